Background: an optimization exercise with open tools, aiming at small area and a short achievable clock period. Do not read the settings as production practice. RTL that was checked went through simulation tests only; none was proved equivalent to the original. Runs are listed by start time; runs that overlapped did not see each other's results, and the first one shown may already differ from the original design. Some runs may be left out. An edit can pass the tests and still lose a function that they never use. No functional check of the RTL was part of runs 2, 3, 5, 11, 15, 18 and 22.

==> design/flow/design.v <==
module addition_normaliser(in_e, in_m, out_e, out_m);
  input [7:0] in_e;
  input [24:0] in_m;
  output [7:0] out_e;
  output [24:0] out_m;
  wire [7:0] in_e;
  wire [24:0] in_m;
  reg [7:0] out_e;
  reg [24:0] out_m;
  always @ ( * ) 
  begin
		out_e = in_e;
		out_m = in_m;
		if (in_m[23:3] == 21'b000000000000000000001) 
		begin
			out_e = in_e - 20;
			out_m = in_m << 20;
		end 
		else if (in_m[23:4] == 20'b00000000000000000001) 
		begin
			out_e = in_e - 19;
			out_m = in_m << 19;
		end 
		else if (in_m[23:5] == 19'b0000000000000000001) 
		begin
			out_e = in_e - 18;
			out_m = in_m << 18;
		end 
		else if (in_m[23:6] == 18'b000000000000000001) 
		begin
			out_e = in_e - 17;
			out_m = in_m << 17;
		end 
		else if (in_m[23:7] == 17'b00000000000000001) 
		begin
			out_e = in_e - 16;
			out_m = in_m << 16;
		end 
		else if (in_m[23:8] == 16'b0000000000000001) 
		begin
			out_e = in_e - 15;
			out_m = in_m << 15;
		end 
		else if (in_m[23:9] == 15'b000000000000001) 
		begin
			out_e = in_e - 14;
			out_m = in_m << 14;
		end 
		else if (in_m[23:10] == 14'b00000000000001) 
		begin
			out_e = in_e - 13;
			out_m = in_m << 13;
		end 
		else if (in_m[23:11] == 13'b0000000000001) 
		begin
			out_e = in_e - 12;
			out_m = in_m << 12;
		end 
		else if (in_m[23:12] == 12'b000000000001) 
		begin
			out_e = in_e - 11;
			out_m = in_m << 11;
		end 
		else if (in_m[23:13] == 11'b00000000001) 
		begin
			out_e = in_e - 10;
			out_m = in_m << 10;
		end 
		else if (in_m[23:14] == 10'b0000000001) 
		begin
			out_e = in_e - 9;
			out_m = in_m << 9;
		end 
		else if (in_m[23:15] == 9'b000000001) 
		begin
			out_e = in_e - 8;
			out_m = in_m << 8;
		end 
		else if (in_m[23:16] == 8'b00000001) 
		begin
			out_e = in_e - 7;
			out_m = in_m << 7;
		end 
		else if (in_m[23:17] == 7'b0000001) 
		begin
			out_e = in_e - 6;
			out_m = in_m << 6;
		end 
		else if (in_m[23:18] == 6'b000001) 
		begin
			out_e = in_e - 5;
			out_m = in_m << 5;
		end 
		else if (in_m[23:19] == 5'b00001) 
		begin
			out_e = in_e - 4;
			out_m = in_m << 4;
		end 
		else if (in_m[23:20] == 4'b0001) 
		begin
			out_e = in_e - 3;
			out_m = in_m << 3;
		end 
		else if (in_m[23:21] == 3'b001) 
		begin
			out_e = in_e - 2;
			out_m = in_m << 2;
		end 
		else if (in_m[23:22] == 2'b01) 
		begin
			out_e = in_e - 1;
			out_m = in_m << 1;
		end
  end
endmodule
module adder(a, b, out);
  input  [31:0] a, b;
  output [31:0] out;
  wire [31:0] out;
	reg a_sign;
	reg [7:0] a_exponent;
	reg [23:0] a_mantissa;
	reg b_sign;
	reg [7:0] b_exponent;
	reg [23:0] b_mantissa;
  reg o_sign;
  reg [7:0] o_exponent;
  reg [24:0] o_mantissa;
  reg [7:0] diff;
  reg [23:0] tmp_mantissa;
  reg [7:0] tmp_exponent;
  reg  [7:0] i_e;
  reg  [24:0] i_m;
  reg  [7:0] pre_exponent;
  reg  [24:0] pre_mantissa;
  reg  pre_sign;
  wire [7:0] o_e;
  wire [24:0] o_m;
  addition_normaliser norm1
  (
    .in_e(i_e),
    .in_m(i_m),
    .out_e(o_e),
    .out_m(o_m)
  );
  reg n_sign;
  reg [7:0] n_exponent;
  reg [24:0] n_mantissa;
  assign out[31] = n_sign;
  assign out[30:23] = n_exponent;
  assign out[22:0] = n_mantissa[22:0];
  always @ ( * ) begin
		diff = 0;
		tmp_mantissa = 0;
		a_sign = a[31];
		if(a[30:23] == 0) 
		begin
			a_exponent = 8'b00000001;
			a_mantissa = {1'b0, a[22:0]};
		end 
		else 
		begin
			a_exponent = a[30:23];
			a_mantissa = {1'b1, a[22:0]};
		end
		b_sign = b[31];
		if(b[30:23] == 0) 
		begin
			b_exponent = 8'b00000001;
			b_mantissa = {1'b0, b[22:0]};
		end 
		else 
		begin
			b_exponent = b[30:23];
			b_mantissa = {1'b1, b[22:0]};
		end
    if (a_exponent == b_exponent) 
	 begin  
      o_exponent = a_exponent;
      if (a_sign == b_sign) 
		begin  
        o_mantissa = a_mantissa + b_mantissa;
        o_mantissa[24] = 1;
        o_sign = a_sign;
      end 
		else 
		begin  
        if(a_mantissa > b_mantissa) 
		  begin
          o_mantissa = a_mantissa - b_mantissa;
          o_sign = a_sign;
        end 
		  else 
		  begin
          o_mantissa = b_mantissa - a_mantissa;
          o_sign = b_sign;
        end
      end
    end 
	 else 
	 begin  
      if (a_exponent > b_exponent) 
		begin  
        o_exponent = a_exponent;
        o_sign = a_sign;
				diff = a_exponent - b_exponent;
        tmp_mantissa = b_mantissa >> diff;
        if (a_sign == b_sign)
          o_mantissa = a_mantissa + tmp_mantissa;
        else
          	o_mantissa = a_mantissa - tmp_mantissa;
      end 
		else
		begin  
        o_exponent = b_exponent;
        o_sign = b_sign;
        diff = b_exponent - a_exponent;
        tmp_mantissa = a_mantissa >> diff;
        if (a_sign == b_sign) 
		  begin
          o_mantissa = b_mantissa + tmp_mantissa;
        end 
		  else 
		  begin
					o_mantissa = b_mantissa - tmp_mantissa;
        end
      end
    end
    pre_sign = o_sign;
    pre_exponent = o_exponent;
    pre_mantissa = o_mantissa;
  end
  always @ ( * ) begin
    i_e = pre_exponent;
    i_m = pre_mantissa;
    n_sign = pre_sign;
    n_exponent = pre_exponent;
    n_mantissa = pre_mantissa;
    if(n_mantissa[24] == 1) 
	 begin
      n_exponent = n_exponent + 1;
      n_mantissa = n_mantissa >> 1;
    end 
	 else if((n_mantissa[23] != 1) && (n_exponent != 0)) 
	 begin
      n_exponent = o_e;
      n_mantissa = o_m;
    end
  end
endmodule
module multiplication_normaliser(in_e, in_m, out_e, out_m);
  input [7:0] in_e;
  input [47:0] in_m;
  output [7:0] out_e;
  output [47:0] out_m;
  wire [7:0] in_e;
  wire [47:0] in_m;
  reg [7:0] out_e;
  reg [47:0] out_m;
  always @ ( * ) 
  begin
		out_e = in_e;
		out_m = in_m;
	  if (in_m[46:41] == 6'b000001) 
	  begin
			out_e = in_e - 5;
			out_m = in_m << 5;
		end 
		else if (in_m[46:42] == 5'b00001) 
		begin
			out_e = in_e - 4;
			out_m = in_m << 4;
		end 
		else if (in_m[46:43] == 4'b0001) 
		begin
			out_e = in_e - 3;
			out_m = in_m << 3;
		end 
		else if (in_m[46:44] == 3'b001) 
		begin
			out_e = in_e - 2;
			out_m = in_m << 2;
		end 
		else if (in_m[46:45] == 2'b01) 
		begin
			out_e = in_e - 1;
			out_m = in_m << 1;
		end
  end
endmodule
module multiplier(a, b, out);
  input  [31:0] a, b;
  output [31:0] out;
  wire [31:0] out;
	reg a_sign;
  reg [7:0] a_exponent;
  reg [23:0] a_mantissa;
	reg b_sign;
  reg [7:0] b_exponent;
  reg [23:0] b_mantissa;
  reg o_sign;
  reg [7:0] o_exponent;
  reg [24:0] o_mantissa;
	reg [47:0] product;
  reg [7:0] n_exponent;
  reg [24:0] n_mantissa;
  reg [47:0] n_product;
  assign out[31] = o_sign;
  assign out[30:23] = n_exponent;
  assign out[22:0] = n_mantissa[22:0];
	reg  [7:0] i_e;
	reg  [47:0] i_m;
	reg  [7:0] pre_exponent;
	reg  [47:0] pre_product;
	wire [7:0] o_e;
	wire [47:0] o_m;
	multiplication_normaliser norm1
	(
		.in_e(i_e),
		.in_m(i_m),
		.out_e(o_e),
		.out_m(o_m)
	);
  always @ ( * ) 
  begin
		a_sign = a[31];
		if(a[30:23] == 0) 
		begin
			a_exponent = 8'b00000001;
			a_mantissa = {1'b0, a[22:0]};
		end 
		else 
		begin
			a_exponent = a[30:23];
			a_mantissa = {1'b1, a[22:0]};
		end
		b_sign = b[31];
		if(b[30:23] == 0) 
		begin
			b_exponent = 8'b00000001;
			b_mantissa = {1'b0, b[22:0]};
		end 
		else 
		begin
			b_exponent = b[30:23];
			b_mantissa = {1'b1, b[22:0]};
		end
    o_sign = a_sign ^ b_sign;
    o_exponent = a_exponent + b_exponent - 127;
    product = a_mantissa * b_mantissa;
    pre_exponent = o_exponent;
    pre_product = product;
	end
	always @ ( * ) 
	begin
    i_e = pre_exponent;
    i_m = pre_product;
    n_exponent = pre_exponent;
    n_product = pre_product;
    if(n_product[47] == 1) 
	 begin
      n_exponent = n_exponent + 1;
      n_product = n_product >> 1;
    end 
	 else if((n_product[46] != 1) && (n_exponent != 0)) 
	 begin
      n_exponent = o_e;
      n_product = o_m;
    end
		n_mantissa = n_product[46:23];
	end
endmodule
module FPU(clk, A, B, opcode, O,flags);
	input clk;
	input [31:0] A, B;
	input [1:0] opcode;
	output [31:0] O;
	output [6:0] flags;
	wire [31:0] O;
	wire [7:0] a_exponent;
	wire [23:0] a_mantissa;
	wire [7:0] b_exponent;
	wire [23:0] b_mantissa;
	reg        o_sign;
	reg [7:0]  o_exponent;
	reg [24:0] o_mantissa;
	wire a_sign, b_sign;
	wire [31:0] adder_a_in;
	wire [31:0] adder_b_in;
	wire [31:0] adder_out;
	wire [31:0] multiplier_a_in;
	wire [31:0] multiplier_b_in;
	wire [31:0] multiplier_out;
	reg Z,S,NaN_A,NaN_B,inf_A,inf_B,NOP;
	assign O[31] = o_sign;
	assign O[30:23] = o_exponent;
	assign O[22:0] = o_mantissa[22:0];
	assign a_sign = A[31];
	assign a_exponent[7:0] = A[30:23];
	assign a_mantissa[23:0] = {1'b1, A[22:0]};
	assign b_sign = B[31];
	assign b_exponent[7:0] = B[30:23];
	assign b_mantissa[23:0] = {1'b1, B[22:0]};
	assign adder_a_in = A;
	assign adder_b_in = opcode[0] ? {~B[31], B[30:0]} : B;
	assign multiplier_a_in = A;
	assign multiplier_b_in = B;
	assign flags[0]=inf_B;
	assign flags[1]=inf_A;
	assign flags[2]=NaN_B;
	assign flags[3]=NaN_A;
	assign flags[4]=S;
	assign flags[5]=Z;
	assign flags[6]=NOP;
	adder A1
	(
		.a(adder_a_in),
		.b(adder_b_in),
		.out(adder_out)
	);
	multiplier M1
	(
		.a(multiplier_a_in),
		.b(multiplier_b_in),
		.out(multiplier_out)
	);
	always @ (*)
	begin
		NOP=0;
		o_sign=0;
		o_exponent=0;
		o_mantissa=0;
		if (opcode[1]==0 && opcode[0]==0) 
		begin
			NOP=0;
			if ((a_exponent == 255 && a_mantissa != 0) || (b_exponent == 0) && (b_mantissa == 0)) 
				begin
					o_sign = a_sign;
					o_exponent = a_exponent;
					o_mantissa = a_mantissa;
				end 
			else if ((b_exponent == 255 && b_mantissa != 0) || (a_exponent == 0) && (a_mantissa == 0)) 
				begin
					o_sign = b_sign;
					o_exponent = b_exponent;
					o_mantissa = b_mantissa;
				end 
			else if ((a_exponent == 255) || (b_exponent == 255)) 
				begin
					o_sign = a_sign ^ b_sign;
					o_exponent = 255;
					o_mantissa = 0;
				end 
			else 
				begin  
					o_sign = adder_out[31];
					o_exponent = adder_out[30:23];
					o_mantissa = adder_out[22:0];
				end
		end
		else if (opcode[1]==0 && opcode[0]==1) 
		begin
			NOP=0;
			if(A==B)
				begin
					o_exponent=0;
					o_mantissa[22:0]=0;
					o_sign=0;
				end
			else
			begin
			if ((a_exponent == 255 && a_mantissa != 0) || (b_exponent == 0) && (b_mantissa == 0)) 
				begin
					o_sign = a_sign;
					o_exponent = a_exponent;
					o_mantissa = a_mantissa;
				end 
			else if ((b_exponent == 255 && b_mantissa != 0) || (a_exponent == 0) && (a_mantissa == 0)) 
				begin
					o_sign = b_sign;
					o_exponent = b_exponent;
					o_mantissa = b_mantissa;
				end 
			else if ((a_exponent == 255) || (b_exponent == 255)) 
				begin
					o_sign = a_sign ^ b_sign;
					o_exponent = 255;
					o_mantissa = 0;
				end 
			else 
				begin  
					o_sign = adder_out[31];
					o_exponent = adder_out[30:23];
					o_mantissa = adder_out[22:0];
				end
		end
		end
		else if(opcode[1]==1 && opcode[0]==0) 
		begin  
			NOP=0;
			if (a_exponent == 255 && a_mantissa != 0) 
				begin
					o_sign = a_sign;
					o_exponent = 255;
					o_mantissa = a_mantissa;
				end 
			else if (b_exponent == 255 && b_mantissa != 0) 
				begin
					o_sign = b_sign;
					o_exponent = 255;
					o_mantissa = b_mantissa;
				end 
			else if ((a_exponent == 0) && (a_mantissa == 0) || (b_exponent == 0) && (b_mantissa == 0)) 
				begin
					o_sign = a_sign ^ b_sign;
					o_exponent = 0;
					o_mantissa = 0;
				end 
			else if ((a_exponent == 255) || (b_exponent == 255)) 
				begin
					o_sign = a_sign;
					o_exponent = 255;
					o_mantissa = 0;
				end 
			else 
				begin  
					o_sign = multiplier_out[31];
					o_exponent = multiplier_out[30:23];
					o_mantissa = multiplier_out[22:0];
				end
		end
		else if(opcode[0]==1 && opcode[1]==1)
			begin
				NOP=1;
			end
	end
	always@(posedge clk)
	begin
		if(a_exponent == 255 && a_mantissa[22:0] != 0)
			NaN_A=1;
		else 
			NaN_A=0;
		if(b_exponent == 255 && b_mantissa[22:0] != 0)
			NaN_B=1;
		else
			NaN_B=0;
		if(b_exponent == 255 && b_mantissa[22:0] == 0)
			inf_B=1;
		else
			inf_B=0;
		if(a_exponent == 255 && a_mantissa[22:0] == 0)
			inf_A=1;
		else
			inf_A=0;
		if(o_sign==1)
			S=1;
		else
			S=0;
		if(o_exponent==8'b0 && o_mantissa[22:0]==0)
			Z=1;
		else
			Z=0;	
	end
endmodule
==> design/flow/run.sh <==
#!/bin/bash
# synth_recipe.tcl (not shown) runs the flow's synth.tcl, then flattens the netlist and writes it again
# the make line also repeats each setting of config.mk as NAME=value (left out here)
make -C /OpenROAD-flow-scripts/flow DESIGN_CONFIG=/design/flow/config.mk WORK_HOME=/design/flow/orfs CLKGATE_MAP_FILE= SYNTH_SCRIPT=/design/flow/synth_recipe.tcl finish
==> design/flow/config.mk <==
export PLATFORM = sky130hd
export DESIGN_NAME = FPU
export DESIGN_NICKNAME = FPU
export VERILOG_FILES = /design/flow/design.v
export SDC_FILE = /design/flow/constraint.sdc
export NUM_CORES = 4
export LEC_CHECK = 0
export CAP_MARGIN = 20
export CORE_MARGIN = 2
export CORE_UTILIZATION = 40
export SLEW_MARGIN = 20
==> design/flow/constraint.sdc <==
create_clock -name core_clock -period 21.0 [get_ports {clk}]
set_input_delay 4.2000 -clock core_clock [delete_from_list [all_inputs] [get_ports {clk}]]
set_output_delay 4.2000 -clock core_clock [all_outputs]
set_load 0.01 [all_outputs]
==> results of run 1 <==
## cells in the mapped netlist, drive strengths merged, types with 72 or more instances
library cell	number	share of area, %
ha	353	11
nor3	134	1.7
xnor2	100	2.1
nand2	772	7.0
clkbuf	317	2.9
mux2i	72	1.7
o22ai	88	1.3
a31oi	75	1.1
nand4	72	1.2
a21oi	398	4.8
nand3	153	1.9
o21ai	344	4.2
inv	627	5.7
buf	128	1.6
o211ai	101	1.8
nor2	541	4.9
a211oi	76	1.4
fa	488	24
## repair_timing
action                                  CTS  global route
hold endpoints to repair                  0             0
setup buffers                             0             2
endpoints found under the setup margin    0             3
resized for setup                         0             2
hold buffers                              0             0
## state kept, by name, indices dropped and copies added, names as in the netlist
register / count
S: 1
NaN_A: 1
NaN_B: 1
Z: 1
inf_A: 1
inf_B: 1
## cells by family after synthesis
group,after synthesis
AO/OA/AOI/OAI,1650
buffers and inverters,1091
adder cells (fa/ha/maj),841
XOR/XNOR,149
multiplexers,104
flip-flops,6
AND/OR/NAND/NOR,2010
## critical path: cells and delay by family
| family | cells | cell delay, ns |
|---|---|---|
| simple gates | 8 | 2.79 |
| compound gates | 6 | 3.30 |
| fa+ha+maj | 8 | 4.14 |
| buf+inv | 6 | 2.08 |
## through the flow
step | setup WS [ns] | hold slack (ns) | instance area, sq um | std cells
after global routing | 0.0535 | 4.71 | 44400 | 7137
after floorplan | 3.52 | 4.38 | 41300 | 5851
final | 0.241 | 4.71 | 44400 | 7141
after CTS | 0.778 | 4.67 | 44400 | 7134
after global placement | 0.590 | 4.93 | 44300 | 7131
after detailed placement | 0.812 | 4.94 | 44300 | 7131
## area by class of cell
| cell class | count | area (sq um) |
|---|---|---|
| Antenna cell | 5 | 12.5 |
| Inverter | 646 | 2420 |
| Tap cell | 1368 | 1710 |
| Clock buffer | 3 | 75.1 |
| Multi-Input combinational cell | 4754 | 37100 |
| Timing Repair Buffer | 359 | 2960 |
| Fill cell | 10800 | 57800 |
| Sequential cell | 6 | 120 |
## layout by cell type, fill, tap and decap left out, types with 48 or more instances in the layout
master | Yosys | routed
nand2_1 | 772 | 772
inv_1 | 623 | 623
nor2_1 | 537 | 532
fa_1 | 488 | 488
a21oi_1 | 396 | 396
ha_1 | 353 | 352
o21ai_0 | 336 | 335
buf_4 | 16 | 250
nand3_1 | 152 | 152
nor3_1 | 128 | 126
o211ai_1 | 100 | 100
clkdlybuf4s50_1 | 0 | 95
xnor2_1 | 99 | 94
o22ai_1 | 88 | 88
a31oi_1 | 75 | 74
a211oi_1 | 74 | 74
mux2i_1 | 72 | 72
nand4_1 | 69 | 69
a21o_1 | 59 | 59
nor4_1 | 50 | 48
## how the worst min path moves through the flow
stage,from,to,slack [ns],cells after the start
final,B[17],inf_B$_DFF_P_,4.71,4
after global routing,B[17],inf_B$_DFF_P_,4.71,4
after CTS,B[17],inf_B$_DFF_P_,4.67,4
after detailed placement,B[17],inf_B$_DFF_P_,4.94,4
after global placement,B[17],inf_B$_DFF_P_,4.93,4
after floorplan,B[16],inf_B$_DFF_P_,4.38,3
## routing by layer
layer | up-vias | wire, microns
met1 | 23900 | 87800
met4 | 10 | 20500
met3 | 1052 | 28400
met5 | - | 63
li1 | 20300 | -
met2 | 3694 | 99700
==> impl_metrics.json, run 1 <==
{
  "die_w_microns": 325,
  "crit_top_cell": "fa_1",
  "dieArea_sq_um": 106000,
  "synth_fp_nets": 6759,
  "gr-total-overflow": 0,
  "setup_viol": 0,
  "drtAntennaViolNets": 0,
  "status": "finished clean",
  "dieHeight_microns": 325,
  "cts_root_buf": "clkbuf_16",
  "drt_pass1_iterations": 7,
  "met2_usage_pct": 65.2,
  "synthToLayoutAreaGrowth_pct": 7.48,
  "grt_pass1_wl_mm": 336,
  "critPathRequiredTime_ns": 16.80,
  "worst_setup_path_start_kind": "input port",
  "synth_adder_area_share_pct": 34.3,
  "path_max_fanout": 24,
  "via_per_inst": 6.86,
  "max_slew_margin_pct": 14.2,
  "slew_violations": 0,
  "tns_ns": 0,
  "grt_antenna_before_repair": 8,
  "routed-via-count": 49000,
  "synth_area_per_cell_sq_um": 7.06,
  "initialDrtViolationCount": 6735,
  "criticalPathCategory": "input port to primary output",
  "cts_tree": "done",
  "cpPeakStageDelay_ns": 0.96,
  "synth_compound_area_share_pct": 26.7,
  "synth-seq-cells": 6,
  "dp_hpwl_mm": 183,
  "min_period_ns": 20.76,
  "grt_pass1_vias": 47200,
  "synthSimpleGateAreaFrac_pct": 22.3,
  "min_path_type": "input port to flip-flop",
  "finalHoldViolCount": 0,
  "ys_async_sr_fraction_pct": 0,
  "wl_mm": 236,
  "crit_path_end": "O[4]",
  "grt_max_degree": 57,
  "worst_pin_slew_ns": 1.29,
  "clockBufferDepth": 2,
  "synth_top_family_by_area": "adder cells",
  "met3_usage_pct": 11.3,
  "cp.arrival_ns": 16.56,
  "gr-usage-all-layers_pct": 43.0,
  "netlist_area_sq_um": 41300,
  "synth_mux_area_share_pct": 2.94,
  "synth-xor-area-share_pct": 3.19,
  "numPortBuffers": 105,
  "drcViolationCount": 0,
  "syn_inst": 5851,
  "synth_edf_count": 0,
  "numClockSinks": 6,
  "cts_buffers": 3,
  "cts_max_level": 1,
  "synth.distinct_cells": 106,
  "fin_nets": 6678,
  "fin_crit_sh_pct": 98.9,
  "use_met1_pct": 53.3,
  "maxCapViolations": 0,
  "crit_start": "A[24]",
  "globalplace.congestion": 1.13,
  "rsz0062_at_grt": "false",
  "fp-row-count": 117,
  "fmax_mhz": 48.2,
  "coreArea_sq_um": 102000,
  "io_pins": 106,
  "critical_path.endpoint_type": "primary output",
  "start_util_pct": 40.4,
  "post_drt_wl_per_cell_microns": 33.1,
  "synth_seq_area_share_pct": 0.291,
  "drive_gt1_share_pct": 7.19,
  "yosysWarnings": 5,
  "final_util_pct": 43.5,
  "clkSlewWorstSetupHoldPaths_ns": 0.04,
  "grt.busiest_layer": "met2",
  "slowest_stage": "and3_1",
  "synth_flop_cell": "dfxtp_1"
}
Power of run 1 is not shown: default switching activity piles up to over one toggle a cycle in this logic, so the estimate is an artifact.
==> run 2: too many edits to list; what changed since run 1 <==
design/flow/design.v: 564 -> 1524 lines; modules unchanged: 0
  fa: new, 6 lines
  FPU: edited, 192 -> 1518 lines, shown in part
  removed: addition_normaliser, adder, multiplication_normaliser, multiplier
==> module fa as of run 2 <==
module fa(a, b, c, s, co);
  input a, b, c;
  output s, co;
  assign s = a ^ b ^ c;
  assign co = (a & b) | (a & c) | (b & c);
endmodule
==> module FPU as of run 2, first 49 of 1518 lines <==
module FPU(clk, A, B, opcode, O, flags);
	input clk;
	input [31:0] A, B;
	input [1:0] opcode;
	output [31:0] O;
	output [6:0] flags;
	wire az = ~|A[30:23];
	wire bz = ~|B[30:23];
	wire [7:0]  ea = {A[30:24], A[23] | az};
	wire [7:0]  eb = {B[30:24], B[23] | bz};
	wire [23:0] ma = {~az, A[22:0]};
	wire [23:0] mb = {~bz, B[22:0]};
	wire sx = A[31];
	wire sy = B[31] ^ opcode[0];
	wire [30:0] cmp_x = B[30:0];
	wire [30:0] cmp_y = ~A[30:0];
	wire [30:0] c_g = cmp_x & cmp_y;
	wire [30:0] c_p = cmp_x ^ cmp_y;
	wire c_G0_m1 = c_g[0] | (c_p[0] & 1'b1);
	wire c_G2_1 = c_g[2] | (c_p[2] & c_g[1]);
	wire c_P2_1 = c_p[2] & c_p[1];
	wire c_G4_3 = c_g[4] | (c_p[4] & c_g[3]);
	wire c_P4_3 = c_p[4] & c_p[3];
	wire c_G6_5 = c_g[6] | (c_p[6] & c_g[5]);
	wire c_P6_5 = c_p[6] & c_p[5];
	wire c_G8_7 = c_g[8] | (c_p[8] & c_g[7]);
	wire c_P8_7 = c_p[8] & c_p[7];
	wire c_G10_9 = c_g[10] | (c_p[10] & c_g[9]);
	wire c_P10_9 = c_p[10] & c_p[9];
	wire c_G12_11 = c_g[12] | (c_p[12] & c_g[11]);
	wire c_P12_11 = c_p[12] & c_p[11];
	wire c_G14_13 = c_g[14] | (c_p[14] & c_g[13]);
	wire c_P14_13 = c_p[14] & c_p[13];
	wire c_G16_15 = c_g[16] | (c_p[16] & c_g[15]);
	wire c_P16_15 = c_p[16] & c_p[15];
	wire c_G18_17 = c_g[18] | (c_p[18] & c_g[17]);
	wire c_P18_17 = c_p[18] & c_p[17];
	wire c_G20_19 = c_g[20] | (c_p[20] & c_g[19]);
	wire c_P20_19 = c_p[20] & c_p[19];
	wire c_G22_21 = c_g[22] | (c_p[22] & c_g[21]);
	wire c_P22_21 = c_p[22] & c_p[21];
	wire c_G24_23 = c_g[24] | (c_p[24] & c_g[23]);
	wire c_P24_23 = c_p[24] & c_p[23];
	wire c_G26_25 = c_g[26] | (c_p[26] & c_g[25]);
	wire c_P26_25 = c_p[26] & c_p[25];
	wire c_G28_27 = c_g[28] | (c_p[28] & c_g[27]);
	wire c_P28_27 = c_p[28] & c_p[27];
	wire c_G30_29 = c_g[30] | (c_p[30] & c_g[29]);
	wire c_P30_29 = c_p[30] & c_p[29];
--- a/design/flow/config.mk
+++ b/design/flow/config.mk
@@ -5,7 +5,10 @@
 export SDC_FILE = /design/flow/constraint.sdc
 export NUM_CORES = 4
 export LEC_CHECK = 0
+export ABC_AREA = 1
 export CAP_MARGIN = 20
 export CORE_MARGIN = 2
-export CORE_UTILIZATION = 40
+export CORE_UTILIZATION = 55
 export SLEW_MARGIN = 20
+export SYNTH_HIERARCHICAL = 1
+export SYNTH_MINIMUM_KEEP_SIZE = 0
==> impl_metrics.json, run 2 <==
{
  "min_path_type": "input port to flip-flop",
  "cts_root_buf": "clkbuf_16",
  "gr-total-overflow": 0,
  "worst_pin_slew_ns": 1.11,
  "routed-via-count": 24500,
  "hold_buffers": 0,
  "numPortBuffers": 105,
  "use_met1_pct": 54.4,
  "rsz0062_at_grt": "false",
  "dieArea_sq_um": 46600,
  "met3_usage_pct": 7.79,
  "critPathRequiredTime_ns": 16.80,
  "crit_top_cell": "nand2_1",
  "post_drt_wl_per_cell_microns": 23.7,
  "synth_area_per_cell_sq_um": 7.34,
  "slew_violations": 0,
  "cts_tree": "done",
  "numClockSinks": 6,
  "die_w_microns": 216,
  "cts_buffers": 3,
  "cpPeakStageDelay_ns": 1.21,
  "maxCapViolations": 0,
  "fin_nets": 4113,
  "synth_fp_nets": 4126,
  "clockBufferDepth": 2,
  "synth_edf_count": 0,
  "grt_pass1_vias": 25400,
  "synth_common_cells": "nand2_1, fa_1, inv_1",
  "wl_mm": 93.5,
  "status": "finished clean",
  "netlist_area_sq_um": 24700,
  "drcViolationCount": 0,
  "layout_common_cells": "nand2_1, fa_1, inv_1, ha_1, o21ai_0",
  "critical_path.endpoint_type": "primary output",
  "slowest_stage": "clkdlybuf4s50_1",
  "drtAntennaViolNets": 0,
  "synthToLayoutAreaGrowth_pct": 7.10,
  "finalHoldViolCount": 0,
  "start_util_pct": 55.8,
  "synthSimpleGateAreaFrac_pct": 23.9,
  "max_slew_margin_pct": 25.9,
  "synth_adder_area_share_pct": 50.9,
  "fp-row-count": 77,
  "fillers": 4137,
  "crit_start": "B[1]",
  "syn_inst": 3364,
  "via_per_inst": 6.22,
  "yosysWarnings": 7,
  "drive_gt1_share_pct": 5.05,
  "clkSlewWorstSetupHoldPaths_ns": 0.05,
  "cp.arrival_ns": 15.85,
  "place_area_sq_um": 26400,
  "layoutNonFillerInstCount": 3941,
  "synth-xor-area-share_pct": 2.27,
  "fin_crit_sh_pct": 95.5,
  "synth-seq-cells": 6,
  "grt_antenna_before_repair": 1,
  "fmax_mhz": 49.9,
  "gr-usage-all-layers_pct": 41.0,
  "criticalPathCategory": "input port to primary output",
  "synth_flop_cell": "dfxtp_1",
  "synth_mux_area_share_pct": 0.0811,
  "synth_largest_area_cell": "fa_1",
  "n_antenna_cell": 0,
  "worst_setup_path_start_kind": "input port",
  "fin_ws_ns": 0.951,
  "dp_hpwl_mm": 73.1,
  "met2_usage_pct": 63.5,
  "post-synth-top-area-fraction_pct": 41.8,
  "grt_pass1_wl_mm": 146,
  "grt_max_degree": 39,
  "synth_top_family_by_area": "adder cells",
  "post-synth-top-count-cell": "nand2_1",
  "crit_path_end": "O[30]",
  "drt_pass1_iterations": 8,
  "synthTopCellsByArea": "fa_1, nand2_1, ha_1",
  "place_ws_ns": 1.14,
  "synth.distinct_cells": 61,
  "layout.cells.most_common": "nand2_1",
  "path_max_fanout": 17,
  "setup_viol": 0,
  "io_pins": 106,
  "ys_async_sr_fraction_pct": 0,
  "dieHeight_microns": 216,
  "synth_seq_area_share_pct": 0.487,
  "initialDrtViolationCount": 2695,
  "min_period_ns": 20.05,
  "final_area_sq_um": 26400,
  "dpl.cell_count": 3938,
  "tns_ns": 0,
  "coreArea_sq_um": 44200,
  "cts_max_level": 1,
  "grt.busiest_layer": "met2",
  "synth_compound_area_share_pct": 11.6,
  "globalplace.congestion": 1.06,
  "min_path_cells": 3
}
## run 2: cell types whose count changed after synthesis, sizes merged, moves of 135 or more
cell,delta
nor2,-390
nand2,+284
a21oi,-282
inv,-184
o21ai,-176
ha,-173
clkbuf,-135
## run 2: how the worst min path moves through the flow
stage / start / endpoint / slack [ns]
floorplan: B[23] / NaN_B$_DFF_P_ / 4.41
global placement: S$_DFF_P_ / flags[4] / 4.94
detailed placement: S$_DFF_P_ / flags[4] / 4.95
CTS: B[31] / S$_DFF_P_ / 4.88
global route: B[31] / S$_DFF_P_ / 4.93
finish: B[31] / S$_DFF_P_ / 4.88
## run 2: area by class of cell
type / instances / area, sq um / area share [%]
Sequential cell: 6 / 120 / 0.454
Clock buffer: 3 / 75.1 / 0.284
Inverter: 450 / 1690 / 6.39
Tap cell: 592 / 741 / 2.80
Timing Repair Buffer: 218 / 1900 / 7.18
Multi-Input combinational cell: 2672 / 21900 / 82.9
## run 2: cell families (layout without fill, tap and decap cells)
family / Yosys count / after routing
multiplexers: 2 / 2
AND/OR/NAND/NOR: 1439 / 1439
XOR/XNOR: 63 / 63
flip-flops: 6 / 6
adder cells (fa/ha/maj): 695 / 695
buffers and inverters: 686 / 671
AO/OA/AOI/OAI: 473 / 473
## run 2: Yosys stat by module, one instance, submodules excluded
| module | area [sq um] | flops+latches | cells |
|---|---|---|---|
| fa | 20.0 | 0 | 1 |
| FPU | 15000 | 6 | 2881 |
## run 2: repair_timing
action | 4_1_cts | 5_1_grt
gates resized for setup | 0 | 1
endpoints found under the setup margin | 0 | 1
buffers inserted | 0 | 0
## run 2: worst max-delay path, delay by kind of cell
family | cells | cell delay, ns
buffers and inverters | 7 | 2.33
and+or+nand+nor | 26 | 3.75
adders and majority gates | 10 | 3.84
xor gates and xnor gates | 2 | 0.32
AOI/OAI and AO/OA | 7 | 1.35
## run 2: routing by layer
| metal | vias up | wire (microns) |
|---|---|---|
| met5 | - | 12 |
| met3 | 394 | 10400 |
| met1 | 12000 | 35300 |
| li1 | 10500 | - |
| met2 | 1622 | 41400 |
| met4 | 2 | 6390 |
## run 2: through the flow
step | util, % | hold slack [ns]
after floorplan | - | 4.41
after detailed placement | 59.6 | 4.95
after CTS | 59.8 | 4.88
final | 59.8 | 4.88
after global placement | 59.6 | 4.94
after global routing | 59.8 | 4.93
Power of run 2 is left out for the same reason.
==> run 3: changes to the inputs <==
--- a/design/flow/config.mk
+++ b/design/flow/config.mk
@@ -9,6 +9,7 @@
 export CAP_MARGIN = 20
 export CORE_MARGIN = 2
 export CORE_UTILIZATION = 55
+export SETUP_SLACK_MARGIN = 3
 export SLEW_MARGIN = 20
 export SYNTH_HIERARCHICAL = 1
 export SYNTH_MINIMUM_KEEP_SIZE = 0
==> impl_metrics.json, run 3 <==
{
  "grt_pass1_wl_mm": 150,
  "min_path_type": "input port to flip-flop",
  "crit_path_end": "O[30]",
  "clockBufferDepth": 2,
  "io_pins": 106,
  "gr-usage-all-layers_pct": 42.2,
  "cp.arrival_ns": 13.55,
  "globalplace.congestion": 1.06,
  "numClockSinks": 6,
  "setup_viol": 0,
  "via_per_inst": 6.24,
  "post-synth-top-area-fraction_pct": 41.8,
  "finalHoldViolCount": 0,
  "crit_top_cell": "fa_1",
  "worst_pin_slew_ns": 1.01,
  "synth-xor-area-share_pct": 2.27,
  "netlist_area_sq_um": 24700,
  "wl_mm": 100,
  "start_util_pct": 55.8,
  "fin_crit_sh_pct": 84.5,
  "min_period_ns": 17.75,
  "drive_gt1_share_pct": 18.1,
  "drcViolationCount": 0,
  "fmax_mhz": 56.3,
  "ys_async_sr_fraction_pct": 0,
  "criticalPathCategory": "input port to primary output",
  "synth_top_family_by_area": "adder cells",
  "gr-total-overflow": 0,
  "numPortBuffers": 105,
  "synth_adder_area_share_pct": 50.9,
  "synth_flop_cell": "dfxtp_1",
  "post-synth-top-count-cell": "nand2_1",
  "syn_inst": 3364,
  "dpl.cell_count": 3938,
  "synth_fp_nets": 4126,
  "n_antenna_cell": 0,
  "worst_setup_path_start_kind": "input port",
  "yosysWarnings": 7,
  "synth-seq-cells": 6,
  "dp_hpwl_mm": 73.1,
  "coreArea_sq_um": 44200,
  "cts_tree": "done",
  "synth_largest_area_cell": "fa_1",
  "synth_edf_count": 0,
  "maxCapViolations": 0,
  "place_area_sq_um": 26400,
  "tns_ns": 0,
  "layout_common_cells": "nand2_1, fa_1, inv_1, buf_4, ha_1",
  "slowest_stage": "fa_1",
  "post_drt_wl_per_cell_microns": 24.4,
  "hold_buffers": 0,
  "initialDrtViolationCount": 3007,
  "cts_root_buf": "clkbuf_16",
  "synthSimpleGateAreaFrac_pct": 23.9,
  "layout.cells.most_common": "nand2_1",
  "fp-row-count": 77,
  "synthTopCellsByArea": "fa_1, nand2_1, ha_1",
  "critPathRequiredTime_ns": 16.80,
  "path_max_fanout": 17,
  "cpPeakStageDelay_ns": 0.58,
  "cts_max_level": 1,
  "synth_mux_area_share_pct": 0.0811,
  "dieHeight_microns": 216,
  "max_slew_margin_pct": 32.3,
  "synth_common_cells": "nand2_1, fa_1, inv_1",
  "synth_area_per_cell_sq_um": 7.34,
  "synth_seq_area_share_pct": 0.487,
  "fin_nets": 4290,
  "min_path_cells": 5,
  "drt_pass1_iterations": 6,
  "synthToLayoutAreaGrowth_pct": 19.2,
  "status": "finished clean",
  "drtAntennaViolNets": 0,
  "synth.distinct_cells": 61,
  "die_w_microns": 216,
  "crit_start": "B[18]",
  "synth_compound_area_share_pct": 11.6,
  "rsz0062_at_grt": "false",
  "grt_antenna_before_repair": 1,
  "layoutNonFillerInstCount": 4118,
  "slew_violations": 0,
  "grt_pass1_vias": 26000,
  "routed-via-count": 25700,
  "cts_buffers": 3,
  "fillers": 3849,
  "final_area_sq_um": 29400,
  "critical_path.endpoint_type": "primary output",
  "grt_max_degree": 39,
  "dieArea_sq_um": 46600,
  "clkSlewWorstSetupHoldPaths_ns": 0.05
}
[run 3: metrics by stage]
stage                     setup slack [ns]  hold slack, ns  util [%]
after global placement                1.26            4.94      59.6
after floorplan                       3.43            4.41         -
final                                 3.25            4.55      66.6
after detailed placement              1.14            4.95      59.6
after CTS                             2.92            4.73      62.2
after global routing                  2.80            4.54      66.6
[run 3: per-layer routing]
layer | share of wire, % | global-route usage (%)
met1 | 37 | 55.5
met2 | 44 | 64.9
met3 | 12 | 8.71
met4 | 7.0 | 24.5
met5 | 0.069 | 0
[run 3: critical path, delay by kind of cell]
kind / cells / cell delay (ns)
AO/OA/AOI/OAI: 8 / 1.26
XOR/XNOR: 2 / 0.32
adder cells (fa/ha/maj): 11 / 4.52
buffers and inverters: 11 / 1.26
AND/OR/NAND/NOR: 16 / 1.97
[run 3: how the worst min path moves through the flow]
stage                   start            end  slack (ns)
floorplan               B[23]  NaN_B$_DFF_P_        4.41
global placement    S$_DFF_P_       flags[4]        4.94
detailed placement  S$_DFF_P_       flags[4]        4.95
CTS                     B[29]  NaN_B$_DFF_P_        4.73
global route            B[23]  NaN_B$_DFF_P_        4.54
finish                  B[23]  NaN_B$_DFF_P_        4.55
[run 3: cell type report]
type	instances	area (sq um)	share of cell area, %
multi-input combinational	2674	23000	78.0
timing repair buffer	392	3780	12.8
inverter	450	1750	5.94
tap	592	741	2.52
sequential	6	120	0.408
clock buffer	3	75.1	0.255
timing repair inverter	1	6.26	0.0213
[run 3: cell families (layout without fill, tap and decap cells)]
family,count (synthesis),after routing
AO/OA/AOI/OAI,473,473
XOR/XNOR,63,63
adder cells (fa/ha/maj),695,695
buffers and inverters,686,846
flip-flops,6,6
multiplexers,2,2
AND/OR/NAND/NOR,1439,1441
[run 3: Yosys stat by module (local to each module, per instance)]
module  copies in the design  cells inside
fa                       483             1
FPU                        1          2881
[run 3: timing repair]
action,in CTS,in global routing
endpoints found under the setup margin,31,31
gates resized for setup,256,496
cloned,9,5
setup buffers,43,120
pin swaps,26,145
Power of run 3 is left out for the same reason.
==> run 4: changes to the inputs <==
==> design/flow/design.v (replaced) <==
module addition_normaliser(in_e, in_m, out_e, out_m);
	input  [7:0]  in_e;
	input  [24:0] in_m;
	output [7:0]  out_e;
	output [22:0] out_m;
	wire [23:0] m0 = in_m[23:0];
	wire none = ~|m0[23:3];
	wire s16 = ~none & ~|m0[23:8];
	wire [23:0] m1 = s16 ? {m0[7:0], 16'd0} : m0;
	wire s8 = ~none & ~|m1[23:16];
	wire [23:0] m2 = s8 ? {m1[15:0], 8'd0} : m1;
	wire s4 = ~none & ~|m2[23:20];
	wire [23:0] m3 = s4 ? {m2[19:0], 4'd0} : m2;
	wire s2 = ~none & ~|m3[23:22];
	wire [23:0] m4 = s2 ? {m3[21:0], 2'd0} : m3;
	wire s1 = ~none & ~m4[23];
	wire [23:0] m5 = s1 ? {m4[22:0], 1'b0} : m4;
	wire [4:0] shift = {s16, s8, s4, s2, s1};
	assign out_e = in_m[24] ? in_e + 8'd1 : in_e - {3'd0, shift};
	assign out_m = in_m[24] ? in_m[23:1] : m5[22:0];
endmodule
module adder(a, b, out);
	input  [31:0] a, b;
	output [31:0] out;
	wire az = ~|a[30:23];
	wire bz = ~|b[30:23];
	wire [7:0]  ea = {a[30:24], a[23] | az};
	wire [7:0]  eb = {b[30:24], b[23] | bz};
	wire [23:0] ma = {~az, a[22:0]};
	wire [23:0] mb = {~bz, b[22:0]};
	wire swap = b[30:0] >= a[30:0];
	wire [7:0]  d_ab = ea - eb;
	wire [7:0]  d_ba = eb - ea;
	wire [7:0]  diff = swap ? d_ba : d_ab;
	wire [23:0] big_m   = swap ? mb : ma;
	wire [23:0] small_m = swap ? ma : mb;
	wire [7:0]  big_e   = swap ? eb : ea;
	wire        big_s   = swap ? b[31] : a[31];
	wire        eff_sub = a[31] ^ b[31];
	wire [23:0] aligned = (|diff[7:5]) ? 24'd0 : (small_m >> diff[4:0]);
	wire [24:0] addend = {1'b0, aligned} ^ {25{eff_sub}};
	wire [24:0] raw = {1'b0, big_m} + addend + {24'd0, eff_sub};
	wire force24 = ~eff_sub & (diff == 8'd0);
	wire [24:0] sum = {raw[24] | force24, raw[23:0]};
	wire [7:0]  n_e;
	wire [22:0] n_m;
	addition_normaliser norm1
	(
		.in_e(big_e),
		.in_m(sum),
		.out_e(n_e),
		.out_m(n_m)
	);
	assign out = {big_s, n_e, n_m};
endmodule
module multiplication_normaliser(in_e, in_m, out_e, out_m);
	input  [7:0]  in_e;
	input  [47:18] in_m;
	output [7:0]  out_e;
	output [22:0] out_m;
	wire ok = ~in_m[46] & (in_e != 8'd0);
	reg [2:0]  k;
	reg [22:0] m;
	always @(*) begin
		k = 3'd0;
		m = in_m[45:23];
		if (ok) begin
			if (in_m[45])      begin k = 3'd1; m = in_m[44:22]; end
			else if (in_m[44]) begin k = 3'd2; m = in_m[43:21]; end
			else if (in_m[43]) begin k = 3'd3; m = in_m[42:20]; end
			else if (in_m[42]) begin k = 3'd4; m = in_m[41:19]; end
			else if (in_m[41]) begin k = 3'd5; m = in_m[40:18]; end
		end
	end
	assign out_e = in_m[47] ? in_e + 8'd1 : in_e - {5'd0, k};
	assign out_m = in_m[47] ? in_m[46:24] : m;
endmodule
module multiplier(a, b, out);
	input  [31:0] a, b;
	output [31:0] out;
	wire az = ~|a[30:23];
	wire bz = ~|b[30:23];
	wire [7:0]  ea = {a[30:24], a[23] | az};
	wire [7:0]  eb = {b[30:24], b[23] | bz};
	wire [23:0] ma = {~az, a[22:0]};
	wire [23:0] mb = {~bz, b[22:0]};
	wire [7:0] e0 = ea + eb + 8'h81;
	wire [47:0] px, py;
	mul24 tree(.a(ma), .b(mb), .x(px), .y(py));
	wire [47:0] p = px + py;
	wire [7:0]  n_e;
	wire [22:0] n_m;
	multiplication_normaliser norm1
	(
		.in_e(e0),
		.in_m(p[47:18]),
		.out_e(n_e),
		.out_m(n_m)
	);
	assign out = {a[31] ^ b[31], n_e, n_m};
endmodule
module mul24(a, b, x, y);
  input  [23:0] a, b;
  output [47:0] x, y;
  wire one0 = b[0] ^ 1'b0;
  wire two0 = (b[1] & ~b[0] & ~1'b0) | (~b[1] & b[0] & 1'b0);
  wire neg0 = b[1];
  wire [24:0] pp0;
  assign pp0[0] = ((one0 & a[0]) | (two0 & 1'b0)) ^ neg0;
  assign pp0[1] = ((one0 & a[1]) | (two0 & a[0])) ^ neg0;
  assign pp0[2] = ((one0 & a[2]) | (two0 & a[1])) ^ neg0;
  assign pp0[3] = ((one0 & a[3]) | (two0 & a[2])) ^ neg0;
  assign pp0[4] = ((one0 & a[4]) | (two0 & a[3])) ^ neg0;
  assign pp0[5] = ((one0 & a[5]) | (two0 & a[4])) ^ neg0;
  assign pp0[6] = ((one0 & a[6]) | (two0 & a[5])) ^ neg0;
  assign pp0[7] = ((one0 & a[7]) | (two0 & a[6])) ^ neg0;
  assign pp0[8] = ((one0 & a[8]) | (two0 & a[7])) ^ neg0;
  assign pp0[9] = ((one0 & a[9]) | (two0 & a[8])) ^ neg0;
  assign pp0[10] = ((one0 & a[10]) | (two0 & a[9])) ^ neg0;
  assign pp0[11] = ((one0 & a[11]) | (two0 & a[10])) ^ neg0;
  assign pp0[12] = ((one0 & a[12]) | (two0 & a[11])) ^ neg0;
  assign pp0[13] = ((one0 & a[13]) | (two0 & a[12])) ^ neg0;
  assign pp0[14] = ((one0 & a[14]) | (two0 & a[13])) ^ neg0;
  assign pp0[15] = ((one0 & a[15]) | (two0 & a[14])) ^ neg0;
  assign pp0[16] = ((one0 & a[16]) | (two0 & a[15])) ^ neg0;
  assign pp0[17] = ((one0 & a[17]) | (two0 & a[16])) ^ neg0;
  assign pp0[18] = ((one0 & a[18]) | (two0 & a[17])) ^ neg0;
  assign pp0[19] = ((one0 & a[19]) | (two0 & a[18])) ^ neg0;
  assign pp0[20] = ((one0 & a[20]) | (two0 & a[19])) ^ neg0;
  assign pp0[21] = ((one0 & a[21]) | (two0 & a[20])) ^ neg0;
  assign pp0[22] = ((one0 & a[22]) | (two0 & a[21])) ^ neg0;
  assign pp0[23] = ((one0 & a[23]) | (two0 & a[22])) ^ neg0;
  assign pp0[24] = ((one0 & 1'b0) | (two0 & a[23])) ^ neg0;
  wire one1 = b[2] ^ b[1];
  wire two1 = (b[3] & ~b[2] & ~b[1]) | (~b[3] & b[2] & b[1]);
  wire neg1 = b[3];
  wire [24:0] pp1;
  assign pp1[0] = ((one1 & a[0]) | (two1 & 1'b0)) ^ neg1;
  assign pp1[1] = ((one1 & a[1]) | (two1 & a[0])) ^ neg1;
  assign pp1[2] = ((one1 & a[2]) | (two1 & a[1])) ^ neg1;
  assign pp1[3] = ((one1 & a[3]) | (two1 & a[2])) ^ neg1;
  assign pp1[4] = ((one1 & a[4]) | (two1 & a[3])) ^ neg1;
  assign pp1[5] = ((one1 & a[5]) | (two1 & a[4])) ^ neg1;
  assign pp1[6] = ((one1 & a[6]) | (two1 & a[5])) ^ neg1;
  assign pp1[7] = ((one1 & a[7]) | (two1 & a[6])) ^ neg1;
  assign pp1[8] = ((one1 & a[8]) | (two1 & a[7])) ^ neg1;
  assign pp1[9] = ((one1 & a[9]) | (two1 & a[8])) ^ neg1;
  assign pp1[10] = ((one1 & a[10]) | (two1 & a[9])) ^ neg1;
  assign pp1[11] = ((one1 & a[11]) | (two1 & a[10])) ^ neg1;
  assign pp1[12] = ((one1 & a[12]) | (two1 & a[11])) ^ neg1;
  assign pp1[13] = ((one1 & a[13]) | (two1 & a[12])) ^ neg1;
  assign pp1[14] = ((one1 & a[14]) | (two1 & a[13])) ^ neg1;
  assign pp1[15] = ((one1 & a[15]) | (two1 & a[14])) ^ neg1;
  assign pp1[16] = ((one1 & a[16]) | (two1 & a[15])) ^ neg1;
  assign pp1[17] = ((one1 & a[17]) | (two1 & a[16])) ^ neg1;
  assign pp1[18] = ((one1 & a[18]) | (two1 & a[17])) ^ neg1;
  assign pp1[19] = ((one1 & a[19]) | (two1 & a[18])) ^ neg1;
  assign pp1[20] = ((one1 & a[20]) | (two1 & a[19])) ^ neg1;
  assign pp1[21] = ((one1 & a[21]) | (two1 & a[20])) ^ neg1;
  assign pp1[22] = ((one1 & a[22]) | (two1 & a[21])) ^ neg1;
  assign pp1[23] = ((one1 & a[23]) | (two1 & a[22])) ^ neg1;
  assign pp1[24] = ((one1 & 1'b0) | (two1 & a[23])) ^ neg1;
  wire one2 = b[4] ^ b[3];
  wire two2 = (b[5] & ~b[4] & ~b[3]) | (~b[5] & b[4] & b[3]);
  wire neg2 = b[5];
  wire [24:0] pp2;
  assign pp2[0] = ((one2 & a[0]) | (two2 & 1'b0)) ^ neg2;
  assign pp2[1] = ((one2 & a[1]) | (two2 & a[0])) ^ neg2;
  assign pp2[2] = ((one2 & a[2]) | (two2 & a[1])) ^ neg2;
  assign pp2[3] = ((one2 & a[3]) | (two2 & a[2])) ^ neg2;
  assign pp2[4] = ((one2 & a[4]) | (two2 & a[3])) ^ neg2;
  assign pp2[5] = ((one2 & a[5]) | (two2 & a[4])) ^ neg2;
  assign pp2[6] = ((one2 & a[6]) | (two2 & a[5])) ^ neg2;
  assign pp2[7] = ((one2 & a[7]) | (two2 & a[6])) ^ neg2;
  assign pp2[8] = ((one2 & a[8]) | (two2 & a[7])) ^ neg2;
  assign pp2[9] = ((one2 & a[9]) | (two2 & a[8])) ^ neg2;
  assign pp2[10] = ((one2 & a[10]) | (two2 & a[9])) ^ neg2;
  assign pp2[11] = ((one2 & a[11]) | (two2 & a[10])) ^ neg2;
  assign pp2[12] = ((one2 & a[12]) | (two2 & a[11])) ^ neg2;
  assign pp2[13] = ((one2 & a[13]) | (two2 & a[12])) ^ neg2;
  assign pp2[14] = ((one2 & a[14]) | (two2 & a[13])) ^ neg2;
  assign pp2[15] = ((one2 & a[15]) | (two2 & a[14])) ^ neg2;
  assign pp2[16] = ((one2 & a[16]) | (two2 & a[15])) ^ neg2;
  assign pp2[17] = ((one2 & a[17]) | (two2 & a[16])) ^ neg2;
  assign pp2[18] = ((one2 & a[18]) | (two2 & a[17])) ^ neg2;
  assign pp2[19] = ((one2 & a[19]) | (two2 & a[18])) ^ neg2;
  assign pp2[20] = ((one2 & a[20]) | (two2 & a[19])) ^ neg2;
  assign pp2[21] = ((one2 & a[21]) | (two2 & a[20])) ^ neg2;
  assign pp2[22] = ((one2 & a[22]) | (two2 & a[21])) ^ neg2;
  assign pp2[23] = ((one2 & a[23]) | (two2 & a[22])) ^ neg2;
  assign pp2[24] = ((one2 & 1'b0) | (two2 & a[23])) ^ neg2;
  wire one3 = b[6] ^ b[5];
  wire two3 = (b[7] & ~b[6] & ~b[5]) | (~b[7] & b[6] & b[5]);
  wire neg3 = b[7];
  wire [24:0] pp3;
  assign pp3[0] = ((one3 & a[0]) | (two3 & 1'b0)) ^ neg3;
  assign pp3[1] = ((one3 & a[1]) | (two3 & a[0])) ^ neg3;
  assign pp3[2] = ((one3 & a[2]) | (two3 & a[1])) ^ neg3;
  assign pp3[3] = ((one3 & a[3]) | (two3 & a[2])) ^ neg3;
  assign pp3[4] = ((one3 & a[4]) | (two3 & a[3])) ^ neg3;
  assign pp3[5] = ((one3 & a[5]) | (two3 & a[4])) ^ neg3;
  assign pp3[6] = ((one3 & a[6]) | (two3 & a[5])) ^ neg3;
  assign pp3[7] = ((one3 & a[7]) | (two3 & a[6])) ^ neg3;
  assign pp3[8] = ((one3 & a[8]) | (two3 & a[7])) ^ neg3;
  assign pp3[9] = ((one3 & a[9]) | (two3 & a[8])) ^ neg3;
  assign pp3[10] = ((one3 & a[10]) | (two3 & a[9])) ^ neg3;
  assign pp3[11] = ((one3 & a[11]) | (two3 & a[10])) ^ neg3;
  assign pp3[12] = ((one3 & a[12]) | (two3 & a[11])) ^ neg3;
  assign pp3[13] = ((one3 & a[13]) | (two3 & a[12])) ^ neg3;
  assign pp3[14] = ((one3 & a[14]) | (two3 & a[13])) ^ neg3;
  assign pp3[15] = ((one3 & a[15]) | (two3 & a[14])) ^ neg3;
  assign pp3[16] = ((one3 & a[16]) | (two3 & a[15])) ^ neg3;
  assign pp3[17] = ((one3 & a[17]) | (two3 & a[16])) ^ neg3;
  assign pp3[18] = ((one3 & a[18]) | (two3 & a[17])) ^ neg3;
  assign pp3[19] = ((one3 & a[19]) | (two3 & a[18])) ^ neg3;
  assign pp3[20] = ((one3 & a[20]) | (two3 & a[19])) ^ neg3;
  assign pp3[21] = ((one3 & a[21]) | (two3 & a[20])) ^ neg3;
  assign pp3[22] = ((one3 & a[22]) | (two3 & a[21])) ^ neg3;
  assign pp3[23] = ((one3 & a[23]) | (two3 & a[22])) ^ neg3;
  assign pp3[24] = ((one3 & 1'b0) | (two3 & a[23])) ^ neg3;
  wire one4 = b[8] ^ b[7];
  wire two4 = (b[9] & ~b[8] & ~b[7]) | (~b[9] & b[8] & b[7]);
  wire neg4 = b[9];
  wire [24:0] pp4;
  assign pp4[0] = ((one4 & a[0]) | (two4 & 1'b0)) ^ neg4;
  assign pp4[1] = ((one4 & a[1]) | (two4 & a[0])) ^ neg4;
  assign pp4[2] = ((one4 & a[2]) | (two4 & a[1])) ^ neg4;
  assign pp4[3] = ((one4 & a[3]) | (two4 & a[2])) ^ neg4;
  assign pp4[4] = ((one4 & a[4]) | (two4 & a[3])) ^ neg4;
  assign pp4[5] = ((one4 & a[5]) | (two4 & a[4])) ^ neg4;
  assign pp4[6] = ((one4 & a[6]) | (two4 & a[5])) ^ neg4;
  assign pp4[7] = ((one4 & a[7]) | (two4 & a[6])) ^ neg4;
  assign pp4[8] = ((one4 & a[8]) | (two4 & a[7])) ^ neg4;
  assign pp4[9] = ((one4 & a[9]) | (two4 & a[8])) ^ neg4;
  assign pp4[10] = ((one4 & a[10]) | (two4 & a[9])) ^ neg4;
  assign pp4[11] = ((one4 & a[11]) | (two4 & a[10])) ^ neg4;
  assign pp4[12] = ((one4 & a[12]) | (two4 & a[11])) ^ neg4;
  assign pp4[13] = ((one4 & a[13]) | (two4 & a[12])) ^ neg4;
  assign pp4[14] = ((one4 & a[14]) | (two4 & a[13])) ^ neg4;
  assign pp4[15] = ((one4 & a[15]) | (two4 & a[14])) ^ neg4;
  assign pp4[16] = ((one4 & a[16]) | (two4 & a[15])) ^ neg4;
  assign pp4[17] = ((one4 & a[17]) | (two4 & a[16])) ^ neg4;
  assign pp4[18] = ((one4 & a[18]) | (two4 & a[17])) ^ neg4;
  assign pp4[19] = ((one4 & a[19]) | (two4 & a[18])) ^ neg4;
  assign pp4[20] = ((one4 & a[20]) | (two4 & a[19])) ^ neg4;
  assign pp4[21] = ((one4 & a[21]) | (two4 & a[20])) ^ neg4;
  assign pp4[22] = ((one4 & a[22]) | (two4 & a[21])) ^ neg4;
  assign pp4[23] = ((one4 & a[23]) | (two4 & a[22])) ^ neg4;
  assign pp4[24] = ((one4 & 1'b0) | (two4 & a[23])) ^ neg4;
  wire one5 = b[10] ^ b[9];
  wire two5 = (b[11] & ~b[10] & ~b[9]) | (~b[11] & b[10] & b[9]);
  wire neg5 = b[11];
  wire [24:0] pp5;
  assign pp5[0] = ((one5 & a[0]) | (two5 & 1'b0)) ^ neg5;
  assign pp5[1] = ((one5 & a[1]) | (two5 & a[0])) ^ neg5;
  assign pp5[2] = ((one5 & a[2]) | (two5 & a[1])) ^ neg5;
  assign pp5[3] = ((one5 & a[3]) | (two5 & a[2])) ^ neg5;
  assign pp5[4] = ((one5 & a[4]) | (two5 & a[3])) ^ neg5;
  assign pp5[5] = ((one5 & a[5]) | (two5 & a[4])) ^ neg5;
  assign pp5[6] = ((one5 & a[6]) | (two5 & a[5])) ^ neg5;
  assign pp5[7] = ((one5 & a[7]) | (two5 & a[6])) ^ neg5;
  assign pp5[8] = ((one5 & a[8]) | (two5 & a[7])) ^ neg5;
  assign pp5[9] = ((one5 & a[9]) | (two5 & a[8])) ^ neg5;
  assign pp5[10] = ((one5 & a[10]) | (two5 & a[9])) ^ neg5;
  assign pp5[11] = ((one5 & a[11]) | (two5 & a[10])) ^ neg5;
  assign pp5[12] = ((one5 & a[12]) | (two5 & a[11])) ^ neg5;
  assign pp5[13] = ((one5 & a[13]) | (two5 & a[12])) ^ neg5;
  assign pp5[14] = ((one5 & a[14]) | (two5 & a[13])) ^ neg5;
  assign pp5[15] = ((one5 & a[15]) | (two5 & a[14])) ^ neg5;
  assign pp5[16] = ((one5 & a[16]) | (two5 & a[15])) ^ neg5;
  assign pp5[17] = ((one5 & a[17]) | (two5 & a[16])) ^ neg5;
  assign pp5[18] = ((one5 & a[18]) | (two5 & a[17])) ^ neg5;
  assign pp5[19] = ((one5 & a[19]) | (two5 & a[18])) ^ neg5;
  assign pp5[20] = ((one5 & a[20]) | (two5 & a[19])) ^ neg5;
  assign pp5[21] = ((one5 & a[21]) | (two5 & a[20])) ^ neg5;
  assign pp5[22] = ((one5 & a[22]) | (two5 & a[21])) ^ neg5;
  assign pp5[23] = ((one5 & a[23]) | (two5 & a[22])) ^ neg5;
  assign pp5[24] = ((one5 & 1'b0) | (two5 & a[23])) ^ neg5;
  wire one6 = b[12] ^ b[11];
  wire two6 = (b[13] & ~b[12] & ~b[11]) | (~b[13] & b[12] & b[11]);
  wire neg6 = b[13];
  wire [24:0] pp6;
  assign pp6[0] = ((one6 & a[0]) | (two6 & 1'b0)) ^ neg6;
  assign pp6[1] = ((one6 & a[1]) | (two6 & a[0])) ^ neg6;
  assign pp6[2] = ((one6 & a[2]) | (two6 & a[1])) ^ neg6;
  assign pp6[3] = ((one6 & a[3]) | (two6 & a[2])) ^ neg6;
  assign pp6[4] = ((one6 & a[4]) | (two6 & a[3])) ^ neg6;
  assign pp6[5] = ((one6 & a[5]) | (two6 & a[4])) ^ neg6;
  assign pp6[6] = ((one6 & a[6]) | (two6 & a[5])) ^ neg6;
  assign pp6[7] = ((one6 & a[7]) | (two6 & a[6])) ^ neg6;
  assign pp6[8] = ((one6 & a[8]) | (two6 & a[7])) ^ neg6;
  assign pp6[9] = ((one6 & a[9]) | (two6 & a[8])) ^ neg6;
  assign pp6[10] = ((one6 & a[10]) | (two6 & a[9])) ^ neg6;
  assign pp6[11] = ((one6 & a[11]) | (two6 & a[10])) ^ neg6;
  assign pp6[12] = ((one6 & a[12]) | (two6 & a[11])) ^ neg6;
  assign pp6[13] = ((one6 & a[13]) | (two6 & a[12])) ^ neg6;
  assign pp6[14] = ((one6 & a[14]) | (two6 & a[13])) ^ neg6;
  assign pp6[15] = ((one6 & a[15]) | (two6 & a[14])) ^ neg6;
  assign pp6[16] = ((one6 & a[16]) | (two6 & a[15])) ^ neg6;
  assign pp6[17] = ((one6 & a[17]) | (two6 & a[16])) ^ neg6;
  assign pp6[18] = ((one6 & a[18]) | (two6 & a[17])) ^ neg6;
  assign pp6[19] = ((one6 & a[19]) | (two6 & a[18])) ^ neg6;
  assign pp6[20] = ((one6 & a[20]) | (two6 & a[19])) ^ neg6;
  assign pp6[21] = ((one6 & a[21]) | (two6 & a[20])) ^ neg6;
  assign pp6[22] = ((one6 & a[22]) | (two6 & a[21])) ^ neg6;
  assign pp6[23] = ((one6 & a[23]) | (two6 & a[22])) ^ neg6;
  assign pp6[24] = ((one6 & 1'b0) | (two6 & a[23])) ^ neg6;
  wire one7 = b[14] ^ b[13];
  wire two7 = (b[15] & ~b[14] & ~b[13]) | (~b[15] & b[14] & b[13]);
  wire neg7 = b[15];
  wire [24:0] pp7;
  assign pp7[0] = ((one7 & a[0]) | (two7 & 1'b0)) ^ neg7;
  assign pp7[1] = ((one7 & a[1]) | (two7 & a[0])) ^ neg7;
  assign pp7[2] = ((one7 & a[2]) | (two7 & a[1])) ^ neg7;
  assign pp7[3] = ((one7 & a[3]) | (two7 & a[2])) ^ neg7;
  assign pp7[4] = ((one7 & a[4]) | (two7 & a[3])) ^ neg7;
  assign pp7[5] = ((one7 & a[5]) | (two7 & a[4])) ^ neg7;
  assign pp7[6] = ((one7 & a[6]) | (two7 & a[5])) ^ neg7;
  assign pp7[7] = ((one7 & a[7]) | (two7 & a[6])) ^ neg7;
  assign pp7[8] = ((one7 & a[8]) | (two7 & a[7])) ^ neg7;
  assign pp7[9] = ((one7 & a[9]) | (two7 & a[8])) ^ neg7;
  assign pp7[10] = ((one7 & a[10]) | (two7 & a[9])) ^ neg7;
  assign pp7[11] = ((one7 & a[11]) | (two7 & a[10])) ^ neg7;
  assign pp7[12] = ((one7 & a[12]) | (two7 & a[11])) ^ neg7;
  assign pp7[13] = ((one7 & a[13]) | (two7 & a[12])) ^ neg7;
  assign pp7[14] = ((one7 & a[14]) | (two7 & a[13])) ^ neg7;
  assign pp7[15] = ((one7 & a[15]) | (two7 & a[14])) ^ neg7;
  assign pp7[16] = ((one7 & a[16]) | (two7 & a[15])) ^ neg7;
  assign pp7[17] = ((one7 & a[17]) | (two7 & a[16])) ^ neg7;
  assign pp7[18] = ((one7 & a[18]) | (two7 & a[17])) ^ neg7;
  assign pp7[19] = ((one7 & a[19]) | (two7 & a[18])) ^ neg7;
  assign pp7[20] = ((one7 & a[20]) | (two7 & a[19])) ^ neg7;
  assign pp7[21] = ((one7 & a[21]) | (two7 & a[20])) ^ neg7;
  assign pp7[22] = ((one7 & a[22]) | (two7 & a[21])) ^ neg7;
  assign pp7[23] = ((one7 & a[23]) | (two7 & a[22])) ^ neg7;
  assign pp7[24] = ((one7 & 1'b0) | (two7 & a[23])) ^ neg7;
  wire one8 = b[16] ^ b[15];
  wire two8 = (b[17] & ~b[16] & ~b[15]) | (~b[17] & b[16] & b[15]);
  wire neg8 = b[17];
  wire [24:0] pp8;
  assign pp8[0] = ((one8 & a[0]) | (two8 & 1'b0)) ^ neg8;
  assign pp8[1] = ((one8 & a[1]) | (two8 & a[0])) ^ neg8;
  assign pp8[2] = ((one8 & a[2]) | (two8 & a[1])) ^ neg8;
  assign pp8[3] = ((one8 & a[3]) | (two8 & a[2])) ^ neg8;
  assign pp8[4] = ((one8 & a[4]) | (two8 & a[3])) ^ neg8;
  assign pp8[5] = ((one8 & a[5]) | (two8 & a[4])) ^ neg8;
  assign pp8[6] = ((one8 & a[6]) | (two8 & a[5])) ^ neg8;
  assign pp8[7] = ((one8 & a[7]) | (two8 & a[6])) ^ neg8;
  assign pp8[8] = ((one8 & a[8]) | (two8 & a[7])) ^ neg8;
  assign pp8[9] = ((one8 & a[9]) | (two8 & a[8])) ^ neg8;
  assign pp8[10] = ((one8 & a[10]) | (two8 & a[9])) ^ neg8;
  assign pp8[11] = ((one8 & a[11]) | (two8 & a[10])) ^ neg8;
  assign pp8[12] = ((one8 & a[12]) | (two8 & a[11])) ^ neg8;
  assign pp8[13] = ((one8 & a[13]) | (two8 & a[12])) ^ neg8;
  assign pp8[14] = ((one8 & a[14]) | (two8 & a[13])) ^ neg8;
  assign pp8[15] = ((one8 & a[15]) | (two8 & a[14])) ^ neg8;
  assign pp8[16] = ((one8 & a[16]) | (two8 & a[15])) ^ neg8;
  assign pp8[17] = ((one8 & a[17]) | (two8 & a[16])) ^ neg8;
  assign pp8[18] = ((one8 & a[18]) | (two8 & a[17])) ^ neg8;
  assign pp8[19] = ((one8 & a[19]) | (two8 & a[18])) ^ neg8;
  assign pp8[20] = ((one8 & a[20]) | (two8 & a[19])) ^ neg8;
  assign pp8[21] = ((one8 & a[21]) | (two8 & a[20])) ^ neg8;
  assign pp8[22] = ((one8 & a[22]) | (two8 & a[21])) ^ neg8;
  assign pp8[23] = ((one8 & a[23]) | (two8 & a[22])) ^ neg8;
  assign pp8[24] = ((one8 & 1'b0) | (two8 & a[23])) ^ neg8;
  wire one9 = b[18] ^ b[17];
  wire two9 = (b[19] & ~b[18] & ~b[17]) | (~b[19] & b[18] & b[17]);
  wire neg9 = b[19];
  wire [24:0] pp9;
  assign pp9[0] = ((one9 & a[0]) | (two9 & 1'b0)) ^ neg9;
  assign pp9[1] = ((one9 & a[1]) | (two9 & a[0])) ^ neg9;
  assign pp9[2] = ((one9 & a[2]) | (two9 & a[1])) ^ neg9;
  assign pp9[3] = ((one9 & a[3]) | (two9 & a[2])) ^ neg9;
  assign pp9[4] = ((one9 & a[4]) | (two9 & a[3])) ^ neg9;
  assign pp9[5] = ((one9 & a[5]) | (two9 & a[4])) ^ neg9;
  assign pp9[6] = ((one9 & a[6]) | (two9 & a[5])) ^ neg9;
  assign pp9[7] = ((one9 & a[7]) | (two9 & a[6])) ^ neg9;
  assign pp9[8] = ((one9 & a[8]) | (two9 & a[7])) ^ neg9;
  assign pp9[9] = ((one9 & a[9]) | (two9 & a[8])) ^ neg9;
  assign pp9[10] = ((one9 & a[10]) | (two9 & a[9])) ^ neg9;
  assign pp9[11] = ((one9 & a[11]) | (two9 & a[10])) ^ neg9;
  assign pp9[12] = ((one9 & a[12]) | (two9 & a[11])) ^ neg9;
  assign pp9[13] = ((one9 & a[13]) | (two9 & a[12])) ^ neg9;
  assign pp9[14] = ((one9 & a[14]) | (two9 & a[13])) ^ neg9;
  assign pp9[15] = ((one9 & a[15]) | (two9 & a[14])) ^ neg9;
  assign pp9[16] = ((one9 & a[16]) | (two9 & a[15])) ^ neg9;
  assign pp9[17] = ((one9 & a[17]) | (two9 & a[16])) ^ neg9;
  assign pp9[18] = ((one9 & a[18]) | (two9 & a[17])) ^ neg9;
  assign pp9[19] = ((one9 & a[19]) | (two9 & a[18])) ^ neg9;
  assign pp9[20] = ((one9 & a[20]) | (two9 & a[19])) ^ neg9;
  assign pp9[21] = ((one9 & a[21]) | (two9 & a[20])) ^ neg9;
  assign pp9[22] = ((one9 & a[22]) | (two9 & a[21])) ^ neg9;
  assign pp9[23] = ((one9 & a[23]) | (two9 & a[22])) ^ neg9;
  assign pp9[24] = ((one9 & 1'b0) | (two9 & a[23])) ^ neg9;
  wire one10 = b[20] ^ b[19];
  wire two10 = (b[21] & ~b[20] & ~b[19]) | (~b[21] & b[20] & b[19]);
  wire neg10 = b[21];
  wire [24:0] pp10;
  assign pp10[0] = ((one10 & a[0]) | (two10 & 1'b0)) ^ neg10;
  assign pp10[1] = ((one10 & a[1]) | (two10 & a[0])) ^ neg10;
  assign pp10[2] = ((one10 & a[2]) | (two10 & a[1])) ^ neg10;
  assign pp10[3] = ((one10 & a[3]) | (two10 & a[2])) ^ neg10;
  assign pp10[4] = ((one10 & a[4]) | (two10 & a[3])) ^ neg10;
  assign pp10[5] = ((one10 & a[5]) | (two10 & a[4])) ^ neg10;
  assign pp10[6] = ((one10 & a[6]) | (two10 & a[5])) ^ neg10;
  assign pp10[7] = ((one10 & a[7]) | (two10 & a[6])) ^ neg10;
  assign pp10[8] = ((one10 & a[8]) | (two10 & a[7])) ^ neg10;
  assign pp10[9] = ((one10 & a[9]) | (two10 & a[8])) ^ neg10;
  assign pp10[10] = ((one10 & a[10]) | (two10 & a[9])) ^ neg10;
  assign pp10[11] = ((one10 & a[11]) | (two10 & a[10])) ^ neg10;
  assign pp10[12] = ((one10 & a[12]) | (two10 & a[11])) ^ neg10;
  assign pp10[13] = ((one10 & a[13]) | (two10 & a[12])) ^ neg10;
  assign pp10[14] = ((one10 & a[14]) | (two10 & a[13])) ^ neg10;
  assign pp10[15] = ((one10 & a[15]) | (two10 & a[14])) ^ neg10;
  assign pp10[16] = ((one10 & a[16]) | (two10 & a[15])) ^ neg10;
  assign pp10[17] = ((one10 & a[17]) | (two10 & a[16])) ^ neg10;
  assign pp10[18] = ((one10 & a[18]) | (two10 & a[17])) ^ neg10;
  assign pp10[19] = ((one10 & a[19]) | (two10 & a[18])) ^ neg10;
  assign pp10[20] = ((one10 & a[20]) | (two10 & a[19])) ^ neg10;
  assign pp10[21] = ((one10 & a[21]) | (two10 & a[20])) ^ neg10;
  assign pp10[22] = ((one10 & a[22]) | (two10 & a[21])) ^ neg10;
  assign pp10[23] = ((one10 & a[23]) | (two10 & a[22])) ^ neg10;
  assign pp10[24] = ((one10 & 1'b0) | (two10 & a[23])) ^ neg10;
  wire one11 = b[22] ^ b[21];
  wire two11 = (b[23] & ~b[22] & ~b[21]) | (~b[23] & b[22] & b[21]);
  wire neg11 = b[23];
  wire [24:0] pp11;
  assign pp11[0] = ((one11 & a[0]) | (two11 & 1'b0)) ^ neg11;
  assign pp11[1] = ((one11 & a[1]) | (two11 & a[0])) ^ neg11;
  assign pp11[2] = ((one11 & a[2]) | (two11 & a[1])) ^ neg11;
  assign pp11[3] = ((one11 & a[3]) | (two11 & a[2])) ^ neg11;
  assign pp11[4] = ((one11 & a[4]) | (two11 & a[3])) ^ neg11;
  assign pp11[5] = ((one11 & a[5]) | (two11 & a[4])) ^ neg11;
  assign pp11[6] = ((one11 & a[6]) | (two11 & a[5])) ^ neg11;
  assign pp11[7] = ((one11 & a[7]) | (two11 & a[6])) ^ neg11;
  assign pp11[8] = ((one11 & a[8]) | (two11 & a[7])) ^ neg11;
  assign pp11[9] = ((one11 & a[9]) | (two11 & a[8])) ^ neg11;
  assign pp11[10] = ((one11 & a[10]) | (two11 & a[9])) ^ neg11;
  assign pp11[11] = ((one11 & a[11]) | (two11 & a[10])) ^ neg11;
  assign pp11[12] = ((one11 & a[12]) | (two11 & a[11])) ^ neg11;
  assign pp11[13] = ((one11 & a[13]) | (two11 & a[12])) ^ neg11;
  assign pp11[14] = ((one11 & a[14]) | (two11 & a[13])) ^ neg11;
  assign pp11[15] = ((one11 & a[15]) | (two11 & a[14])) ^ neg11;
  assign pp11[16] = ((one11 & a[16]) | (two11 & a[15])) ^ neg11;
  assign pp11[17] = ((one11 & a[17]) | (two11 & a[16])) ^ neg11;
  assign pp11[18] = ((one11 & a[18]) | (two11 & a[17])) ^ neg11;
  assign pp11[19] = ((one11 & a[19]) | (two11 & a[18])) ^ neg11;
  assign pp11[20] = ((one11 & a[20]) | (two11 & a[19])) ^ neg11;
  assign pp11[21] = ((one11 & a[21]) | (two11 & a[20])) ^ neg11;
  assign pp11[22] = ((one11 & a[22]) | (two11 & a[21])) ^ neg11;
  assign pp11[23] = ((one11 & a[23]) | (two11 & a[22])) ^ neg11;
  assign pp11[24] = ((one11 & 1'b0) | (two11 & a[23])) ^ neg11;
  wire s1 = ~(a[1] & b[23]);
  wire s3 = ~(a[1] & b[23]);
  wire s5 = ~(a[4] & b[23]);
  wire s7 = ~(a[6] & b[23]);
  wire s9 = ~(a[8] & b[23]);
  wire s11 = ~(a[10] & b[23]);
  wire s13 = ~(a[12] & b[23]);
  wire s15 = ~(a[14] & b[23]);
  wire s17 = ~(a[16] & b[23]);
  wire s19 = ~(a[18] & b[23]);
  wire s21 = ~(a[20] & b[23]);
  wire s23 = ~(a[22] & b[23]);
  wire s25 = neg8 ^ pp0[16];
  wire c26 = neg8 & pp0[16];
  wire s27 = pp0[17] ^ pp1[15];
  wire c28 = pp0[17] & pp1[15];
  wire s29 = neg9 ^ pp0[18] ^ pp1[16];
  wire c30 = (neg9 & pp0[18]) | (neg9 & pp1[16]) | (pp0[18] & pp1[16]);
  wire s31 = pp2[14] ^ pp3[12];
  wire c32 = pp2[14] & pp3[12];
  wire s33 = pp0[19] ^ pp1[17] ^ pp2[15];
  wire c34 = (pp0[19] & pp1[17]) | (pp0[19] & pp2[15]) | (pp1[17] & pp2[15]);
  wire s35 = pp3[13] ^ pp4[11];
  wire c36 = pp3[13] & pp4[11];
  wire s37 = neg10 ^ pp0[20] ^ pp10[0];
  wire c38 = (neg10 & pp0[20]) | (neg10 & pp10[0]) | (pp0[20] & pp10[0]);
  wire s39 = pp1[18] ^ pp2[16] ^ pp3[14];
  wire c40 = (pp1[18] & pp2[16]) | (pp1[18] & pp3[14]) | (pp2[16] & pp3[14]);
  wire s41 = pp4[12] ^ pp5[10];
  wire c42 = pp4[12] & pp5[10];
  wire s43 = pp0[21] ^ pp10[1] ^ pp1[19];
  wire c44 = (pp0[21] & pp10[1]) | (pp0[21] & pp1[19]) | (pp10[1] & pp1[19]);
  wire s45 = pp2[17] ^ pp3[15] ^ pp4[13];
  wire c46 = (pp2[17] & pp3[15]) | (pp2[17] & pp4[13]) | (pp3[15] & pp4[13]);
  wire s47 = pp5[11] ^ pp6[9];
  wire c48 = pp5[11] & pp6[9];
  wire s49 = neg11 ^ pp0[22] ^ pp10[2];
  wire c50 = (neg11 & pp0[22]) | (neg11 & pp10[2]) | (pp0[22] & pp10[2]);
  wire s51 = pp11[0] ^ pp1[20] ^ pp2[18];
  wire c52 = (pp11[0] & pp1[20]) | (pp11[0] & pp2[18]) | (pp1[20] & pp2[18]);
  wire s53 = pp3[16] ^ pp4[14] ^ pp5[12];
  wire c54 = (pp3[16] & pp4[14]) | (pp3[16] & pp5[12]) | (pp4[14] & pp5[12]);
  wire s55 = pp6[10] ^ pp7[8];
  wire c56 = pp6[10] & pp7[8];
  wire s57 = pp0[23] ^ pp10[3] ^ pp11[1];
  wire c58 = (pp0[23] & pp10[3]) | (pp0[23] & pp11[1]) | (pp10[3] & pp11[1]);
  wire s59 = pp1[21] ^ pp2[19] ^ pp3[17];
  wire c60 = (pp1[21] & pp2[19]) | (pp1[21] & pp3[17]) | (pp2[19] & pp3[17]);
  wire s61 = pp4[15] ^ pp5[13] ^ pp6[11];
  wire c62 = (pp4[15] & pp5[13]) | (pp4[15] & pp6[11]) | (pp5[13] & pp6[11]);
  wire s63 = pp7[9] ^ pp8[7];
  wire c64 = pp7[9] & pp8[7];
  wire s65 = (a[0] & b[23]) ^ pp0[24] ^ pp10[4];
  wire c66 = ((a[0] & b[23]) & pp0[24]) | ((a[0] & b[23]) & pp10[4]) | (pp0[24] & pp10[4]);
  wire s67 = pp11[2] ^ pp1[22] ^ pp2[20];
  wire c68 = (pp11[2] & pp1[22]) | (pp11[2] & pp2[20]) | (pp1[22] & pp2[20]);
  wire s69 = pp3[18] ^ pp4[16] ^ pp5[14];
  wire c70 = (pp3[18] & pp4[16]) | (pp3[18] & pp5[14]) | (pp4[16] & pp5[14]);
  wire s71 = pp6[12] ^ pp7[10] ^ pp8[8];
  wire c72 = (pp6[12] & pp7[10]) | (pp6[12] & pp8[8]) | (pp7[10] & pp8[8]);
  wire s73 = s1 ^ ~neg0 ^ pp10[5];
  wire c74 = (s1 & ~neg0) | (s1 & pp10[5]) | (~neg0 & pp10[5]);
  wire s75 = pp11[3] ^ pp1[23] ^ pp2[21];
  wire c76 = (pp11[3] & pp1[23]) | (pp11[3] & pp2[21]) | (pp1[23] & pp2[21]);
  wire s77 = pp3[19] ^ pp4[17] ^ pp5[15];
  wire c78 = (pp3[19] & pp4[17]) | (pp3[19] & pp5[15]) | (pp4[17] & pp5[15]);
  wire s79 = pp6[13] ^ pp7[11] ^ pp8[9];
  wire c80 = (pp6[13] & pp7[11]) | (pp6[13] & pp8[9]) | (pp7[11] & pp8[9]);
  wire s81 = (a[2] & b[23]) ^ s3 ^ pp10[6];
  wire c82 = ((a[2] & b[23]) & s3) | ((a[2] & b[23]) & pp10[6]) | (s3 & pp10[6]);
  wire s83 = pp11[4] ^ pp1[24] ^ pp2[22];
  wire c84 = (pp11[4] & pp1[24]) | (pp11[4] & pp2[22]) | (pp1[24] & pp2[22]);
  wire s85 = pp3[20] ^ pp4[18] ^ pp5[16];
  wire c86 = (pp3[20] & pp4[18]) | (pp3[20] & pp5[16]) | (pp4[18] & pp5[16]);
  wire s87 = pp6[14] ^ pp7[12] ^ pp8[10];
  wire c88 = (pp6[14] & pp7[12]) | (pp6[14] & pp8[10]) | (pp7[12] & pp8[10]);
  wire s89 = (a[1] & b[23]) ^ (a[3] & b[23]) ^ ~neg1;
  wire c90 = ((a[1] & b[23]) & (a[3] & b[23])) | ((a[1] & b[23]) & ~neg1) | ((a[3] & b[23]) & ~neg1);
  wire s91 = pp10[7] ^ pp11[5] ^ pp2[23];
  wire c92 = (pp10[7] & pp11[5]) | (pp10[7] & pp2[23]) | (pp11[5] & pp2[23]);
  wire s93 = pp3[21] ^ pp4[19] ^ pp5[17];
  wire c94 = (pp3[21] & pp4[19]) | (pp3[21] & pp5[17]) | (pp4[19] & pp5[17]);
  wire s95 = pp6[15] ^ pp7[13] ^ pp8[11];
  wire c96 = (pp6[15] & pp7[13]) | (pp6[15] & pp8[11]) | (pp7[13] & pp8[11]);
  wire s97 = s5 ^ pp10[8] ^ pp11[6];
  wire c98 = (s5 & pp10[8]) | (s5 & pp11[6]) | (pp10[8] & pp11[6]);
  wire s99 = pp2[24] ^ pp3[22] ^ pp4[20];
  wire c100 = (pp2[24] & pp3[22]) | (pp2[24] & pp4[20]) | (pp3[22] & pp4[20]);
  wire s101 = pp5[18] ^ pp6[16] ^ pp7[14];
  wire c102 = (pp5[18] & pp6[16]) | (pp5[18] & pp7[14]) | (pp6[16] & pp7[14]);
  wire s103 = (a[4] & b[23]) ^ (a[5] & b[23]) ^ ~neg2;
  wire c104 = ((a[4] & b[23]) & (a[5] & b[23])) | ((a[4] & b[23]) & ~neg2) | ((a[5] & b[23]) & ~neg2);
  wire s105 = pp10[9] ^ pp11[7] ^ pp3[23];
  wire c106 = (pp10[9] & pp11[7]) | (pp10[9] & pp3[23]) | (pp11[7] & pp3[23]);
  wire s107 = pp4[21] ^ pp5[19] ^ pp6[17];
  wire c108 = (pp4[21] & pp5[19]) | (pp4[21] & pp6[17]) | (pp5[19] & pp6[17]);
  wire s109 = s7 ^ pp10[10] ^ pp11[8];
  wire c110 = (s7 & pp10[10]) | (s7 & pp11[8]) | (pp10[10] & pp11[8]);
  wire s111 = pp3[24] ^ pp4[22] ^ pp5[20];
  wire c112 = (pp3[24] & pp4[22]) | (pp3[24] & pp5[20]) | (pp4[22] & pp5[20]);
  wire s113 = (a[6] & b[23]) ^ (a[7] & b[23]) ^ ~neg3;
  wire c114 = ((a[6] & b[23]) & (a[7] & b[23])) | ((a[6] & b[23]) & ~neg3) | ((a[7] & b[23]) & ~neg3);
  wire s115 = pp10[11] ^ pp11[9] ^ pp4[23];
  wire c116 = (pp10[11] & pp11[9]) | (pp10[11] & pp4[23]) | (pp11[9] & pp4[23]);
  wire s117 = s9 ^ pp10[12] ^ pp11[10];
  wire c118 = (s9 & pp10[12]) | (s9 & pp11[10]) | (pp10[12] & pp11[10]);
  wire s119 = (a[8] & b[23]) ^ (a[9] & b[23]) ^ ~neg4;
  wire c120 = ((a[8] & b[23]) & (a[9] & b[23])) | ((a[8] & b[23]) & ~neg4) | ((a[9] & b[23]) & ~neg4);
  wire s121 = neg5 ^ pp0[10];
  wire c122 = neg5 & pp0[10];
  wire s123 = pp0[11] ^ pp1[9];
  wire c124 = pp0[11] & pp1[9];
  wire s125 = neg6 ^ pp0[12] ^ pp1[10];
  wire c126 = (neg6 & pp0[12]) | (neg6 & pp1[10]) | (pp0[12] & pp1[10]);
  wire s127 = pp2[8] ^ pp3[6];
  wire c128 = pp2[8] & pp3[6];
  wire s129 = pp0[13] ^ pp1[11] ^ pp2[9];
  wire c130 = (pp0[13] & pp1[11]) | (pp0[13] & pp2[9]) | (pp1[11] & pp2[9]);
  wire s131 = pp3[7] ^ pp4[5];
  wire c132 = pp3[7] & pp4[5];
  wire s133 = neg7 ^ pp0[14] ^ pp1[12];
  wire c134 = (neg7 & pp0[14]) | (neg7 & pp1[12]) | (pp0[14] & pp1[12]);
  wire s135 = pp2[10] ^ pp3[8] ^ pp4[6];
  wire c136 = (pp2[10] & pp3[8]) | (pp2[10] & pp4[6]) | (pp3[8] & pp4[6]);
  wire s137 = pp5[4] ^ pp6[2];
  wire c138 = pp5[4] & pp6[2];
  wire s139 = pp0[15] ^ pp1[13] ^ pp2[11];
  wire c140 = (pp0[15] & pp1[13]) | (pp0[15] & pp2[11]) | (pp1[13] & pp2[11]);
  wire s141 = pp3[9] ^ pp4[7] ^ pp5[5];
  wire c142 = (pp3[9] & pp4[7]) | (pp3[9] & pp5[5]) | (pp4[7] & pp5[5]);
  wire s143 = pp6[3] ^ pp7[1];
  wire c144 = pp6[3] & pp7[1];
  wire s145 = pp1[14] ^ pp2[12] ^ pp3[10];
  wire c146 = (pp1[14] & pp2[12]) | (pp1[14] & pp3[10]) | (pp2[12] & pp3[10]);
  wire s147 = pp4[8] ^ pp5[6] ^ pp6[4];
  wire c148 = (pp4[8] & pp5[6]) | (pp4[8] & pp6[4]) | (pp5[6] & pp6[4]);
  wire s149 = pp7[2] ^ pp8[0] ^ s25;
  wire c150 = (pp7[2] & pp8[0]) | (pp7[2] & s25) | (pp8[0] & s25);
  wire s151 = pp2[13] ^ pp3[11] ^ pp4[9];
  wire c152 = (pp2[13] & pp3[11]) | (pp2[13] & pp4[9]) | (pp3[11] & pp4[9]);
  wire s153 = pp5[7] ^ pp6[5] ^ pp7[3];
  wire c154 = (pp5[7] & pp6[5]) | (pp5[7] & pp7[3]) | (pp6[5] & pp7[3]);
  wire s155 = pp8[1] ^ c26 ^ s27;
  wire c156 = (pp8[1] & c26) | (pp8[1] & s27) | (c26 & s27);
  wire s157 = pp4[10] ^ pp5[8] ^ pp6[6];
  wire c158 = (pp4[10] & pp5[8]) | (pp4[10] & pp6[6]) | (pp5[8] & pp6[6]);
  wire s159 = pp7[4] ^ pp8[2] ^ pp9[0];
  wire c160 = (pp7[4] & pp8[2]) | (pp7[4] & pp9[0]) | (pp8[2] & pp9[0]);
  wire s161 = c28 ^ s31 ^ s29;
  wire c162 = (c28 & s31) | (c28 & s29) | (s31 & s29);
  wire s163 = pp5[9] ^ pp6[7] ^ pp7[5];
  wire c164 = (pp5[9] & pp6[7]) | (pp5[9] & pp7[5]) | (pp6[7] & pp7[5]);
  wire s165 = pp8[3] ^ pp9[1] ^ c32;
  wire c166 = (pp8[3] & pp9[1]) | (pp8[3] & c32) | (pp9[1] & c32);
  wire s167 = s35 ^ c30 ^ s33;
  wire c168 = (s35 & c30) | (s35 & s33) | (c30 & s33);
  wire s169 = pp6[8] ^ pp7[6] ^ pp8[4];
  wire c170 = (pp6[8] & pp7[6]) | (pp6[8] & pp8[4]) | (pp7[6] & pp8[4]);
  wire s171 = pp9[2] ^ c36 ^ s41;
  wire c172 = (pp9[2] & c36) | (pp9[2] & s41) | (c36 & s41);
  wire s173 = c34 ^ s37 ^ s39;
  wire c174 = (c34 & s37) | (c34 & s39) | (s37 & s39);
  wire s175 = pp7[7] ^ pp8[5] ^ pp9[3];
  wire c176 = (pp7[7] & pp8[5]) | (pp7[7] & pp9[3]) | (pp8[5] & pp9[3]);
  wire s177 = c42 ^ s47 ^ c38;
  wire c178 = (c42 & s47) | (c42 & c38) | (s47 & c38);
  wire s179 = c40 ^ s43 ^ s45;
  wire c180 = (c40 & s43) | (c40 & s45) | (s43 & s45);
  wire s181 = pp8[6] ^ pp9[4] ^ c48;
  wire c182 = (pp8[6] & pp9[4]) | (pp8[6] & c48) | (pp9[4] & c48);
  wire s183 = s55 ^ c44 ^ c46;
  wire c184 = (s55 & c44) | (s55 & c46) | (c44 & c46);
  wire s185 = s49 ^ s51 ^ s53;
  wire c186 = (s49 & s51) | (s49 & s53) | (s51 & s53);
  wire s187 = pp9[5] ^ c56 ^ s63;
  wire c188 = (pp9[5] & c56) | (pp9[5] & s63) | (c56 & s63);
  wire s189 = c50 ^ c52 ^ c54;
  wire c190 = (c50 & c52) | (c50 & c54) | (c52 & c54);
  wire s191 = s57 ^ s59 ^ s61;
  wire c192 = (s57 & s59) | (s57 & s61) | (s59 & s61);
  wire s193 = pp9[6] ^ c64 ^ c58;
  wire c194 = (pp9[6] & c64) | (pp9[6] & c58) | (c64 & c58);
  wire s195 = c60 ^ c62 ^ s65;
  wire c196 = (c60 & c62) | (c60 & s65) | (c62 & s65);
  wire s197 = s67 ^ s69 ^ s71;
  wire c198 = (s67 & s69) | (s67 & s71) | (s69 & s71);
  wire s199 = pp9[7] ^ c66 ^ c68;
  wire c200 = (pp9[7] & c66) | (pp9[7] & c68) | (c66 & c68);
  wire s201 = c70 ^ c72 ^ s73;
  wire c202 = (c70 & c72) | (c70 & s73) | (c72 & s73);
  wire s203 = s75 ^ s77 ^ s79;
  wire c204 = (s75 & s77) | (s75 & s79) | (s77 & s79);
  wire s205 = pp9[8] ^ c74 ^ c76;
  wire c206 = (pp9[8] & c74) | (pp9[8] & c76) | (c74 & c76);
  wire s207 = c78 ^ c80 ^ s81;
  wire c208 = (c78 & c80) | (c78 & s81) | (c80 & s81);
  wire s209 = s83 ^ s85 ^ s87;
  wire c210 = (s83 & s85) | (s83 & s87) | (s85 & s87);
  wire s211 = pp9[9] ^ s89 ^ c82;
  wire c212 = (pp9[9] & s89) | (pp9[9] & c82) | (s89 & c82);
  wire s213 = c84 ^ c86 ^ c88;
  wire c214 = (c84 & c86) | (c84 & c88) | (c86 & c88);
  wire s215 = s91 ^ s93 ^ s95;
  wire c216 = (s91 & s93) | (s91 & s95) | (s93 & s95);
  wire s217 = c90 ^ pp8[12] ^ pp9[10];
  wire c218 = (c90 & pp8[12]) | (c90 & pp9[10]) | (pp8[12] & pp9[10]);
  wire s219 = c92 ^ c94 ^ c96;
  wire c220 = (c92 & c94) | (c92 & c96) | (c94 & c96);
  wire s221 = s101 ^ s97 ^ s99;
  wire c222 = (s101 & s97) | (s101 & s99) | (s97 & s99);
  wire s223 = pp7[15] ^ pp8[13] ^ pp9[11];
  wire c224 = (pp7[15] & pp8[13]) | (pp7[15] & pp9[11]) | (pp8[13] & pp9[11]);
  wire s225 = s103 ^ c100 ^ c102;
  wire c226 = (s103 & c100) | (s103 & c102) | (c100 & c102);
  wire s227 = c98 ^ s105 ^ s107;
  wire c228 = (c98 & s105) | (c98 & s107) | (s105 & s107);
  wire s229 = c104 ^ pp6[18] ^ pp7[16];
  wire c230 = (c104 & pp6[18]) | (c104 & pp7[16]) | (pp6[18] & pp7[16]);
  wire s231 = pp8[14] ^ pp9[12] ^ c106;
  wire c232 = (pp8[14] & pp9[12]) | (pp8[14] & c106) | (pp9[12] & c106);
  wire s233 = c108 ^ s109 ^ s111;
  wire c234 = (c108 & s109) | (c108 & s111) | (s109 & s111);
  wire s235 = pp5[21] ^ pp6[19] ^ pp7[17];
  wire c236 = (pp5[21] & pp6[19]) | (pp5[21] & pp7[17]) | (pp6[19] & pp7[17]);
  wire s237 = pp8[15] ^ pp9[13] ^ s113;
  wire c238 = (pp8[15] & pp9[13]) | (pp8[15] & s113) | (pp9[13] & s113);
  wire s239 = c110 ^ c112 ^ s115;
  wire c240 = (c110 & c112) | (c110 & s115) | (c112 & s115);
  wire s241 = c114 ^ pp4[24] ^ pp5[22];
  wire c242 = (c114 & pp4[24]) | (c114 & pp5[22]) | (pp4[24] & pp5[22]);
  wire s243 = pp6[20] ^ pp7[18] ^ pp8[16];
  wire c244 = (pp6[20] & pp7[18]) | (pp6[20] & pp8[16]) | (pp7[18] & pp8[16]);
  wire s245 = pp9[14] ^ c116 ^ s117;
  wire c246 = (pp9[14] & c116) | (pp9[14] & s117) | (c116 & s117);
  wire s247 = pp10[13] ^ pp11[11] ^ pp5[23];
  wire c248 = (pp10[13] & pp11[11]) | (pp10[13] & pp5[23]) | (pp11[11] & pp5[23]);
  wire s249 = pp6[21] ^ pp7[19] ^ pp8[17];
  wire c250 = (pp6[21] & pp7[19]) | (pp6[21] & pp8[17]) | (pp7[19] & pp8[17]);
  wire s251 = pp9[15] ^ s119 ^ c118;
  wire c252 = (pp9[15] & s119) | (pp9[15] & c118) | (s119 & c118);
  wire s253 = s11 ^ c120 ^ pp10[14];
  wire c254 = (s11 & c120) | (s11 & pp10[14]) | (c120 & pp10[14]);
  wire s255 = pp11[12] ^ pp5[24] ^ pp6[22];
  wire c256 = (pp11[12] & pp5[24]) | (pp11[12] & pp6[22]) | (pp5[24] & pp6[22]);
  wire s257 = pp7[20] ^ pp8[18] ^ pp9[16];
  wire c258 = (pp7[20] & pp8[18]) | (pp7[20] & pp9[16]) | (pp8[18] & pp9[16]);
  wire s259 = (a[10] & b[23]) ^ (a[11] & b[23]) ^ ~neg5;
  wire c260 = ((a[10] & b[23]) & (a[11] & b[23])) | ((a[10] & b[23]) & ~neg5) | ((a[11] & b[23]) & ~neg5);
  wire s261 = pp10[15] ^ pp11[13] ^ pp6[23];
  wire c262 = (pp10[15] & pp11[13]) | (pp10[15] & pp6[23]) | (pp11[13] & pp6[23]);
  wire s263 = pp7[21] ^ pp8[19] ^ pp9[17];
  wire c264 = (pp7[21] & pp8[19]) | (pp7[21] & pp9[17]) | (pp8[19] & pp9[17]);
  wire s265 = s13 ^ pp10[16] ^ pp11[14];
  wire c266 = (s13 & pp10[16]) | (s13 & pp11[14]) | (pp10[16] & pp11[14]);
  wire s267 = pp6[24] ^ pp7[22] ^ pp8[20];
  wire c268 = (pp6[24] & pp7[22]) | (pp6[24] & pp8[20]) | (pp7[22] & pp8[20]);
  wire s269 = (a[12] & b[23]) ^ (a[13] & b[23]) ^ ~neg6;
  wire c270 = ((a[12] & b[23]) & (a[13] & b[23])) | ((a[12] & b[23]) & ~neg6) | ((a[13] & b[23]) & ~neg6);
  wire s271 = pp10[17] ^ pp11[15] ^ pp7[23];
  wire c272 = (pp10[17] & pp11[15]) | (pp10[17] & pp7[23]) | (pp11[15] & pp7[23]);
  wire s273 = s15 ^ pp10[18] ^ pp11[16];
  wire c274 = (s15 & pp10[18]) | (s15 & pp11[16]) | (pp10[18] & pp11[16]);
  wire s275 = (a[14] & b[23]) ^ (a[15] & b[23]) ^ ~neg7;
  wire c276 = ((a[14] & b[23]) & (a[15] & b[23])) | ((a[14] & b[23]) & ~neg7) | ((a[15] & b[23]) & ~neg7);
  wire s277 = neg3 ^ pp0[6];
  wire c278 = neg3 & pp0[6];
  wire s279 = pp0[7] ^ pp1[5];
  wire c280 = pp0[7] & pp1[5];
  wire s281 = neg4 ^ pp0[8] ^ pp1[6];
  wire c282 = (neg4 & pp0[8]) | (neg4 & pp1[6]) | (pp0[8] & pp1[6]);
  wire s283 = pp2[4] ^ pp3[2];
  wire c284 = pp2[4] & pp3[2];
  wire s285 = pp0[9] ^ pp1[7] ^ pp2[5];
  wire c286 = (pp0[9] & pp1[7]) | (pp0[9] & pp2[5]) | (pp1[7] & pp2[5]);
  wire s287 = pp3[3] ^ pp4[1];
  wire c288 = pp3[3] & pp4[1];
  wire s289 = pp1[8] ^ pp2[6] ^ pp3[4];
  wire c290 = (pp1[8] & pp2[6]) | (pp1[8] & pp3[4]) | (pp2[6] & pp3[4]);
  wire s291 = pp4[2] ^ pp5[0] ^ s121;
  wire c292 = (pp4[2] & pp5[0]) | (pp4[2] & s121) | (pp5[0] & s121);
  wire s293 = pp2[7] ^ pp3[5] ^ pp4[3];
  wire c294 = (pp2[7] & pp3[5]) | (pp2[7] & pp4[3]) | (pp3[5] & pp4[3]);
  wire s295 = pp5[1] ^ c122 ^ s123;
  wire c296 = (pp5[1] & c122) | (pp5[1] & s123) | (c122 & s123);
  wire s297 = pp4[4] ^ pp5[2] ^ pp6[0];
  wire c298 = (pp4[4] & pp5[2]) | (pp4[4] & pp6[0]) | (pp5[2] & pp6[0]);
  wire s299 = c124 ^ s127 ^ s125;
  wire c300 = (c124 & s127) | (c124 & s125) | (s127 & s125);
  wire s301 = pp5[3] ^ pp6[1] ^ c128;
  wire c302 = (pp5[3] & pp6[1]) | (pp5[3] & c128) | (pp6[1] & c128);
  wire s303 = s131 ^ c126 ^ s129;
  wire c304 = (s131 & c126) | (s131 & s129) | (c126 & s129);
  wire s305 = pp7[0] ^ c132 ^ s137;
  wire c306 = (pp7[0] & c132) | (pp7[0] & s137) | (c132 & s137);
  wire s307 = c130 ^ s133 ^ s135;
  wire c308 = (c130 & s133) | (c130 & s135) | (s133 & s135);
  wire s309 = c138 ^ s143 ^ c134;
  wire c310 = (c138 & s143) | (c138 & c134) | (s143 & c134);
  wire s311 = c136 ^ s139 ^ s141;
  wire c312 = (c136 & s139) | (c136 & s141) | (s139 & s141);
  wire s313 = c144 ^ c140 ^ c142;
  wire c314 = (c144 & c140) | (c144 & c142) | (c140 & c142);
  wire s315 = s145 ^ s147 ^ s149;
  wire c316 = (s145 & s147) | (s145 & s149) | (s147 & s149);
  wire s317 = c146 ^ c148 ^ s151;
  wire c318 = (c146 & c148) | (c146 & s151) | (c148 & s151);
  wire s319 = s153 ^ c150 ^ s155;
  wire c320 = (s153 & c150) | (s153 & s155) | (c150 & s155);
  wire s321 = c152 ^ c154 ^ s157;
  wire c322 = (c152 & c154) | (c152 & s157) | (c154 & s157);
  wire s323 = s159 ^ c156 ^ s161;
  wire c324 = (s159 & c156) | (s159 & s161) | (c156 & s161);
  wire s325 = c158 ^ c160 ^ s163;
  wire c326 = (c158 & c160) | (c158 & s163) | (c160 & s163);
  wire s327 = s165 ^ c162 ^ s167;
  wire c328 = (s165 & c162) | (s165 & s167) | (c162 & s167);
  wire s329 = c164 ^ s169 ^ c166;
  wire c330 = (c164 & s169) | (c164 & c166) | (s169 & c166);
  wire s331 = s171 ^ c168 ^ s173;
  wire c332 = (s171 & c168) | (s171 & s173) | (c168 & s173);
  wire s333 = c170 ^ s175 ^ c172;
  wire c334 = (c170 & s175) | (c170 & c172) | (s175 & c172);
  wire s335 = c174 ^ s177 ^ s179;
  wire c336 = (c174 & s177) | (c174 & s179) | (s177 & s179);
  wire s337 = c176 ^ s181 ^ c178;
  wire c338 = (c176 & s181) | (c176 & c178) | (s181 & c178);
  wire s339 = c180 ^ s183 ^ s185;
  wire c340 = (c180 & s183) | (c180 & s185) | (s183 & s185);
  wire s341 = c182 ^ c184 ^ s187;
  wire c342 = (c182 & c184) | (c182 & s187) | (c184 & s187);
  wire s343 = c186 ^ s189 ^ s191;
  wire c344 = (c186 & s189) | (c186 & s191) | (s189 & s191);
  wire s345 = c188 ^ c190 ^ c192;
  wire c346 = (c188 & c190) | (c188 & c192) | (c190 & c192);
  wire s347 = s193 ^ s195 ^ s197;
  wire c348 = (s193 & s195) | (s193 & s197) | (s195 & s197);
  wire s349 = c194 ^ c196 ^ c198;
  wire c350 = (c194 & c196) | (c194 & c198) | (c196 & c198);
  wire s351 = s199 ^ s201 ^ s203;
  wire c352 = (s199 & s201) | (s199 & s203) | (s201 & s203);
  wire s353 = c200 ^ c202 ^ c204;
  wire c354 = (c200 & c202) | (c200 & c204) | (c202 & c204);
  wire s355 = s205 ^ s207 ^ s209;
  wire c356 = (s205 & s207) | (s205 & s209) | (s207 & s209);
  wire s357 = c206 ^ c208 ^ c210;
  wire c358 = (c206 & c208) | (c206 & c210) | (c208 & c210);
  wire s359 = s211 ^ s213 ^ s215;
  wire c360 = (s211 & s213) | (s211 & s215) | (s213 & s215);
  wire s361 = s217 ^ c212 ^ c214;
  wire c362 = (s217 & c212) | (s217 & c214) | (c212 & c214);
  wire s363 = c216 ^ s219 ^ s221;
  wire c364 = (c216 & s219) | (c216 & s221) | (s219 & s221);
  wire s365 = c218 ^ s223 ^ c220;
  wire c366 = (c218 & s223) | (c218 & c220) | (s223 & c220);
  wire s367 = c222 ^ s225 ^ s227;
  wire c368 = (c222 & s225) | (c222 & s227) | (s225 & s227);
  wire s369 = c224 ^ s229 ^ c226;
  wire c370 = (c224 & s229) | (c224 & c226) | (s229 & c226);
  wire s371 = c228 ^ s231 ^ s233;
  wire c372 = (c228 & s231) | (c228 & s233) | (s231 & s233);
  wire s373 = c230 ^ s235 ^ s237;
  wire c374 = (c230 & s235) | (c230 & s237) | (s235 & s237);
  wire s375 = c232 ^ c234 ^ s239;
  wire c376 = (c232 & c234) | (c232 & s239) | (c234 & s239);
  wire s377 = c236 ^ c238 ^ s241;
  wire c378 = (c236 & c238) | (c236 & s241) | (c238 & s241);
  wire s379 = s243 ^ c240 ^ s245;
  wire c380 = (s243 & c240) | (s243 & s245) | (c240 & s245);
  wire s381 = c242 ^ c244 ^ s247;
  wire c382 = (c242 & c244) | (c242 & s247) | (c244 & s247);
  wire s383 = s249 ^ c246 ^ s251;
  wire c384 = (s249 & c246) | (s249 & s251) | (c246 & s251);
  wire s385 = c248 ^ c250 ^ s253;
  wire c386 = (c248 & c250) | (c248 & s253) | (c250 & s253);
  wire s387 = s255 ^ s257 ^ c252;
  wire c388 = (s255 & s257) | (s255 & c252) | (s257 & c252);
  wire s389 = s259 ^ c254 ^ c256;
  wire c390 = (s259 & c254) | (s259 & c256) | (c254 & c256);
  wire s391 = c258 ^ s261 ^ s263;
  wire c392 = (c258 & s261) | (c258 & s263) | (s261 & s263);
  wire s393 = c260 ^ pp9[18] ^ c262;
  wire c394 = (c260 & pp9[18]) | (c260 & c262) | (pp9[18] & c262);
  wire s395 = c264 ^ s265 ^ s267;
  wire c396 = (c264 & s265) | (c264 & s267) | (s265 & s267);
  wire s397 = pp8[21] ^ pp9[19] ^ s269;
  wire c398 = (pp8[21] & pp9[19]) | (pp8[21] & s269) | (pp9[19] & s269);
  wire s399 = c266 ^ c268 ^ s271;
  wire c400 = (c266 & c268) | (c266 & s271) | (c268 & s271);
  wire s401 = c270 ^ pp7[24] ^ pp8[22];
  wire c402 = (c270 & pp7[24]) | (c270 & pp8[22]) | (pp7[24] & pp8[22]);
  wire s403 = pp9[20] ^ c272 ^ s273;
  wire c404 = (pp9[20] & c272) | (pp9[20] & s273) | (c272 & s273);
  wire s405 = pp10[19] ^ pp11[17] ^ pp8[23];
  wire c406 = (pp10[19] & pp11[17]) | (pp10[19] & pp8[23]) | (pp11[17] & pp8[23]);
  wire s407 = pp9[21] ^ s275 ^ c274;
  wire c408 = (pp9[21] & s275) | (pp9[21] & c274) | (s275 & c274);
  wire s409 = s17 ^ c276 ^ pp10[20];
  wire c410 = (s17 & c276) | (s17 & pp10[20]) | (c276 & pp10[20]);
  wire s411 = pp11[18] ^ pp8[24] ^ pp9[22];
  wire c412 = (pp11[18] & pp8[24]) | (pp11[18] & pp9[22]) | (pp8[24] & pp9[22]);
  wire s413 = (a[16] & b[23]) ^ (a[17] & b[23]) ^ ~neg8;
  wire c414 = ((a[16] & b[23]) & (a[17] & b[23])) | ((a[16] & b[23]) & ~neg8) | ((a[17] & b[23]) & ~neg8);
  wire s415 = pp10[21] ^ pp11[19] ^ pp9[23];
  wire c416 = (pp10[21] & pp11[19]) | (pp10[21] & pp9[23]) | (pp11[19] & pp9[23]);
  wire s417 = s19 ^ pp10[22] ^ pp11[20];
  wire c418 = (s19 & pp10[22]) | (s19 & pp11[20]) | (pp10[22] & pp11[20]);
  wire s419 = (a[18] & b[23]) ^ (a[19] & b[23]) ^ ~neg9;
  wire c420 = ((a[18] & b[23]) & (a[19] & b[23])) | ((a[18] & b[23]) & ~neg9) | ((a[19] & b[23]) & ~neg9);
  wire s421 = neg2 ^ pp0[4];
  wire c422 = neg2 & pp0[4];
  wire s423 = pp0[5] ^ pp1[3];
  wire c424 = pp0[5] & pp1[3];
  wire s425 = pp1[4] ^ pp2[2] ^ pp3[0];
  wire c426 = (pp1[4] & pp2[2]) | (pp1[4] & pp3[0]) | (pp2[2] & pp3[0]);
  wire s427 = pp2[3] ^ pp3[1] ^ c278;
  wire c428 = (pp2[3] & pp3[1]) | (pp2[3] & c278) | (pp3[1] & c278);
  wire s429 = pp4[0] ^ c280 ^ s283;
  wire c430 = (pp4[0] & c280) | (pp4[0] & s283) | (c280 & s283);
  wire s431 = c284 ^ s287 ^ c282;
  wire c432 = (c284 & s287) | (c284 & c282) | (s287 & c282);
  wire s433 = c288 ^ c286 ^ s289;
  wire c434 = (c288 & c286) | (c288 & s289) | (c286 & s289);
  wire s435 = c290 ^ s293 ^ c292;
  wire c436 = (c290 & s293) | (c290 & c292) | (s293 & c292);
  wire s437 = c294 ^ s297 ^ c296;
  wire c438 = (c294 & s297) | (c294 & c296) | (s297 & c296);
  wire s439 = c298 ^ s301 ^ c300;
  wire c440 = (c298 & s301) | (c298 & c300) | (s301 & c300);
  wire s441 = c302 ^ s305 ^ c304;
  wire c442 = (c302 & s305) | (c302 & c304) | (s305 & c304);
  wire s443 = c306 ^ c308 ^ s309;
  wire c444 = (c306 & c308) | (c306 & s309) | (c308 & s309);
  wire s445 = c310 ^ c312 ^ s313;
  wire c446 = (c310 & c312) | (c310 & s313) | (c312 & s313);
  wire s447 = c314 ^ s317 ^ c316;
  wire c448 = (c314 & s317) | (c314 & c316) | (s317 & c316);
  wire s449 = c318 ^ s321 ^ c320;
  wire c450 = (c318 & s321) | (c318 & c320) | (s321 & c320);
  wire s451 = c322 ^ s325 ^ c324;
  wire c452 = (c322 & s325) | (c322 & c324) | (s325 & c324);
  wire s453 = c326 ^ s329 ^ c328;
  wire c454 = (c326 & s329) | (c326 & c328) | (s329 & c328);
  wire s455 = c330 ^ s333 ^ c332;
  wire c456 = (c330 & s333) | (c330 & c332) | (s333 & c332);
  wire s457 = c334 ^ s337 ^ c336;
  wire c458 = (c334 & s337) | (c334 & c336) | (s337 & c336);
  wire s459 = c338 ^ s341 ^ c340;
  wire c460 = (c338 & s341) | (c338 & c340) | (s341 & c340);
  wire s461 = c342 ^ c344 ^ s345;
  wire c462 = (c342 & c344) | (c342 & s345) | (c344 & s345);
  wire s463 = c346 ^ c348 ^ s349;
  wire c464 = (c346 & c348) | (c346 & s349) | (c348 & s349);
  wire s465 = c350 ^ c352 ^ s353;
  wire c466 = (c350 & c352) | (c350 & s353) | (c352 & s353);
  wire s467 = c354 ^ c356 ^ s357;
  wire c468 = (c354 & c356) | (c354 & s357) | (c356 & s357);
  wire s469 = c358 ^ s361 ^ c360;
  wire c470 = (c358 & s361) | (c358 & c360) | (s361 & c360);
  wire s471 = c362 ^ s365 ^ c364;
  wire c472 = (c362 & s365) | (c362 & c364) | (s365 & c364);
  wire s473 = c366 ^ s369 ^ c368;
  wire c474 = (c366 & s369) | (c366 & c368) | (s369 & c368);
  wire s475 = s373 ^ c370 ^ c372;
  wire c476 = (s373 & c370) | (s373 & c372) | (c370 & c372);
  wire s477 = c374 ^ s377 ^ c376;
  wire c478 = (c374 & s377) | (c374 & c376) | (s377 & c376);
  wire s479 = c378 ^ s381 ^ c380;
  wire c480 = (c378 & s381) | (c378 & c380) | (s381 & c380);
  wire s481 = c382 ^ s385 ^ c384;
  wire c482 = (c382 & s385) | (c382 & c384) | (s385 & c384);
  wire s483 = c386 ^ s389 ^ s391;
  wire c484 = (c386 & s389) | (c386 & s391) | (s389 & s391);
  wire s485 = c390 ^ c392 ^ s393;
  wire c486 = (c390 & c392) | (c390 & s393) | (c392 & s393);
  wire s487 = s397 ^ c394 ^ c396;
  wire c488 = (s397 & c394) | (s397 & c396) | (c394 & c396);
  wire s489 = c398 ^ s401 ^ c400;
  wire c490 = (c398 & s401) | (c398 & c400) | (s401 & c400);
  wire s491 = c402 ^ s405 ^ c404;
  wire c492 = (c402 & s405) | (c402 & c404) | (s405 & c404);
  wire s493 = c406 ^ s409 ^ s411;
  wire c494 = (c406 & s409) | (c406 & s411) | (s409 & s411);
  wire s495 = s413 ^ c410 ^ c412;
  wire c496 = (s413 & c410) | (s413 & c412) | (c410 & c412);
  wire s497 = c414 ^ pp9[24] ^ c416;
  wire c498 = (c414 & pp9[24]) | (c414 & c416) | (pp9[24] & c416);
  wire s499 = pp10[23] ^ pp11[21] ^ s419;
  wire c500 = (pp10[23] & pp11[21]) | (pp10[23] & s419) | (pp11[21] & s419);
  wire s501 = s21 ^ c420 ^ pp10[24];
  wire c502 = (s21 & c420) | (s21 & pp10[24]) | (c420 & pp10[24]);
  wire s503 = (a[20] & b[23]) ^ (a[21] & b[23]) ^ ~neg10;
  wire c504 = ((a[20] & b[23]) & (a[21] & b[23])) | ((a[20] & b[23]) & ~neg10) | ((a[21] & b[23]) & ~neg10);
  wire s505 = neg1 ^ pp0[2];
  wire c506 = neg1 & pp0[2];
  wire s507 = pp0[3] ^ pp1[1];
  wire c508 = pp0[3] & pp1[1];
  wire s509 = pp1[2] ^ pp2[0] ^ s421;
  wire c510 = (pp1[2] & pp2[0]) | (pp1[2] & s421) | (pp2[0] & s421);
  wire s511 = pp2[1] ^ c422 ^ s423;
  wire c512 = (pp2[1] & c422) | (pp2[1] & s423) | (c422 & s423);
  wire s513 = c424 ^ s277 ^ s425;
  wire c514 = (c424 & s277) | (c424 & s425) | (s277 & s425);
  wire s515 = s279 ^ c426 ^ s427;
  wire c516 = (s279 & c426) | (s279 & s427) | (c426 & s427);
  wire s517 = s281 ^ c428 ^ s429;
  wire c518 = (s281 & c428) | (s281 & s429) | (c428 & s429);
  wire s519 = s285 ^ c430 ^ s431;
  wire c520 = (s285 & c430) | (s285 & s431) | (c430 & s431);
  wire s521 = c432 ^ s291 ^ s433;
  wire c522 = (c432 & s291) | (c432 & s433) | (s291 & s433);
  wire s523 = s295 ^ c434 ^ s435;
  wire c524 = (s295 & c434) | (s295 & s435) | (c434 & s435);
  wire s525 = s299 ^ c436 ^ s437;
  wire c526 = (s299 & c436) | (s299 & s437) | (c436 & s437);
  wire s527 = s303 ^ c438 ^ s439;
  wire c528 = (s303 & c438) | (s303 & s439) | (c438 & s439);
  wire s529 = s307 ^ c440 ^ s441;
  wire c530 = (s307 & c440) | (s307 & s441) | (c440 & s441);
  wire s531 = s311 ^ c442 ^ s443;
  wire c532 = (s311 & c442) | (s311 & s443) | (c442 & s443);
  wire s533 = c444 ^ s315 ^ s445;
  wire c534 = (c444 & s315) | (c444 & s445) | (s315 & s445);
  wire s535 = c446 ^ s319 ^ s447;
  wire c536 = (c446 & s319) | (c446 & s447) | (s319 & s447);
  wire s537 = s323 ^ c448 ^ s449;
  wire c538 = (s323 & c448) | (s323 & s449) | (c448 & s449);
  wire s539 = s327 ^ c450 ^ s451;
  wire c540 = (s327 & c450) | (s327 & s451) | (c450 & s451);
  wire s541 = s331 ^ c452 ^ s453;
  wire c542 = (s331 & c452) | (s331 & s453) | (c452 & s453);
  wire s543 = s335 ^ c454 ^ s455;
  wire c544 = (s335 & c454) | (s335 & s455) | (c454 & s455);
  wire s545 = s339 ^ c456 ^ s457;
  wire c546 = (s339 & c456) | (s339 & s457) | (c456 & s457);
  wire s547 = s343 ^ c458 ^ s459;
  wire c548 = (s343 & c458) | (s343 & s459) | (c458 & s459);
  wire s549 = s347 ^ c460 ^ s461;
  wire c550 = (s347 & c460) | (s347 & s461) | (c460 & s461);
  wire s551 = s351 ^ c462 ^ s463;
  wire c552 = (s351 & c462) | (s351 & s463) | (c462 & s463);
  wire s553 = s355 ^ c464 ^ s465;
  wire c554 = (s355 & c464) | (s355 & s465) | (c464 & s465);
  wire s555 = s359 ^ c466 ^ s467;
  wire c556 = (s359 & c466) | (s359 & s467) | (c466 & s467);
  wire s557 = s363 ^ c468 ^ s469;
  wire c558 = (s363 & c468) | (s363 & s469) | (c468 & s469);
  wire s559 = s367 ^ c470 ^ s471;
  wire c560 = (s367 & c470) | (s367 & s471) | (c470 & s471);
  wire s561 = s371 ^ c472 ^ s473;
  wire c562 = (s371 & c472) | (s371 & s473) | (c472 & s473);
  wire s563 = s375 ^ c474 ^ s475;
  wire c564 = (s375 & c474) | (s375 & s475) | (c474 & s475);
  wire s565 = s379 ^ c476 ^ s477;
  wire c566 = (s379 & c476) | (s379 & s477) | (c476 & s477);
  wire s567 = s383 ^ c478 ^ s479;
  wire c568 = (s383 & c478) | (s383 & s479) | (c478 & s479);
  wire s569 = s387 ^ c480 ^ s481;
  wire c570 = (s387 & c480) | (s387 & s481) | (c480 & s481);
  wire s571 = c388 ^ s483 ^ c482;
  wire c572 = (c388 & s483) | (c388 & c482) | (s483 & c482);
  wire s573 = s395 ^ c484 ^ s485;
  wire c574 = (s395 & c484) | (s395 & s485) | (c484 & s485);
  wire s575 = s399 ^ c486 ^ s487;
  wire c576 = (s399 & c486) | (s399 & s487) | (c486 & s487);
  wire s577 = s403 ^ c488 ^ s489;
  wire c578 = (s403 & c488) | (s403 & s489) | (c488 & s489);
  wire s579 = s407 ^ c490 ^ s491;
  wire c580 = (s407 & c490) | (s407 & s491) | (c490 & s491);
  wire s581 = c408 ^ s493 ^ c492;
  wire c582 = (c408 & s493) | (c408 & c492) | (s493 & c492);
  wire s583 = s415 ^ c494 ^ s495;
  wire c584 = (s415 & c494) | (s415 & s495) | (c494 & s495);
  wire s585 = s417 ^ c496 ^ s497;
  wire c586 = (s417 & c496) | (s417 & s497) | (c496 & s497);
  wire s587 = c418 ^ s499 ^ c498;
  wire c588 = (c418 & s499) | (c418 & c498) | (s499 & c498);
  wire s589 = pp11[22] ^ c500 ^ s501;
  wire c590 = (pp11[22] & c500) | (pp11[22] & s501) | (c500 & s501);
  wire s591 = pp11[23] ^ s503 ^ c502;
  wire c592 = (pp11[23] & s503) | (pp11[23] & c502) | (s503 & c502);
  wire s593 = s23 ^ c504 ^ pp11[24];
  wire c594 = (s23 & c504) | (s23 & pp11[24]) | (c504 & pp11[24]);
  wire s595 = (a[22] & b[23]) ^ (a[23] & b[23]) ^ ~neg11;
  wire c596 = ((a[22] & b[23]) & (a[23] & b[23])) | ((a[22] & b[23]) & ~neg11) | ((a[23] & b[23]) & ~neg11);
  assign x = {c594, c592, c590, c588, c586, c584, c582, c580, c578, c576, c574, c572, c570, c568, c566, c564, c562, c560, c558, c556, c554, c552, c550, c548, c546, c544, c542, c540, c538, c536, c534, c532, c530, c528, c526, c524, c522, c520, c518, c516, c514, c512, c510, c508, c506, s505, pp0[1], neg0};
  assign y = {s595, s593, s591, s589, s587, s585, s583, s581, s579, s577, s575, s573, s571, s569, s567, s565, s563, s561, s559, s557, s555, s553, s551, s549, s547, s545, s543, s541, s539, s537, s535, s533, s531, s529, s527, s525, s523, s521, s519, s517, s515, s513, s511, s509, s507, pp1[0], 1'b0, pp0[0]};
endmodule
module FPU(clk, A, B, opcode, O, flags);
	input clk;
	input [31:0] A, B;
	input [1:0] opcode;
	output [31:0] O;
	output [6:0] flags;
	wire [31:0] adder_out;
	wire [31:0] multiplier_out;
	wire a_max = &A[30:23];
	wire b_max = &B[30:23];
	wire a_frac_zero = ~|A[22:0];
	wire b_frac_zero = ~|B[22:0];
	adder A1
	(
		.a(A),
		.b({B[31] ^ opcode[0], B[30:0]}),
		.out(adder_out)
	);
	multiplier M1
	(
		.a(A),
		.b(B),
		.out(multiplier_out)
	);
	wire nop = opcode[1] & opcode[0];
	wire zero_out = nop | (~opcode[1] & opcode[0] & (A == B));
	wire [31:0] arith = opcode[1] ? multiplier_out : adder_out;
	wire [31:0] special = a_max ? A : B;
	wire [31:0] res = (a_max | b_max) ? special : arith;
	assign O = zero_out ? 32'd0 : res;
	reg Z, S, NaN_A, NaN_B, inf_A, inf_B;
	always @(posedge clk)
	begin
		NaN_A <= a_max & ~a_frac_zero;
		NaN_B <= b_max & ~b_frac_zero;
		inf_A <= a_max & a_frac_zero;
		inf_B <= b_max & b_frac_zero;
		S <= O[31];
		Z <= ~|O[30:0];
	end
	assign flags[0] = inf_B;
	assign flags[1] = inf_A;
	assign flags[2] = NaN_B;
	assign flags[3] = NaN_A;
	assign flags[4] = S;
	assign flags[5] = Z;
	assign flags[6] = nop;
endmodule
--- a/design/flow/config.mk
+++ b/design/flow/config.mk
@@ -8,8 +8,5 @@
 export ABC_AREA = 1
 export CAP_MARGIN = 20
 export CORE_MARGIN = 2
-export CORE_UTILIZATION = 55
-export SETUP_SLACK_MARGIN = 3
+export CORE_UTILIZATION = 60
 export SLEW_MARGIN = 20
-export SYNTH_HIERARCHICAL = 1
-export SYNTH_MINIMUM_KEEP_SIZE = 0
==> impl_metrics.json, run 4 <==
{
  "fmax_mhz": 50.0,
  "clkSlewWorstSetupHoldPaths_ns": 0.04,
  "grt_antenna_before_repair": 0,
  "hold_buffers": 0,
  "critical_path.endpoint_type": "primary output",
  "min_from": "B[31]",
  "critPathRequiredTime_ns": 16.80,
  "cts_max_level": 1,
  "synth_flop_cell": "dfxtp_1",
  "slew_violations": 0,
  "synthTopCellsByArea": "fa_1, xor2_1, nand2_1",
  "min_path_cells": 3,
  "initialDrtViolationCount": 4370,
  "drtAntennaViolNets": 0,
  "fp-row-count": 73,
  "clockBufferDepth": 2,
  "synth-seq-cells": 6,
  "cts_tree": "done",
  "min_period_ns": 20.02,
  "wl_mm": 99.8,
  "die_w_microns": 203,
  "cpPeakStageDelay_ns": 0.75,
  "ys_async_sr_fraction_pct": 0,
  "fin_crit_sh_pct": 95.3,
  "post-cts-setup-buffer-count": 0,
  "routed-via-count": 27400,
  "post_drt_wl_per_cell_microns": 24.2,
  "grt_max_degree": 48,
  "drcViolationCount": 0,
  "yosysWarnings": 2,
  "criticalPathCategory": "input port to primary output",
  "via_per_inst": 6.64,
  "post-synth-top-count-cell": "nand2_1",
  "fin_nets": 4097,
  "synthToLayoutAreaGrowth_pct": 6.80,
  "numPortBuffers": 105,
  "dp_hpwl_mm": 75.8,
  "globalplace.congestion": 1.02,
  "cts_buffers": 3,
  "fillers": 3571,
  "register_area_sq_um": 120,
  "crit_top_cell": "nand2_1",
  "grt_pass1_wl_mm": 152,
  "n_antenna_cell": 0,
  "worst_setup_path_start_kind": "input port",
  "synth_area_per_cell_sq_um": 6.58,
  "gr-total-overflow": 0,
  "cts_root_buf": "clkbuf_16",
  "cp.arrival_ns": 15.82,
  "rsz0062_at_grt": "false",
  "synth_common_cells": "nand2_1, inv_1, xor2_1",
  "synth_largest_area_cell": "fa_1",
  "synth_seq_area_share_pct": 0.503,
  "maxCapViolations": 0,
  "dieArea_sq_um": 41400,
  "drt_pass1_iterations": 10,
  "coreArea_sq_um": 39500,
  "layout_common_cells": "nand2_1, inv_1, xor2_1, o22ai_1, fa_1",
  "start_util_pct": 60.4,
  "netlist_area_sq_um": 23900,
  "finalHoldViolCount": 0,
  "drive_gt1_share_pct": 5.11,
  "min_path_type": "input port to flip-flop",
  "synth.distinct_cells": 58,
  "min_to": "S$_DFF_P_",
  "grt_pass1_vias": 26600,
  "status": "finished clean",
  "syn_inst": 3631,
  "dieHeight_microns": 203,
  "max_slew_margin_pct": 27.3,
  "io_pins": 106,
  "post-synth-top-area-fraction_pct": 22.5,
  "synth_fp_nets": 4126,
  "worst_pin_slew_ns": 1.08,
  "slowest_stage": "clkdlybuf4s50_1",
  "multi_input_area_sq_um": 20800,
  "setup_viol": 0,
  "layout.cells.most_common": "nand2_1",
  "gr-usage-all-layers_pct": 47.3,
  "path_max_fanout": 20,
  "tns_ns": 0,
  "numClockSinks": 6,
  "synth_edf_count": 0
}
==> run 4: cell types whose count changed after synthesis, sizes merged, moves of 28 or more <==
cell,before,now
o22ai,49,300
inv,443,529
o21ai,168,196
xor2,44,360
fa,515,268
a21oi,116,202
nand3,153,188
nand2,1056,697
nor2,151,247
==> run 4: logic make-up (layout without fill, tap and decap cells) <==
family	Yosys count	after routing	synth area share, %
xor gates and xnor gates	379	379	14.0
buffers and inverters	783	752	12.7
DFF	6	6	0.503
muxes	2	2	0.0838
adders and majority gates	428	428	30.9
and+or+nand+nor	1207	1207	21.2
AOI/OAI and AO/OA	826	826	20.6
==> run 4: how the worst max path moves through the flow <==
stage / startpoint / end / slack [ns]
finish: B[6] / O[30] / 0.98
global route: A[19] / O[30] / 0.04
CTS: B[5] / O[30] / 0.73
detailed placement: B[5] / O[30] / 0.75
global placement: B[5] / O[30] / 1.04
floorplan: B[24] / O[30] / 3.54
==> run 4: worst max-delay path: cells and delay by family <==
family / cells / cell delay (ns)
AND/OR/NAND/NOR: 28 / 3.62
XOR/XNOR: 3 / 0.56
AO/OA/AOI/OAI: 8 / 1.30
adder cells (fa/ha/maj): 9 / 3.51
buffers and inverters: 10 / 2.60
==> run 4: per-stage QoR <==
stage               setup WS [ns]  instances  utilization (%)  hold slack (ns)  cell area, sq um
finish                      0.981       4125             64.5             4.75             25500
global route               0.0403       4125             64.5             4.77             25500
CTS                         0.734       4125             64.3             4.75             25400
detailed placement          0.754       4122             64.1             4.94             25400
global placement             1.04       4122             64.1             4.94             25400
floorplan                    3.54       3631                -             4.39             23900
==> run 4: final cells by class <==
type / count / area share [%]
tap: 525 / 2.58
clock buffer: 3 / 0.294
inverter: 550 / 8.11
timing repair buffer: 199 / 6.96
multi-input combinational: 2842 / 81.6
sequential: 6 / 0.471
==> run 4: repair_timing <==
action,CTS,global route
gates resized for setup,0,19
hold endpoints to repair,0,0
setup endpoints to repair,0,3
==> run 4: per-layer routing <==
layer / global-route usage, % / wire length (microns)
met3: 16.3 / 15200
met1: 61.4 / 36800
met5: 0 / 0
met4: 23.5 / 7200
met2: 70.1 / 40600
Power of run 4 is left out for the same reason.
--- run 5: outline of the changes from run 4 ---
design/flow/design.v: 1087 -> 1386 lines; modules unchanged: 0
  fa: new, 6 lines
  FPU: edited, 48 -> 1380 lines, shown in part
  removed: addition_normaliser, adder, multiplication_normaliser, multiplier, mul24
==> module fa as of run 5 <==
module fa(a, b, c, s, co);
  input a, b, c;
  output s, co;
  assign s = a ^ b ^ c;
  assign co = (a & b) | (a & c) | (b & c);
endmodule
==> module FPU, changes in run 5, first 48 of 1375 lines <==
@@ -4,27 +4,1359 @@
 	input [1:0] opcode;
 	output [31:0] O;
 	output [6:0] flags;
-	wire [31:0] adder_out;
-	wire [31:0] multiplier_out;
+	wire az = ~|A[30:23];
+	wire bz = ~|B[30:23];
+	wire [7:0]  ea = {A[30:24], A[23] | az};
+	wire [7:0]  eb = {B[30:24], B[23] | bz};
+	wire [23:0] ma = {~az, A[22:0]};
+	wire [23:0] mb = {~bz, B[22:0]};
+	wire sx = A[31];
+	wire sy = B[31] ^ opcode[0];
+	wire [30:0] cmp_x = B[30:0];
+	wire [30:0] cmp_y = ~A[30:0];
+	wire [30:0] c_g = cmp_x & cmp_y;
+	wire [30:0] c_p = cmp_x ^ cmp_y;
+	wire c_G0_m1 = c_g[0] | (c_p[0] & 1'b1);
+	wire c_G2_1 = c_g[2] | (c_p[2] & c_g[1]);
+	wire c_P2_1 = c_p[2] & c_p[1];
+	wire c_G4_3 = c_g[4] | (c_p[4] & c_g[3]);
+	wire c_P4_3 = c_p[4] & c_p[3];
+	wire c_G6_5 = c_g[6] | (c_p[6] & c_g[5]);
+	wire c_P6_5 = c_p[6] & c_p[5];
+	wire c_G8_7 = c_g[8] | (c_p[8] & c_g[7]);
+	wire c_P8_7 = c_p[8] & c_p[7];
+	wire c_G10_9 = c_g[10] | (c_p[10] & c_g[9]);
+	wire c_P10_9 = c_p[10] & c_p[9];
+	wire c_G12_11 = c_g[12] | (c_p[12] & c_g[11]);
+	wire c_P12_11 = c_p[12] & c_p[11];
+	wire c_G14_13 = c_g[14] | (c_p[14] & c_g[13]);
+	wire c_P14_13 = c_p[14] & c_p[13];
+	wire c_G16_15 = c_g[16] | (c_p[16] & c_g[15]);
+	wire c_P16_15 = c_p[16] & c_p[15];
+	wire c_G18_17 = c_g[18] | (c_p[18] & c_g[17]);
+	wire c_P18_17 = c_p[18] & c_p[17];
+	wire c_G20_19 = c_g[20] | (c_p[20] & c_g[19]);
+	wire c_P20_19 = c_p[20] & c_p[19];
+	wire c_G22_21 = c_g[22] | (c_p[22] & c_g[21]);
+	wire c_P22_21 = c_p[22] & c_p[21];
+	wire c_G24_23 = c_g[24] | (c_p[24] & c_g[23]);
+	wire c_P24_23 = c_p[24] & c_p[23];
+	wire c_G26_25 = c_g[26] | (c_p[26] & c_g[25]);
+	wire c_P26_25 = c_p[26] & c_p[25];
+	wire c_G28_27 = c_g[28] | (c_p[28] & c_g[27]);
+	wire c_P28_27 = c_p[28] & c_p[27];
+	wire c_G30_29 = c_g[30] | (c_p[30] & c_g[29]);
--- a/design/flow/config.mk
+++ b/design/flow/config.mk
@@ -8,5 +8,7 @@
 export ABC_AREA = 1
 export CAP_MARGIN = 20
 export CORE_MARGIN = 2
-export CORE_UTILIZATION = 60
+export CORE_UTILIZATION = 55
 export SLEW_MARGIN = 20
+export SYNTH_HIERARCHICAL = 1
+export SYNTH_MINIMUM_KEEP_SIZE = 0
==> impl_metrics.json, run 5 <==
{
  "finalHoldViolCount": 0,
  "cpPeakStageDelay_ns": 0.83,
  "ys_async_sr_fraction_pct": 0,
  "routed-via-count": 25800,
  "synthTopCellsByArea": "fa_1, xor2_1, nand2_1",
  "via_per_inst": 6.16,
  "start_util_pct": 55.7,
  "grt_max_degree": 76,
  "cts_tree": "done",
  "synthToLayoutAreaGrowth_pct": 6.56,
  "criticalPathCategory": "input port to primary output",
  "crit_start": "B[4]",
  "grt_antenna_before_repair": 2,
  "synth_seq_area_share_pct": 0.499,
  "drtAntennaViolNets": 0,
  "syn_inst": 3627,
  "fmax_mhz": 50.8,
  "min_path_type": "input port to flip-flop",
  "min_path_cells": 3,
  "layout.cells.most_common": "nand2_1",
  "gr-usage-all-layers_pct": 41.4,
  "grt_pass1_wl_mm": 144,
  "worst_pin_slew_ns": 1.12,
  "synth_fp_nets": 4141,
  "fin_ws_ns": 1.33,
  "cp.arrival_ns": 15.47,
  "die_w_microns": 213,
  "synth_area_per_cell_sq_um": 6.63,
  "post_drt_wl_per_cell_microns": 22.6,
  "wl_mm": 94.5,
  "path_depth": 50,
  "initialDrtViolationCount": 3586,
  "final_area_sq_um": 25600,
  "dp_hpwl_mm": 76.9,
  "critPathRequiredTime_ns": 16.80,
  "critPathBufInv": 11,
  "maxCapViolations": 0,
  "synth_largest_area_cell": "fa_1",
  "cts_buffers": 3,
  "fp-row-count": 76,
  "drcViolationCount": 0,
  "rsz0062_at_grt": "false",
  "synth_common_cells": "nand2_1, inv_1, o22ai_1",
  "cts_root_buf": "clkbuf_16",
  "layout_common_cells": "nand2_1, inv_1, o22ai_1, xor2_1, fa_1",
  "dieHeight_microns": 213,
  "netlist_area_sq_um": 24100,
  "post-synth-top-area-fraction_pct": 23.7,
  "io_pins": 106,
  "status": "finished clean",
  "slowest_stage": "nor2_2",
  "synth_edf_count": 0,
  "slew_violations": 0,
  "coreArea_sq_um": 43200,
  "post-synth-top-count-cell": "nand2_1",
  "gr-total-overflow": 0,
  "synth_flop_cell": "dfxtp_1",
  "critPathTopFamily": "adder cells",
  "place_area_sq_um": 25500,
  "numPortBuffers": 105,
  "synth.distinct_cells": 65,
  "fin_crit_sh_pct": 93.7,
  "numClockSinks": 6,
  "min_from": "B[31]",
  "drive_gt1_share_pct": 4.94,
  "worst_setup_path_start_kind": "input port",
  "grt_pass1_vias": 24700,
  "clkSlewWorstSetupHoldPaths_ns": 0.04,
  "cts_max_level": 1,
  "fillers": 4221,
  "setup_viol": 0,
  "path_max_fanout": 20,
  "min_period_ns": 19.67,
  "critical_path.endpoint_type": "primary output",
  "synth-seq-cells": 6,
  "place_ws_ns": 1.21,
  "max_slew_margin_pct": 25.5,
  "clockBufferDepth": 2,
  "crit_top_cell": "nand2_1",
  "globalplace.congestion": 0.997,
  "drt_pass1_iterations": 6,
  "fin_nets": 4119,
  "yosysWarnings": 7,
  "dieArea_sq_um": 45400,
  "min_to": "S$_DFF_P_",
  "tns_ns": 0
}
-- run 5: cell type report --
| class | count | area [sq um] | share of cell area [%] |
|---|---|---|---|
| Antenna cell | 2 | 5.00 | 0.0195 |
| Sequential cell | 6 | 120 | 0.468 |
| Timing Repair Buffer | 165 | 1500 | 5.85 |
| Clock buffer | 3 | 75.1 | 0.293 |
| Multi-Input combinational cell | 2715 | 20500 | 80.1 |
| Tap cell | 585 | 732 | 2.85 |
| Inverter | 714 | 2680 | 10.5 |
-- run 5: routing by layer --
| layer | global-route usage (%) | routed length [microns] | vias to the layer above |
|---|---|---|---|
| li1 | - | - | 11700 |
| met1 | 57.4 | 39200 | 12200 |
| met2 | 62.9 | 39600 | 1674 |
| met3 | 10.6 | 11700 | 285 |
| met4 | 14.0 | 3990 | 0 |
| met5 | 0 | 0 | - |
-- run 5: modules after synthesis, one instance, submodules excluded --
module,cells inside,flip-flops and latches,copies in the design
FPU,3363,6,1
fa,1,0,264
-- run 5: logic make-up after synthesis --
family	count (synthesis)	share of synthesized area, %
adders and majority gates	447	32.1
and+or+nand+nor	1127	20.0
xor gates and xnor gates	359	13.2
buffers and inverters	906	14.6
DFF	6	0.499
muxes	2	0.0832
AOI/OAI and AO/OA	780	19.5
-- run 5: how the worst max path moves through the flow --
stage | to | slack [ns]
6_report | O[28] | 1.33
5_1_grt | O[30] | 0.31
4_1_cts | O[30] | 1.18
3_5_place_dp | O[30] | 1.21
3_3_place_gp | O[30] | 1.37
2_1_floorplan | O[30] | 4.24
-- run 5: metrics by stage --
step	hold WS, ns	utilization (%)	cells
floorplan	4.39	-	3627
CTS	4.75	59.3	4188
detailed placement	4.94	59.1	4185
global placement	4.94	59.1	4185
finish	4.75	59.4	4190
global route	4.77	59.4	4188
-- run 5: timing repair --
action                                 CTS  global route
resized for setup                        0             3
buffers inserted                         0             0
endpoints found under the hold margin    0             0
hold buffers                             0             0
setup endpoints to repair                0             3
Power of run 5 is left out for the same reason.
==> run 6: changes to the inputs <==
--- a/design/flow/design.v
+++ b/design/flow/design.v
@@ -394,75 +394,75 @@
 	wire m_two0 = (mb[1] & ~mb[0] & ~1'b0) | (~mb[1] & mb[0] & 1'b0);
 	wire m_neg0 = mb[1] & ~(mb[0] & 1'b0);
 	wire [24:0] m_bx0 = {1'b0, ma} ^ {25{m_neg0}};
-	wire [24:0] m_pp0 = ~(({25{m_one0}} & m_bx0) | ({25{m_two0}} & {m_bx0[23:0], m_neg0}));
+	wire [24:0] m_pp0 = ({25{m_one0}} & m_bx0) | ({25{m_two0}} & {m_bx0[23:0], m_neg0});
 	wire m_nn1 = ~m_neg0;
 	wire m_one1 = mb[2] ^ mb[1];
 	wire m_two1 = (mb[3] & ~mb[2] & ~mb[1]) | (~mb[3] & mb[2] & mb[1]);
 	wire m_neg1 = mb[3] & ~(mb[2] & mb[1]);
 	wire [24:0] m_bx1 = {1'b0, ma} ^ {25{m_neg1}};
-	wire [24:0] m_pp1 = ~(({25{m_one1}} & m_bx1) | ({25{m_two1}} & {m_bx1[23:0], m_neg1}));
+	wire [24:0] m_pp1 = ({25{m_one1}} & m_bx1) | ({25{m_two1}} & {m_bx1[23:0], m_neg1});
 	wire m_nn2 = ~m_neg1;
 	wire m_one2 = mb[4] ^ mb[3];
 	wire m_two2 = (mb[5] & ~mb[4] & ~mb[3]) | (~mb[5] & mb[4] & mb[3]);
 	wire m_neg2 = mb[5] & ~(mb[4] & mb[3]);
 	wire [24:0] m_bx2 = {1'b0, ma} ^ {25{m_neg2}};
-	wire [24:0] m_pp2 = ~(({25{m_one2}} & m_bx2) | ({25{m_two2}} & {m_bx2[23:0], m_neg2}));
+	wire [24:0] m_pp2 = ({25{m_one2}} & m_bx2) | ({25{m_two2}} & {m_bx2[23:0], m_neg2});
 	wire m_nn3 = ~m_neg2;
 	wire m_one3 = mb[6] ^ mb[5];
 	wire m_two3 = (mb[7] & ~mb[6] & ~mb[5]) | (~mb[7] & mb[6] & mb[5]);
 	wire m_neg3 = mb[7] & ~(mb[6] & mb[5]);
 	wire [24:0] m_bx3 = {1'b0, ma} ^ {25{m_neg3}};
-	wire [24:0] m_pp3 = ~(({25{m_one3}} & m_bx3) | ({25{m_two3}} & {m_bx3[23:0], m_neg3}));
+	wire [24:0] m_pp3 = ({25{m_one3}} & m_bx3) | ({25{m_two3}} & {m_bx3[23:0], m_neg3});
 	wire m_nn4 = ~m_neg3;
 	wire m_one4 = mb[8] ^ mb[7];
 	wire m_two4 = (mb[9] & ~mb[8] & ~mb[7]) | (~mb[9] & mb[8] & mb[7]);
 	wire m_neg4 = mb[9] & ~(mb[8] & mb[7]);
 	wire [24:0] m_bx4 = {1'b0, ma} ^ {25{m_neg4}};
-	wire [24:0] m_pp4 = ~(({25{m_one4}} & m_bx4) | ({25{m_two4}} & {m_bx4[23:0], m_neg4}));
+	wire [24:0] m_pp4 = ({25{m_one4}} & m_bx4) | ({25{m_two4}} & {m_bx4[23:0], m_neg4});
 	wire m_nn5 = ~m_neg4;
 	wire m_one5 = mb[10] ^ mb[9];
 	wire m_two5 = (mb[11] & ~mb[10] & ~mb[9]) | (~mb[11] & mb[10] & mb[9]);
 	wire m_neg5 = mb[11] & ~(mb[10] & mb[9]);
 	wire [24:0] m_bx5 = {1'b0, ma} ^ {25{m_neg5}};
-	wire [24:0] m_pp5 = ~(({25{m_one5}} & m_bx5) | ({25{m_two5}} & {m_bx5[23:0], m_neg5}));
+	wire [24:0] m_pp5 = ({25{m_one5}} & m_bx5) | ({25{m_two5}} & {m_bx5[23:0], m_neg5});
 	wire m_nn6 = ~m_neg5;
 	wire m_one6 = mb[12] ^ mb[11];
 	wire m_two6 = (mb[13] & ~mb[12] & ~mb[11]) | (~mb[13] & mb[12] & mb[11]);
 	wire m_neg6 = mb[13] & ~(mb[12] & mb[11]);
 	wire [24:0] m_bx6 = {1'b0, ma} ^ {25{m_neg6}};
-	wire [24:0] m_pp6 = ~(({25{m_one6}} & m_bx6) | ({25{m_two6}} & {m_bx6[23:0], m_neg6}));
+	wire [24:0] m_pp6 = ({25{m_one6}} & m_bx6) | ({25{m_two6}} & {m_bx6[23:0], m_neg6});
 	wire m_nn7 = ~m_neg6;
 	wire m_one7 = mb[14] ^ mb[13];
 	wire m_two7 = (mb[15] & ~mb[14] & ~mb[13]) | (~mb[15] & mb[14] & mb[13]);
 	wire m_neg7 = mb[15] & ~(mb[14] & mb[13]);
 	wire [24:0] m_bx7 = {1'b0, ma} ^ {25{m_neg7}};
-	wire [24:0] m_pp7 = ~(({25{m_one7}} & m_bx7) | ({25{m_two7}} & {m_bx7[23:0], m_neg7}));
+	wire [24:0] m_pp7 = ({25{m_one7}} & m_bx7) | ({25{m_two7}} & {m_bx7[23:0], m_neg7});
 	wire m_nn8 = ~m_neg7;
 	wire m_one8 = mb[16] ^ mb[15];
 	wire m_two8 = (mb[17] & ~mb[16] & ~mb[15]) | (~mb[17] & mb[16] & mb[15]);
 	wire m_neg8 = mb[17] & ~(mb[16] & mb[15]);
 	wire [24:0] m_bx8 = {1'b0, ma} ^ {25{m_neg8}};
-	wire [24:0] m_pp8 = ~(({25{m_one8}} & m_bx8) | ({25{m_two8}} & {m_bx8[23:0], m_neg8}));
+	wire [24:0] m_pp8 = ({25{m_one8}} & m_bx8) | ({25{m_two8}} & {m_bx8[23:0], m_neg8});
 	wire m_nn9 = ~m_neg8;
 	wire m_one9 = mb[18] ^ mb[17];
 	wire m_two9 = (mb[19] & ~mb[18] & ~mb[17]) | (~mb[19] & mb[18] & mb[17]);
 	wire m_neg9 = mb[19] & ~(mb[18] & mb[17]);
 	wire [24:0] m_bx9 = {1'b0, ma} ^ {25{m_neg9}};
-	wire [24:0] m_pp9 = ~(({25{m_one9}} & m_bx9) | ({25{m_two9}} & {m_bx9[23:0], m_neg9}));
+	wire [24:0] m_pp9 = ({25{m_one9}} & m_bx9) | ({25{m_two9}} & {m_bx9[23:0], m_neg9});
 	wire m_nn10 = ~m_neg9;
 	wire m_one10 = mb[20] ^ mb[19];
 	wire m_two10 = (mb[21] & ~mb[20] & ~mb[19]) | (~mb[21] & mb[20] & mb[19]);
 	wire m_neg10 = mb[21] & ~(mb[20] & mb[19]);
 	wire [24:0] m_bx10 = {1'b0, ma} ^ {25{m_neg10}};
-	wire [24:0] m_pp10 = ~(({25{m_one10}} & m_bx10) | ({25{m_two10}} & {m_bx10[23:0], m_neg10}));
+	wire [24:0] m_pp10 = ({25{m_one10}} & m_bx10) | ({25{m_two10}} & {m_bx10[23:0], m_neg10});
 	wire m_nn11 = ~m_neg10;
 	wire m_one11 = mb[22] ^ mb[21];
 	wire m_two11 = (mb[23] & ~mb[22] & ~mb[21]) | (~mb[23] & mb[22] & mb[21]);
 	wire m_neg11 = mb[23] & ~(mb[22] & mb[21]);
 	wire [24:0] m_bx11 = {1'b0, ma} ^ {25{m_neg11}};
-	wire [24:0] m_pp11 = ~(({25{m_one11}} & m_bx11) | ({25{m_two11}} & {m_bx11[23:0], m_neg11}));
+	wire [24:0] m_pp11 = ({25{m_one11}} & m_bx11) | ({25{m_two11}} & {m_bx11[23:0], m_neg11});
 	wire m_nn12 = ~m_neg11;
-	wire [23:0] m_pt = ~(ma & {24{mb[23]}});
+	wire [23:0] m_pt = ma & {24{mb[23]}};
 	wire m_s13 = ~m_pt[1];
 	wire m_s15 = ~m_pt[1];
 	wire m_s17 = ~m_pt[4];
@@ -475,46 +475,46 @@
 	wire m_s31 = ~m_pt[18];
 	wire m_s33 = ~m_pt[20];
 	wire m_s35 = ~m_pt[22];
-	wire m_s37 = ~(m_nn9 ^ m_pp0[16]);
-	wire m_c38 = m_nn9 | m_pp0[16];
-	wire m_s39 = ~(m_pp0[17] ^ m_pp1[15]);
-	wire m_c40 = m_pp0[17] | m_pp1[15];
+	wire m_s37 = m_neg8 ^ m_pp0[16];
+	wire m_c38 = m_neg8 & m_pp0[16];
+	wire m_s39 = m_pp0[17] ^ m_pp1[15];
+	wire m_c40 = m_pp0[17] & m_pp1[15];
 	wire m_s41, m_c42;
-	fa m_um_s41(.a(m_nn10), .b(m_pp0[18]), .c(m_pp1[16]), .s(m_s41), .co(m_c42));
-	wire m_s43 = ~(m_pp2[14] ^ m_pp3[12]);
-	wire m_c44 = m_pp2[14] | m_pp3[12];
+	fa m_um_s41(.a(m_neg9), .b(m_pp0[18]), .c(m_pp1[16]), .s(m_s41), .co(m_c42));
+	wire m_s43 = m_pp2[14] ^ m_pp3[12];
+	wire m_c44 = m_pp2[14] & m_pp3[12];
 	wire m_s45, m_c46;
 	fa m_um_s45(.a(m_pp0[19]), .b(m_pp1[17]), .c(m_pp2[15]), .s(m_s45), .co(m_c46));
-	wire m_s47 = ~(m_pp3[13] ^ m_pp4[11]);
-	wire m_c48 = m_pp3[13] | m_pp4[11];
+	wire m_s47 = m_pp3[13] ^ m_pp4[11];
+	wire m_c48 = m_pp3[13] & m_pp4[11];
 	wire m_s49, m_c50;
-	fa m_um_s49(.a(m_nn11), .b(m_pp0[20]), .c(m_pp1[18]), .s(m_s49), .co(m_c50));
+	fa m_um_s49(.a(m_neg10), .b(m_pp0[20]), .c(m_pp1[18]), .s(m_s49), .co(m_c50));
 	wire m_s51, m_c52;
 	fa m_um_s51(.a(m_pp2[16]), .b(m_pp3[14]), .c(m_pp4[12]), .s(m_s51), .co(m_c52));
-	wire m_s53 = ~(m_pp5[10] ^ m_pp6[8]);
-	wire m_c54 = m_pp5[10] | m_pp6[8];
+	wire m_s53 = m_pp5[10] ^ m_pp6[8];
+	wire m_c54 = m_pp5[10] & m_pp6[8];
 	wire m_s55, m_c56;
 	fa m_um_s55(.a(m_pp0[21]), .b(m_pp1[19]), .c(m_pp2[17]), .s(m_s55), .co(m_c56));
 	wire m_s57, m_c58;
 	fa m_um_s57(.a(m_pp3[15]), .b(m_pp4[13]), .c(m_pp5[11]), .s(m_s57), .co(m_c58));
-	wire m_s59 = ~(m_pp6[9] ^ m_pp7[7]);
-	wire m_c60 = m_pp6[9] | m_pp7[7];
+	wire m_s59 = m_pp6[9] ^ m_pp7[7];
+	wire m_c60 = m_pp6[9] & m_pp7[7];
 	wire m_s61, m_c62;
-	fa m_um_s61(.a(m_nn12), .b(m_pp0[22]), .c(m_pp1[20]), .s(m_s61), .co(m_c62));
+	fa m_um_s61(.a(m_neg11), .b(m_pp0[22]), .c(m_pp1[20]), .s(m_s61), .co(m_c62));
 	wire m_s63, m_c64;
 	fa m_um_s63(.a(m_pp2[18]), .b(m_pp3[16]), .c(m_pp4[14]), .s(m_s63), .co(m_c64));
 	wire m_s65, m_c66;
 	fa m_um_s65(.a(m_pp5[12]), .b(m_pp6[10]), .c(m_pp7[8]), .s(m_s65), .co(m_c66));
-	wire m_s67 = ~(m_pp8[6] ^ m_pp9[4]);
-	wire m_c68 = m_pp8[6] | m_pp9[4];
+	wire m_s67 = m_pp8[6] ^ m_pp9[4];
+	wire m_c68 = m_pp8[6] & m_pp9[4];
 	wire m_s69, m_c70;
 	fa m_um_s69(.a(m_pp0[23]), .b(m_pp1[21]), .c(m_pp2[19]), .s(m_s69), .co(m_c70));
 	wire m_s71, m_c72;
 	fa m_um_s71(.a(m_pp3[17]), .b(m_pp4[15]), .c(m_pp5[13]), .s(m_s71), .co(m_c72));
 	wire m_s73, m_c74;
 	fa m_um_s73(.a(m_pp6[11]), .b(m_pp7[9]), .c(m_pp8[7]), .s(m_s73), .co(m_c74));
-	wire m_s75 = ~(m_pp9[5] ^ m_pp10[3]);
-	wire m_c76 = m_pp9[5] | m_pp10[3];
+	wire m_s75 = m_pp9[5] ^ m_pp10[3];
+	wire m_c76 = m_pp9[5] & m_pp10[3];
 	wire m_s77, m_c78;
 	fa m_um_s77(.a(m_pt[0]), .b(m_pp0[24]), .c(m_pp1[22]), .s(m_s77), .co(m_c78));
 	wire m_s79, m_c80;
@@ -524,7 +524,7 @@
 	wire m_s83, m_c84;
 	fa m_um_s83(.a(m_pp8[8]), .b(m_pp9[6]), .c(m_pp10[4]), .s(m_s83), .co(m_c84));
 	wire m_s85, m_c86;
-	fa m_um_s85(.a(m_s13), .b(m_neg0), .c(m_pp1[23]), .s(m_s85), .co(m_c86));
+	fa m_um_s85(.a(m_s13), .b(m_nn1), .c(m_pp1[23]), .s(m_s85), .co(m_c86));
 	wire m_s87, m_c88;
 	fa m_um_s87(.a(m_pp2[21]), .b(m_pp3[19]), .c(m_pp4[17]), .s(m_s87), .co(m_c88));
 	wire m_s89, m_c90;
@@ -540,7 +540,7 @@
 	wire m_s99, m_c100;
 	fa m_um_s99(.a(m_pp8[10]), .b(m_pp9[8]), .c(m_pp10[6]), .s(m_s99), .co(m_c100));
 	wire m_s101, m_c102;
-	fa m_um_s101(.a(m_pt[3]), .b(m_pt[1]), .c(m_neg1), .s(m_s101), .co(m_c102));
+	fa m_um_s101(.a(m_pt[3]), .b(m_pt[1]), .c(m_nn2), .s(m_s101), .co(m_c102));
 	wire m_s103, m_c104;
 	fa m_um_s103(.a(m_pp2[23]), .b(m_pp3[21]), .c(m_pp4[19]), .s(m_s103), .co(m_c104));
 	wire m_s105, m_c106;
@@ -554,7 +554,7 @@
 	wire m_s113, m_c114;
 	fa m_um_s113(.a(m_pp7[14]), .b(m_pp8[12]), .c(m_pp9[10]), .s(m_s113), .co(m_c114));
 	wire m_s115, m_c116;
-	fa m_um_s115(.a(m_pt[5]), .b(m_pt[4]), .c(m_neg2), .s(m_s115), .co(m_c116));
+	fa m_um_s115(.a(m_pt[5]), .b(m_pt[4]), .c(m_nn3), .s(m_s115), .co(m_c116));
 	wire m_s117, m_c118;
 	fa m_um_s117(.a(m_pp3[23]), .b(m_pp4[21]), .c(m_pp5[19]), .s(m_s117), .co(m_c118));
 	wire m_s119, m_c120;
@@ -564,37 +564,37 @@
 	wire m_s123, m_c124;
 	fa m_um_s123(.a(m_pp5[20]), .b(m_pp6[18]), .c(m_pp7[16]), .s(m_s123), .co(m_c124));
 	wire m_s125, m_c126;
-	fa m_um_s125(.a(m_pt[7]), .b(m_pt[6]), .c(m_neg3), .s(m_s125), .co(m_c126));
+	fa m_um_s125(.a(m_pt[7]), .b(m_pt[6]), .c(m_nn4), .s(m_s125), .co(m_c126));
 	wire m_s127, m_c128;
 	fa m_um_s127(.a(m_pp4[23]), .b(m_pp5[21]), .c(m_pp6[19]), .s(m_s127), .co(m_c128));
 	wire m_s129, m_c130;
 	fa m_um_s129(.a(m_s21), .b(m_pp4[24]), .c(m_pp5[22]), .s(m_s129), .co(m_c130));
 	wire m_s131, m_c132;
-	fa m_um_s131(.a(m_pt[9]), .b(m_pt[8]), .c(m_neg4), .s(m_s131), .co(m_c132));
-	wire m_s133 = ~(m_nn6 ^ m_pp0[10]);
-	wire m_c134 = m_nn6 | m_pp0[10];
-	wire m_s135 = ~(m_pp0[11] ^ m_pp1[9]);
-	wire m_c136 = m_pp0[11] | m_pp1[9];
+	fa m_um_s131(.a(m_pt[9]), .b(m_pt[8]), .c(m_nn5), .s(m_s131), .co(m_c132));
+	wire m_s133 = m_neg5 ^ m_pp0[10];
+	wire m_c134 = m_neg5 & m_pp0[10];
+	wire m_s135 = m_pp0[11] ^ m_pp1[9];
+	wire m_c136 = m_pp0[11] & m_pp1[9];
 	wire m_s137, m_c138;
-	fa m_um_s137(.a(m_nn7), .b(m_pp0[12]), .c(m_pp1[10]), .s(m_s137), .co(m_c138));
-	wire m_s139 = ~(m_pp2[8] ^ m_pp3[6]);
-	wire m_c140 = m_pp2[8] | m_pp3[6];
+	fa m_um_s137(.a(m_neg6), .b(m_pp0[12]), .c(m_pp1[10]), .s(m_s137), .co(m_c138));
+	wire m_s139 = m_pp2[8] ^ m_pp3[6];
+	wire m_c140 = m_pp2[8] & m_pp3[6];
 	wire m_s141, m_c142;
 	fa m_um_s141(.a(m_pp0[13]), .b(m_pp1[11]), .c(m_pp2[9]), .s(m_s141), .co(m_c142));
-	wire m_s143 = ~(m_pp3[7] ^ m_pp4[5]);
-	wire m_c144 = m_pp3[7] | m_pp4[5];
+	wire m_s143 = m_pp3[7] ^ m_pp4[5];
+	wire m_c144 = m_pp3[7] & m_pp4[5];
 	wire m_s145, m_c146;
-	fa m_um_s145(.a(m_nn8), .b(m_pp0[14]), .c(m_pp1[12]), .s(m_s145), .co(m_c146));
+	fa m_um_s145(.a(m_neg7), .b(m_pp0[14]), .c(m_pp1[12]), .s(m_s145), .co(m_c146));
 	wire m_s147, m_c148;
 	fa m_um_s147(.a(m_pp2[10]), .b(m_pp3[8]), .c(m_pp4[6]), .s(m_s147), .co(m_c148));
-	wire m_s149 = ~(m_pp5[4] ^ m_pp6[2]);
-	wire m_c150 = m_pp5[4] | m_pp6[2];
+	wire m_s149 = m_pp5[4] ^ m_pp6[2];
+	wire m_c150 = m_pp5[4] & m_pp6[2];
 	wire m_s151, m_c152;
 	fa m_um_s151(.a(m_pp0[15]), .b(m_pp1[13]), .c(m_pp2[11]), .s(m_s151), .co(m_c152));
 	wire m_s153, m_c154;
 	fa m_um_s153(.a(m_pp3[9]), .b(m_pp4[7]), .c(m_pp5[5]), .s(m_s153), .co(m_c154));
-	wire m_s155 = ~(m_pp6[3] ^ m_pp7[1]);
-	wire m_c156 = m_pp6[3] | m_pp7[1];
+	wire m_s155 = m_pp6[3] ^ m_pp7[1];
+	wire m_c156 = m_pp6[3] & m_pp7[1];
 	wire m_s157, m_c158;
 	fa m_um_s157(.a(m_pp1[14]), .b(m_pp2[12]), .c(m_pp3[10]), .s(m_s157), .co(m_c158));
 	wire m_s159, m_c160;
@@ -710,7 +710,7 @@
 	wire m_s269, m_c270;
 	fa m_um_s269(.a(m_pp9[16]), .b(m_pp10[14]), .c(m_pp11[12]), .s(m_s269), .co(m_c270));
 	wire m_s271, m_c272;
-	fa m_um_s271(.a(m_pt[11]), .b(m_pt[10]), .c(m_neg5), .s(m_s271), .co(m_c272));
+	fa m_um_s271(.a(m_pt[11]), .b(m_pt[10]), .c(m_nn6), .s(m_s271), .co(m_c272));
 	wire m_s273, m_c274;
 	fa m_um_s273(.a(m_pp6[23]), .b(m_pp7[21]), .c(m_pp8[19]), .s(m_s273), .co(m_c274));
 	wire m_s275, m_c276;
@@ -720,25 +720,25 @@
 	wire m_s279, m_c280;
 	fa m_um_s279(.a(m_pp8[20]), .b(m_pp9[18]), .c(m_pp10[16]), .s(m_s279), .co(m_c280));
 	wire m_s281, m_c282;
-	fa m_um_s281(.a(m_pt[13]), .b(m_pt[12]), .c(m_neg6), .s(m_s281), .co(m_c282));
+	fa m_um_s281(.a(m_pt[13]), .b(m_pt[12]), .c(m_nn7), .s(m_s281), .co(m_c282));
 	wire m_s283, m_c284;
 	fa m_um_s283(.a(m_pp7[23]), .b(m_pp8[21]), .c(m_pp9[19]), .s(m_s283), .co(m_c284));
 	wire m_s285, m_c286;
 	fa m_um_s285(.a(m_s27), .b(m_pp7[24]), .c(m_pp8[22]), .s(m_s285), .co(m_c286));
 	wire m_s287, m_c288;
-	fa m_um_s287(.a(m_pt[15]), .b(m_pt[14]), .c(m_neg7), .s(m_s287), .co(m_c288));
-	wire m_s289 = ~(m_nn4 ^ m_pp0[6]);
-	wire m_c290 = m_nn4 | m_pp0[6];
-	wire m_s291 = ~(m_pp0[7] ^ m_pp1[5]);
-	wire m_c292 = m_pp0[7] | m_pp1[5];
+	fa m_um_s287(.a(m_pt[15]), .b(m_pt[14]), .c(m_nn8), .s(m_s287), .co(m_c288));
+	wire m_s289 = m_neg3 ^ m_pp0[6];
+	wire m_c290 = m_neg3 & m_pp0[6];
+	wire m_s291 = m_pp0[7] ^ m_pp1[5];
+	wire m_c292 = m_pp0[7] & m_pp1[5];
 	wire m_s293, m_c294;
-	fa m_um_s293(.a(m_nn5), .b(m_pp0[8]), .c(m_pp1[6]), .s(m_s293), .co(m_c294));
-	wire m_s295 = ~(m_pp2[4] ^ m_pp3[2]);
-	wire m_c296 = m_pp2[4] | m_pp3[2];
+	fa m_um_s293(.a(m_neg4), .b(m_pp0[8]), .c(m_pp1[6]), .s(m_s293), .co(m_c294));
+	wire m_s295 = m_pp2[4] ^ m_pp3[2];
+	wire m_c296 = m_pp2[4] & m_pp3[2];
 	wire m_s297, m_c298;
 	fa m_um_s297(.a(m_pp0[9]), .b(m_pp1[7]), .c(m_pp2[5]), .s(m_s297), .co(m_c298));
-	wire m_s299 = ~(m_pp3[3] ^ m_pp4[1]);
-	wire m_c300 = m_pp3[3] | m_pp4[1];
+	wire m_s299 = m_pp3[3] ^ m_pp4[1];
+	wire m_c300 = m_pp3[3] & m_pp4[1];
 	wire m_s301, m_c302;
 	fa m_um_s301(.a(m_pp1[8]), .b(m_pp2[6]), .c(m_pp3[4]), .s(m_s301), .co(m_c302));
 	wire m_s303, m_c304;
@@ -864,17 +864,17 @@
 	wire m_s423, m_c424;
 	fa m_um_s423(.a(m_pp9[22]), .b(m_pp10[20]), .c(m_pp11[18]), .s(m_s423), .co(m_c424));
 	wire m_s425, m_c426;
-	fa m_um_s425(.a(m_pt[17]), .b(m_pt[16]), .c(m_neg8), .s(m_s425), .co(m_c426));
+	fa m_um_s425(.a(m_pt[17]), .b(m_pt[16]), .c(m_nn9), .s(m_s425), .co(m_c426));
 	wire m_s427, m_c428;
 	fa m_um_s427(.a(m_pp9[23]), .b(m_pp10[21]), .c(m_pp11[19]), .s(m_s427), .co(m_c428));
 	wire m_s429, m_c430;
 	fa m_um_s429(.a(m_s31), .b(m_pp9[24]), .c(m_pp10[22]), .s(m_s429), .co(m_c430));
 	wire m_s431, m_c432;
-	fa m_um_s431(.a(m_pt[19]), .b(m_pt[18]), .c(m_neg9), .s(m_s431), .co(m_c432));
-	wire m_s433 = ~(m_nn3 ^ m_pp0[4]);
-	wire m_c434 = m_nn3 | m_pp0[4];
-	wire m_s435 = ~(m_pp0[5] ^ m_pp1[3]);
-	wire m_c436 = m_pp0[5] | m_pp1[3];
+	fa m_um_s431(.a(m_pt[19]), .b(m_pt[18]), .c(m_nn10), .s(m_s431), .co(m_c432));
+	wire m_s433 = m_neg2 ^ m_pp0[4];
+	wire m_c434 = m_neg2 & m_pp0[4];
+	wire m_s435 = m_pp0[5] ^ m_pp1[3];
+	wire m_c436 = m_pp0[5] & m_pp1[3];
 	wire m_s437, m_c438;
 	fa m_um_s437(.a(m_pp1[4]), .b(m_pp2[2]), .c(m_pp3[0]), .s(m_s437), .co(m_c438));
 	wire m_s439, m_c440;
@@ -954,11 +954,11 @@
 	wire m_s513, m_c514;
 	fa m_um_s513(.a(m_s33), .b(m_c432), .c(m_pp10[24]), .s(m_s513), .co(m_c514));
 	wire m_s515, m_c516;
-	fa m_um_s515(.a(m_pt[21]), .b(m_pt[20]), .c(m_neg10), .s(m_s515), .co(m_c516));
-	wire m_s517 = ~(m_nn2 ^ m_pp0[2]);
-	wire m_c518 = m_nn2 | m_pp0[2];
-	wire m_s519 = ~(m_pp0[3] ^ m_pp1[1]);
-	wire m_c520 = m_pp0[3] | m_pp1[1];
+	fa m_um_s515(.a(m_pt[21]), .b(m_pt[20]), .c(m_nn11), .s(m_s515), .co(m_c516));
+	wire m_s517 = m_neg1 ^ m_pp0[2];
+	wire m_c518 = m_neg1 & m_pp0[2];
+	wire m_s519 = m_pp0[3] ^ m_pp1[1];
+	wire m_c520 = m_pp0[3] & m_pp1[1];
 	wire m_s521, m_c522;
 	fa m_um_s521(.a(m_pp1[2]), .b(m_pp2[0]), .c(m_s433), .s(m_s521), .co(m_c522));
 	wire m_s523, m_c524;
@@ -1046,297 +1046,225 @@
 	wire m_s605, m_c606;
 	fa m_um_s605(.a(m_s35), .b(m_c516), .c(m_pp11[24]), .s(m_s605), .co(m_c606));
 	wire m_s607, m_c608;
-	fa m_um_s607(.a(m_pt[23]), .b(m_pt[22]), .c(m_neg11), .s(m_s607), .co(m_c608));
-	wire [47:0] m_rx = {~m_c606, ~m_c604, ~m_c602, ~m_c600, ~m_c598, ~m_c596, ~m_c594, ~m_c592, ~m_c590, ~m_c588, ~m_c586, ~m_c584, ~m_c582, ~m_c580, ~m_c578, ~m_c576, ~m_c574, ~m_c572, ~m_c570, ~m_c568, ~m_c566, ~m_c564, ~m_c562, ~m_c560, ~m_c558, ~m_c556, ~m_c554, ~m_c552, ~m_c550, ~m_c548, ~m_c546, ~m_c544, ~m_c542, ~m_c540, ~m_c538, ~m_c536, ~m_c534, ~m_c532, ~m_c530, ~m_c528, ~m_c526, ~m_c524, ~m_c522, ~m_c520, ~m_c518, ~m_s517, ~m_pp0[1], ~m_nn1};
-	wire [47:0] m_ry = {~m_s607, ~m_s605, ~m_s603, ~m_s601, ~m_s599, ~m_s597, ~m_s595, ~m_s593, ~m_s591, ~m_s589, ~m_s587, ~m_s585, ~m_s583, ~m_s581, ~m_s579, ~m_s577, ~m_s575, ~m_s573, ~m_s571, ~m_s569, ~m_s567, ~m_s565, ~m_s563, ~m_s561, ~m_s559, ~m_s557, ~m_s555, ~m_s553, ~m_s551, ~m_s549, ~m_s547, ~m_s545, ~m_s543, ~m_s541, ~m_s539, ~m_s537, ~m_s535, ~m_s533, ~m_s531, ~m_s529, ~m_s527, ~m_s525, ~m_s523, ~m_s521, ~m_s519, ~m_pp1[0], 1'b0, ~m_pp0[0]};
-	wire [47:0] m_fg = m_rx & m_ry;
-	wire [47:0] m_fp = m_rx ^ m_ry;
-	wire m_fG1_0 = m_fg[1] | (m_fp[1] & m_fg[0]);
-	wire m_fP1_0 = m_fp[1] & m_fp[0];
-	wire m_fG3_2 = m_fg[3] | (m_fp[3] & m_fg[2]);
-	wire m_fP3_2 = m_fp[3] & m_fp[2];
-	wire m_fG5_4 = m_fg[5] | (m_fp[5] & m_fg[4]);
-	wire m_fP5_4 = m_fp[5] & m_fp[4];
-	wire m_fG7_6 = m_fg[7] | (m_fp[7] & m_fg[6]);
-	wire m_fP7_6 = m_fp[7] & m_fp[6];
-	wire m_fG9_8 = m_fg[9] | (m_fp[9] & m_fg[8]);
-	wire m_fP9_8 = m_fp[9] & m_fp[8];
-	wire m_fG11_10 = m_fg[11] | (m_fp[11] & m_fg[10]);
-	wire m_fP11_10 = m_fp[11] & m_fp[10];
-	wire m_fG13_12 = m_fg[13] | (m_fp[13] & m_fg[12]);
-	wire m_fP13_12 = m_fp[13] & m_fp[12];
-	wire m_fG15_14 = m_fg[15] | (m_fp[15] & m_fg[14]);
-	wire m_fP15_14 = m_fp[15] & m_fp[14];
-	wire m_fG17_16 = m_fg[17] | (m_fp[17] & m_fg[16]);
-	wire m_fP17_16 = m_fp[17] & m_fp[16];
-	wire m_fG19_18 = m_fg[19] | (m_fp[19] & m_fg[18]);
-	wire m_fP19_18 = m_fp[19] & m_fp[18];
-	wire m_fG21_20 = m_fg[21] | (m_fp[21] & m_fg[20]);
-	wire m_fP21_20 = m_fp[21] & m_fp[20];
-	wire m_fG23_22 = m_fg[23] | (m_fp[23] & m_fg[22]);
-	wire m_fP23_22 = m_fp[23] & m_fp[22];
-	wire m_fG25_24 = m_fg[25] | (m_fp[25] & m_fg[24]);
-	wire m_fP25_24 = m_fp[25] & m_fp[24];
-	wire m_fG27_26 = m_fg[27] | (m_fp[27] & m_fg[26]);
-	wire m_fP27_26 = m_fp[27] & m_fp[26];
-	wire m_fG29_28 = m_fg[29] | (m_fp[29] & m_fg[28]);
-	wire m_fP29_28 = m_fp[29] & m_fp[28];
-	wire m_fG31_30 = m_fg[31] | (m_fp[31] & m_fg[30]);
-	wire m_fP31_30 = m_fp[31] & m_fp[30];
-	wire m_fG33_32 = m_fg[33] | (m_fp[33] & m_fg[32]);
-	wire m_fP33_32 = m_fp[33] & m_fp[32];
-	wire m_fG35_34 = m_fg[35] | (m_fp[35] & m_fg[34]);
-	wire m_fP35_34 = m_fp[35] & m_fp[34];
-	wire m_fG37_36 = m_fg[37] | (m_fp[37] & m_fg[36]);
-	wire m_fP37_36 = m_fp[37] & m_fp[36];
-	wire m_fG39_38 = m_fg[39] | (m_fp[39] & m_fg[38]);
-	wire m_fP39_38 = m_fp[39] & m_fp[38];
-	wire m_fG41_40 = m_fg[41] | (m_fp[41] & m_fg[40]);
-	wire m_fP41_40 = m_fp[41] & m_fp[40];
-	wire m_fG43_42 = m_fg[43] | (m_fp[43] & m_fg[42]);
-	wire m_fP43_42 = m_fp[43] & m_fp[42];
-	wire m_fG45_44 = m_fg[45] | (m_fp[45] & m_fg[44]);
-	wire m_fP45_44 = m_fp[45] & m_fp[44];
-	wire m_fG47_46 = m_fg[47] | (m_fp[47] & m_fg[46]);
-	wire m_fP47_46 = m_fp[47] & m_fp[46];
-	wire m_fG2_0 = m_fg[2] | (m_fp[2] & m_fG1_0);
-	wire m_fP2_0 = m_fp[2] & m_fP1_0;
-	wire m_fG3_0 = m_fG3_2 | (m_fP3_2 & m_fG1_0);
-	wire m_fP3_0 = m_fP3_2 & m_fP1_0;
-	wire m_fG6_4 = m_fg[6] | (m_fp[6] & m_fG5_4);
-	wire m_fP6_4 = m_fp[6] & m_fP5_4;
-	wire m_fG7_4 = m_fG7_6 | (m_fP7_6 & m_fG5_4);
-	wire m_fP7_4 = m_fP7_6 & m_fP5_4;
-	wire m_fG10_8 = m_fg[10] | (m_fp[10] & m_fG9_8);
-	wire m_fP10_8 = m_fp[10] & m_fP9_8;
-	wire m_fG11_8 = m_fG11_10 | (m_fP11_10 & m_fG9_8);
-	wire m_fP11_8 = m_fP11_10 & m_fP9_8;
-	wire m_fG14_12 = m_fg[14] | (m_fp[14] & m_fG13_12);
-	wire m_fP14_12 = m_fp[14] & m_fP13_12;
-	wire m_fG15_12 = m_fG15_14 | (m_fP15_14 & m_fG13_12);
-	wire m_fP15_12 = m_fP15_14 & m_fP13_12;
-	wire m_fG18_16 = m_fg[18] | (m_fp[18] & m_fG17_16);
-	wire m_fP18_16 = m_fp[18] & m_fP17_16;
-	wire m_fG19_16 = m_fG19_18 | (m_fP19_18 & m_fG17_16);
-	wire m_fP19_16 = m_fP19_18 & m_fP17_16;
-	wire m_fG22_20 = m_fg[22] | (m_fp[22] & m_fG21_20);
-	wire m_fP22_20 = m_fp[22] & m_fP21_20;
-	wire m_fG23_20 = m_fG23_22 | (m_fP23_22 & m_fG21_20);
-	wire m_fP23_20 = m_fP23_22 & m_fP21_20;
-	wire m_fG26_24 = m_fg[26] | (m_fp[26] & m_fG25_24);
-	wire m_fP26_24 = m_fp[26] & m_fP25_24;
-	wire m_fG27_24 = m_fG27_26 | (m_fP27_26 & m_fG25_24);
-	wire m_fP27_24 = m_fP27_26 & m_fP25_24;
-	wire m_fG30_28 = m_fg[30] | (m_fp[30] & m_fG29_28);
-	wire m_fP30_28 = m_fp[30] & m_fP29_28;
-	wire m_fG31_28 = m_fG31_30 | (m_fP31_30 & m_fG29_28);
-	wire m_fP31_28 = m_fP31_30 & m_fP29_28;
-	wire m_fG34_32 = m_fg[34] | (m_fp[34] & m_fG33_32);
-	wire m_fP34_32 = m_fp[34] & m_fP33_32;
-	wire m_fG35_32 = m_fG35_34 | (m_fP35_34 & m_fG33_32);
-	wire m_fP35_32 = m_fP35_34 & m_fP33_32;
-	wire m_fG38_36 = m_fg[38] | (m_fp[38] & m_fG37_36);
-	wire m_fP38_36 = m_fp[38] & m_fP37_36;
-	wire m_fG39_36 = m_fG39_38 | (m_fP39_38 & m_fG37_36);
-	wire m_fP39_36 = m_fP39_38 & m_fP37_36;
-	wire m_fG42_40 = m_fg[42] | (m_fp[42] & m_fG41_40);
-	wire m_fP42_40 = m_fp[42] & m_fP41_40;
-	wire m_fG43_40 = m_fG43_42 | (m_fP43_42 & m_fG41_40);
-	wire m_fP43_40 = m_fP43_42 & m_fP41_40;
-	wire m_fG46_44 = m_fg[46] | (m_fp[46] & m_fG45_44);
-	wire m_fP46_44 = m_fp[46] & m_fP45_44;
-	wire m_fG47_44 = m_fG47_46 | (m_fP47_46 & m_fG45_44);
-	wire m_fP47_44 = m_fP47_46 & m_fP45_44;
-	wire m_fG4_0 = m_fg[4] | (m_fp[4] & m_fG3_0);
-	wire m_fP4_0 = m_fp[4] & m_fP3_0;
-	wire m_fG5_0 = m_fG5_4 | (m_fP5_4 & m_fG3_0);
-	wire m_fP5_0 = m_fP5_4 & m_fP3_0;
-	wire m_fG6_0 = m_fG6_4 | (m_fP6_4 & m_fG3_0);
-	wire m_fP6_0 = m_fP6_4 & m_fP3_0;
-	wire m_fG7_0 = m_fG7_4 | (m_fP7_4 & m_fG3_0);
-	wire m_fP7_0 = m_fP7_4 & m_fP3_0;
-	wire m_fG12_8 = m_fg[12] | (m_fp[12] & m_fG11_8);
-	wire m_fP12_8 = m_fp[12] & m_fP11_8;
-	wire m_fG13_8 = m_fG13_12 | (m_fP13_12 & m_fG11_8);
-	wire m_fP13_8 = m_fP13_12 & m_fP11_8;
-	wire m_fG14_8 = m_fG14_12 | (m_fP14_12 & m_fG11_8);
-	wire m_fP14_8 = m_fP14_12 & m_fP11_8;
-	wire m_fG15_8 = m_fG15_12 | (m_fP15_12 & m_fG11_8);
-	wire m_fP15_8 = m_fP15_12 & m_fP11_8;
-	wire m_fG20_16 = m_fg[20] | (m_fp[20] & m_fG19_16);
-	wire m_fP20_16 = m_fp[20] & m_fP19_16;
-	wire m_fG21_16 = m_fG21_20 | (m_fP21_20 & m_fG19_16);
-	wire m_fP21_16 = m_fP21_20 & m_fP19_16;
-	wire m_fG22_16 = m_fG22_20 | (m_fP22_20 & m_fG19_16);
-	wire m_fP22_16 = m_fP22_20 & m_fP19_16;
-	wire m_fG23_16 = m_fG23_20 | (m_fP23_20 & m_fG19_16);
-	wire m_fP23_16 = m_fP23_20 & m_fP19_16;
-	wire m_fG28_24 = m_fg[28] | (m_fp[28] & m_fG27_24);
-	wire m_fP28_24 = m_fp[28] & m_fP27_24;
-	wire m_fG29_24 = m_fG29_28 | (m_fP29_28 & m_fG27_24);
-	wire m_fP29_24 = m_fP29_28 & m_fP27_24;
-	wire m_fG30_24 = m_fG30_28 | (m_fP30_28 & m_fG27_24);
-	wire m_fP30_24 = m_fP30_28 & m_fP27_24;
-	wire m_fG31_24 = m_fG31_28 | (m_fP31_28 & m_fG27_24);
-	wire m_fP31_24 = m_fP31_28 & m_fP27_24;
-	wire m_fG36_32 = m_fg[36] | (m_fp[36] & m_fG35_32);
-	wire m_fP36_32 = m_fp[36] & m_fP35_32;
-	wire m_fG37_32 = m_fG37_36 | (m_fP37_36 & m_fG35_32);
-	wire m_fP37_32 = m_fP37_36 & m_fP35_32;
-	wire m_fG38_32 = m_fG38_36 | (m_fP38_36 & m_fG35_32);
-	wire m_fP38_32 = m_fP38_36 & m_fP35_32;
-	wire m_fG39_32 = m_fG39_36 | (m_fP39_36 & m_fG35_32);
-	wire m_fP39_32 = m_fP39_36 & m_fP35_32;
-	wire m_fG44_40 = m_fg[44] | (m_fp[44] & m_fG43_40);
-	wire m_fP44_40 = m_fp[44] & m_fP43_40;
-	wire m_fG45_40 = m_fG45_44 | (m_fP45_44 & m_fG43_40);
-	wire m_fP45_40 = m_fP45_44 & m_fP43_40;
-	wire m_fG46_40 = m_fG46_44 | (m_fP46_44 & m_fG43_40);
-	wire m_fP46_40 = m_fP46_44 & m_fP43_40;
-	wire m_fG47_40 = m_fG47_44 | (m_fP47_44 & m_fG43_40);
-	wire m_fP47_40 = m_fP47_44 & m_fP43_40;
-	wire m_fG8_0 = m_fg[8] | (m_fp[8] & m_fG7_0);
-	wire m_fP8_0 = m_fp[8] & m_fP7_0;
-	wire m_fG9_0 = m_fG9_8 | (m_fP9_8 & m_fG7_0);
-	wire m_fP9_0 = m_fP9_8 & m_fP7_0;
-	wire m_fG10_0 = m_fG10_8 | (m_fP10_8 & m_fG7_0);
-	wire m_fP10_0 = m_fP10_8 & m_fP7_0;
-	wire m_fG11_0 = m_fG11_8 | (m_fP11_8 & m_fG7_0);
-	wire m_fP11_0 = m_fP11_8 & m_fP7_0;
-	wire m_fG12_0 = m_fG12_8 | (m_fP12_8 & m_fG7_0);
-	wire m_fP12_0 = m_fP12_8 & m_fP7_0;
-	wire m_fG13_0 = m_fG13_8 | (m_fP13_8 & m_fG7_0);
-	wire m_fP13_0 = m_fP13_8 & m_fP7_0;
-	wire m_fG14_0 = m_fG14_8 | (m_fP14_8 & m_fG7_0);
-	wire m_fP14_0 = m_fP14_8 & m_fP7_0;
-	wire m_fG15_0 = m_fG15_8 | (m_fP15_8 & m_fG7_0);
-	wire m_fP15_0 = m_fP15_8 & m_fP7_0;
-	wire m_fG24_16 = m_fg[24] | (m_fp[24] & m_fG23_16);
-	wire m_fP24_16 = m_fp[24] & m_fP23_16;
-	wire m_fG25_16 = m_fG25_24 | (m_fP25_24 & m_fG23_16);
-	wire m_fP25_16 = m_fP25_24 & m_fP23_16;
-	wire m_fG26_16 = m_fG26_24 | (m_fP26_24 & m_fG23_16);
-	wire m_fP26_16 = m_fP26_24 & m_fP23_16;
-	wire m_fG27_16 = m_fG27_24 | (m_fP27_24 & m_fG23_16);
-	wire m_fP27_16 = m_fP27_24 & m_fP23_16;
-	wire m_fG28_16 = m_fG28_24 | (m_fP28_24 & m_fG23_16);
-	wire m_fP28_16 = m_fP28_24 & m_fP23_16;
-	wire m_fG29_16 = m_fG29_24 | (m_fP29_24 & m_fG23_16);
-	wire m_fP29_16 = m_fP29_24 & m_fP23_16;
-	wire m_fG30_16 = m_fG30_24 | (m_fP30_24 & m_fG23_16);
-	wire m_fP30_16 = m_fP30_24 & m_fP23_16;
-	wire m_fG31_16 = m_fG31_24 | (m_fP31_24 & m_fG23_16);
-	wire m_fP31_16 = m_fP31_24 & m_fP23_16;
-	wire m_fG40_32 = m_fg[40] | (m_fp[40] & m_fG39_32);
-	wire m_fP40_32 = m_fp[40] & m_fP39_32;
-	wire m_fG41_32 = m_fG41_40 | (m_fP41_40 & m_fG39_32);
-	wire m_fP41_32 = m_fP41_40 & m_fP39_32;
-	wire m_fG42_32 = m_fG42_40 | (m_fP42_40 & m_fG39_32);
-	wire m_fP42_32 = m_fP42_40 & m_fP39_32;
-	wire m_fG43_32 = m_fG43_40 | (m_fP43_40 & m_fG39_32);
-	wire m_fP43_32 = m_fP43_40 & m_fP39_32;
-	wire m_fG44_32 = m_fG44_40 | (m_fP44_40 & m_fG39_32);
-	wire m_fP44_32 = m_fP44_40 & m_fP39_32;
-	wire m_fG45_32 = m_fG45_40 | (m_fP45_40 & m_fG39_32);
-	wire m_fP45_32 = m_fP45_40 & m_fP39_32;
-	wire m_fG46_32 = m_fG46_40 | (m_fP46_40 & m_fG39_32);
-	wire m_fP46_32 = m_fP46_40 & m_fP39_32;
-	wire m_fG47_32 = m_fG47_40 | (m_fP47_40 & m_fG39_32);
-	wire m_fP47_32 = m_fP47_40 & m_fP39_32;
-	wire m_fG16_0 = m_fg[16] | (m_fp[16] & m_fG15_0);
-	wire m_fP16_0 = m_fp[16] & m_fP15_0;
-	wire m_fG17_0 = m_fG17_16 | (m_fP17_16 & m_fG15_0);
-	wire m_fP17_0 = m_fP17_16 & m_fP15_0;
-	wire m_fG18_0 = m_fG18_16 | (m_fP18_16 & m_fG15_0);
-	wire m_fP18_0 = m_fP18_16 & m_fP15_0;
-	wire m_fG19_0 = m_fG19_16 | (m_fP19_16 & m_fG15_0);
-	wire m_fP19_0 = m_fP19_16 & m_fP15_0;
-	wire m_fG20_0 = m_fG20_16 | (m_fP20_16 & m_fG15_0);
-	wire m_fP20_0 = m_fP20_16 & m_fP15_0;
-	wire m_fG21_0 = m_fG21_16 | (m_fP21_16 & m_fG15_0);
-	wire m_fP21_0 = m_fP21_16 & m_fP15_0;
-	wire m_fG22_0 = m_fG22_16 | (m_fP22_16 & m_fG15_0);
-	wire m_fP22_0 = m_fP22_16 & m_fP15_0;
-	wire m_fG23_0 = m_fG23_16 | (m_fP23_16 & m_fG15_0);
-	wire m_fP23_0 = m_fP23_16 & m_fP15_0;
-	wire m_fG24_0 = m_fG24_16 | (m_fP24_16 & m_fG15_0);
-	wire m_fP24_0 = m_fP24_16 & m_fP15_0;
-	wire m_fG25_0 = m_fG25_16 | (m_fP25_16 & m_fG15_0);
-	wire m_fP25_0 = m_fP25_16 & m_fP15_0;
-	wire m_fG26_0 = m_fG26_16 | (m_fP26_16 & m_fG15_0);
-	wire m_fP26_0 = m_fP26_16 & m_fP15_0;
-	wire m_fG27_0 = m_fG27_16 | (m_fP27_16 & m_fG15_0);
-	wire m_fP27_0 = m_fP27_16 & m_fP15_0;
-	wire m_fG28_0 = m_fG28_16 | (m_fP28_16 & m_fG15_0);
-	wire m_fP28_0 = m_fP28_16 & m_fP15_0;
-	wire m_fG29_0 = m_fG29_16 | (m_fP29_16 & m_fG15_0);
-	wire m_fP29_0 = m_fP29_16 & m_fP15_0;
-	wire m_fG30_0 = m_fG30_16 | (m_fP30_16 & m_fG15_0);
-	wire m_fP30_0 = m_fP30_16 & m_fP15_0;
-	wire m_fG31_0 = m_fG31_16 | (m_fP31_16 & m_fG15_0);
-	wire m_fP31_0 = m_fP31_16 & m_fP15_0;
-	wire m_fG32_0 = m_fg[32] | (m_fp[32] & m_fG31_0);
-	wire m_fP32_0 = m_fp[32] & m_fP31_0;
-	wire m_fG33_0 = m_fG33_32 | (m_fP33_32 & m_fG31_0);
-	wire m_fP33_0 = m_fP33_32 & m_fP31_0;
-	wire m_fG34_0 = m_fG34_32 | (m_fP34_32 & m_fG31_0);
-	wire m_fP34_0 = m_fP34_32 & m_fP31_0;
-	wire m_fG35_0 = m_fG35_32 | (m_fP35_32 & m_fG31_0);
-	wire m_fP35_0 = m_fP35_32 & m_fP31_0;
-	wire m_fG36_0 = m_fG36_32 | (m_fP36_32 & m_fG31_0);
-	wire m_fP36_0 = m_fP36_32 & m_fP31_0;
-	wire m_fG37_0 = m_fG37_32 | (m_fP37_32 & m_fG31_0);
-	wire m_fP37_0 = m_fP37_32 & m_fP31_0;
-	wire m_fG38_0 = m_fG38_32 | (m_fP38_32 & m_fG31_0);
-	wire m_fP38_0 = m_fP38_32 & m_fP31_0;
-	wire m_fG39_0 = m_fG39_32 | (m_fP39_32 & m_fG31_0);
-	wire m_fP39_0 = m_fP39_32 & m_fP31_0;
-	wire m_fG40_0 = m_fG40_32 | (m_fP40_32 & m_fG31_0);
-	wire m_fP40_0 = m_fP40_32 & m_fP31_0;
-	wire m_fG41_0 = m_fG41_32 | (m_fP41_32 & m_fG31_0);
-	wire m_fP41_0 = m_fP41_32 & m_fP31_0;
-	wire m_fG42_0 = m_fG42_32 | (m_fP42_32 & m_fG31_0);
-	wire m_fP42_0 = m_fP42_32 & m_fP31_0;
-	wire m_fG43_0 = m_fG43_32 | (m_fP43_32 & m_fG31_0);
-	wire m_fP43_0 = m_fP43_32 & m_fP31_0;
-	wire m_fG44_0 = m_fG44_32 | (m_fP44_32 & m_fG31_0);
-	wire m_fP44_0 = m_fP44_32 & m_fP31_0;
-	wire m_fG45_0 = m_fG45_32 | (m_fP45_32 & m_fG31_0);
-	wire m_fP45_0 = m_fP45_32 & m_fP31_0;
-	wire m_fG46_0 = m_fG46_32 | (m_fP46_32 & m_fG31_0);
-	wire m_fP46_0 = m_fP46_32 & m_fP31_0;
-	wire m_fG47_0 = m_fG47_32 | (m_fP47_32 & m_fG31_0);
-	wire m_fP47_0 = m_fP47_32 & m_fP31_0;
-	assign p[18] = m_fp[18] ^ m_fG17_0;
-	assign p[19] = m_fp[19] ^ m_fG18_0;
-	assign p[20] = m_fp[20] ^ m_fG19_0;
-	assign p[21] = m_fp[21] ^ m_fG20_0;
-	assign p[22] = m_fp[22] ^ m_fG21_0;
-	assign p[23] = m_fp[23] ^ m_fG22_0;
-	assign p[24] = m_fp[24] ^ m_fG23_0;
-	assign p[25] = m_fp[25] ^ m_fG24_0;
-	assign p[26] = m_fp[26] ^ m_fG25_0;
-	assign p[27] = m_fp[27] ^ m_fG26_0;
-	assign p[28] = m_fp[28] ^ m_fG27_0;
-	assign p[29] = m_fp[29] ^ m_fG28_0;
-	assign p[30] = m_fp[30] ^ m_fG29_0;
-	assign p[31] = m_fp[31] ^ m_fG30_0;
-	assign p[32] = m_fp[32] ^ m_fG31_0;
-	assign p[33] = m_fp[33] ^ m_fG32_0;
-	assign p[34] = m_fp[34] ^ m_fG33_0;
-	assign p[35] = m_fp[35] ^ m_fG34_0;
-	assign p[36] = m_fp[36] ^ m_fG35_0;
-	assign p[37] = m_fp[37] ^ m_fG36_0;
-	assign p[38] = m_fp[38] ^ m_fG37_0;
-	assign p[39] = m_fp[39] ^ m_fG38_0;
-	assign p[40] = m_fp[40] ^ m_fG39_0;
-	assign p[41] = m_fp[41] ^ m_fG40_0;
-	assign p[42] = m_fp[42] ^ m_fG41_0;
-	assign p[43] = m_fp[43] ^ m_fG42_0;
-	assign p[44] = m_fp[44] ^ m_fG43_0;
-	assign p[45] = m_fp[45] ^ m_fG44_0;
-	assign p[46] = m_fp[46] ^ m_fG45_0;
-	assign p[47] = m_fp[47] ^ m_fG46_0;
+	fa m_um_s607(.a(m_pt[23]), .b(m_pt[22]), .c(m_nn12), .s(m_s607), .co(m_c608));
+	wire [47:0] m_rx = {m_c606, m_c604, m_c602, m_c600, m_c598, m_c596, m_c594, m_c592, m_c590, m_c588, m_c586, m_c584, m_c582, m_c580, m_c578, m_c576, m_c574, m_c572, m_c570, m_c568, m_c566, m_c564, m_c562, m_c560, m_c558, m_c556, m_c554, m_c552, m_c550, m_c548, m_c546, m_c544, m_c542, m_c540, m_c538, m_c536, m_c534, m_c532, m_c530, m_c528, m_c526, m_c524, m_c522, m_c520, m_c518, m_s517, m_pp0[1], m_neg0};
+	wire [47:0] m_ry = {m_s607, m_s605, m_s603, m_s601, m_s599, m_s597, m_s595, m_s593, m_s591, m_s589, m_s587, m_s585, m_s583, m_s581, m_s579, m_s577, m_s575, m_s573, m_s571, m_s569, m_s567, m_s565, m_s563, m_s561, m_s559, m_s557, m_s555, m_s553, m_s551, m_s549, m_s547, m_s545, m_s543, m_s541, m_s539, m_s537, m_s535, m_s533, m_s531, m_s529, m_s527, m_s525, m_s523, m_s521, m_s519, m_pp1[0], 1'b0, m_pp0[0]};
+	wire [17:0] m_lx = m_rx[17:0];
+	wire [17:0] m_ly = m_ry[17:0];
+	wire [29:0] m_hx = m_rx[47:18];
+	wire [29:0] m_hy = m_ry[47:18];
+	wire [17:0] m_flg = m_lx & m_ly;
+	wire [17:0] m_flp = m_lx ^ m_ly;
+	wire m_flG1_0 = m_flg[1] | (m_flp[1] & m_flg[0]);
+	wire m_flP1_0 = m_flp[1] & m_flp[0];
+	wire m_flG3_2 = m_flg[3] | (m_flp[3] & m_flg[2]);
+	wire m_flP3_2 = m_flp[3] & m_flp[2];
+	wire m_flG5_4 = m_flg[5] | (m_flp[5] & m_flg[4]);
+	wire m_flP5_4 = m_flp[5] & m_flp[4];
+	wire m_flG7_6 = m_flg[7] | (m_flp[7] & m_flg[6]);
+	wire m_flP7_6 = m_flp[7] & m_flp[6];
+	wire m_flG9_8 = m_flg[9] | (m_flp[9] & m_flg[8]);
+	wire m_flP9_8 = m_flp[9] & m_flp[8];
+	wire m_flG11_10 = m_flg[11] | (m_flp[11] & m_flg[10]);
+	wire m_flP11_10 = m_flp[11] & m_flp[10];
+	wire m_flG13_12 = m_flg[13] | (m_flp[13] & m_flg[12]);
+	wire m_flP13_12 = m_flp[13] & m_flp[12];
+	wire m_flG15_14 = m_flg[15] | (m_flp[15] & m_flg[14]);
+	wire m_flP15_14 = m_flp[15] & m_flp[14];
+	wire m_flG17_16 = m_flg[17] | (m_flp[17] & m_flg[16]);
+	wire m_flP17_16 = m_flp[17] & m_flp[16];
+	wire m_flG3_0 = m_flG3_2 | (m_flP3_2 & m_flG1_0);
+	wire m_flP3_0 = m_flP3_2 & m_flP1_0;
+	wire m_flG7_4 = m_flG7_6 | (m_flP7_6 & m_flG5_4);
+	wire m_flP7_4 = m_flP7_6 & m_flP5_4;
+	wire m_flG11_8 = m_flG11_10 | (m_flP11_10 & m_flG9_8);
+	wire m_flP11_8 = m_flP11_10 & m_flP9_8;
+	wire m_flG15_12 = m_flG15_14 | (m_flP15_14 & m_flG13_12);
+	wire m_flP15_12 = m_flP15_14 & m_flP13_12;
+	wire m_flG7_0 = m_flG7_4 | (m_flP7_4 & m_flG3_0);
+	wire m_flP7_0 = m_flP7_4 & m_flP3_0;
+	wire m_flG15_8 = m_flG15_12 | (m_flP15_12 & m_flG11_8);
+	wire m_flP15_8 = m_flP15_12 & m_flP11_8;
+	wire m_flG15_0 = m_flG15_8 | (m_flP15_8 & m_flG7_0);
+	wire m_flP15_0 = m_flP15_8 & m_flP7_0;
+	wire m_flG11_0 = m_flG11_8 | (m_flP11_8 & m_flG7_0);
+	wire m_flP11_0 = m_flP11_8 & m_flP7_0;
+	wire m_flG5_0 = m_flG5_4 | (m_flP5_4 & m_flG3_0);
+	wire m_flP5_0 = m_flP5_4 & m_flP3_0;
+	wire m_flG9_0 = m_flG9_8 | (m_flP9_8 & m_flG7_0);
+	wire m_flP9_0 = m_flP9_8 & m_flP7_0;
+	wire m_flG13_0 = m_flG13_12 | (m_flP13_12 & m_flG11_0);
+	wire m_flP13_0 = m_flP13_12 & m_flP11_0;
+	wire m_flG17_0 = m_flG17_16 | (m_flP17_16 & m_flG15_0);
+	wire m_flP17_0 = m_flP17_16 & m_flP15_0;
+	wire m_flG2_0 = m_flg[2] | (m_flp[2] & m_flG1_0);
+	wire m_flP2_0 = m_flp[2] & m_flP1_0;
+	wire m_flG4_0 = m_flg[4] | (m_flp[4] & m_flG3_0);
+	wire m_flP4_0 = m_flp[4] & m_flP3_0;
+	wire m_flG6_0 = m_flg[6] | (m_flp[6] & m_flG5_0);
+	wire m_flP6_0 = m_flp[6] & m_flP5_0;
+	wire m_flG8_0 = m_flg[8] | (m_flp[8] & m_flG7_0);
+	wire m_flP8_0 = m_flp[8] & m_flP7_0;
+	wire m_flG10_0 = m_flg[10] | (m_flp[10] & m_flG9_0);
+	wire m_flP10_0 = m_flp[10] & m_flP9_0;
+	wire m_flG12_0 = m_flg[12] | (m_flp[12] & m_flG11_0);
+	wire m_flP12_0 = m_flp[12] & m_flP11_0;
+	wire m_flG14_0 = m_flg[14] | (m_flp[14] & m_flG13_0);
+	wire m_flP14_0 = m_flp[14] & m_flP13_0;
+	wire m_flG16_0 = m_flg[16] | (m_flp[16] & m_flG15_0);
+	wire m_flP16_0 = m_flp[16] & m_flP15_0;
+	wire [29:0] m_fhg = m_hx & m_hy;
+	wire [29:0] m_fhp = m_hx ^ m_hy;
+	wire m_fhG0_m1 = m_fhg[0] | (m_fhp[0] & m_flG17_0);
+	wire m_fhG2_1 = m_fhg[2] | (m_fhp[2] & m_fhg[1]);
+	wire m_fhP2_1 = m_fhp[2] & m_fhp[1];
+	wire m_fhG4_3 = m_fhg[4] | (m_fhp[4] & m_fhg[3]);
+	wire m_fhP4_3 = m_fhp[4] & m_fhp[3];
+	wire m_fhG6_5 = m_fhg[6] | (m_fhp[6] & m_fhg[5]);
+	wire m_fhP6_5 = m_fhp[6] & m_fhp[5];
+	wire m_fhG8_7 = m_fhg[8] | (m_fhp[8] & m_fhg[7]);
+	wire m_fhP8_7 = m_fhp[8] & m_fhp[7];
+	wire m_fhG10_9 = m_fhg[10] | (m_fhp[10] & m_fhg[9]);
+	wire m_fhP10_9 = m_fhp[10] & m_fhp[9];
+	wire m_fhG12_11 = m_fhg[12] | (m_fhp[12] & m_fhg[11]);
+	wire m_fhP12_11 = m_fhp[12] & m_fhp[11];
+	wire m_fhG14_13 = m_fhg[14] | (m_fhp[14] & m_fhg[13]);
+	wire m_fhP14_13 = m_fhp[14] & m_fhp[13];
+	wire m_fhG16_15 = m_fhg[16] | (m_fhp[16] & m_fhg[15]);
+	wire m_fhP16_15 = m_fhp[16] & m_fhp[15];
+	wire m_fhG18_17 = m_fhg[18] | (m_fhp[18] & m_fhg[17]);
+	wire m_fhP18_17 = m_fhp[18] & m_fhp[17];
+	wire m_fhG20_19 = m_fhg[20] | (m_fhp[20] & m_fhg[19]);
+	wire m_fhP20_19 = m_fhp[20] & m_fhp[19];
+	wire m_fhG22_21 = m_fhg[22] | (m_fhp[22] & m_fhg[21]);
+	wire m_fhP22_21 = m_fhp[22] & m_fhp[21];
+	wire m_fhG24_23 = m_fhg[24] | (m_fhp[24] & m_fhg[23]);
+	wire m_fhP24_23 = m_fhp[24] & m_fhp[23];
+	wire m_fhG26_25 = m_fhg[26] | (m_fhp[26] & m_fhg[25]);
+	wire m_fhP26_25 = m_fhp[26] & m_fhp[25];
+	wire m_fhG28_27 = m_fhg[28] | (m_fhp[28] & m_fhg[27]);
+	wire m_fhP28_27 = m_fhp[28] & m_fhp[27];
+	wire m_fhG1_m1 = m_fhg[1] | (m_fhp[1] & m_fhG0_m1);
+	wire m_fhG2_m1 = m_fhG2_1 | (m_fhP2_1 & m_fhG0_m1);
+	wire m_fhG5_3 = m_fhg[5] | (m_fhp[5] & m_fhG4_3);
+	wire m_fhP5_3 = m_fhp[5] & m_fhP4_3;
+	wire m_fhG6_3 = m_fhG6_5 | (m_fhP6_5 & m_fhG4_3);
+	wire m_fhP6_3 = m_fhP6_5 & m_fhP4_3;
+	wire m_fhG9_7 = m_fhg[9] | (m_fhp[9] & m_fhG8_7);
+	wire m_fhP9_7 = m_fhp[9] & m_fhP8_7;
+	wire m_fhG10_7 = m_fhG10_9 | (m_fhP10_9 & m_fhG8_7);
+	wire m_fhP10_7 = m_fhP10_9 & m_fhP8_7;
+	wire m_fhG13_11 = m_fhg[13] | (m_fhp[13] & m_fhG12_11);
+	wire m_fhP13_11 = m_fhp[13] & m_fhP12_11;
+	wire m_fhG14_11 = m_fhG14_13 | (m_fhP14_13 & m_fhG12_11);
+	wire m_fhP14_11 = m_fhP14_13 & m_fhP12_11;
+	wire m_fhG17_15 = m_fhg[17] | (m_fhp[17] & m_fhG16_15);
+	wire m_fhP17_15 = m_fhp[17] & m_fhP16_15;
+	wire m_fhG18_15 = m_fhG18_17 | (m_fhP18_17 & m_fhG16_15);
+	wire m_fhP18_15 = m_fhP18_17 & m_fhP16_15;
+	wire m_fhG21_19 = m_fhg[21] | (m_fhp[21] & m_fhG20_19);
+	wire m_fhP21_19 = m_fhp[21] & m_fhP20_19;
+	wire m_fhG22_19 = m_fhG22_21 | (m_fhP22_21 & m_fhG20_19);
+	wire m_fhP22_19 = m_fhP22_21 & m_fhP20_19;
+	wire m_fhG25_23 = m_fhg[25] | (m_fhp[25] & m_fhG24_23);
+	wire m_fhP25_23 = m_fhp[25] & m_fhP24_23;
+	wire m_fhG26_23 = m_fhG26_25 | (m_fhP26_25 & m_fhG24_23);
+	wire m_fhP26_23 = m_fhP26_25 & m_fhP24_23;
+	wire m_fhG29_27 = m_fhg[29] | (m_fhp[29] & m_fhG28_27);
+	wire m_fhP29_27 = m_fhp[29] & m_fhP28_27;
+	wire m_fhG3_m1 = m_fhg[3] | (m_fhp[3] & m_fhG2_m1);
+	wire m_fhG4_m1 = m_fhG4_3 | (m_fhP4_3 & m_fhG2_m1);
+	wire m_fhG5_m1 = m_fhG5_3 | (m_fhP5_3 & m_fhG2_m1);
+	wire m_fhG6_m1 = m_fhG6_3 | (m_fhP6_3 & m_fhG2_m1);
+	wire m_fhG11_7 = m_fhg[11] | (m_fhp[11] & m_fhG10_7);
+	wire m_fhP11_7 = m_fhp[11] & m_fhP10_7;
+	wire m_fhG12_7 = m_fhG12_11 | (m_fhP12_11 & m_fhG10_7);
+	wire m_fhP12_7 = m_fhP12_11 & m_fhP10_7;
+	wire m_fhG13_7 = m_fhG13_11 | (m_fhP13_11 & m_fhG10_7);
+	wire m_fhP13_7 = m_fhP13_11 & m_fhP10_7;
+	wire m_fhG14_7 = m_fhG14_11 | (m_fhP14_11 & m_fhG10_7);
+	wire m_fhP14_7 = m_fhP14_11 & m_fhP10_7;
+	wire m_fhG19_15 = m_fhg[19] | (m_fhp[19] & m_fhG18_15);
+	wire m_fhP19_15 = m_fhp[19] & m_fhP18_15;
+	wire m_fhG20_15 = m_fhG20_19 | (m_fhP20_19 & m_fhG18_15);
+	wire m_fhP20_15 = m_fhP20_19 & m_fhP18_15;
+	wire m_fhG21_15 = m_fhG21_19 | (m_fhP21_19 & m_fhG18_15);
+	wire m_fhP21_15 = m_fhP21_19 & m_fhP18_15;
+	wire m_fhG22_15 = m_fhG22_19 | (m_fhP22_19 & m_fhG18_15);
+	wire m_fhP22_15 = m_fhP22_19 & m_fhP18_15;
+	wire m_fhG27_23 = m_fhg[27] | (m_fhp[27] & m_fhG26_23);
+	wire m_fhP27_23 = m_fhp[27] & m_fhP26_23;
+	wire m_fhG28_23 = m_fhG28_27 | (m_fhP28_27 & m_fhG26_23);
+	wire m_fhP28_23 = m_fhP28_27 & m_fhP26_23;
+	wire m_fhG29_23 = m_fhG29_27 | (m_fhP29_27 & m_fhG26_23);
+	wire m_fhP29_23 = m_fhP29_27 & m_fhP26_23;
+	wire m_fhG7_m1 = m_fhg[7] | (m_fhp[7] & m_fhG6_m1);
+	wire m_fhG8_m1 = m_fhG8_7 | (m_fhP8_7 & m_fhG6_m1);
+	wire m_fhG9_m1 = m_fhG9_7 | (m_fhP9_7 & m_fhG6_m1);
+	wire m_fhG10_m1 = m_fhG10_7 | (m_fhP10_7 & m_fhG6_m1);
+	wire m_fhG11_m1 = m_fhG11_7 | (m_fhP11_7 & m_fhG6_m1);
+	wire m_fhG12_m1 = m_fhG12_7 | (m_fhP12_7 & m_fhG6_m1);
+	wire m_fhG13_m1 = m_fhG13_7 | (m_fhP13_7 & m_fhG6_m1);
+	wire m_fhG14_m1 = m_fhG14_7 | (m_fhP14_7 & m_fhG6_m1);
+	wire m_fhG23_15 = m_fhg[23] | (m_fhp[23] & m_fhG22_15);
+	wire m_fhP23_15 = m_fhp[23] & m_fhP22_15;
+	wire m_fhG24_15 = m_fhG24_23 | (m_fhP24_23 & m_fhG22_15);
+	wire m_fhP24_15 = m_fhP24_23 & m_fhP22_15;
+	wire m_fhG25_15 = m_fhG25_23 | (m_fhP25_23 & m_fhG22_15);
+	wire m_fhP25_15 = m_fhP25_23 & m_fhP22_15;
+	wire m_fhG26_15 = m_fhG26_23 | (m_fhP26_23 & m_fhG22_15);
+	wire m_fhP26_15 = m_fhP26_23 & m_fhP22_15;
+	wire m_fhG27_15 = m_fhG27_23 | (m_fhP27_23 & m_fhG22_15);
+	wire m_fhP27_15 = m_fhP27_23 & m_fhP22_15;
+	wire m_fhG28_15 = m_fhG28_23 | (m_fhP28_23 & m_fhG22_15);
+	wire m_fhP28_15 = m_fhP28_23 & m_fhP22_15;
+	wire m_fhG29_15 = m_fhG29_23 | (m_fhP29_23 & m_fhG22_15);
+	wire m_fhP29_15 = m_fhP29_23 & m_fhP22_15;
+	wire m_fhG15_m1 = m_fhg[15] | (m_fhp[15] & m_fhG14_m1);
+	wire m_fhG16_m1 = m_fhG16_15 | (m_fhP16_15 & m_fhG14_m1);
+	wire m_fhG17_m1 = m_fhG17_15 | (m_fhP17_15 & m_fhG14_m1);
+	wire m_fhG18_m1 = m_fhG18_15 | (m_fhP18_15 & m_fhG14_m1);
+	wire m_fhG19_m1 = m_fhG19_15 | (m_fhP19_15 & m_fhG14_m1);
+	wire m_fhG20_m1 = m_fhG20_15 | (m_fhP20_15 & m_fhG14_m1);
+	wire m_fhG21_m1 = m_fhG21_15 | (m_fhP21_15 & m_fhG14_m1);
+	wire m_fhG22_m1 = m_fhG22_15 | (m_fhP22_15 & m_fhG14_m1);
+	wire m_fhG23_m1 = m_fhG23_15 | (m_fhP23_15 & m_fhG14_m1);
+	wire m_fhG24_m1 = m_fhG24_15 | (m_fhP24_15 & m_fhG14_m1);
+	wire m_fhG25_m1 = m_fhG25_15 | (m_fhP25_15 & m_fhG14_m1);
+	wire m_fhG26_m1 = m_fhG26_15 | (m_fhP26_15 & m_fhG14_m1);
+	wire m_fhG27_m1 = m_fhG27_15 | (m_fhP27_15 & m_fhG14_m1);
+	wire m_fhG28_m1 = m_fhG28_15 | (m_fhP28_15 & m_fhG14_m1);
+	wire m_fhG29_m1 = m_fhG29_15 | (m_fhP29_15 & m_fhG14_m1);
+	assign p[18] = m_fhp[0] ^ m_flG17_0;
+	assign p[19] = m_fhp[1] ^ m_fhG0_m1;
+	assign p[20] = m_fhp[2] ^ m_fhG1_m1;
+	assign p[21] = m_fhp[3] ^ m_fhG2_m1;
+	assign p[22] = m_fhp[4] ^ m_fhG3_m1;
+	assign p[23] = m_fhp[5] ^ m_fhG4_m1;
+	assign p[24] = m_fhp[6] ^ m_fhG5_m1;
+	assign p[25] = m_fhp[7] ^ m_fhG6_m1;
+	assign p[26] = m_fhp[8] ^ m_fhG7_m1;
+	assign p[27] = m_fhp[9] ^ m_fhG8_m1;
+	assign p[28] = m_fhp[10] ^ m_fhG9_m1;
+	assign p[29] = m_fhp[11] ^ m_fhG10_m1;
+	assign p[30] = m_fhp[12] ^ m_fhG11_m1;
+	assign p[31] = m_fhp[13] ^ m_fhG12_m1;
+	assign p[32] = m_fhp[14] ^ m_fhG13_m1;
+	assign p[33] = m_fhp[15] ^ m_fhG14_m1;
+	assign p[34] = m_fhp[16] ^ m_fhG15_m1;
+	assign p[35] = m_fhp[17] ^ m_fhG16_m1;
+	assign p[36] = m_fhp[18] ^ m_fhG17_m1;
+	assign p[37] = m_fhp[19] ^ m_fhG18_m1;
+	assign p[38] = m_fhp[20] ^ m_fhG19_m1;
+	assign p[39] = m_fhp[21] ^ m_fhG20_m1;
+	assign p[40] = m_fhp[22] ^ m_fhG21_m1;
+	assign p[41] = m_fhp[23] ^ m_fhG22_m1;
+	assign p[42] = m_fhp[24] ^ m_fhG23_m1;
+	assign p[43] = m_fhp[25] ^ m_fhG24_m1;
+	assign p[44] = m_fhp[26] ^ m_fhG25_m1;
+	assign p[45] = m_fhp[27] ^ m_fhG26_m1;
+	assign p[46] = m_fhp[28] ^ m_fhG27_m1;
+	assign p[47] = m_fhp[29] ^ m_fhG28_m1;
 	wire mok = ~p[46] & (e0 != 8'd0);
 	reg [2:0]  mk;
 	reg [22:0] mm;
@@ -1362,10 +1290,12 @@
 	wire b_frac_zero = ~|B[22:0];
 	wire nop = opcode[1] & opcode[0];
 	wire zero_out = nop | (~opcode[1] & opcode[0] & (A == B));
-	wire [31:0] arith = opcode[1] ? mul_out : add_out;
-	wire [31:0] special = a_max ? A : B;
-	wire [31:0] res = (a_max | b_max) ? special : arith;
-	assign O = zero_out ? 32'd0 : res;
+	wire sel_a = ~zero_out & a_max;
+	wire sel_b = ~zero_out & ~a_max & b_max;
+	wire sel_m = ~zero_out & ~a_max & ~b_max & opcode[1];
+	wire sel_d = ~zero_out & ~a_max & ~b_max & ~opcode[1];
+	assign O = ({32{sel_a}} & A) | ({32{sel_b}} & B) |
+	           ({32{sel_m}} & mul_out) | ({32{sel_d}} & add_out);
 	reg Z, S, NaN_A, NaN_B, inf_A, inf_B;
 	always @(posedge clk)
 	begin
==> impl_metrics.json, run 6 <==
{
  "status": "finished clean",
  "cp.arrival_ns": 15.69,
  "grt_pass1_wl_mm": 138,
  "yosysWarnings": 7,
  "fin_nets": 3649,
  "maxCapViolations": 0,
  "syn_inst": 3156,
  "synthTopCellsByArea": "fa_1, xor2_1, o22ai_1",
  "numClockSinks": 6,
  "drcViolationCount": 0,
  "dieHeight_microns": 206,
  "critPathRequiredTime_ns": 16.80,
  "coreArea_sq_um": 40000,
  "slew_violations": 0,
  "post-synth-top-area-fraction_pct": 25.8,
  "gr-total-overflow": 0,
  "post-cts-setup-buffer-count": 0,
  "drive_gt1_share_pct": 5.27,
  "synth-seq-cells": 6,
  "via_per_inst": 6.61,
  "cts_tree": "done",
  "synth_largest_area_cell": "fa_1",
  "path_max_fanout": 50,
  "dpl.cell_count": 3651,
  "clockBufferDepth": 2,
  "synth_flop_cell": "dfxtp_1",
  "register_area_sq_um": 120,
  "io_pins": 106,
  "min_period_ns": 19.89,
  "gr-usage-all-layers_pct": 43.0,
  "hold_buffers": 0,
  "fmax_mhz": 50.3,
  "grt_antenna_before_repair": 7,
  "die_w_microns": 206,
  "netlist_area_sq_um": 22400,
  "drt_pass1_iterations": 10,
  "dieArea_sq_um": 42400,
  "fin_crit_sh_pct": 94.7,
  "fillers": 3833,
  "synthToLayoutAreaGrowth_pct": 6.36,
  "cts_resized": 0,
  "grt_max_degree": 54,
  "synth_fp_nets": 3673,
  "grt_pass1_vias": 23300,
  "initialDrtViolationCount": 3491,
  "dp_hpwl_mm": 73.5,
  "multi_input_area_sq_um": 20200,
  "cts_buffers": 3,
  "layout_common_cells": "nand2_1, o22ai_1, xor2_1, inv_1, fa_1",
  "ys_async_sr_fraction_pct": 0,
  "cpPeakStageDelay_ns": 0.89,
  "start_util_pct": 56.0,
  "synth_edf_count": 0,
  "finalHoldViolCount": 0,
  "place_area_sq_um": 23700,
  "slowest_stage": "o21ai_2",
  "criticalPathCategory": "input port to primary output",
  "crit_top_cell": "nand2_1",
  "cts_root_buf": "clkbuf_16",
  "synth_seq_area_share_pct": 0.536,
  "final_area_sq_um": 23800,
  "drtAntennaViolNets": 0,
  "tns_ns": 0,
  "clkSlewWorstSetupHoldPaths_ns": 0.04,
  "min_path_type": "input port to flip-flop",
  "worst_pin_slew_ns": 1.17,
  "fp-row-count": 73,
  "wl_mm": 92.3,
  "layout.cells.most_common": "nand2_1",
  "post_drt_wl_per_cell_microns": 25.2,
  "cts_max_level": 1,
  "max_slew_margin_pct": 21.8,
  "post-synth-top-count-cell": "nand2_1",
  "rsz0062_at_grt": "false",
  "numPortBuffers": 105,
  "worst_setup_path_start_kind": "input port",
  "layoutNonFillerInstCount": 3658,
  "critical_path.endpoint_type": "primary output",
  "synth.distinct_cells": 63,
  "routed-via-count": 24200,
  "setup_viol": 0,
  "globalplace.congestion": 1.04,
  "synth_area_per_cell_sq_um": 7.10,
  "synth_common_cells": "nand2_1, o22ai_1, xor2_1"
}
## run 6: worst max-delay path: cells and delay by family
kind            cells  cell delay [ns]
buf+inv             9             2.34
simple gates       31             4.25
compound gates     12             3.23
xor+xnor            1             0.25
fa+ha+maj           4             1.34
## run 6: final cells by class
class,instances,area share (%)
antenna,3,0.0315
clock buffer,3,0.315
inverter,338,5.35
multi-input combinational,2625,85.0
sequential,6,0.504
tap,525,2.76
timing repair buffer,158,6.08
## run 6: logic make-up (layout without fill, tap and decap cells)
kind of cell	Yosys count	after routing	share of synthesized area [%]
AND/OR/NAND/NOR	1011	1011	19.7
AO/OA/AOI/OAI	801	801	21.3
buffers and inverters	525	499	9.43
adder cells (fa/ha/maj)	450	450	34.8
XOR/XNOR	358	358	14.0
flip-flops	6	6	0.536
multiplexers	5	5	0.223
other	0	3	0
## run 6: per-module statistics from Yosys, one instance, submodules excluded
| module | flip-flops and latches | cells inside | cell area, sq um | times used |
|---|---|---|---|---|
| FPU | 6 | 2892 | 17100 | 1 |
| fa | 0 | 1 | 20.0 | 264 |
## run 6: final timing paths
| kind | startpoint | end | cells after the start |
|---|---|---|---|
| worst max-delay path | A[15] | O[30] | 57 |
| worst min-delay path | B[31] | S$_DFF_P_ | 3 |
## run 6: metal layers
layer | track usage (%) | wire length [microns] | vias up
met5 | 0 | 210 | -
met4 | 16.6 | 4590 | 10
met3 | 16.3 | 13300 | 384
met2 | 63.1 | 37900 | 1728
met1 | 57.0 | 36400 | 11400
li1 | - | - | 10700
## run 6: per-stage QoR
step / utilization (%) / hold WS (ns) / worst slack, ns
floorplan: - / 4.39 / 4.51
global placement: 59.3 / 4.94 / 1.60
detailed placement: 59.3 / 4.95 / 1.46
CTS: 59.5 / 4.75 / 1.41
global route: 59.5 / 4.78 / 0.196
finish: 59.6 / 4.76 / 1.11
Power of run 6 is left out for the same reason.
==> run 7: changes to the inputs <==
--- a/design/flow/config.mk
+++ b/design/flow/config.mk
@@ -9,6 +9,7 @@
 export CAP_MARGIN = 20
 export CORE_MARGIN = 2
 export CORE_UTILIZATION = 55
+export SETUP_SLACK_MARGIN = 2
 export SLEW_MARGIN = 20
 export SYNTH_HIERARCHICAL = 1
 export SYNTH_MINIMUM_KEEP_SIZE = 0
==> impl_metrics.json, run 7 <==
{
  "post-synth-top-count-cell": "nand2_1",
  "synth_fp_nets": 3673,
  "finalHoldViolCount": 0,
  "crit_top_cell": "nand2_1",
  "start_util_pct": 56.0,
  "tns_ns": 0,
  "fmax_mhz": 53.6,
  "synth.distinct_cells": 63,
  "synth_edf_count": 0,
  "synth_seq_area_share_pct": 0.536,
  "layout.cells.most_common": "nand2_1",
  "slew_violations": 0,
  "synth_largest_area_cell": "fa_1",
  "path_max_fanout": 28,
  "wl_mm": 94.0,
  "initialDrtViolationCount": 3771,
  "final_area_sq_um": 24400,
  "routed-via-count": 24600,
  "worst_pin_slew_ns": 1.22,
  "synth_compound_area_share_pct": 21.3,
  "numClockSinks": 6,
  "grt_pass1_vias": 23500,
  "status": "finished clean",
  "coreArea_sq_um": 40000,
  "synth_top_family_by_area": "adder cells",
  "synthTopCellsByArea": "fa_1, xor2_1, o22ai_1",
  "dieHeight_microns": 206,
  "synth-xor-area-share_pct": 14.0,
  "cp.arrival_ns": 14.46,
  "criticalPathCategory": "input port to primary output",
  "maxCapViolations": 0,
  "min_period_ns": 18.66,
  "netlist_area_sq_um": 22400,
  "synthSimpleGateAreaFrac_pct": 19.7,
  "drt_pass1_iterations": 10,
  "drive_gt1_share_pct": 7.21,
  "setup_viol": 0,
  "clockBufferDepth": 2,
  "place_area_sq_um": 23700,
  "io_pins": 106,
  "grt_antenna_before_repair": 5,
  "fp-row-count": 73,
  "ys_async_sr_fraction_pct": 0,
  "synth_adder_area_share_pct": 34.8,
  "gr-usage-all-layers_pct": 43.3,
  "fin_nets": 3683,
  "numPortBuffers": 105,
  "dp_hpwl_mm": 73.5,
  "cts_root_buf": "clkbuf_16",
  "final_util_pct": 61.0,
  "cts_buffers": 3,
  "min_from": "A[21]",
  "worst_setup_path_start_kind": "input port",
  "drcViolationCount": 0,
  "cpPeakStageDelay_ns": 0.77,
  "grt_max_degree": 54,
  "synth_common_cells": "nand2_1, o22ai_1, xor2_1",
  "synth_mux_area_share_pct": 0.223,
  "gr-total-overflow": 0,
  "layout_common_cells": "nand2_1, o22ai_1, xor2_1, fa_1, inv_1",
  "max_slew_margin_pct": 18.8,
  "fillers": 3762,
  "cts_max_level": 1,
  "post_drt_wl_per_cell_microns": 25.5,
  "dieArea_sq_um": 42400,
  "synth_flop_cell": "dfxtp_1",
  "critPathRequiredTime_ns": 16.80,
  "synth-seq-cells": 6,
  "fin_crit_sh_pct": 88.9,
  "die_w_microns": 206,
  "min_path_type": "input port to flip-flop",
  "synth_area_per_cell_sq_um": 7.10,
  "clkSlewWorstSetupHoldPaths_ns": 0.04,
  "hold-worst-slack_ns": 4.71,
  "rsz0062_at_grt": "true",
  "yosysWarnings": 7,
  "slowest_stage": "clkdlybuf4s50_1",
  "globalplace.congestion": 1.04,
  "post-synth-top-area-fraction_pct": 25.8,
  "cts_tree": "done",
  "synthToLayoutAreaGrowth_pct": 9.00,
  "critical_path.endpoint_type": "primary output",
  "grt_pass1_wl_mm": 139,
  "syn_inst": 3156,
  "via_per_inst": 6.65,
  "drtAntennaViolNets": 0,
  "crit_start": "B[15]"
}
[run 7: cell count changes in the layout (fill, tap and decap cells not counted), sizes merged]
cell           before  now
clkdlybuf4s50     105   89
diode               3    4
a21oi             154  155
buf                52   76
o21ai             201  202
dlymetal6s2s        0   15
nand2             568  571
clkinv             18   17
inv               320  313
clkbuf              4    5
clkinvlp            0   13
[run 7: cells by family after synthesis]
logic type / after synthesis
simple gates: 1011
compound gates: 801
buf+inv: 525
fa+ha+maj: 450
xor+xnor: 358
flops: 6
mux: 5
[run 7: area by class of cell]
type | count | area [sq um] | share of cell area [%]
clock buffer | 3 | 75.1 | 0.307
antenna | 4 | 10.0 | 0.0410
tap | 525 | 657 | 2.69
timing repair inverter | 5 | 27.5 | 0.113
sequential | 6 | 120 | 0.492
timing repair buffer | 182 | 1720 | 7.03
multi-input combinational | 2630 | 20500 | 83.8
inverter | 338 | 1340 | 5.48
[run 7: through the flow]
stage,worst slack [ns],cells
after global routing,1.98,3690
after detailed placement,1.46,3651
after global placement,1.60,3651
final,2.34,3693
after CTS,2.07,3661
after floorplan,4.51,3156
[run 7: per-module statistics from Yosys (local to each module, per instance)]
module,cell area (sq um),cells inside,times used
FPU,17100,2892,1
fa,20.0,1,264
[run 7: timing repair]
action                     in CTS  in global routing
buffers inserted                2                 21
gates resized for setup        12                 90
pin swaps                       4                  6
setup endpoints to repair       5                  6
cloned                          5                  6
hold buffers                    0                  0
[run 7: path summary, 6_finish.rpt]
kind / end / depth (start not counted) / slack [ns]
worst max-delay path: O[27] / 46 / 2.34
worst min-delay path: inf_A$_DFF_P_ / 4 / 4.71
[run 7: critical path, delay by kind of cell]
kind | cells | cell delay [ns]
simple gates | 19 | 2.53
fa+ha+maj | 9 | 3.48
compound gates | 8 | 1.21
buf+inv | 9 | 2.80
xor+xnor | 1 | 0.21
[run 7: routing by layer]
metal,up-vias,wire length (microns),GRT usage [%]
met5,-,26,0
met3,386,13800,16.5
met4,4,4680,17.4
met1,11600,36800,57.3
li1,10700,-,-
met2,1871,38700,63.4
Power of run 7 is left out for the same reason.
==> run 8: changes to the inputs <==
--- a/design/flow/config.mk
+++ b/design/flow/config.mk
@@ -9,7 +9,7 @@
 export CAP_MARGIN = 20
 export CORE_MARGIN = 2
 export CORE_UTILIZATION = 55
-export SETUP_SLACK_MARGIN = 2
+export SETUP_SLACK_MARGIN = 4
 export SLEW_MARGIN = 20
 export SYNTH_HIERARCHICAL = 1
 export SYNTH_MINIMUM_KEEP_SIZE = 0
==> impl_metrics.json, run 8 <==
{
  "slowest_stage": "clkdlybuf4s50_1",
  "drcViolationCount": 0,
  "worst_pin_slew_ns": 1.20,
  "finalHoldViolCount": 0,
  "slew_violations": 0,
  "post-synth-top-area-fraction_pct": 25.8,
  "drt_pass1_iterations": 14,
  "rsz0062_at_grt": "true",
  "fmax_mhz": 59.5,
  "post-synth-top-count-cell": "nand2_1",
  "synth_area_per_cell_sq_um": 7.10,
  "crit_start": "A[30]",
  "fin_crit_sh_pct": 80.1,
  "grt_max_degree": 39,
  "synth_edf_count": 0,
  "worst_setup_path_start_kind": "input port",
  "wl_mm": 101,
  "max_slew_margin_pct": 19.2,
  "gr-usage-all-layers_pct": 46.0,
  "synth_seq_area_share_pct": 0.536,
  "maxCapViolations": 0,
  "netlist_area_sq_um": 22400,
  "synth.distinct_cells": 63,
  "via_per_inst": 6.72,
  "synthToLayoutAreaGrowth_pct": 18.8,
  "cts_root_buf": "clkbuf_16",
  "numClockSinks": 6,
  "dp_hpwl_mm": 73.5,
  "setup_viol": 0,
  "min_path_type": "input port to flip-flop",
  "drive_gt1_share_pct": 17.0,
  "fp-row-count": 73,
  "cts_buffers": 3,
  "grt_antenna_before_repair": 7,
  "crit_top_cell": "nand2_1",
  "cpPeakStageDelay_ns": 0.48,
  "synthTopCellsByArea": "fa_1, xor2_1, o22ai_1",
  "clockBufferDepth": 2,
  "cp.arrival_ns": 12.62,
  "numPortBuffers": 105,
  "routed-via-count": 25600,
  "status": "finished clean",
  "layout_common_cells": "nand2_1, o22ai_1, xor2_1, fa_1, inv_1",
  "grt_pass1_vias": 24700,
  "synth_fp_nets": 3673,
  "hold_buffers": 0,
  "yosysWarnings": 7,
  "min_path_cells": 4,
  "crit_path_end": "O[30]",
  "cts_tree": "done",
  "dieArea_sq_um": 42400,
  "synth_flop_cell": "dfxtp_1",
  "syn_inst": 3156,
  "dieHeight_microns": 206,
  "coreArea_sq_um": 40000,
  "drtAntennaViolNets": 0,
  "start_util_pct": 56.0,
  "tns_ns": 0,
  "post_drt_wl_per_cell_microns": 26.4,
  "synth-seq-cells": 6,
  "min_period_ns": 16.82,
  "layout.cells.most_common": "nand2_1",
  "fin_nets": 3806,
  "critPathRequiredTime_ns": 16.80,
  "synth_largest_area_cell": "fa_1",
  "ys_async_sr_fraction_pct": 0,
  "cts_max_level": 1,
  "globalplace.congestion": 1.04,
  "die_w_microns": 206,
  "grt_pass1_wl_mm": 147,
  "io_pins": 106,
  "gr-total-overflow": 0,
  "initialDrtViolationCount": 4009,
  "criticalPathCategory": "input port to primary output",
  "clkSlewWorstSetupHoldPaths_ns": 0.04,
  "synth_common_cells": "nand2_1, o22ai_1, xor2_1",
  "critical_path.endpoint_type": "primary output",
  "path_max_fanout": 13
}
run 8: layout make-up:
type,instances,area (sq um)
Multi-Input combinational cell,2635,21500
Clock buffer,3,75.1
Timing Repair inverter,10,55.1
Sequential cell,6,120
Tap cell,525,657
Inverter,338,1500
Antenna cell,1,2.50
Timing Repair Buffer,295,2710
Fill cell,3493,13400
run 8: per-layer routing:
metal	part of all wire (%)	vias to the layer above	track usage [%]
met3	15	564	18.3
met5	0.21	-	0
li1	-	11000	-
met4	6.4	15	21.8
met2	40	2049	66.9
met1	38	12000	59.6
run 8: modules after synthesis (local to each module, per instance):
module	flops+latches	times used	cells	cell area, sq um
FPU	6	1	2892	17100
fa	0	264	1	20.0
run 8: cells by family after synthesis:
| logic type | synth area share (%) |
|---|---|
| AO/OA/AOI/OAI | 21.3 |
| XOR/XNOR | 14.0 |
| adder cells (fa/ha/maj) | 34.8 |
| buffers and inverters | 9.43 |
| flip-flops | 0.536 |
| multiplexers | 0.223 |
| AND/OR/NAND/NOR | 19.7 |
run 8: worst min-delay path by stage:
stage	startpoint	to	slack, ns
6_report	A[1]	inf_A$_DFF_P_	4.55
5_1_grt	A[1]	inf_A$_DFF_P_	4.53
4_1_cts	A[12]	inf_A$_DFF_P_	4.59
3_5_place_dp	S$_DFF_P_	flags[4]	4.95
3_3_place_gp	S$_DFF_P_	flags[4]	4.94
2_1_floorplan	A[9]	inf_A$_DFF_P_	4.39
run 8: per-stage QoR:
stage	hold WS (ns)	util, %	instance area [sq um]	worst slack [ns]	instances
floorplan	4.39	-	22400	4.51	3156
global placement	4.94	59.3	23700	1.60	3651
detailed placement	4.95	59.3	23700	1.46	3651
CTS	4.59	64.1	25700	3.98	3767
global route	4.53	66.5	26600	3.73	3812
finish	4.55	66.5	26600	4.18	3813
run 8: repair_timing:
item,4_1_cts,5_1_grt
buffers inserted,90,41
endpoints found under the hold margin,0,0
pin swaps,45,63
endpoints found under the setup margin,31,29
resized for setup,361,239
gates cloned,23,3
run 8: critical path, delay by kind of cell:
kind | cells | cell delay [ns]
AND/OR/NAND/NOR | 24 | 2.89
buffers and inverters | 11 | 1.55
AO/OA/AOI/OAI | 13 | 1.88
adder cells (fa/ha/maj) | 5 | 1.46
XOR/XNOR | 3 | 0.61
Power of run 8 is left out for the same reason.
==> run 9: changes to the inputs <==
--- a/design/flow/design.v
+++ b/design/flow/design.v
@@ -353,9 +353,69 @@
 	wire none = ~lz_v;
 	wire [4:0] lshift = none ? 5'd0 : lz_cnt;
 	wire [23:0] m5 = sum[23:0] << lshift;
-	wire [6:0] ae_lo = {2'b00, big_e[4:0]} + (sum[24] ? 7'd1 : -{2'b00, lshift});
-	wire [2:0] ae_hi = ae_lo[6] ? big_e[7:5] - 3'd1 : (ae_lo[5] ? big_e[7:5] + 3'd1 : big_e[7:5]);
-	wire [7:0]  add_e = {ae_hi, ae_lo[4:0]};
+	wire [7:0] ae_y = ~{3'b000, lshift};
+	wire [7:0] aes_g = big_e & ae_y;
+	wire [7:0] aes_p = big_e ^ ae_y;
+	wire aes_G0_m1 = aes_g[0] | (aes_p[0] & 1'b1);
+	wire aes_G2_1 = aes_g[2] | (aes_p[2] & aes_g[1]);
+	wire aes_P2_1 = aes_p[2] & aes_p[1];
+	wire aes_G4_3 = aes_g[4] | (aes_p[4] & aes_g[3]);
+	wire aes_P4_3 = aes_p[4] & aes_p[3];
+	wire aes_G6_5 = aes_g[6] | (aes_p[6] & aes_g[5]);
+	wire aes_P6_5 = aes_p[6] & aes_p[5];
+	wire aes_G1_m1 = aes_g[1] | (aes_p[1] & aes_G0_m1);
+	wire aes_G2_m1 = aes_G2_1 | (aes_P2_1 & aes_G0_m1);
+	wire aes_G5_3 = aes_g[5] | (aes_p[5] & aes_G4_3);
+	wire aes_P5_3 = aes_p[5] & aes_P4_3;
+	wire aes_G6_3 = aes_G6_5 | (aes_P6_5 & aes_G4_3);
+	wire aes_P6_3 = aes_P6_5 & aes_P4_3;
+	wire aes_G3_m1 = aes_g[3] | (aes_p[3] & aes_G2_m1);
+	wire aes_G4_m1 = aes_G4_3 | (aes_P4_3 & aes_G2_m1);
+	wire aes_G5_m1 = aes_G5_3 | (aes_P5_3 & aes_G2_m1);
+	wire aes_G6_m1 = aes_G6_3 | (aes_P6_3 & aes_G2_m1);
+	wire aes_G7_m1 = aes_g[7] | (aes_p[7] & aes_G6_m1);
+	wire [7:0] aes_s;
+	assign aes_s[0] = aes_p[0] ^ 1'b1;
+	assign aes_s[1] = aes_p[1] ^ aes_G0_m1;
+	assign aes_s[2] = aes_p[2] ^ aes_G1_m1;
+	assign aes_s[3] = aes_p[3] ^ aes_G2_m1;
+	assign aes_s[4] = aes_p[4] ^ aes_G3_m1;
+	assign aes_s[5] = aes_p[5] ^ aes_G4_m1;
+	assign aes_s[6] = aes_p[6] ^ aes_G5_m1;
+	assign aes_s[7] = aes_p[7] ^ aes_G6_m1;
+	wire aes_co = aes_G7_m1;
+	wire [7:0] ae_z = 8'd0;
+	wire [7:0] aei_g = big_e & ae_z;
+	wire [7:0] aei_p = big_e ^ ae_z;
+	wire aei_G0_m1 = aei_g[0] | (aei_p[0] & 1'b1);
+	wire aei_G2_1 = aei_g[2] | (aei_p[2] & aei_g[1]);
+	wire aei_P2_1 = aei_p[2] & aei_p[1];
+	wire aei_G4_3 = aei_g[4] | (aei_p[4] & aei_g[3]);
+	wire aei_P4_3 = aei_p[4] & aei_p[3];
+	wire aei_G6_5 = aei_g[6] | (aei_p[6] & aei_g[5]);
+	wire aei_P6_5 = aei_p[6] & aei_p[5];
+	wire aei_G1_m1 = aei_g[1] | (aei_p[1] & aei_G0_m1);
+	wire aei_G2_m1 = aei_G2_1 | (aei_P2_1 & aei_G0_m1);
+	wire aei_G5_3 = aei_g[5] | (aei_p[5] & aei_G4_3);
+	wire aei_P5_3 = aei_p[5] & aei_P4_3;
+	wire aei_G6_3 = aei_G6_5 | (aei_P6_5 & aei_G4_3);
+	wire aei_P6_3 = aei_P6_5 & aei_P4_3;
+	wire aei_G3_m1 = aei_g[3] | (aei_p[3] & aei_G2_m1);
+	wire aei_G4_m1 = aei_G4_3 | (aei_P4_3 & aei_G2_m1);
+	wire aei_G5_m1 = aei_G5_3 | (aei_P5_3 & aei_G2_m1);
+	wire aei_G6_m1 = aei_G6_3 | (aei_P6_3 & aei_G2_m1);
+	wire aei_G7_m1 = aei_g[7] | (aei_p[7] & aei_G6_m1);
+	wire [7:0] aei_s;
+	assign aei_s[0] = aei_p[0] ^ 1'b1;
+	assign aei_s[1] = aei_p[1] ^ aei_G0_m1;
+	assign aei_s[2] = aei_p[2] ^ aei_G1_m1;
+	assign aei_s[3] = aei_p[3] ^ aei_G2_m1;
+	assign aei_s[4] = aei_p[4] ^ aei_G3_m1;
+	assign aei_s[5] = aei_p[5] ^ aei_G4_m1;
+	assign aei_s[6] = aei_p[6] ^ aei_G5_m1;
+	assign aei_s[7] = aei_p[7] ^ aei_G6_m1;
+	wire aei_co = aei_G7_m1;
+	wire [7:0]  add_e = sum[24] ? aei_s : aes_s;
 	wire [22:0] add_m = sum[24] ? sum[23:1] : m5[22:0];
 	wire [31:0] add_out = {big_s, add_e, add_m};
 	wire [7:0] es_g = ea & eb;
@@ -1265,24 +1325,32 @@
 	assign p[45] = m_fhp[27] ^ m_fhG26_m1;
 	assign p[46] = m_fhp[28] ^ m_fhG27_m1;
 	assign p[47] = m_fhp[29] ^ m_fhG28_m1;
-	wire mok = ~p[46] & (e0 != 8'd0);
-	reg [2:0]  mk;
-	reg [22:0] mm;
-	always @(*) begin
-		mk = 3'd0;
-		mm = p[45:23];
-		if (mok) begin
-			if (p[45])      begin mk = 3'd1; mm = p[44:22]; end
-			else if (p[44]) begin mk = 3'd2; mm = p[43:21]; end
-			else if (p[43]) begin mk = 3'd3; mm = p[42:20]; end
-			else if (p[42]) begin mk = 3'd4; mm = p[41:19]; end
-			else if (p[41]) begin mk = 3'd5; mm = p[40:18]; end
-		end
-	end
-	wire [4:0] me_lo = {2'b00, e0[2:0]} + (p[47] ? 5'd1 : -{2'b00, mk});
-	wire [4:0] me_hi = me_lo[4] ? e0[7:3] - 5'd1 : (me_lo[3] ? e0[7:3] + 5'd1 : e0[7:3]);
-	wire [7:0] mul_e = {me_hi, me_lo[2:0]};
-	wire [22:0] mul_m = p[47] ? p[46:24] : mm;
+	wire mok = ~p[47] & ~p[46] & (e0 != 8'd0);
+	wire hr = p[47];
+	wire h1 = mok & p[45];
+	wire h2 = mok & ~p[45] & p[44];
+	wire h3 = mok & ~p[45] & ~p[44] & p[43];
+	wire h4 = mok & ~p[45] & ~p[44] & ~p[43] & p[42];
+	wire h5 = mok & ~p[45] & ~p[44] & ~p[43] & ~p[42] & p[41];
+	wire h0 = ~(hr | h1 | h2 | h3 | h4 | h5);
+	wire [22:0] mul_m = ({23{hr}} & p[46:24]) | ({23{h0}} & p[45:23]) |
+	                    ({23{h1}} & p[44:22]) | ({23{h2}} & p[43:21]) |
+	                    ({23{h3}} & p[42:20]) | ({23{h4}} & p[41:19]) |
+	                    ({23{h5}} & p[40:18]);
+	wire [3:0] el_r = {1'b0, e0[2:0]} + 4'd1;
+	wire [3:0] el_0 = {1'b0, e0[2:0]};
+	wire [3:0] el_1 = {1'b0, e0[2:0]} - 4'd1;
+	wire [3:0] el_2 = {1'b0, e0[2:0]} - 4'd2;
+	wire [3:0] el_3 = {1'b0, e0[2:0]} - 4'd3;
+	wire [3:0] el_4 = {1'b0, e0[2:0]} - 4'd4;
+	wire [3:0] el_5 = {1'b0, e0[2:0]} - 4'd5;
+	wire [4:0] eh_m = e0[7:3] - 5'd1;
+	wire [4:0] eh_p = e0[7:3] + 5'd1;
+	wire [3:0] el = ({4{hr}} & el_r) | ({4{h0}} & el_0) | ({4{h1}} & el_1) |
+	                ({4{h2}} & el_2) | ({4{h3}} & el_3) | ({4{h4}} & el_4) |
+	                ({4{h5}} & el_5);
+	wire [4:0] mul_eh = el[3] ? (hr ? eh_p : eh_m) : e0[7:3];
+	wire [7:0] mul_e = {mul_eh, el[2:0]};
 	wire [31:0] mul_out = {A[31] ^ B[31], mul_e, mul_m};
 	wire a_max = &A[30:23];
 	wire b_max = &B[30:23];
==> design/flow/flow/run.sh (new file) <==
#!/bin/bash
# Layout flow: the standard flow (standard.sh: ORFS synthesis to the
# final layout), with the input and output port buffers taken from
# sky130_fd_sc_hd__buf_4 instead of the cell buffer_ports picks by itself.
# ORFS writes each step's log under orfs/logs; make's own output goes to
# standard.log here.
set -euo pipefail
bash standard.sh BUFFER_PORTS_ARGS="-buffer_cell sky130_fd_sc_hd__buf_4" finish > standard.log 2>&1
==> design/flow/standard.sh (new file) <==
#!/bin/bash
# synth_recipe.tcl (not shown) runs the flow's synth.tcl, then flattens the netlist and writes it again
# the make line also repeats each setting of config.mk as NAME=value (left out here)
make -C /OpenROAD-flow-scripts/flow DESIGN_CONFIG=/design/flow/config.mk WORK_HOME=/design/flow/orfs CLKGATE_MAP_FILE= SYNTH_SCRIPT=/design/flow/synth_recipe.tcl "${@:-finish}"
--- a/design/flow/config.mk
+++ b/design/flow/config.mk
@@ -8,8 +8,8 @@
 export ABC_AREA = 1
 export CAP_MARGIN = 20
 export CORE_MARGIN = 2
-export CORE_UTILIZATION = 55
-export SETUP_SLACK_MARGIN = 4
+export CORE_UTILIZATION = 50
+export SETUP_SLACK_MARGIN = 3
 export SLEW_MARGIN = 20
 export SYNTH_HIERARCHICAL = 1
 export SYNTH_MINIMUM_KEEP_SIZE = 0
removed: design/flow/run.sh
==> impl_metrics.json, run 9 <==
{
  "cp.arrival_ns": 13.23,
  "slew_violations": 0,
  "synth_fp_nets": 3660,
  "hold_buffers": 0,
  "fp-row-count": 77,
  "path_depth": 55,
  "grt_antenna_before_repair": 2,
  "synthToLayoutAreaGrowth_pct": 6.93,
  "crit_start": "A[15]",
  "wl_mm": 93.8,
  "start_util_pct": 50.4,
  "fin_crit_sh_pct": 83.0,
  "synth_flop_cell": "dfxtp_1",
  "worst_setup_path_start_kind": "input port",
  "dieArea_sq_um": 45900,
  "min_period_ns": 17.44,
  "coreArea_sq_um": 43900,
  "drtAntennaViolNets": 0,
  "cts_root_buf": "clkbuf_16",
  "syn_inst": 3141,
  "post_drt_wl_per_cell_microns": 25.2,
  "synth.distinct_cells": 63,
  "yosysWarnings": 7,
  "numPortBuffers": 105,
  "critPathRequiredTime_ns": 16.80,
  "post-synth-top-area-fraction_pct": 26.2,
  "critical_path.endpoint_type": "primary output",
  "dpl.cell_count": 3705,
  "dieHeight_microns": 214,
  "crit_top_cell": "nand2_1",
  "max_slew_margin_pct": 24.3,
  "post-synth-top-count-cell": "nand2_1",
  "setup_viol": 0,
  "place_ws_ns": 2.12,
  "initialDrtViolationCount": 3071,
  "synth_seq_area_share_pct": 0.543,
  "drcViolationCount": 0,
  "tns_ns": 0,
  "gr-total-overflow": 0,
  "cts_max_level": 1,
  "fin_ws_ns": 3.57,
  "numClockSinks": 6,
  "synth-seq-cells": 6,
  "ys_async_sr_fraction_pct": 0,
  "rsz0062_at_grt": "true",
  "fin_nets": 3656,
  "die_w_microns": 214,
  "globalplace.congestion": 1.00,
  "synthTopCellsByArea": "fa_1, xor2_1, nand2_1",
  "crit_path_end": "O[30]",
  "layoutNonFillerInstCount": 3730,
  "routed-via-count": 23900,
  "via_per_inst": 6.41,
  "cts_tree": "done",
  "cpPeakStageDelay_ns": 0.48,
  "fmax_mhz": 57.4,
  "gr-usage-all-layers_pct": 39.6,
  "slowest_stage": "inv_2",
  "grt_pass1_vias": 23400,
  "worst_pin_slew_ns": 1.12,
  "synth_edf_count": 0,
  "criticalPathCategory": "input port to primary output",
  "io_pins": 106,
  "synth_largest_area_cell": "fa_1",
  "grt_max_degree": 53,
  "min_path_type": "input port to flip-flop",
  "critPathBufInv": 9,
  "synth_common_cells": "nand2_1, o22ai_1, xor2_1",
  "drt_pass1_iterations": 6,
  "drive_gt1_share_pct": 9.54,
  "clockBufferDepth": 2,
  "layout.cells.most_common": "nand2_1",
  "synth_area_per_cell_sq_um": 7.04,
  "critPathTopFamily": "simple AND/OR/NAND/NOR gates",
  "maxCapViolations": 0,
  "dp_hpwl_mm": 73.2,
  "cts_buffers": 3,
  "clkSlewWorstSetupHoldPaths_ns": 0.04,
  "path_max_fanout": 26,
  "netlist_area_sq_um": 22100,
  "status": "finished clean",
  "finalHoldViolCount": 0,
  "layout_common_cells": "nand2_1, o22ai_1, xor2_1, fa_1, inv_1",
  "grt_pass1_wl_mm": 141
}
[run 9: cell types whose count changed after synthesis, sizes merged, moves of 8 or more]
cell and delta:
buf -11, o22ai -24, o21bai -8, nand2 +30
inv -13, a21oi -23, o221ai -8, nor2 +53
xnor2 -16, nand3 -9, xor2 +8, o21ai -16
nand4 +19
[run 9: what timing repair did]
action | CTS | global route
pin swaps | 3 | 3
gates resized for setup | 13 | 37
endpoints found under the setup margin | 26 | 29
buffers inserted | 1 | 10
cloned | 3 | 5
[run 9: layout make-up]
class / count / area [sq um]
fill: 4429 / 20300
multi-input combinational: 2630 / 20200
inverter: 329 / 1290
timing repair buffer: 164 / 1240
tap: 592 / 741
sequential: 6 / 120
clock buffer: 3 / 75.1
timing repair inverter: 3 / 17.5
antenna: 3 / 7.51
[run 9: logic make-up (layout without fill, tap and decap cells)]
kind of cell / count (synthesis) / count (layout) / share of synthesized area, %
multiplexers: 1 / 1 / 0.0452
adder cells (fa/ha/maj): 452 / 452 / 35.4
other: 0 / 3 / 0
flip-flops: 6 / 6 / 0.543
AND/OR/NAND/NOR: 1098 / 1101 / 21.5
AO/OA/AOI/OAI: 724 / 726 / 19.4
XOR/XNOR: 350 / 350 / 13.9
buffers and inverters: 510 / 499 / 9.23
[run 9: Yosys stat by module, one instance, submodules excluded]
| module | cell area [sq um] | cells |
|---|---|---|
| FPU | 16800 | 2877 |
| fa | 20.0 | 1 |
[run 9: how the worst min path moves through the flow]
stage	startpoint	cells past startpoint	end	slack (ns)
floorplan	A[12]	3	inf_A$_DFF_P_	4.39
global placement	B[31]	3	S$_DFF_P_	4.52
detailed placement	B[31]	3	S$_DFF_P_	4.53
CTS	B[31]	3	S$_DFF_P_	4.29
global route	B[31]	3	S$_DFF_P_	4.33
finish	B[31]	3	S$_DFF_P_	4.31
[run 9: metrics by stage]
| step | hold WS, ns | util [%] | cell area, sq um |
|---|---|---|---|
| after floorplan | 4.39 | - | 22100 |
| after global placement | 4.52 | 53.0 | 23300 |
| after detailed placement | 4.53 | 53.0 | 23300 |
| final | 4.31 | 53.9 | 23700 |
| after global routing | 4.33 | 53.8 | 23700 |
| after CTS | 4.29 | 53.3 | 23400 |
[run 9: metal layers]
| metal | vias up | global-route usage, % | part of all wire, % |
|---|---|---|---|
| met2 | 1550 | 60.1 | 42 |
| met4 | 4 | 12.9 | 3.8 |
| met3 | 249 | 10.8 | 12 |
| met5 | - | 2.81 | 0.21 |
| li1 | 10600 | - | - |
| met1 | 11500 | 54.4 | 42 |
Power of run 9 is left out for the same reason.
==> run 10: changes to the inputs <==
==> design/flow/run.sh (new file) <==
#!/bin/bash
# synth_recipe.tcl (not shown) runs the flow's synth.tcl, then flattens the netlist and writes it again
# the make line also repeats each setting of config.mk as NAME=value (left out here)
make -C /OpenROAD-flow-scripts/flow DESIGN_CONFIG=/design/flow/config.mk WORK_HOME=/design/flow/orfs CLKGATE_MAP_FILE= SYNTH_SCRIPT=/design/flow/synth_recipe.tcl finish
removed: design/flow/flow/run.sh
removed: design/flow/standard.sh
==> impl_metrics.json, run 10 <==
{
  "status": "finished clean",
  "final_util_pct": 56.5,
  "gr-usage-all-layers_pct": 39.6,
  "io_pins": 106,
  "n_antenna_cell": 0,
  "grt_pass1_vias": 23200,
  "min_path_type": "input port to flip-flop",
  "max_slew_margin_pct": 24.2,
  "fin_nets": 3721,
  "post-synth-top-area-fraction_pct": 26.2,
  "post-synth-top-count-cell": "nand2_1",
  "post_drt_wl_per_cell_microns": 25.1,
  "numPortBuffers": 105,
  "die_w_microns": 214,
  "rsz0062_at_grt": "false",
  "globalplace.congestion": 1.01,
  "cp.arrival_ns": 13.39,
  "cts_tree": "done",
  "fmax_mhz": 56.8,
  "setup_viol": 0,
  "synth_largest_area_cell": "fa_1",
  "yosysWarnings": 7,
  "drive_gt1_share_pct": 9.16,
  "maxCapViolations": 0,
  "routed-via-count": 24200,
  "worst_pin_slew_ns": 1.13,
  "synth_edf_count": 0,
  "dpl.cell_count": 3706,
  "critPathBufInv": 6,
  "dieHeight_microns": 214,
  "drt_pass1_iterations": 9,
  "cpPeakStageDelay_ns": 0.62,
  "fin_ws_ns": 3.41,
  "slew_violations": 0,
  "grt_pass1_wl_mm": 140,
  "clkSlewWorstSetupHoldPaths_ns": 0.03,
  "slowest_stage": "clkdlybuf4s50_1",
  "crit_top_cell": "nand2_1",
  "synth.distinct_cells": 63,
  "criticalPathCategory": "input port to primary output",
  "via_per_inst": 6.39,
  "synth_seq_area_share_pct": 0.543,
  "dieArea_sq_um": 45900,
  "ys_async_sr_fraction_pct": 0,
  "netlist_area_sq_um": 22100,
  "layoutNonFillerInstCount": 3792,
  "path_max_fanout": 20,
  "synthTopCellsByArea": "fa_1, xor2_1, nand2_1",
  "synth_common_cells": "nand2_1, o22ai_1, xor2_1",
  "synth-seq-cells": 6,
  "fin_crit_sh_pct": 83.8,
  "finalHoldViolCount": 0,
  "layout_common_cells": "nand2_1, o22ai_1, xor2_1, fa_1, inv_1",
  "start_util_pct": 50.4,
  "syn_inst": 3141,
  "critPathRequiredTime_ns": 16.80,
  "grt_max_degree": 53,
  "wl_mm": 95.3,
  "coreArea_sq_um": 43900,
  "drtAntennaViolNets": 0,
  "cts_root_buf": "clkbuf_16",
  "min_path_cells": 6,
  "dp_hpwl_mm": 73.4,
  "synth_fp_nets": 3660,
  "numClockSinks": 6,
  "cts_max_level": 1,
  "drcViolationCount": 0,
  "synthToLayoutAreaGrowth_pct": 12.1,
  "top_layer_used": "met5",
  "route.met2.wl_mm": 40.1,
  "min_to": "NaN_A$_DFF_P_",
  "layout.cells.most_common": "nand2_1",
  "gr-total-overflow": 0,
  "cts_buffers": 3,
  "critPathTopFamily": "adder cells",
  "place_ws_ns": 1.66,
  "min_from": "A[28]",
  "tns_ns": 0,
  "wl_met1_mm": 39.1,
  "grt_antenna_before_repair": 2,
  "initialDrtViolationCount": 3139,
  "wl_met3_mm": 12.1,
  "critical_path.endpoint_type": "primary output",
  "synth_area_per_cell_sq_um": 7.04,
  "fp-row-count": 77,
  "worst_setup_path_start_kind": "input port",
  "min_period_ns": 17.59,
  "clockBufferDepth": 2,
  "synth_flop_cell": "dfxtp_1"
}
## run 10: area by class of cell
cell class | count | area (sq um)
Tap cell | 592 | 741
Clock buffer | 3 | 75.1
Fill cell | 4297 | 19100
Timing Repair Buffer | 226 | 2130
Sequential cell | 6 | 120
Multi-Input combinational cell | 2631 | 20400
Inverter | 329 | 1330
Timing Repair inverter | 5 | 30.0
## run 10: layer usage
layer	GRT usage [%]	up-vias
met2	59.4	1529
li1	-	10700
met4	13.0	2
met5	0	-
met1	53.9	11700
met3	12.6	290
## run 10: worst max-delay path by stage
stage                      from  cells after the start     to
after floorplan           A[16]                     61  O[30]
after global placement    A[18]                     56  O[30]
after detailed placement  A[18]                     53  O[30]
after CTS                  B[3]                     38  O[27]
after global routing      A[27]                     59  O[30]
final                      B[7]                     40  O[20]
## run 10: logic make-up (layout without fill, tap and decap cells)
family                   Yosys count  after routing  share of synthesized area (%)
AND/OR/NAND/NOR                 1098           1102                           21.5
AO/OA/AOI/OAI                    724            726                           19.4
buffers and inverters            510            563                           9.23
adder cells (fa/ha/maj)          452            452                           35.4
XOR/XNOR                         350            350                           13.9
flip-flops                         6              6                          0.543
multiplexers                       1              1                         0.0452
## run 10: repair_timing
action,CTS,global route
hold buffers,0,0
endpoints found under the hold margin,0,0
pin swaps,4,18
gates resized for setup,41,142
gates cloned,4,8
setup endpoints to repair,31,31
buffers inserted,11,60
## run 10: per-stage QoR
| stage | instance area [sq um] | hold WS, ns |
|---|---|---|
| after floorplan | 22100 | 4.39 |
| after global placement | 23500 | 4.94 |
| after detailed placement | 23500 | 4.94 |
| after CTS | 23800 | 4.72 |
| after global routing | 24800 | 4.65 |
| final | 24800 | 4.66 |
## run 10: worst min-delay path, stage by stage
cell            delay [ns]
dlymetal6s2s_1        0.17
inv_1                 0.12
nor4_1                0.06
and2_1                0.18
nand2_1               0.08
inv_1                 0.03
## run 10: per-module statistics from Yosys (local to each module, per instance)
module  area (sq um)  cells inside  times used  flip-flops and latches
fa              20.0             1         264                       0
FPU            16800          2877           1                       6
Power of run 10 is left out for the same reason.
==> run 11: changes to the inputs <==
--- a/design/flow/design.v
+++ b/design/flow/design.v
@@ -171,7 +171,7 @@
 	wire dba_co = dba_G7_m1;
 	wire [7:0]  d_ab = dab_s;
 	wire [7:0]  d_ba = dba_s;
-	wire [7:0]  diff = swap ? d_ba : d_ab;
+	wire [7:0]  diff = dab_co ? d_ab : d_ba;
 	wire [23:0] big_m   = swap ? mb : ma;
 	wire [23:0] small_m = swap ? ma : mb;
 	wire [7:0]  big_e   = swap ? eb : ea;
==> design/flow/flow/run.sh (new file) <==
#!/bin/bash
# Layout flow: the standard flow (standard.sh: ORFS synthesis to the
# final layout), with the input and output port buffers taken from
# sky130_fd_sc_hd__buf_4 instead of the cell buffer_ports picks by itself.
# ORFS writes each step's log under orfs/logs; make's own output goes to
# standard.log here.
set -euo pipefail
bash standard.sh BUFFER_PORTS_ARGS="-buffer_cell sky130_fd_sc_hd__buf_4" finish > standard.log 2>&1
==> design/flow/standard.sh (new file) <==
#!/bin/bash
# synth_recipe.tcl (not shown) runs the flow's synth.tcl, then flattens the netlist and writes it again
# the make line also repeats each setting of config.mk as NAME=value (left out here)
make -C /OpenROAD-flow-scripts/flow DESIGN_CONFIG=/design/flow/config.mk WORK_HOME=/design/flow/orfs CLKGATE_MAP_FILE= SYNTH_SCRIPT=/design/flow/synth_recipe.tcl "${@:-finish}"
removed: design/flow/run.sh
==> impl_metrics.json, run 11 <==
{
  "status": "finished clean",
  "via_per_inst": 6.39,
  "cts_max_level": 1,
  "numPortBuffers": 105,
  "layout_common_cells": "nand2_1, xor2_1, o22ai_1, fa_1, inv_1",
  "fin_crit_sh_pct": 83.9,
  "tns_ns": 0,
  "fmax_mhz": 56.8,
  "dieHeight_microns": 215,
  "synth-seq-cells": 6,
  "grt_pass1_vias": 22600,
  "cpPeakStageDelay_ns": 0.80,
  "slew_violations": 0,
  "slowest_stage": "nor2_2",
  "worst_setup_path_start_kind": "input port",
  "finalHoldViolCount": 0,
  "rsz0062_at_grt": "false",
  "synth_area_per_cell_sq_um": 7.08,
  "synth_edf_count": 0,
  "syn_inst": 3149,
  "worst_pin_slew_ns": 1.13,
  "hold_buffers": 0,
  "crit_top_cell": "nand2_1",
  "wl_mm": 94.6,
  "cts_buffers": 3,
  "cts_tree": "done",
  "netlist_area_sq_um": 22300,
  "min_period_ns": 17.62,
  "synth_seq_area_share_pct": 0.539,
  "start_util_pct": 50.5,
  "cts_root_buf": "clkbuf_16",
  "dp_hpwl_mm": 74.6,
  "post_drt_wl_per_cell_microns": 25.3,
  "cp.arrival_ns": 13.42,
  "fp-row-count": 77,
  "grt_max_degree": 96,
  "critical_path.endpoint_type": "primary output",
  "synthTopCellsByArea": "fa_1, xor2_1, nand2_1",
  "layout.cells.most_common": "nand2_1",
  "synth.distinct_cells": 66,
  "yosysWarnings": 7,
  "initialDrtViolationCount": 3209,
  "clkSlewWorstSetupHoldPaths_ns": 0.04,
  "critPathBufInv": 5,
  "synth_largest_area_cell": "fa_1",
  "synth_flop_cell": "dfxtp_1",
  "criticalPathCategory": "input port to primary output",
  "fin_nets": 3670,
  "synth_fp_nets": 3669,
  "synthToLayoutAreaGrowth_pct": 7.49,
  "die_w_microns": 215,
  "post-synth-top-count-cell": "nand2_1",
  "drive_gt1_share_pct": 10.8,
  "grt_antenna_before_repair": 3,
  "maxCapViolations": 0,
  "clockBufferDepth": 2,
  "dieArea_sq_um": 46300,
  "max_slew_margin_pct": 24.3,
  "synth_common_cells": "nand2_1, xor2_1, o22ai_1",
  "ys_async_sr_fraction_pct": 0,
  "path_max_fanout": 21,
  "drtAntennaViolNets": 0,
  "drcViolationCount": 0,
  "coreArea_sq_um": 44100,
  "globalplace.congestion": 1.05,
  "io_pins": 106,
  "setup_viol": 0,
  "grt_pass1_wl_mm": 140,
  "routed-via-count": 23900,
  "post-synth-top-area-fraction_pct": 26.1,
  "gr-usage-all-layers_pct": 39.5,
  "gr-total-overflow": 0,
  "drt_pass1_iterations": 8,
  "numClockSinks": 6,
  "critPathTopFamily": "simple AND/OR/NAND/NOR gates",
  "critPathRequiredTime_ns": 16.80,
  "min_path_type": "input port to flip-flop"
}
## run 11: final timing paths
check	cells after the start	from	endpoint	slack, ns
worst max-delay path	39	B[5]	O[18]	3.38
worst min-delay path	3	A[31]	S$_DFF_P_	4.27
## run 11: modules after synthesis, one instance, submodules excluded
module	cell area, sq um	flops+latches
FPU	17000	6
fa	20.0	0
## run 11: cell type report
cell class                      instances  area, sq um
Inverter                              342         1320
Antenna cell                            1         2.50
Fill cell                            4496        20200
Tap cell                              592          741
Sequential cell                         6          120
Timing Repair inverter                  2         10.0
Clock buffer                            3         75.1
Multi-Input combinational cell       2616        20300
Timing Repair Buffer                  179         1410
## run 11: what timing repair did
action,in CTS,in global routing
pin swaps,0,8
setup endpoints to repair,19,31
gates resized for setup,7,63
setup buffers,1,13
cloned,1,6
## run 11: cell families (layout without fill, tap and decap cells)
kind of cell | after synthesis | after routing | synth area share, %
xor+xnor | 352 | 352 | 13.9
simple gates | 1087 | 1089 | 21.2
fa+ha+maj | 453 | 453 | 35.2
compound gates | 717 | 718 | 19.3
mux | 4 | 4 | 0.180
flops | 6 | 6 | 0.539
buf+inv | 530 | 526 | 9.66
other cells | 0 | 1 | 0
## run 11: through the flow
step / instances / cell area, sq um / util [%] / hold slack [ns] / worst slack [ns]
finish: 3741 / 24000 / 54.3 / 4.27 / 3.38
global route: 3740 / 24000 / 54.3 / 4.30 / 2.97
CTS: 3721 / 23600 / 53.5 / 4.27 / 3.03
detailed placement: 3716 / 23500 / 53.2 / 4.51 / 2.20
global placement: 3716 / 23500 / 53.2 / 4.49 / 2.51
floorplan: 3149 / 22300 / - / 4.39 / 4.27
## run 11: routing by layer
metal  track usage, %  vias to the layer above  routed length [microns]
met5                0                        -                       23
met4             14.3                        4                     4350
met3             10.1                      265                    12500
met2             58.9                     1631                    39400
met1             55.1                    11400                    38400
li1                 -                    10600                        -
Power of run 11 is left out for the same reason.
==> run 12: changes to the inputs <==
--- a/design/flow/design.v
+++ b/design/flow/design.v
@@ -171,7 +171,7 @@
 	wire dba_co = dba_G7_m1;
 	wire [7:0]  d_ab = dab_s;
 	wire [7:0]  d_ba = dba_s;
-	wire [7:0]  diff = dab_co ? d_ab : d_ba;
+	wire [7:0]  diff = swap ? d_ba : d_ab;
 	wire [23:0] big_m   = swap ? mb : ma;
 	wire [23:0] small_m = swap ? ma : mb;
 	wire [7:0]  big_e   = swap ? eb : ea;
==> design/flow/flow/run.sh (replaced) <==
#!/bin/bash
# Layout flow: the standard flow (standard.sh: ORFS synthesis to the
# final layout) with two changes: synthesis maps with an area-oriented ABC
# script (flow/synth.tcl), and the input and output port buffers are
# sky130_fd_sc_hd__buf_4 instead of the cell buffer_ports picks by itself.
# ORFS writes each step's log under orfs/logs; make's own output goes to
# standard.log here.
set -euo pipefail
here=$(pwd)
bash standard.sh SYNTH_SCRIPT="$here/flow/synth.tcl" BUFFER_PORTS_ARGS="-buffer_cell sky130_fd_sc_hd__buf_4" finish > standard.log 2>&1
==> design/flow/flow/abc_area_nodelay.script (new file) <==
strash
dch
map -a
topo
stime -c
buffer -c
upsize -c
dnsize -c
==> design/flow/flow/synth.tcl (new file) <==
# synth_recipe.tcl (the standard synthesis: ORFS synth.tcl without the
# fsm and share passes, then flatten and rename), with ORFS's ABC area
# script replaced by flow/abc_area_nodelay.script (area-oriented mapping
# without ORFS's delay bound).
set my_dir [file dirname [file normalize [info script]]]
set f [open $::env(SCRIPTS_DIR)/synth.tcl]; set synth_txt [read $f]; close $f
set pre "source \$::env(SCRIPTS_DIR)/synth_preamble.tcl"
set synth_txt [string map [list $pre "$pre\nset abc_args \[lreplace \$abc_args 1 1 [file join $my_dir abc_area_nodelay.script]\]"] $synth_txt]
set f [open [file join $my_dir .. synth_recipe.tcl]]; set my_txt [read $f]; close $f
set my_txt [string map [list "source \$::env(SCRIPTS_DIR)/synth.tcl" "eval \$synth_txt"] $my_txt]
eval $my_txt
==> impl_metrics.json, run 12 <==
{
  "cts_tree": "done",
  "ys_async_sr_fraction_pct": 0,
  "drt_pass1_iterations": 6,
  "worst_setup_path_start_kind": "input port",
  "post_drt_wl_per_cell_microns": 26.0,
  "multi_input_area_sq_um": 19700,
  "fmax_mhz": 56.9,
  "grt_max_degree": 50,
  "layout.cells.most_common": "xor2_1",
  "synth_fp_nets": 3309,
  "layout_common_cells": "xor2_1, o22ai_1, nand2_1, fa_1, buf_4",
  "rsz0062_at_grt": "true",
  "dieArea_sq_um": 43300,
  "criticalPathCategory": "input port to primary output",
  "max_slew_margin_pct": 31.8,
  "fillers": 3919,
  "dp_hpwl_mm": 67.9,
  "min_period_ns": 17.58,
  "io_pins": 106,
  "slowest_stage": "fa_1",
  "netlist_area_sq_um": 20800,
  "clkSlewWorstSetupHoldPaths_ns": 0.03,
  "dieHeight_microns": 208,
  "grt_pass1_wl_mm": 134,
  "synth_seq_area_share_pct": 0.577,
  "critical_path.endpoint_type": "primary output",
  "cp.arrival_ns": 13.38,
  "tns_ns": 0,
  "grt_antenna_before_repair": 4,
  "drive_gt1_share_pct": 16.8,
  "drcViolationCount": 0,
  "path_max_fanout": 30,
  "via_per_inst": 6.61,
  "finalHoldViolCount": 0,
  "initialDrtViolationCount": 2621,
  "cts_root_buf": "clkbuf_16",
  "critPathRequiredTime_ns": 16.80,
  "fin_nets": 3408,
  "syn_inst": 2790,
  "globalplace.congestion": 0.988,
  "gr-total-overflow": 0,
  "synth_largest_area_cell": "fa_1",
  "start_util_pct": 50.9,
  "drtAntennaViolNets": 0,
  "wl_mm": 89.0,
  "synth_edf_count": 0,
  "yosysWarnings": 7,
  "gr-usage-all-layers_pct": 39.9,
  "status": "finished clean",
  "fin_crit_sh_pct": 83.7,
  "register_area_sq_um": 120,
  "met3_usage_pct": 8.39,
  "synth_flop_cell": "dfxtp_1",
  "place_area_sq_um": 22100,
  "use_met1_pct": 52.1,
  "worst_pin_slew_ns": 1.01,
  "synth.distinct_cells": 63,
  "synth_common_cells": "xor2_1, o22ai_1, nand2_1",
  "synth-seq-cells": 6,
  "min_path_type": "input port to flip-flop",
  "die_w_microns": 208,
  "synthToLayoutAreaGrowth_pct": 15.1,
  "final_area_sq_um": 24000,
  "coreArea_sq_um": 40900,
  "synth_area_per_cell_sq_um": 7.46,
  "cpPeakStageDelay_ns": 0.56,
  "clockBufferDepth": 2,
  "post-synth-top-count-cell": "xor2_1",
  "post-synth-top-area-fraction_pct": 27.9,
  "numClockSinks": 6,
  "final_util_pct": 58.6,
  "grt_pass1_vias": 22200,
  "met2_usage_pct": 63.0,
  "fp-row-count": 74,
  "slew_violations": 0,
  "routed-via-count": 22600,
  "setup_viol": 0,
  "synthTopCellsByArea": "fa_1, xor2_1, ha_1",
  "crit_top_cell": "nor2_2",
  "cts_max_level": 1,
  "grt.busiest_layer": "met2",
  "numPortBuffers": 105,
  "cts_buffers": 3,
  "maxCapViolations": 0
}
[run 12: cell types whose count changed in the layout (fill, tap and decap cells not counted), sizes merged, moves of 8 or more]
| cell | before | now |
|---|---|---|
| a21oi | 106 | 134 |
| a22oi | 11 | 37 |
| a31oi | 11 | 19 |
| buf | 178 | 260 |
| inv | 320 | 251 |
| nand2 | 619 | 314 |
| nand3 | 168 | 53 |
| nand4 | 40 | 22 |
| nor2 | 199 | 233 |
| nor4 | 8 | 18 |
| o21ai | 205 | 249 |
| o221ai | 3 | 26 |
| or2 | 15 | 6 |
[run 12: worst paths after layout]
kind / endpoint / cells past startpoint / startpoint / slack (ns)
worst min-delay path: S$_DFF_P_ / 3 / B[31] / 4.33
worst max-delay path: O[17] / 50 / B[1] / 3.42
[run 12: cell type report]
| type | instances | area share, % |
|---|---|---|
| multi-input cells | 2336 | 82.1 |
| repair inverters | 4 | 0.0835 |
| flip-flops and latches | 6 | 0.501 |
| inverters | 273 | 4.75 |
| clock buffers | 3 | 0.313 |
| repair buffers | 265 | 9.45 |
| diodes | 3 | 0.0313 |
| well taps | 532 | 2.78 |
[run 12: stage by stage]
stage / setup WS, ns / cells / hold slack, ns
floorplan: 3.23 / 2790 / 4.39
global placement: 1.34 / 3309 / 4.56
detailed placement: 1.20 / 3309 / 4.55
CTS: 3.00 / 3354 / 4.32
global route: 2.89 / 3422 / 4.35
finish: 3.42 / 3422 / 4.33
[run 12: cells by family (layout without fill, tap and decap cells)]
| kind of cell | count (synthesis) | after routing | synth area share (%) |
|---|---|---|---|
| mux | 4 | 4 | 0.192 |
| other cells | 0 | 3 | 0 |
| fa+ha+maj | 452 | 452 | 37.6 |
| buf+inv | 452 | 545 | 8.40 |
| compound gates | 858 | 858 | 25.1 |
| xor+xnor | 347 | 347 | 14.6 |
| simple gates | 671 | 675 | 13.5 |
| flops | 6 | 6 | 0.577 |
[run 12: repair_timing]
item,in CTS,in global routing
buffers inserted,36,57
gates cloned,6,8
pin swaps,20,45
gates resized for setup,75,159
endpoints found under the setup margin,31,31
hold buffers,0,0
[run 12: worst max-delay path: cells and delay by family]
family                   cells  cell delay (ns)
AO/OA/AOI/OAI               16             3.04
adder cells (fa/ha/maj)      6             2.46
AND/OR/NAND/NOR             18             2.13
buffers and inverters        8             0.98
XOR/XNOR                     2             0.53
[run 12: modules after synthesis, one instance, submodules excluded]
module	copies in the design	cell area [sq um]
fa	264	20.0
FPU	1	15500
[run 12: metal layers]
layer,wire length [microns],up-vias
met3,9810,351
met1,34100,10900
li1,-,9882
met5,0,-
met2,39600,1465
met4,5480,0
Power of run 12 is left out for the same reason.
==> run 13: changes to the inputs <==
==> design/flow/flow/run.sh (replaced) <==
#!/bin/bash
# Layout flow: the standard flow (standard.sh: ORFS synthesis to the
# final layout), with the input and output port buffers taken from
# sky130_fd_sc_hd__buf_4 instead of the cell buffer_ports picks by itself.
# ORFS writes each step's log under orfs/logs; make's own output goes to
# standard.log here.
set -euo pipefail
bash standard.sh BUFFER_PORTS_ARGS="-buffer_cell sky130_fd_sc_hd__buf_4" finish > standard.log 2>&1
--- a/design/flow/config.mk
+++ b/design/flow/config.mk
@@ -9,7 +9,7 @@
 export CAP_MARGIN = 20
 export CORE_MARGIN = 2
 export CORE_UTILIZATION = 50
-export SETUP_SLACK_MARGIN = 3
+export SETUP_SLACK_MARGIN = 5
 export SLEW_MARGIN = 20
 export SYNTH_HIERARCHICAL = 1
 export SYNTH_MINIMUM_KEEP_SIZE = 0
removed: design/flow/flow/abc_area_nodelay.script
removed: design/flow/flow/synth.tcl
==> impl_metrics.json, run 13 <==
{
  "ys_async_sr_fraction_pct": 0,
  "fillers": 3969,
  "numClockSinks": 6,
  "synth-seq-cells": 6,
  "drive_gt1_share_pct": 23.1,
  "finalHoldViolCount": 0,
  "initialDrtViolationCount": 3286,
  "synth_seq_area_share_pct": 0.543,
  "dpl.cell_count": 3706,
  "dieArea_sq_um": 45900,
  "hold_buffers": 0,
  "drt_pass1_iterations": 8,
  "slowest_stage": "a22oi_2",
  "synth_fp_nets": 3660,
  "layout.cells.most_common": "nand2_1",
  "max_slew_margin_pct": 32.9,
  "syn_inst": 3141,
  "slew_violations": 0,
  "setup_viol": 0,
  "start_util_pct": 50.4,
  "min_path_type": "input port to flip-flop",
  "min_period_ns": 16.04,
  "post-synth-top-count-cell": "nand2_1",
  "critPathBufInv": 44,
  "routed-via-count": 25900,
  "synth_common_cells": "nand2_1, o22ai_1, xor2_1",
  "grt_pass1_vias": 24100,
  "post-synth-top-area-fraction_pct": 26.2,
  "die_w_microns": 214,
  "critPathRequiredTime_ns": 16.80,
  "drtAntennaViolNets": 0,
  "netlist_area_sq_um": 22100,
  "yosysWarnings": 7,
  "grt_antenna_before_repair": 2,
  "synthToLayoutAreaGrowth_pct": 25.1,
  "maxCapViolations": 0,
  "coreArea_sq_um": 43900,
  "fmax_mhz": 62.4,
  "clkSlewWorstSetupHoldPaths_ns": 0.04,
  "gr-usage-all-layers_pct": 42.1,
  "dieHeight_microns": 214,
  "synth.distinct_cells": 63,
  "cpPeakStageDelay_ns": 0.38,
  "criticalPathCategory": "input port to primary output",
  "cp.arrival_ns": 11.84,
  "tns_ns": 0,
  "gr-total-overflow": 0,
  "layoutNonFillerInstCount": 3960,
  "critical_path.endpoint_type": "primary output",
  "via_per_inst": 6.53,
  "drcViolationCount": 0,
  "io_pins": 106,
  "cts_max_level": 1,
  "numPortBuffers": 105,
  "synth_edf_count": 0,
  "status": "finished clean",
  "grt_max_degree": 53,
  "fp-row-count": 77,
  "dp_hpwl_mm": 74.1,
  "cts_root_buf": "clkbuf_16",
  "rsz0062_at_grt": "true",
  "critPathTopFamily": "buffers and inverters",
  "layout_common_cells": "nand2_1, o22ai_1, buf_4, xor2_1, fa_1",
  "cts_buffers": 3,
  "worst_pin_slew_ns": 0.995,
  "crit_top_cell": "buf_4",
  "synthTopCellsByArea": "fa_1, xor2_1, nand2_1",
  "path_max_fanout": 18,
  "synth_flop_cell": "dfxtp_1",
  "fin_crit_sh_pct": 76.4,
  "synth_largest_area_cell": "fa_1",
  "synth_area_per_cell_sq_um": 7.04,
  "fin_nets": 3887,
  "wl_mm": 104,
  "clockBufferDepth": 2,
  "cts_tree": "done",
  "post_drt_wl_per_cell_microns": 26.2,
  "globalplace.congestion": 0.991,
  "worst_setup_path_start_kind": "input port",
  "grt_pass1_wl_mm": 149
}
==> run 13: changes by cell type in the layout (fill, tap and decap cells not counted), sizes merged, moves of 9 or more <==
cell / before / now
nand2: 314 / 607
nand3: 53 / 181
buf: 260 / 373
o21ai: 249 / 187
inv: 251 / 282
a22oi: 37 / 10
clkinvlp: 11 / 38
o221ai: 26 / 3
nand4: 22 / 43
o22ai: 309 / 322
a221oi: 11 / 2
nor4: 18 / 9
==> run 13: timing repair <==
item,CTS,global route
gates cloned,21,10
setup endpoints to repair,31,32
setup buffers,102,116
pin swaps,43,123
gates resized for setup,218,335
==> run 13: tightest hold or removal path, cell delays in order <==
cell and delay (ns):
buf_4 0.10, nand2_1 0.05, o2111ai_1 0.10
==> run 13: kinds of logic after synthesis <==
| group | Yosys count | synth area share [%] |
|---|---|---|
| AND/OR/NAND/NOR | 1098 | 21.5 |
| AO/OA/AOI/OAI | 724 | 19.4 |
| buffers and inverters | 510 | 9.23 |
| adder cells (fa/ha/maj) | 452 | 35.4 |
| XOR/XNOR | 350 | 13.9 |
| flip-flops | 6 | 0.543 |
| multiplexers | 1 | 0.0452 |
==> run 13: layout make-up <==
| cell class | count | area [sq um] | share of cell area (%) |
|---|---|---|---|
| diodes | 2 | 5.00 | 0.0181 |
| clock buffers | 3 | 75.1 | 0.271 |
| inverters | 329 | 1560 | 5.64 |
| multi-input cells | 2637 | 21700 | 78.3 |
| flip-flops and latches | 6 | 120 | 0.434 |
| well taps | 592 | 741 | 2.68 |
| repair buffers | 379 | 3430 | 12.4 |
| repair inverters | 12 | 72.6 | 0.262 |
==> run 13: per-stage QoR <==
stage                     setup WS (ns)  area, sq um  util, %  hold WS [ns]
final                              4.96        27700     63.0          4.26
after global routing               4.74        27700     63.0          4.27
after CTS                          4.99        25300     57.5          4.25
after detailed placement           2.03        23300     53.0          4.49
after global placement             2.25        23300     53.0          4.48
after floorplan                    5.00        22200        -          4.39
==> run 13: final timing paths <==
check | startpoint | to | slack (ns) | cells after the start
min | B[31] | S$_DFF_P_ | 4.26 | 3
max | A[22] | O[16] | 4.96 | 56
==> run 13: routing by layer <==
layer  global-route usage [%]  vias up  share of wire, %
met2                     61.6     1964                41
met3                     13.0      489                14
met5                    0.833        -             0.073
met1                     57.7    12400                39
li1                         -    11100                 -
met4                     17.4        6               5.9
==> run 13: modules after synthesis (local to each module, per instance) <==
module	times used	cell area, sq um
FPU	1	16800
fa	264	20.0
Power of run 13 is left out for the same reason.
==> run 14: changes to the inputs <==
--- a/design/flow/config.mk
+++ b/design/flow/config.mk
@@ -8,8 +8,8 @@
 export ABC_AREA = 1
 export CAP_MARGIN = 20
 export CORE_MARGIN = 2
-export CORE_UTILIZATION = 50
-export SETUP_SLACK_MARGIN = 5
+export CORE_UTILIZATION = 65
+export SETUP_SLACK_MARGIN = 3
 export SLEW_MARGIN = 20
 export SYNTH_HIERARCHICAL = 1
 export SYNTH_MINIMUM_KEEP_SIZE = 0
==> impl_metrics.json, run 14 <==
{
  "clockBufferDepth": 2,
  "die_w_microns": 188,
  "ys_async_sr_fraction_pct": 0,
  "synth_fp_nets": 3660,
  "routed-via-count": 25500,
  "fin_crit_sh_pct": 84.3,
  "synth_seq_area_share_pct": 0.543,
  "setup_viol": 0,
  "final_area_sq_um": 23500,
  "cp.arrival_ns": 13.50,
  "place_ws_ns": 2.15,
  "grt_max_degree": 53,
  "synth_common_cells": "nand2_1, o22ai_1, xor2_1",
  "fin_nets": 3658,
  "gr-usage-all-layers_pct": 51.5,
  "grt_antenna_before_repair": 1,
  "worst_pin_slew_ns": 1.14,
  "crit_top_cell": "nand2_1",
  "clkSlewWorstSetupHoldPaths_ns": 0.04,
  "path_max_fanout": 30,
  "initialDrtViolationCount": 4529,
  "critical_path.endpoint_type": "primary output",
  "synthTopCellsByArea": "fa_1, xor2_1, nand2_1",
  "post_drt_wl_per_cell_microns": 26.1,
  "synth_edf_count": 0,
  "layoutNonFillerInstCount": 3586,
  "fp-row-count": 67,
  "cts_max_level": 1,
  "synth.distinct_cells": 63,
  "hold_buffers": 0,
  "fin_ws_ns": 3.30,
  "io_pins": 106,
  "finalHoldViolCount": 0,
  "maxCapViolations": 0,
  "min_period_ns": 17.70,
  "tns_ns": 0,
  "slowest_stage": "fa_1",
  "via_per_inst": 7.11,
  "synth_largest_area_cell": "fa_1",
  "dpl.cell_count": 3552,
  "synth_flop_cell": "dfxtp_1",
  "dieArea_sq_um": 35500,
  "synth-seq-cells": 6,
  "place_area_sq_um": 23000,
  "syn_inst": 3141,
  "netlist_area_sq_um": 22100,
  "critPathRequiredTime_ns": 16.80,
  "layout_common_cells": "nand2_1, o22ai_1, xor2_1, fa_1, inv_1",
  "fillers": 2755,
  "coreArea_sq_um": 33500,
  "drive_gt1_share_pct": 9.75,
  "layout.cells.most_common": "nand2_1",
  "cts_root_buf": "clkbuf_16",
  "dp_hpwl_mm": 71.8,
  "status": "finished clean",
  "numClockSinks": 6,
  "yosysWarnings": 7,
  "grt_pass1_wl_mm": 141,
  "synth_area_per_cell_sq_um": 7.04,
  "grt_pass1_vias": 24700,
  "max_slew_margin_pct": 22.9,
  "cpPeakStageDelay_ns": 0.54,
  "dieHeight_microns": 188,
  "cts_tree": "done",
  "min_path_type": "input port to flip-flop",
  "post-synth-top-area-fraction_pct": 26.2,
  "cts_buffers": 3,
  "rsz0062_at_grt": "false",
  "numPortBuffers": 105,
  "drt_pass1_iterations": 14,
  "criticalPathCategory": "input port to primary output",
  "globalplace.congestion": 1.08,
  "drcViolationCount": 0,
  "worst_setup_path_start_kind": "input port",
  "slew_violations": 0,
  "synthToLayoutAreaGrowth_pct": 6.24,
  "gr-total-overflow": 0,
  "drtAntennaViolNets": 0,
  "post-synth-top-count-cell": "nand2_1",
  "start_util_pct": 66.0,
  "fmax_mhz": 56.5,
  "wl_mm": 93.7
}
## run 14: cell families (layout without fill, tap and decap cells)
kind of cell / Yosys count / after routing / share of synthesized area (%)
AND/OR/NAND/NOR: 1098 / 1100 / 21.5
AO/OA/AOI/OAI: 724 / 725 / 19.4
buffers and inverters: 510 / 503 / 9.23
adder cells (fa/ha/maj): 452 / 452 / 35.4
XOR/XNOR: 350 / 350 / 13.9
flip-flops: 6 / 6 / 0.543
multiplexers: 1 / 1 / 0.0452
other: 0 / 1 / 0
## run 14: critical path: cells and delay by family
family          cells  cell delay, ns
simple gates       17            2.85
buf+inv             4            1.19
fa+ha+maj           7            3.00
compound gates      8            2.17
## run 14: path summary, 6_finish.rpt
| check | start | endpoint | slack, ns | depth (start not counted) |
|---|---|---|---|---|
| worst max-delay path | B[1] | O[21] | 3.30 | 36 |
| worst min-delay path | B[31] | S$_DFF_P_ | 4.26 | 3 |
## run 14: cell type report
cell class	count	area [sq um]	share of cell area, %
Timing Repair inverter	1	5.00	0.0213
Tap cell	448	561	2.38
Antenna cell	1	2.50	0.0106
Timing Repair Buffer	170	1300	5.53
Clock buffer	3	75.1	0.319
Sequential cell	6	120	0.511
Multi-Input combinational cell	2628	20200	85.7
Inverter	329	1290	5.49
## run 14: stage by stage
step	utilization, %	hold WS [ns]
floorplan	-	4.39
global placement	68.7	4.47
detailed placement	68.7	4.49
CTS	69.1	4.25
global route	70.1	4.26
finish	70.1	4.26
## run 14: Yosys stat by module, one instance, submodules excluded
module,flops+latches,area [sq um]
FPU,6,16800
fa,0,20.0
## run 14: routing by layer
| metal | GRT usage, % | wire (microns) | part of all wire, % | up-vias |
|---|---|---|---|---|
| li1 | - | - | - | 10600 |
| met3 | 22.9 | 16300 | 17 | 794 |
| met2 | 73.7 | 37100 | 40 | 2522 |
| met4 | 28.7 | 7800 | 8.3 | 10 |
| met1 | 64.3 | 32200 | 34 | 11600 |
| met5 | 3.98 | 316 | 0.34 | - |
## run 14: timing repair
action,in CTS,in global routing
buffers inserted,0,25
resized for setup,15,36
cloned,2,2
setup endpoints to repair,23,30
pin swaps,2,6
Power of run 14 is left out for the same reason.
==> run 15: changes to the inputs <==
--- a/design/flow/design.v
+++ b/design/flow/design.v
@@ -53,58 +53,104 @@
 	wire c_P28_27 = c_p[28] & c_p[27];
 	wire c_G30_29 = c_g[30] | (c_p[30] & c_g[29]);
 	wire c_P30_29 = c_p[30] & c_p[29];
+	wire c_G1_m1 = c_g[1] | (c_p[1] & c_G0_m1);
 	wire c_G2_m1 = c_G2_1 | (c_P2_1 & c_G0_m1);
+	wire c_G5_3 = c_g[5] | (c_p[5] & c_G4_3);
+	wire c_P5_3 = c_p[5] & c_P4_3;
 	wire c_G6_3 = c_G6_5 | (c_P6_5 & c_G4_3);
 	wire c_P6_3 = c_P6_5 & c_P4_3;
+	wire c_G9_7 = c_g[9] | (c_p[9] & c_G8_7);
+	wire c_P9_7 = c_p[9] & c_P8_7;
 	wire c_G10_7 = c_G10_9 | (c_P10_9 & c_G8_7);
 	wire c_P10_7 = c_P10_9 & c_P8_7;
+	wire c_G13_11 = c_g[13] | (c_p[13] & c_G12_11);
+	wire c_P13_11 = c_p[13] & c_P12_11;
 	wire c_G14_11 = c_G14_13 | (c_P14_13 & c_G12_11);
 	wire c_P14_11 = c_P14_13 & c_P12_11;
+	wire c_G17_15 = c_g[17] | (c_p[17] & c_G16_15);
+	wire c_P17_15 = c_p[17] & c_P16_15;
 	wire c_G18_15 = c_G18_17 | (c_P18_17 & c_G16_15);
 	wire c_P18_15 = c_P18_17 & c_P16_15;
+	wire c_G21_19 = c_g[21] | (c_p[21] & c_G20_19);
+	wire c_P21_19 = c_p[21] & c_P20_19;
 	wire c_G22_19 = c_G22_21 | (c_P22_21 & c_G20_19);
 	wire c_P22_19 = c_P22_21 & c_P20_19;
+	wire c_G25_23 = c_g[25] | (c_p[25] & c_G24_23);
+	wire c_P25_23 = c_p[25] & c_P24_23;
 	wire c_G26_23 = c_G26_25 | (c_P26_25 & c_G24_23);
 	wire c_P26_23 = c_P26_25 & c_P24_23;
+	wire c_G29_27 = c_g[29] | (c_p[29] & c_G28_27);
+	wire c_P29_27 = c_p[29] & c_P28_27;
 	wire c_G30_27 = c_G30_29 | (c_P30_29 & c_G28_27);
 	wire c_P30_27 = c_P30_29 & c_P28_27;
+	wire c_G3_m1 = c_g[3] | (c_p[3] & c_G2_m1);
+	wire c_G4_m1 = c_G4_3 | (c_P4_3 & c_G2_m1);
+	wire c_G5_m1 = c_G5_3 | (c_P5_3 & c_G2_m1);
 	wire c_G6_m1 = c_G6_3 | (c_P6_3 & c_G2_m1);
+	wire c_G11_7 = c_g[11] | (c_p[11] & c_G10_7);
+	wire c_P11_7 = c_p[11] & c_P10_7;
+	wire c_G12_7 = c_G12_11 | (c_P12_11 & c_G10_7);
+	wire c_P12_7 = c_P12_11 & c_P10_7;
+	wire c_G13_7 = c_G13_11 | (c_P13_11 & c_G10_7);
+	wire c_P13_7 = c_P13_11 & c_P10_7;
 	wire c_G14_7 = c_G14_11 | (c_P14_11 & c_G10_7);
 	wire c_P14_7 = c_P14_11 & c_P10_7;
+	wire c_G19_15 = c_g[19] | (c_p[19] & c_G18_15);
+	wire c_P19_15 = c_p[19] & c_P18_15;
+	wire c_G20_15 = c_G20_19 | (c_P20_19 & c_G18_15);
+	wire c_P20_15 = c_P20_19 & c_P18_15;
+	wire c_G21_15 = c_G21_19 | (c_P21_19 & c_G18_15);
+	wire c_P21_15 = c_P21_19 & c_P18_15;
 	wire c_G22_15 = c_G22_19 | (c_P22_19 & c_G18_15);
 	wire c_P22_15 = c_P22_19 & c_P18_15;
+	wire c_G27_23 = c_g[27] | (c_p[27] & c_G26_23);
+	wire c_P27_23 = c_p[27] & c_P26_23;
+	wire c_G28_23 = c_G28_27 | (c_P28_27 & c_G26_23);
+	wire c_P28_23 = c_P28_27 & c_P26_23;
+	wire c_G29_23 = c_G29_27 | (c_P29_27 & c_G26_23);
+	wire c_P29_23 = c_P29_27 & c_P26_23;
 	wire c_G30_23 = c_G30_27 | (c_P30_27 & c_G26_23);
 	wire c_P30_23 = c_P30_27 & c_P26_23;
+	wire c_G7_m1 = c_g[7] | (c_p[7] & c_G6_m1);
+	wire c_G8_m1 = c_G8_7 | (c_P8_7 & c_G6_m1);
+	wire c_G9_m1 = c_G9_7 | (c_P9_7 & c_G6_m1);
+	wire c_G10_m1 = c_G10_7 | (c_P10_7 & c_G6_m1);
+	wire c_G11_m1 = c_G11_7 | (c_P11_7 & c_G6_m1);
+	wire c_G12_m1 = c_G12_7 | (c_P12_7 & c_G6_m1);
+	wire c_G13_m1 = c_G13_7 | (c_P13_7 & c_G6_m1);
 	wire c_G14_m1 = c_G14_7 | (c_P14_7 & c_G6_m1);
+	wire c_G23_15 = c_g[23] | (c_p[23] & c_G22_15);
+	wire c_P23_15 = c_p[23] & c_P22_15;
+	wire c_G24_15 = c_G24_23 | (c_P24_23 & c_G22_15);
+	wire c_P24_15 = c_P24_23 & c_P22_15;
+	wire c_G25_15 = c_G25_23 | (c_P25_23 & c_G22_15);
+	wire c_P25_15 = c_P25_23 & c_P22_15;
+	wire c_G26_15 = c_G26_23 | (c_P26_23 & c_G22_15);
+	wire c_P26_15 = c_P26_23 & c_P22_15;
+	wire c_G27_15 = c_G27_23 | (c_P27_23 & c_G22_15);
+	wire c_P27_15 = c_P27_23 & c_P22_15;
+	wire c_G28_15 = c_G28_23 | (c_P28_23 & c_G22_15);
+	wire c_P28_15 = c_P28_23 & c_P22_15;
+	wire c_G29_15 = c_G29_23 | (c_P29_23 & c_G22_15);
+	wire c_P29_15 = c_P29_23 & c_P22_15;
 	wire c_G30_15 = c_G30_23 | (c_P30_23 & c_G22_15);
 	wire c_P30_15 = c_P30_23 & c_P22_15;
-	wire c_G30_m1 = c_G30_15 | (c_P30_15 & c_G14_m1);
-	wire c_G22_m1 = c_G22_15 | (c_P22_15 & c_G14_m1);
-	wire c_G10_m1 = c_G10_7 | (c_P10_7 & c_G6_m1);
-	wire c_G18_m1 = c_G18_15 | (c_P18_15 & c_G14_m1);
-	wire c_G26_m1 = c_G26_23 | (c_P26_23 & c_G22_m1);
-	wire c_G4_m1 = c_G4_3 | (c_P4_3 & c_G2_m1);
-	wire c_G8_m1 = c_G8_7 | (c_P8_7 & c_G6_m1);
-	wire c_G12_m1 = c_G12_11 | (c_P12_11 & c_G10_m1);
-	wire c_G16_m1 = c_G16_15 | (c_P16_15 & c_G14_m1);
-	wire c_G20_m1 = c_G20_19 | (c_P20_19 & c_G18_m1);
-	wire c_G24_m1 = c_G24_23 | (c_P24_23 & c_G22_m1);
-	wire c_G28_m1 = c_G28_27 | (c_P28_27 & c_G26_m1);
-	wire c_G1_m1 = c_g[1] | (c_p[1] & c_G0_m1);
-	wire c_G3_m1 = c_g[3] | (c_p[3] & c_G2_m1);
-	wire c_G5_m1 = c_g[5] | (c_p[5] & c_G4_m1);
-	wire c_G7_m1 = c_g[7] | (c_p[7] & c_G6_m1);
-	wire c_G9_m1 = c_g[9] | (c_p[9] & c_G8_m1);
-	wire c_G11_m1 = c_g[11] | (c_p[11] & c_G10_m1);
-	wire c_G13_m1 = c_g[13] | (c_p[13] & c_G12_m1);
 	wire c_G15_m1 = c_g[15] | (c_p[15] & c_G14_m1);
-	wire c_G17_m1 = c_g[17] | (c_p[17] & c_G16_m1);
-	wire c_G19_m1 = c_g[19] | (c_p[19] & c_G18_m1);
-	wire c_G21_m1 = c_g[21] | (c_p[21] & c_G20_m1);
-	wire c_G23_m1 = c_g[23] | (c_p[23] & c_G22_m1);
-	wire c_G25_m1 = c_g[25] | (c_p[25] & c_G24_m1);
-	wire c_G27_m1 = c_g[27] | (c_p[27] & c_G26_m1);
-	wire c_G29_m1 = c_g[29] | (c_p[29] & c_G28_m1);
+	wire c_G16_m1 = c_G16_15 | (c_P16_15 & c_G14_m1);
+	wire c_G17_m1 = c_G17_15 | (c_P17_15 & c_G14_m1);
+	wire c_G18_m1 = c_G18_15 | (c_P18_15 & c_G14_m1);
+	wire c_G19_m1 = c_G19_15 | (c_P19_15 & c_G14_m1);
+	wire c_G20_m1 = c_G20_15 | (c_P20_15 & c_G14_m1);
+	wire c_G21_m1 = c_G21_15 | (c_P21_15 & c_G14_m1);
+	wire c_G22_m1 = c_G22_15 | (c_P22_15 & c_G14_m1);
+	wire c_G23_m1 = c_G23_15 | (c_P23_15 & c_G14_m1);
+	wire c_G24_m1 = c_G24_15 | (c_P24_15 & c_G14_m1);
+	wire c_G25_m1 = c_G25_15 | (c_P25_15 & c_G14_m1);
+	wire c_G26_m1 = c_G26_15 | (c_P26_15 & c_G14_m1);
+	wire c_G27_m1 = c_G27_15 | (c_P27_15 & c_G14_m1);
+	wire c_G28_m1 = c_G28_15 | (c_P28_15 & c_G14_m1);
+	wire c_G29_m1 = c_G29_15 | (c_P29_15 & c_G14_m1);
+	wire c_G30_m1 = c_G30_15 | (c_P30_15 & c_G14_m1);
 	wire c_co = c_G30_m1;
 	wire swap = c_co;
 	wire [7:0]  eb_n = ~eb;
@@ -207,44 +253,70 @@
 	wire s_P22_21 = s_p[22] & s_p[21];
 	wire s_G24_23 = s_g[24] | (s_p[24] & s_g[23]);
 	wire s_P24_23 = s_p[24] & s_p[23];
+	wire s_G1_m1 = s_g[1] | (s_p[1] & s_G0_m1);
 	wire s_G2_m1 = s_G2_1 | (s_P2_1 & s_G0_m1);
+	wire s_G5_3 = s_g[5] | (s_p[5] & s_G4_3);
+	wire s_P5_3 = s_p[5] & s_P4_3;
 	wire s_G6_3 = s_G6_5 | (s_P6_5 & s_G4_3);
 	wire s_P6_3 = s_P6_5 & s_P4_3;
+	wire s_G9_7 = s_g[9] | (s_p[9] & s_G8_7);
+	wire s_P9_7 = s_p[9] & s_P8_7;
 	wire s_G10_7 = s_G10_9 | (s_P10_9 & s_G8_7);
 	wire s_P10_7 = s_P10_9 & s_P8_7;
+	wire s_G13_11 = s_g[13] | (s_p[13] & s_G12_11);
+	wire s_P13_11 = s_p[13] & s_P12_11;
 	wire s_G14_11 = s_G14_13 | (s_P14_13 & s_G12_11);
 	wire s_P14_11 = s_P14_13 & s_P12_11;
+	wire s_G17_15 = s_g[17] | (s_p[17] & s_G16_15);
+	wire s_P17_15 = s_p[17] & s_P16_15;
 	wire s_G18_15 = s_G18_17 | (s_P18_17 & s_G16_15);
 	wire s_P18_15 = s_P18_17 & s_P16_15;
+	wire s_G21_19 = s_g[21] | (s_p[21] & s_G20_19);
+	wire s_P21_19 = s_p[21] & s_P20_19;
 	wire s_G22_19 = s_G22_21 | (s_P22_21 & s_G20_19);
 	wire s_P22_19 = s_P22_21 & s_P20_19;
+	wire s_G3_m1 = s_g[3] | (s_p[3] & s_G2_m1);
+	wire s_G4_m1 = s_G4_3 | (s_P4_3 & s_G2_m1);
+	wire s_G5_m1 = s_G5_3 | (s_P5_3 & s_G2_m1);
 	wire s_G6_m1 = s_G6_3 | (s_P6_3 & s_G2_m1);
+	wire s_G11_7 = s_g[11] | (s_p[11] & s_G10_7);
+	wire s_P11_7 = s_p[11] & s_P10_7;
+	wire s_G12_7 = s_G12_11 | (s_P12_11 & s_G10_7);
+	wire s_P12_7 = s_P12_11 & s_P10_7;
+	wire s_G13_7 = s_G13_11 | (s_P13_11 & s_G10_7);
+	wire s_P13_7 = s_P13_11 & s_P10_7;
 	wire s_G14_7 = s_G14_11 | (s_P14_11 & s_G10_7);
 	wire s_P14_7 = s_P14_11 & s_P10_7;
+	wire s_G19_15 = s_g[19] | (s_p[19] & s_G18_15);
+	wire s_P19_15 = s_p[19] & s_P18_15;
+	wire s_G20_15 = s_G20_19 | (s_P20_19 & s_G18_15);
+	wire s_P20_15 = s_P20_19 & s_P18_15;
+	wire s_G21_15 = s_G21_19 | (s_P21_19 & s_G18_15);
+	wire s_P21_15 = s_P21_19 & s_P18_15;
 	wire s_G22_15 = s_G22_19 | (s_P22_19 & s_G18_15);
 	wire s_P22_15 = s_P22_19 & s_P18_15;
-	wire s_G14_m1 = s_G14_7 | (s_P14_7 & s_G6_m1);
-	wire s_G22_m1 = s_G22_15 | (s_P22_15 & s_G14_m1);
-	wire s_G10_m1 = s_G10_7 | (s_P10_7 & s_G6_m1);
-	wire s_G18_m1 = s_G18_15 | (s_P18_15 & s_G14_m1);
-	wire s_G4_m1 = s_G4_3 | (s_P4_3 & s_G2_m1);
-	wire s_G8_m1 = s_G8_7 | (s_P8_7 & s_G6_m1);
-	wire s_G12_m1 = s_G12_11 | (s_P12_11 & s_G10_m1);
-	wire s_G16_m1 = s_G16_15 | (s_P16_15 & s_G14_m1);
-	wire s_G20_m1 = s_G20_19 | (s_P20_19 & s_G18_m1);
-	wire s_G24_m1 = s_G24_23 | (s_P24_23 & s_G22_m1);
-	wire s_G1_m1 = s_g[1] | (s_p[1] & s_G0_m1);
-	wire s_G3_m1 = s_g[3] | (s_p[3] & s_G2_m1);
-	wire s_G5_m1 = s_g[5] | (s_p[5] & s_G4_m1);
 	wire s_G7_m1 = s_g[7] | (s_p[7] & s_G6_m1);
-	wire s_G9_m1 = s_g[9] | (s_p[9] & s_G8_m1);
-	wire s_G11_m1 = s_g[11] | (s_p[11] & s_G10_m1);
-	wire s_G13_m1 = s_g[13] | (s_p[13] & s_G12_m1);
+	wire s_G8_m1 = s_G8_7 | (s_P8_7 & s_G6_m1);
+	wire s_G9_m1 = s_G9_7 | (s_P9_7 & s_G6_m1);
+	wire s_G10_m1 = s_G10_7 | (s_P10_7 & s_G6_m1);
+	wire s_G11_m1 = s_G11_7 | (s_P11_7 & s_G6_m1);
+	wire s_G12_m1 = s_G12_7 | (s_P12_7 & s_G6_m1);
+	wire s_G13_m1 = s_G13_7 | (s_P13_7 & s_G6_m1);
+	wire s_G14_m1 = s_G14_7 | (s_P14_7 & s_G6_m1);
+	wire s_G23_15 = s_g[23] | (s_p[23] & s_G22_15);
+	wire s_P23_15 = s_p[23] & s_P22_15;
+	wire s_G24_15 = s_G24_23 | (s_P24_23 & s_G22_15);
+	wire s_P24_15 = s_P24_23 & s_P22_15;
 	wire s_G15_m1 = s_g[15] | (s_p[15] & s_G14_m1);
-	wire s_G17_m1 = s_g[17] | (s_p[17] & s_G16_m1);
-	wire s_G19_m1 = s_g[19] | (s_p[19] & s_G18_m1);
-	wire s_G21_m1 = s_g[21] | (s_p[21] & s_G20_m1);
-	wire s_G23_m1 = s_g[23] | (s_p[23] & s_G22_m1);
+	wire s_G16_m1 = s_G16_15 | (s_P16_15 & s_G14_m1);
+	wire s_G17_m1 = s_G17_15 | (s_P17_15 & s_G14_m1);
+	wire s_G18_m1 = s_G18_15 | (s_P18_15 & s_G14_m1);
+	wire s_G19_m1 = s_G19_15 | (s_P19_15 & s_G14_m1);
+	wire s_G20_m1 = s_G20_15 | (s_P20_15 & s_G14_m1);
+	wire s_G21_m1 = s_G21_15 | (s_P21_15 & s_G14_m1);
+	wire s_G22_m1 = s_G22_15 | (s_P22_15 & s_G14_m1);
+	wire s_G23_m1 = s_G23_15 | (s_P23_15 & s_G14_m1);
+	wire s_G24_m1 = s_G24_15 | (s_P24_15 & s_G14_m1);
 	wire [24:0] s_s;
 	assign s_s[0] = s_p[0] ^ eff_sub;
 	assign s_s[1] = s_p[1] ^ s_G0_m1;
@@ -1325,18 +1397,17 @@
 	assign p[45] = m_fhp[27] ^ m_fhG26_m1;
 	assign p[46] = m_fhp[28] ^ m_fhG27_m1;
 	assign p[47] = m_fhp[29] ^ m_fhG28_m1;
-	wire mok = ~p[47] & ~p[46] & (e0 != 8'd0);
-	wire hr = p[47];
-	wire h1 = mok & p[45];
-	wire h2 = mok & ~p[45] & p[44];
-	wire h3 = mok & ~p[45] & ~p[44] & p[43];
-	wire h4 = mok & ~p[45] & ~p[44] & ~p[43] & p[42];
-	wire h5 = mok & ~p[45] & ~p[44] & ~p[43] & ~p[42] & p[41];
-	wire h0 = ~(hr | h1 | h2 | h3 | h4 | h5);
-	wire [22:0] mul_m = ({23{hr}} & p[46:24]) | ({23{h0}} & p[45:23]) |
-	                    ({23{h1}} & p[44:22]) | ({23{h2}} & p[43:21]) |
-	                    ({23{h3}} & p[42:20]) | ({23{h4}} & p[41:19]) |
-	                    ({23{h5}} & p[40:18]);
+	wire mok = ~p[46] & (e0 != 8'd0);
+	wire g1 = mok & p[45];
+	wire g2 = mok & ~p[45] & p[44];
+	wire g3 = mok & ~p[45] & ~p[44] & p[43];
+	wire g4 = mok & ~p[45] & ~p[44] & ~p[43] & p[42];
+	wire g5 = mok & ~p[45] & ~p[44] & ~p[43] & ~p[42] & p[41];
+	wire g0 = ~(g1 | g2 | g3 | g4 | g5);
+	wire [22:0] mm = ({23{g0}} & p[45:23]) | ({23{g1}} & p[44:22]) |
+	                 ({23{g2}} & p[43:21]) | ({23{g3}} & p[42:20]) |
+	                 ({23{g4}} & p[41:19]) | ({23{g5}} & p[40:18]);
+	wire [22:0] mul_m = p[47] ? p[46:24] : mm;
 	wire [3:0] el_r = {1'b0, e0[2:0]} + 4'd1;
 	wire [3:0] el_0 = {1'b0, e0[2:0]};
 	wire [3:0] el_1 = {1'b0, e0[2:0]} - 4'd1;
@@ -1346,11 +1417,11 @@
 	wire [3:0] el_5 = {1'b0, e0[2:0]} - 4'd5;
 	wire [4:0] eh_m = e0[7:3] - 5'd1;
 	wire [4:0] eh_p = e0[7:3] + 5'd1;
-	wire [3:0] el = ({4{hr}} & el_r) | ({4{h0}} & el_0) | ({4{h1}} & el_1) |
-	                ({4{h2}} & el_2) | ({4{h3}} & el_3) | ({4{h4}} & el_4) |
-	                ({4{h5}} & el_5);
-	wire [4:0] mul_eh = el[3] ? (hr ? eh_p : eh_m) : e0[7:3];
-	wire [7:0] mul_e = {mul_eh, el[2:0]};
+	wire [3:0] el = ({4{g0}} & el_0) | ({4{g1}} & el_1) | ({4{g2}} & el_2) |
+	                ({4{g3}} & el_3) | ({4{g4}} & el_4) | ({4{g5}} & el_5);
+	wire [7:0] me_r = {el_r[3] ? eh_p : e0[7:3], el_r[2:0]};
+	wire [7:0] me_n = {el[3] ? eh_m : e0[7:3], el[2:0]};
+	wire [7:0] mul_e = p[47] ? me_r : me_n;
 	wire [31:0] mul_out = {A[31] ^ B[31], mul_e, mul_m};
 	wire a_max = &A[30:23];
 	wire b_max = &B[30:23];
--- a/design/flow/config.mk
+++ b/design/flow/config.mk
@@ -8,7 +8,7 @@
 export ABC_AREA = 1
 export CAP_MARGIN = 20
 export CORE_MARGIN = 2
-export CORE_UTILIZATION = 65
+export CORE_UTILIZATION = 50
 export SETUP_SLACK_MARGIN = 3
 export SLEW_MARGIN = 20
 export SYNTH_HIERARCHICAL = 1
==> impl_metrics.json, run 15 <==
{
  "status": "finished clean",
  "worst_pin_slew_ns": 1.10,
  "slew_violations": 0,
  "die_w_microns": 215,
  "crit_top_cell": "nand2_1",
  "synth_fp_nets": 3640,
  "clkSlewWorstSetupHoldPaths_ns": 0.05,
  "post-synth-top-area-fraction_pct": 25.2,
  "crit_path_end": "O[22]",
  "synth_seq_area_share_pct": 0.538,
  "rsz0062_at_grt": "true",
  "start_util_pct": 50.6,
  "synth-seq-cells": 6,
  "yosysWarnings": 7,
  "path_max_fanout": 25,
  "initialDrtViolationCount": 2816,
  "fin_nets": 3642,
  "synth_largest_area_cell": "fa_1",
  "criticalPathCategory": "input port to primary output",
  "finalHoldViolCount": 0,
  "fin_crit_sh_pct": 83.1,
  "gr-total-overflow": 0,
  "synth_common_cells": "nand2_1, xor2_1, o22ai_1",
  "grt_max_degree": 86,
  "dieArea_sq_um": 46300,
  "fillers": 4472,
  "critPathRequiredTime_ns": 16.80,
  "drcViolationCount": 0,
  "globalplace.congestion": 1.10,
  "cts_buffers": 3,
  "dieHeight_microns": 215,
  "synth_flop_cell": "dfxtp_1",
  "cpPeakStageDelay_ns": 0.65,
  "routed-via-count": 24200,
  "crit_start": "B[11]",
  "drive_gt1_share_pct": 10.8,
  "synth_area_per_cell_sq_um": 7.13,
  "cts_tree": "done",
  "min_period_ns": 17.45,
  "grt_pass1_wl_mm": 141,
  "worst_setup_path_start_kind": "input port",
  "syn_inst": 3130,
  "fp-row-count": 77,
  "slowest_stage": "inv_1",
  "gr-usage-all-layers_pct": 39.2,
  "io_pins": 106,
  "wl_mm": 93.1,
  "cts_max_level": 1,
  "ys_async_sr_fraction_pct": 0,
  "critical_path.endpoint_type": "primary output",
  "synthTopCellsByArea": "fa_1, xor2_1, ha_1",
  "numClockSinks": 6,
  "setup_viol": 0,
  "cts_root_buf": "clkbuf_16",
  "fmax_mhz": 57.3,
  "cp.arrival_ns": 13.25,
  "layout_common_cells": "nand2_1, xor2_1, o22ai_1, fa_1, inv_1",
  "layout.cells.most_common": "nand2_1",
  "min_path_type": "input port to flip-flop",
  "drtAntennaViolNets": 0,
  "hold_buffers": 0,
  "synth_edf_count": 0,
  "post-synth-top-count-cell": "nand2_1",
  "dp_hpwl_mm": 72.4,
  "netlist_area_sq_um": 22300,
  "tns_ns": 0,
  "numPortBuffers": 105,
  "drt_pass1_iterations": 9,
  "maxCapViolations": 0,
  "grt_pass1_vias": 23700,
  "synthToLayoutAreaGrowth_pct": 7.59,
  "clockBufferDepth": 2,
  "post_drt_wl_per_cell_microns": 25.0,
  "coreArea_sq_um": 44100,
  "max_slew_margin_pct": 26.4,
  "grt_antenna_before_repair": 3,
  "synth.distinct_cells": 61,
  "via_per_inst": 6.49
}
## run 15: changes by cell type after synthesis, sizes merged, moves of 8 or more
cell | before | now
nand2 | 598 | 565
nor2 | 225 | 187
o22ai | 322 | 312
o21ai | 185 | 143
a221oi | 2 | 11
fa | 290 | 281
buf | 54 | 68
nand3 | 181 | 246
o221ai | 3 | 43
a31oi | 16 | 25
a22oi | 10 | 2
## run 15: area by class of cell
class / instances / area (sq um) / share of cell area, %
diodes: 2 / 5.00 / 0.0208
multi-input cells: 2613 / 20300 / 84.8
well taps: 592 / 741 / 3.09
repair inverters: 3 / 15.0 / 0.0625
clock buffers: 3 / 75.1 / 0.313
repair buffers: 178 / 1420 / 5.93
flip-flops and latches: 6 / 120 / 0.500
inverters: 327 / 1280 / 5.33
## run 15: per-layer routing
metal	wire length (microns)	vias to the layer above	share of wire [%]	track usage (%)
met1	36900	11500	40	53.0
met2	39400	1649	42	59.4
li1	-	10700	-	-
met5	0	-	0	0
met3	11500	330	12	8.97
met4	5340	0	5.7	17.8
## run 15: logic make-up after synthesis
kind of cell | Yosys count | synth area share, %
flip-flops | 6 | 0.538
buffers and inverters | 515 | 9.41
AND/OR/NAND/NOR | 1090 | 21.9
adder cells (fa/ha/maj) | 443 | 34.3
XOR/XNOR | 352 | 13.8
multiplexers | 1 | 0.0449
AO/OA/AOI/OAI | 723 | 20.0
## run 15: what timing repair did
| action | CTS | global route |
|---|---|---|
| gates resized for setup | 23 | 39 |
| cloned | 2 | 6 |
| pin swaps | 1 | 9 |
| setup endpoints to repair | 30 | 31 |
| buffers inserted | 1 | 28 |
## run 15: how the worst min path moves through the flow
stage | slack (ns) | depth (start not counted) | endpoint | startpoint
2_1_floorplan | 4.39 | 3 | inf_A$_DFF_P_ | A[22]
3_3_place_gp | 4.60 | 1 | flags[5] | Z$_DFF_P_
3_5_place_dp | 4.60 | 1 | flags[5] | Z$_DFF_P_
4_1_cts | 4.40 | 3 | S$_DFF_P_ | A[31]
5_1_grt | 4.42 | 3 | S$_DFF_P_ | A[31]
6_report | 4.42 | 3 | S$_DFF_P_ | A[31]
## run 15: Yosys stat by module, one instance, submodules excluded
| module | cells inside | copies in the design |
|---|---|---|
| FPU | 2866 | 1 |
| fa | 1 | 264 |
## run 15: stage by stage
stage	worst slack [ns]	std cells	util, %	hold slack [ns]	instance area [sq um]
floorplan	4.64	3130	-	4.39	22300
global placement	2.15	3682	52.9	4.60	23400
detailed placement	1.98	3682	52.9	4.60	23400
CTS	2.96	3688	53.4	4.40	23500
global route	2.93	3722	54.4	4.42	24000
finish	3.55	3724	54.4	4.42	24000
## run 15: critical path: cells and delay by family
family                   cells  cell delay (ns)
AO/OA/AOI/OAI               10             1.98
AND/OR/NAND/NOR             23             2.88
buffers and inverters        5             1.30
adder cells (fa/ha/maj)      7             2.85
Power of run 15 is left out for the same reason.
==> run 16: changes to the inputs <==
==> design/flow/design.v: back to that of run 9 <==
--- a/design/flow/config.mk
+++ b/design/flow/config.mk
@@ -6,10 +6,10 @@
 export NUM_CORES = 4
 export LEC_CHECK = 0
 export ABC_AREA = 1
-export CAP_MARGIN = 20
+export CAP_MARGIN = 5
 export CORE_MARGIN = 2
 export CORE_UTILIZATION = 50
 export SETUP_SLACK_MARGIN = 3
-export SLEW_MARGIN = 20
+export SLEW_MARGIN = 5
 export SYNTH_HIERARCHICAL = 1
 export SYNTH_MINIMUM_KEEP_SIZE = 0
==> impl_metrics.json, run 16 <==
{
  "cts_root_buf": "clkbuf_16",
  "worst_pin_slew_ns": 1.12,
  "grt_max_degree": 53,
  "post-synth-top-area-fraction_pct": 26.2,
  "post_drt_wl_per_cell_microns": 25.2,
  "drt_pass1_iterations": 6,
  "cts_buffers": 3,
  "netlist_area_sq_um": 22100,
  "crit_top_cell": "nand2_1",
  "dpl.cell_count": 3705,
  "worst_setup_path_start_kind": "input port",
  "coreArea_sq_um": 43900,
  "gr-usage-all-layers_pct": 39.6,
  "synth_fp_nets": 3660,
  "numPortBuffers": 105,
  "criticalPathCategory": "input port to primary output",
  "rsz0062_at_grt": "true",
  "synth_largest_area_cell": "fa_1",
  "dieArea_sq_um": 45900,
  "critPathRequiredTime_ns": 16.80,
  "wl_mm": 93.8,
  "hold_buffers": 0,
  "maxCapViolations": 0,
  "synth_edf_count": 0,
  "register_area_sq_um": 120,
  "cts_max_level": 1,
  "dieHeight_microns": 214,
  "grt_pass1_vias": 23400,
  "numClockSinks": 6,
  "crit_start": "A[15]",
  "slew_violations": 0,
  "layout_common_cells": "nand2_1, o22ai_1, xor2_1, fa_1, inv_1",
  "syn_inst": 3141,
  "hold-worst-slack_ns": 4.31,
  "cp.arrival_ns": 13.23,
  "gr-total-overflow": 0,
  "synthTopCellsByArea": "fa_1, xor2_1, nand2_1",
  "fillers": 4429,
  "synthToLayoutAreaGrowth_pct": 6.93,
  "synth_flop_cell": "dfxtp_1",
  "path_max_fanout": 26,
  "final_area_sq_um": 23700,
  "min_from": "B[31]",
  "multi_input_area_sq_um": 20200,
  "max_slew_margin_pct": 24.3,
  "layoutNonFillerInstCount": 3730,
  "synth-seq-cells": 6,
  "tns_ns": 0,
  "post-synth-top-count-cell": "nand2_1",
  "synth_area_per_cell_sq_um": 7.04,
  "fp-row-count": 77,
  "globalplace.congestion": 1.00,
  "die_w_microns": 214,
  "grt_antenna_before_repair": 2,
  "setup_viol": 0,
  "routed-via-count": 23900,
  "fmax_mhz": 57.4,
  "io_pins": 106,
  "start_util_pct": 50.4,
  "drive_gt1_share_pct": 9.54,
  "synth_common_cells": "nand2_1, o22ai_1, xor2_1",
  "place_area_sq_um": 23300,
  "fin_nets": 3656,
  "min_path_type": "input port to flip-flop",
  "initialDrtViolationCount": 3071,
  "synth_seq_area_share_pct": 0.543,
  "critical_path.endpoint_type": "primary output",
  "drcViolationCount": 0,
  "cts_tree": "done",
  "status": "finished clean",
  "min_to": "S$_DFF_P_",
  "clockBufferDepth": 2,
  "min_period_ns": 17.44,
  "grt_pass1_wl_mm": 141,
  "finalHoldViolCount": 0,
  "yosysWarnings": 7,
  "via_per_inst": 6.41,
  "dp_hpwl_mm": 73.2,
  "fin_crit_sh_pct": 83.0,
  "synth.distinct_cells": 63,
  "ys_async_sr_fraction_pct": 0,
  "clkSlewWorstSetupHoldPaths_ns": 0.04,
  "drtAntennaViolNets": 0,
  "cpPeakStageDelay_ns": 0.48,
  "layout.cells.most_common": "nand2_1",
  "min_path_cells": 3,
  "slowest_stage": "inv_2"
}
run 16: layout make-up:
type	instances	area share [%]
antenna	3	0.0317
timing repair buffer	164	5.25
tap	592	3.13
inverter	329	5.47
timing repair inverter	3	0.0740
clock buffer	3	0.317
sequential	6	0.508
multi-input combinational	2630	85.2
run 16: metal layers:
| metal | up-vias | GRT usage [%] | share of wire (%) |
|---|---|---|---|
| li1 | 10600 | - | - |
| met1 | 11500 | 54.4 | 42 |
| met2 | 1550 | 60.1 | 42 |
| met3 | 249 | 10.8 | 12 |
| met4 | 4 | 12.9 | 3.8 |
| met5 | - | 2.81 | 0.21 |
run 16: repair_timing:
action | CTS | global route
endpoints found under the hold margin | 0 | 0
pin swaps | 3 | 3
gates cloned | 3 | 5
setup buffers | 1 | 10
setup endpoints to repair | 26 | 29
gates resized for setup | 13 | 37
run 16: worst max-delay path by stage:
stage / to / slack (ns)
2_1_floorplan: O[30] / 4.71
3_3_place_gp: O[30] / 2.30
3_5_place_dp: O[30] / 2.12
4_1_cts: O[30] / 3.05
5_1_grt: O[30] / 2.98
6_report: O[30] / 3.57
run 16: per-stage QoR:
step	utilization (%)	setup slack (ns)
2_1_floorplan	-	4.71
3_3_place_gp	53.0	2.30
5_1_grt	53.8	2.98
6_report	53.9	3.57
4_1_cts	53.3	3.05
3_5_place_dp	53.0	2.12
run 16: critical path: cells and delay by family:
kind	cells	cell delay (ns)
buffers and inverters	9	1.62
AO/OA/AOI/OAI	13	2.27
adder cells (fa/ha/maj)	4	1.46
XOR/XNOR	1	0.23
AND/OR/NAND/NOR	28	3.41
run 16: logic make-up (layout without fill, tap and decap cells):
group                      after synthesis  after routing  synth area share (%)
DFF                                      6              6                 0.543
muxes                                    1              1                0.0452
other                                    0              3                     0
AOI/OAI and AO/OA                      724            726                  19.4
adders and majority gates              452            452                  35.4
xor gates and xnor gates               350            350                  13.9
and+or+nand+nor                       1098           1101                  21.5
buffers and inverters                  510            499                  9.23
run 16: Yosys stat by module (local to each module, per instance):
module	cells inside	cell area [sq um]	flops+latches
FPU	2877	16800	6
fa	1	20.0	0
Power of run 16 is left out for the same reason.
==> run 17: changes to the inputs <==
==> design/flow/flow/run.sh (replaced) <==
#!/bin/bash
# Layout flow: the standard flow (standard.sh: ORFS synthesis to the
# final layout), with the input and output port buffers taken from
# sky130_fd_sc_hd__buf_2 instead of the cell buffer_ports picks by itself.
# ORFS writes each step's log under orfs/logs; make's own output goes to
# standard.log here.
set -euo pipefail
bash standard.sh BUFFER_PORTS_ARGS="-buffer_cell sky130_fd_sc_hd__buf_2" finish > standard.log 2>&1
--- a/design/flow/config.mk
+++ b/design/flow/config.mk
@@ -6,10 +6,10 @@
 export NUM_CORES = 4
 export LEC_CHECK = 0
 export ABC_AREA = 1
-export CAP_MARGIN = 5
+export CAP_MARGIN = 20
 export CORE_MARGIN = 2
 export CORE_UTILIZATION = 50
 export SETUP_SLACK_MARGIN = 3
-export SLEW_MARGIN = 5
+export SLEW_MARGIN = 20
 export SYNTH_HIERARCHICAL = 1
 export SYNTH_MINIMUM_KEEP_SIZE = 0
==> impl_metrics.json, run 17 <==
{
  "routed-via-count": 23700,
  "grt_pass1_wl_mm": 141,
  "crit_top_cell": "nand2_1",
  "setup_viol": 0,
  "io_pins": 106,
  "gr-usage-all-layers_pct": 39.9,
  "wl_mm": 93.9,
  "cts_max_level": 1,
  "layout.cells.most_common": "nand2_1",
  "path_max_fanout": 30,
  "min_path_type": "input port to flip-flop",
  "yosysWarnings": 7,
  "synthToLayoutAreaGrowth_pct": 6.16,
  "post-synth-top-area-fraction_pct": 26.2,
  "criticalPathCategory": "input port to primary output",
  "fin_crit_sh_pct": 83.5,
  "clockBufferDepth": 2,
  "start_util_pct": 50.4,
  "hold_buffers": 0,
  "clkSlewWorstSetupHoldPaths_ns": 0.04,
  "fillers": 4504,
  "dieArea_sq_um": 45900,
  "synth_largest_area_cell": "fa_1",
  "place_ws_ns": 1.92,
  "dp_hpwl_mm": 73.0,
  "globalplace.congestion": 1.00,
  "finalHoldViolCount": 0,
  "synth.distinct_cells": 63,
  "synth_fp_nets": 3660,
  "dpl.cell_count": 3706,
  "cpPeakStageDelay_ns": 0.54,
  "drt_pass1_iterations": 7,
  "cp.arrival_ns": 13.33,
  "post_drt_wl_per_cell_microns": 25.1,
  "cts_root_buf": "clkbuf_16",
  "slew_violations": 0,
  "post-synth-top-count-cell": "nand2_1",
  "synth_area_per_cell_sq_um": 7.04,
  "tns_ns": 0,
  "slowest_stage": "fa_1",
  "fin_nets": 3664,
  "status": "finished clean",
  "synth_common_cells": "nand2_1, o22ai_1, xor2_1",
  "netlist_area_sq_um": 22100,
  "synth_flop_cell": "dfxtp_1",
  "maxCapViolations": 0,
  "layout_common_cells": "nand2_1, o22ai_1, xor2_1, fa_1, inv_1",
  "register_area_sq_um": 120,
  "cts_buffers": 3,
  "synth_seq_area_share_pct": 0.543,
  "numClockSinks": 6,
  "drcViolationCount": 0,
  "grt_pass1_vias": 23400,
  "syn_inst": 3141,
  "worst_pin_slew_ns": 1.18,
  "critical_path.endpoint_type": "primary output",
  "fp-row-count": 77,
  "ys_async_sr_fraction_pct": 0,
  "fmax_mhz": 57.1,
  "drive_gt1_share_pct": 9.99,
  "synthTopCellsByArea": "fa_1, xor2_1, nand2_1",
  "grt_antenna_before_repair": 3,
  "worst_setup_path_start_kind": "input port",
  "grt_max_degree": 53,
  "gr-total-overflow": 0,
  "numPortBuffers": 105,
  "drtAntennaViolNets": 0,
  "synth-seq-cells": 6,
  "via_per_inst": 6.35,
  "hold-worst-slack_ns": 4.34,
  "cts_tree": "done",
  "die_w_microns": 214,
  "n_antenna_cell": 0,
  "dieHeight_microns": 214,
  "fin_ws_ns": 3.47,
  "initialDrtViolationCount": 3019,
  "rsz0062_at_grt": "true",
  "min_period_ns": 17.53,
  "synth_edf_count": 0,
  "layoutNonFillerInstCount": 3735,
  "multi_input_area_sq_um": 20200,
  "critPathRequiredTime_ns": 16.80,
  "max_slew_margin_pct": 20.5,
  "coreArea_sq_um": 43900
}
[run 17: cell counts after synthesis]
No cell type changed its count.
[run 17: logic make-up (layout without fill, tap and decap cells)]
kind of cell,after synthesis,after routing,share of synthesized area (%)
multiplexers,1,1,0.0452
adder cells (fa/ha/maj),452,452,35.4
buffers and inverters,510,507,9.23
AND/OR/NAND/NOR,1098,1101,21.5
AO/OA/AOI/OAI,724,726,19.4
flip-flops,6,6,0.543
XOR/XNOR,350,350,13.9
[run 17: worst paths after layout]
kind	from	endpoint	slack [ns]	cells after the start
setup / recovery	B[1]	O[21]	3.47	42
hold / removal	B[31]	S$_DFF_P_	4.34	3
[run 17: per-layer routing]
layer / share of wire (%) / wire length (microns) / global-route usage, % / vias up
met2: 42 / 39800 / 60.3 / 1451
met1: 41 / 38900 / 55.1 / 11400
met4: 3.6 / 3350 / 12.1 / 6
met5: 0.033 / 31 / 0 / -
met3: 13 / 11800 / 11.7 / 248
li1: - / - / - / 10600
[run 17: area by class of cell]
class	count	area share, %
multi-input combinational	2630	86.0
tap	592	3.15
sequential	6	0.511
inverter	329	5.54
timing repair inverter	2	0.0533
clock buffer	3	0.320
timing repair buffer	173	4.46
[run 17: stage by stage]
stage,utilization (%),instance area (sq um)
after floorplan,-,22100
after global placement,52.4,23000
after detailed placement,52.4,23000
after CTS,52.7,23200
after global routing,53.5,23500
final,53.5,23500
[run 17: repair_timing]
action	in CTS	in global routing
pin swaps	2	5
setup endpoints to repair	30	31
setup buffers	1	18
gates cloned	4	3
resized for setup	12	49
[run 17: critical path, delay by kind of cell]
family | cells | cell delay (ns)
buffers and inverters | 7 | 1.63
AOI/OAI and AO/OA | 8 | 1.84
and+or+nand+nor | 19 | 2.42
xor gates and xnor gates | 1 | 0.15
adders and majority gates | 7 | 3.05
[run 17: per-module statistics from Yosys, one instance, submodules excluded]
module,flip-flops and latches,times used,cells inside,area (sq um)
FPU,6,1,2877,16800
fa,0,264,1,20.0
Power of run 17 is left out for the same reason.
==> run 18: changes to the inputs <==
--- a/design/flow/design.v
+++ b/design/flow/design.v
@@ -53,58 +53,104 @@
 	wire c_P28_27 = c_p[28] & c_p[27];
 	wire c_G30_29 = c_g[30] | (c_p[30] & c_g[29]);
 	wire c_P30_29 = c_p[30] & c_p[29];
+	wire c_G1_m1 = c_g[1] | (c_p[1] & c_G0_m1);
 	wire c_G2_m1 = c_G2_1 | (c_P2_1 & c_G0_m1);
+	wire c_G5_3 = c_g[5] | (c_p[5] & c_G4_3);
+	wire c_P5_3 = c_p[5] & c_P4_3;
 	wire c_G6_3 = c_G6_5 | (c_P6_5 & c_G4_3);
 	wire c_P6_3 = c_P6_5 & c_P4_3;
+	wire c_G9_7 = c_g[9] | (c_p[9] & c_G8_7);
+	wire c_P9_7 = c_p[9] & c_P8_7;
 	wire c_G10_7 = c_G10_9 | (c_P10_9 & c_G8_7);
 	wire c_P10_7 = c_P10_9 & c_P8_7;
+	wire c_G13_11 = c_g[13] | (c_p[13] & c_G12_11);
+	wire c_P13_11 = c_p[13] & c_P12_11;
 	wire c_G14_11 = c_G14_13 | (c_P14_13 & c_G12_11);
 	wire c_P14_11 = c_P14_13 & c_P12_11;
+	wire c_G17_15 = c_g[17] | (c_p[17] & c_G16_15);
+	wire c_P17_15 = c_p[17] & c_P16_15;
 	wire c_G18_15 = c_G18_17 | (c_P18_17 & c_G16_15);
 	wire c_P18_15 = c_P18_17 & c_P16_15;
+	wire c_G21_19 = c_g[21] | (c_p[21] & c_G20_19);
+	wire c_P21_19 = c_p[21] & c_P20_19;
 	wire c_G22_19 = c_G22_21 | (c_P22_21 & c_G20_19);
 	wire c_P22_19 = c_P22_21 & c_P20_19;
+	wire c_G25_23 = c_g[25] | (c_p[25] & c_G24_23);
+	wire c_P25_23 = c_p[25] & c_P24_23;
 	wire c_G26_23 = c_G26_25 | (c_P26_25 & c_G24_23);
 	wire c_P26_23 = c_P26_25 & c_P24_23;
+	wire c_G29_27 = c_g[29] | (c_p[29] & c_G28_27);
+	wire c_P29_27 = c_p[29] & c_P28_27;
 	wire c_G30_27 = c_G30_29 | (c_P30_29 & c_G28_27);
 	wire c_P30_27 = c_P30_29 & c_P28_27;
+	wire c_G3_m1 = c_g[3] | (c_p[3] & c_G2_m1);
+	wire c_G4_m1 = c_G4_3 | (c_P4_3 & c_G2_m1);
+	wire c_G5_m1 = c_G5_3 | (c_P5_3 & c_G2_m1);
 	wire c_G6_m1 = c_G6_3 | (c_P6_3 & c_G2_m1);
+	wire c_G11_7 = c_g[11] | (c_p[11] & c_G10_7);
+	wire c_P11_7 = c_p[11] & c_P10_7;
+	wire c_G12_7 = c_G12_11 | (c_P12_11 & c_G10_7);
+	wire c_P12_7 = c_P12_11 & c_P10_7;
+	wire c_G13_7 = c_G13_11 | (c_P13_11 & c_G10_7);
+	wire c_P13_7 = c_P13_11 & c_P10_7;
 	wire c_G14_7 = c_G14_11 | (c_P14_11 & c_G10_7);
 	wire c_P14_7 = c_P14_11 & c_P10_7;
+	wire c_G19_15 = c_g[19] | (c_p[19] & c_G18_15);
+	wire c_P19_15 = c_p[19] & c_P18_15;
+	wire c_G20_15 = c_G20_19 | (c_P20_19 & c_G18_15);
+	wire c_P20_15 = c_P20_19 & c_P18_15;
+	wire c_G21_15 = c_G21_19 | (c_P21_19 & c_G18_15);
+	wire c_P21_15 = c_P21_19 & c_P18_15;
 	wire c_G22_15 = c_G22_19 | (c_P22_19 & c_G18_15);
 	wire c_P22_15 = c_P22_19 & c_P18_15;
+	wire c_G27_23 = c_g[27] | (c_p[27] & c_G26_23);
+	wire c_P27_23 = c_p[27] & c_P26_23;
+	wire c_G28_23 = c_G28_27 | (c_P28_27 & c_G26_23);
+	wire c_P28_23 = c_P28_27 & c_P26_23;
+	wire c_G29_23 = c_G29_27 | (c_P29_27 & c_G26_23);
+	wire c_P29_23 = c_P29_27 & c_P26_23;
 	wire c_G30_23 = c_G30_27 | (c_P30_27 & c_G26_23);
 	wire c_P30_23 = c_P30_27 & c_P26_23;
+	wire c_G7_m1 = c_g[7] | (c_p[7] & c_G6_m1);
+	wire c_G8_m1 = c_G8_7 | (c_P8_7 & c_G6_m1);
+	wire c_G9_m1 = c_G9_7 | (c_P9_7 & c_G6_m1);
+	wire c_G10_m1 = c_G10_7 | (c_P10_7 & c_G6_m1);
+	wire c_G11_m1 = c_G11_7 | (c_P11_7 & c_G6_m1);
+	wire c_G12_m1 = c_G12_7 | (c_P12_7 & c_G6_m1);
+	wire c_G13_m1 = c_G13_7 | (c_P13_7 & c_G6_m1);
 	wire c_G14_m1 = c_G14_7 | (c_P14_7 & c_G6_m1);
+	wire c_G23_15 = c_g[23] | (c_p[23] & c_G22_15);
+	wire c_P23_15 = c_p[23] & c_P22_15;
+	wire c_G24_15 = c_G24_23 | (c_P24_23 & c_G22_15);
+	wire c_P24_15 = c_P24_23 & c_P22_15;
+	wire c_G25_15 = c_G25_23 | (c_P25_23 & c_G22_15);
+	wire c_P25_15 = c_P25_23 & c_P22_15;
+	wire c_G26_15 = c_G26_23 | (c_P26_23 & c_G22_15);
+	wire c_P26_15 = c_P26_23 & c_P22_15;
+	wire c_G27_15 = c_G27_23 | (c_P27_23 & c_G22_15);
+	wire c_P27_15 = c_P27_23 & c_P22_15;
+	wire c_G28_15 = c_G28_23 | (c_P28_23 & c_G22_15);
+	wire c_P28_15 = c_P28_23 & c_P22_15;
+	wire c_G29_15 = c_G29_23 | (c_P29_23 & c_G22_15);
+	wire c_P29_15 = c_P29_23 & c_P22_15;
 	wire c_G30_15 = c_G30_23 | (c_P30_23 & c_G22_15);
 	wire c_P30_15 = c_P30_23 & c_P22_15;
-	wire c_G30_m1 = c_G30_15 | (c_P30_15 & c_G14_m1);
-	wire c_G22_m1 = c_G22_15 | (c_P22_15 & c_G14_m1);
-	wire c_G10_m1 = c_G10_7 | (c_P10_7 & c_G6_m1);
-	wire c_G18_m1 = c_G18_15 | (c_P18_15 & c_G14_m1);
-	wire c_G26_m1 = c_G26_23 | (c_P26_23 & c_G22_m1);
-	wire c_G4_m1 = c_G4_3 | (c_P4_3 & c_G2_m1);
-	wire c_G8_m1 = c_G8_7 | (c_P8_7 & c_G6_m1);
-	wire c_G12_m1 = c_G12_11 | (c_P12_11 & c_G10_m1);
-	wire c_G16_m1 = c_G16_15 | (c_P16_15 & c_G14_m1);
-	wire c_G20_m1 = c_G20_19 | (c_P20_19 & c_G18_m1);
-	wire c_G24_m1 = c_G24_23 | (c_P24_23 & c_G22_m1);
-	wire c_G28_m1 = c_G28_27 | (c_P28_27 & c_G26_m1);
-	wire c_G1_m1 = c_g[1] | (c_p[1] & c_G0_m1);
-	wire c_G3_m1 = c_g[3] | (c_p[3] & c_G2_m1);
-	wire c_G5_m1 = c_g[5] | (c_p[5] & c_G4_m1);
-	wire c_G7_m1 = c_g[7] | (c_p[7] & c_G6_m1);
-	wire c_G9_m1 = c_g[9] | (c_p[9] & c_G8_m1);
-	wire c_G11_m1 = c_g[11] | (c_p[11] & c_G10_m1);
-	wire c_G13_m1 = c_g[13] | (c_p[13] & c_G12_m1);
 	wire c_G15_m1 = c_g[15] | (c_p[15] & c_G14_m1);
-	wire c_G17_m1 = c_g[17] | (c_p[17] & c_G16_m1);
-	wire c_G19_m1 = c_g[19] | (c_p[19] & c_G18_m1);
-	wire c_G21_m1 = c_g[21] | (c_p[21] & c_G20_m1);
-	wire c_G23_m1 = c_g[23] | (c_p[23] & c_G22_m1);
-	wire c_G25_m1 = c_g[25] | (c_p[25] & c_G24_m1);
-	wire c_G27_m1 = c_g[27] | (c_p[27] & c_G26_m1);
-	wire c_G29_m1 = c_g[29] | (c_p[29] & c_G28_m1);
+	wire c_G16_m1 = c_G16_15 | (c_P16_15 & c_G14_m1);
+	wire c_G17_m1 = c_G17_15 | (c_P17_15 & c_G14_m1);
+	wire c_G18_m1 = c_G18_15 | (c_P18_15 & c_G14_m1);
+	wire c_G19_m1 = c_G19_15 | (c_P19_15 & c_G14_m1);
+	wire c_G20_m1 = c_G20_15 | (c_P20_15 & c_G14_m1);
+	wire c_G21_m1 = c_G21_15 | (c_P21_15 & c_G14_m1);
+	wire c_G22_m1 = c_G22_15 | (c_P22_15 & c_G14_m1);
+	wire c_G23_m1 = c_G23_15 | (c_P23_15 & c_G14_m1);
+	wire c_G24_m1 = c_G24_15 | (c_P24_15 & c_G14_m1);
+	wire c_G25_m1 = c_G25_15 | (c_P25_15 & c_G14_m1);
+	wire c_G26_m1 = c_G26_15 | (c_P26_15 & c_G14_m1);
+	wire c_G27_m1 = c_G27_15 | (c_P27_15 & c_G14_m1);
+	wire c_G28_m1 = c_G28_15 | (c_P28_15 & c_G14_m1);
+	wire c_G29_m1 = c_G29_15 | (c_P29_15 & c_G14_m1);
+	wire c_G30_m1 = c_G30_15 | (c_P30_15 & c_G14_m1);
 	wire c_co = c_G30_m1;
 	wire swap = c_co;
 	wire [7:0]  eb_n = ~eb;
@@ -207,44 +253,70 @@
 	wire s_P22_21 = s_p[22] & s_p[21];
 	wire s_G24_23 = s_g[24] | (s_p[24] & s_g[23]);
 	wire s_P24_23 = s_p[24] & s_p[23];
+	wire s_G1_m1 = s_g[1] | (s_p[1] & s_G0_m1);
 	wire s_G2_m1 = s_G2_1 | (s_P2_1 & s_G0_m1);
+	wire s_G5_3 = s_g[5] | (s_p[5] & s_G4_3);
+	wire s_P5_3 = s_p[5] & s_P4_3;
 	wire s_G6_3 = s_G6_5 | (s_P6_5 & s_G4_3);
 	wire s_P6_3 = s_P6_5 & s_P4_3;
+	wire s_G9_7 = s_g[9] | (s_p[9] & s_G8_7);
+	wire s_P9_7 = s_p[9] & s_P8_7;
 	wire s_G10_7 = s_G10_9 | (s_P10_9 & s_G8_7);
 	wire s_P10_7 = s_P10_9 & s_P8_7;
+	wire s_G13_11 = s_g[13] | (s_p[13] & s_G12_11);
+	wire s_P13_11 = s_p[13] & s_P12_11;
 	wire s_G14_11 = s_G14_13 | (s_P14_13 & s_G12_11);
 	wire s_P14_11 = s_P14_13 & s_P12_11;
+	wire s_G17_15 = s_g[17] | (s_p[17] & s_G16_15);
+	wire s_P17_15 = s_p[17] & s_P16_15;
 	wire s_G18_15 = s_G18_17 | (s_P18_17 & s_G16_15);
 	wire s_P18_15 = s_P18_17 & s_P16_15;
+	wire s_G21_19 = s_g[21] | (s_p[21] & s_G20_19);
+	wire s_P21_19 = s_p[21] & s_P20_19;
 	wire s_G22_19 = s_G22_21 | (s_P22_21 & s_G20_19);
 	wire s_P22_19 = s_P22_21 & s_P20_19;
+	wire s_G3_m1 = s_g[3] | (s_p[3] & s_G2_m1);
+	wire s_G4_m1 = s_G4_3 | (s_P4_3 & s_G2_m1);
+	wire s_G5_m1 = s_G5_3 | (s_P5_3 & s_G2_m1);
 	wire s_G6_m1 = s_G6_3 | (s_P6_3 & s_G2_m1);
+	wire s_G11_7 = s_g[11] | (s_p[11] & s_G10_7);
+	wire s_P11_7 = s_p[11] & s_P10_7;
+	wire s_G12_7 = s_G12_11 | (s_P12_11 & s_G10_7);
+	wire s_P12_7 = s_P12_11 & s_P10_7;
+	wire s_G13_7 = s_G13_11 | (s_P13_11 & s_G10_7);
+	wire s_P13_7 = s_P13_11 & s_P10_7;
 	wire s_G14_7 = s_G14_11 | (s_P14_11 & s_G10_7);
 	wire s_P14_7 = s_P14_11 & s_P10_7;
+	wire s_G19_15 = s_g[19] | (s_p[19] & s_G18_15);
+	wire s_P19_15 = s_p[19] & s_P18_15;
+	wire s_G20_15 = s_G20_19 | (s_P20_19 & s_G18_15);
+	wire s_P20_15 = s_P20_19 & s_P18_15;
+	wire s_G21_15 = s_G21_19 | (s_P21_19 & s_G18_15);
+	wire s_P21_15 = s_P21_19 & s_P18_15;
 	wire s_G22_15 = s_G22_19 | (s_P22_19 & s_G18_15);
 	wire s_P22_15 = s_P22_19 & s_P18_15;
-	wire s_G14_m1 = s_G14_7 | (s_P14_7 & s_G6_m1);
-	wire s_G22_m1 = s_G22_15 | (s_P22_15 & s_G14_m1);
-	wire s_G10_m1 = s_G10_7 | (s_P10_7 & s_G6_m1);
-	wire s_G18_m1 = s_G18_15 | (s_P18_15 & s_G14_m1);
-	wire s_G4_m1 = s_G4_3 | (s_P4_3 & s_G2_m1);
-	wire s_G8_m1 = s_G8_7 | (s_P8_7 & s_G6_m1);
-	wire s_G12_m1 = s_G12_11 | (s_P12_11 & s_G10_m1);
-	wire s_G16_m1 = s_G16_15 | (s_P16_15 & s_G14_m1);
-	wire s_G20_m1 = s_G20_19 | (s_P20_19 & s_G18_m1);
-	wire s_G24_m1 = s_G24_23 | (s_P24_23 & s_G22_m1);
-	wire s_G1_m1 = s_g[1] | (s_p[1] & s_G0_m1);
-	wire s_G3_m1 = s_g[3] | (s_p[3] & s_G2_m1);
-	wire s_G5_m1 = s_g[5] | (s_p[5] & s_G4_m1);
 	wire s_G7_m1 = s_g[7] | (s_p[7] & s_G6_m1);
-	wire s_G9_m1 = s_g[9] | (s_p[9] & s_G8_m1);
-	wire s_G11_m1 = s_g[11] | (s_p[11] & s_G10_m1);
-	wire s_G13_m1 = s_g[13] | (s_p[13] & s_G12_m1);
+	wire s_G8_m1 = s_G8_7 | (s_P8_7 & s_G6_m1);
+	wire s_G9_m1 = s_G9_7 | (s_P9_7 & s_G6_m1);
+	wire s_G10_m1 = s_G10_7 | (s_P10_7 & s_G6_m1);
+	wire s_G11_m1 = s_G11_7 | (s_P11_7 & s_G6_m1);
+	wire s_G12_m1 = s_G12_7 | (s_P12_7 & s_G6_m1);
+	wire s_G13_m1 = s_G13_7 | (s_P13_7 & s_G6_m1);
+	wire s_G14_m1 = s_G14_7 | (s_P14_7 & s_G6_m1);
+	wire s_G23_15 = s_g[23] | (s_p[23] & s_G22_15);
+	wire s_P23_15 = s_p[23] & s_P22_15;
+	wire s_G24_15 = s_G24_23 | (s_P24_23 & s_G22_15);
+	wire s_P24_15 = s_P24_23 & s_P22_15;
 	wire s_G15_m1 = s_g[15] | (s_p[15] & s_G14_m1);
-	wire s_G17_m1 = s_g[17] | (s_p[17] & s_G16_m1);
-	wire s_G19_m1 = s_g[19] | (s_p[19] & s_G18_m1);
-	wire s_G21_m1 = s_g[21] | (s_p[21] & s_G20_m1);
-	wire s_G23_m1 = s_g[23] | (s_p[23] & s_G22_m1);
+	wire s_G16_m1 = s_G16_15 | (s_P16_15 & s_G14_m1);
+	wire s_G17_m1 = s_G17_15 | (s_P17_15 & s_G14_m1);
+	wire s_G18_m1 = s_G18_15 | (s_P18_15 & s_G14_m1);
+	wire s_G19_m1 = s_G19_15 | (s_P19_15 & s_G14_m1);
+	wire s_G20_m1 = s_G20_15 | (s_P20_15 & s_G14_m1);
+	wire s_G21_m1 = s_G21_15 | (s_P21_15 & s_G14_m1);
+	wire s_G22_m1 = s_G22_15 | (s_P22_15 & s_G14_m1);
+	wire s_G23_m1 = s_G23_15 | (s_P23_15 & s_G14_m1);
+	wire s_G24_m1 = s_G24_15 | (s_P24_15 & s_G14_m1);
 	wire [24:0] s_s;
 	assign s_s[0] = s_p[0] ^ eff_sub;
 	assign s_s[1] = s_p[1] ^ s_G0_m1;
@@ -1109,222 +1181,294 @@
 	fa m_um_s607(.a(m_pt[23]), .b(m_pt[22]), .c(m_nn12), .s(m_s607), .co(m_c608));
 	wire [47:0] m_rx = {m_c606, m_c604, m_c602, m_c600, m_c598, m_c596, m_c594, m_c592, m_c590, m_c588, m_c586, m_c584, m_c582, m_c580, m_c578, m_c576, m_c574, m_c572, m_c570, m_c568, m_c566, m_c564, m_c562, m_c560, m_c558, m_c556, m_c554, m_c552, m_c550, m_c548, m_c546, m_c544, m_c542, m_c540, m_c538, m_c536, m_c534, m_c532, m_c530, m_c528, m_c526, m_c524, m_c522, m_c520, m_c518, m_s517, m_pp0[1], m_neg0};
 	wire [47:0] m_ry = {m_s607, m_s605, m_s603, m_s601, m_s599, m_s597, m_s595, m_s593, m_s591, m_s589, m_s587, m_s585, m_s583, m_s581, m_s579, m_s577, m_s575, m_s573, m_s571, m_s569, m_s567, m_s565, m_s563, m_s561, m_s559, m_s557, m_s555, m_s553, m_s551, m_s549, m_s547, m_s545, m_s543, m_s541, m_s539, m_s537, m_s535, m_s533, m_s531, m_s529, m_s527, m_s525, m_s523, m_s521, m_s519, m_pp1[0], 1'b0, m_pp0[0]};
-	wire [17:0] m_lx = m_rx[17:0];
-	wire [17:0] m_ly = m_ry[17:0];
-	wire [29:0] m_hx = m_rx[47:18];
-	wire [29:0] m_hy = m_ry[47:18];
-	wire [17:0] m_flg = m_lx & m_ly;
-	wire [17:0] m_flp = m_lx ^ m_ly;
-	wire m_flG1_0 = m_flg[1] | (m_flp[1] & m_flg[0]);
-	wire m_flP1_0 = m_flp[1] & m_flp[0];
-	wire m_flG3_2 = m_flg[3] | (m_flp[3] & m_flg[2]);
-	wire m_flP3_2 = m_flp[3] & m_flp[2];
-	wire m_flG5_4 = m_flg[5] | (m_flp[5] & m_flg[4]);
-	wire m_flP5_4 = m_flp[5] & m_flp[4];
-	wire m_flG7_6 = m_flg[7] | (m_flp[7] & m_flg[6]);
-	wire m_flP7_6 = m_flp[7] & m_flp[6];
-	wire m_flG9_8 = m_flg[9] | (m_flp[9] & m_flg[8]);
-	wire m_flP9_8 = m_flp[9] & m_flp[8];
-	wire m_flG11_10 = m_flg[11] | (m_flp[11] & m_flg[10]);
-	wire m_flP11_10 = m_flp[11] & m_flp[10];
-	wire m_flG13_12 = m_flg[13] | (m_flp[13] & m_flg[12]);
-	wire m_flP13_12 = m_flp[13] & m_flp[12];
-	wire m_flG15_14 = m_flg[15] | (m_flp[15] & m_flg[14]);
-	wire m_flP15_14 = m_flp[15] & m_flp[14];
-	wire m_flG17_16 = m_flg[17] | (m_flp[17] & m_flg[16]);
-	wire m_flP17_16 = m_flp[17] & m_flp[16];
-	wire m_flG3_0 = m_flG3_2 | (m_flP3_2 & m_flG1_0);
-	wire m_flP3_0 = m_flP3_2 & m_flP1_0;
-	wire m_flG7_4 = m_flG7_6 | (m_flP7_6 & m_flG5_4);
-	wire m_flP7_4 = m_flP7_6 & m_flP5_4;
-	wire m_flG11_8 = m_flG11_10 | (m_flP11_10 & m_flG9_8);
-	wire m_flP11_8 = m_flP11_10 & m_flP9_8;
-	wire m_flG15_12 = m_flG15_14 | (m_flP15_14 & m_flG13_12);
-	wire m_flP15_12 = m_flP15_14 & m_flP13_12;
-	wire m_flG7_0 = m_flG7_4 | (m_flP7_4 & m_flG3_0);
-	wire m_flP7_0 = m_flP7_4 & m_flP3_0;
-	wire m_flG15_8 = m_flG15_12 | (m_flP15_12 & m_flG11_8);
-	wire m_flP15_8 = m_flP15_12 & m_flP11_8;
-	wire m_flG15_0 = m_flG15_8 | (m_flP15_8 & m_flG7_0);
-	wire m_flP15_0 = m_flP15_8 & m_flP7_0;
-	wire m_flG11_0 = m_flG11_8 | (m_flP11_8 & m_flG7_0);
-	wire m_flP11_0 = m_flP11_8 & m_flP7_0;
-	wire m_flG5_0 = m_flG5_4 | (m_flP5_4 & m_flG3_0);
-	wire m_flP5_0 = m_flP5_4 & m_flP3_0;
-	wire m_flG9_0 = m_flG9_8 | (m_flP9_8 & m_flG7_0);
-	wire m_flP9_0 = m_flP9_8 & m_flP7_0;
-	wire m_flG13_0 = m_flG13_12 | (m_flP13_12 & m_flG11_0);
-	wire m_flP13_0 = m_flP13_12 & m_flP11_0;
-	wire m_flG17_0 = m_flG17_16 | (m_flP17_16 & m_flG15_0);
-	wire m_flP17_0 = m_flP17_16 & m_flP15_0;
-	wire m_flG2_0 = m_flg[2] | (m_flp[2] & m_flG1_0);
-	wire m_flP2_0 = m_flp[2] & m_flP1_0;
-	wire m_flG4_0 = m_flg[4] | (m_flp[4] & m_flG3_0);
-	wire m_flP4_0 = m_flp[4] & m_flP3_0;
-	wire m_flG6_0 = m_flg[6] | (m_flp[6] & m_flG5_0);
-	wire m_flP6_0 = m_flp[6] & m_flP5_0;
-	wire m_flG8_0 = m_flg[8] | (m_flp[8] & m_flG7_0);
-	wire m_flP8_0 = m_flp[8] & m_flP7_0;
-	wire m_flG10_0 = m_flg[10] | (m_flp[10] & m_flG9_0);
-	wire m_flP10_0 = m_flp[10] & m_flP9_0;
-	wire m_flG12_0 = m_flg[12] | (m_flp[12] & m_flG11_0);
-	wire m_flP12_0 = m_flp[12] & m_flP11_0;
-	wire m_flG14_0 = m_flg[14] | (m_flp[14] & m_flG13_0);
-	wire m_flP14_0 = m_flp[14] & m_flP13_0;
-	wire m_flG16_0 = m_flg[16] | (m_flp[16] & m_flG15_0);
-	wire m_flP16_0 = m_flp[16] & m_flP15_0;
-	wire [29:0] m_fhg = m_hx & m_hy;
-	wire [29:0] m_fhp = m_hx ^ m_hy;
-	wire m_fhG0_m1 = m_fhg[0] | (m_fhp[0] & m_flG17_0);
-	wire m_fhG2_1 = m_fhg[2] | (m_fhp[2] & m_fhg[1]);
-	wire m_fhP2_1 = m_fhp[2] & m_fhp[1];
-	wire m_fhG4_3 = m_fhg[4] | (m_fhp[4] & m_fhg[3]);
-	wire m_fhP4_3 = m_fhp[4] & m_fhp[3];
-	wire m_fhG6_5 = m_fhg[6] | (m_fhp[6] & m_fhg[5]);
-	wire m_fhP6_5 = m_fhp[6] & m_fhp[5];
-	wire m_fhG8_7 = m_fhg[8] | (m_fhp[8] & m_fhg[7]);
-	wire m_fhP8_7 = m_fhp[8] & m_fhp[7];
-	wire m_fhG10_9 = m_fhg[10] | (m_fhp[10] & m_fhg[9]);
-	wire m_fhP10_9 = m_fhp[10] & m_fhp[9];
-	wire m_fhG12_11 = m_fhg[12] | (m_fhp[12] & m_fhg[11]);
-	wire m_fhP12_11 = m_fhp[12] & m_fhp[11];
-	wire m_fhG14_13 = m_fhg[14] | (m_fhp[14] & m_fhg[13]);
-	wire m_fhP14_13 = m_fhp[14] & m_fhp[13];
-	wire m_fhG16_15 = m_fhg[16] | (m_fhp[16] & m_fhg[15]);
-	wire m_fhP16_15 = m_fhp[16] & m_fhp[15];
-	wire m_fhG18_17 = m_fhg[18] | (m_fhp[18] & m_fhg[17]);
-	wire m_fhP18_17 = m_fhp[18] & m_fhp[17];
-	wire m_fhG20_19 = m_fhg[20] | (m_fhp[20] & m_fhg[19]);
-	wire m_fhP20_19 = m_fhp[20] & m_fhp[19];
-	wire m_fhG22_21 = m_fhg[22] | (m_fhp[22] & m_fhg[21]);
-	wire m_fhP22_21 = m_fhp[22] & m_fhp[21];
-	wire m_fhG24_23 = m_fhg[24] | (m_fhp[24] & m_fhg[23]);
-	wire m_fhP24_23 = m_fhp[24] & m_fhp[23];
-	wire m_fhG26_25 = m_fhg[26] | (m_fhp[26] & m_fhg[25]);
-	wire m_fhP26_25 = m_fhp[26] & m_fhp[25];
-	wire m_fhG28_27 = m_fhg[28] | (m_fhp[28] & m_fhg[27]);
-	wire m_fhP28_27 = m_fhp[28] & m_fhp[27];
-	wire m_fhG1_m1 = m_fhg[1] | (m_fhp[1] & m_fhG0_m1);
-	wire m_fhG2_m1 = m_fhG2_1 | (m_fhP2_1 & m_fhG0_m1);
-	wire m_fhG5_3 = m_fhg[5] | (m_fhp[5] & m_fhG4_3);
-	wire m_fhP5_3 = m_fhp[5] & m_fhP4_3;
-	wire m_fhG6_3 = m_fhG6_5 | (m_fhP6_5 & m_fhG4_3);
-	wire m_fhP6_3 = m_fhP6_5 & m_fhP4_3;
-	wire m_fhG9_7 = m_fhg[9] | (m_fhp[9] & m_fhG8_7);
-	wire m_fhP9_7 = m_fhp[9] & m_fhP8_7;
-	wire m_fhG10_7 = m_fhG10_9 | (m_fhP10_9 & m_fhG8_7);
-	wire m_fhP10_7 = m_fhP10_9 & m_fhP8_7;
-	wire m_fhG13_11 = m_fhg[13] | (m_fhp[13] & m_fhG12_11);
-	wire m_fhP13_11 = m_fhp[13] & m_fhP12_11;
-	wire m_fhG14_11 = m_fhG14_13 | (m_fhP14_13 & m_fhG12_11);
-	wire m_fhP14_11 = m_fhP14_13 & m_fhP12_11;
-	wire m_fhG17_15 = m_fhg[17] | (m_fhp[17] & m_fhG16_15);
-	wire m_fhP17_15 = m_fhp[17] & m_fhP16_15;
-	wire m_fhG18_15 = m_fhG18_17 | (m_fhP18_17 & m_fhG16_15);
-	wire m_fhP18_15 = m_fhP18_17 & m_fhP16_15;
-	wire m_fhG21_19 = m_fhg[21] | (m_fhp[21] & m_fhG20_19);
-	wire m_fhP21_19 = m_fhp[21] & m_fhP20_19;
-	wire m_fhG22_19 = m_fhG22_21 | (m_fhP22_21 & m_fhG20_19);
-	wire m_fhP22_19 = m_fhP22_21 & m_fhP20_19;
-	wire m_fhG25_23 = m_fhg[25] | (m_fhp[25] & m_fhG24_23);
-	wire m_fhP25_23 = m_fhp[25] & m_fhP24_23;
-	wire m_fhG26_23 = m_fhG26_25 | (m_fhP26_25 & m_fhG24_23);
-	wire m_fhP26_23 = m_fhP26_25 & m_fhP24_23;
-	wire m_fhG29_27 = m_fhg[29] | (m_fhp[29] & m_fhG28_27);
-	wire m_fhP29_27 = m_fhp[29] & m_fhP28_27;
-	wire m_fhG3_m1 = m_fhg[3] | (m_fhp[3] & m_fhG2_m1);
-	wire m_fhG4_m1 = m_fhG4_3 | (m_fhP4_3 & m_fhG2_m1);
-	wire m_fhG5_m1 = m_fhG5_3 | (m_fhP5_3 & m_fhG2_m1);
-	wire m_fhG6_m1 = m_fhG6_3 | (m_fhP6_3 & m_fhG2_m1);
-	wire m_fhG11_7 = m_fhg[11] | (m_fhp[11] & m_fhG10_7);
-	wire m_fhP11_7 = m_fhp[11] & m_fhP10_7;
-	wire m_fhG12_7 = m_fhG12_11 | (m_fhP12_11 & m_fhG10_7);
-	wire m_fhP12_7 = m_fhP12_11 & m_fhP10_7;
-	wire m_fhG13_7 = m_fhG13_11 | (m_fhP13_11 & m_fhG10_7);
-	wire m_fhP13_7 = m_fhP13_11 & m_fhP10_7;
-	wire m_fhG14_7 = m_fhG14_11 | (m_fhP14_11 & m_fhG10_7);
-	wire m_fhP14_7 = m_fhP14_11 & m_fhP10_7;
-	wire m_fhG19_15 = m_fhg[19] | (m_fhp[19] & m_fhG18_15);
-	wire m_fhP19_15 = m_fhp[19] & m_fhP18_15;
-	wire m_fhG20_15 = m_fhG20_19 | (m_fhP20_19 & m_fhG18_15);
-	wire m_fhP20_15 = m_fhP20_19 & m_fhP18_15;
-	wire m_fhG21_15 = m_fhG21_19 | (m_fhP21_19 & m_fhG18_15);
-	wire m_fhP21_15 = m_fhP21_19 & m_fhP18_15;
-	wire m_fhG22_15 = m_fhG22_19 | (m_fhP22_19 & m_fhG18_15);
-	wire m_fhP22_15 = m_fhP22_19 & m_fhP18_15;
-	wire m_fhG27_23 = m_fhg[27] | (m_fhp[27] & m_fhG26_23);
-	wire m_fhP27_23 = m_fhp[27] & m_fhP26_23;
-	wire m_fhG28_23 = m_fhG28_27 | (m_fhP28_27 & m_fhG26_23);
-	wire m_fhP28_23 = m_fhP28_27 & m_fhP26_23;
-	wire m_fhG29_23 = m_fhG29_27 | (m_fhP29_27 & m_fhG26_23);
-	wire m_fhP29_23 = m_fhP29_27 & m_fhP26_23;
-	wire m_fhG7_m1 = m_fhg[7] | (m_fhp[7] & m_fhG6_m1);
-	wire m_fhG8_m1 = m_fhG8_7 | (m_fhP8_7 & m_fhG6_m1);
-	wire m_fhG9_m1 = m_fhG9_7 | (m_fhP9_7 & m_fhG6_m1);
-	wire m_fhG10_m1 = m_fhG10_7 | (m_fhP10_7 & m_fhG6_m1);
-	wire m_fhG11_m1 = m_fhG11_7 | (m_fhP11_7 & m_fhG6_m1);
-	wire m_fhG12_m1 = m_fhG12_7 | (m_fhP12_7 & m_fhG6_m1);
-	wire m_fhG13_m1 = m_fhG13_7 | (m_fhP13_7 & m_fhG6_m1);
-	wire m_fhG14_m1 = m_fhG14_7 | (m_fhP14_7 & m_fhG6_m1);
-	wire m_fhG23_15 = m_fhg[23] | (m_fhp[23] & m_fhG22_15);
-	wire m_fhP23_15 = m_fhp[23] & m_fhP22_15;
-	wire m_fhG24_15 = m_fhG24_23 | (m_fhP24_23 & m_fhG22_15);
-	wire m_fhP24_15 = m_fhP24_23 & m_fhP22_15;
-	wire m_fhG25_15 = m_fhG25_23 | (m_fhP25_23 & m_fhG22_15);
-	wire m_fhP25_15 = m_fhP25_23 & m_fhP22_15;
-	wire m_fhG26_15 = m_fhG26_23 | (m_fhP26_23 & m_fhG22_15);
-	wire m_fhP26_15 = m_fhP26_23 & m_fhP22_15;
-	wire m_fhG27_15 = m_fhG27_23 | (m_fhP27_23 & m_fhG22_15);
-	wire m_fhP27_15 = m_fhP27_23 & m_fhP22_15;
-	wire m_fhG28_15 = m_fhG28_23 | (m_fhP28_23 & m_fhG22_15);
-	wire m_fhP28_15 = m_fhP28_23 & m_fhP22_15;
-	wire m_fhG29_15 = m_fhG29_23 | (m_fhP29_23 & m_fhG22_15);
-	wire m_fhP29_15 = m_fhP29_23 & m_fhP22_15;
-	wire m_fhG15_m1 = m_fhg[15] | (m_fhp[15] & m_fhG14_m1);
-	wire m_fhG16_m1 = m_fhG16_15 | (m_fhP16_15 & m_fhG14_m1);
-	wire m_fhG17_m1 = m_fhG17_15 | (m_fhP17_15 & m_fhG14_m1);
-	wire m_fhG18_m1 = m_fhG18_15 | (m_fhP18_15 & m_fhG14_m1);
-	wire m_fhG19_m1 = m_fhG19_15 | (m_fhP19_15 & m_fhG14_m1);
-	wire m_fhG20_m1 = m_fhG20_15 | (m_fhP20_15 & m_fhG14_m1);
-	wire m_fhG21_m1 = m_fhG21_15 | (m_fhP21_15 & m_fhG14_m1);
-	wire m_fhG22_m1 = m_fhG22_15 | (m_fhP22_15 & m_fhG14_m1);
-	wire m_fhG23_m1 = m_fhG23_15 | (m_fhP23_15 & m_fhG14_m1);
-	wire m_fhG24_m1 = m_fhG24_15 | (m_fhP24_15 & m_fhG14_m1);
-	wire m_fhG25_m1 = m_fhG25_15 | (m_fhP25_15 & m_fhG14_m1);
-	wire m_fhG26_m1 = m_fhG26_15 | (m_fhP26_15 & m_fhG14_m1);
-	wire m_fhG27_m1 = m_fhG27_15 | (m_fhP27_15 & m_fhG14_m1);
-	wire m_fhG28_m1 = m_fhG28_15 | (m_fhP28_15 & m_fhG14_m1);
-	wire m_fhG29_m1 = m_fhG29_15 | (m_fhP29_15 & m_fhG14_m1);
-	assign p[18] = m_fhp[0] ^ m_flG17_0;
-	assign p[19] = m_fhp[1] ^ m_fhG0_m1;
-	assign p[20] = m_fhp[2] ^ m_fhG1_m1;
-	assign p[21] = m_fhp[3] ^ m_fhG2_m1;
-	assign p[22] = m_fhp[4] ^ m_fhG3_m1;
-	assign p[23] = m_fhp[5] ^ m_fhG4_m1;
-	assign p[24] = m_fhp[6] ^ m_fhG5_m1;
-	assign p[25] = m_fhp[7] ^ m_fhG6_m1;
-	assign p[26] = m_fhp[8] ^ m_fhG7_m1;
-	assign p[27] = m_fhp[9] ^ m_fhG8_m1;
-	assign p[28] = m_fhp[10] ^ m_fhG9_m1;
-	assign p[29] = m_fhp[11] ^ m_fhG10_m1;
-	assign p[30] = m_fhp[12] ^ m_fhG11_m1;
-	assign p[31] = m_fhp[13] ^ m_fhG12_m1;
-	assign p[32] = m_fhp[14] ^ m_fhG13_m1;
-	assign p[33] = m_fhp[15] ^ m_fhG14_m1;
-	assign p[34] = m_fhp[16] ^ m_fhG15_m1;
-	assign p[35] = m_fhp[17] ^ m_fhG16_m1;
-	assign p[36] = m_fhp[18] ^ m_fhG17_m1;
-	assign p[37] = m_fhp[19] ^ m_fhG18_m1;
-	assign p[38] = m_fhp[20] ^ m_fhG19_m1;
-	assign p[39] = m_fhp[21] ^ m_fhG20_m1;
-	assign p[40] = m_fhp[22] ^ m_fhG21_m1;
-	assign p[41] = m_fhp[23] ^ m_fhG22_m1;
-	assign p[42] = m_fhp[24] ^ m_fhG23_m1;
-	assign p[43] = m_fhp[25] ^ m_fhG24_m1;
-	assign p[44] = m_fhp[26] ^ m_fhG25_m1;
-	assign p[45] = m_fhp[27] ^ m_fhG26_m1;
-	assign p[46] = m_fhp[28] ^ m_fhG27_m1;
-	assign p[47] = m_fhp[29] ^ m_fhG28_m1;
+	wire [47:0] m_fg = m_rx & m_ry;
+	wire [47:0] m_fp = m_rx ^ m_ry;
+	wire m_fG1_0 = m_fg[1] | (m_fp[1] & m_fg[0]);
+	wire m_fP1_0 = m_fp[1] & m_fp[0];
+	wire m_fG3_2 = m_fg[3] | (m_fp[3] & m_fg[2]);
+	wire m_fP3_2 = m_fp[3] & m_fp[2];
+	wire m_fG5_4 = m_fg[5] | (m_fp[5] & m_fg[4]);
+	wire m_fP5_4 = m_fp[5] & m_fp[4];
+	wire m_fG7_6 = m_fg[7] | (m_fp[7] & m_fg[6]);
+	wire m_fP7_6 = m_fp[7] & m_fp[6];
+	wire m_fG9_8 = m_fg[9] | (m_fp[9] & m_fg[8]);
+	wire m_fP9_8 = m_fp[9] & m_fp[8];
+	wire m_fG11_10 = m_fg[11] | (m_fp[11] & m_fg[10]);
+	wire m_fP11_10 = m_fp[11] & m_fp[10];
+	wire m_fG13_12 = m_fg[13] | (m_fp[13] & m_fg[12]);
+	wire m_fP13_12 = m_fp[13] & m_fp[12];
+	wire m_fG15_14 = m_fg[15] | (m_fp[15] & m_fg[14]);
+	wire m_fP15_14 = m_fp[15] & m_fp[14];
+	wire m_fG17_16 = m_fg[17] | (m_fp[17] & m_fg[16]);
+	wire m_fP17_16 = m_fp[17] & m_fp[16];
+	wire m_fG19_18 = m_fg[19] | (m_fp[19] & m_fg[18]);
+	wire m_fP19_18 = m_fp[19] & m_fp[18];
+	wire m_fG21_20 = m_fg[21] | (m_fp[21] & m_fg[20]);
+	wire m_fP21_20 = m_fp[21] & m_fp[20];
+	wire m_fG23_22 = m_fg[23] | (m_fp[23] & m_fg[22]);
+	wire m_fP23_22 = m_fp[23] & m_fp[22];
+	wire m_fG25_24 = m_fg[25] | (m_fp[25] & m_fg[24]);
+	wire m_fP25_24 = m_fp[25] & m_fp[24];
+	wire m_fG27_26 = m_fg[27] | (m_fp[27] & m_fg[26]);
+	wire m_fP27_26 = m_fp[27] & m_fp[26];
+	wire m_fG29_28 = m_fg[29] | (m_fp[29] & m_fg[28]);
+	wire m_fP29_28 = m_fp[29] & m_fp[28];
+	wire m_fG31_30 = m_fg[31] | (m_fp[31] & m_fg[30]);
+	wire m_fP31_30 = m_fp[31] & m_fp[30];
+	wire m_fG33_32 = m_fg[33] | (m_fp[33] & m_fg[32]);
+	wire m_fP33_32 = m_fp[33] & m_fp[32];
+	wire m_fG35_34 = m_fg[35] | (m_fp[35] & m_fg[34]);
+	wire m_fP35_34 = m_fp[35] & m_fp[34];
+	wire m_fG37_36 = m_fg[37] | (m_fp[37] & m_fg[36]);
+	wire m_fP37_36 = m_fp[37] & m_fp[36];
+	wire m_fG39_38 = m_fg[39] | (m_fp[39] & m_fg[38]);
+	wire m_fP39_38 = m_fp[39] & m_fp[38];
+	wire m_fG41_40 = m_fg[41] | (m_fp[41] & m_fg[40]);
+	wire m_fP41_40 = m_fp[41] & m_fp[40];
+	wire m_fG43_42 = m_fg[43] | (m_fp[43] & m_fg[42]);
+	wire m_fP43_42 = m_fp[43] & m_fp[42];
+	wire m_fG45_44 = m_fg[45] | (m_fp[45] & m_fg[44]);
+	wire m_fP45_44 = m_fp[45] & m_fp[44];
+	wire m_fG47_46 = m_fg[47] | (m_fp[47] & m_fg[46]);
+	wire m_fP47_46 = m_fp[47] & m_fp[46];
+	wire m_fG2_0 = m_fg[2] | (m_fp[2] & m_fG1_0);
+	wire m_fP2_0 = m_fp[2] & m_fP1_0;
+	wire m_fG3_0 = m_fG3_2 | (m_fP3_2 & m_fG1_0);
+	wire m_fP3_0 = m_fP3_2 & m_fP1_0;
+	wire m_fG6_4 = m_fg[6] | (m_fp[6] & m_fG5_4);
+	wire m_fP6_4 = m_fp[6] & m_fP5_4;
+	wire m_fG7_4 = m_fG7_6 | (m_fP7_6 & m_fG5_4);
+	wire m_fP7_4 = m_fP7_6 & m_fP5_4;
+	wire m_fG10_8 = m_fg[10] | (m_fp[10] & m_fG9_8);
+	wire m_fP10_8 = m_fp[10] & m_fP9_8;
+	wire m_fG11_8 = m_fG11_10 | (m_fP11_10 & m_fG9_8);
+	wire m_fP11_8 = m_fP11_10 & m_fP9_8;
+	wire m_fG14_12 = m_fg[14] | (m_fp[14] & m_fG13_12);
+	wire m_fP14_12 = m_fp[14] & m_fP13_12;
+	wire m_fG15_12 = m_fG15_14 | (m_fP15_14 & m_fG13_12);
+	wire m_fP15_12 = m_fP15_14 & m_fP13_12;
+	wire m_fG18_16 = m_fg[18] | (m_fp[18] & m_fG17_16);
+	wire m_fP18_16 = m_fp[18] & m_fP17_16;
+	wire m_fG19_16 = m_fG19_18 | (m_fP19_18 & m_fG17_16);
+	wire m_fP19_16 = m_fP19_18 & m_fP17_16;
+	wire m_fG22_20 = m_fg[22] | (m_fp[22] & m_fG21_20);
+	wire m_fP22_20 = m_fp[22] & m_fP21_20;
+	wire m_fG23_20 = m_fG23_22 | (m_fP23_22 & m_fG21_20);
+	wire m_fP23_20 = m_fP23_22 & m_fP21_20;
+	wire m_fG26_24 = m_fg[26] | (m_fp[26] & m_fG25_24);
+	wire m_fP26_24 = m_fp[26] & m_fP25_24;
+	wire m_fG27_24 = m_fG27_26 | (m_fP27_26 & m_fG25_24);
+	wire m_fP27_24 = m_fP27_26 & m_fP25_24;
+	wire m_fG30_28 = m_fg[30] | (m_fp[30] & m_fG29_28);
+	wire m_fP30_28 = m_fp[30] & m_fP29_28;
+	wire m_fG31_28 = m_fG31_30 | (m_fP31_30 & m_fG29_28);
+	wire m_fP31_28 = m_fP31_30 & m_fP29_28;
+	wire m_fG34_32 = m_fg[34] | (m_fp[34] & m_fG33_32);
+	wire m_fP34_32 = m_fp[34] & m_fP33_32;
+	wire m_fG35_32 = m_fG35_34 | (m_fP35_34 & m_fG33_32);
+	wire m_fP35_32 = m_fP35_34 & m_fP33_32;
+	wire m_fG38_36 = m_fg[38] | (m_fp[38] & m_fG37_36);
+	wire m_fP38_36 = m_fp[38] & m_fP37_36;
+	wire m_fG39_36 = m_fG39_38 | (m_fP39_38 & m_fG37_36);
+	wire m_fP39_36 = m_fP39_38 & m_fP37_36;
+	wire m_fG42_40 = m_fg[42] | (m_fp[42] & m_fG41_40);
+	wire m_fP42_40 = m_fp[42] & m_fP41_40;
+	wire m_fG43_40 = m_fG43_42 | (m_fP43_42 & m_fG41_40);
+	wire m_fP43_40 = m_fP43_42 & m_fP41_40;
+	wire m_fG46_44 = m_fg[46] | (m_fp[46] & m_fG45_44);
+	wire m_fP46_44 = m_fp[46] & m_fP45_44;
+	wire m_fG47_44 = m_fG47_46 | (m_fP47_46 & m_fG45_44);
+	wire m_fP47_44 = m_fP47_46 & m_fP45_44;
+	wire m_fG4_0 = m_fg[4] | (m_fp[4] & m_fG3_0);
+	wire m_fP4_0 = m_fp[4] & m_fP3_0;
+	wire m_fG5_0 = m_fG5_4 | (m_fP5_4 & m_fG3_0);
+	wire m_fP5_0 = m_fP5_4 & m_fP3_0;
+	wire m_fG6_0 = m_fG6_4 | (m_fP6_4 & m_fG3_0);
+	wire m_fP6_0 = m_fP6_4 & m_fP3_0;
+	wire m_fG7_0 = m_fG7_4 | (m_fP7_4 & m_fG3_0);
+	wire m_fP7_0 = m_fP7_4 & m_fP3_0;
+	wire m_fG12_8 = m_fg[12] | (m_fp[12] & m_fG11_8);
+	wire m_fP12_8 = m_fp[12] & m_fP11_8;
+	wire m_fG13_8 = m_fG13_12 | (m_fP13_12 & m_fG11_8);
+	wire m_fP13_8 = m_fP13_12 & m_fP11_8;
+	wire m_fG14_8 = m_fG14_12 | (m_fP14_12 & m_fG11_8);
+	wire m_fP14_8 = m_fP14_12 & m_fP11_8;
+	wire m_fG15_8 = m_fG15_12 | (m_fP15_12 & m_fG11_8);
+	wire m_fP15_8 = m_fP15_12 & m_fP11_8;
+	wire m_fG20_16 = m_fg[20] | (m_fp[20] & m_fG19_16);
+	wire m_fP20_16 = m_fp[20] & m_fP19_16;
+	wire m_fG21_16 = m_fG21_20 | (m_fP21_20 & m_fG19_16);
+	wire m_fP21_16 = m_fP21_20 & m_fP19_16;
+	wire m_fG22_16 = m_fG22_20 | (m_fP22_20 & m_fG19_16);
+	wire m_fP22_16 = m_fP22_20 & m_fP19_16;
+	wire m_fG23_16 = m_fG23_20 | (m_fP23_20 & m_fG19_16);
+	wire m_fP23_16 = m_fP23_20 & m_fP19_16;
+	wire m_fG28_24 = m_fg[28] | (m_fp[28] & m_fG27_24);
+	wire m_fP28_24 = m_fp[28] & m_fP27_24;
+	wire m_fG29_24 = m_fG29_28 | (m_fP29_28 & m_fG27_24);
+	wire m_fP29_24 = m_fP29_28 & m_fP27_24;
+	wire m_fG30_24 = m_fG30_28 | (m_fP30_28 & m_fG27_24);
+	wire m_fP30_24 = m_fP30_28 & m_fP27_24;
+	wire m_fG31_24 = m_fG31_28 | (m_fP31_28 & m_fG27_24);
+	wire m_fP31_24 = m_fP31_28 & m_fP27_24;
+	wire m_fG36_32 = m_fg[36] | (m_fp[36] & m_fG35_32);
+	wire m_fP36_32 = m_fp[36] & m_fP35_32;
+	wire m_fG37_32 = m_fG37_36 | (m_fP37_36 & m_fG35_32);
+	wire m_fP37_32 = m_fP37_36 & m_fP35_32;
+	wire m_fG38_32 = m_fG38_36 | (m_fP38_36 & m_fG35_32);
+	wire m_fP38_32 = m_fP38_36 & m_fP35_32;
+	wire m_fG39_32 = m_fG39_36 | (m_fP39_36 & m_fG35_32);
+	wire m_fP39_32 = m_fP39_36 & m_fP35_32;
+	wire m_fG44_40 = m_fg[44] | (m_fp[44] & m_fG43_40);
+	wire m_fP44_40 = m_fp[44] & m_fP43_40;
+	wire m_fG45_40 = m_fG45_44 | (m_fP45_44 & m_fG43_40);
+	wire m_fP45_40 = m_fP45_44 & m_fP43_40;
+	wire m_fG46_40 = m_fG46_44 | (m_fP46_44 & m_fG43_40);
+	wire m_fP46_40 = m_fP46_44 & m_fP43_40;
+	wire m_fG47_40 = m_fG47_44 | (m_fP47_44 & m_fG43_40);
+	wire m_fP47_40 = m_fP47_44 & m_fP43_40;
+	wire m_fG8_0 = m_fg[8] | (m_fp[8] & m_fG7_0);
+	wire m_fP8_0 = m_fp[8] & m_fP7_0;
+	wire m_fG9_0 = m_fG9_8 | (m_fP9_8 & m_fG7_0);
+	wire m_fP9_0 = m_fP9_8 & m_fP7_0;
+	wire m_fG10_0 = m_fG10_8 | (m_fP10_8 & m_fG7_0);
+	wire m_fP10_0 = m_fP10_8 & m_fP7_0;
+	wire m_fG11_0 = m_fG11_8 | (m_fP11_8 & m_fG7_0);
+	wire m_fP11_0 = m_fP11_8 & m_fP7_0;
+	wire m_fG12_0 = m_fG12_8 | (m_fP12_8 & m_fG7_0);
+	wire m_fP12_0 = m_fP12_8 & m_fP7_0;
+	wire m_fG13_0 = m_fG13_8 | (m_fP13_8 & m_fG7_0);
+	wire m_fP13_0 = m_fP13_8 & m_fP7_0;
+	wire m_fG14_0 = m_fG14_8 | (m_fP14_8 & m_fG7_0);
+	wire m_fP14_0 = m_fP14_8 & m_fP7_0;
+	wire m_fG15_0 = m_fG15_8 | (m_fP15_8 & m_fG7_0);
+	wire m_fP15_0 = m_fP15_8 & m_fP7_0;
+	wire m_fG24_16 = m_fg[24] | (m_fp[24] & m_fG23_16);
+	wire m_fP24_16 = m_fp[24] & m_fP23_16;
+	wire m_fG25_16 = m_fG25_24 | (m_fP25_24 & m_fG23_16);
+	wire m_fP25_16 = m_fP25_24 & m_fP23_16;
+	wire m_fG26_16 = m_fG26_24 | (m_fP26_24 & m_fG23_16);
+	wire m_fP26_16 = m_fP26_24 & m_fP23_16;
+	wire m_fG27_16 = m_fG27_24 | (m_fP27_24 & m_fG23_16);
+	wire m_fP27_16 = m_fP27_24 & m_fP23_16;
+	wire m_fG28_16 = m_fG28_24 | (m_fP28_24 & m_fG23_16);
+	wire m_fP28_16 = m_fP28_24 & m_fP23_16;
+	wire m_fG29_16 = m_fG29_24 | (m_fP29_24 & m_fG23_16);
+	wire m_fP29_16 = m_fP29_24 & m_fP23_16;
+	wire m_fG30_16 = m_fG30_24 | (m_fP30_24 & m_fG23_16);
+	wire m_fP30_16 = m_fP30_24 & m_fP23_16;
+	wire m_fG31_16 = m_fG31_24 | (m_fP31_24 & m_fG23_16);
+	wire m_fP31_16 = m_fP31_24 & m_fP23_16;
+	wire m_fG40_32 = m_fg[40] | (m_fp[40] & m_fG39_32);
+	wire m_fP40_32 = m_fp[40] & m_fP39_32;
+	wire m_fG41_32 = m_fG41_40 | (m_fP41_40 & m_fG39_32);
+	wire m_fP41_32 = m_fP41_40 & m_fP39_32;
+	wire m_fG42_32 = m_fG42_40 | (m_fP42_40 & m_fG39_32);
+	wire m_fP42_32 = m_fP42_40 & m_fP39_32;
+	wire m_fG43_32 = m_fG43_40 | (m_fP43_40 & m_fG39_32);
+	wire m_fP43_32 = m_fP43_40 & m_fP39_32;
+	wire m_fG44_32 = m_fG44_40 | (m_fP44_40 & m_fG39_32);
+	wire m_fP44_32 = m_fP44_40 & m_fP39_32;
+	wire m_fG45_32 = m_fG45_40 | (m_fP45_40 & m_fG39_32);
+	wire m_fP45_32 = m_fP45_40 & m_fP39_32;
+	wire m_fG46_32 = m_fG46_40 | (m_fP46_40 & m_fG39_32);
+	wire m_fP46_32 = m_fP46_40 & m_fP39_32;
+	wire m_fG47_32 = m_fG47_40 | (m_fP47_40 & m_fG39_32);
+	wire m_fP47_32 = m_fP47_40 & m_fP39_32;
+	wire m_fG16_0 = m_fg[16] | (m_fp[16] & m_fG15_0);
+	wire m_fP16_0 = m_fp[16] & m_fP15_0;
+	wire m_fG17_0 = m_fG17_16 | (m_fP17_16 & m_fG15_0);
+	wire m_fP17_0 = m_fP17_16 & m_fP15_0;
+	wire m_fG18_0 = m_fG18_16 | (m_fP18_16 & m_fG15_0);
+	wire m_fP18_0 = m_fP18_16 & m_fP15_0;
+	wire m_fG19_0 = m_fG19_16 | (m_fP19_16 & m_fG15_0);
+	wire m_fP19_0 = m_fP19_16 & m_fP15_0;
+	wire m_fG20_0 = m_fG20_16 | (m_fP20_16 & m_fG15_0);
+	wire m_fP20_0 = m_fP20_16 & m_fP15_0;
+	wire m_fG21_0 = m_fG21_16 | (m_fP21_16 & m_fG15_0);
+	wire m_fP21_0 = m_fP21_16 & m_fP15_0;
+	wire m_fG22_0 = m_fG22_16 | (m_fP22_16 & m_fG15_0);
+	wire m_fP22_0 = m_fP22_16 & m_fP15_0;
+	wire m_fG23_0 = m_fG23_16 | (m_fP23_16 & m_fG15_0);
+	wire m_fP23_0 = m_fP23_16 & m_fP15_0;
+	wire m_fG24_0 = m_fG24_16 | (m_fP24_16 & m_fG15_0);
+	wire m_fP24_0 = m_fP24_16 & m_fP15_0;
+	wire m_fG25_0 = m_fG25_16 | (m_fP25_16 & m_fG15_0);
+	wire m_fP25_0 = m_fP25_16 & m_fP15_0;
+	wire m_fG26_0 = m_fG26_16 | (m_fP26_16 & m_fG15_0);
+	wire m_fP26_0 = m_fP26_16 & m_fP15_0;
+	wire m_fG27_0 = m_fG27_16 | (m_fP27_16 & m_fG15_0);
+	wire m_fP27_0 = m_fP27_16 & m_fP15_0;
+	wire m_fG28_0 = m_fG28_16 | (m_fP28_16 & m_fG15_0);
+	wire m_fP28_0 = m_fP28_16 & m_fP15_0;
+	wire m_fG29_0 = m_fG29_16 | (m_fP29_16 & m_fG15_0);
+	wire m_fP29_0 = m_fP29_16 & m_fP15_0;
+	wire m_fG30_0 = m_fG30_16 | (m_fP30_16 & m_fG15_0);
+	wire m_fP30_0 = m_fP30_16 & m_fP15_0;
+	wire m_fG31_0 = m_fG31_16 | (m_fP31_16 & m_fG15_0);
+	wire m_fP31_0 = m_fP31_16 & m_fP15_0;
+	wire m_fG32_0 = m_fg[32] | (m_fp[32] & m_fG31_0);
+	wire m_fP32_0 = m_fp[32] & m_fP31_0;
+	wire m_fG33_0 = m_fG33_32 | (m_fP33_32 & m_fG31_0);
+	wire m_fP33_0 = m_fP33_32 & m_fP31_0;
+	wire m_fG34_0 = m_fG34_32 | (m_fP34_32 & m_fG31_0);
+	wire m_fP34_0 = m_fP34_32 & m_fP31_0;
+	wire m_fG35_0 = m_fG35_32 | (m_fP35_32 & m_fG31_0);
+	wire m_fP35_0 = m_fP35_32 & m_fP31_0;
+	wire m_fG36_0 = m_fG36_32 | (m_fP36_32 & m_fG31_0);
+	wire m_fP36_0 = m_fP36_32 & m_fP31_0;
+	wire m_fG37_0 = m_fG37_32 | (m_fP37_32 & m_fG31_0);
+	wire m_fP37_0 = m_fP37_32 & m_fP31_0;
+	wire m_fG38_0 = m_fG38_32 | (m_fP38_32 & m_fG31_0);
+	wire m_fP38_0 = m_fP38_32 & m_fP31_0;
+	wire m_fG39_0 = m_fG39_32 | (m_fP39_32 & m_fG31_0);
+	wire m_fP39_0 = m_fP39_32 & m_fP31_0;
+	wire m_fG40_0 = m_fG40_32 | (m_fP40_32 & m_fG31_0);
+	wire m_fP40_0 = m_fP40_32 & m_fP31_0;
+	wire m_fG41_0 = m_fG41_32 | (m_fP41_32 & m_fG31_0);
+	wire m_fP41_0 = m_fP41_32 & m_fP31_0;
+	wire m_fG42_0 = m_fG42_32 | (m_fP42_32 & m_fG31_0);
+	wire m_fP42_0 = m_fP42_32 & m_fP31_0;
+	wire m_fG43_0 = m_fG43_32 | (m_fP43_32 & m_fG31_0);
+	wire m_fP43_0 = m_fP43_32 & m_fP31_0;
+	wire m_fG44_0 = m_fG44_32 | (m_fP44_32 & m_fG31_0);
+	wire m_fP44_0 = m_fP44_32 & m_fP31_0;
+	wire m_fG45_0 = m_fG45_32 | (m_fP45_32 & m_fG31_0);
+	wire m_fP45_0 = m_fP45_32 & m_fP31_0;
+	wire m_fG46_0 = m_fG46_32 | (m_fP46_32 & m_fG31_0);
+	wire m_fP46_0 = m_fP46_32 & m_fP31_0;
+	wire m_fG47_0 = m_fG47_32 | (m_fP47_32 & m_fG31_0);
+	wire m_fP47_0 = m_fP47_32 & m_fP31_0;
+	assign p[18] = m_fp[18] ^ m_fG17_0;
+	assign p[19] = m_fp[19] ^ m_fG18_0;
+	assign p[20] = m_fp[20] ^ m_fG19_0;
+	assign p[21] = m_fp[21] ^ m_fG20_0;
+	assign p[22] = m_fp[22] ^ m_fG21_0;
+	assign p[23] = m_fp[23] ^ m_fG22_0;
+	assign p[24] = m_fp[24] ^ m_fG23_0;
+	assign p[25] = m_fp[25] ^ m_fG24_0;
+	assign p[26] = m_fp[26] ^ m_fG25_0;
+	assign p[27] = m_fp[27] ^ m_fG26_0;
+	assign p[28] = m_fp[28] ^ m_fG27_0;
+	assign p[29] = m_fp[29] ^ m_fG28_0;
+	assign p[30] = m_fp[30] ^ m_fG29_0;
+	assign p[31] = m_fp[31] ^ m_fG30_0;
+	assign p[32] = m_fp[32] ^ m_fG31_0;
+	assign p[33] = m_fp[33] ^ m_fG32_0;
+	assign p[34] = m_fp[34] ^ m_fG33_0;
+	assign p[35] = m_fp[35] ^ m_fG34_0;
+	assign p[36] = m_fp[36] ^ m_fG35_0;
+	assign p[37] = m_fp[37] ^ m_fG36_0;
+	assign p[38] = m_fp[38] ^ m_fG37_0;
+	assign p[39] = m_fp[39] ^ m_fG38_0;
+	assign p[40] = m_fp[40] ^ m_fG39_0;
+	assign p[41] = m_fp[41] ^ m_fG40_0;
+	assign p[42] = m_fp[42] ^ m_fG41_0;
+	assign p[43] = m_fp[43] ^ m_fG42_0;
+	assign p[44] = m_fp[44] ^ m_fG43_0;
+	assign p[45] = m_fp[45] ^ m_fG44_0;
+	assign p[46] = m_fp[46] ^ m_fG45_0;
+	assign p[47] = m_fp[47] ^ m_fG46_0;
 	wire mok = ~p[47] & ~p[46] & (e0 != 8'd0);
 	wire hr = p[47];
 	wire h1 = mok & p[45];
==> impl_metrics.json, run 18 <==
{
  "hold-worst-slack_ns": 4.46,
  "path_max_fanout": 19,
  "critPathRequiredTime_ns": 16.80,
  "fillers": 4499,
  "synth_area_per_cell_sq_um": 7.02,
  "synth_largest_area_cell": "fa_1",
  "drtAntennaViolNets": 0,
  "drt_pass1_iterations": 6,
  "gr-total-overflow": 0,
  "ys_async_sr_fraction_pct": 0,
  "grt_antenna_before_repair": 3,
  "netlist_area_sq_um": 22200,
  "synth.distinct_cells": 55,
  "max_slew_margin_pct": 22.2,
  "post_drt_wl_per_cell_microns": 25.6,
  "syn_inst": 3166,
  "hold_buffers": 0,
  "final_area_sq_um": 23400,
  "synth_common_cells": "nand2_1, xor2_1, o22ai_1",
  "setup_viol": 0,
  "clkSlewWorstSetupHoldPaths_ns": 0.04,
  "worst_setup_path_start_kind": "input port",
  "synth_compound_area_share_pct": 19.3,
  "slowest_stage": "nor2_4",
  "globalplace.congestion": 1.02,
  "synth_mux_area_share_pct": 0,
  "drive_gt1_share_pct": 8.65,
  "dieHeight_microns": 215,
  "synth_fp_nets": 3675,
  "status": "finished clean",
  "min_path_type": "input port to flip-flop",
  "synth_edf_count": 0,
  "drcViolationCount": 0,
  "die_w_microns": 215,
  "start_util_pct": 50.5,
  "synth-xor-area-share_pct": 14.2,
  "numPortBuffers": 105,
  "cp.arrival_ns": 13.48,
  "routed-via-count": 24200,
  "maxCapViolations": 0,
  "fin_crit_sh_pct": 84.2,
  "min_period_ns": 17.68,
  "wl_mm": 95.8,
  "finalHoldViolCount": 0,
  "synth_adder_area_share_pct": 34.3,
  "coreArea_sq_um": 44000,
  "fmax_mhz": 56.6,
  "rsz0062_at_grt": "true",
  "slew_violations": 0,
  "fin_nets": 3655,
  "layout.cells.most_common": "nand2_1",
  "synthToLayoutAreaGrowth_pct": 5.30,
  "synth_seq_area_share_pct": 0.540,
  "clockBufferDepth": 2,
  "fp-row-count": 77,
  "post-synth-top-area-fraction_pct": 25.0,
  "cts_buffers": 3,
  "io_pins": 106,
  "synthSimpleGateAreaFrac_pct": 22.1,
  "numClockSinks": 6,
  "synth-seq-cells": 6,
  "synth_flop_cell": "dfxtp_1",
  "post-synth-top-count-cell": "nand2_1",
  "synthTopCellsByArea": "fa_1, xor2_1, nand2_1",
  "place_ws_ns": 2.35,
  "via_per_inst": 6.48,
  "crit_top_cell": "nand2_1",
  "tns_ns": 0,
  "yosysWarnings": 7,
  "cts_root_buf": "clkbuf_16",
  "grt_pass1_vias": 23500,
  "gr-usage-all-layers_pct": 40.5,
  "cts_tree": "done",
  "synth_top_family_by_area": "adder cells",
  "dieArea_sq_um": 46200,
  "min_path_cells": 3,
  "cpPeakStageDelay_ns": 0.57,
  "fin_ws_ns": 3.32,
  "grt_max_degree": 96,
  "worst_pin_slew_ns": 1.17,
  "place_area_sq_um": 23000,
  "grt_pass1_wl_mm": 144,
  "critical_path.endpoint_type": "primary output",
  "initialDrtViolationCount": 3746,
  "dp_hpwl_mm": 75.9,
  "cts_max_level": 1,
  "criticalPathCategory": "input port to primary output",
  "layout_common_cells": "nand2_1, xor2_1, o22ai_1, inv_1, fa_1"
}
## run 18: changes by cell type after synthesis, sizes merged, moves of 12 or more
cell,before,now
o22ai,322,310
fa,290,278
nor2,225,177
nand3,181,273
buf,54,68
o221ai,3,19
o21ai,185,151
a221oi,2,22
## run 18: through the flow
step	std cells	utilization, %
6_report	3739	53.2
2_1_floorplan	3166	-
3_5_place_dp	3713	52.2
5_1_grt	3739	53.2
3_3_place_gp	3713	52.2
4_1_cts	3716	52.5
## run 18: cells by family after synthesis
| family | count (synthesis) |
|---|---|
| buffers and inverters | 524 |
| xor gates and xnor gates | 360 |
| and+or+nand+nor | 1128 |
| adders and majority gates | 442 |
| DFF | 6 |
| AOI/OAI and AO/OA | 706 |
## run 18: area by class of cell
type	instances	area, sq um	area share, %
multi-input cells	2638	20200	86.2
inverters	334	1290	5.51
repair buffers	162	997	4.26
well taps	592	741	3.16
flip-flops and latches	6	120	0.513
clock buffers	3	75.1	0.321
diodes	3	7.51	0.0321
repair inverters	1	5.00	0.0214
## run 18: routing by layer
metal	global-route usage [%]	vias up	share of wire, %
li1	-	10700	-
met1	56.0	11600	41
met2	60.9	1668	42
met3	10.0	275	12
met4	15.4	0	4.6
met5	0	-	0
## run 18: modules after synthesis (local to each module, per instance)
module	copies in the design	area, sq um
fa	264	20.0
FPU	1	16900
## run 18: worst paths after layout
check,start,end
setup / recovery,B[9],O[17]
hold / removal,B[31],S$_DFF_P_
## run 18: repair_timing
action,CTS,global route
resized for setup,17,32
endpoints found under the hold margin,0,0
pin swaps,0,6
gates cloned,0,4
setup buffers,0,16
setup endpoints to repair,15,30
## run 18: worst max-delay path: cells and delay by family
family | cells | cell delay [ns]
xor+xnor | 2 | 0.38
simple gates | 13 | 2.51
fa+ha+maj | 7 | 2.92
compound gates | 6 | 1.41
buf+inv | 8 | 2.06
Power of run 18 is left out for the same reason.
==> run 19: changes to the inputs <==
==> design/flow/design.v: back to that of run 9 <==
--- a/design/flow/config.mk
+++ b/design/flow/config.mk
@@ -9,7 +9,7 @@
 export CAP_MARGIN = 20
 export CORE_MARGIN = 2
 export CORE_UTILIZATION = 50
-export SETUP_SLACK_MARGIN = 3
+export SETUP_SLACK_MARGIN = 2
 export SLEW_MARGIN = 20
 export SYNTH_HIERARCHICAL = 1
 export SYNTH_MINIMUM_KEEP_SIZE = 0
==> impl_metrics.json, run 19 <==
{
  "status": "finished clean",
  "gr-usage-all-layers_pct": 39.7,
  "initialDrtViolationCount": 2857,
  "post-synth-top-area-fraction_pct": 26.2,
  "min_from": "B[31]",
  "synth.distinct_cells": 63,
  "min_period_ns": 18.25,
  "worst_pin_slew_ns": 1.21,
  "synth-seq-cells": 6,
  "hold_buffers": 0,
  "path_max_fanout": 26,
  "grt_pass1_wl_mm": 141,
  "n_antenna_cell": 0,
  "grt_pass1_vias": 23300,
  "routed-via-count": 23800,
  "layout_common_cells": "nand2_1, o22ai_1, xor2_1, fa_1, inv_1",
  "post-synth-top-count-cell": "nand2_1",
  "fillers": 4497,
  "ys_async_sr_fraction_pct": 0,
  "netlist_area_sq_um": 22100,
  "setup_viol": 0,
  "dp_hpwl_mm": 73.0,
  "max_slew_margin_pct": 18.5,
  "synth_mux_area_share_pct": 0.0452,
  "drcViolationCount": 0,
  "synthSimpleGateAreaFrac_pct": 21.5,
  "synth_top_family_by_area": "adder cells",
  "use_met1_pct": 55.0,
  "met2_usage_pct": 59.7,
  "cts_buffers": 3,
  "drtAntennaViolNets": 0,
  "coreArea_sq_um": 43900,
  "critical_path.endpoint_type": "primary output",
  "synthTopCellsByArea": "fa_1, xor2_1, nand2_1",
  "grt_antenna_before_repair": 3,
  "worst_setup_path_start_kind": "input port",
  "slowest_stage": "clkinv_1",
  "syn_inst": 3141,
  "drt_pass1_iterations": 8,
  "fin_crit_sh_pct": 86.9,
  "grt_max_degree": 105,
  "fp-row-count": 77,
  "start_util_pct": 50.4,
  "layout.cells.most_common": "nand2_1",
  "maxCapViolations": 0,
  "io_pins": 106,
  "min_path_type": "input port to flip-flop",
  "fin_nets": 3649,
  "yosysWarnings": 7,
  "synth_largest_area_cell": "fa_1",
  "rsz0062_at_grt": "false",
  "synth_flop_cell": "dfxtp_1",
  "cts_tree": "done",
  "cts_max_level": 1,
  "clkSlewWorstSetupHoldPaths_ns": 0.04,
  "wl_mm": 93.2,
  "synthToLayoutAreaGrowth_pct": 5.06,
  "tns_ns": 0,
  "synth_common_cells": "nand2_1, o22ai_1, xor2_1",
  "crit_start": "B[0]",
  "synth-xor-area-share_pct": 13.9,
  "synth_seq_area_share_pct": 0.543,
  "cts_root_buf": "clkbuf_16",
  "critPathBufInv": 7,
  "synth_fp_nets": 3660,
  "finalHoldViolCount": 0,
  "crit_top_cell": "nand2_1",
  "dieArea_sq_um": 45900,
  "numPortBuffers": 105,
  "globalplace.congestion": 1.00,
  "gr-total-overflow": 0,
  "clockBufferDepth": 2,
  "grt.busiest_layer": "met2",
  "post_drt_wl_per_cell_microns": 25.1,
  "via_per_inst": 6.39,
  "synth_area_per_cell_sq_um": 7.04,
  "cp.arrival_ns": 14.05,
  "numClockSinks": 6,
  "dieHeight_microns": 214,
  "critPathRequiredTime_ns": 16.80,
  "critPathTopFamily": "simple AND/OR/NAND/NOR gates",
  "die_w_microns": 214,
  "synth_adder_area_share_pct": 35.4,
  "synth_edf_count": 0,
  "criticalPathCategory": "input port to primary output",
  "cpPeakStageDelay_ns": 0.77,
  "met3_usage_pct": 11.6,
  "synth_compound_area_share_pct": 19.4,
  "drive_gt1_share_pct": 9.11,
  "slew_violations": 0,
  "fmax_mhz": 54.8
}
-- run 19: path summary, 6_finish.rpt --
path	endpoint	slack (ns)	cells past startpoint
worst max-delay path	O[17]	2.75	41
worst min-delay path	S$_DFF_P_	4.33	3
-- run 19: through the flow --
step | hold slack (ns) | utilization (%) | std cells | area [sq um] | setup WS (ns)
floorplan | 4.39 | - | 3141 | 22100 | 4.71
global placement | 4.52 | 52.4 | 3706 | 23000 | 2.19
detailed placement | 4.55 | 52.4 | 3706 | 23000 | 1.92
CTS | 4.31 | 52.6 | 3709 | 23100 | 2.10
global route | 4.35 | 52.9 | 3720 | 23200 | 2.11
finish | 4.33 | 52.9 | 3720 | 23200 | 2.75
-- run 19: cell type report --
class,instances,area (sq um),area share (%)
clock buffer,3,75.1,0.323
timing repair inverter,2,12.5,0.0538
multi-input combinational,2627,20100,86.4
sequential,6,120,0.517
inverter,329,1270,5.47
tap,592,741,3.19
timing repair buffer,161,950,4.09
-- run 19: cells by family after synthesis --
group | after synthesis
compound gates | 724
xor+xnor | 350
fa+ha+maj | 452
buf+inv | 510
flops | 6
mux | 1
simple gates | 1098
-- run 19: worst min-delay path, stage by stage --
cell       delay, ns
buf_2           0.12
nand2_1         0.06
o2111ai_1       0.12
-- run 19: per-module statistics from Yosys (local to each module, per instance) --
module / copies in the design / flip-flops and latches / cells inside / cell area (sq um)
FPU: 1 / 6 / 2877 / 16800
fa: 264 / 0 / 1 / 20.0
-- run 19: timing repair --
action,4_1_cts,5_1_grt
hold endpoints to repair,0,0
setup buffers,0,7
cloned,0,4
pin swaps,0,2
resized for setup,2,18
endpoints found under the setup margin,1,29
-- run 19: metal layers --
layer	routed length, microns	part of all wire [%]	vias to the layer above
met4	3440	3.7	6
met2	39400	42	1437
li1	-	-	10600
met1	38800	42	11500
met5	30	0.032	-
met3	11600	12	263
Power of run 19 is left out for the same reason.
==> run 20: changes to the inputs <==
--- a/design/flow/config.mk
+++ b/design/flow/config.mk
@@ -9,7 +9,7 @@
 export CAP_MARGIN = 20
 export CORE_MARGIN = 2
 export CORE_UTILIZATION = 50
-export SETUP_SLACK_MARGIN = 2
+export SETUP_SLACK_MARGIN = 4
 export SLEW_MARGIN = 20
 export SYNTH_HIERARCHICAL = 1
 export SYNTH_MINIMUM_KEEP_SIZE = 0
==> impl_metrics.json, run 20 <==
{
  "status": "finished clean",
  "fin_crit_sh_pct": 79.0,
  "synth_common_cells": "nand2_1, o22ai_1, xor2_1",
  "slew_violations": 0,
  "critPathRequiredTime_ns": 16.80,
  "cts_max_level": 1,
  "drcViolationCount": 0,
  "synth_seq_area_share_pct": 0.543,
  "via_per_inst": 6.39,
  "coreArea_sq_um": 43900,
  "fin_ws_ns": 4.42,
  "min_period_ns": 16.58,
  "clkSlewWorstSetupHoldPaths_ns": 0.04,
  "ys_async_sr_fraction_pct": 0,
  "min_path_cells": 3,
  "synth-seq-cells": 6,
  "dieHeight_microns": 214,
  "min_to": "S$_DFF_P_",
  "hold_buffers": 0,
  "synthTopCellsByArea": "fa_1, xor2_1, nand2_1",
  "post_drt_wl_per_cell_microns": 25.3,
  "cts_root_buf": "clkbuf_16",
  "rsz0062_at_grt": "false",
  "critical_path.endpoint_type": "primary output",
  "finalHoldViolCount": 0,
  "synthToLayoutAreaGrowth_pct": 9.65,
  "yosysWarnings": 7,
  "cts_tree": "done",
  "max_slew_margin_pct": 18.4,
  "die_w_microns": 214,
  "worst_setup_path_start_kind": "input port",
  "synth_largest_area_cell": "fa_1",
  "fillers": 4438,
  "start_util_pct": 50.4,
  "synth_fp_nets": 3660,
  "maxCapViolations": 0,
  "tns_ns": 0,
  "cpPeakStageDelay_ns": 0.57,
  "initialDrtViolationCount": 3077,
  "final_util_pct": 55.2,
  "fin_nets": 3700,
  "n_antenna_cell": 0,
  "numPortBuffers": 105,
  "layout.cells.most_common": "nand2_1",
  "fmax_mhz": 60.3,
  "worst_pin_slew_ns": 1.21,
  "cts_buffers": 3,
  "use_met1_pct": 55.5,
  "met3_usage_pct": 11.9,
  "dp_hpwl_mm": 73.0,
  "numClockSinks": 6,
  "synth.distinct_cells": 63,
  "post-synth-top-count-cell": "nand2_1",
  "drive_gt1_share_pct": 12.7,
  "path_max_fanout": 28,
  "grt_max_degree": 53,
  "routed-via-count": 24100,
  "globalplace.congestion": 1.00,
  "grt.busiest_layer": "met2",
  "slowest_stage": "fa_1",
  "gr-total-overflow": 0,
  "crit_top_cell": "nand2_1",
  "synth_flop_cell": "dfxtp_1",
  "fp-row-count": 77,
  "met2_usage_pct": 61.0,
  "wl_mm": 95.3,
  "dieArea_sq_um": 45900,
  "post-synth-top-area-fraction_pct": 26.2,
  "gr-usage-all-layers_pct": 40.2,
  "syn_inst": 3141,
  "grt_antenna_before_repair": 3,
  "netlist_area_sq_um": 22100,
  "cp.arrival_ns": 12.38,
  "criticalPathCategory": "input port to primary output",
  "synth_area_per_cell_sq_um": 7.04,
  "grt_pass1_vias": 23500,
  "layout_common_cells": "nand2_1, o22ai_1, xor2_1, fa_1, inv_1",
  "clockBufferDepth": 2,
  "drt_pass1_iterations": 8,
  "place_ws_ns": 1.92,
  "synth_edf_count": 0,
  "setup_viol": 0,
  "min_from": "B[31]",
  "drtAntennaViolNets": 0,
  "min_path_type": "input port to flip-flop",
  "grt_pass1_wl_mm": 142,
  "io_pins": 106
}
## run 20: through the flow
stage / std cells / hold WS [ns] / cell area [sq um]
floorplan: 3141 / 4.39 / 22100
global placement: 3706 / 4.52 / 23000
detailed placement: 3706 / 4.55 / 23000
CTS: 3726 / 4.31 / 23400
global route: 3771 / 4.35 / 24300
finish: 3771 / 4.34 / 24300
## run 20: how the worst max path moves through the flow
| stage | from | endpoint | cells after the start |
|---|---|---|---|
| CTS | B[26] | O[30] | 56 |
| global placement | A[18] | O[30] | 53 |
| floorplan | A[16] | O[30] | 61 |
| finish | B[7] | O[27] | 35 |
| detailed placement | A[18] | O[30] | 55 |
| global route | B[26] | O[30] | 55 |
## run 20: area by class of cell
type / count / area (sq um) / share of cell area (%)
inverter: 329 / 1380 / 5.70
tap: 592 / 741 / 3.05
clock buffer: 3 / 75.1 / 0.309
timing repair inverter: 2 / 12.5 / 0.0516
timing repair buffer: 206 / 1420 / 5.84
multi-input combinational: 2633 / 20500 / 84.6
sequential: 6 / 120 / 0.495
## run 20: critical path: cells and delay by family
kind | cells | cell delay, ns
adders and majority gates | 6 | 2.83
and+or+nand+nor | 15 | 2.04
xor gates and xnor gates | 2 | 0.66
buffers and inverters | 6 | 1.56
AOI/OAI and AO/OA | 6 | 1.03
## run 20: layer usage
metal | wire [microns] | part of all wire [%] | vias to the layer above
li1 | - | - | 10700
met1 | 39100 | 41 | 11600
met2 | 40300 | 42 | 1514
met3 | 12100 | 13 | 266
met4 | 3560 | 3.7 | 6
met5 | 105 | 0.11 | -
## run 20: per-module statistics from Yosys, one instance, submodules excluded
module	cell area [sq um]	cells inside
FPU	16800	2877
fa	20.0	1
## run 20: cell families (layout without fill, tap and decap cells)
kind of cell	after synthesis	after routing	synth area share, %
compound gates	724	727	19.4
fa+ha+maj	452	452	35.4
xor+xnor	350	350	13.9
buf+inv	510	540	9.23
mux	1	1	0.0452
simple gates	1098	1103	21.5
flops	6	6	0.543
## run 20: timing repair
item                                    CTS  global route
cloned                                    6             6
gates resized for setup                  53           132
buffers inserted                         11            39
pin swaps                                 5            26
endpoints found under the setup margin   31            31
Power of run 20 is left out for the same reason.
==> run 21: changes to the inputs <==
--- a/design/flow/config.mk
+++ b/design/flow/config.mk
@@ -9,7 +9,7 @@
 export CAP_MARGIN = 20
 export CORE_MARGIN = 2
 export CORE_UTILIZATION = 50
-export SETUP_SLACK_MARGIN = 4
+export SETUP_SLACK_MARGIN = 4.5
 export SLEW_MARGIN = 20
 export SYNTH_HIERARCHICAL = 1
 export SYNTH_MINIMUM_KEEP_SIZE = 0
==> impl_metrics.json, run 21 <==
{
  "globalplace.congestion": 1.00,
  "drtAntennaViolNets": 0,
  "max_slew_margin_pct": 15.1,
  "drt_pass1_iterations": 7,
  "die_w_microns": 214,
  "synth-seq-cells": 6,
  "min_path_type": "input port to flip-flop",
  "slowest_stage": "fa_1",
  "synth_area_per_cell_sq_um": 7.04,
  "initialDrtViolationCount": 3188,
  "post-synth-top-area-fraction_pct": 26.2,
  "hold-worst-slack_ns": 4.33,
  "cts_max_level": 1,
  "netlist_area_sq_um": 22100,
  "min_to": "S$_DFF_P_",
  "start_util_pct": 50.4,
  "layout_common_cells": "nand2_1, o22ai_1, xor2_1, fa_1, inv_1",
  "dieHeight_microns": 214,
  "tns_ns": 0,
  "critPathRequiredTime_ns": 16.80,
  "synth_largest_area_cell": "fa_1",
  "gr-usage-all-layers_pct": 40.7,
  "rsz0062_at_grt": "false",
  "finalHoldViolCount": 0,
  "min_from": "B[31]",
  "min_path_cells": 3,
  "cp.arrival_ns": 12.05,
  "drive_gt1_share_pct": 16.6,
  "final_area_sq_um": 25500,
  "synth_edf_count": 0,
  "io_pins": 106,
  "place_area_sq_um": 23000,
  "numPortBuffers": 105,
  "post-synth-top-count-cell": "nand2_1",
  "synth_fp_nets": 3660,
  "synthTopCellsByArea": "fa_1, xor2_1, nand2_1",
  "numClockSinks": 6,
  "critical_path.endpoint_type": "primary output",
  "ys_async_sr_fraction_pct": 0,
  "gr-total-overflow": 0,
  "path_max_fanout": 26,
  "setup_viol": 0,
  "dieArea_sq_um": 45900,
  "fmax_mhz": 61.5,
  "cts_tree": "done",
  "clkSlewWorstSetupHoldPaths_ns": 0.04,
  "cts_buffers": 3,
  "crit_top_cell": "nand2_1",
  "grt_antenna_before_repair": 3,
  "crit_start": "B[11]",
  "final_util_pct": 58.1,
  "via_per_inst": 6.40,
  "synthToLayoutAreaGrowth_pct": 15.4,
  "worst_setup_path_start_kind": "input port",
  "wl_mm": 98.2,
  "grt_max_degree": 53,
  "clockBufferDepth": 2,
  "yosysWarnings": 7,
  "cpPeakStageDelay_ns": 0.53,
  "synth_seq_area_share_pct": 0.543,
  "dp_hpwl_mm": 73.0,
  "post_drt_wl_per_cell_microns": 25.5,
  "drcViolationCount": 0,
  "fin_crit_sh_pct": 77.4,
  "criticalPathCategory": "input port to primary output",
  "fillers": 4323,
  "worst_pin_slew_ns": 1.26,
  "slew_violations": 0,
  "grt_pass1_vias": 23700,
  "syn_inst": 3141,
  "layout.cells.most_common": "nand2_1",
  "grt_pass1_wl_mm": 144,
  "coreArea_sq_um": 43900,
  "synth_common_cells": "nand2_1, o22ai_1, xor2_1",
  "fin_nets": 3775,
  "status": "finished clean",
  "hold_buffers": 0,
  "cts_root_buf": "clkbuf_16",
  "fp-row-count": 77,
  "synth.distinct_cells": 63,
  "maxCapViolations": 0,
  "routed-via-count": 24600,
  "min_period_ns": 16.25,
  "synth_flop_cell": "dfxtp_1"
}
[run 21: cell counts after synthesis]
Identical to the previous run, type by type.
[run 21: worst max path at each step]
stage / slack [ns] / depth (start not counted) / to
after floorplan: 4.71 / 61 / O[30]
after global placement: 2.19 / 53 / O[30]
after detailed placement: 1.92 / 55 / O[30]
after CTS: 4.42 / 54 / O[30]
after global routing: 4.39 / 56 / O[30]
final: 4.75 / 40 / O[7]
[run 21: final cells by class]
type / instances / area (sq um) / share of cell area (%)
multi-input cells: 2637 / 21000 / 82.1
repair buffers: 275 / 2110 / 8.28
inverters: 329 / 1490 / 5.84
well taps: 592 / 741 / 2.90
flip-flops and latches: 6 / 120 / 0.470
clock buffers: 3 / 75.1 / 0.294
repair inverters: 4 / 22.5 / 0.0882
diodes: 1 / 2.50 / 0.00980
[run 21: timing repair]
item / in CTS / in global routing
pin swaps: 13 / 77
buffers inserted: 27 / 90
endpoints found under the setup margin: 31 / 31
gates cloned: 9 / 11
gates resized for setup: 107 / 247
[run 21: Yosys stat by module, one instance, submodules excluded]
module,cells,times used,area [sq um]
FPU,2877,1,16800
fa,1,264,20.0
[run 21: metal layers]
layer  GRT usage, %  vias up  share of wire [%]
li1               -    10800                  -
met1           56.2    11900                 40
met2           61.7     1640                 42
met3           11.8      289                 13
met4           11.8        8                4.0
met5              0        -               0.20
[run 21: per-stage QoR]
step | setup WS (ns) | instances
3_5_place_dp | 1.92 | 3706
2_1_floorplan | 4.71 | 3141
3_3_place_gp | 2.19 | 3706
4_1_cts | 4.42 | 3745
5_1_grt | 4.39 | 3846
6_report | 4.75 | 3847
[run 21: kinds of logic (layout without fill, tap and decap cells)]
group / count (synthesis) / after routing / synth area share (%)
adders and majority gates: 452 / 452 / 35.4
muxes: 1 / 1 / 0.0452
xor gates and xnor gates: 350 / 350 / 13.9
AOI/OAI and AO/OA: 724 / 728 / 19.4
DFF: 6 / 6 / 0.543
other: 0 / 1 / 0
buffers and inverters: 510 / 611 / 9.23
and+or+nand+nor: 1098 / 1106 / 21.5
[run 21: critical path: cells and delay by family]
family,cells,cell delay (ns)
AOI/OAI and AO/OA,6,0.87
xor gates and xnor gates,1,0.25
adders and majority gates,6,2.51
buffers and inverters,8,1.81
and+or+nand+nor,19,2.38
Power of run 21 is left out for the same reason.
==> run 22: changes to the inputs <==
==> design/flow/design.v: back to that of run 18 <==
--- a/design/flow/config.mk
+++ b/design/flow/config.mk
@@ -9,7 +9,7 @@
 export CAP_MARGIN = 20
 export CORE_MARGIN = 2
 export CORE_UTILIZATION = 50
-export SETUP_SLACK_MARGIN = 4.5
+export SETUP_SLACK_MARGIN = 4
 export SLEW_MARGIN = 20
 export SYNTH_HIERARCHICAL = 1
 export SYNTH_MINIMUM_KEEP_SIZE = 0
==> impl_metrics.json, run 22 <==
{
  "criticalPathCategory": "input port to primary output",
  "routed-via-count": 24600,
  "worst_setup_path_start_kind": "input port",
  "gr-usage-all-layers_pct": 40.9,
  "status": "finished clean",
  "dp_hpwl_mm": 75.9,
  "globalplace.congestion": 1.02,
  "numClockSinks": 6,
  "crit_start": "B[15]",
  "clkSlewWorstSetupHoldPaths_ns": 0.04,
  "clockBufferDepth": 2,
  "drcViolationCount": 0,
  "drtAntennaViolNets": 0,
  "numPortBuffers": 105,
  "layout.cells.most_common": "nand2_1",
  "grt_antenna_before_repair": 4,
  "min_period_ns": 16.67,
  "critPathRequiredTime_ns": 16.80,
  "yosysWarnings": 7,
  "via_per_inst": 6.51,
  "dieArea_sq_um": 46200,
  "path_max_fanout": 16,
  "wl_mm": 96.7,
  "die_w_microns": 215,
  "fillers": 4416,
  "maxCapViolations": 0,
  "rsz0062_at_grt": "true",
  "synthTopCellsByArea": "fa_1, xor2_1, nand2_1",
  "io_pins": 106,
  "critical_path.endpoint_type": "primary output",
  "synth_fp_nets": 3675,
  "drt_pass1_iterations": 9,
  "fp-row-count": 77,
  "fin_nets": 3687,
  "cts_root_buf": "clkbuf_16",
  "layout_common_cells": "nand2_1, xor2_1, o22ai_1, fa_1, inv_1",
  "coreArea_sq_um": 44000,
  "min_path_cells": 3,
  "netlist_area_sq_um": 22200,
  "cts_tree": "done",
  "tns_ns": 0,
  "syn_inst": 3166,
  "cp.arrival_ns": 12.47,
  "setup_viol": 0,
  "grt_max_degree": 49,
  "post-synth-top-area-fraction_pct": 25.0,
  "post_drt_wl_per_cell_microns": 25.6,
  "grt_pass1_vias": 23800,
  "cpPeakStageDelay_ns": 0.94,
  "crit_top_cell": "nand2_1",
  "synth_edf_count": 0,
  "slowest_stage": "nor2_2",
  "synth.distinct_cells": 55,
  "gr-total-overflow": 0,
  "initialDrtViolationCount": 3888,
  "synth_seq_area_share_pct": 0.540,
  "max_slew_margin_pct": 22.1,
  "fmax_mhz": 60.0,
  "synthToLayoutAreaGrowth_pct": 8.43,
  "cts_max_level": 1,
  "min_path_type": "input port to flip-flop",
  "cts_buffers": 3,
  "grt_pass1_wl_mm": 145,
  "finalHoldViolCount": 0,
  "ys_async_sr_fraction_pct": 0,
  "fin_crit_sh_pct": 79.4,
  "post-synth-top-count-cell": "nand2_1",
  "min_from": "B[31]",
  "synth-seq-cells": 6,
  "hold-worst-slack_ns": 4.47,
  "worst_pin_slew_ns": 1.17,
  "start_util_pct": 50.5,
  "synth_flop_cell": "dfxtp_1",
  "synth_largest_area_cell": "fa_1",
  "synth_area_per_cell_sq_um": 7.02,
  "synth_common_cells": "nand2_1, xor2_1, o22ai_1",
  "dieHeight_microns": 215,
  "slew_violations": 0,
  "drive_gt1_share_pct": 11.3
}
## run 22: changes by cell type in the layout (fill, tap and decap cells not counted), moves of 17 or more
| cell | change |
|---|---|
| buf_2 | +23 |
| buf_4 | -88 |
| o221ai_1 | +18 |
| nand3_1 | +100 |
| nor2_1 | -46 |
| o21ai_2 | -17 |
## run 22: cell families after synthesis
family / synth area share [%]
AOI/OAI and AO/OA: 19.3
xor gates and xnor gates: 14.2
adders and majority gates: 34.3
buffers and inverters: 9.61
DFF: 0.540
and+or+nand+nor: 22.1
## run 22: path summary, 6_finish.rpt
kind | slack, ns | to
setup / recovery | 4.33 | O[21]
hold / removal | 4.47 | S$_DFF_P_
## run 22: layout make-up
type,count,area (sq um),area share (%)
antenna,4,10.0,0.0415
multi-input combinational,2639,20500,84.9
timing repair inverter,3,15.0,0.0623
inverter,334,1380,5.71
tap,592,741,3.07
sequential,6,120,0.498
timing repair buffer,191,1310,5.44
clock buffer,3,75.1,0.311
## run 22: repair_timing
| action | CTS | global route |
|---|---|---|
| gates resized for setup | 52 | 111 |
| hold buffers | 0 | 0 |
| setup buffers | 10 | 34 |
| cloned | 3 | 5 |
| pin swaps | 6 | 11 |
| endpoints found under the setup margin | 31 | 30 |
## run 22: worst max-delay path, delay by kind of cell
kind / cells / cell delay [ns]
and+or+nand+nor: 15 / 2.83
adders and majority gates: 6 / 2.66
buffers and inverters: 7 / 1.10
AOI/OAI and AO/OA: 6 / 1.19
xor gates and xnor gates: 2 / 0.46
## run 22: per-stage QoR
| step | cell area (sq um) | setup slack [ns] | util [%] | std cells |
|---|---|---|---|---|
| 6_report | 24100 | 4.33 | 54.7 | 3772 |
| 4_1_cts | 23400 | 4.01 | 53.1 | 3729 |
| 3_5_place_dp | 23000 | 2.35 | 52.2 | 3713 |
| 3_3_place_gp | 23000 | 2.48 | 52.2 | 3713 |
| 5_1_grt | 24100 | 3.81 | 54.7 | 3771 |
| 2_1_floorplan | 22200 | 5.23 | - | 3166 |
## run 22: metal layers
layer,share of wire [%],wire [microns],up-vias,GRT usage (%)
li1,-,-,10800,-
met1,40,38600,11700,56.2
met2,42,40500,1721,60.8
met3,13,12400,329,11.1
met4,5.2,5020,4,16.6
met5,0.14,139,-,0
## run 22: modules after synthesis (local to each module, per instance)
module,cells inside,area [sq um],copies in the design
fa,1,20.0,264
FPU,2902,16900,1
Power of run 22 is left out for the same reason.

-- port drivers added, routing unchanged --
The results above use ideal ports. As a check the final layouts listed here were re-extracted and re-timed, cells and wires unchanged.
Step 1 sets driving cells, clkbuf_16 on the clock port and buf_2 on the other inputs (assumed; they add their load-dependent delay and slew).
Step 2 also shifts input and output timing later by t, the mid clock arrival at the registers, as if the neighbouring blocks saw the same clock.
Three values: ideal, step 1, step 2; two values: the first two.
run | t, ns | slack for setup (ns) | worst setup path at the end
run 1 | 0.320 | 0.241 / 0.199 / 0.199 | input to output
run 2 | 0.279 | 0.951 / 0.915 / 0.915 | input to output
run 3 | 0.278 | 3.246 / 3.221 / 3.221 | input to output
run 4 | 0.262 | 0.981 / 0.959 / 0.959 | input to output
run 5 | 0.253 | 1.327 / 1.288 / 1.288 | input to output
run 6 | 0.266 | 1.112 / 1.083 / 1.083 | input to output
run 7 | 0.270 | 2.340 / 2.313 / 2.313 | input to output
run 8 | 0.271 | 4.180 / 4.150 / 4.150 | input to output
run 9 | 0.263 | 3.565 / 3.534 / 3.534 | input to output
run 10 | 0.262 | 3.409 / 3.389 / 3.389 | input to output
run 11 | 0.259 | 3.381 / 3.345 / 3.345 | input to output
run 12 | 0.258 | 3.418 / 3.384 / 3.384 | input to output
run 13 | 0.260 | 4.964 / 4.911 / 4.911 | input to output
run 14 | 0.259 | 3.299 / 3.276 / 3.276 | input to output
run 15 | 0.275 | 3.549 / 3.509 / 3.509 | input to output
run 16 | 0.263 | 3.565 / 3.534 / 3.534 | input to output
run 17 | 0.262 | 3.474 / 3.456 / 3.456 | input to output
run 18 | 0.272 | 3.324 / 3.296 / 3.296 | input to output
run 19 | 0.261 | 2.752 / 2.732 / 2.732 | input to output
run 20 | 0.261 | 4.419 / 4.396 / 4.396 | input to output
run 21 | 0.263 | 4.749 / 4.722 / 4.722 | input to output
run 22 | 0.276 | 4.328 / 4.296 / 4.296 | input to output
After both steps setup and hold are still met in every run listed. The setup slack of run 13, which loses most, moves by -0.053 ns with the drivers and by -0.053 ns with both steps.
